This is an optimization exercise on Yosys and OpenROAD, whose aim is small area, not a production implementation.
RTL that was checked went through simulation tests only; none was proved equivalent to the original.
The runs stand in the order in which they began. Some may have run side by side, so a run need not build on the results above it, and the first need not be the original design.
Some runs may be left out. An edit can pass the tests and still lose a function that they never use.
Only the layout flow was run in run 8; the RTL was not checked for function there.

==> flow/design.v <==
module multiplier(a,b,c);
input [12:0]a,b;
output [12:0]c;
wire [12:0]c,d;
wire [11:0]e;
assign d[0]=(a[0]&b[0]);
assign d[1]=(a[1]&b[0])^(a[0]&b[1]);
assign d[2]=(a[2]&b[0])^(a[1]&b[1])^(a[0]&b[2]);
assign d[3]=(a[3]&b[0])^(a[2]&b[1])^(a[1]&b[2])^(a[0]&b[3]);
assign d[4]=(a[4]&b[0])^(a[3]&b[1])^(a[2]&b[2])^(a[1]&b[3])^(a[0]&b[4]);
assign d[5]=(a[5]&b[0])^(a[4]&b[1])^(a[3]&b[2])^(a[2]&b[3])^(a[1]&b[4])^(a[0]&b[5]);
assign d[6]=(a[6]&b[0])^(a[5]&b[1])^(a[4]&b[2])^(a[3]&b[3])^(a[2]&b[4])^(a[1]&b[5])^(a[0]&b[6]);
assign d[7]=(a[7]&b[0])^(a[6]&b[1])^(a[5]&b[2])^(a[4]&b[3])^(a[3]&b[4])^(a[2]&b[5])^(a[1]&b[6])^(a[0]&b[7]);
assign d[8]=(a[8]&b[0])^(a[7]&b[1])^(a[6]&b[2])^(a[5]&b[3])^(a[4]&b[4])^(a[3]&b[5])^(a[2]&b[6])^(a[1]&b[7])^(a[0]&b[8]);
assign d[9]=(a[9]&b[0])^(a[8]&b[1])^(a[7]&b[2])^(a[6]&b[3])^(a[5]&b[4])^(a[4]&b[5])^(a[3]&b[6])^(a[2]&b[7])^(a[1]&b[8])^(a[0]&b[9]);
assign d[10]=(a[10]&b[0])^(a[9]&b[1])^(a[8]&b[2])^(a[7]&b[3])^(a[6]&b[4])^(a[5]&b[5])^(a[4]&b[6])^(a[3]&b[7])^(a[2]&b[8])^(a[1]&b[9])^(a[0]&b[10]);
assign d[11]=(a[11]&b[0])^(a[10]&b[1])^(a[9]&b[2])^(a[8]&b[3])^(a[7]&b[4])^(a[6]&b[5])^(a[5]&b[6])^(a[4]&b[7])^(a[3]&b[8])^(a[2]&b[9])^(a[1]&b[10])^(a[0]&b[11]);
assign d[12]=(a[12]&b[0])^(a[11]&b[1])^(a[10]&b[2])^(a[9]&b[3])^(a[8]&b[4])^(a[7]&b[5])^(a[6]&b[6])^(a[5]&b[7])^(a[4]&b[8])^(a[3]&b[9])^(a[2]&b[10])^(a[1]&b[11])^(a[0]&b[12]);
assign e[0]=(a[12]&b[1])^(a[11]&b[2])^(a[10]&b[3])^(a[9]&b[4])^(a[8]&b[5])^(a[7]&b[6])^(a[6]&b[7])^(a[5]&b[8])^(a[4]&b[9])^(a[3]&b[10])^(a[2]&b[11])^(a[1]&b[12]);
assign e[1]=(a[12]&b[2])^(a[11]&b[3])^(a[10]&b[4])^(a[9]&b[5])^(a[8]&b[6])^(a[7]&b[7])^(a[6]&b[8])^(a[5]&b[9])^(a[4]&b[10])^(a[3]&b[11])^(a[2]&b[12]);
assign e[2]=(a[12]&b[3])^(a[11]&b[4])^(a[10]&b[5])^(a[9]&b[6])^(a[8]&b[7])^(a[7]&b[8])^(a[6]&b[9])^(a[5]&b[10])^(a[4]&b[11])^(a[3]&b[12]);
assign e[3]=(a[12]&b[4])^(a[11]&b[5])^(a[10]&b[6])^(a[9]&b[7])^(a[8]&b[8])^(a[7]&b[9])^(a[6]&b[10])^(a[5]&b[11])^(a[4]&b[12]);
assign e[4]=(a[12]&b[5])^(a[11]&b[6])^(a[10]&b[7])^(a[9]&b[8])^(a[8]&b[9])^(a[7]&b[10])^(a[6]&b[11])^(a[5]&b[12]);
assign e[5]=(a[12]&b[6])^(a[11]&b[7])^(a[10]&b[8])^(a[9]&b[9])^(a[8]&b[10])^(a[7]&b[11])^(a[6]&b[12]);
assign e[6]=(a[12]&b[7])^(a[11]&b[8])^(a[10]&b[9])^(a[9]&b[10])^(a[8]&b[11])^(a[7]&b[12]);
assign e[7]=(a[12]&b[8])^(a[11]&b[9])^(a[10]&b[10])^(a[9]&b[11])^(a[8]&b[12]);
assign e[8]=(a[12]&b[9])^(a[11]&b[10])^(a[10]&b[11])^(a[9]&b[12]);
assign e[9]=(a[12]&b[10])^(a[11]&b[11])^(a[10]&b[12]);
assign e[10]=(a[12]&b[11])^(a[11]&b[12]);
assign e[11]=(a[12]&b[12]);
assign c[0]=d[0]^e[0] ^e[9] ^e[10] ;
assign c[1]=d[1]^e[0] ^e[1] ^e[9] ^e[11] ;
assign c[2]=d[2]^e[1] ^e[2] ^e[10] ;
assign c[3]=d[3]^e[0] ^e[2] ^e[3] ^e[9] ^e[10] ^e[11] ;
assign c[4]=d[4]^e[0] ^e[1] ^e[3] ^e[4] ^e[9] ^e[11] ;
assign c[5]=d[5]^e[1] ^e[2] ^e[4] ^e[5] ^e[10] ;
assign c[6]=d[6]^e[2] ^e[3] ^e[5] ^e[6] ^e[11] ;
assign c[7]=d[7]^e[3] ^e[4] ^e[6] ^e[7] ;
assign c[8]=d[8]^e[4] ^e[5] ^e[7] ^e[8] ;
assign c[9]=d[9]^e[5] ^e[6] ^e[8] ^e[9] ;
assign c[10]=d[10]^e[6] ^e[7] ^e[9] ^e[10] ;
assign c[11]=d[11]^e[7] ^e[8] ^e[10] ^e[11] ;
assign c[12]=d[12]^e[8] ^e[9] ^e[11] ;
endmodule
module multiplier_column8_p16(b,P1,P2,P3,P4,P5,P6,P7,P8,
                                P9,P10,P11,P12,P13,P14,P15,P16);
input [12:0]b;
output [12:0]P1,P2,P3,P4,P5,P6,P7,P8,P9,P10,P11,P12,P13,P14,P15,P16; 
wire	[207:0]P;
wire BBM1,BBM2,BBM3,BBM4,BBM5,BBM6,BBM7,BBM8,BBM9,BBM10,
BBM11,BBM12,BBM13,BBM14,BBM15,BBM16,BBM17,BBM18,BBM19,BBM20,
BBM21,BBM22,BBM23,BBM24,BBM25,BBM26,BBM27,BBM28,BBM29,BBM30,
BBM31,BBM32,BBM33,BBM34,BBM35,BBM36,BBM37,BBM38,BBM39,BBM40,
BBM41,BBM42,BBM43,BBM44,BBM45,BBM46,BBM47,BBM48,BBM49,BBM50,
BBM51,BBM52,BBM53,BBM54,BBM55,BBM56,BBM57,BBM58,BBM59,BBM60,
BBM61,BBM62,BBM63,BBM64,BBM65,BBM66,BBM67,BBM68,BBM69,BBM70,
BBM71,BBM72,BBM73,BBM74,BBM75,BBM76,BBM77,BBM78,BBM79,BBM80,
BBM81,BBM82,BBM83,BBM84,BBM85,BBM86,BBM87,BBM88,BBM89,BBM90,
BBM91,BBM92,BBM93,BBM94,BBM95,BBM96,BBM97,BBM98,BBM99,BBM100,
BBM101,BBM102,BBM103,BBM104,BBM105,BBM106,BBM107,BBM108,BBM109,BBM110,
BBM111,BBM112,BBM113,BBM114,BBM115,BBM116,BBM117,BBM118,BBM119,BBM120,
BBM121,BBM122,BBM123,BBM124,BBM125,BBM126,BBM127,BBM128,BBM129,BBM130,
BBM131,BBM132,BBM133,BBM134,BBM135,BBM136,BBM137,BBM138,BBM139,BBM140,
BBM141,BBM142,BBM143,BBM144,BBM145,BBM146,BBM147,BBM148,BBM149,BBM150,
BBM151,BBM152,BBM153,BBM154,BBM155,BBM156,BBM157,BBM158,BBM159,BBM160,
BBM161,BBM162,BBM163,BBM164,BBM165,BBM166,BBM167,BBM168,BBM169,BBM170,
BBM171,BBM172,BBM173,BBM174,BBM175,BBM176,BBM177,BBM178,BBM179,BBM180,
BBM181,BBM182,BBM183,BBM184,BBM185,BBM186,BBM187,BBM188,BBM189,BBM190,
BBM191,BBM192,BBM193,BBM194,BBM195,BBM196,BBM197,BBM198,BBM199,BBM200,
BBM201,BBM202,BBM203,BBM204,BBM205,BBM206,BBM207,BBM208,BBM209,BBM210,
BBM211,BBM212,BBM213,BBM214,BBM215,BBM216,BBM217,BBM218,BBM219,BBM220,
BBM221,BBM222,BBM223,BBM224,BBM225,BBM226,BBM227,BBM228,BBM229,BBM230,
BBM231;
assign BBM1=BBM4^BBM186;
assign BBM2=BBM5^BBM167;
assign BBM3=BBM24^BBM188;
assign BBM4=BBM25^BBM176;
assign BBM5=BBM42^BBM189;
assign BBM6=BBM11^b[3];
assign BBM7=BBM43^BBM190;
assign BBM8=BBM43^BBM191;
assign BBM9=BBM26^BBM181;
assign BBM10=BBM44^b[0];
assign BBM11=BBM33^b[2];
assign BBM12=BBM41^b[12];
assign BBM13=BBM48^BBM193;
assign BBM14=BBM39^b[0];
assign BBM15=BBM45^b[4];
assign BBM16=BBM46^b[2];
assign BBM17=BBM47^BBM210;
assign BBM18=BBM46^b[3];
assign BBM19=BBM44^b[2];
assign BBM20=BBM53^BBM167;
assign BBM21=BBM51^BBM190;
assign BBM22=BBM59^b[5];
assign BBM23=BBM60^b[1];
assign BBM24=BBM83^BBM194;
assign BBM25=BBM59^b[9];
assign BBM26=BBM54^b[3];
assign BBM27=BBM57^b[0];
assign BBM28=BBM58^b[3];
assign BBM29=BBM62^b[3];
assign BBM30=BBM63^b[11];
assign BBM31=BBM62^b[1];
assign BBM32=BBM84^BBM195;
assign BBM33=BBM64^b[7];
assign BBM34=BBM92^BBM183;
assign BBM35=BBM79^BBM177;
assign BBM36=BBM60^b[3];
assign BBM37=BBM63^b[1];
assign BBM38=BBM78^BBM174;
assign BBM39=BBM93^BBM197;
assign BBM40=BBM56^b[4];
assign BBM41=BBM75^b[1]^b[4];
assign BBM42=BBM88^BBM197;
assign BBM43=BBM102^BBM184^b[7];
assign BBM44=BBM98^BBM153;
assign BBM45=BBM64^b[2];
assign BBM46=BBM81^BBM179;
assign BBM47=BBM116^BBM198;
assign BBM48=BBM74^b[6];
assign BBM49=BBM69^b[5];
assign BBM50=BBM92^b[6];
assign BBM51=BBM82^b[2];
assign BBM52=BBM77^b[3];
assign BBM53=BBM123^b[0]^b[6];
assign BBM54=BBM86^b[8];
assign BBM55=BBM108^BBM199;
assign BBM56=BBM95^b[11];
assign BBM57=BBM93^b[9];
assign BBM58=BBM72^b[6];
assign BBM59=BBM123^BBM163;
assign BBM60=BBM95^b[8];
assign BBM62=BBM107^BBM172;
assign BBM63=BBM124^BBM164;
assign BBM64=BBM91^b[5];
assign BBM65=BBM134^BBM202;
assign BBM66=BBM125^b[6];
assign BBM67=BBM119^b[4];
assign BBM68=BBM120^b[5];
assign BBM69=BBM106^b[12];
assign BBM70=BBM136^b[0]^b[3];
assign BBM71=BBM126^b[2];
assign BBM72=BBM103^b[0];
assign BBM73=BBM147^BBM177;
assign BBM74=BBM113^b[12];
assign BBM75=BBM104^b[8];
assign BBM76=BBM149^BBM199;
assign BBM77=BBM135^BBM204;
assign BBM78=BBM126^b[0];
assign BBM79=BBM140^BBM194;
assign BBM80=BBM112^b[0];
assign BBM81=BBM115^b[1];
assign BBM82=BBM125^b[7];
assign BBM83=BBM152^BBM170;
assign BBM84=BBM122^b[0];
assign BBM85=BBM139^BBM198;
assign BBM86=BBM138^BBM180;
assign BBM87=BBM154^BBM207;
assign BBM88=BBM101^b[12];
assign BBM89=BBM126^b[6];
assign BBM90=BBM118^b[0];
assign BBM91=BBM117^b[6];
assign BBM92=BBM131^BBM169;
assign BBM93=BBM137^BBM173;
assign BBM95=BBM99^b[5];
assign BBM96=BBM150^b[9];
assign BBM97=BBM142^b[10];
assign BBM98=BBM143^b[12];
assign BBM99=BBM131^b[7];
assign BBM100=BBM154^b[2];
assign BBM101=BBM170^b[2]^b[8];
assign BBM102=BBM148^b[6];
assign BBM103=BBM129^b[4];
assign BBM104=BBM174^BBM197;
assign BBM105=BBM134^b[5];
assign BBM106=BBM153^b[3];
assign BBM107=BBM156^b[4];
assign BBM108=BBM161^BBM170;
assign BBM109=BBM162^BBM210;
assign BBM111=BBM177^BBM211;
assign BBM112=BBM174^b[4]^b[8];
assign BBM113=BBM158^b[7];
assign BBM115=BBM181^BBM206;
assign BBM116=BBM150^b[3];
assign BBM117=BBM160^b[12];
assign BBM118=BBM156^b[10];
assign BBM119=BBM160^b[3];
assign BBM120=BBM158^b[12];
assign BBM121=BBM165^BBM176;
assign BBM122=BBM141^b[12];
assign BBM123=BBM165^BBM218;
assign BBM124=BBM151^b[4];
assign BBM125=BBM168^BBM186;
assign BBM126=BBM182^BBM215;
assign BBM129=BBM211^b[5];
assign BBM130=BBM166^b[8];
assign BBM131=BBM171^b[10];
assign BBM132=BBM209^b[6];
assign BBM133=BBM178^b[6];
assign BBM134=BBM218^b[0];
assign BBM135=BBM171^b[5];
assign BBM136=BBM167^b[8];
assign BBM137=BBM169^b[4];
assign BBM138=BBM168^b[6];
assign BBM139=BBM206^b[0];
assign BBM140=BBM210^b[5];
assign BBM141=BBM172^b[7];
assign BBM142=BBM162^b[9];
assign BBM143=BBM194^b[9];
assign BBM144=BBM170^b[11];
assign BBM145=BBM164^b[1];
assign BBM147=BBM166^b[11];
assign BBM148=BBM172^b[11];
assign BBM149=BBM189^b[5];
assign BBM150=BBM161^b[8];
assign BBM151=BBM174^b[0];
assign BBM152=BBM204^b[9];
assign BBM153=BBM162^b[4];
assign BBM154=BBM167^b[7];
assign BBM156=BBM194^b[12];
assign BBM157=BBM166^b[9];
assign BBM158=BBM190^b[2];
assign BBM160=BBM199^b[0];
assign BBM61=b[1]^b[2]^b[6]^b[7]^b[8]^b[12];
assign BBM94=b[1]^b[4]^b[5]^b[9]^b[10];
assign BBM110=b[6]^b[7]^b[9]^b[10];
assign BBM114=b[2]^b[3]^b[7]^b[8];
assign BBM127=b[4]^b[8]^b[10]^b[11];
assign BBM128=b[7]^b[9]^b[10]^b[12];
assign BBM146=b[7]^b[8]^b[10];
assign BBM155=b[0]^b[7]^b[11];
assign BBM159=b[5]^b[6]^b[8];
assign BBM161=b[5]^b[6];
assign BBM162=b[6]^b[7];
assign BBM163=b[1]^b[10];
assign BBM164=b[2]^b[12];
assign BBM165=b[3]^b[12];
assign BBM166=b[7]^b[10];
assign BBM167=b[1]^b[9];
assign BBM168=b[1]^b[12];
assign BBM169=b[1]^b[2];
assign BBM170=b[0]^b[10];
assign BBM171=b[9]^b[12];
assign BBM172=b[2]^b[5];
assign BBM173=b[3]^b[10];
assign BBM174=b[3]^b[9];
assign BBM175=b[3]^b[4];
assign BBM176=b[4]^b[6];
assign BBM177=b[2]^b[3];
assign BBM178=b[10]^b[12];
assign BBM179=b[6]^b[8];
assign BBM180=b[2]^b[7];
assign BBM181=b[9]^b[10];
assign BBM182=b[4]^b[11];
assign BBM183=b[3]^b[8];
assign BBM184=b[0]^b[9];
assign BBM185=b[5]^b[12];
assign BBM186=b[0]^b[8];
assign BBM187=b[1]^b[9];
assign BBM188=b[3]^b[5];
assign BBM189=b[4]^b[7];
assign BBM190=b[4]^b[10];
assign BBM191=b[1]^b[8];
assign BBM192=b[6]^b[7];
assign BBM193=b[5]^b[9];
assign BBM194=b[8]^b[11];
assign BBM195=b[4]^b[9];
assign BBM196=b[3]^b[8];
assign BBM197=b[5]^b[11];
assign BBM198=b[10]^b[11];
assign BBM199=b[1]^b[11];
assign BBM200=b[1]^b[10];
assign BBM201=b[2]^b[5];
assign BBM202=b[8]^b[9];
assign BBM203=b[2]^b[3];
assign BBM204=b[2]^b[6];
assign BBM205=b[0]^b[10];
assign BBM206=b[4]^b[5];
assign BBM207=b[11]^b[12];
assign BBM208=b[2]^b[10];
assign BBM209=b[9]^b[11];
assign BBM210=b[0]^b[1];
assign BBM211=b[7]^b[8];
assign BBM212=b[4]^b[10];
assign BBM213=b[4]^b[6];
assign BBM214=b[0]^b[8];
assign BBM215=b[8]^b[10];
assign BBM216=b[1]^b[12];
assign BBM217=b[7]^b[9];
assign BBM218=b[7]^b[11];
assign BBM219=b[8]^b[11];
assign BBM220=b[7]^b[10];
assign BBM221=b[5]^b[6];
assign BBM222=b[1]^b[11];
assign BBM223=b[6]^b[7];
assign BBM224=b[1]^b[9];
assign BBM225=b[1]^b[12];
assign BBM226=b[0]^b[10];
assign BBM227=b[2]^b[5];
assign BBM228=b[4]^b[6];
assign BBM229=b[2]^b[3];
assign BBM230=b[3]^b[8];
assign BBM231=b[5];
assign P[1]=BBM161;
assign P[2]=BBM162;
assign P[3]=BBM129;
assign P[4]=BBM96;
assign P[5]=BBM97;
assign P[6]=BBM130^b[11];
assign P[7]=BBM98;
assign P[8]=BBM131^b[0];
assign P[9]=BBM163^b[11];
assign P[10]=BBM164^b[11];
assign P[11]=BBM165;
assign P[13]=BBM97;
assign P[14]=BBM132^b[8];
assign P[15]=BBM99;
assign P[16]=BBM65^b[6];
assign P[17]=BBM66;
assign P[18]=BBM100;
assign P[19]=BBM101^b[3];
assign P[20]=BBM67^b[9];
assign P[21]=BBM68^b[1];
assign P[22]=BBM102^b[3];
assign P[23]=BBM69;
assign P[24]=BBM103;
assign P[25]=BBM96;
assign P[26]=BBM100;
assign P[27]=BBM70^BBM166;
assign P[28]=BBM71^BBM167;
assign P[29]=BBM22^b[0];
assign P[30]=BBM10;
assign P[31]=BBM23;
assign P[32]=BBM24;
assign P[33]=BBM25;
assign P[34]=BBM71^b[12];
assign P[35]=BBM104^b[12];
assign P[36]=BBM133^b[4];
assign P[37]=BBM105;
assign P[38]=BBM66;
assign P[39]=BBM23;
assign P[40]=BBM11;
assign P[41]=BBM26^b[0];
assign P[42]=BBM68^b[3];
assign P[43]=BBM1;
assign P[44]=BBM2;
assign P[45]=BBM3^BBM168;
assign P[46]=BBM4^b[2];
assign P[47]=BBM5^b[3];
assign P[48]=BBM12^b[6];
assign P[49]=BBM13;
assign P[50]=BBM47^b[7];
assign P[51]=BBM10;
assign P[52]=BBM2;
assign P[53]=BBM106;
assign P[54]=BBM72;
assign P[55]=BBM48^b[11];
assign P[56]=BBM27;
assign P[57]=BBM14;
assign P[58]=BBM15^b[3];
assign P[59]=BBM49^BBM169;
assign P[60]=BBM28^b[2];
assign P[61]=BBM28^BBM167;
assign P[62]=BBM16^b[7];
assign P[63]=BBM3^b[7];
assign P[64]=BBM1;
assign P[65]=BBM14;
assign P[66]=BBM133;
assign P[67]=BBM134;
assign P[68]=BBM29^b[10];
assign P[69]=BBM50;
assign P[70]=BBM73;
assign P[71]=BBM107^b[3];
assign P[72]=BBM135^b[4];
assign P[73]=BBM108;
assign P[74]=BBM109^b[11];
assign P[75]=BBM51;
assign P[76]=BBM70^b[2];
assign P[77]=BBM27;
assign P[78]=BBM73;
assign P[79]=BBM74^b[8];
assign P[80]=BBM75;
assign P[81]=BBM30^BBM162;
assign P[82]=BBM31;
assign P[83]=BBM52;
assign P[84]=BBM106^BBM170;
assign P[85]=BBM76^b[8];
assign P[86]=BBM77^b[8];
assign P[87]=BBM97^b[3];
assign P[88]=BBM78^b[7];
assign P[89]=BBM79^BBM171;
assign P[90]=BBM50;
assign P[91]=BBM52;
assign P[92]=BBM32^b[10];
assign P[93]=BBM17;
assign P[94]=BBM76^b[3];
assign P[95]=BBM80;
assign P[96]=BBM81;
assign P[97]=BBM102^b[10];
assign P[98]=BBM53;
assign P[99]=BBM82^b[4];
assign P[100]=BBM136^BBM172;
assign P[101]=BBM83^b[3];
assign P[102]=BBM67^BBM166;
assign P[103]=BBM31;
assign P[104]=BBM81;
assign P[105]=BBM132^BBM137;
assign P[106]=BBM84^BBM173;
assign P[107]=BBM47^b[9];
assign P[108]=BBM33;
assign P[109]=BBM54;
assign P[110]=BBM111^b[9];
assign P[111]=BBM112^b[10];
assign P[112]=BBM85^b[9];
assign P[113]=BBM55^b[12];
assign P[114]=BBM86^b[11];
assign P[115]=BBM111^b[12];
assign P[116]=BBM80;
assign P[117]=BBM54;
assign P[118]=BBM138^BBM174;
assign P[119]=BBM113;
assign P[120]=BBM6;
assign P[121]=BBM175;
assign P[122]=BBM139;
assign P[123]=BBM140^b[6];
assign P[124]=BBM109^b[2];
assign P[125]=BBM111^b[1];
assign P[126]=BBM112^b[2];
assign P[127]=BBM115^b[3];
assign P[128]=BBM85^b[6];
assign P[129]=BBM33;
assign P[130]=BBM139;
assign P[131]=BBM176^b[1];
assign P[132]=BBM141;
assign P[133]=BBM116^b[4];
assign P[134]=BBM142;
assign P[135]=BBM130;
assign P[136]=BBM143;
assign P[137]=BBM131;
assign P[138]=BBM144;
assign P[139]=BBM117;
assign P[140]=BBM145;
assign P[141]=BBM177;
assign P[142]=BBM175;
assign P[143]=BBM130;
assign P[144]=BBM147^b[9];
assign P[145]=BBM118;
assign P[146]=BBM65^BBM178;
assign P[147]=BBM87;
assign P[148]=BBM88;
assign P[149]=BBM119^b[9];
assign P[150]=BBM120^b[1];
assign P[151]=BBM148^b[3];
assign P[152]=BBM121;
assign P[153]=BBM149;
assign P[154]=BBM150;
assign P[155]=BBM142;
assign P[156]=BBM88;
assign P[157]=BBM34^b[11];
assign P[158]=BBM30^b[10];
assign P[159]=BBM35^b[4];
assign P[160]=BBM18;
assign P[161]=BBM7;
assign P[162]=BBM22^BBM179;
assign P[163]=BBM19;
assign P[164]=BBM36;
assign P[165]=BBM89^b[9];
assign P[166]=BBM56;
assign P[167]=BBM90^b[6];
assign P[168]=BBM87;
assign P[169]=BBM7;
assign P[170]=BBM37^b[8];
assign P[171]=BBM57^b[5];
assign P[172]=BBM151^b[7];
assign P[173]=BBM8;
assign P[174]=BBM9;
assign P[175]=BBM38^BBM180;
assign P[176]=BBM12^BBM170;
assign P[177]=BBM15^BBM181;
assign P[178]=BBM6^b[10];
assign P[179]=BBM26^BBM182;
assign P[180]=BBM32^BBM183;
assign P[181]=BBM18;
assign P[182]=BBM9;
assign P[183]=BBM91^b[4];
assign P[184]=BBM122^b[1];
assign P[185]=BBM99^b[1];
assign P[186]=BBM20;
assign P[187]=BBM21;
assign P[188]=BBM35^b[9];
assign P[189]=BBM27^b[6]^b[12];
assign P[190]=BBM39^b[7];
assign P[191]=BBM29^b[6];
assign P[192]=BBM49^BBM184;
assign P[193]=BBM58^BBM163;
assign P[194]=BBM8;
assign P[195]=BBM21;
assign P[196]=BBM40^b[3];
assign P[197]=BBM89^BBM185;
assign P[198]=BBM16^b[11];
assign P[199]=BBM41^b[6];
assign P[200]=BBM13^b[0];
assign P[201]=BBM17^b[7];
assign P[202]=BBM19^b[1];
assign P[203]=BBM36^b[2];
assign P[204]=BBM38^b[6];
assign P[205]=BBM40^b[1];
assign P[206]=BBM42^b[6];
assign P[207]=BBM20;
assign P[0]=b[5];
assign P[12]=b[4];
assign P1[12:0]=P[12:0];
assign P2[12:0]=P[25:13];
assign P3[12:0]=P[38:26];
assign P4[12:0]=P[51:39];
assign P5[12:0]=P[64:52];
assign P6[12:0]=P[77:65];
assign P7[12:0]=P[90:78];
assign P8[12:0]=P[103:91];
assign P9[12:0]=P[116:104];
assign P10[12:0]=P[129:117];
assign P11[12:0]=P[142:130];
assign P12[12:0]=P[155:143];
assign P13[12:0]=P[168:156];
assign P14[12:0]=P[181:169];
assign P15[12:0]=P[194:182];
assign P16[12:0]=P[207:195];
endmodule
module multiplier_column1_p16(b,P1,P2,P3,P4,P5,P6,P7,P8,
                                P9,P10,P11,P12,P13,P14,P15,P16);
input [12:0]b;
output [12:0]P1,P2,P3,P4,P5,P6,P7,P8,P9,P10,P11,P12,P13,P14,P15,P16; 
wire	[207:0]P;
wire BBM1,BBM2,BBM3,BBM4,BBM5,BBM6,BBM7,BBM8,BBM9,BBM10,
BBM11,BBM12,BBM13,BBM14,BBM15,BBM16,BBM17,BBM18,BBM19,BBM20,
BBM21,BBM22,BBM23,BBM24,BBM25,BBM26,BBM27,BBM28,BBM29,BBM30,
BBM31,BBM32,BBM33,BBM34,BBM35,BBM36,BBM37,BBM38,BBM39,BBM40,
BBM41,BBM42,BBM43,BBM44,BBM45,BBM46,BBM47,BBM48,BBM49,BBM50,
BBM51,BBM52,BBM53,BBM54,BBM55,BBM56,BBM57,BBM58,BBM59,BBM60,
BBM61,BBM62,BBM63,BBM64,BBM65,BBM66,BBM67,BBM68,BBM69,BBM70,
BBM71,BBM72,BBM73,BBM74,BBM75,BBM76,BBM77,BBM78,BBM79,BBM80,
BBM81,BBM82,BBM83,BBM84,BBM85,BBM86,BBM87,BBM88,BBM89,BBM90,
BBM91,BBM92,BBM93,BBM94,BBM95,BBM96,BBM97,BBM98,BBM99,BBM100,
BBM101,BBM102,BBM103,BBM104,BBM105,BBM106,BBM107,BBM108,BBM109,BBM110,
BBM111,BBM112,BBM113,BBM114,BBM115,BBM116,BBM117,BBM118,BBM119,BBM120,
BBM121,BBM122,BBM123,BBM124,BBM125,BBM126,BBM127,BBM128,BBM129,BBM130,
BBM131,BBM132,BBM133,BBM134,BBM135,BBM136,BBM137,BBM138,BBM139,BBM140,
BBM141,BBM142,BBM143,BBM144,BBM145,BBM146,BBM147,BBM148,BBM149,BBM150,
BBM151,BBM152,BBM153,BBM154,BBM155,BBM156,BBM157,BBM158,BBM159,BBM160,
BBM161,BBM162,BBM163,BBM164,BBM165,BBM166,BBM167,BBM168,BBM169,BBM170,
BBM171,BBM172,BBM173,BBM174,BBM175,BBM176,BBM177,BBM178,BBM179,BBM180,
BBM181,BBM182,BBM183,BBM184,BBM185,BBM186,BBM187,BBM188,BBM189,BBM190,
BBM191,BBM192,BBM193,BBM194,BBM195,BBM196,BBM197,BBM198,BBM199,BBM200,
BBM201,BBM202,BBM203,BBM204,BBM205,BBM206,BBM207,BBM208;
assign BBM1=BBM37^BBM135;
assign BBM2=BBM59^BBM134;
assign BBM8=BBM95^BBM115;
assign BBM9=BBM98^BBM130;
assign BBM11=BBM59^b[12];
assign BBM13=BBM129^BBM136^b[8];
assign BBM22=BBM83^b[9];
assign BBM23=BBM85^b[8];
assign BBM24=BBM87^b[7];
assign BBM26=BBM89^b[6];
assign BBM28=BBM91^b[5];
assign BBM31=BBM93^b[4];
assign BBM37=BBM114^BBM127;
assign BBM41=BBM114^BBM135;
assign BBM42=BBM115^BBM118;
assign BBM49=BBM87^b[0];
assign BBM50=BBM120^b[1]^b[8];
assign BBM53=BBM89^b[12];
assign BBM54=BBM141^b[1]^b[2];
assign BBM57=BBM91^b[11];
assign BBM59=BBM117^b[0]^b[9];
assign BBM82=BBM114^b[11];
assign BBM83=BBM113^b[10];
assign BBM84=BBM117^b[10];
assign BBM85=BBM116^b[9];
assign BBM87=BBM118^b[8];
assign BBM89=BBM120^b[7];
assign BBM91=BBM121^b[6];
assign BBM93=BBM123^b[5];
assign BBM95=BBM124^b[4];
assign BBM97=BBM115^b[4];
assign BBM98=BBM126^b[3];
assign BBM100=BBM130^b[3];
assign BBM3=b[1]^b[2]^b[4]^b[5]^b[10]^b[12];
assign BBM4=b[0]^b[1]^b[3]^b[4]^b[9]^b[11];
assign BBM5=b[1]^b[2]^b[4]^b[5]^b[10]^b[12];
assign BBM6=b[0]^b[1]^b[3]^b[4]^b[9]^b[11];
assign BBM7=b[1]^b[2]^b[4]^b[5]^b[10]^b[12];
assign BBM10=b[3]^b[4]^b[6]^b[7]^b[12];
assign BBM12=b[2]^b[3]^b[5]^b[6]^b[11];
assign BBM14=b[3]^b[4]^b[6]^b[7]^b[12];
assign BBM15=b[2]^b[3]^b[5]^b[6]^b[11];
assign BBM16=b[0]^b[2]^b[3]^b[8]^b[10];
assign BBM17=b[3]^b[4]^b[6]^b[7]^b[12];
assign BBM18=b[2]^b[3]^b[5]^b[6]^b[11];
assign BBM19=b[3]^b[4]^b[6]^b[7]^b[12];
assign BBM20=b[2]^b[3]^b[5]^b[6]^b[11];
assign BBM21=b[3]^b[4]^b[6]^b[7]^b[12];
assign BBM25=b[0]^b[9]^b[10]^b[12];
assign BBM27=b[8]^b[9]^b[11]^b[12];
assign BBM29=b[7]^b[8]^b[10]^b[11];
assign BBM30=b[0]^b[9]^b[10]^b[12];
assign BBM32=b[6]^b[7]^b[9]^b[10];
assign BBM33=b[8]^b[9]^b[11]^b[12];
assign BBM34=b[5]^b[6]^b[8]^b[9];
assign BBM35=b[7]^b[8]^b[10]^b[11];
assign BBM36=b[0]^b[9]^b[10]^b[12];
assign BBM38=b[4]^b[5]^b[7]^b[8];
assign BBM39=b[6]^b[7]^b[9]^b[10];
assign BBM40=b[8]^b[9]^b[11]^b[12];
assign BBM43=b[5]^b[6]^b[8]^b[9];
assign BBM44=b[7]^b[8]^b[10]^b[11];
assign BBM45=b[0]^b[9]^b[10]^b[12];
assign BBM46=b[4]^b[5]^b[7]^b[8];
assign BBM47=b[6]^b[7]^b[9]^b[10];
assign BBM48=b[8]^b[9]^b[11]^b[12];
assign BBM51=b[5]^b[6]^b[8]^b[9];
assign BBM52=b[7]^b[8]^b[10]^b[11];
assign BBM55=b[4]^b[5]^b[7]^b[8];
assign BBM56=b[6]^b[7]^b[9]^b[10];
assign BBM58=b[5]^b[6]^b[8]^b[9];
assign BBM60=b[0]^b[9]^b[10]^b[12];
assign BBM61=b[8]^b[9]^b[11]^b[12];
assign BBM62=b[7]^b[8]^b[10]^b[11];
assign BBM63=b[6]^b[7]^b[9]^b[10];
assign BBM64=b[0]^b[9]^b[10]^b[12];
assign BBM65=b[4]^b[5]^b[7]^b[8];
assign BBM66=b[8]^b[9]^b[11]^b[12];
assign BBM67=b[5]^b[6]^b[8]^b[9];
assign BBM68=b[7]^b[8]^b[10]^b[11];
assign BBM69=b[6]^b[7]^b[9]^b[10];
assign BBM70=b[0]^b[9]^b[10]^b[12];
assign BBM71=b[4]^b[5]^b[7]^b[8];
assign BBM72=b[8]^b[9]^b[11]^b[12];
assign BBM73=b[5]^b[6]^b[8]^b[9];
assign BBM74=b[7]^b[8]^b[10]^b[11];
assign BBM75=b[6]^b[7]^b[9]^b[10];
assign BBM76=b[0]^b[9]^b[10]^b[12];
assign BBM77=b[4]^b[5]^b[7]^b[8];
assign BBM78=b[8]^b[9]^b[11]^b[12];
assign BBM79=b[5]^b[6]^b[8]^b[9];
assign BBM80=b[7]^b[8]^b[10]^b[11];
assign BBM81=b[6]^b[7]^b[9]^b[10];
assign BBM86=b[2]^b[11]^b[12];
assign BBM88=b[1]^b[10]^b[11];
assign BBM90=b[2]^b[11]^b[12];
assign BBM92=b[1]^b[10]^b[11];
assign BBM94=b[2]^b[11]^b[12];
assign BBM96=b[1]^b[10]^b[11];
assign BBM99=b[2]^b[11]^b[12];
assign BBM101=b[1]^b[10]^b[11];
assign BBM102=b[6]^b[8]^b[9];
assign BBM103=b[8]^b[10]^b[11];
assign BBM104=b[7]^b[9]^b[10];
assign BBM105=b[2]^b[11]^b[12];
assign BBM106=b[1]^b[10]^b[11];
assign BBM107=b[2]^b[11]^b[12];
assign BBM108=b[1]^b[10]^b[11];
assign BBM109=b[2]^b[11]^b[12];
assign BBM110=b[1]^b[10]^b[11];
assign BBM111=b[2]^b[11]^b[12];
assign BBM112=b[1]^b[10]^b[11];
assign BBM113=b[0]^b[12];
assign BBM114=b[2]^b[12];
assign BBM115=b[3]^b[12];
assign BBM116=b[11]^b[12];
assign BBM117=b[1]^b[11];
assign BBM118=b[10]^b[11];
assign BBM119=b[3]^b[12];
assign BBM120=b[9]^b[10];
assign BBM121=b[8]^b[9];
assign BBM122=b[3]^b[12];
assign BBM123=b[7]^b[8];
assign BBM124=b[6]^b[7];
assign BBM125=b[3]^b[12];
assign BBM126=b[5]^b[6];
assign BBM127=b[4]^b[5];
assign BBM128=b[3]^b[12];
assign BBM129=b[0]^b[2];
assign BBM130=b[2]^b[11];
assign BBM131=b[0]^b[7];
assign BBM132=b[1]^b[12];
assign BBM133=b[6]^b[8];
assign BBM134=b[3]^b[4];
assign BBM135=b[1]^b[10];
assign BBM136=b[3]^b[10];
assign BBM137=b[3]^b[12];
assign BBM138=b[4]^b[5];
assign BBM139=b[11]^b[12];
assign BBM140=b[8]^b[9];
assign BBM141=b[7]^b[9];
assign BBM142=b[0]^b[12];
assign BBM143=b[7]^b[8];
assign BBM144=b[6]^b[7];
assign BBM145=b[5]^b[6];
assign BBM146=b[2]^b[11];
assign BBM147=b[10]^b[11];
assign BBM148=b[11]^b[12];
assign BBM149=b[10]^b[11];
assign BBM150=b[3]^b[12];
assign BBM151=b[3]^b[12];
assign BBM152=b[2]^b[11];
assign BBM153=b[3]^b[12];
assign BBM154=b[3]^b[12];
assign BBM155=b[12];
assign P[1]=BBM113;
assign P[3]=BBM114;
assign P[4]=BBM115;
assign P[14]=BBM116;
assign P[15]=BBM113;
assign P[16]=BBM117;
assign P[17]=BBM82;
assign P[18]=BBM115;
assign P[27]=BBM118;
assign P[28]=BBM116;
assign P[29]=BBM83;
assign P[30]=BBM84;
assign P[31]=BBM82;
assign P[32]=BBM115;
assign P[40]=BBM120;
assign P[41]=BBM118;
assign P[42]=BBM85;
assign P[43]=BBM22;
assign P[44]=BBM84;
assign P[45]=BBM82;
assign P[46]=BBM115;
assign P[53]=BBM121;
assign P[54]=BBM120;
assign P[55]=BBM87;
assign P[56]=BBM23;
assign P[57]=BBM22;
assign P[58]=BBM84;
assign P[59]=BBM82;
assign P[60]=BBM115;
assign P[66]=BBM123;
assign P[67]=BBM121;
assign P[68]=BBM89;
assign P[69]=BBM24;
assign P[70]=BBM23;
assign P[71]=BBM22;
assign P[72]=BBM84;
assign P[73]=BBM82;
assign P[74]=BBM115;
assign P[79]=BBM124;
assign P[80]=BBM123;
assign P[81]=BBM91;
assign P[82]=BBM26;
assign P[83]=BBM24;
assign P[84]=BBM23;
assign P[85]=BBM22;
assign P[86]=BBM84;
assign P[87]=BBM82;
assign P[88]=BBM115;
assign P[92]=BBM126;
assign P[93]=BBM124;
assign P[94]=BBM93;
assign P[95]=BBM28;
assign P[96]=BBM26;
assign P[97]=BBM24;
assign P[98]=BBM23;
assign P[99]=BBM22;
assign P[100]=BBM84;
assign P[101]=BBM82;
assign P[102]=BBM115;
assign P[105]=BBM127;
assign P[106]=BBM126;
assign P[107]=BBM95;
assign P[108]=BBM31;
assign P[109]=BBM28;
assign P[110]=BBM26;
assign P[111]=BBM24;
assign P[112]=BBM23;
assign P[113]=BBM22;
assign P[114]=BBM84;
assign P[115]=BBM82;
assign P[116]=BBM115;
assign P[117]=BBM115;
assign P[118]=BBM97;
assign P[119]=BBM127;
assign P[120]=BBM98^b[12];
assign P[121]=BBM8;
assign P[122]=BBM31;
assign P[123]=BBM28;
assign P[124]=BBM26;
assign P[125]=BBM24;
assign P[126]=BBM23;
assign P[127]=BBM22;
assign P[128]=BBM84;
assign P[129]=BBM82;
assign P[130]=BBM82;
assign P[131]=BBM100;
assign P[132]=BBM97;
assign P[133]=BBM37^b[11];
assign P[134]=BBM9;
assign P[135]=BBM8;
assign P[136]=BBM31;
assign P[137]=BBM28;
assign P[138]=BBM26;
assign P[139]=BBM24;
assign P[140]=BBM23;
assign P[141]=BBM22;
assign P[142]=BBM84;
assign P[143]=BBM84;
assign P[144]=BBM41;
assign P[145]=BBM100;
assign P[146]=BBM42^b[1]^b[4];
assign P[147]=BBM1;
assign P[148]=BBM9;
assign P[149]=BBM8;
assign P[150]=BBM31;
assign P[151]=BBM28;
assign P[152]=BBM26;
assign P[153]=BBM24;
assign P[154]=BBM23;
assign P[155]=BBM22;
assign P[156]=BBM22;
assign P[157]=BBM11;
assign P[158]=BBM41;
assign P[159]=BBM22^BBM100;
assign P[160]=BBM2;
assign P[161]=BBM1;
assign P[162]=BBM9;
assign P[163]=BBM8;
assign P[164]=BBM31;
assign P[165]=BBM28;
assign P[166]=BBM26;
assign P[167]=BBM24;
assign P[168]=BBM23;
assign P[169]=BBM23;
assign P[170]=BBM49;
assign P[171]=BBM11;
assign P[172]=BBM50^BBM130;
assign P[173]=BBM13;
assign P[174]=BBM2;
assign P[175]=BBM1;
assign P[176]=BBM9;
assign P[177]=BBM8;
assign P[178]=BBM31;
assign P[179]=BBM28;
assign P[180]=BBM26;
assign P[181]=BBM24;
assign P[182]=BBM24;
assign P[183]=BBM53;
assign P[184]=BBM49;
assign P[185]=BBM22^BBM123^b[1];
assign P[186]=BBM54;
assign P[187]=BBM13;
assign P[188]=BBM2;
assign P[189]=BBM1;
assign P[190]=BBM9;
assign P[191]=BBM8;
assign P[192]=BBM31;
assign P[193]=BBM28;
assign P[194]=BBM26;
assign P[195]=BBM26;
assign P[196]=BBM57;
assign P[197]=BBM53;
assign P[198]=BBM57^BBM131;
assign P[199]=BBM113^BBM133^b[1];
assign P[200]=BBM54;
assign P[201]=BBM13;
assign P[202]=BBM2;
assign P[203]=BBM1;
assign P[204]=BBM9;
assign P[205]=BBM8;
assign P[206]=BBM31;
assign P[207]=BBM28;
assign P[0]=b[12];
assign P[2]=b[1];
assign P[5]=b[4];
assign P[6]=b[5];
assign P[7]=b[6];
assign P[8]=b[7];
assign P[9]=b[8];
assign P[10]=b[9];
assign P[11]=b[10];
assign P[12]=b[11];
assign P[13]=b[11];
assign P[19]=b[4];
assign P[20]=b[5];
assign P[21]=b[6];
assign P[22]=b[7];
assign P[23]=b[8];
assign P[24]=b[9];
assign P[25]=b[10];
assign P[26]=b[10];
assign P[33]=b[4];
assign P[34]=b[5];
assign P[35]=b[6];
assign P[36]=b[7];
assign P[37]=b[8];
assign P[38]=b[9];
assign P[39]=b[9];
assign P[47]=b[4];
assign P[48]=b[5];
assign P[49]=b[6];
assign P[50]=b[7];
assign P[51]=b[8];
assign P[52]=b[8];
assign P[61]=b[4];
assign P[62]=b[5];
assign P[63]=b[6];
assign P[64]=b[7];
assign P[65]=b[7];
assign P[75]=b[4];
assign P[76]=b[5];
assign P[77]=b[6];
assign P[78]=b[6];
assign P[89]=b[4];
assign P[90]=b[5];
assign P[91]=b[5];
assign P[103]=b[4];
assign P[104]=b[4];
assign P1[12:0]=P[12:0];
assign P2[12:0]=P[25:13];
assign P3[12:0]=P[38:26];
assign P4[12:0]=P[51:39];
assign P5[12:0]=P[64:52];
assign P6[12:0]=P[77:65];
assign P7[12:0]=P[90:78];
assign P8[12:0]=P[103:91];
assign P9[12:0]=P[116:104];
assign P10[12:0]=P[129:117];
assign P11[12:0]=P[142:130];
assign P12[12:0]=P[155:143];
assign P13[12:0]=P[168:156];
assign P14[12:0]=P[181:169];
assign P15[12:0]=P[194:182];
assign P16[12:0]=P[207:195];
endmodule
module multiplier_column2_p16(b,P1,P2,P3,P4,P5,P6,P7,P8,
                                P9,P10,P11,P12,P13,P14,P15,P16);
input [12:0]b;
output [12:0]P1,P2,P3,P4,P5,P6,P7,P8,P9,P10,P11,P12,P13,P14,P15,P16; 
wire	[207:0]P;
wire BBM1,BBM2,BBM3,BBM4,BBM5,BBM6,BBM7,BBM8,BBM9,BBM10,
BBM11,BBM12,BBM13,BBM14,BBM15,BBM16,BBM17,BBM18,BBM19,BBM20,
BBM21,BBM22,BBM23,BBM24,BBM25,BBM26,BBM27,BBM28,BBM29,BBM30,
BBM31,BBM32,BBM33,BBM34,BBM35,BBM36,BBM37,BBM38,BBM39,BBM40,
BBM41,BBM42,BBM43,BBM44,BBM45,BBM46,BBM47,BBM48,BBM49,BBM50,
BBM51,BBM52,BBM53,BBM54,BBM55,BBM56,BBM57,BBM58,BBM59,BBM60,
BBM61,BBM62,BBM63,BBM64,BBM65,BBM66,BBM67,BBM68,BBM69,BBM70,
BBM71,BBM72,BBM73,BBM74,BBM75,BBM76,BBM77,BBM78,BBM79,BBM80,
BBM81,BBM82,BBM83,BBM84,BBM85,BBM86,BBM87,BBM88,BBM89,BBM90,
BBM91,BBM92,BBM93,BBM94,BBM95,BBM96,BBM97,BBM98,BBM99,BBM100,
BBM101,BBM102,BBM103,BBM104,BBM105,BBM106,BBM107,BBM108,BBM109,BBM110,
BBM111,BBM112,BBM113,BBM114,BBM115,BBM116,BBM117,BBM118,BBM119,BBM120,
BBM121,BBM122,BBM123,BBM124,BBM125,BBM126,BBM127,BBM128,BBM129,BBM130,
BBM131,BBM132,BBM133,BBM134,BBM135,BBM136,BBM137,BBM138,BBM139,BBM140,
BBM141,BBM142,BBM143,BBM144,BBM145,BBM146,BBM147,BBM148,BBM149,BBM150,
BBM151,BBM152,BBM153,BBM154,BBM155,BBM156,BBM157,BBM158,BBM159,BBM160,
BBM161,BBM162,BBM163,BBM164,BBM165,BBM166,BBM167,BBM168,BBM169,BBM170,
BBM171,BBM172,BBM173,BBM174,BBM175,BBM176,BBM177,BBM178,BBM179,BBM180,
BBM181,BBM182,BBM183,BBM184,BBM185,BBM186,BBM187,BBM188,BBM189,BBM190,
BBM191,BBM192,BBM193,BBM194,BBM195,BBM196,BBM197,BBM198,BBM199,BBM200,
BBM201,BBM202,BBM203,BBM204,BBM205,BBM206,BBM207,BBM208;
assign BBM1=BBM8^BBM142;
assign BBM2=BBM19^BBM171^b[8];
assign BBM3=BBM16^BBM143;
assign BBM5=BBM45^BBM144;
assign BBM6=BBM29^BBM176;
assign BBM8=BBM49^BBM177;
assign BBM9=BBM29^b[6];
assign BBM10=BBM47^BBM177;
assign BBM16=BBM34^b[6];
assign BBM17=BBM75^b[0]^b[6];
assign BBM18=BBM76^b[3]^b[11];
assign BBM19=BBM49^b[7];
assign BBM20=BBM76^BBM179;
assign BBM21=BBM83^BBM145;
assign BBM29=BBM57^BBM178;
assign BBM34=BBM113^b[1]^b[4];
assign BBM35=BBM74^b[1];
assign BBM36=BBM75^b[1];
assign BBM37=BBM96^b[3]^b[4];
assign BBM40=BBM115^BBM180;
assign BBM43=BBM106^b[0]^b[1];
assign BBM45=BBM114^BBM168;
assign BBM46=BBM146^BBM147;
assign BBM47=BBM73^b[10];
assign BBM49=BBM113^b[0]^b[5];
assign BBM53=BBM117^b[3];
assign BBM54=BBM138^BBM162;
assign BBM55=BBM146^BBM184;
assign BBM57=BBM139^BBM181;
assign BBM58=BBM114^b[0];
assign BBM60=BBM141^BBM168;
assign BBM64=BBM129^b[3]^b[5];
assign BBM67=BBM116^b[10];
assign BBM71=BBM144^b[5]^b[10];
assign BBM72=BBM116^b[7];
assign BBM73=BBM117^b[5];
assign BBM74=BBM115^b[5];
assign BBM75=BBM140^BBM183;
assign BBM76=BBM100^b[1];
assign BBM82=BBM154^BBM157;
assign BBM83=BBM158^BBM159;
assign BBM84=BBM129^b[8];
assign BBM85=BBM160^BBM162;
assign BBM86=BBM131^b[6];
assign BBM88=BBM145^b[12];
assign BBM89=BBM133^b[4];
assign BBM96=BBM155^b[0]^b[9];
assign BBM100=BBM131^b[12];
assign BBM101=BBM143^b[1];
assign BBM104=BBM178^b[6]^b[10];
assign BBM105=BBM167^BBM168;
assign BBM106=BBM175^b[7]^b[12];
assign BBM113=BBM153^BBM184;
assign BBM114=BBM142^b[12];
assign BBM115=BBM137^b[4];
assign BBM116=BBM160^BBM173;
assign BBM117=BBM147^b[4];
assign BBM128=BBM153^b[2];
assign BBM129=BBM153^b[9];
assign BBM130=BBM155^b[10];
assign BBM131=BBM157^b[7];
assign BBM133=BBM159^b[5];
assign BBM137=BBM183^b[12];
assign BBM138=BBM165^b[11];
assign BBM139=BBM170^b[8];
assign BBM140=BBM160^b[11];
assign BBM141=BBM181^b[4];
assign BBM143=BBM177^b[7];
assign BBM144=BBM166^b[4];
assign BBM145=BBM162^b[3];
assign BBM146=BBM172^b[0];
assign BBM147=BBM163^b[12];
assign BBM4=b[0]^b[2]^b[3]^b[4]^b[5]^b[7]^b[8]^b[10]^b[11]^b[12];
assign BBM7=b[1]^b[3]^b[4]^b[5]^b[6]^b[8]^b[9]^b[11]^b[12];
assign BBM11=b[0]^b[4]^b[6]^b[7]^b[8]^b[9]^b[11]^b[12];
assign BBM12=b[2]^b[4]^b[5]^b[6]^b[7]^b[9]^b[10]^b[12];
assign BBM13=b[0]^b[4]^b[6]^b[7]^b[8]^b[9]^b[11]^b[12];
assign BBM14=b[2]^b[4]^b[5]^b[6]^b[7]^b[9]^b[10]^b[12];
assign BBM15=b[0]^b[4]^b[6]^b[7]^b[8]^b[9]^b[11]^b[12];
assign BBM22=b[0]^b[2]^b[6]^b[8]^b[9]^b[10]^b[11];
assign BBM23=b[1]^b[3]^b[7]^b[9]^b[10]^b[11]^b[12];
assign BBM24=b[1]^b[5]^b[7]^b[8]^b[9]^b[10]^b[12];
assign BBM25=b[1]^b[3]^b[7]^b[9]^b[10]^b[11]^b[12];
assign BBM26=b[3]^b[5]^b[6]^b[7]^b[8]^b[10]^b[11];
assign BBM27=b[0]^b[2]^b[6]^b[8]^b[9]^b[10]^b[11];
assign BBM28=b[1]^b[5]^b[7]^b[8]^b[9]^b[10]^b[12];
assign BBM30=b[3]^b[5]^b[6]^b[7]^b[8]^b[10]^b[11];
assign BBM31=b[0]^b[2]^b[6]^b[8]^b[9]^b[10]^b[11];
assign BBM32=b[1]^b[3]^b[7]^b[9]^b[10]^b[11]^b[12];
assign BBM33=b[1]^b[5]^b[7]^b[8]^b[9]^b[10]^b[12];
assign BBM38=b[1]^b[2]^b[4]^b[5]^b[10]^b[12];
assign BBM39=b[0]^b[1]^b[3]^b[4]^b[9]^b[11];
assign BBM41=b[1]^b[2]^b[4]^b[5]^b[10]^b[12];
assign BBM42=b[0]^b[1]^b[3]^b[4]^b[9]^b[11];
assign BBM44=b[2]^b[4]^b[8]^b[10]^b[11]^b[12];
assign BBM48=b[2]^b[4]^b[8]^b[10]^b[11]^b[12];
assign BBM50=b[1]^b[2]^b[4]^b[5]^b[10]^b[12];
assign BBM51=b[0]^b[1]^b[3]^b[4]^b[9]^b[11];
assign BBM52=b[2]^b[4]^b[8]^b[10]^b[11]^b[12];
assign BBM56=b[3]^b[4]^b[6]^b[7]^b[12];
assign BBM59=b[2]^b[3]^b[5]^b[6]^b[11];
assign BBM61=b[0]^b[2]^b[3]^b[8]^b[10];
assign BBM62=b[3]^b[4]^b[6]^b[7]^b[12];
assign BBM63=b[2]^b[3]^b[5]^b[6]^b[11];
assign BBM65=b[0]^b[1]^b[6]^b[8]^b[12];
assign BBM66=b[0]^b[2]^b[3]^b[8]^b[10];
assign BBM68=b[3]^b[5]^b[9]^b[11]^b[12];
assign BBM69=b[0]^b[1]^b[6]^b[8]^b[12];
assign BBM70=b[3]^b[5]^b[9]^b[11]^b[12];
assign BBM77=b[3]^b[4]^b[6]^b[7]^b[12];
assign BBM78=b[2]^b[3]^b[5]^b[6]^b[11];
assign BBM79=b[0]^b[2]^b[3]^b[8]^b[10];
assign BBM80=b[0]^b[1]^b[6]^b[8]^b[12];
assign BBM81=b[3]^b[5]^b[9]^b[11]^b[12];
assign BBM87=b[0]^b[9]^b[10]^b[12];
assign BBM90=b[7]^b[8]^b[10]^b[11];
assign BBM91=b[8]^b[9]^b[11]^b[12];
assign BBM92=b[5]^b[6]^b[8]^b[9];
assign BBM93=b[6]^b[7]^b[9]^b[10];
assign BBM94=b[0]^b[9]^b[10]^b[12];
assign BBM95=b[8]^b[9]^b[11]^b[12];
assign BBM97=b[4]^b[5]^b[7]^b[8];
assign BBM98=b[7]^b[8]^b[10]^b[11];
assign BBM99=b[6]^b[7]^b[9]^b[10];
assign BBM102=b[5]^b[6]^b[8]^b[9];
assign BBM103=b[4]^b[5]^b[7]^b[8];
assign BBM107=b[1]^b[2]^b[7]^b[9];
assign BBM108=b[4]^b[6]^b[10]^b[12];
assign BBM109=b[0]^b[5]^b[7]^b[11];
assign BBM110=b[1]^b[2]^b[7]^b[9];
assign BBM111=b[0]^b[5]^b[7]^b[11];
assign BBM112=b[4]^b[6]^b[10]^b[12];
assign BBM118=b[7]^b[8]^b[10]^b[11];
assign BBM119=b[0]^b[9]^b[10]^b[12];
assign BBM120=b[8]^b[9]^b[11]^b[12];
assign BBM121=b[5]^b[6]^b[8]^b[9];
assign BBM122=b[6]^b[7]^b[9]^b[10];
assign BBM123=b[4]^b[5]^b[7]^b[8];
assign BBM124=b[7]^b[8]^b[10]^b[11];
assign BBM125=b[1]^b[2]^b[7]^b[9];
assign BBM126=b[4]^b[6]^b[10]^b[12];
assign BBM127=b[0]^b[5]^b[7]^b[11];
assign BBM132=b[2]^b[11]^b[12];
assign BBM134=b[1]^b[10]^b[11];
assign BBM135=b[2]^b[11]^b[12];
assign BBM136=b[1]^b[10]^b[11];
assign BBM142=b[1]^b[6]^b[8];
assign BBM148=b[9]^b[11]^b[12];
assign BBM149=b[7]^b[9]^b[10];
assign BBM150=b[5]^b[7]^b[8];
assign BBM151=b[2]^b[11]^b[12];
assign BBM152=b[1]^b[10]^b[11];
assign BBM153=b[11]^b[12];
assign BBM154=b[0]^b[12];
assign BBM155=b[1]^b[11];
assign BBM156=b[3]^b[12];
assign BBM157=b[9]^b[10];
assign BBM158=b[10]^b[11];
assign BBM159=b[7]^b[8];
assign BBM160=b[8]^b[9];
assign BBM161=b[3]^b[12];
assign BBM162=b[5]^b[6];
assign BBM163=b[6]^b[7];
assign BBM164=b[3]^b[12];
assign BBM165=b[2]^b[3];
assign BBM166=b[3]^b[9];
assign BBM167=b[0]^b[7];
assign BBM168=b[5]^b[11];
assign BBM169=b[6]^b[11];
assign BBM170=b[0]^b[11];
assign BBM171=b[2]^b[4];
assign BBM172=b[2]^b[8];
assign BBM173=b[1]^b[3];
assign BBM174=b[3]^b[6];
assign BBM175=b[2]^b[5];
assign BBM176=b[1]^b[10];
assign BBM177=b[2]^b[9];
assign BBM178=b[4]^b[12];
assign BBM179=b[5]^b[8];
assign BBM180=b[8]^b[11];
assign BBM181=b[7]^b[9];
assign BBM182=b[5]^b[11];
assign BBM183=b[2]^b[10];
assign BBM184=b[3]^b[10];
assign BBM185=b[7]^b[9];
assign BBM186=b[11]^b[12];
assign BBM187=b[7]^b[8];
assign BBM188=b[11]^b[12];
assign BBM189=b[3]^b[12];
assign BBM190=b[3]^b[12];
assign BBM191=b[5]^b[11];
assign BBM192=b[7]^b[9];
assign BBM193=b[11];
assign P[1]=BBM153;
assign P[2]=BBM154;
assign P[3]=BBM155;
assign P[4]=BBM128;
assign P[5]=BBM156;
assign P[14]=BBM157;
assign P[15]=BBM158;
assign P[16]=BBM129;
assign P[17]=BBM82;
assign P[18]=BBM130;
assign P[19]=BBM128;
assign P[20]=BBM156;
assign P[27]=BBM159;
assign P[28]=BBM160;
assign P[29]=BBM131;
assign P[30]=BBM83;
assign P[31]=BBM84;
assign P[32]=BBM82;
assign P[33]=BBM130;
assign P[34]=BBM128;
assign P[35]=BBM156;
assign P[40]=BBM162;
assign P[41]=BBM163;
assign P[42]=BBM133;
assign P[43]=BBM85;
assign P[44]=BBM86;
assign P[45]=BBM83;
assign P[46]=BBM84;
assign P[47]=BBM82;
assign P[48]=BBM130;
assign P[49]=BBM128;
assign P[50]=BBM156;
assign P[52]=BBM156;
assign P[53]=BBM156^b[4];
assign P[55]=BBM88;
assign P[56]=BBM53;
assign P[57]=BBM89;
assign P[58]=BBM85;
assign P[59]=BBM86;
assign P[60]=BBM83;
assign P[61]=BBM84;
assign P[62]=BBM82;
assign P[63]=BBM130;
assign P[64]=BBM128;
assign P[65]=BBM130;
assign P[66]=BBM137^b[1];
assign P[67]=BBM138;
assign P[68]=BBM34;
assign P[69]=BBM35;
assign P[70]=BBM54;
assign P[71]=BBM53;
assign P[72]=BBM89;
assign P[73]=BBM85;
assign P[74]=BBM86;
assign P[75]=BBM83;
assign P[76]=BBM84;
assign P[77]=BBM82;
assign P[78]=BBM84;
assign P[79]=BBM139^b[10];
assign P[80]=BBM96^b[12];
assign P[81]=BBM36;
assign P[82]=BBM55;
assign P[83]=BBM37;
assign P[84]=BBM35;
assign P[85]=BBM54;
assign P[86]=BBM53;
assign P[87]=BBM89;
assign P[88]=BBM85;
assign P[89]=BBM86;
assign P[90]=BBM83;
assign P[91]=BBM86;
assign P[92]=BBM140^b[6];
assign P[93]=BBM100;
assign P[94]=BBM57^b[6];
assign P[95]=BBM58;
assign P[96]=BBM101;
assign P[97]=BBM55;
assign P[98]=BBM37;
assign P[99]=BBM35;
assign P[100]=BBM54;
assign P[101]=BBM53;
assign P[102]=BBM89;
assign P[103]=BBM85;
assign P[104]=BBM89;
assign P[105]=BBM141^b[6];
assign P[106]=BBM133^b[10];
assign P[107]=BBM60^b[6];
assign P[108]=BBM104;
assign P[109]=BBM105;
assign P[110]=BBM58;
assign P[111]=BBM101;
assign P[112]=BBM55;
assign P[113]=BBM37;
assign P[114]=BBM35;
assign P[115]=BBM54;
assign P[116]=BBM53;
assign P[117]=BBM54;
assign P[118]=BBM106^b[4]^b[11];
assign P[119]=BBM88^b[8];
assign P[120]=BBM60^BBM165;
assign P[121]=BBM40;
assign P[122]=BBM64;
assign P[123]=BBM104;
assign P[124]=BBM105;
assign P[125]=BBM58;
assign P[126]=BBM101;
assign P[127]=BBM55;
assign P[128]=BBM37;
assign P[129]=BBM35;
assign P[130]=BBM37;
assign P[131]=BBM8;
assign P[132]=BBM16;
assign P[133]=BBM43^BBM166;
assign P[134]=BBM17;
assign P[135]=BBM18;
assign P[136]=BBM40;
assign P[137]=BBM64;
assign P[138]=BBM104;
assign P[139]=BBM105;
assign P[140]=BBM58;
assign P[141]=BBM101;
assign P[142]=BBM55;
assign P[143]=BBM101;
assign P[144]=BBM67^BBM167;
assign P[145]=BBM36^b[4];
assign P[146]=BBM19^b[1];
assign P[147]=BBM9;
assign P[148]=BBM20;
assign P[149]=BBM17;
assign P[150]=BBM18;
assign P[151]=BBM40;
assign P[152]=BBM64;
assign P[153]=BBM104;
assign P[154]=BBM105;
assign P[155]=BBM58;
assign P[156]=BBM105;
assign P[157]=BBM45^b[7];
assign P[158]=BBM46^b[9];
assign P[159]=BBM67^BBM168;
assign P[160]=BBM10;
assign P[161]=BBM21;
assign P[162]=BBM9;
assign P[163]=BBM20;
assign P[164]=BBM17;
assign P[165]=BBM18;
assign P[166]=BBM40;
assign P[167]=BBM64;
assign P[168]=BBM104;
assign P[169]=BBM64;
assign P[170]=BBM71^BBM169;
assign P[171]=BBM47^BBM170;
assign P[172]=BBM72^b[6];
assign P[173]=BBM2;
assign P[174]=BBM5;
assign P[175]=BBM10;
assign P[176]=BBM21;
assign P[177]=BBM9;
assign P[178]=BBM20;
assign P[179]=BBM17;
assign P[180]=BBM18;
assign P[181]=BBM40;
assign P[182]=BBM18;
assign P[183]=BBM72^BBM171;
assign P[184]=BBM71^BBM172;
assign P[185]=BBM73^b[1];
assign P[186]=BBM1;
assign P[187]=BBM3;
assign P[188]=BBM2;
assign P[189]=BBM5;
assign P[190]=BBM10;
assign P[191]=BBM21;
assign P[192]=BBM9;
assign P[193]=BBM20;
assign P[194]=BBM17;
assign P[195]=BBM20;
assign P[196]=BBM43^BBM169;
assign P[197]=BBM46^BBM173;
assign P[198]=BBM74^b[3];
assign P[199]=BBM6^BBM174;
assign P[200]=BBM6^BBM175;
assign P[201]=BBM1;
assign P[202]=BBM3;
assign P[203]=BBM2;
assign P[204]=BBM5;
assign P[205]=BBM10;
assign P[206]=BBM21;
assign P[207]=BBM9;
assign P[0]=b[11];
assign P[6]=b[4];
assign P[7]=b[5];
assign P[8]=b[6];
assign P[9]=b[7];
assign P[10]=b[8];
assign P[11]=b[9];
assign P[12]=b[10];
assign P[13]=b[9];
assign P[21]=b[4];
assign P[22]=b[5];
assign P[23]=b[6];
assign P[24]=b[7];
assign P[25]=b[8];
assign P[26]=b[7];
assign P[36]=b[4];
assign P[37]=b[5];
assign P[38]=b[6];
assign P[39]=b[5];
assign P[51]=b[4];
assign P[54]=b[4]^b[5];
assign P1[12:0]=P[12:0];
assign P2[12:0]=P[25:13];
assign P3[12:0]=P[38:26];
assign P4[12:0]=P[51:39];
assign P5[12:0]=P[64:52];
assign P6[12:0]=P[77:65];
assign P7[12:0]=P[90:78];
assign P8[12:0]=P[103:91];
assign P9[12:0]=P[116:104];
assign P10[12:0]=P[129:117];
assign P11[12:0]=P[142:130];
assign P12[12:0]=P[155:143];
assign P13[12:0]=P[168:156];
assign P14[12:0]=P[181:169];
assign P15[12:0]=P[194:182];
assign P16[12:0]=P[207:195];
endmodule
module multiplier_column3_p16(b,P1,P2,P3,P4,P5,P6,P7,P8,
                                P9,P10,P11,P12,P13,P14,P15,P16);
input [12:0]b;
output [12:0]P1,P2,P3,P4,P5,P6,P7,P8,P9,P10,P11,P12,P13,P14,P15,P16; 
wire	[207:0]P;
wire BBM1,BBM2,BBM3,BBM4,BBM5,BBM6,BBM7,BBM8,BBM9,BBM10,
BBM11,BBM12,BBM13,BBM14,BBM15,BBM16,BBM17,BBM18,BBM19,BBM20,
BBM21,BBM22,BBM23,BBM24,BBM25,BBM26,BBM27,BBM28,BBM29,BBM30,
BBM31,BBM32,BBM33,BBM34,BBM35,BBM36,BBM37,BBM38,BBM39,BBM40,
BBM41,BBM42,BBM43,BBM44,BBM45,BBM46,BBM47,BBM48,BBM49,BBM50,
BBM51,BBM52,BBM53,BBM54,BBM55,BBM56,BBM57,BBM58,BBM59,BBM60,
BBM61,BBM62,BBM63,BBM64,BBM65,BBM66,BBM67,BBM68,BBM69,BBM70,
BBM71,BBM72,BBM73,BBM74,BBM75,BBM76,BBM77,BBM78,BBM79,BBM80,
BBM81,BBM82,BBM83,BBM84,BBM85,BBM86,BBM87,BBM88,BBM89,BBM90,
BBM91,BBM92,BBM93,BBM94,BBM95,BBM96,BBM97,BBM98,BBM99,BBM100,
BBM101,BBM102,BBM103,BBM104,BBM105,BBM106,BBM107,BBM108,BBM109,BBM110,
BBM111,BBM112,BBM113,BBM114,BBM115,BBM116,BBM117,BBM118,BBM119,BBM120,
BBM121,BBM122,BBM123,BBM124,BBM125,BBM126,BBM127,BBM128,BBM129,BBM130,
BBM131,BBM132,BBM133,BBM134,BBM135,BBM136,BBM137,BBM138,BBM139,BBM140,
BBM141,BBM142,BBM143,BBM144,BBM145,BBM146,BBM147,BBM148,BBM149,BBM150,
BBM151,BBM152,BBM153,BBM154,BBM155,BBM156,BBM157,BBM158,BBM159,BBM160,
BBM161,BBM162,BBM163,BBM164,BBM165,BBM166,BBM167,BBM168,BBM169,BBM170,
BBM171,BBM172,BBM173,BBM174,BBM175,BBM176,BBM177,BBM178,BBM179,BBM180,
BBM181,BBM182,BBM183,BBM184,BBM185,BBM186,BBM187,BBM188,BBM189,BBM190,
BBM191,BBM192,BBM193,BBM194,BBM195,BBM196,BBM197,BBM198,BBM199,BBM200,
BBM201,BBM202,BBM203,BBM204,BBM205,BBM206,BBM207,BBM208,BBM209,BBM210,
BBM211,BBM212,BBM213,BBM214,BBM215
;
assign BBM1=BBM24^b[1]^b[12];
assign BBM2=BBM23^BBM183;
assign BBM3=BBM23^b[2]^b[5];
assign BBM8=BBM41^BBM152;
assign BBM9=BBM36^BBM178;
assign BBM10=BBM24^b[7];
assign BBM15=BBM69^BBM153;
assign BBM17=BBM53^BBM184;
assign BBM18=BBM53^BBM185;
assign BBM19=BBM49^BBM186;
assign BBM23=BBM40^BBM187;
assign BBM24=BBM44^BBM180;
assign BBM26=BBM101^BBM144^b[0];
assign BBM27=BBM79^BBM154;
assign BBM30=BBM92^BBM155;
assign BBM31=BBM68^BBM188;
assign BBM32=BBM67^BBM188;
assign BBM36=BBM60^BBM180;
assign BBM40=BBM62^b[12];
assign BBM41=BBM56^b[6];
assign BBM42=BBM98^BBM192;
assign BBM43=BBM98^BBM190;
assign BBM44=BBM91^BBM193;
assign BBM45=BBM94^BBM175;
assign BBM49=BBM119^BBM156;
assign BBM51=BBM89^BBM191;
assign BBM53=BBM79^BBM181;
assign BBM56=BBM127^BBM194;
assign BBM57=BBM95^b[10];
assign BBM58=BBM127^BBM195;
assign BBM60=BBM99^b[12];
assign BBM62=BBM128^b[9]^b[10];
assign BBM63=BBM87^b[11];
assign BBM64=BBM118^BBM194;
assign BBM65=BBM129^BBM196;
assign BBM67=BBM129^b[4]^b[12];
assign BBM68=BBM141^BBM171^b[0];
assign BBM69=BBM97^b[9];
assign BBM70=BBM128^BBM197;
assign BBM71=BBM130^BBM195;
assign BBM76=BBM123^b[11];
assign BBM77=BBM144^BBM168;
assign BBM78=BBM124^b[8];
assign BBM79=BBM116^b[5];
assign BBM80=BBM156^b[8]^b[12];
assign BBM83=BBM130^b[4];
assign BBM84=BBM160^BBM192;
assign BBM87=BBM131^b[9];
assign BBM89=BBM149^BBM186;
assign BBM90=BBM147^b[7]^b[10];
assign BBM91=BBM111^b[6];
assign BBM92=BBM103^b[0];
assign BBM93=BBM104^b[1];
assign BBM94=BBM148^BBM192;
assign BBM95=BBM157^BBM197;
assign BBM96=BBM151^BBM200;
assign BBM97=BBM159^BBM196;
assign BBM98=BBM110^b[1];
assign BBM99=BBM131^b[11];
assign BBM100=BBM166^BBM169;
assign BBM101=BBM167^BBM170;
assign BBM102=BBM140^b[9];
assign BBM103=BBM148^b[4];
assign BBM104=BBM170^BBM172;
assign BBM105=BBM143^b[6];
assign BBM106=BBM154^b[1];
assign BBM110=BBM143^b[12];
assign BBM111=BBM158^b[8];
assign BBM112=BBM149^b[7];
assign BBM116=BBM144^b[9];
assign BBM117=BBM150^b[4];
assign BBM118=BBM151^b[5];
assign BBM119=BBM142^b[5];
assign BBM123=BBM155^b[5];
assign BBM124=BBM184^BBM185;
assign BBM125=BBM160^b[4];
assign BBM126=BBM172^BBM191;
assign BBM127=BBM176^BBM187;
assign BBM128=BBM169^BBM201;
assign BBM129=BBM153^b[7];
assign BBM130=BBM176^b[2]^b[8];
assign BBM131=BBM185^b[4]^b[8];
assign BBM140=BBM191^b[12];
assign BBM141=BBM166^b[1];
assign BBM142=BBM167^b[2];
assign BBM143=BBM179^b[10];
assign BBM144=BBM174^b[6];
assign BBM147=BBM188^b[11];
assign BBM148=BBM169^b[5];
assign BBM149=BBM193^b[1];
assign BBM150=BBM175^b[12];
assign BBM151=BBM178^b[11];
assign BBM152=BBM179^b[2];
assign BBM153=BBM172^b[1];
assign BBM154=BBM185^b[12];
assign BBM155=BBM183^b[2];
assign BBM156=BBM200^b[0];
assign BBM157=BBM171^b[1];
assign BBM158=BBM166^b[0];
assign BBM159=BBM168^b[4];
assign BBM161=BBM179^b[6];
assign BBM4=b[0]^b[1]^b[2]^b[3]^b[5]^b[6]^b[8]^b[9]^b[10]^b[11]^b[12];
assign BBM5=b[0]^b[1]^b[3]^b[4]^b[6]^b[7]^b[8]^b[9]^b[10]^b[11]^b[12];
assign BBM6=b[0]^b[1]^b[2]^b[4]^b[5]^b[7]^b[8]^b[9]^b[10]^b[11]^b[12];
assign BBM7=b[0]^b[1]^b[2]^b[3]^b[5]^b[6]^b[8]^b[9]^b[10]^b[11]^b[12];
assign BBM11=b[1]^b[2]^b[3]^b[4]^b[6]^b[7]^b[9]^b[10]^b[11]^b[12];
assign BBM12=b[0]^b[2]^b[3]^b[4]^b[5]^b[7]^b[8]^b[10]^b[11]^b[12];
assign BBM13=b[0]^b[2]^b[3]^b[5]^b[6]^b[7]^b[8]^b[9]^b[10]^b[11];
assign BBM14=b[0]^b[2]^b[3]^b[5]^b[6]^b[7]^b[8]^b[9]^b[10]^b[11];
assign BBM16=b[1]^b[3]^b[4]^b[5]^b[6]^b[8]^b[9]^b[11]^b[12];
assign BBM20=b[0]^b[1]^b[3]^b[4]^b[5]^b[6]^b[7]^b[8]^b[9];
assign BBM21=b[1]^b[2]^b[4]^b[5]^b[6]^b[7]^b[8]^b[9]^b[10];
assign BBM22=b[0]^b[1]^b[2]^b[3]^b[4]^b[5]^b[6]^b[11]^b[12];
assign BBM25=b[1]^b[3]^b[4]^b[5]^b[6]^b[8]^b[9]^b[11]^b[12];
assign BBM28=b[0]^b[4]^b[6]^b[7]^b[8]^b[9]^b[11]^b[12];
assign BBM29=b[2]^b[4]^b[5]^b[6]^b[7]^b[9]^b[10]^b[12];
assign BBM33=b[0]^b[2]^b[3]^b[4]^b[5]^b[6]^b[7]^b[8];
assign BBM34=b[0]^b[1]^b[2]^b[3]^b[4]^b[5]^b[10]^b[11];
assign BBM35=b[1]^b[2]^b[3]^b[4]^b[5]^b[6]^b[7]^b[12];
assign BBM37=b[0]^b[4]^b[6]^b[7]^b[8]^b[9]^b[11]^b[12];
assign BBM38=b[0]^b[2]^b[3]^b[4]^b[5]^b[6]^b[7]^b[8];
assign BBM39=b[0]^b[1]^b[2]^b[3]^b[4]^b[5]^b[10]^b[11];
assign BBM46=b[1]^b[3]^b[7]^b[9]^b[10]^b[11]^b[12];
assign BBM47=b[1]^b[5]^b[7]^b[8]^b[9]^b[10]^b[12];
assign BBM48=b[0]^b[2]^b[6]^b[8]^b[9]^b[10]^b[11];
assign BBM50=b[3]^b[5]^b[6]^b[7]^b[8]^b[10]^b[11];
assign BBM52=b[0]^b[1]^b[2]^b[3]^b[4]^b[9]^b[10];
assign BBM54=b[1]^b[3]^b[7]^b[9]^b[10]^b[11]^b[12];
assign BBM55=b[0]^b[2]^b[6]^b[8]^b[9]^b[10]^b[11];
assign BBM59=b[1]^b[2]^b[4]^b[5]^b[10]^b[12];
assign BBM61=b[0]^b[1]^b[3]^b[4]^b[9]^b[11];
assign BBM66=b[2]^b[4]^b[8]^b[10]^b[11]^b[12];
assign BBM72=b[0]^b[1]^b[2]^b[7]^b[8]^b[12];
assign BBM73=b[0]^b[1]^b[2]^b[3]^b[8]^b[9];
assign BBM74=b[1]^b[2]^b[4]^b[5]^b[10]^b[12];
assign BBM75=b[2]^b[4]^b[8]^b[10]^b[11]^b[12];
assign BBM81=b[2]^b[3]^b[5]^b[6]^b[11];
assign BBM82=b[3]^b[4]^b[6]^b[7]^b[12];
assign BBM85=b[0]^b[2]^b[3]^b[8]^b[10];
assign BBM86=b[0]^b[1]^b[6]^b[8]^b[12];
assign BBM88=b[3]^b[5]^b[9]^b[11]^b[12];
assign BBM107=b[7]^b[8]^b[10]^b[11];
assign BBM108=b[8]^b[9]^b[11]^b[12];
assign BBM109=b[0]^b[9]^b[10]^b[12];
assign BBM113=b[4]^b[5]^b[7]^b[8];
assign BBM114=b[5]^b[6]^b[8]^b[9];
assign BBM115=b[6]^b[7]^b[9]^b[10];
assign BBM120=b[1]^b[2]^b[7]^b[9];
assign BBM121=b[4]^b[6]^b[10]^b[12];
assign BBM122=b[0]^b[5]^b[7]^b[11];
assign BBM132=b[4]^b[5]^b[7]^b[8];
assign BBM133=b[7]^b[8]^b[10]^b[11];
assign BBM134=b[8]^b[9]^b[11]^b[12];
assign BBM135=b[5]^b[6]^b[8]^b[9];
assign BBM136=b[1]^b[2]^b[7]^b[9];
assign BBM137=b[4]^b[5]^b[7]^b[8];
assign BBM138=b[4]^b[6]^b[10]^b[12];
assign BBM139=b[0]^b[5]^b[7]^b[11];
assign BBM145=b[1]^b[10]^b[11];
assign BBM146=b[2]^b[11]^b[12];
assign BBM160=b[5]^b[9]^b[12];
assign BBM162=b[5]^b[7]^b[8];
assign BBM163=b[0]^b[7]^b[11];
assign BBM164=b[1]^b[10]^b[11];
assign BBM165=b[2]^b[11]^b[12];
assign BBM166=b[10]^b[11];
assign BBM167=b[11]^b[12];
assign BBM168=b[3]^b[12];
assign BBM169=b[7]^b[8];
assign BBM170=b[8]^b[9];
assign BBM171=b[4]^b[5];
assign BBM172=b[5]^b[6];
assign BBM173=b[3]^b[12];
assign BBM174=b[4]^b[7];
assign BBM175=b[6]^b[10];
assign BBM176=b[1]^b[3];
assign BBM177=b[4]^b[6];
assign BBM178=b[0]^b[7];
assign BBM179=b[7]^b[9];
assign BBM180=b[3]^b[5];
assign BBM181=b[1]^b[8];
assign BBM182=b[6]^b[9];
assign BBM183=b[3]^b[6];
assign BBM184=b[0]^b[3];
assign BBM185=b[2]^b[10];
assign BBM186=b[3]^b[4];
assign BBM187=b[4]^b[11];
assign BBM188=b[2]^b[3];
assign BBM189=b[3]^b[5];
assign BBM190=b[5]^b[8];
assign BBM191=b[0]^b[10];
assign BBM192=b[3]^b[11];
assign BBM193=b[2]^b[9];
assign BBM194=b[10]^b[12];
assign BBM195=b[0]^b[9];
assign BBM196=b[8]^b[11];
assign BBM197=b[2]^b[12];
assign BBM198=b[6]^b[7];
assign BBM199=b[3]^b[11];
assign BBM200=b[1]^b[6];
assign BBM201=b[0]^b[1];
assign BBM202=b[2]^b[3];
assign BBM203=b[2]^b[10];
assign BBM204=b[7]^b[8];
assign BBM205=b[10]^b[12];
assign BBM206=b[7]^b[9];
assign BBM207=b[0]^b[11];
assign BBM208=b[10]^b[11];
assign BBM209=b[11]^b[12];
assign BBM210=b[3]^b[12];
assign BBM211=b[7]^b[8];
assign BBM212=b[2]^b[10];
assign BBM213=b[3]^b[11];
assign BBM214=b[10]^b[12];
assign BBM215=b[10];
assign P[1]=BBM166;
assign P[2]=BBM167;
assign P[3]=BBM140;
assign P[4]=BBM141;
assign P[5]=BBM142;
assign P[6]=BBM168;
assign P[14]=BBM169;
assign P[15]=BBM170;
assign P[16]=BBM143;
assign P[17]=BBM100;
assign P[18]=BBM101;
assign P[19]=BBM102;
assign P[20]=BBM141;
assign P[21]=BBM142;
assign P[22]=BBM168;
assign P[27]=BBM171;
assign P[28]=BBM172;
assign P[29]=BBM144;
assign P[30]=BBM103;
assign P[31]=BBM104;
assign P[32]=BBM105;
assign P[33]=BBM100;
assign P[34]=BBM101;
assign P[35]=BBM102;
assign P[36]=BBM141;
assign P[37]=BBM142;
assign P[38]=BBM168;
assign P[39]=BBM141;
assign P[40]=BBM106;
assign P[41]=BBM147;
assign P[42]=BBM56;
assign P[43]=BBM57;
assign P[44]=BBM76;
assign P[45]=BBM77;
assign P[46]=BBM103;
assign P[47]=BBM104;
assign P[48]=BBM105;
assign P[49]=BBM100;
assign P[50]=BBM101;
assign P[51]=BBM102;
assign P[52]=BBM100;
assign P[53]=BBM110;
assign P[54]=BBM111;
assign P[55]=BBM40;
assign P[56]=BBM112;
assign P[57]=BBM78;
assign P[58]=BBM58;
assign P[59]=BBM57;
assign P[60]=BBM76;
assign P[61]=BBM77;
assign P[62]=BBM103;
assign P[63]=BBM104;
assign P[64]=BBM105;
assign P[65]=BBM103;
assign P[66]=BBM116;
assign P[67]=BBM148^b[10];
assign P[68]=BBM79^b[11];
assign P[69]=BBM117;
assign P[70]=BBM118;
assign P[71]=BBM80;
assign P[72]=BBM112;
assign P[73]=BBM78;
assign P[74]=BBM58;
assign P[75]=BBM57;
assign P[76]=BBM76;
assign P[77]=BBM77;
assign P[78]=BBM57;
assign P[79]=BBM41;
assign P[80]=BBM119^BBM174;
assign P[81]=BBM83^BBM175;
assign P[82]=BBM42;
assign P[83]=BBM60;
assign P[84]=BBM84;
assign P[85]=BBM117;
assign P[86]=BBM118;
assign P[87]=BBM80;
assign P[88]=BBM112;
assign P[89]=BBM78;
assign P[90]=BBM58;
assign P[91]=BBM112;
assign P[92]=BBM62^b[3];
assign P[93]=BBM63^b[1];
assign P[94]=BBM64^BBM176;
assign P[95]=BBM26;
assign P[96]=BBM43;
assign P[97]=BBM44;
assign P[98]=BBM42;
assign P[99]=BBM60;
assign P[100]=BBM84;
assign P[101]=BBM117;
assign P[102]=BBM118;
assign P[103]=BBM80;
assign P[104]=BBM117;
assign P[105]=BBM64^BBM177;
assign P[106]=BBM65^b[12];
assign P[107]=BBM87^BBM178;
assign P[108]=BBM15;
assign P[109]=BBM27;
assign P[110]=BBM45;
assign P[111]=BBM26;
assign P[112]=BBM43;
assign P[113]=BBM44;
assign P[114]=BBM42;
assign P[115]=BBM60;
assign P[116]=BBM84;
assign P[117]=BBM42;
assign P[118]=BBM83^BBM179;
assign P[119]=BBM87^BBM180;
assign P[120]=BBM67;
assign P[121]=BBM1;
assign P[122]=BBM8;
assign P[123]=BBM9;
assign P[124]=BBM15;
assign P[125]=BBM27;
assign P[126]=BBM45;
assign P[127]=BBM26;
assign P[128]=BBM43;
assign P[129]=BBM44;
assign P[130]=BBM26;
assign P[131]=BBM68^b[6];
assign P[132]=BBM49^b[7];
assign P[133]=BBM89^b[11];
assign P[134]=BBM10;
assign P[135]=BBM2;
assign P[136]=BBM3;
assign P[137]=BBM1;
assign P[138]=BBM8;
assign P[139]=BBM9;
assign P[140]=BBM15;
assign P[141]=BBM27;
assign P[142]=BBM45;
assign P[143]=BBM15;
assign P[144]=BBM90^BBM181;
assign P[145]=BBM69^b[2];
assign P[146]=BBM91^b[1];
assign P[147]=BBM30;
assign P[148]=BBM17;
assign P[149]=BBM18;
assign P[150]=BBM10;
assign P[151]=BBM2;
assign P[152]=BBM3;
assign P[153]=BBM1;
assign P[154]=BBM8;
assign P[155]=BBM9;
assign P[156]=BBM1;
assign P[157]=BBM92;
assign P[158]=BBM93^b[0];
assign P[159]=BBM94^b[12];
assign P[160]=BBM31;
assign P[161]=BBM19;
assign P[162]=BBM32;
assign P[163]=BBM30;
assign P[164]=BBM17;
assign P[165]=BBM18;
assign P[166]=BBM10;
assign P[167]=BBM2;
assign P[168]=BBM3;
assign P[169]=BBM10;
assign P[170]=BBM95;
assign P[171]=BBM123;
assign P[172]=BBM63^b[0]^b[5];
assign P[173]=BBM70;
assign P[174]=BBM71;
assign P[175]=BBM51;
assign P[176]=BBM31;
assign P[177]=BBM19;
assign P[178]=BBM32;
assign P[179]=BBM30;
assign P[180]=BBM17;
assign P[181]=BBM18;
assign P[182]=BBM30;
assign P[183]=BBM149;
assign P[184]=BBM124;
assign P[185]=BBM65^b[2];
assign P[186]=BBM125;
assign P[187]=BBM126;
assign P[188]=BBM96;
assign P[189]=BBM70;
assign P[190]=BBM71;
assign P[191]=BBM51;
assign P[192]=BBM31;
assign P[193]=BBM19;
assign P[194]=BBM32;
assign P[195]=BBM31;
assign P[196]=BBM150;
assign P[197]=BBM151;
assign P[198]=BBM36;
assign P[199]=BBM106^BBM182;
assign P[200]=BBM90;
assign P[201]=BBM97;
assign P[202]=BBM125;
assign P[203]=BBM126;
assign P[204]=BBM96;
assign P[205]=BBM70;
assign P[206]=BBM71;
assign P[207]=BBM51;
assign P[0]=b[10];
assign P[7]=b[4];
assign P[8]=b[5];
assign P[9]=b[6];
assign P[10]=b[7];
assign P[11]=b[8];
assign P[12]=b[9];
assign P[13]=b[7];
assign P[23]=b[4];
assign P[24]=b[5];
assign P[25]=b[6];
assign P[26]=b[4];
assign P1[12:0]=P[12:0];
assign P2[12:0]=P[25:13];
assign P3[12:0]=P[38:26];
assign P4[12:0]=P[51:39];
assign P5[12:0]=P[64:52];
assign P6[12:0]=P[77:65];
assign P7[12:0]=P[90:78];
assign P8[12:0]=P[103:91];
assign P9[12:0]=P[116:104];
assign P10[12:0]=P[129:117];
assign P11[12:0]=P[142:130];
assign P12[12:0]=P[155:143];
assign P13[12:0]=P[168:156];
assign P14[12:0]=P[181:169];
assign P15[12:0]=P[194:182];
assign P16[12:0]=P[207:195];
endmodule
module multiplier_column4_p16(b,P1,P2,P3,P4,P5,P6,P7,P8,
                                P9,P10,P11,P12,P13,P14,P15,P16);
input [12:0]b;
output [12:0]P1,P2,P3,P4,P5,P6,P7,P8,P9,P10,P11,P12,P13,P14,P15,P16; 
wire	[207:0]P;
wire BBM1,BBM2,BBM3,BBM4,BBM5,BBM6,BBM7,BBM8,BBM9,BBM10,
BBM11,BBM12,BBM13,BBM14,BBM15,BBM16,BBM17,BBM18,BBM19,BBM20,
BBM21,BBM22,BBM23,BBM24,BBM25,BBM26,BBM27,BBM28,BBM29,BBM30,
BBM31,BBM32,BBM33,BBM34,BBM35,BBM36,BBM37,BBM38,BBM39,BBM40,
BBM41,BBM42,BBM43,BBM44,BBM45,BBM46,BBM47,BBM48,BBM49,BBM50,
BBM51,BBM52,BBM53,BBM54,BBM55,BBM56,BBM57,BBM58,BBM59,BBM60,
BBM61,BBM62,BBM63,BBM64,BBM65,BBM66,BBM67,BBM68,BBM69,BBM70,
BBM71,BBM72,BBM73,BBM74,BBM75,BBM76,BBM77,BBM78,BBM79,BBM80,
BBM81,BBM82,BBM83,BBM84,BBM85,BBM86,BBM87,BBM88,BBM89,BBM90,
BBM91,BBM92,BBM93,BBM94,BBM95,BBM96,BBM97,BBM98,BBM99,BBM100,
BBM101,BBM102,BBM103,BBM104,BBM105,BBM106,BBM107,BBM108,BBM109,BBM110,
BBM111,BBM112,BBM113,BBM114,BBM115,BBM116,BBM117,BBM118,BBM119,BBM120,
BBM121,BBM122,BBM123,BBM124,BBM125,BBM126,BBM127,BBM128,BBM129,BBM130,
BBM131,BBM132,BBM133,BBM134,BBM135,BBM136,BBM137,BBM138,BBM139,BBM140,
BBM141,BBM142,BBM143,BBM144,BBM145,BBM146,BBM147,BBM148,BBM149,BBM150,
BBM151,BBM152,BBM153,BBM154,BBM155,BBM156,BBM157,BBM158,BBM159,BBM160,
BBM161,BBM162,BBM163,BBM164,BBM165,BBM166,BBM167,BBM168,BBM169,BBM170,
BBM171,BBM172,BBM173,BBM174,BBM175,BBM176,BBM177,BBM178,BBM179,BBM180,
BBM181,BBM182,BBM183,BBM184,BBM185,BBM186,BBM187,BBM188,BBM189,BBM190,
BBM191,BBM192,BBM193,BBM194,BBM195,BBM196,BBM197,BBM198,BBM199,BBM200,
BBM201,BBM202,BBM203,BBM204,BBM205,BBM206,BBM207,BBM208,BBM209,BBM210,
BBM211,BBM212,BBM213,BBM214,BBM215,BBM216,BBM217,BBM218,BBM219,BBM220,
BBM221,BBM222,BBM223,BBM224,BBM225,BBM226,BBM227;
assign BBM1=BBM17^BBM183;
assign BBM2=BBM16^BBM181;
assign BBM3=BBM16^BBM184;
assign BBM6=BBM26^BBM185;
assign BBM7=BBM17^b[2];
assign BBM8=BBM27^BBM179;
assign BBM10=BBM43^BBM186;
assign BBM12=BBM43^BBM185;
assign BBM13=BBM51^BBM171^b[7];
assign BBM14=BBM33^BBM187;
assign BBM16=BBM37^BBM188;
assign BBM17=BBM30^BBM176;
assign BBM18=BBM46^b[4]^b[12];
assign BBM19=BBM41^b[6];
assign BBM21=BBM70^BBM183;
assign BBM22=BBM69^b[2]^b[4];
assign BBM23=BBM70^BBM190;
assign BBM26=BBM49^BBM192;
assign BBM27=BBM48^BBM183;
assign BBM28=BBM64^b[8];
assign BBM29=BBM98^BBM188;
assign BBM30=BBM72^BBM193;
assign BBM31=BBM109^BBM171^b[3];
assign BBM33=BBM99^BBM194;
assign BBM34=BBM97^BBM195;
assign BBM35=BBM100^BBM188;
assign BBM37=BBM110^b[0]^b[1]^b[5];
assign BBM38=BBM74^BBM197;
assign BBM39=BBM99^BBM199;
assign BBM40=BBM87^BBM198;
assign BBM41=BBM84^BBM193;
assign BBM43=BBM107^BBM153;
assign BBM45=BBM84^b[1];
assign BBM46=BBM98^b[7];
assign BBM47=BBM87^b[9];
assign BBM48=BBM133^BBM197;
assign BBM49=BBM93^b[11];
assign BBM51=BBM131^BBM195;
assign BBM52=BBM121^b[10]^b[12];
assign BBM54=BBM135^BBM169;
assign BBM55=BBM103^b[2];
assign BBM56=BBM130^BBM200;
assign BBM57=BBM111^BBM202;
assign BBM58=BBM104^b[8];
assign BBM59=BBM109^b[0]^b[4];
assign BBM60=BBM104^b[3];
assign BBM61=BBM123^BBM173;
assign BBM62=BBM96^b[8];
assign BBM64=BBM116^b[1]^b[5];
assign BBM65=BBM103^b[4];
assign BBM66=BBM125^BBM202;
assign BBM69=BBM134^BBM174;
assign BBM70=BBM123^b[2]^b[5];
assign BBM72=BBM143^BBM170;
assign BBM73=BBM132^b[3];
assign BBM74=BBM123^b[12];
assign BBM75=BBM135^b[12];
assign BBM76=BBM125^b[8];
assign BBM78=BBM144^BBM181;
assign BBM79=BBM142^BBM192;
assign BBM80=BBM151^BBM177;
assign BBM83=BBM155^BBM202;
assign BBM84=BBM138^b[5];
assign BBM85=BBM147^BBM198;
assign BBM86=BBM155^b[8]^b[12];
assign BBM87=BBM137^b[11];
assign BBM88=BBM149^b[1]^b[6];
assign BBM90=BBM108^b[3];
assign BBM93=BBM138^b[8];
assign BBM95=BBM156^BBM206;
assign BBM96=BBM157^BBM207;
assign BBM97=BBM139^b[0];
assign BBM98=BBM115^b[0];
assign BBM99=BBM144^b[1]^b[5];
assign BBM100=BBM137^b[9];
assign BBM103=BBM154^BBM208;
assign BBM104=BBM158^BBM209;
assign BBM106=BBM161^b[0];
assign BBM107=BBM162^b[9];
assign BBM108=BBM168^BBM172;
assign BBM109=BBM152^b[8];
assign BBM110=BBM142^b[8];
assign BBM111=BBM160^b[1];
assign BBM112=BBM145^b[4];
assign BBM115=BBM159^b[6];
assign BBM116=BBM161^b[7];
assign BBM117=BBM178^b[1]^b[7];
assign BBM119=BBM162^b[3];
assign BBM120=BBM148^b[4];
assign BBM121=BBM149^b[5];
assign BBM123=BBM163^b[4];
assign BBM124=BBM181^BBM183;
assign BBM125=BBM173^BBM212;
assign BBM126=BBM164^b[6];
assign BBM127=BBM158^b[4];
assign BBM129=BBM159^b[5];
assign BBM130=BBM183^b[3]^b[9];
assign BBM131=BBM168^BBM207;
assign BBM132=BBM171^b[2]^b[11];
assign BBM133=BBM192^b[2]^b[7];
assign BBM134=BBM164^b[11];
assign BBM135=BBM177^BBM194;
assign BBM137=BBM153^b[0];
assign BBM138=BBM160^b[4];
assign BBM139=BBM163^b[12];
assign BBM142=BBM186^b[9];
assign BBM143=BBM169^b[1];
assign BBM144=BBM186^b[2];
assign BBM145=BBM208^b[5];
assign BBM147=BBM212^b[11];
assign BBM148=BBM179^b[12];
assign BBM149=BBM185^b[11];
assign BBM151=BBM193^b[3];
assign BBM152=BBM169^b[7];
assign BBM153=BBM174^b[4];
assign BBM154=BBM190^b[0];
assign BBM155=BBM187^b[11];
assign BBM156=BBM200^b[5];
assign BBM157=BBM211^b[7];
assign BBM158=BBM215^b[5];
assign BBM159=BBM197^b[8];
assign BBM160=BBM188^b[12];
assign BBM161=BBM168^b[12];
assign BBM162=BBM171^b[8];
assign BBM163=BBM172^b[3];
assign BBM164=BBM173^b[5];
assign BBM4=b[0]^b[1]^b[2]^b[4]^b[5]^b[7]^b[8]^b[9]^b[10]^b[11]^b[12];
assign BBM5=b[0]^b[1]^b[3]^b[4]^b[6]^b[7]^b[8]^b[9]^b[10]^b[11]^b[12];
assign BBM9=b[0]^b[2]^b[3]^b[4]^b[5]^b[7]^b[8]^b[10]^b[11]^b[12];
assign BBM11=b[1]^b[3]^b[4]^b[5]^b[6]^b[8]^b[9]^b[11]^b[12];
assign BBM15=b[0]^b[1]^b[3]^b[4]^b[5]^b[6]^b[7]^b[8]^b[9];
assign BBM20=b[0]^b[4]^b[6]^b[7]^b[8]^b[9]^b[11]^b[12];
assign BBM24=b[0]^b[2]^b[3]^b[4]^b[5]^b[6]^b[7]^b[8];
assign BBM25=b[0]^b[1]^b[2]^b[3]^b[4]^b[5]^b[10]^b[11];
assign BBM32=b[1]^b[5]^b[7]^b[8]^b[9]^b[10]^b[12];
assign BBM36=b[0]^b[1]^b[2]^b[3]^b[4]^b[9]^b[10];
assign BBM42=b[1]^b[2]^b[4]^b[5]^b[8]^b[11]^b[12];
assign BBM44=b[0]^b[1]^b[5]^b[8]^b[9]^b[11]^b[12];
assign BBM50=b[1]^b[2]^b[4]^b[5]^b[10]^b[12];
assign BBM53=b[2]^b[4]^b[8]^b[10]^b[11]^b[12];
assign BBM63=b[1]^b[2]^b[6]^b[9]^b[10]^b[12];
assign BBM67=b[2]^b[5]^b[6]^b[8]^b[9]^b[12];
assign BBM68=b[2]^b[3]^b[5]^b[6]^b[9]^b[12];
assign BBM71=b[2]^b[4]^b[8]^b[10]^b[11]^b[12];
assign BBM77=b[2]^b[3]^b[5]^b[6]^b[11];
assign BBM81=b[0]^b[1]^b[6]^b[8]^b[12];
assign BBM82=b[3]^b[5]^b[9]^b[11]^b[12];
assign BBM89=b[0]^b[1]^b[6]^b[7]^b[11];
assign BBM91=b[2]^b[3]^b[7]^b[10]^b[11];
assign BBM92=b[3]^b[4]^b[8]^b[11]^b[12];
assign BBM94=b[3]^b[6]^b[7]^b[9]^b[10];
assign BBM101=b[3]^b[4]^b[6]^b[7]^b[12];
assign BBM102=b[2]^b[4]^b[5]^b[10]^b[12];
assign BBM105=b[2]^b[3]^b[7]^b[10]^b[11];
assign BBM113=b[0]^b[9]^b[10]^b[12];
assign BBM114=b[6]^b[7]^b[9]^b[10];
assign BBM118=b[5]^b[6]^b[8]^b[9];
assign BBM122=b[1]^b[2]^b[7]^b[9];
assign BBM128=b[0]^b[5]^b[6]^b[10];
assign BBM136=b[0]^b[2]^b[3]^b[10];
assign BBM140=b[5]^b[6]^b[8]^b[9];
assign BBM141=b[6]^b[7]^b[9]^b[10];
assign BBM146=b[1]^b[10]^b[11];
assign BBM150=b[2]^b[11]^b[12];
assign BBM165=b[8]^b[9]^b[11];
assign BBM166=b[1]^b[10]^b[11];
assign BBM167=b[2]^b[11]^b[12];
assign BBM168=b[9]^b[10];
assign BBM169=b[10]^b[11];
assign BBM170=b[3]^b[12];
assign BBM171=b[5]^b[6];
assign BBM172=b[6]^b[7];
assign BBM173=b[0]^b[10];
assign BBM174=b[1]^b[3];
assign BBM175=b[5]^b[10];
assign BBM176=b[4]^b[6];
assign BBM177=b[1]^b[8];
assign BBM178=b[2]^b[9];
assign BBM179=b[6]^b[10];
assign BBM180=b[6]^b[8];
assign BBM181=b[4]^b[7];
assign BBM182=b[0]^b[2];
assign BBM183=b[0]^b[8];
assign BBM184=b[3]^b[6];
assign BBM185=b[0]^b[7];
assign BBM186=b[11]^b[12];
assign BBM187=b[3]^b[4];
assign BBM188=b[2]^b[10];
assign BBM189=b[1]^b[10];
assign BBM190=b[1]^b[12];
assign BBM191=b[0]^b[8];
assign BBM192=b[3]^b[5];
assign BBM193=b[7]^b[9];
assign BBM194=b[0]^b[6];
assign BBM195=b[2]^b[8];
assign BBM196=b[2]^b[10];
assign BBM197=b[9]^b[11];
assign BBM198=b[7]^b[10];
assign BBM199=b[4]^b[8];
assign BBM200=b[1]^b[2];
assign BBM201=b[10]^b[11];
assign BBM202=b[6]^b[9];
assign BBM203=b[3]^b[12];
assign BBM204=b[4]^b[7];
assign BBM205=b[6]^b[9];
assign BBM206=b[8]^b[9];
assign BBM207=b[1]^b[4];
assign BBM208=b[7]^b[8];
assign BBM209=b[2]^b[6];
assign BBM210=b[0]^b[7];
assign BBM211=b[5]^b[11];
assign BBM212=b[2]^b[3];
assign BBM213=b[1]^b[8];
assign BBM214=b[9]^b[10];
assign BBM215=b[9]^b[12];
assign BBM216=b[6]^b[10];
assign BBM217=b[7]^b[9];
assign BBM218=b[3]^b[4];
assign BBM219=b[5]^b[6];
assign BBM220=b[9]^b[11];
assign BBM221=b[11]^b[12];
assign BBM222=b[9]^b[10];
assign BBM223=b[10]^b[11];
assign BBM224=b[0]^b[8];
assign BBM225=b[0]^b[7];
assign BBM226=b[2]^b[10];
assign BBM227=b[9];
assign P[1]=BBM168;
assign P[2]=BBM169;
assign P[3]=BBM142;
assign P[4]=BBM106;
assign P[5]=BBM143;
assign P[6]=BBM144;
assign P[7]=BBM170;
assign P[14]=BBM171;
assign P[15]=BBM172;
assign P[16]=BBM145;
assign P[17]=BBM107;
assign P[18]=BBM108;
assign P[19]=BBM109;
assign P[20]=BBM110;
assign P[21]=BBM106;
assign P[22]=BBM143;
assign P[23]=BBM144;
assign P[24]=BBM170;
assign P[26]=BBM143;
assign P[27]=BBM111;
assign P[28]=BBM147;
assign P[29]=BBM72^b[4];
assign P[30]=BBM45;
assign P[31]=BBM73;
assign P[32]=BBM74;
assign P[33]=BBM112;
assign P[34]=BBM107;
assign P[35]=BBM108;
assign P[36]=BBM109;
assign P[37]=BBM110;
assign P[38]=BBM106;
assign P[39]=BBM108;
assign P[40]=BBM115;
assign P[41]=BBM116;
assign P[42]=BBM46;
assign P[43]=BBM75;
assign P[44]=BBM117;
assign P[45]=BBM76;
assign P[46]=BBM47;
assign P[47]=BBM45;
assign P[48]=BBM73;
assign P[49]=BBM74;
assign P[50]=BBM112;
assign P[51]=BBM107;
assign P[52]=BBM73;
assign P[53]=BBM78^b[5];
assign P[54]=BBM119^b[12];
assign P[55]=BBM48^b[4];
assign P[56]=BBM49;
assign P[57]=BBM79;
assign P[58]=BBM120;
assign P[59]=BBM121;
assign P[60]=BBM75;
assign P[61]=BBM117;
assign P[62]=BBM76;
assign P[63]=BBM47;
assign P[64]=BBM45;
assign P[65]=BBM117;
assign P[66]=BBM80^BBM173;
assign P[67]=BBM51^b[11];
assign P[68]=BBM52^BBM174;
assign P[69]=BBM18;
assign P[70]=BBM28;
assign P[71]=BBM29;
assign P[72]=BBM30;
assign P[73]=BBM49;
assign P[74]=BBM79;
assign P[75]=BBM120;
assign P[76]=BBM121;
assign P[77]=BBM75;
assign P[78]=BBM79;
assign P[79]=BBM83^BBM175;
assign P[80]=BBM52^BBM176;
assign P[81]=BBM80^b[6];
assign P[82]=BBM6;
assign P[83]=BBM10;
assign P[84]=BBM19;
assign P[85]=BBM31;
assign P[86]=BBM18;
assign P[87]=BBM28;
assign P[88]=BBM29;
assign P[89]=BBM30;
assign P[90]=BBM49;
assign P[91]=BBM28;
assign P[92]=BBM33^b[7];
assign P[93]=BBM34^b[1];
assign P[94]=BBM84^b[3];
assign P[95]=BBM1;
assign P[96]=BBM2;
assign P[97]=BBM3;
assign P[98]=BBM7;
assign P[99]=BBM6;
assign P[100]=BBM10;
assign P[101]=BBM19;
assign P[102]=BBM31;
assign P[103]=BBM18;
assign P[104]=BBM10;
assign P[105]=BBM85^BBM177;
assign P[106]=BBM86^BBM178;
assign P[107]=BBM54;
assign P[108]=BBM21;
assign P[109]=BBM12;
assign P[110]=BBM13;
assign P[111]=BBM8;
assign P[112]=BBM1;
assign P[113]=BBM2;
assign P[114]=BBM3;
assign P[115]=BBM7;
assign P[116]=BBM6;
assign P[117]=BBM2;
assign P[118]=BBM123;
assign P[119]=BBM112^b[0];
assign P[120]=BBM78^BBM179;
assign P[121]=BBM35;
assign P[122]=BBM22;
assign P[123]=BBM14;
assign P[124]=BBM23;
assign P[125]=BBM21;
assign P[126]=BBM12;
assign P[127]=BBM13;
assign P[128]=BBM8;
assign P[129]=BBM1;
assign P[130]=BBM12;
assign P[131]=BBM125;
assign P[132]=BBM87;
assign P[133]=BBM34^b[9];
assign P[134]=BBM126;
assign P[135]=BBM88;
assign P[136]=BBM55;
assign P[137]=BBM56;
assign P[138]=BBM35;
assign P[139]=BBM22;
assign P[140]=BBM14;
assign P[141]=BBM23;
assign P[142]=BBM21;
assign P[143]=BBM22;
assign P[144]=BBM148;
assign P[145]=BBM149;
assign P[146]=BBM26;
assign P[147]=BBM57;
assign P[148]=BBM85;
assign P[149]=BBM86;
assign P[150]=BBM127;
assign P[151]=BBM126;
assign P[152]=BBM88;
assign P[153]=BBM55;
assign P[154]=BBM56;
assign P[155]=BBM35;
assign P[156]=BBM88;
assign P[157]=BBM144^BBM180;
assign P[158]=BBM151^b[12];
assign P[159]=BBM54^BBM181;
assign P[160]=BBM58;
assign P[161]=BBM90;
assign P[162]=BBM59;
assign P[163]=BBM37;
assign P[164]=BBM57;
assign P[165]=BBM85;
assign P[166]=BBM86;
assign P[167]=BBM127;
assign P[168]=BBM126;
assign P[169]=BBM85;
assign P[170]=BBM93^b[7];
assign P[171]=BBM129^b[3];
assign P[172]=BBM38^BBM182;
assign P[173]=BBM39;
assign P[174]=BBM60;
assign P[175]=BBM61;
assign P[176]=BBM62;
assign P[177]=BBM58;
assign P[178]=BBM90;
assign P[179]=BBM59;
assign P[180]=BBM37;
assign P[181]=BBM57;
assign P[182]=BBM90;
assign P[183]=BBM83^BBM183;
assign P[184]=BBM64^b[4];
assign P[185]=BBM27;
assign P[186]=BBM65;
assign P[187]=BBM95;
assign P[188]=BBM66;
assign P[189]=BBM40;
assign P[190]=BBM39;
assign P[191]=BBM60;
assign P[192]=BBM61;
assign P[193]=BBM62;
assign P[194]=BBM58;
assign P[195]=BBM60;
assign P[196]=BBM41^b[0];
assign P[197]=BBM54^BBM192;
assign P[198]=BBM96^b[3];
assign P[199]=BBM130^b[4];
assign P[200]=BBM131^b[5];
assign P[201]=BBM132^b[10];
assign P[202]=BBM97^b[11];
assign P[203]=BBM65;
assign P[204]=BBM95;
assign P[205]=BBM66;
assign P[206]=BBM40;
assign P[207]=BBM39;
assign P[0]=b[9];
assign P[8]=b[4];
assign P[9]=b[5];
assign P[10]=b[6];
assign P[11]=b[7];
assign P[12]=b[8];
assign P[13]=b[5];
assign P[25]=b[4];
assign P1[12:0]=P[12:0];
assign P2[12:0]=P[25:13];
assign P3[12:0]=P[38:26];
assign P4[12:0]=P[51:39];
assign P5[12:0]=P[64:52];
assign P6[12:0]=P[77:65];
assign P7[12:0]=P[90:78];
assign P8[12:0]=P[103:91];
assign P9[12:0]=P[116:104];
assign P10[12:0]=P[129:117];
assign P11[12:0]=P[142:130];
assign P12[12:0]=P[155:143];
assign P13[12:0]=P[168:156];
assign P14[12:0]=P[181:169];
assign P15[12:0]=P[194:182];
assign P16[12:0]=P[207:195];
endmodule
module multiplier_column5_p16(b,P1,P2,P3,P4,P5,P6,P7,P8,
                                P9,P10,P11,P12,P13,P14,P15,P16);
input [12:0]b;
output [12:0]P1,P2,P3,P4,P5,P6,P7,P8,P9,P10,P11,P12,P13,P14,P15,P16; 
wire	[207:0]P;
wire BBM1,BBM2,BBM3,BBM4,BBM5,BBM6,BBM7,BBM8,BBM9,BBM10,
BBM11,BBM12,BBM13,BBM14,BBM15,BBM16,BBM17,BBM18,BBM19,BBM20,
BBM21,BBM22,BBM23,BBM24,BBM25,BBM26,BBM27,BBM28,BBM29,BBM30,
BBM31,BBM32,BBM33,BBM34,BBM35,BBM36,BBM37,BBM38,BBM39,BBM40,
BBM41,BBM42,BBM43,BBM44,BBM45,BBM46,BBM47,BBM48,BBM49,BBM50,
BBM51,BBM52,BBM53,BBM54,BBM55,BBM56,BBM57,BBM58,BBM59,BBM60,
BBM61,BBM62,BBM63,BBM64,BBM65,BBM66,BBM67,BBM68,BBM69,BBM70,
BBM71,BBM72,BBM73,BBM74,BBM75,BBM76,BBM77,BBM78,BBM79,BBM80,
BBM81,BBM82,BBM83,BBM84,BBM85,BBM86,BBM87,BBM88,BBM89,BBM90,
BBM91,BBM92,BBM93,BBM94,BBM95,BBM96,BBM97,BBM98,BBM99,BBM100,
BBM101,BBM102,BBM103,BBM104,BBM105,BBM106,BBM107,BBM108,BBM109,BBM110,
BBM111,BBM112,BBM113,BBM114,BBM115,BBM116,BBM117,BBM118,BBM119,BBM120,
BBM121,BBM122,BBM123,BBM124,BBM125,BBM126,BBM127,BBM128,BBM129,BBM130,
BBM131,BBM132,BBM133,BBM134,BBM135,BBM136,BBM137,BBM138,BBM139,BBM140,
BBM141,BBM142,BBM143,BBM144,BBM145,BBM146,BBM147,BBM148,BBM149,BBM150,
BBM151,BBM152,BBM153,BBM154,BBM155,BBM156,BBM157,BBM158,BBM159,BBM160,
BBM161,BBM162,BBM163,BBM164,BBM165,BBM166,BBM167,BBM168,BBM169,BBM170,
BBM171,BBM172,BBM173,BBM174,BBM175,BBM176,BBM177,BBM178,BBM179,BBM180,
BBM181,BBM182,BBM183,BBM184,BBM185,BBM186,BBM187,BBM188,BBM189,BBM190,
BBM191,BBM192,BBM193,BBM194,BBM195,BBM196,BBM197,BBM198,BBM199,BBM200,
BBM201,BBM202,BBM203,BBM204,BBM205,BBM206,BBM207,BBM208,BBM209,BBM210,
BBM211,BBM212,BBM213,BBM214,BBM215,BBM216,BBM217,BBM218,BBM219,BBM220,
BBM221,BBM222,BBM223,BBM224;
assign BBM1=BBM11^BBM178;
assign BBM2=BBM13^BBM179;
assign BBM3=BBM13^BBM180;
assign BBM4=BBM22^BBM170^b[3];
assign BBM5=BBM12^b[4];
assign BBM6=BBM19^BBM181;
assign BBM7=BBM31^BBM182;
assign BBM8=BBM35^BBM177;
assign BBM9=BBM35^BBM183;
assign BBM10=BBM20^b[4];
assign BBM11=BBM40^BBM149;
assign BBM12=BBM36^b[10]^b[12];
assign BBM13=BBM21^BBM184;
assign BBM14=BBM53^BBM185;
assign BBM15=BBM43^BBM186;
assign BBM16=BBM64^BBM175;
assign BBM17=BBM42^BBM187;
assign BBM18=BBM65^b[4]^b[6];
assign BBM19=BBM36^b[9];
assign BBM20=BBM64^BBM188;
assign BBM21=BBM41^b[12];
assign BBM22=BBM83^BBM189;
assign BBM23=BBM77^BBM190;
assign BBM24=BBM58^b[9];
assign BBM25=BBM93^BBM191;
assign BBM26=BBM76^BBM190;
assign BBM27=BBM94^BBM171;
assign BBM28=BBM95^BBM192;
assign BBM29=BBM94^BBM193;
assign BBM30=BBM95^BBM194;
assign BBM31=BBM57^b[9];
assign BBM32=BBM61^b[5];
assign BBM33=BBM66^b[10];
assign BBM34=BBM66^b[7];
assign BBM35=BBM96^BBM164;
assign BBM36=BBM65^b[11];
assign BBM37=BBM125^BBM195;
assign BBM38=BBM97^b[2];
assign BBM39=BBM126^BBM183;
assign BBM40=BBM93^b[12];
assign BBM41=BBM127^BBM192;
assign BBM42=BBM96^b[12];
assign BBM43=BBM83^b[7];
assign BBM44=BBM99^b[2];
assign BBM45=BBM124^BBM192;
assign BBM46=BBM110^BBM209;
assign BBM47=BBM121^BBM183;
assign BBM48=BBM97^b[7];
assign BBM49=BBM100^b[3];
assign BBM50=BBM115^b[0]^b[10];
assign BBM51=BBM107^BBM199;
assign BBM52=BBM100^b[8];
assign BBM53=BBM125^BBM200;
assign BBM54=BBM99^b[4];
assign BBM55=BBM117^BBM201;
assign BBM56=BBM128^BBM202;
assign BBM57=BBM90^b[4];
assign BBM58=BBM127^BBM182;
assign BBM59=BBM101^b[9];
assign BBM60=BBM102^b[11];
assign BBM61=BBM129^b[2]^b[7];
assign BBM62=BBM101^b[6];
assign BBM63=BBM102^b[8];
assign BBM64=BBM130^BBM199;
assign BBM65=BBM130^BBM203;
assign BBM66=BBM122^BBM204;
assign BBM67=BBM115^b[12];
assign BBM68=BBM117^b[8];
assign BBM69=BBM132^b[3];
assign BBM70=BBM147^BBM178;
assign BBM71=BBM120^b[12];
assign BBM72=BBM133^b[6];
assign BBM73=BBM136^b[2];
assign BBM74=BBM126^b[3];
assign BBM75=BBM105^b[4];
assign BBM76=BBM144^BBM199;
assign BBM77=BBM150^BBM206;
assign BBM78=BBM123^b[11];
assign BBM79=BBM151^BBM193;
assign BBM81=BBM109^b[3];
assign BBM82=BBM145^BBM207;
assign BBM83=BBM113^b[2];
assign BBM84=BBM135^b[12];
assign BBM85=BBM136^b[0];
assign BBM86=BBM137^b[1];
assign BBM87=BBM132^b[10];
assign BBM88=BBM135^b[9];
assign BBM89=BBM136^b[10];
assign BBM90=BBM150^BBM195;
assign BBM92=BBM137^b[3];
assign BBM93=BBM152^BBM208;
assign BBM94=BBM149^BBM209;
assign BBM95=BBM153^BBM210;
assign BBM96=BBM154^BBM168;
assign BBM97=BBM153^BBM175;
assign BBM99=BBM133^b[7];
assign BBM100=BBM152^BBM182;
assign BBM101=BBM148^BBM191;
assign BBM102=BBM154^b[2]^b[12];
assign BBM104=BBM155^b[9];
assign BBM105=BBM156^b[10];
assign BBM106=BBM157^b[5];
assign BBM107=BBM168^BBM203;
assign BBM108=BBM164^b[5]^b[6];
assign BBM109=BBM165^BBM214;
assign BBM110=BBM141^b[7];
assign BBM111=BBM141^b[0];
assign BBM112=BBM145^b[7];
assign BBM113=BBM175^BBM188;
assign BBM114=BBM178^b[0]^b[7];
assign BBM115=BBM167^BBM214;
assign BBM117=BBM151^b[0];
assign BBM118=BBM160^b[12];
assign BBM119=BBM161^b[10];
assign BBM120=BBM146^b[3];
assign BBM121=BBM188^b[1]^b[9];
assign BBM122=BBM161^b[1];
assign BBM123=BBM154^b[0];
assign BBM124=BBM163^b[1];
assign BBM125=BBM184^BBM192;
assign BBM126=BBM155^b[4];
assign BBM127=BBM170^b[8]^b[10];
assign BBM128=BBM157^b[7];
assign BBM129=BBM156^b[4];
assign BBM130=BBM172^BBM173;
assign BBM132=BBM178^b[2]^b[6];
assign BBM133=BBM208^b[1]^b[12];
assign BBM135=BBM163^b[7];
assign BBM136=BBM164^BBM167;
assign BBM137=BBM160^b[10];
assign BBM141=BBM191^b[8];
assign BBM142=BBM191^b[1];
assign BBM143=BBM204^b[2];
assign BBM144=BBM185^b[9];
assign BBM145=BBM171^b[1];
assign BBM146=BBM178^b[9];
assign BBM147=BBM194^b[7];
assign BBM148=BBM168^b[0];
assign BBM149=BBM190^b[1];
assign BBM150=BBM200^b[11];
assign BBM151=BBM183^b[3];
assign BBM152=BBM171^b[6];
assign BBM153=BBM182^b[1];
assign BBM154=BBM170^b[6];
assign BBM155=BBM204^b[8];
assign BBM156=BBM192^b[12];
assign BBM157=BBM166^b[6];
assign BBM160=BBM168^b[9];
assign BBM163=BBM176^b[2];
assign BBM80=b[3]^b[4]^b[8]^b[11]^b[12];
assign BBM91=b[2]^b[3]^b[4]^b[8]^b[9];
assign BBM98=b[2]^b[4]^b[6]^b[10]^b[12];
assign BBM103=b[2]^b[3]^b[4]^b[8]^b[9];
assign BBM116=b[4]^b[5]^b[7]^b[8];
assign BBM131=b[0]^b[2]^b[3]^b[10];
assign BBM134=b[6]^b[7]^b[9]^b[10];
assign BBM138=b[4]^b[6]^b[10]^b[12];
assign BBM139=b[3]^b[4]^b[8]^b[9];
assign BBM140=b[4]^b[5]^b[7]^b[8];
assign BBM158=b[8]^b[10]^b[11];
assign BBM159=b[1]^b[2]^b[9];
assign BBM161=b[0]^b[5]^b[6];
assign BBM162=b[1]^b[6]^b[7];
assign BBM164=b[8]^b[9];
assign BBM165=b[9]^b[10];
assign BBM166=b[3]^b[12];
assign BBM167=b[3]^b[4];
assign BBM168=b[4]^b[5];
assign BBM169=b[3]^b[9];
assign BBM170=b[1]^b[7];
assign BBM171=b[2]^b[9];
assign BBM172=b[3]^b[5];
assign BBM173=b[0]^b[2];
assign BBM174=b[1]^b[2];
assign BBM175=b[4]^b[10];
assign BBM176=b[3]^b[8];
assign BBM177=b[0]^b[3];
assign BBM178=b[5]^b[11];
assign BBM179=b[3]^b[6];
assign BBM180=b[2]^b[5];
assign BBM181=b[6]^b[10];
assign BBM182=b[5]^b[12];
assign BBM183=b[2]^b[10];
assign BBM184=b[4]^b[11];
assign BBM185=b[7]^b[12];
assign BBM186=b[5]^b[9];
assign BBM187=b[2]^b[3];
assign BBM188=b[6]^b[12];
assign BBM189=b[9]^b[11];
assign BBM190=b[3]^b[10];
assign BBM191=b[10]^b[11];
assign BBM192=b[0]^b[9];
assign BBM193=b[7]^b[11];
assign BBM194=b[2]^b[4];
assign BBM195=b[1]^b[3];
assign BBM196=b[0]^b[9];
assign BBM197=b[4]^b[7];
assign BBM198=b[2]^b[10];
assign BBM199=b[1]^b[11];
assign BBM200=b[6]^b[8];
assign BBM201=b[6]^b[9];
assign BBM202=b[0]^b[11];
assign BBM203=b[7]^b[8];
assign BBM204=b[11]^b[12];
assign BBM205=b[1]^b[11];
assign BBM206=b[5]^b[7];
assign BBM207=b[5]^b[8];
assign BBM208=b[0]^b[8];
assign BBM209=b[0]^b[4];
assign BBM210=b[8]^b[11];
assign BBM211=b[4]^b[10];
assign BBM212=b[5]^b[12];
assign BBM213=b[1]^b[10];
assign BBM214=b[6]^b[7];
assign BBM215=b[4]^b[7];
assign BBM216=b[8]^b[11];
assign BBM217=b[0]^b[9];
assign BBM218=b[3]^b[12];
assign BBM219=b[4]^b[5];
assign BBM220=b[5]^b[12];
assign BBM221=b[0]^b[9];
assign BBM222=b[1]^b[11];
assign BBM223=b[8]^b[11];
assign BBM224=b[8];
assign P[1]=BBM164;
assign P[2]=BBM165;
assign P[3]=BBM141;
assign P[4]=BBM104;
assign P[5]=BBM105;
assign P[6]=BBM142;
assign P[7]=BBM143;
assign P[8]=BBM166;
assign P[13]=BBM166;
assign P[14]=BBM166^b[4];
assign P[15]=BBM168;
assign P[16]=BBM106;
assign P[17]=BBM67;
assign P[18]=BBM107;
assign P[19]=BBM108;
assign P[20]=BBM109;
assign P[21]=BBM110;
assign P[22]=BBM104;
assign P[23]=BBM105;
assign P[24]=BBM142;
assign P[25]=BBM143;
assign P[26]=BBM110;
assign P[27]=BBM144^b[10];
assign P[28]=BBM111;
assign P[29]=BBM21;
assign P[30]=BBM112;
assign P[31]=BBM68;
assign P[32]=BBM37;
assign P[33]=BBM38;
assign P[34]=BBM69;
assign P[35]=BBM67;
assign P[36]=BBM107;
assign P[37]=BBM108;
assign P[38]=BBM109;
assign P[39]=BBM69;
assign P[40]=BBM70^b[12];
assign P[41]=BBM106^b[8];
assign P[42]=BBM70^BBM169;
assign P[43]=BBM39;
assign P[44]=BBM71;
assign P[45]=BBM113;
assign P[46]=BBM114;
assign P[47]=BBM72;
assign P[48]=BBM112;
assign P[49]=BBM68;
assign P[50]=BBM37;
assign P[51]=BBM38;
assign P[52]=BBM72;
assign P[53]=BBM40^b[7];
assign P[54]=BBM41^b[3];
assign P[55]=BBM22^b[0];
assign P[56]=BBM23;
assign P[57]=BBM14;
assign P[58]=BBM24;
assign P[59]=BBM25;
assign P[60]=BBM26;
assign P[61]=BBM39;
assign P[62]=BBM71;
assign P[63]=BBM113;
assign P[64]=BBM114;
assign P[65]=BBM26;
assign P[66]=BBM73^BBM170;
assign P[67]=BBM73^b[5]^b[10];
assign P[68]=BBM42;
assign P[69]=BBM1;
assign P[70]=BBM4;
assign P[71]=BBM5;
assign P[72]=BBM7;
assign P[73]=BBM15;
assign P[74]=BBM23;
assign P[75]=BBM14;
assign P[76]=BBM24;
assign P[77]=BBM25;
assign P[78]=BBM15;
assign P[79]=BBM73^BBM204;
assign P[80]=BBM75^BBM172;
assign P[81]=BBM76^BBM173;
assign P[82]=BBM8;
assign P[83]=BBM9;
assign P[84]=BBM6;
assign P[85]=BBM2;
assign P[86]=BBM3;
assign P[87]=BBM1;
assign P[88]=BBM4;
assign P[89]=BBM5;
assign P[90]=BBM7;
assign P[91]=BBM3;
assign P[92]=BBM115;
assign P[93]=BBM107^b[0];
assign P[94]=BBM43^b[11];
assign P[95]=BBM27;
assign P[96]=BBM16;
assign P[97]=BBM10;
assign P[98]=BBM17;
assign P[99]=BBM18;
assign P[100]=BBM8;
assign P[101]=BBM9;
assign P[102]=BBM6;
assign P[103]=BBM2;
assign P[104]=BBM18;
assign P[105]=BBM145;
assign P[106]=BBM117;
assign P[107]=BBM77^BBM174;
assign P[108]=BBM118;
assign P[109]=BBM119;
assign P[110]=BBM78;
assign P[111]=BBM44;
assign P[112]=BBM45;
assign P[113]=BBM27;
assign P[114]=BBM16;
assign P[115]=BBM10;
assign P[116]=BBM17;
assign P[117]=BBM45;
assign P[118]=BBM175^b[8];
assign P[119]=BBM146;
assign P[120]=BBM11;
assign P[121]=BBM46;
assign P[122]=BBM28;
assign P[123]=BBM47;
assign P[124]=BBM79;
assign P[125]=BBM74;
assign P[126]=BBM118;
assign P[127]=BBM119;
assign P[128]=BBM78;
assign P[129]=BBM44;
assign P[130]=BBM74;
assign P[131]=BBM120^b[8];
assign P[132]=BBM75^b[6];
assign P[133]=BBM48^BBM176;
assign P[134]=BBM49;
assign P[135]=BBM50;
assign P[136]=BBM51;
assign P[137]=BBM52;
assign P[138]=BBM81;
assign P[139]=BBM46;
assign P[140]=BBM28;
assign P[141]=BBM47;
assign P[142]=BBM79;
assign P[143]=BBM81;
assign P[144]=BBM53^b[3];
assign P[145]=BBM48^b[9];
assign P[146]=BBM19;
assign P[147]=BBM54;
assign P[148]=BBM82;
assign P[149]=BBM55;
assign P[150]=BBM29;
assign P[151]=BBM30;
assign P[152]=BBM49;
assign P[153]=BBM50;
assign P[154]=BBM51;
assign P[155]=BBM52;
assign P[156]=BBM30;
assign P[157]=BBM31;
assign P[158]=BBM32^b[10];
assign P[159]=BBM83^BBM177;
assign P[160]=BBM84;
assign P[161]=BBM85;
assign P[162]=BBM86;
assign P[163]=BBM87;
assign P[164]=BBM56;
assign P[165]=BBM54;
assign P[166]=BBM82;
assign P[167]=BBM55;
assign P[168]=BBM29;
assign P[169]=BBM56;
assign P[170]=BBM57;
assign P[171]=BBM32;
assign P[172]=BBM58^b[11];
assign P[173]=BBM88;
assign P[174]=BBM89;
assign P[175]=BBM59;
assign P[176]=BBM33;
assign P[177]=BBM60;
assign P[178]=BBM84;
assign P[179]=BBM85;
assign P[180]=BBM86;
assign P[181]=BBM87;
assign P[182]=BBM60;
assign P[183]=BBM90;
assign P[184]=BBM61;
assign P[185]=BBM12^b[6];
assign P[186]=BBM73;
assign P[187]=BBM92;
assign P[188]=BBM62;
assign P[189]=BBM34;
assign P[190]=BBM63;
assign P[191]=BBM88;
assign P[192]=BBM89;
assign P[193]=BBM59;
assign P[194]=BBM33;
assign P[195]=BBM63;
assign P[196]=BBM121^b[3];
assign P[197]=BBM147^b[10];
assign P[198]=BBM20^b[7];
assign P[199]=BBM167;
assign P[200]=BBM148;
assign P[201]=BBM122;
assign P[202]=BBM123^b[2];
assign P[203]=BBM124^b[7];
assign P[204]=BBM73;
assign P[205]=BBM92;
assign P[206]=BBM62;
assign P[207]=BBM34;
assign P[0]=b[8];
assign P[9]=b[4];
assign P[10]=b[5];
assign P[11]=b[6];
assign P[12]=b[7];
assign P1[12:0]=P[12:0];
assign P2[12:0]=P[25:13];
assign P3[12:0]=P[38:26];
assign P4[12:0]=P[51:39];
assign P5[12:0]=P[64:52];
assign P6[12:0]=P[77:65];
assign P7[12:0]=P[90:78];
assign P8[12:0]=P[103:91];
assign P9[12:0]=P[116:104];
assign P10[12:0]=P[129:117];
assign P11[12:0]=P[142:130];
assign P12[12:0]=P[155:143];
assign P13[12:0]=P[168:156];
assign P14[12:0]=P[181:169];
assign P15[12:0]=P[194:182];
assign P16[12:0]=P[207:195];
endmodule
module multiplier_column6_p16(b,P1,P2,P3,P4,P5,P6,P7,P8,
                                P9,P10,P11,P12,P13,P14,P15,P16);
input [12:0]b;
output [12:0]P1,P2,P3,P4,P5,P6,P7,P8,P9,P10,P11,P12,P13,P14,P15,P16; 
wire	[207:0]P;
wire BBM1,BBM2,BBM3,BBM4,BBM5,BBM6,BBM7,BBM8,BBM9,BBM10,
BBM11,BBM12,BBM13,BBM14,BBM15,BBM16,BBM17,BBM18,BBM19,BBM20,
BBM21,BBM22,BBM23,BBM24,BBM25,BBM26,BBM27,BBM28,BBM29,BBM30,
BBM31,BBM32,BBM33,BBM34,BBM35,BBM36,BBM37,BBM38,BBM39,BBM40,
BBM41,BBM42,BBM43,BBM44,BBM45,BBM46,BBM47,BBM48,BBM49,BBM50,
BBM51,BBM52,BBM53,BBM54,BBM55,BBM56,BBM57,BBM58,BBM59,BBM60,
BBM61,BBM62,BBM63,BBM64,BBM65,BBM66,BBM67,BBM68,BBM69,BBM70,
BBM71,BBM72,BBM73,BBM74,BBM75,BBM76,BBM77,BBM78,BBM79,BBM80,
BBM81,BBM82,BBM83,BBM84,BBM85,BBM86,BBM87,BBM88,BBM89,BBM90,
BBM91,BBM92,BBM93,BBM94,BBM95,BBM96,BBM97,BBM98,BBM99,BBM100,
BBM101,BBM102,BBM103,BBM104,BBM105,BBM106,BBM107,BBM108,BBM109,BBM110,
BBM111,BBM112,BBM113,BBM114,BBM115,BBM116,BBM117,BBM118,BBM119,BBM120,
BBM121,BBM122,BBM123,BBM124,BBM125,BBM126,BBM127,BBM128,BBM129,BBM130,
BBM131,BBM132,BBM133,BBM134,BBM135,BBM136,BBM137,BBM138,BBM139,BBM140,
BBM141,BBM142,BBM143,BBM144,BBM145,BBM146,BBM147,BBM148,BBM149,BBM150,
BBM151,BBM152,BBM153,BBM154,BBM155,BBM156,BBM157,BBM158,BBM159,BBM160,
BBM161,BBM162,BBM163,BBM164,BBM165,BBM166,BBM167,BBM168,BBM169,BBM170,
BBM171,BBM172,BBM173,BBM174,BBM175,BBM176,BBM177,BBM178,BBM179,BBM180,
BBM181,BBM182,BBM183,BBM184,BBM185,BBM186,BBM187,BBM188,BBM189,BBM190,
BBM191,BBM192,BBM193,BBM194,BBM195,BBM196,BBM197,BBM198,BBM199,BBM200,
BBM201,BBM202,BBM203,BBM204,BBM205,BBM206,BBM207,BBM208,BBM209,BBM210,
BBM211,BBM212,BBM213,BBM214,BBM215,BBM216,BBM217,BBM218;
assign BBM1=BBM9^BBM184;
assign BBM2=BBM16^BBM182^b[6];
assign BBM3=BBM13^b[0]^b[7];
assign BBM4=BBM9^b[7];
assign BBM5=BBM24^BBM185;
assign BBM6=BBM27^BBM186;
assign BBM7=BBM27^BBM187;
assign BBM8=BBM26^b[1]^b[4];
assign BBM9=BBM15^b[3]^b[5];
assign BBM10=BBM39^BBM177;
assign BBM11=BBM45^BBM188;
assign BBM12=BBM46^b[5]^b[11];
assign BBM13=BBM31^b[3]^b[5];
assign BBM14=BBM40^b[8];
assign BBM15=BBM47^b[6];
assign BBM16=BBM48^BBM183;
assign BBM17=BBM62^BBM189;
assign BBM18=BBM47^b[5];
assign BBM19=BBM46^b[9];
assign BBM20=BBM57^BBM179;
assign BBM21=BBM45^b[9];
assign BBM22=BBM64^BBM191;
assign BBM23=BBM80^BBM192;
assign BBM24=BBM72^BBM193;
assign BBM25=BBM61^BBM185;
assign BBM26=BBM65^BBM194;
assign BBM27=BBM81^BBM195;
assign BBM28=BBM59^b[10];
assign BBM29=BBM108^BBM194;
assign BBM30=BBM95^BBM185;
assign BBM31=BBM106^BBM182;
assign BBM32=BBM99^BBM193;
assign BBM33=BBM82^b[2];
assign BBM34=BBM108^b[0]^b[2];
assign BBM35=BBM88^BBM195;
assign BBM36=BBM109^BBM197;
assign BBM37=BBM81^b[11];
assign BBM38=BBM68^b[8];
assign BBM39=BBM110^BBM188;
assign BBM40=BBM98^BBM198;
assign BBM41=BBM82^b[4];
assign BBM42=BBM109^BBM199;
assign BBM43=BBM83^b[11];
assign BBM44=BBM83^b[8];
assign BBM45=BBM80^b[8];
assign BBM46=BBM105^BBM200;
assign BBM47=BBM94^b[9]^b[11];
assign BBM48=BBM125^BBM165;
assign BBM49=BBM96^b[11];
assign BBM50=BBM107^b[7];
assign BBM51=BBM111^b[5];
assign BBM52=BBM112^b[6];
assign BBM53=BBM143^b[0]^b[9];
assign BBM54=BBM113^b[4];
assign BBM55=BBM144^BBM201;
assign BBM56=BBM120^b[2];
assign BBM57=BBM101^b[5];
assign BBM58=BBM126^BBM194;
assign BBM59=BBM114^b[5];
assign BBM60=BBM144^b[4]^b[8];
assign BBM61=BBM115^b[11];
assign BBM62=BBM91^b[9];
assign BBM63=BBM90^b[3];
assign BBM64=BBM117^b[7];
assign BBM65=BBM86^b[0];
assign BBM67=BBM113^b[5];
assign BBM68=BBM146^BBM201;
assign BBM69=BBM119^b[12];
assign BBM70=BBM120^b[0];
assign BBM71=BBM103^b[1];
assign BBM72=BBM111^b[1];
assign BBM73=BBM119^b[9];
assign BBM74=BBM120^b[10];
assign BBM75=BBM117^b[5];
assign BBM76=BBM115^b[2];
assign BBM77=BBM119^b[1];
assign BBM79=BBM88^b[4];
assign BBM80=BBM133^BBM189;
assign BBM81=BBM89^b[1];
assign BBM82=BBM112^b[7];
assign BBM83=BBM135^b[6]^b[7];
assign BBM85=BBM137^b[11];
assign BBM86=BBM138^b[12];
assign BBM87=BBM139^b[0];
assign BBM88=BBM135^b[10];
assign BBM89=BBM136^b[8];
assign BBM90=BBM124^b[6];
assign BBM91=BBM130^b[4];
assign BBM92=BBM131^b[5];
assign BBM93=BBM149^b[7];
assign BBM94=BBM174^BBM200;
assign BBM95=BBM125^b[0];
assign BBM96=BBM171^BBM172;
assign BBM97=BBM151^b[12];
assign BBM98=BBM168^BBM202;
assign BBM99=BBM132^b[11];
assign BBM100=BBM152^b[11];
assign BBM101=BBM153^b[1];
assign BBM102=BBM154^b[5];
assign BBM103=BBM151^b[10];
assign BBM104=BBM140^b[0];
assign BBM105=BBM176^BBM180;
assign BBM106=BBM147^b[12];
assign BBM107=BBM153^b[3];
assign BBM108=BBM155^b[1];
assign BBM109=BBM152^b[10];
assign BBM110=BBM138^b[0];
assign BBM111=BBM188^b[9]^b[11];
assign BBM112=BBM169^b[0]^b[12];
assign BBM113=BBM149^b[8];
assign BBM114=BBM135^b[4];
assign BBM115=BBM154^b[7];
assign BBM117=BBM134^b[4];
assign BBM119=BBM145^b[8];
assign BBM120=BBM155^b[4];
assign BBM124=BBM183^b[10];
assign BBM125=BBM166^b[1];
assign BBM126=BBM179^b[11];
assign BBM127=BBM170^b[5];
assign BBM128=BBM183^b[6];
assign BBM129=BBM168^b[8];
assign BBM130=BBM192^b[6];
assign BBM131=BBM173^b[7];
assign BBM132=BBM168^b[6];
assign BBM133=BBM181^b[3];
assign BBM134=BBM166^b[0];
assign BBM135=BBM176^b[12];
assign BBM136=BBM197^b[5];
assign BBM137=BBM162^b[10];
assign BBM138=BBM163^b[11];
assign BBM139=BBM192^b[9];
assign BBM140=BBM164^b[1];
assign BBM143=BBM191^b[11];
assign BBM144=BBM164^b[3];
assign BBM145=BBM167^b[2];
assign BBM146=BBM178^b[6];
assign BBM147=BBM166^b[8];
assign BBM149=BBM176^b[9];
assign BBM150=BBM173^b[1];
assign BBM151=BBM201^b[4];
assign BBM152=BBM171^b[0];
assign BBM153=BBM188^b[12];
assign BBM154=BBM208^b[6];
assign BBM155=BBM163^b[3];
assign BBM66=b[2]^b[3]^b[7]^b[10]^b[11];
assign BBM78=b[2]^b[3]^b[4]^b[8]^b[9];
assign BBM84=b[2]^b[3]^b[4]^b[8]^b[9];
assign BBM116=b[4]^b[6]^b[10]^b[12];
assign BBM118=b[8]^b[9]^b[11]^b[12];
assign BBM121=b[2]^b[3]^b[7]^b[8];
assign BBM122=b[4]^b[5]^b[7]^b[8];
assign BBM123=b[3]^b[4]^b[8]^b[9];
assign BBM141=b[5]^b[6]^b[8];
assign BBM142=b[6]^b[7]^b[9];
assign BBM148=b[1]^b[2]^b[12];
assign BBM156=b[0]^b[10]^b[11];
assign BBM157=b[8]^b[9]^b[11];
assign BBM158=b[2]^b[3]^b[7];
assign BBM159=b[4]^b[5]^b[7];
assign BBM160=b[6]^b[7]^b[9];
assign BBM161=b[1]^b[2]^b[12];
assign BBM162=b[7]^b[8];
assign BBM163=b[8]^b[9];
assign BBM164=b[11]^b[12];
assign BBM165=b[3]^b[12];
assign BBM166=b[10]^b[11];
assign BBM167=b[3]^b[7];
assign BBM168=b[5]^b[10];
assign BBM169=b[1]^b[8];
assign BBM170=b[6]^b[8];
assign BBM171=b[3]^b[6];
assign BBM172=b[2]^b[5];
assign BBM173=b[0]^b[11];
assign BBM174=b[2]^b[8];
assign BBM175=b[8]^b[11];
assign BBM176=b[1]^b[2];
assign BBM177=b[7]^b[12];
assign BBM178=b[2]^b[12];
assign BBM179=b[2]^b[3];
assign BBM180=b[3]^b[4];
assign BBM181=b[0]^b[5];
assign BBM182=b[2]^b[4];
assign BBM183=b[7]^b[9];
assign BBM184=b[1]^b[12];
assign BBM185=b[5]^b[12];
assign BBM186=b[0]^b[3];
assign BBM187=b[2]^b[10];
assign BBM188=b[4]^b[6];
assign BBM189=b[2]^b[7];
assign BBM190=b[2]^b[3];
assign BBM191=b[1]^b[3];
assign BBM192=b[10]^b[12];
assign BBM193=b[3]^b[8];
assign BBM194=b[7]^b[10];
assign BBM195=b[6]^b[9];
assign BBM196=b[5]^b[12];
assign BBM197=b[4]^b[7];
assign BBM198=b[9]^b[12];
assign BBM199=b[2]^b[9];
assign BBM200=b[0]^b[10];
assign BBM201=b[5]^b[9];
assign BBM202=b[1]^b[7];
assign BBM203=b[3]^b[6];
assign BBM204=b[4]^b[9];
assign BBM205=b[7]^b[9];
assign BBM206=b[10]^b[11];
assign BBM207=b[5]^b[10];
assign BBM208=b[0]^b[1];
assign BBM209=b[4]^b[6];
assign BBM210=b[10]^b[11];
assign BBM211=b[8]^b[9];
assign BBM212=b[1]^b[2];
assign BBM213=b[5]^b[10];
assign BBM214=b[3]^b[6];
assign BBM215=b[2]^b[3];
assign BBM216=b[7]^b[9];
assign BBM217=b[10]^b[11];
assign BBM218=b[7];
assign P[1]=BBM162;
assign P[2]=BBM163;
assign P[3]=BBM124;
assign P[4]=BBM85;
assign P[5]=BBM86;
assign P[6]=BBM87;
assign P[7]=BBM125;
assign P[8]=BBM164^b[2];
assign P[9]=BBM165;
assign P[13]=BBM125;
assign P[14]=BBM88;
assign P[15]=BBM126;
assign P[16]=BBM48^b[4];
assign P[17]=BBM28;
assign P[18]=BBM49;
assign P[19]=BBM50;
assign P[20]=BBM89;
assign P[21]=BBM127^b[9];
assign P[22]=BBM90;
assign P[23]=BBM85;
assign P[24]=BBM86;
assign P[25]=BBM87;
assign P[26]=BBM89;
assign P[27]=BBM128^b[4];
assign P[28]=BBM129^b[7];
assign P[29]=BBM51^b[7];
assign P[30]=BBM91;
assign P[31]=BBM92;
assign P[32]=BBM52;
assign P[33]=BBM93;
assign P[34]=BBM94^b[3];
assign P[35]=BBM53^b[4];
assign P[36]=BBM28;
assign P[37]=BBM49;
assign P[38]=BBM50;
assign P[39]=BBM93;
assign P[40]=BBM29^b[0];
assign P[41]=BBM54^BBM166;
assign P[42]=BBM30^BBM167;
assign P[43]=BBM10;
assign P[44]=BBM14;
assign P[45]=BBM15;
assign P[46]=BBM16;
assign P[47]=BBM31;
assign P[48]=BBM55;
assign P[49]=BBM91;
assign P[50]=BBM92;
assign P[51]=BBM52;
assign P[52]=BBM16;
assign P[53]=BBM54^BBM167;
assign P[54]=BBM56^BBM168;
assign P[55]=BBM57^b[7];
assign P[56]=BBM1;
assign P[57]=BBM2;
assign P[58]=BBM3;
assign P[59]=BBM5;
assign P[60]=BBM17^b[5];
assign P[61]=BBM32^b[7];
assign P[62]=BBM10;
assign P[63]=BBM14;
assign P[64]=BBM15;
assign P[65]=BBM5;
assign P[66]=BBM58^BBM169;
assign P[67]=BBM56^BBM164;
assign P[68]=BBM95^BBM170;
assign P[69]=BBM11;
assign P[70]=BBM6;
assign P[71]=BBM7;
assign P[72]=BBM4;
assign P[73]=BBM8^BBM171;
assign P[74]=BBM8^BBM172;
assign P[75]=BBM1;
assign P[76]=BBM2;
assign P[77]=BBM3;
assign P[78]=BBM4;
assign P[79]=BBM59;
assign P[80]=BBM96;
assign P[81]=BBM18^b[4];
assign P[82]=BBM33;
assign P[83]=BBM34;
assign P[84]=BBM19;
assign P[85]=BBM12;
assign P[86]=BBM20^BBM173;
assign P[87]=BBM20^b[7];
assign P[88]=BBM11;
assign P[89]=BBM6;
assign P[90]=BBM7;
assign P[91]=BBM12;
assign P[92]=BBM130;
assign P[93]=BBM131;
assign P[94]=BBM13;
assign P[95]=BBM35;
assign P[96]=BBM58;
assign P[97]=BBM60;
assign P[98]=BBM97;
assign P[99]=BBM132^b[0];
assign P[100]=BBM61;
assign P[101]=BBM33;
assign P[102]=BBM34;
assign P[103]=BBM19;
assign P[104]=BBM97;
assign P[105]=BBM62^b[0];
assign P[106]=BBM98^b[11];
assign P[107]=BBM51^BBM174;
assign P[108]=BBM36;
assign P[109]=BBM37;
assign P[110]=BBM38;
assign P[111]=BBM63;
assign P[112]=BBM64^b[8];
assign P[113]=BBM65^b[1]^b[5];
assign P[114]=BBM35;
assign P[115]=BBM58;
assign P[116]=BBM60;
assign P[117]=BBM63;
assign P[118]=BBM39^b[3];
assign P[119]=BBM40^b[4];
assign P[120]=BBM21^b[11];
assign P[121]=BBM41;
assign P[122]=BBM67;
assign P[123]=BBM42;
assign P[124]=BBM22;
assign P[125]=BBM59^BBM175;
assign P[126]=BBM68^b[3];
assign P[127]=BBM36;
assign P[128]=BBM37;
assign P[129]=BBM38;
assign P[130]=BBM22;
assign P[131]=BBM23^b[8];
assign P[132]=BBM24;
assign P[133]=BBM55^BBM176;
assign P[134]=BBM43;
assign P[135]=BBM69;
assign P[136]=BBM70;
assign P[137]=BBM71;
assign P[138]=BBM99^b[2];
assign P[139]=BBM100^BBM177;
assign P[140]=BBM41;
assign P[141]=BBM67;
assign P[142]=BBM42;
assign P[143]=BBM71;
assign P[144]=BBM72^b[2];
assign P[145]=BBM23;
assign P[146]=BBM32^b[9];
assign P[147]=BBM25;
assign P[148]=BBM44;
assign P[149]=BBM73;
assign P[150]=BBM74;
assign P[151]=BBM75^b[9];
assign P[152]=BBM30^b[6];
assign P[153]=BBM43;
assign P[154]=BBM69;
assign P[155]=BBM70;
assign P[156]=BBM74;
assign P[157]=BBM133^BBM175;
assign P[158]=BBM101^b[9];
assign P[159]=BBM21^b[4];
assign P[160]=BBM102;
assign P[161]=BBM76;
assign P[162]=BBM77;
assign P[163]=BBM56;
assign P[164]=BBM103^b[3];
assign P[165]=BBM75^b[6];
assign P[166]=BBM25;
assign P[167]=BBM44;
assign P[168]=BBM73;
assign P[169]=BBM56;
assign P[170]=BBM129^b[2];
assign P[171]=BBM100^b[9];
assign P[172]=BBM29^BBM178;
assign P[173]=BBM134;
assign P[174]=BBM104;
assign P[175]=BBM135;
assign P[176]=BBM179;
assign P[177]=BBM180;
assign P[178]=BBM181^b[4];
assign P[179]=BBM102;
assign P[180]=BBM76;
assign P[181]=BBM77;
assign P[182]=BBM179;
assign P[183]=BBM182;
assign P[184]=BBM133;
assign P[185]=BBM105^b[6];
assign P[186]=BBM136;
assign P[187]=BBM127;
assign P[188]=BBM128;
assign P[189]=BBM137;
assign P[190]=BBM138;
assign P[191]=BBM139;
assign P[192]=BBM134;
assign P[193]=BBM104;
assign P[194]=BBM135;
assign P[195]=BBM137;
assign P[196]=BBM124^b[11];
assign P[197]=BBM106;
assign P[198]=BBM26;
assign P[199]=BBM140^BBM183;
assign P[200]=BBM94^b[12];
assign P[201]=BBM53;
assign P[202]=BBM79;
assign P[203]=BBM126^b[5];
assign P[204]=BBM107;
assign P[205]=BBM136;
assign P[206]=BBM127;
assign P[207]=BBM128;
assign P[0]=b[7];
assign P[10]=b[4];
assign P[11]=b[5];
assign P[12]=b[6];
assign P1[12:0]=P[12:0];
assign P2[12:0]=P[25:13];
assign P3[12:0]=P[38:26];
assign P4[12:0]=P[51:39];
assign P5[12:0]=P[64:52];
assign P6[12:0]=P[77:65];
assign P7[12:0]=P[90:78];
assign P8[12:0]=P[103:91];
assign P9[12:0]=P[116:104];
assign P10[12:0]=P[129:117];
assign P11[12:0]=P[142:130];
assign P12[12:0]=P[155:143];
assign P13[12:0]=P[168:156];
assign P14[12:0]=P[181:169];
assign P15[12:0]=P[194:182];
assign P16[12:0]=P[207:195];
endmodule
module multiplier_column7_p16(b,P1,P2,P3,P4,P5,P6,P7,P8,
                                P9,P10,P11,P12,P13,P14,P15,P16);
input [12:0]b;
output [12:0]P1,P2,P3,P4,P5,P6,P7,P8,P9,P10,P11,P12,P13,P14,P15,P16; 
wire	[207:0]P;
wire BBM1,BBM2,BBM3,BBM4,BBM5,BBM6,BBM7,BBM8,BBM9,BBM10,
BBM11,BBM12,BBM13,BBM14,BBM15,BBM16,BBM17,BBM18,BBM19,BBM20,
BBM21,BBM22,BBM23,BBM24,BBM25,BBM26,BBM27,BBM28,BBM29,BBM30,
BBM31,BBM32,BBM33,BBM34,BBM35,BBM36,BBM37,BBM38,BBM39,BBM40,
BBM41,BBM42,BBM43,BBM44,BBM45,BBM46,BBM47,BBM48,BBM49,BBM50,
BBM51,BBM52,BBM53,BBM54,BBM55,BBM56,BBM57,BBM58,BBM59,BBM60,
BBM61,BBM62,BBM63,BBM64,BBM65,BBM66,BBM67,BBM68,BBM69,BBM70,
BBM71,BBM72,BBM73,BBM74,BBM75,BBM76,BBM77,BBM78,BBM79,BBM80,
BBM81,BBM82,BBM83,BBM84,BBM85,BBM86,BBM87,BBM88,BBM89,BBM90,
BBM91,BBM92,BBM93,BBM94,BBM95,BBM96,BBM97,BBM98,BBM99,BBM100,
BBM101,BBM102,BBM103,BBM104,BBM105,BBM106,BBM107,BBM108,BBM109,BBM110,
BBM111,BBM112,BBM113,BBM114,BBM115,BBM116,BBM117,BBM118,BBM119,BBM120,
BBM121,BBM122,BBM123,BBM124,BBM125,BBM126,BBM127,BBM128,BBM129,BBM130,
BBM131,BBM132,BBM133,BBM134,BBM135,BBM136,BBM137,BBM138,BBM139,BBM140,
BBM141,BBM142,BBM143,BBM144,BBM145,BBM146,BBM147,BBM148,BBM149,BBM150,
BBM151,BBM152,BBM153,BBM154,BBM155,BBM156,BBM157,BBM158,BBM159,BBM160,
BBM161,BBM162,BBM163,BBM164,BBM165,BBM166,BBM167,BBM168,BBM169,BBM170,
BBM171,BBM172,BBM173,BBM174,BBM175,BBM176,BBM177,BBM178,BBM179,BBM180,
BBM181,BBM182,BBM183,BBM184,BBM185,BBM186,BBM187,BBM188,BBM189,BBM190,
BBM191,BBM192,BBM193,BBM194,BBM195,BBM196,BBM197,BBM198,BBM199,BBM200,
BBM201,BBM202,BBM203,BBM204,BBM205,BBM206,BBM207,BBM208,BBM209,BBM210,
BBM211,BBM212,BBM213,BBM214,BBM215,BBM216,BBM217,BBM218,BBM219,BBM220,
BBM221,BBM222,BBM223,BBM224,BBM225,BBM226,BBM227,BBM228,BBM229,BBM230,
BBM231,BBM232;
assign BBM1=BBM17^BBM182;
assign BBM2=BBM16^BBM183;
assign BBM3=BBM32^BBM161;
assign BBM4=BBM24^b[1]^b[9];
assign BBM5=BBM33^BBM184;
assign BBM6=BBM30^BBM185;
assign BBM7=BBM25^BBM183;
assign BBM8=BBM29^BBM187;
assign BBM9=BBM20^BBM188;
assign BBM10=BBM33^b[12];
assign BBM11=BBM56^BBM189;
assign BBM12=BBM49^BBM174;
assign BBM13=BBM32^b[10];
assign BBM14=BBM31^b[7];
assign BBM15=BBM36^BBM190;
assign BBM16=BBM71^BBM146;
assign BBM17=BBM48^BBM173;
assign BBM19=BBM82^BBM183;
assign BBM20=BBM53^b[7];
assign BBM21=BBM58^b[0];
assign BBM22=BBM57^b[0];
assign BBM23=BBM62^BBM193;
assign BBM24=BBM85^BBM179;
assign BBM25=BBM59^BBM179;
assign BBM26=BBM63^BBM184;
assign BBM27=BBM86^BBM183;
assign BBM28=BBM58^b[2];
assign BBM29=BBM87^BBM165;
assign BBM30=BBM60^BBM194;
assign BBM31=BBM88^BBM195;
assign BBM32=BBM64^b[5]^b[9];
assign BBM33=BBM87^BBM197;
assign BBM34=BBM83^b[4];
assign BBM35=BBM68^b[10];
assign BBM36=BBM113^BBM170;
assign BBM37=BBM70^b[11];
assign BBM38=BBM92^b[5]^b[6];
assign BBM39=BBM114^BBM198;
assign BBM40=BBM94^BBM188;
assign BBM41=BBM80^b[12];
assign BBM42=BBM74^b[2];
assign BBM43=BBM102^BBM199;
assign BBM44=BBM113^b[0]^b[4];
assign BBM45=BBM105^BBM163;
assign BBM46=BBM95^BBM186;
assign BBM47=BBM85^b[10];
assign BBM48=BBM92^b[0]^b[4];
assign BBM49=BBM116^BBM202;
assign BBM50=BBM99^BBM162;
assign BBM51=BBM89^b[9];
assign BBM52=BBM98^BBM204;
assign BBM53=BBM89^b[6];
assign BBM54=BBM117^b[5]^b[10];
assign BBM55=BBM94^BBM170;
assign BBM56=BBM90^b[7];
assign BBM57=BBM90^b[9];
assign BBM58=BBM117^BBM206;
assign BBM59=BBM107^b[9];
assign BBM60=BBM127^BBM207;
assign BBM61=BBM135^BBM199;
assign BBM62=BBM109^b[7];
assign BBM63=BBM116^b[11];
assign BBM64=BBM120^b[4];
assign BBM65=BBM100^b[12];
assign BBM66=BBM121^b[3];
assign BBM67=BBM120^b[9];
assign BBM68=BBM112^b[5];
assign BBM69=BBM144^BBM208;
assign BBM70=BBM132^BBM163;
assign BBM71=BBM97^b[2];
assign BBM72=BBM121^b[1];
assign BBM73=BBM147^BBM209;
assign BBM74=BBM148^BBM210;
assign BBM75=BBM103^b[9];
assign BBM76=BBM104^b[10];
assign BBM77=BBM122^b[12];
assign BBM78=BBM122^b[0];
assign BBM79=BBM103^b[1];
assign BBM80=BBM104^b[2];
assign BBM82=BBM117^b[1];
assign BBM83=BBM106^b[1];
assign BBM84=BBM126^b[3]^b[7];
assign BBM85=BBM119^b[0];
assign BBM86=BBM148^BBM204;
assign BBM87=BBM130^BBM171;
assign BBM88=BBM124^b[12];
assign BBM89=BBM115^b[5];
assign BBM90=BBM149^BBM183;
assign BBM91=BBM140^b[10];
assign BBM92=BBM141^b[11];
assign BBM93=BBM142^b[12];
assign BBM94=BBM136^b[8];
assign BBM95=BBM147^b[3];
assign BBM96=BBM138^b[8];
assign BBM97=BBM125^b[5];
assign BBM98=BBM151^b[0];
assign BBM99=BBM146^b[6];
assign BBM100=BBM131^b[3];
assign BBM101=BBM152^b[3];
assign BBM102=BBM153^b[1];
assign BBM103=BBM160^BBM173;
assign BBM104=BBM176^BBM207;
assign BBM105=BBM151^b[9];
assign BBM106=BBM172^b[0]^b[9];
assign BBM107=BBM154^b[0];
assign BBM108=BBM162^BBM168;
assign BBM109=BBM155^b[12];
assign BBM110=BBM125^b[10];
assign BBM111=BBM150^b[12];
assign BBM112=BBM137^b[4];
assign BBM113=BBM127^b[3];
assign BBM114=BBM141^b[5];
assign BBM115=BBM136^b[4];
assign BBM116=BBM133^b[2];
assign BBM117=BBM161^BBM215;
assign BBM118=BBM154^b[9];
assign BBM119=BBM155^b[7];
assign BBM120=BBM167^BBM184;
assign BBM121=BBM171^BBM180;
assign BBM122=BBM159^BBM193;
assign BBM124=BBM153^b[3];
assign BBM125=BBM201^b[8];
assign BBM126=BBM180^b[12];
assign BBM127=BBM174^b[10];
assign BBM128=BBM170^b[10];
assign BBM129=BBM190^b[0];
assign BBM130=BBM166^b[9];
assign BBM131=BBM189^b[5];
assign BBM132=BBM185^b[8];
assign BBM133=BBM171^b[12];
assign BBM134=BBM202^b[5];
assign BBM135=BBM163^b[8];
assign BBM136=BBM209^b[0];
assign BBM137=BBM193^b[12];
assign BBM138=BBM171^b[7];
assign BBM139=BBM179^b[6];
assign BBM140=BBM159^b[9];
assign BBM141=BBM160^b[10];
assign BBM142=BBM181^b[9];
assign BBM143=BBM160^b[5];
assign BBM144=BBM172^b[2];
assign BBM145=BBM215^b[3];
assign BBM146=BBM194^b[11];
assign BBM147=BBM168^b[6];
assign BBM148=BBM178^b[8];
assign BBM149=BBM177^b[1];
assign BBM150=BBM217^b[0];
assign BBM151=BBM170^b[1];
assign BBM152=BBM180^b[6];
assign BBM153=BBM188^b[8];
assign BBM154=BBM161^b[1];
assign BBM155=BBM167^b[4];
assign BBM18=b[1]^b[3]^b[4]^b[5]^b[6]^b[8]^b[9]^b[10];
assign BBM81=b[3]^b[4]^b[5]^b[9]^b[10];
assign BBM123=b[2]^b[3]^b[7]^b[8];
assign BBM156=b[1]^b[10]^b[11];
assign BBM157=b[7]^b[8]^b[10];
assign BBM158=b[0]^b[10]^b[11];
assign BBM159=b[6]^b[7];
assign BBM160=b[7]^b[8];
assign BBM161=b[11]^b[12];
assign BBM162=b[3]^b[12];
assign BBM163=b[2]^b[10];
assign BBM164=b[6]^b[11];
assign BBM165=b[0]^b[12];
assign BBM166=b[2]^b[7];
assign BBM167=b[3]^b[6];
assign BBM168=b[2]^b[5];
assign BBM169=b[2]^b[6];
assign BBM170=b[6]^b[12];
assign BBM171=b[4]^b[5];
assign BBM172=b[3]^b[11];
assign BBM173=b[2]^b[3];
assign BBM174=b[1]^b[11];
assign BBM175=b[0]^b[2];
assign BBM176=b[3]^b[4];
assign BBM177=b[2]^b[4];
assign BBM178=b[0]^b[1];
assign BBM179=b[5]^b[8];
assign BBM180=b[9]^b[10];
assign BBM181=b[8]^b[11];
assign BBM182=b[5]^b[12];
assign BBM183=b[3]^b[10];
assign BBM184=b[1]^b[8];
assign BBM185=b[4]^b[12];
assign BBM186=b[9]^b[12];
assign BBM187=b[3]^b[8];
assign BBM188=b[2]^b[9];
assign BBM189=b[9]^b[11];
assign BBM190=b[5]^b[7];
assign BBM191=b[2]^b[3];
assign BBM192=b[1]^b[11];
assign BBM193=b[1]^b[2];
assign BBM194=b[0]^b[7];
assign BBM195=b[1]^b[10];
assign BBM196=b[4]^b[5];
assign BBM197=b[6]^b[10];
assign BBM198=b[1]^b[12];
assign BBM199=b[0]^b[3];
assign BBM200=b[2]^b[10];
assign BBM201=b[6]^b[9];
assign BBM202=b[0]^b[6];
assign BBM203=b[3]^b[12];
assign BBM204=b[5]^b[11];
assign BBM205=b[6]^b[11];
assign BBM206=b[4]^b[6];
assign BBM207=b[8]^b[9];
assign BBM208=b[7]^b[10];
assign BBM209=b[10]^b[11];
assign BBM210=b[7]^b[12];
assign BBM211=b[10]^b[12];
assign BBM212=b[3]^b[10];
assign BBM213=b[1]^b[8];
assign BBM214=b[4]^b[5];
assign BBM215=b[7]^b[9];
assign BBM216=b[9]^b[11];
assign BBM217=b[8]^b[10];
assign BBM218=b[5]^b[7];
assign BBM219=b[5]^b[8];
assign BBM220=b[3]^b[11];
assign BBM221=b[7]^b[9];
assign BBM222=b[6]^b[12];
assign BBM223=b[9]^b[10];
assign BBM224=b[2]^b[9];
assign BBM225=b[2]^b[10];
assign BBM226=b[4]^b[5];
assign BBM227=b[2]^b[3];
assign BBM228=b[1]^b[11];
assign BBM229=b[1]^b[8];
assign BBM230=b[5]^b[7];
assign BBM231=b[4]^b[5];
assign BBM232=b[6];
assign P[1]=BBM159;
assign P[2]=BBM160;
assign P[3]=BBM125;
assign P[4]=BBM91;
assign P[5]=BBM92;
assign P[6]=BBM93;
assign P[7]=BBM126^b[0];
assign P[8]=BBM127;
assign P[9]=BBM161^b[2];
assign P[10]=BBM162;
assign P[13]=BBM93;
assign P[14]=BBM94;
assign P[15]=BBM59;
assign P[16]=BBM60^b[2];
assign P[17]=BBM61;
assign P[18]=BBM34;
assign P[19]=BBM35;
assign P[20]=BBM95^b[11];
assign P[21]=BBM62;
assign P[22]=BBM96;
assign P[23]=BBM97;
assign P[24]=BBM91;
assign P[25]=BBM92;
assign P[26]=BBM35;
assign P[27]=BBM36^b[4];
assign P[28]=BBM63^b[7];
assign P[29]=BBM64^BBM163;
assign P[30]=BBM19;
assign P[31]=BBM37;
assign P[32]=BBM65;
assign P[33]=BBM128^b[4];
assign P[34]=BBM129^b[11];
assign P[35]=BBM98^b[8];
assign P[36]=BBM130^b[1];
assign P[37]=BBM61;
assign P[38]=BBM34;
assign P[39]=BBM65;
assign P[40]=BBM66^BBM164;
assign P[41]=BBM20^b[12];
assign P[42]=BBM67^b[7];
assign P[43]=BBM1;
assign P[44]=BBM3;
assign P[45]=BBM10;
assign P[46]=BBM38^b[3];
assign P[47]=BBM21^b[8];
assign P[48]=BBM39^b[9];
assign P[49]=BBM40^b[6];
assign P[50]=BBM19;
assign P[51]=BBM37;
assign P[52]=BBM10;
assign P[53]=BBM41^b[11];
assign P[54]=BBM66^BBM165;
assign P[55]=BBM59^BBM166;
assign P[56]=BBM4;
assign P[57]=BBM5;
assign P[58]=BBM2;
assign P[59]=BBM6^BBM167;
assign P[60]=BBM6^BBM168;
assign P[61]=BBM7^BBM169;
assign P[62]=BBM11^BBM170;
assign P[63]=BBM1;
assign P[64]=BBM3;
assign P[65]=BBM2;
assign P[66]=BBM68;
assign P[67]=BBM95;
assign P[68]=BBM40^BBM171;
assign P[69]=BBM42;
assign P[70]=BBM43;
assign P[71]=BBM22;
assign P[72]=BBM44^BBM168;
assign P[73]=BBM12^b[3];
assign P[74]=BBM23^b[5];
assign P[75]=BBM24^b[2];
assign P[76]=BBM4;
assign P[77]=BBM5;
assign P[78]=BBM22;
assign P[79]=BBM131;
assign P[80]=BBM128;
assign P[81]=BBM11;
assign P[82]=BBM25;
assign P[83]=BBM45;
assign P[84]=BBM69;
assign P[85]=BBM132^BBM172;
assign P[86]=BBM133^b[9];
assign P[87]=BBM134^b[10];
assign P[88]=BBM99^b[1];
assign P[89]=BBM42;
assign P[90]=BBM43;
assign P[91]=BBM69;
assign P[92]=BBM70^b[7];
assign P[93]=BBM100^b[8];
assign P[94]=BBM21^BBM173;
assign P[95]=BBM26;
assign P[96]=BBM46;
assign P[97]=BBM47;
assign P[98]=BBM96^BBM174;
assign P[99]=BBM71^b[12];
assign P[100]=BBM91^b[3];
assign P[101]=BBM48;
assign P[102]=BBM25;
assign P[103]=BBM45;
assign P[104]=BBM47;
assign P[105]=BBM27^b[6];
assign P[106]=BBM28^b[1];
assign P[107]=BBM49^b[8];
assign P[108]=BBM72;
assign P[109]=BBM73;
assign P[110]=BBM50;
assign P[111]=BBM74^b[4];
assign P[112]=BBM102^b[5];
assign P[113]=BBM101^BBM175;
assign P[114]=BBM44^b[7];
assign P[115]=BBM26;
assign P[116]=BBM46;
assign P[117]=BBM50;
assign P[118]=BBM64^b[11];
assign P[119]=BBM29;
assign P[120]=BBM39^b[11];
assign P[121]=BBM75;
assign P[122]=BBM76;
assign P[123]=BBM51;
assign P[124]=BBM52^b[10];
assign P[125]=BBM77^b[11];
assign P[126]=BBM103^b[12];
assign P[127]=BBM104^b[0];
assign P[128]=BBM72;
assign P[129]=BBM73;
assign P[130]=BBM51;
assign P[131]=BBM105^b[4];
assign P[132]=BBM129^BBM163;
assign P[133]=BBM13^b[0];
assign P[134]=BBM78;
assign P[135]=BBM79;
assign P[136]=BBM80;
assign P[137]=BBM66;
assign P[138]=BBM53;
assign P[139]=BBM52^b[7];
assign P[140]=BBM77^b[8];
assign P[141]=BBM75;
assign P[142]=BBM76;
assign P[143]=BBM80;
assign P[144]=BBM135^b[5];
assign P[145]=BBM106^b[6];
assign P[146]=BBM14;
assign P[147]=BBM136;
assign P[148]=BBM107;
assign P[149]=BBM137;
assign P[150]=BBM173;
assign P[151]=BBM176;
assign P[152]=BBM171^b[0];
assign P[153]=BBM134^b[1];
assign P[154]=BBM78;
assign P[155]=BBM79;
assign P[156]=BBM137;
assign P[157]=BBM162^b[1];
assign P[158]=BBM177;
assign P[159]=BBM108^BBM178;
assign P[160]=BBM109;
assign P[161]=BBM138;
assign P[162]=BBM139;
assign P[163]=BBM140;
assign P[164]=BBM141;
assign P[165]=BBM142;
assign P[166]=BBM126;
assign P[167]=BBM136;
assign P[168]=BBM107;
assign P[169]=BBM139;
assign P[170]=BBM143^b[9];
assign P[171]=BBM110;
assign P[172]=BBM38^b[9];
assign P[173]=BBM54;
assign P[174]=BBM55;
assign P[175]=BBM82;
assign P[176]=BBM111^b[2];
assign P[177]=BBM83;
assign P[178]=BBM112^b[10];
assign P[179]=BBM144^b[5];
assign P[180]=BBM109;
assign P[181]=BBM138;
assign P[182]=BBM82;
assign P[183]=BBM30^b[2];
assign P[184]=BBM31^b[11];
assign P[185]=BBM56^b[0];
assign P[186]=BBM8;
assign P[187]=BBM13;
assign P[188]=BBM9;
assign P[189]=BBM15^b[8];
assign P[190]=BBM28^b[8];
assign P[191]=BBM84^BBM179;
assign P[192]=BBM110^b[4]^b[11];
assign P[193]=BBM54;
assign P[194]=BBM55;
assign P[195]=BBM9;
assign P[196]=BBM41^BBM178;
assign P[197]=BBM57^b[5];
assign P[198]=BBM145^b[0];
assign P[199]=BBM16^b[1];
assign P[200]=BBM14^b[6];
assign P[201]=BBM17^b[9];
assign P[202]=BBM7^b[4];
assign P[203]=BBM12^BBM180;
assign P[204]=BBM15^BBM175;
assign P[205]=BBM23^BBM181;
assign P[206]=BBM8;
assign P[207]=BBM13;
assign P[0]=b[6];
assign P[11]=b[4];
assign P[12]=b[5];
assign P1[12:0]=P[12:0];
assign P2[12:0]=P[25:13];
assign P3[12:0]=P[38:26];
assign P4[12:0]=P[51:39];
assign P5[12:0]=P[64:52];
assign P6[12:0]=P[77:65];
assign P7[12:0]=P[90:78];
assign P8[12:0]=P[103:91];
assign P9[12:0]=P[116:104];
assign P10[12:0]=P[129:117];
assign P11[12:0]=P[142:130];
assign P12[12:0]=P[155:143];
assign P13[12:0]=P[168:156];
assign P14[12:0]=P[181:169];
assign P15[12:0]=P[194:182];
assign P16[12:0]=P[207:195];
endmodule
module multiply_7934(a,c);
input [12:0]a;
output [12:0] c;
wire   [12:0] c;
assign c[0] =a[0]^a[1]^a[2]^a[3]^a[7]^a[9]^a[12];
assign c[1] =a[0]^a[4]^a[7]^a[8]^a[9]^a[10]^a[12];
assign c[2] =a[1]^a[5]^a[8]^a[9]^a[10]^a[11];
assign c[3] =a[0]^a[1]^a[3]^a[6]^a[7]^a[10]^a[11];
assign c[4] =a[0]^a[3]^a[4]^a[8]^a[9]^a[11];
assign c[5] =a[1]^a[4]^a[5]^a[9]^a[10]^a[12];
assign c[6] =a[0]^a[2]^a[5]^a[6]^a[10]^a[11];
assign c[7] =a[1]^a[3]^a[6]^a[7]^a[11]^a[12];
assign c[8] =a[2]^a[4]^a[7]^a[8]^a[12];
assign c[9] =a[3]^a[5]^a[8]^a[9];
assign c[10] =a[0]^a[4]^a[6]^a[9]^a[10];
assign c[11] =a[0]^a[1]^a[5]^a[7]^a[10]^a[11];
assign c[12] =a[0]^a[1]^a[2]^a[6]^a[8]^a[11]^a[12];
endmodule
module multiply_3196(a,c);
input [12:0]a;
output [12:0] c;
wire   [12:0] c;
assign c[0] =a[2]^a[4]^a[5]^a[7]^a[10]^a[11]^a[12];
assign c[1] =a[2]^a[3]^a[4]^a[6]^a[7]^a[8]^a[10];
assign c[2] =a[3]^a[4]^a[5]^a[7]^a[8]^a[9]^a[11];
assign c[3] =a[0]^a[2]^a[6]^a[7]^a[8]^a[9]^a[11];
assign c[4] =a[1]^a[2]^a[3]^a[4]^a[5]^a[8]^a[9]^a[11];
assign c[5] =a[2]^a[3]^a[4]^a[5]^a[6]^a[9]^a[10]^a[12];
assign c[6] =a[0]^a[3]^a[4]^a[5]^a[6]^a[7]^a[10]^a[11];
assign c[7] =a[1]^a[4]^a[5]^a[6]^a[7]^a[8]^a[11]^a[12];
assign c[8] =a[0]^a[2]^a[5]^a[6]^a[7]^a[8]^a[9]^a[12];
assign c[9] =a[0]^a[1]^a[3]^a[6]^a[7]^a[8]^a[9]^a[10];
assign c[10] =a[1]^a[2]^a[4]^a[7]^a[8]^a[9]^a[10]^a[11];
assign c[11] =a[0]^a[2]^a[3]^a[5]^a[8]^a[9]^a[10]^a[11]^a[12];
assign c[12] =a[1]^a[3]^a[4]^a[6]^a[9]^a[10]^a[11]^a[12];
endmodule
module multiply_3453(a,c);
input [12:0]a;
output [12:0] c;
wire   [12:0] c;
assign c[0] =a[3]^a[4]^a[8]^a[10]^a[11];
assign c[1] =a[0]^a[3]^a[5]^a[8]^a[9]^a[10]^a[12];
assign c[2] =a[0]^a[1]^a[4]^a[6]^a[9]^a[10]^a[11];
assign c[3] =a[0]^a[1]^a[2]^a[3]^a[4]^a[5]^a[7]^a[8]^a[12];
assign c[4] =a[1]^a[2]^a[5]^a[6]^a[9]^a[10]^a[11];
assign c[5] =a[0]^a[2]^a[3]^a[6]^a[7]^a[10]^a[11]^a[12];
assign c[6] =a[1]^a[3]^a[4]^a[7]^a[8]^a[11]^a[12];
assign c[7] =a[2]^a[4]^a[5]^a[8]^a[9]^a[12];
assign c[8] =a[3]^a[5]^a[6]^a[9]^a[10];
assign c[9] =a[0]^a[4]^a[6]^a[7]^a[10]^a[11];
assign c[10] =a[0]^a[1]^a[5]^a[7]^a[8]^a[11]^a[12];
assign c[11] =a[1]^a[2]^a[6]^a[8]^a[9]^a[12];
assign c[12] =a[2]^a[3]^a[7]^a[9]^a[10];
endmodule
module multiply_3710(a,c);
input [12:0]a;
output [12:0] c;
wire   [12:0] c;
assign c[0] =a[3]^a[4]^a[5]^a[6]^a[9]^a[10]^a[11]^a[12];
assign c[1] =a[3]^a[7]^a[9];
assign c[2] =a[0]^a[4]^a[8]^a[10];
assign c[3] =a[0]^a[1]^a[3]^a[4]^a[6]^a[10]^a[12];
assign c[4] =a[0]^a[1]^a[2]^a[3]^a[6]^a[7]^a[9]^a[10]^a[12];
assign c[5] =a[1]^a[2]^a[3]^a[4]^a[7]^a[8]^a[10]^a[11];
assign c[6] =a[2]^a[3]^a[4]^a[5]^a[8]^a[9]^a[11]^a[12];
assign c[7] =a[0]^a[3]^a[4]^a[5]^a[6]^a[9]^a[10]^a[12];
assign c[8] =a[0]^a[1]^a[4]^a[5]^a[6]^a[7]^a[10]^a[11];
assign c[9] =a[0]^a[1]^a[2]^a[5]^a[6]^a[7]^a[8]^a[11]^a[12];
assign c[10] =a[0]^a[1]^a[2]^a[3]^a[6]^a[7]^a[8]^a[9]^a[12];
assign c[11] =a[1]^a[2]^a[3]^a[4]^a[7]^a[8]^a[9]^a[10];
assign c[12] =a[2]^a[3]^a[4]^a[5]^a[8]^a[9]^a[10]^a[11];
endmodule
module multiply_3967(a,c);
input [12:0]a;
output [12:0] c;
wire   [12:0] c;
assign c[0] =a[0]^a[1]^a[8]^a[10]^a[11];
assign c[1] =a[2]^a[8]^a[9]^a[10]^a[12];
assign c[2] =a[3]^a[9]^a[10]^a[11];
assign c[3] =a[1]^a[4]^a[8]^a[12];
assign c[4] =a[1]^a[2]^a[5]^a[8]^a[9]^a[10]^a[11];
assign c[5] =a[0]^a[2]^a[3]^a[6]^a[9]^a[10]^a[11]^a[12];
assign c[6] =a[1]^a[3]^a[4]^a[7]^a[10]^a[11]^a[12];
assign c[7] =a[2]^a[4]^a[5]^a[8]^a[11]^a[12];
assign c[8] =a[3]^a[5]^a[6]^a[9]^a[12];
assign c[9] =a[4]^a[6]^a[7]^a[10];
assign c[10] =a[5]^a[7]^a[8]^a[11];
assign c[11] =a[6]^a[8]^a[9]^a[12];
assign c[12] =a[0]^a[7]^a[9]^a[10];
endmodule
module multiply_7163(a,c);
input [12:0]a;
output [12:0] c;
wire   [12:0] c;
assign c[0] =a[1]^a[2]^a[4]^a[5]^a[9]^a[11]^a[12];
assign c[1] =a[1]^a[3]^a[4]^a[6]^a[9]^a[10]^a[11];
assign c[2] =a[0]^a[2]^a[4]^a[5]^a[7]^a[10]^a[11]^a[12];
assign c[3] =a[0]^a[2]^a[3]^a[4]^a[6]^a[8]^a[9];
assign c[4] =a[0]^a[2]^a[3]^a[7]^a[10]^a[11]^a[12];
assign c[5] =a[1]^a[3]^a[4]^a[8]^a[11]^a[12];
assign c[6] =a[2]^a[4]^a[5]^a[9]^a[12];
assign c[7] =a[3]^a[5]^a[6]^a[10];
assign c[8] =a[0]^a[4]^a[6]^a[7]^a[11];
assign c[9] =a[0]^a[1]^a[5]^a[7]^a[8]^a[12];
assign c[10] =a[1]^a[2]^a[6]^a[8]^a[9];
assign c[11] =a[0]^a[2]^a[3]^a[7]^a[9]^a[10];
assign c[12] =a[0]^a[1]^a[3]^a[4]^a[8]^a[10]^a[11];
endmodule
module multiply_7420(a,c);
input [12:0]a;
output [12:0] c;
wire   [12:0] c;
assign c[0] =a[2]^a[3]^a[4]^a[5]^a[7]^a[9]^a[10]^a[12];
assign c[1] =a[0]^a[2]^a[6]^a[7]^a[8]^a[9]^a[11]^a[12];
assign c[2] =a[0]^a[1]^a[3]^a[7]^a[8]^a[9]^a[10]^a[12];
assign c[3] =a[0]^a[1]^a[3]^a[5]^a[7]^a[8]^a[11]^a[12];
assign c[4] =a[0]^a[1]^a[3]^a[5]^a[6]^a[7]^a[8]^a[10];
assign c[5] =a[1]^a[2]^a[4]^a[6]^a[7]^a[8]^a[9]^a[11];
assign c[6] =a[0]^a[2]^a[3]^a[5]^a[7]^a[8]^a[9]^a[10]^a[12];
assign c[7] =a[1]^a[3]^a[4]^a[6]^a[8]^a[9]^a[10]^a[11];
assign c[8] =a[0]^a[2]^a[4]^a[5]^a[7]^a[9]^a[10]^a[11]^a[12];
assign c[9] =a[0]^a[1]^a[3]^a[5]^a[6]^a[8]^a[10]^a[11]^a[12];
assign c[10] =a[0]^a[1]^a[2]^a[4]^a[6]^a[7]^a[9]^a[11]^a[12];
assign c[11] =a[0]^a[1]^a[2]^a[3]^a[5]^a[7]^a[8]^a[10]^a[12];
assign c[12] =a[1]^a[2]^a[3]^a[4]^a[6]^a[8]^a[9]^a[11];
endmodule
module multiply_7677(a,c);
input [12:0]a;
output [12:0] c;
wire   [12:0] c;
assign c[0] =a[1]^a[4]^a[6]^a[10];
assign c[1] =a[1]^a[2]^a[4]^a[5]^a[6]^a[7]^a[10]^a[11];
assign c[2] =a[0]^a[2]^a[3]^a[5]^a[6]^a[7]^a[8]^a[11]^a[12];
assign c[3] =a[3]^a[7]^a[8]^a[9]^a[10]^a[12];
assign c[4] =a[1]^a[6]^a[8]^a[9]^a[11];
assign c[5] =a[2]^a[7]^a[9]^a[10]^a[12];
assign c[6] =a[3]^a[8]^a[10]^a[11];
assign c[7] =a[0]^a[4]^a[9]^a[11]^a[12];
assign c[8] =a[1]^a[5]^a[10]^a[12];
assign c[9] =a[0]^a[2]^a[6]^a[11];
assign c[10] =a[1]^a[3]^a[7]^a[12];
assign c[11] =a[2]^a[4]^a[8];
assign c[12] =a[0]^a[3]^a[5]^a[9];
endmodule
module mux_13_2to1(a,b,sel,out);  
input [12:0]a,b;
input sel;
output [12:0]out;
wire [12:0]out;
assign out=sel?a:b;
endmodule
module mux13_13(a,b,sel,enable, out,clk,reset);  
parameter DELAY =1;
input [12:0]a,b;
input sel,clk,reset;
input enable;
output [12:0]out;
reg [12:0]out;
always@(posedge clk)
begin
 if(reset==0)
 begin
    out  <= 0;
 end
 if(reset==1)
 begin
 out <= enable== 1'b0 ? out : sel? a : b;
 end
end
endmodule
module mux_1_2to1(a,b,sel,out);  
input a,b;
input sel;
output out;
wire out;
assign out=sel?a:b;
endmodule
module mux_5(a,b,sel,out);
input [4:0]a,b;
input sel;
output [4:0]out;
wire [4:0]out;
assign out=sel?a:b;
endmodule
module mux_5_2to1(a,b,sel,out);  
input [4:0]a,b;
input sel;
output [4:0]out;
wire [4:0]out;
assign out=sel?a:b;
endmodule
module mux_13(a,b,sel,out);  
input [12:0]a,b;
input sel;
output [12:0]out;
wire [12:0]out;
assign out=sel?a:b;
endmodule
module feedback_ckt(Din,start,Qout,clk,reset);
input [12:0]Din;
input start,clk,reset;
output[12:0]Qout;
parameter DELAY =1;    
reg [12:0]D;
wire [12:0]feedback;
wire [12:0]out;
mux_13 mux(.a(feedback),.b(Din),.sel(start),.out(out));
assign feedback=Qout;
assign Qout=D;
always@(posedge clk or negedge reset)
begin
	 if(!reset)
	 begin
	     D <= 0;
	 end
	 else 
	 begin 
	    D <= out;
	 end 
end
endmodule
module degree_computation(deg_Ri,deg_Qi,stop_i,d1out,start, 
                          deg_Ro,deg_Qo,stop_o,sw, 
					 clk,reset); 
input [4:0]deg_Ri,deg_Qi;
input [12:0]d1out;
input stop_i,clk,start,reset;
output [4:0]deg_Ro,deg_Qo;
output stop_o,sw;
parameter DELAY =1;    
wire out,j1_signal,j2_signal,z_lead,stop1_signal,stop2_signal;
wire [4:0]rmux_signal,qmux_signal,
      addr_signal,addq_signal,
	 mr_signal,mq_signal,
	 r2mux_signal,q2mux_signal;
wire [12:0]dmux_signal;
reg shift_reg,sw_reg,start_reg;
reg [4:0]DR1,DR2,DR3,DQ1,DQ2,DQ3; 
assign out=(deg_Ri<deg_Qi);  
assign sw=shift_reg;
mux_5 mdeg1(.a(DQ1),.b(DR1),.sel(sw_reg),.out(rmux_signal));
mux_5 mdeg2(.a(DR1),.b(DQ1),.sel(sw_reg),.out(qmux_signal));
assign addr_signal=DR2-5'd1;
assign addq_signal=DQ2-5'd1;
mux_5 mdeg3(.a(DR2),.b(addr_signal),.sel(z_lead),.out(mr_signal));
mux_5 mdeg4(.a(addq_signal),.b(DQ2),.sel(z_lead),.out(mq_signal));
mux_5 mdeg5(.a(DR2),.b(mr_signal),.sel(stop_i),.out(r2mux_signal));
mux_5 mdeg6(.a(DQ2),.b(mq_signal),.sel(stop_i),.out(q2mux_signal));
assign deg_Ro=DR3;
assign deg_Qo=DQ3;
assign j1_signal=(mr_signal<8);
assign j2_signal=(mq_signal<8);
assign stop1_signal=(j1_signal || j2_signal); 
assign stop2_signal=start_reg;
assign stop_o=stop1_signal && stop2_signal;
mux_13 mdeg7(.a(d1out),.b(13'd1),.sel(start_reg),.out(dmux_signal));
assign z_lead=(dmux_signal==0);
always@(posedge clk or negedge reset)
begin
	   if(!reset)
	   begin
	    shift_reg <= 0;
		  sw_reg <= 0;
		  start_reg <= 1;
		  DR1 <= 0;
		  DR2 <= 0;
		  DR3 <= 0;
		  DQ1 <= 0;
		  DQ2 <= 0;
		  DQ3 <= 0;
	   end
	   else
	   begin
	         shift_reg <= out;
	         sw_reg <= out;
	         DR1 <= deg_Ri;
	         DQ1 <= deg_Qi;
           DR2 <= rmux_signal;
	         DQ2 <= qmux_signal;
	         DR3 <= r2mux_signal;
	         DQ3 <= q2mux_signal;
	         start_reg <= start;
	   end
end
endmodule
module euclidean_cell(deg_Ri,deg_Qi,stop_i,
                      Rin,Qin,Lin,Uin,start, 
                      deg_Ro,deg_Qo,stop_o,
				  Rout,Qout,Lout,Uout,st_out, 
				  clk,reset);
input clk,reset;
input stop_i;
input [4:0]deg_Ri,deg_Qi;
input [12:0]Rin,Qin,Lin,Uin;
input start;
output [4:0]deg_Ro,deg_Qo;
output stop_o;
output [12:0]Rout,Qout,Lout,Uout;
output st_out;
parameter DELAY =1;    
wire st_out;
wire [12:0]Rout,Qout,Lout,Uout;
wire [12:0]r_mux,q_mux,l_mux ,u_mux;
wire [12:0]d1out,d2out,d3out,d4out;
wire [12:0]m1out,m2out,m3out,m4out;
wire [12:0]add1out,add2out;
wire start_temp,sw;
reg [12:0]R1,R2,Q1,Q2,Q3,L1,L2,U1,U2,U3;
reg S1,S2,S3;
degree_computation degree1(.deg_Ri(deg_Ri),.deg_Qi(deg_Qi),.stop_i(stop_i),
                           .d1out(d1out),.start(start), 
                           .deg_Ro(deg_Ro),.deg_Qo(deg_Qo),.stop_o(stop_o),
				       .sw(sw), 
				       .clk(clk),.reset(reset));
mux_13 m1(.a(Q1),.b(R1),.sel(sw),.out(r_mux));
mux_13 m2(.a(R1),.b(Q1),.sel(sw),.out(q_mux));
mux_13 m3(.a(U1),.b(L1),.sel(sw),.out(l_mux));
mux_13 m4(.a(L1),.b(U1),.sel(sw),.out(u_mux));
assign st_out=S3; 
feedback_ckt D1(.Din(q_mux),.start(start_temp),.Qout(d1out),.clk(clk),.reset(reset));
feedback_ckt D2(.Din(r_mux),.start(start_temp),.Qout(d2out),.clk(clk),.reset(reset));
feedback_ckt D3(.Din(q_mux),.start(start_temp),.Qout(d3out),.clk(clk),.reset(reset));
feedback_ckt D4(.Din(r_mux),.start(start_temp),.Qout(d4out),.clk(clk),.reset(reset));
assign start_temp=S1;
multiplier mx1(.a(R2),.b(d1out),.c(m1out));
multiplier mx2(.a(d2out),.b(Q2),.c(m2out));
multiplier mx3(.a(L2),.b(d3out),.c(m3out));
multiplier mx4(.a(d4out),.b(U2),.c(m4out));
assign add1out=m1out^m2out;
assign add2out=m3out^m4out;
mux_13 m5(.a(R2),.b(add1out),.sel(stop_i),.out(Rout));
mux_13 m6(.a(Q2),.b(Q3),.sel(stop_i),.out(Qout));
mux_13 m7(.a(L2),.b(add2out),.sel(stop_i),.out(Lout));
mux_13 m8(.a(U2),.b(U3),.sel(stop_i),.out(Uout));
always@(posedge  clk or negedge reset)
begin
	if(!reset)
	begin
	     R1 <= 13'b0;
		R2 <= 13'b0;
          Q1 <= 13'b0;
		Q2 <= 13'b0;
		Q3 <= 13'b0;
		L1 <= 13'b0;
		L2 <= 13'b0;
		U1 <= 13'b0;
		U2 <= 13'b0;
		U3 <= 13'b0;
		S1 <= 1'b1;
		S2 <= 1'b1;
		S3 <= 1'b1;
	end
	else 
	begin
	R1 <= Rin;
	Q1 <= Qin;
	L1 <= Lin;
	U1 <= Uin;
     R2 <= r_mux;
	Q2 <= q_mux;
	L2 <= l_mux;
	U2 <= u_mux;
     Q3 <= Q2;
	U3 <= U2;
	S1 <= start;
	S2 <= S1;
	S3 <= S2;
	end
end
endmodule
module euclidean_4cells(deg_Ri,deg_Qi,stop_i, 
                         Rin,Qin,Lin,Uin,start,start_cnt, 
                         deg_Ro,deg_Qo,stop_o, 
				     Rout,Qout,Lout,Uout,st_out, 
				     clk,reset); 
parameter DELAY =1; 
input clk,reset;
input stop_i; 
input start_cnt;
input [4:0]deg_Ri,deg_Qi;
input [12:0]Rin,Qin,Lin,Uin;
input start;
output [4:0]deg_Ro,deg_Qo;
output stop_o; 
output [12:0]Rout,Qout,Lout,Uout; 
output st_out;
wire [4:0]L_dR1,L_dR2,L_dR3,L_dR4,L_dR5,L_dR6,L_dR7,
          L_dQ1,L_dQ2,L_dQ3,L_dQ4,L_dQ5,L_dQ6,L_dQ7;
wire [12:0]LR1,LR2,LR3,LR4,LR5,LR6,LR7, 
           LQ1,LQ2,LQ3,LQ4,LQ5,LQ6,LQ7,
		 LL1,LL2,LL3,LL4,LL5,LL6,LL7,
		 LU1,LU2,LU3,LU4,LU5,LU6,LU7;
wire LS1,LS2,LS3,LS4,LS5,LS6,LS7,
     Lstop1,Lstop2,Lstop3,Lstop4,Lstop5,Lstop6,Lstop7;
reg [3:0]stop1,stop2,stop3,stop4,stop5,
         stop6,stop7;
reg [12:0]L1,L2;
wire [12:0]Lout_temp;
wire [12:0]out_sel;
wire out_sel2;
reg ST1,ST2; 
wire [4:0]dR,dQ;
wire SS,St;
wire [12:0]RR,QQ,LL,UU;
reg feedback_sel;
reg temp; 
reg [4:0]dR_reg,dQ_reg;
reg SS_reg,St_reg;
reg [12:0]Rin_reg,Qin_reg,Lin_reg,Uin_reg;
reg [9:0]count;
reg [2:0]s_reg;
reg [4:0]DR1,DR2,DR3,DR4,DR5,DR6,DR7,DR8;
reg [4:0]DQ1,DQ2,DQ3,DQ4,DQ5,DQ6,DQ7,DQ8;
reg STOP1,STOP2,STOP3,STOP4,STOP5,STOP6,STOP7,STOP8;
reg [12:0]R1,R2,R3,R4,R5,R6,R7,R8;
reg [12:0]Q1,Q2,Q3,Q4,Q5,Q6,Q7,Q8;
reg [12:0]LLL1,LLL2,LLL3,LLL4,LLL5,LLL6,LLL7,LLL8;
reg [12:0]U1,U2,U3,U4,U5,U6,U7,U8;
reg START1,START2,START3,START4,START5,START6,START7,START8;
reg [12:0]Uout_temp;
mux_5_2to1    mmm1(.a(dR_reg),.b(DR8),.sel(feedback_sel),.out(dR)); 
mux_5_2to1    mmm2(.a(dQ_reg),.b(DQ8),.sel(feedback_sel),.out(dQ)); 
mux_1_2to1    mmm3(.a(St_reg),.b(s_reg[2]),.sel(feedback_sel),.out(St));
mux_13_2to1   mmm4(.a(Rin_reg),.b(R8),.sel(feedback_sel),.out(RR));
mux_13_2to1   mmm5(.a(Qin_reg),.b(Q8),.sel(feedback_sel),.out(QQ));
mux_13_2to1   mmm6(.a(Lin_reg),.b(LLL8),.sel(feedback_sel),.out(LL));
mux_13_2to1   mmm7(.a(Uin_reg),.b(U8),.sel(feedback_sel),.out(UU));
mux_1_2to1    mmm8(.a(SS_reg),.b(START8),.sel(feedback_sel),.out(SS));
euclidean_cell  cell_1(.deg_Ri(dR),
                       .deg_Qi(dQ),
			        .stop_i(St),
                       .Rin(RR),
			        .Qin(QQ),
			        .Lin(LL),
			        .Uin(UU),
			        .start(SS), 
                       .deg_Ro(L_dR1),
			        .deg_Qo(L_dQ1),
			        .stop_o(Lstop1), 
			        .Rout(LR1),
			        .Qout(LQ1),
			        .Lout(LL1),
			        .Uout(LU1),
			        .st_out(LS1), 
			        .clk(clk),
				   .reset(reset));
euclidean_cell  cell_2(.deg_Ri(L_dR1),
                       .deg_Qi(L_dQ1),
			        .stop_i(stop1[2]),
                       .Rin(LR1),
			        .Qin(LQ1),
			        .Lin(LL1),
			        .Uin(LU1),
			        .start(LS1), 
                       .deg_Ro(L_dR2),
			        .deg_Qo(L_dQ2),
			        .stop_o(Lstop2),
			        .Rout(LR2),
			        .Qout(LQ2),
			        .Lout(LL2),
			        .Uout(LU2),
			        .st_out(LS2), 
			        .clk(clk),
				   .reset(reset));
euclidean_cell  cell_3(.deg_Ri(L_dR2),
                       .deg_Qi(L_dQ2),
			        .stop_i(stop2[2]),
                       .Rin(LR2),
			        .Qin(LQ2),
			        .Lin(LL2),
			        .Uin(LU2),
			        .start(LS2), 
                       .deg_Ro(L_dR3),
			        .deg_Qo(L_dQ3),
			        .stop_o(Lstop3),
			        .Rout(LR3),
			        .Qout(LQ3),
			        .Lout(LL3),
			        .Uout(LU3),
			        .st_out(LS3), 
			        .clk(clk),
				   .reset(reset));
euclidean_cell  cell_4(.deg_Ri(L_dR3),
                       .deg_Qi(L_dQ3),
			        .stop_i(stop3[2]),
                       .Rin(LR3),	
			        .Qin(LQ3),
			        .Lin(LL3),
			        .Uin(LU3),
			        .start(LS3), 
                       .deg_Ro(deg_Ro),
			        .deg_Qo(deg_Qo),
			        .stop_o(stop_o),
			        .Rout(Rout),
			        .Qout(Qout),
			        .Lout(Lout_temp),
			        .Uout(Uout),
			        .st_out(st_out), 
			        .clk(clk),
				   .reset(reset)); 
 feedback_ckt F1(.Din(Qout),.start(ST2),.Qout(out_sel),.clk(clk),.reset(reset));
assign out_sel2=out_sel[0]||out_sel[1]||out_sel[2]||out_sel[3]||out_sel[4]||out_sel[5]||
                out_sel[6]||out_sel[7]||out_sel[8]||out_sel[9]||out_sel[10]||out_sel[11]||
			 out_sel[12];	   
mux_13  m_out(.a(L2),.b(Uout_temp),.sel(out_sel2),.out(Lout));					
always@(posedge clk or negedge reset)
begin
	 if(!reset)
	 begin
	 temp<=1	;
	    stop1 <= 3'b111;
	    stop2 <= 3'b111;
	    stop3 <= 3'b111;
	    L1 <= 13'd0;
	    L2 <= 13'd0;
	    ST1 <= 1'b0;
	    ST2 <= 1'b0;
	    Uout_temp <= 13'b0;
	    feedback_sel <= 1'b1;
	    dR_reg <= 5'b0;
	    dQ_reg <= 5'b0;
	    St_reg <= 1'b1;
	    SS_reg <= 1'b1;
         Rin_reg <= 13'b0;
	    Qin_reg <= 13'b0;
	    Lin_reg <= 13'b0;
	    Uin_reg <= 13'b0;
	    s_reg <= 3'b111;
	    DR1 <= 5'b0; DR2 <= 5'b0; DR3 <= 5'b0; 
	    DR4 <= 5'b0; DR5 <= 5'b0; DR6 <= 5'b0;
	    DR7 <= 5'b0; DR8 <= 5'b0;
      DQ1 <= 5'b0; DQ2 <= 5'b0; DQ3 <= 5'b0;
	    DQ4 <= 5'b0; DQ5 <= 5'b0; DQ6 <= 5'b0; 
	    DQ7 <= 5'b0; DQ8 <= 5'b0;
         STOP1 <= 1'b1; STOP2 <= 1'b1; STOP3 <= 1'b1; 
	    STOP4 <= 1'b1; STOP5 <= 1'b1; STOP6 <= 1'b1;
	    STOP7 <= 1'b1; STOP8 <= 1'b1;
         R1 <= 13'b0; R2 <= 13'b0; R3 <= 13'b0;
	    R4 <= 13'b0; R5 <= 13'b0; R6 <= 13'b0;
	    R7 <= 13'b0; R8 <= 13'b0;
         Q1 <= 13'b0; Q2 <= 13'b0; Q3 <= 13'b0;
	    Q4 <= 13'b0; Q5 <= 13'b0; Q6 <= 13'b0;
	    Q7 <= 13'b0; Q8 <= 13'b0;
         LLL1 <= 13'b0; LLL2 <= 13'b0; LLL3 <= 13'b0;
	    LLL4 <= 13'b0; LLL5 <= 13'b0; LLL6 <= 13'b0;
	    LLL7 <= 13'b0; LLL8 <= 13'b0;
         U1 <= 13'b0; U2 <= 13'b0; U3 <= 13'b0;
	    U4 <= 13'b0; U5 <= 13'b0; U6 <= 13'b0;
	    U7 <= 13'b0; U8 <= 13'b0;
         START1 <= 1'b1; START2 <= 1'b1; START3 <= 1'b1;
	    START4 <= 1'b1; START5 <= 1'b1; START6 <= 1'b1;
	    START7 <= 1'b1; START8 <= 1'b1; 
	 end
	 else 
	 begin
      stop1[0] <= Lstop1;
	 stop1[1] <= stop1[0];
	 stop1[2] <= stop1[1];
	 stop2[0] <= Lstop2;
	 stop2[1] <= stop2[0];
	 stop2[2] <= stop2[1];
	 stop3[0] <= Lstop3;
	 stop3[1] <= stop3[0];
	 stop3[2] <= stop3[1];
             L1 <= Lout_temp;
		   L2 <= L1;
		   ST1 <= stop_o;     
		   ST2 <= ST1;
		   Uout_temp <= Uout;
      dR_reg <= deg_Ri;
	 dQ_reg <= deg_Qi;
	 St_reg <= stop_i;
	 SS_reg <= start;
	 Rin_reg <= Rin;
	 Qin_reg <= Qin;
	 Lin_reg <= Lin;
	 Uin_reg <= Uin;
	  DR1 <= deg_Ro;
	  DR2 <= DR1;
	  DR3 <= DR2;
	  DR4 <= DR3;
	  DR5 <= DR4;
	  DR6 <= DR5;
	  DR7 <= DR6;
	  DR8 <= DR7;
	  DQ1 <= deg_Qo;
	  DQ2 <= DQ1;
	  DQ3 <= DQ2;
	  DQ4 <= DQ3;
	  DQ5 <= DQ4;
	  DQ6 <= DQ5;
	  DQ7 <= DQ6;
	  DQ8 <= DQ7;
	  STOP1 <= stop_o;
	  STOP2 <= STOP1;
	  STOP3 <= STOP2;
	  STOP4 <= STOP3;
	  STOP5 <= STOP4;
	  STOP6 <= STOP5;
	  STOP7 <= STOP6;
	  STOP8 <= STOP7;
	  R1 <= Rout;
	  R2 <= R1;
	  R3 <= R2;
	  R4 <= R3;
	  R5 <= R4;
	  R6 <= R5;
	  R7 <= R6;
	  R8 <= R7;
	  Q1 <= Qout;
	  Q2 <= Q1;
	  Q3 <= Q2;
	  Q4 <= Q3;
	  Q5 <= Q4;
	  Q6 <= Q5;
	  Q7 <= Q6;
	  Q8 <= Q7;
	  LLL1 <= Lout_temp;
	  LLL2 <= LLL1;
	  LLL3 <= LLL2;
	  LLL4 <= LLL3;
	  LLL5 <= LLL4;
	  LLL6 <= LLL5;
	  LLL7 <= LLL6;
	  LLL8 <= LLL7;
	  U1 <= Uout;
	  U2 <= U1;
	  U3 <= U2;
	  U4 <= U3;
	  U5 <= U4;
	  U6 <= U5;
	  U7 <= U6;
	  U8 <= U7;
	  START1 <= st_out;
	  START2 <= START1;
	  START3 <= START2;
	  START4 <= START3;
	  START5 <= START4;
	  START6 <= START5;
	  START7 <= START6;
	  START8 <= START7;
	  s_reg[0] <= STOP8;
       s_reg[1] <= s_reg[0];
       s_reg[2] <= s_reg[1];
	 if(count==10'd20)
	 begin
	 feedback_sel <= 0;
	 end
	 end	  
end	
always @ (posedge clk or negedge reset)
begin
	if(!reset)          count <= 10'b0;
	else if(start_cnt)  count <= count + 10'b1;
	else		    count <= count;
end			    
endmodule
module chien_search_p16_t8(lambda0,lambda1,lambda2,lambda3,lambda4,
                           lambda5,lambda6,lambda7,lambda8, 
					  enable,
       sigma1,sigma2,sigma3,sigma4,sigma5,sigma6,sigma7,sigma8,
	  sigma9,sigma10,sigma11,sigma12,sigma13,sigma14,sigma15,sigma16, 
	  sel,clk,reset); 
input [12:0]lambda0,lambda1,lambda2,lambda3,lambda4,lambda5,lambda6,lambda7,lambda8;
input sel,clk,reset;
input enable;
output [12:0]sigma1,sigma2,sigma3,sigma4,sigma5,sigma6,sigma7,sigma8,
             sigma9,sigma10,sigma11,sigma12,sigma13,sigma14,sigma15,sigma16; 
reg [12:0]sigma1,sigma2,sigma3,sigma4,sigma5,sigma6,sigma7,sigma8,
          sigma9,sigma10,sigma11,sigma12,sigma13,sigma14,sigma15,sigma16;
wire [12:0]col0,col1,col2,col3,col4,col5,col6,col7,col8;
wire [12:0]L1_1,L1_2,L1_3,L1_4,L1_5,L1_6,L1_7,L1_8,
L2_1,L2_2,L2_3,L2_4,L2_5,L2_6,L2_7,L2_8,
L3_1,L3_2,L3_3,L3_4,L3_5,L3_6,L3_7,L3_8,
L4_1,L4_2,L4_3,L4_4,L4_5,L4_6,L4_7,L4_8,
L5_1,L5_2,L5_3,L5_4,L5_5,L5_6,L5_7,L5_8,
L6_1,L6_2,L6_3,L6_4,L6_5,L6_6,L6_7,L6_8,
L7_1,L7_2,L7_3,L7_4,L7_5,L7_6,L7_7,L7_8,
L8_1,L8_2,L8_3,L8_4,L8_5,L8_6,L8_7,L8_8,
L9_1,L9_2,L9_3,L9_4,L9_5,L9_6,L9_7,L9_8,
L10_1,L10_2,L10_3,L10_4,L10_5,L10_6,L10_7,L10_8,
L11_1,L11_2,L11_3,L11_4,L11_5,L11_6,L11_7,L11_8,
L12_1,L12_2,L12_3,L12_4,L12_5,L12_6,L12_7,L12_8,
L13_1,L13_2,L13_3,L13_4,L13_5,L13_6,L13_7,L13_8,
L14_1,L14_2,L14_3,L14_4,L14_5,L14_6,L14_7,L14_8,
L15_1,L15_2,L15_3,L15_4,L15_5,L15_6,L15_7,L15_8,
L16_1,L16_2,L16_3,L16_4,L16_5,L16_6,L16_7,L16_8;
wire [12:0]line1,line2,line3,line4,line5,line6,line7,line8;
   multiply_3967 m1(.a(lambda1),.c(line1));
   multiply_7934 m2(.a(lambda2),.c(line2));
   multiply_3710 m3(.a(lambda3),.c(line3));
   multiply_7677 m4(.a(lambda4),.c(line4));
   multiply_3453 m5(.a(lambda5),.c(line5));
   multiply_7420 m6(.a(lambda6),.c(line6));
   multiply_3196 m7(.a(lambda7),.c(line7));
   multiply_7163 m8(.a(lambda8),.c(line8));
   mux13_13 mmm0(.a(lambda0),.b(col0 ),.sel(sel),.enable(enable) ,.out(col0),.clk(clk),.reset(reset));
   mux13_13 mmm1(.a(line1),.b(L16_1 ),.sel(sel),.enable(enable) ,.out(col1),.clk(clk),.reset(reset));
   mux13_13 mmm2(.a(line2),.b(L16_2 ),.sel(sel),.enable(enable) ,.out(col2),.clk(clk),.reset(reset));
   mux13_13 mmm3(.a(line3),.b(L16_3 ),.sel(sel),.enable(enable) ,.out(col3),.clk(clk),.reset(reset));
   mux13_13 mmm4(.a(line4),.b(L16_4 ),.sel(sel),.enable(enable) ,.out(col4),.clk(clk),.reset(reset));
   mux13_13 mmm5(.a(line5),.b(L16_5 ),.sel(sel),.enable(enable) ,.out(col5),.clk(clk),.reset(reset));
   mux13_13 mmm6(.a(line6),.b(L16_6 ),.sel(sel),.enable(enable) ,.out(col6),.clk(clk),.reset(reset));
   mux13_13 mmm7(.a(line7),.b(L16_7 ),.sel(sel),.enable(enable) ,.out(col7),.clk(clk),.reset(reset));
   mux13_13 mmm8(.a(line8),.b(L16_8 ),.sel(sel),.enable(enable) ,.out(col8),.clk(clk),.reset(reset));
  multiplier_column1_p16 c1(.b(col1),
.P1(L1_1),.P2(L2_1),.P3(L3_1),.P4(L4_1),.P5(L5_1),
.P6(L6_1),.P7(L7_1),.P8(L8_1),.P9(L9_1),.P10(L10_1),
.P11(L11_1),.P12(L12_1),.P13(L13_1),.P14(L14_1),.P15(L15_1),
.P16(L16_1));
 multiplier_column2_p16 c2(.b(col2),
.P1(L1_2),.P2(L2_2),.P3(L3_2),.P4(L4_2),.P5(L5_2),
.P6(L6_2),.P7(L7_2),.P8(L8_2),.P9(L9_2),.P10(L10_2),
.P11(L11_2),.P12(L12_2),.P13(L13_2),.P14(L14_2),.P15(L15_2),
.P16(L16_2));
 multiplier_column3_p16 c3(.b(col3),
.P1(L1_3),.P2(L2_3),.P3(L3_3),.P4(L4_3),.P5(L5_3),
.P6(L6_3),.P7(L7_3),.P8(L8_3),.P9(L9_3),.P10(L10_3),
.P11(L11_3),.P12(L12_3),.P13(L13_3),.P14(L14_3),.P15(L15_3),
.P16(L16_3));
 multiplier_column4_p16 c4(.b(col4),
.P1(L1_4),.P2(L2_4),.P3(L3_4),.P4(L4_4),.P5(L5_4),
.P6(L6_4),.P7(L7_4),.P8(L8_4),.P9(L9_4),.P10(L10_4),
.P11(L11_4),.P12(L12_4),.P13(L13_4),.P14(L14_4),.P15(L15_4),
.P16(L16_4));
 multiplier_column5_p16 c5(.b(col5),
.P1(L1_5),.P2(L2_5),.P3(L3_5),.P4(L4_5),.P5(L5_5),
.P6(L6_5),.P7(L7_5),.P8(L8_5),.P9(L9_5),.P10(L10_5),
.P11(L11_5),.P12(L12_5),.P13(L13_5),.P14(L14_5),.P15(L15_5),
.P16(L16_5));
 multiplier_column6_p16 c6(.b(col6),
.P1(L1_6),.P2(L2_6),.P3(L3_6),.P4(L4_6),.P5(L5_6),
.P6(L6_6),.P7(L7_6),.P8(L8_6),.P9(L9_6),.P10(L10_6),
.P11(L11_6),.P12(L12_6),.P13(L13_6),.P14(L14_6),.P15(L15_6),
.P16(L16_6));
 multiplier_column7_p16 c7(.b(col7),
.P1(L1_7),.P2(L2_7),.P3(L3_7),.P4(L4_7),.P5(L5_7),
.P6(L6_7),.P7(L7_7),.P8(L8_7),.P9(L9_7),.P10(L10_7),
.P11(L11_7),.P12(L12_7),.P13(L13_7),.P14(L14_7),.P15(L15_7),
.P16(L16_7));
 multiplier_column8_p16 c8(.b(col8),
.P1(L1_8),.P2(L2_8),.P3(L3_8),.P4(L4_8),.P5(L5_8),
.P6(L6_8),.P7(L7_8),.P8(L8_8),.P9(L9_8),.P10(L10_8),
.P11(L11_8),.P12(L12_8),.P13(L13_8),.P14(L14_8),.P15(L15_8),
.P16(L16_8));
always@(posedge clk or negedge reset)
begin
	if(!reset)
	begin
	  sigma1<= 13'b0;
	  sigma2<= 13'b0;
	  sigma3<= 13'b0;
	  sigma4<= 13'b0;
	  sigma5<= 13'b0;
	  sigma6<= 13'b0;
	  sigma7<= 13'b0;
	  sigma8<= 13'b0;
	  sigma9<= 13'b0;
	  sigma10<= 13'b0;
	  sigma11<= 13'b0;
	  sigma12<= 13'b0;
	  sigma13<= 13'b0;
	  sigma14<= 13'b0;
	  sigma15<= 13'b0;
	  sigma16<= 13'b0;
	end
	else if( enable)
	begin 
 sigma1<= col0^L1_1^L1_2^L1_3^L1_4^L1_5^L1_6^L1_7^L1_8;
 sigma2<= col0^L2_1^L2_2^L2_3^L2_4^L2_5^L2_6^L2_7^L2_8;
 sigma3<= col0^L3_1^L3_2^L3_3^L3_4^L3_5^L3_6^L3_7^L3_8;
 sigma4<= col0^L4_1^L4_2^L4_3^L4_4^L4_5^L4_6^L4_7^L4_8;
 sigma5<= col0^L5_1^L5_2^L5_3^L5_4^L5_5^L5_6^L5_7^L5_8;
 sigma6<= col0^L6_1^L6_2^L6_3^L6_4^L6_5^L6_6^L6_7^L6_8;
 sigma7<= col0^L7_1^L7_2^L7_3^L7_4^L7_5^L7_6^L7_7^L7_8;
 sigma8<= col0^L8_1^L8_2^L8_3^L8_4^L8_5^L8_6^L8_7^L8_8;
 sigma9<= col0^L9_1^L9_2^L9_3^L9_4^L9_5^L9_6^L9_7^L9_8;
 sigma10<= col0^L10_1^L10_2^L10_3^L10_4^L10_5^L10_6^L10_7^L10_8;
 sigma11<= col0^L11_1^L11_2^L11_3^L11_4^L11_5^L11_6^L11_7^L11_8;
 sigma12<= col0^L12_1^L12_2^L12_3^L12_4^L12_5^L12_6^L12_7^L12_8;
 sigma13<= col0^L13_1^L13_2^L13_3^L13_4^L13_5^L13_6^L13_7^L13_8;
 sigma14<= col0^L14_1^L14_2^L14_3^L14_4^L14_5^L14_6^L14_7^L14_8;
 sigma15<= col0^L15_1^L15_2^L15_3^L15_4^L15_5^L15_6^L15_7^L15_8;
 sigma16<= col0^L16_1^L16_2^L16_3^L16_4^L16_5^L16_6^L16_7^L16_8;
	end
end
endmodule
module correct_module_4cells_p16(rstn,clk,start,
                      gsynd,
				  aadd1,aadd2,aadd3,aadd4,aadd5,aadd6,aadd7,aadd8,
				   sigma1,sigma2,sigma3,sigma4,sigma5,sigma6,sigma7,sigma8,
	  sigma9,sigma10,sigma11,sigma12,sigma13,sigma14,sigma15,sigma16, 
				  Lout); 
input rstn,clk,start; 
input [12:0]gsynd; 
output [12:0]aadd1,aadd2,aadd3,aadd4,aadd5,aadd6,aadd7,aadd8;
output [12:0]Lout; 
output [12:0]sigma1,sigma2,sigma3,sigma4,sigma5,sigma6,sigma7,sigma8,
             sigma9,sigma10,sigma11,sigma12,sigma13,sigma14,sigma15,sigma16; 
parameter DELAY =1;    
reg [9:0]count; 
wire [4:0]deg_Ri=5'd16;
wire [4:0]deg_Qi=5'd15;
wire [12:0]Lin = 13'd0;
reg [12:0]Rin,Uin;	 
reg start_eu;  
reg stop_i;
reg [12:0]err_loc0,err_loc1,err_loc2,err_loc3,err_loc4,err_loc5,err_loc6,
          err_loc7,err_loc8;
reg sel_ch;
    wire [12:0] sigma1;
    wire [12:0] sigma2;
    wire [12:0] sigma3;
    wire [12:0] sigma4;
    wire [12:0] sigma5;
    wire [12:0] sigma6;
    wire [12:0] sigma7;
    wire [12:0] sigma8;
    wire [12:0] sigma9;
    wire [12:0] sigma10;
    wire [12:0] sigma11;
    wire [12:0] sigma12;
    wire [12:0] sigma13;
    wire [12:0] sigma14;
    wire [12:0] sigma15;
    wire [12:0] sigma16;
wire x1,x2,x3,x4,x5,x6,x7,x8,x9,x10,
    x11,x12,x13,x14,x15,x16;
wire  x_1_w ,  
      x_2_w ,
      x_3_w ,
      x_4_w ,
      x_5_w ,
      x_6_w ,
      x_7_w ,
      x_8_w ,
      x_9_w ,
      x_10_w,
      x_11_w,
      x_12_w,
      x_13_w,
      x_14_w,
      x_15_w,
      x_16_w;
reg e1,e2,e3,e4,e5,e6,e7,e8,e9,e10,
    e11,e12,e13,e14,e15,e16;
reg [3:0]error_number;
reg [12:0]aadd[7:0]; 
reg [12:0]err_count;
reg start_aadd;
wire  enable_cs;
wire sig_all_zero;
euclidean_4cells euclidean(
                  .deg_Ri(deg_Ri),.deg_Qi(deg_Qi),.stop_i(stop_i), 
                  .Rin(Rin),.Qin(gsynd),.Lin(Lin),.Uin(Uin),.start(start_eu),.start_cnt(start), 
			    .Lout(Lout), 
			   .clk(clk),.reset(rstn));
chien_search_p16_t8 chien(
     .lambda0(err_loc0),.lambda1(err_loc1),.lambda2(err_loc2),.lambda3(err_loc3),
	.lambda4(err_loc4),.lambda5(err_loc5),.lambda6(err_loc6),.lambda7(err_loc7),
	.lambda8(err_loc8),
	   .sigma1(sigma1), 
        .sigma2(sigma2), 
        .sigma3(sigma3), 
        .sigma4(sigma4), 
        .sigma5(sigma5), 
        .sigma6(sigma6), 
        .sigma7(sigma7), 
        .sigma8(sigma8), 
        .sigma9(sigma9), 
        .sigma10(sigma10), 
        .sigma11(sigma11), 
        .sigma12(sigma12), 
        .sigma13(sigma13), 
        .sigma14(sigma14), 
        .sigma15(sigma15), 
        .sigma16(sigma16),  
     .sel(sel_ch),
     .enable(enable_cs),
	.clk(clk),
	.reset(rstn));
or(x1_w,sigma1[0],sigma1[1],sigma1[2],sigma1[3],sigma1[4],sigma1[5],sigma1[6],sigma1[7],sigma1[8],sigma1[9],sigma1[10],sigma1[11],sigma1[12]);
or(x2_w,sigma2[0],sigma2[1],sigma2[2],sigma2[3],sigma2[4],sigma2[5],sigma2[6],sigma2[7],sigma2[8],sigma2[9],sigma2[10],sigma2[11],sigma2[12]);
or(x3_w,sigma3[0],sigma3[1],sigma3[2],sigma3[3],sigma3[4],sigma3[5],sigma3[6],sigma3[7],sigma3[8],sigma3[9],sigma3[10],sigma3[11],sigma3[12]);
or(x4_w,sigma4[0],sigma4[1],sigma4[2],sigma4[3],sigma4[4],sigma4[5],sigma4[6],sigma4[7],sigma4[8],sigma4[9],sigma4[10],sigma4[11],sigma4[12]);
or(x5_w,sigma5[0],sigma5[1],sigma5[2],sigma5[3],sigma5[4],sigma5[5],sigma5[6],sigma5[7],sigma5[8],sigma5[9],sigma5[10],sigma5[11],sigma5[12]);
or(x6_w,sigma6[0],sigma6[1],sigma6[2],sigma6[3],sigma6[4],sigma6[5],sigma6[6],sigma6[7],sigma6[8],sigma6[9],sigma6[10],sigma6[11],sigma6[12]);
or(x7_w,sigma7[0],sigma7[1],sigma7[2],sigma7[3],sigma7[4],sigma7[5],sigma7[6],sigma7[7],sigma7[8],sigma7[9],sigma7[10],sigma7[11],sigma7[12]);
or(x8_w,sigma8[0],sigma8[1],sigma8[2],sigma8[3],sigma8[4],sigma8[5],sigma8[6],sigma8[7],sigma8[8],sigma8[9],sigma8[10],sigma8[11],sigma8[12]);
or(x9_w,sigma9[0],sigma9[1],sigma9[2],sigma9[3],sigma9[4],sigma9[5],sigma9[6],sigma9[7],sigma9[8],sigma9[9],sigma9[10],sigma9[11],sigma9[12]);
or(x10_w,sigma10[0],sigma10[1],sigma10[2],sigma10[3],sigma10[4],sigma10[5],sigma10[6],sigma10[7],sigma10[8],sigma10[9],sigma10[10],sigma10[11],sigma10[12]);
or(x11_w,sigma11[0],sigma11[1],sigma11[2],sigma11[3],sigma11[4],sigma11[5],sigma11[6],sigma11[7],sigma11[8],sigma11[9],sigma11[10],sigma11[11],sigma11[12]);
or(x12_w,sigma12[0],sigma12[1],sigma12[2],sigma12[3],sigma12[4],sigma12[5],sigma12[6],sigma12[7],sigma12[8],sigma12[9],sigma12[10],sigma12[11],sigma12[12]);
or(x13_w,sigma13[0],sigma13[1],sigma13[2],sigma13[3],sigma13[4],sigma13[5],sigma13[6],sigma13[7],sigma13[8],sigma13[9],sigma13[10],sigma13[11],sigma13[12]);
or(x14_w,sigma14[0],sigma14[1],sigma14[2],sigma14[3],sigma14[4],sigma14[5],sigma14[6],sigma14[7],sigma14[8],sigma14[9],sigma14[10],sigma14[11],sigma14[12]);
or(x15_w,sigma15[0],sigma15[1],sigma15[2],sigma15[3],sigma15[4],sigma15[5],sigma15[6],sigma15[7],sigma15[8],sigma15[9],sigma15[10],sigma15[11],sigma15[12]);
or(x16_w,sigma16[0],sigma16[1],sigma16[2],sigma16[3],sigma16[4],sigma16[5],sigma16[6],sigma16[7],sigma16[8],sigma16[9],sigma16[10],sigma16[11],sigma16[12]);
assign sig_all_zero=x1_w|x2_w|x3_w|x4_w|x5_w|x6_w|x7_w|x8_w|x9_w|x10_w|x11_w|x12_w|x13_w|x14_w|x15_w|x16_w;
assign aadd1=aadd[0];
assign aadd2=aadd[1];
assign aadd3=aadd[2];
assign aadd4=aadd[3];
assign aadd5=aadd[4];
assign aadd6=aadd[5];
assign aadd7=aadd[6];
assign aadd8=aadd[7];
always@(posedge clk or negedge rstn) 
begin
  if(!rstn)
    begin
      Rin <= 13'b1;
      Uin <= 13'b0;
      start_eu <= 1'b0;
      count    <= 10'b0;
      stop_i   <= 1'b1;
    end
else if(start==1)
begin 
    if(count== 10'd0) 
    begin
	    Rin <= 13'b0;
	    Uin <= 13'b0;
	    start_eu <= 1'b1;
	    stop_i <= 1'b1;
    end
    else if(count==10'd1)
    begin
      Rin <= 13'b0;
	    Uin <= 13'b0;
	    start_eu <= 1'b1;
	    stop_i <= 1'b0;
    end
    else if(count>10'd1 && count<10'd14)
    begin
      Rin <= 13'b0;
	    Uin <= 13'b0;
	    start_eu <= 1'b1;
	    stop_i <= 1'b0;
    end
    else if(count==10'd14)
    begin
      Rin <= 13'b0;
	    Uin <= 13'b1;
	    start_eu <= 1'b1;
	    stop_i <= 1'b0;
    end
    else if(count==10'd15)
    begin
      Rin <= 13'b0;
	    Uin <= 13'b0;
	    start_eu <= 1'b1;
	    stop_i <= 1'b0;
    end
    else if(count>10'd15)
    begin
      Rin <= 13'b0;
	    Uin <= 13'b0;
	    start_eu <= 1'b1;
	    stop_i <= 1'b0;
    end
    if(count==10'd1000)
    begin
       count <= 10'b0;
    end
    else
    	 count <= count+10'b1;
end  
else
begin
      Rin <= Rin;
      Uin <= Uin;
      start_eu <= start_eu;
      count    <= count;
      stop_i   <= stop_i;
end
end 
always@(posedge clk or negedge rstn)
begin
if(!rstn)
begin
err_loc0 <= 13'b0;
err_loc1 <= 13'b0;
err_loc2 <= 13'b0;
err_loc3 <= 13'b0;
err_loc4 <= 13'b0;
err_loc5 <= 13'b0;
err_loc6 <= 13'b0;
err_loc7 <= 13'b0;
err_loc8 <= 13'b0;
sel_ch <= 1'b0;
end
else if(start==1 & enable_cs)
begin
err_loc0 <= Lout;
err_loc1 <= err_loc0;
err_loc2 <= err_loc1;
err_loc3 <= err_loc2;
err_loc4 <= err_loc3;
err_loc5 <= err_loc4;
err_loc6 <= err_loc5;
err_loc7 <= err_loc6;
err_loc8 <= err_loc7;
if(count==10'd82) 
begin
   sel_ch <= 1'b1;
end
else
begin
   sel_ch <= 1'b0;
end
end  
else
begin
err_loc0 <= err_loc0;
err_loc1 <= err_loc1;
err_loc2 <= err_loc2;
err_loc3 <= err_loc3;
err_loc4 <= err_loc4;
err_loc5 <= err_loc5;
err_loc6 <= err_loc6;
err_loc7 <= err_loc7;
err_loc8 <= err_loc8;
sel_ch <= sel_ch;
end
end 
reg       start_aadd_d;
reg enable_cs_r;
reg  [3:0]e_sum_r; 
reg [15:0]e_vecter_r; 
always@(posedge clk or negedge rstn)
begin
	if(!rstn) begin
   enable_cs_r<= 1'b0;
	end
	else begin
   enable_cs_r<= enable_cs;
   end
end
assign   enable_cs = (err_count<=13'd4208 && error_number<=4'd8)?((e_sum_r<=3'd1)?1'b1:1'b0):(1'b0);  
assign x1 =(enable_cs==1&&sig_all_zero==1)?(x1_w ):e1;
assign x2 =(enable_cs==1&&sig_all_zero==1)?(x2_w ):e2;          
assign x3 =(enable_cs==1&&sig_all_zero==1)?(x3_w ):e3;          
assign x4 =(enable_cs==1&&sig_all_zero==1)?(x4_w ):e4;          
assign x5 =(enable_cs==1&&sig_all_zero==1)?(x5_w ):e5;          
assign x6 =(enable_cs==1&&sig_all_zero==1)?(x6_w ):e6;          
assign x7 =(enable_cs==1&&sig_all_zero==1)?(x7_w ):e7;          
assign x8 =(enable_cs==1&&sig_all_zero==1)?(x8_w ):e8;          
assign x9 =(enable_cs==1&&sig_all_zero==1)?(x9_w ):e9;          
assign x10=(enable_cs==1&&sig_all_zero==1)?(x10_w):e10;         
assign x11=(enable_cs==1&&sig_all_zero==1)?(x11_w):e11;         
assign x12=(enable_cs==1&&sig_all_zero==1)?(x12_w):e12;         
assign x13=(enable_cs==1&&sig_all_zero==1)?(x13_w):e13;         
assign x14=(enable_cs==1&&sig_all_zero==1)?(x14_w):e14;         
assign x15=(enable_cs==1&&sig_all_zero==1)?(x15_w):e15;         
assign x16=(enable_cs==1&&sig_all_zero==1)?(x16_w):e16;         
wire	e1go;
wire	e2go;
wire	e3go;
wire	e4go;
wire	e5go;
wire	e6go;
wire	e7go;
wire	e8go;
wire	e9go;
wire	e10go;
wire	e11go;
wire	e12go;
wire	e13go;
wire	e14go;
wire	e15go;
wire	e16go;
assign e1go = !e1;
assign e2go = (e1 && !e2);
assign e3go = (e1 && e2 && !e3);
assign e4go = (e1 && e2 && e3 && !e4);
assign e5go = (e1 && e2 && e3 && e4 && !e5);
assign e6go = (e1 && e2 && e3 && e4 && e5 && !e6);
assign e7go = (e1 && e2 && e3 && e4 && e5 && e6 && !e7);
assign e8go = (e1 && e2 && e3 && e4 && e5 && e6 && e7 && !e8);
assign e9go = (e1 && e2 && e3 && e4 && e5 && e6 && e7 && e8 && !e9);
assign e10go = (e1 && e2 && e3 && e4 && e5 && e6 && e7 && e8 && e9 && !e10);
assign e11go = (e1 && e2 && e3 && e4 && e5 && e6 && e7 && e8 && e9 && e10 && !e11);
assign e12go = (e1 && e2 && e3 && e4 && e5 && e6 && e7 && e8 && e9 && e10 && e11 && !e12); 
assign e13go = (e1 && e2 && e3 && e4 && e5 && e6 && e7 && e8 && e9 && e10 && e11 && e12 && !e13); 
assign e14go = (e1 && e2 && e3 && e4 && e5 && e6 && e7 && e8 && e9 && e10 && e11 && e12 && e13 && !e14);
assign e15go = (e1 && e2 && e3 && e4 && e5 && e6 && e7 && e8 && e9 && e10 && e11 && e12 && e13 && e14 && !e15);
assign e16go = (e1 && e2 && e3 && e4 && e5 && e6 && e7 && e8 && e9 && e10 && e11 && e12 && e13 && e14 && e15 && !e16);
always@(posedge clk or negedge rstn)
begin
if(!rstn)
begin
     aadd[0]  <= 13'd8191;
     aadd[1]  <= 13'd8191;
     aadd[2]  <= 13'd8191;
     aadd[3]  <= 13'd8191;
     aadd[4]  <= 13'd8191;
     aadd[5]  <= 13'd8191;
     aadd[6]  <= 13'd8191;
     aadd[7]  <= 13'd8191;
     e_sum_r <= 3'b0;
     err_count  <= 13'd4208;  
     error_number  <= 4'b0;
     start_aadd  <= 1'b0;
end
else if(start==1 )
begin
    e_sum_r <= {3'd0,~x1}+{3'd0,~x2}+{3'd0,~x3}+{3'd0,~x4}+{3'd0,~x5}+{3'd0,~x6}+{3'd0,~x7}+{3'd0,~x8}+{3'd0,~x9}
          +{3'd0,~x10}+{3'd0,~x11}+{3'd0,~x12}+{3'd0,~x13}+{3'd0,~x14}+{3'd0,~x15}+{3'd0,~x16};
  if(start_aadd==1)
        begin  
           if(e1go)
                 begin
                     aadd[error_number]  <= {err_count[12:4], 4'd15}; 
                     error_number        <= error_number+4'b1;
                 end
				else if(e2go)
                 begin
                     aadd[error_number]  <= {err_count[12:4], 4'd14}; 
                     error_number        <= error_number+4'b1;
                 end
        else if(e3go)
                 begin
                     aadd[error_number]  <= {err_count[12:4], 4'd13}; 
                     error_number        <= error_number+4'b1;
                 end
        else if(e4go)
                 begin
                     aadd[error_number]  <= {err_count[12:4], 4'd12}; 
                     error_number        <= error_number+4'b1;
                 end
        else if(e5go)
                 begin
                     aadd[error_number]  <= {err_count[12:4], 4'd11}; 
                     error_number        <= error_number+4'b1;
                 end
        else if(e6go)  
                 begin
                     aadd[error_number]  <= {err_count[12:4], 4'd10}; 
                     error_number        <= error_number+4'b1;
                 end
        else if(e7go)  
                 begin
                     aadd[error_number]  <= {err_count[12:4], 4'd9}; 
                     error_number        <= error_number+4'b1;
                 end
       else if(e8go)  
                 begin
                     aadd[error_number]  <= {err_count[12:4], 4'd8}; 
                     error_number        <= error_number+4'b1;
                 end
			  else if(e9go)  
                 begin
                     aadd[error_number]  <= {err_count[12:4], 4'd7}; 
                     error_number        <= error_number+4'b1;
                 end
       else if(e10go)  
                 begin
                     aadd[error_number]  <= {err_count[12:4], 4'd6}; 
                     error_number        <= error_number+4'b1;
                 end
      else if(e11go)  
                 begin
                     aadd[error_number]  <= {err_count[12:4], 4'd5}; 
                     error_number        <= error_number+4'b1;
                 end
      else if(e12go)  
                 begin
                     aadd[error_number]  <= {err_count[12:4], 4'd4}; 
                     error_number        <= error_number+4'b1;
                 end
     else if(e13go)  
                 begin
                     aadd[error_number]  <= {err_count[12:4], 4'd3}; 
                     error_number        <= error_number+4'b1;
                 end
     else if(e14go)  
                 begin
                     aadd[error_number]  <= {err_count[12:4], 4'd2}; 
                     error_number        <= error_number+4'b1;
                 end
    else if(e15go)  
                 begin
                     aadd[error_number]  <= {err_count[12:4], 4'd1}; 
                     error_number        <= error_number+4'b1;
                 end
    else if(e16go)  
                 begin
                     aadd[error_number]  <= {err_count[12:4], 4'd0}; 
                     error_number        <= error_number+4'b1;
                 end
               else
               begin
                  aadd[error_number]  <= aadd[error_number]; 
                     error_number        <= error_number;
               end
        end
	if(count>=10'd85) 
	begin
	     start_aadd  <= 1'b1;
	end
     if((count>=10'd86) && enable_cs)   
     begin
          err_count  <= err_count+ 13'b1111111110000;  
     end
end  
else begin
     aadd[0]  <= aadd[0];
     aadd[1]  <= aadd[1];
     aadd[2]  <= aadd[2];
     aadd[3]  <= aadd[3];
     aadd[4]  <= aadd[4];
     aadd[5]  <= aadd[5];
     aadd[6]  <= aadd[6];
     aadd[7]  <= aadd[7];
     e_sum_r <= e_sum_r;
     err_count  <= err_count;  
     error_number  <= error_number ;
     start_aadd  <= start_aadd;
end
end  
always@(posedge clk or negedge rstn)
begin
if(!rstn)
begin
   e1 <= 1'b1;
   e2 <= 1'b1;
   e3 <= 1'b1;
   e4 <= 1'b1;
   e5 <= 1'b1;
   e6 <= 1'b1;
   e7 <= 1'b1;
   e8 <= 1'b1;              
    e9 <= 1'b1;
   e10 <= 1'b1;
   e11 <= 1'b1;
   e12 <= 1'b1;
   e13 <= 1'b1;
   e14 <= 1'b1;
   e15 <= 1'b1;
   e16 <= 1'b1;
end 
else if(start==1 )
begin
   if(enable_cs==1&&sig_all_zero==1)
   begin
        e1 <= x1_w;
        e2 <= x2_w;
        e3 <= x3_w;
        e4 <= x4_w;
        e5 <= x5_w;
        e6 <= x6_w;
        e7 <= x7_w;
        e8 <= x8_w;  
        e9 <= x9_w;
        e10 <= x10_w;
        e11 <= x11_w;
        e12 <= x12_w;
        e13 <= x13_w;
        e14 <= x14_w;
        e15 <= x15_w;
        e16 <= x16_w;
   end
   else 
   begin
 	      if(e1go) e1 <= 1'b1;
 	      else    e1 <= e1;
 	      if(e2go) e2 <= 1'b1;
 	      else		 e2 <= e2;
 	      if(e3go) e3 <= 1'b1;
 	      else		 e3 <= e3;
 	      if(e4go) e4 <= 1'b1;
 	      else		 e4 <= e4;
 	      if(e5go) e5 <= 1'b1;
 	      else		 e5 <= e5;
 	      if(e6go) e6 <= 1'b1;
 	      else		 e6 <= e6;
 	      if(e7go) e7 <= 1'b1;
 	      else		 e7 <= e7;
 	      if(e8go) e8 <= 1'b1;
 	      else		 e8 <= e8;
 	      if(e9go) e9 <= 1'b1;
 	      else		 e9 <= e9;
  			if(e10go) e10 <= 1'b1;
 	      else		  e10 <= e10;
  			if(e11go) e11 <= 1'b1;
 	      else		  e11 <= e11;
 	      if(e12go) e12 <= 1'b1;
 	      else 		  e12 <= e12;
 	      if(e13go) e13 <= 1'b1;
 	      else 		  e13 <= e13;
 	      if(e14go) e14 <= 1'b1;
 	      else 		  e14 <= e14;
 	      if(e15go) e15 <= 1'b1;
 	      else 		  e15 <= e15;
 	      if(e16go) e16 <= 1'b1;
 	      else 		  e16 <= e16;
   end
end 
else begin
 	 e1 <= e1;
 	 e2 <= e2;
 	 e3 <= e3;
 	 e4 <= e4;
 	 e5 <= e5;
 	 e6 <= e6;
 	 e7 <= e7;
 	 e8 <= e8;
 	 e9 <= e8;
 	 e10 <= e10;
 	 e11 <= e11;
 	 e12 <= e12;
 	 e13 <= e13;
 	 e14 <= e14;
 	 e15 <= e15;
 	 e16 <= e16;
end
end 
endmodule
module bch_kes_chien(clk, rstn, start, gsynd,
                     aadd1, aadd2, aadd3, aadd4, aadd5, aadd6, aadd7, aadd8);
input clk, rstn, start;
input [12:0] gsynd;
output [12:0] aadd1, aadd2, aadd3, aadd4, aadd5, aadd6, aadd7, aadd8;
correct_module_4cells_p16 u_core(
  .rstn(rstn), .clk(clk), .start(start), .gsynd(gsynd),
  .aadd1(aadd1), .aadd2(aadd2), .aadd3(aadd3), .aadd4(aadd4),
  .aadd5(aadd5), .aadd6(aadd6), .aadd7(aadd7), .aadd8(aadd8),
  .sigma1(), .sigma2(), .sigma3(), .sigma4(), .sigma5(), .sigma6(), .sigma7(), .sigma8(),
  .sigma9(), .sigma10(), .sigma11(), .sigma12(), .sigma13(), .sigma14(), .sigma15(), .sigma16(),
  .Lout());
endmodule
==> flow/run.sh <==
#!/bin/bash
# synth_recipe.tcl (not shown) runs the flow's synth.tcl, then flattens the netlist and writes it again
# the make line also repeats each setting of config.mk as NAME=value (left out here)
make -C /OpenROAD-flow-scripts/flow DESIGN_CONFIG=/design/flow/config.mk WORK_HOME=/design/flow/orfs CLKGATE_MAP_FILE= SYNTH_SCRIPT=/design/flow/synth_recipe.tcl finish
==> flow/config.mk <==
export PLATFORM = sky130hd
export DESIGN_NAME = bch_kes_chien
export DESIGN_NICKNAME = bch_kes_chien
export VERILOG_FILES = /design/flow/design.v
export SDC_FILE = /design/flow/constraint.sdc
export NUM_CORES = 4
export LEC_CHECK = 0
export CAP_MARGIN = 20
export CORE_MARGIN = 2
export CORE_UTILIZATION = 40
export SLEW_MARGIN = 20
==> flow/constraint.sdc <==
create_clock -name core_clock -period 8.0 [get_ports {clk}]
set_input_delay 1.6000 -clock core_clock [delete_from_list [all_inputs] [get_ports {clk}]]
set_output_delay 1.6000 -clock core_clock [all_outputs]
set_load 0.01 [all_outputs]
==> results of run 1 <==
[worst paths after layout]
kind	to	cells past startpoint
min in group asynchronous	u_core.euclidean.Q3[10]$_DFF_PN0_	1
worst max-delay path	u_core.e_sum_r[1]$_DFFE_PN0P_	15
worst min-delay path	u_core.euclidean.R2[0]$_DFF_PN0_	0
max in group asynchronous	u_core.euclidean.LLL2[10]$_DFF_PN0_	3
worst min register to register	u_core.euclidean.R2[0]$_DFF_PN0_	0
worst max register to register	u_core.e_sum_r[1]$_DFFE_PN0P_	15
[kinds of logic after synthesis]
kind of cell	share of synthesized area, %
buffers and inverters	3.058
and+or+nand+nor	10.81
AOI/OAI and AO/OA	3.331
xor gates and xnor gates	41.90
adders and majority gates	0.5338
DFF	34.51
other	0.002712
muxes	5.858
[cell usage after synthesis, types with 16 or more instances]
library cell     n  area share [%]
xnor2_1       4983              32
nand2_1       3306             9.0
dfrtp_1       1636              30
xor2_1        1311             8.3
clkbuf_1       715             1.9
mux2_2         682             5.6
o21ai_0        376             1.4
dfstp_2        169             3.2
nor2_1         151            0.41
a21oi_1        147            0.53
buf_2          134            0.48
buf_1          129            0.35
dfxtp_1        117             1.7
inv_1           85            0.23
o21ai_1         74            0.27
nor2b_1         66            0.30
xnor2_2         59            0.69
nand3_1         57            0.21
nor4_1          50            0.23
a21boi_0        46            0.25
xnor3_1         44            0.72
ha_1            43            0.39
mux2i_1         42            0.30
xor2_2          41            0.48
o211ai_1        39            0.21
nor3_1          34            0.12
nand4_1         25            0.11
nand2b_1        21           0.095
a31oi_1         20           0.090
and2_1          20           0.090
and3_1          20           0.090
a22oi_1         19            0.10
a211oi_1        16           0.087
[through the flow]
stage / cell area [µm²] / instances
2_1_floorplan: 138300 / 14810
3_3_place_gp: 147200 / 19080
3_5_place_dp: 147300 / 19080
4_1_cts: 154400 / 19450
5_1_grt: 154600 / 19450
6_report: 154600 / 19470
[worst max-delay path, cell delays in order (launching register included)]
cell and delay [ns]:
dfrtp_1 0.39, nor4_1 0.37, nand4_1 0.94, nor4_1 0.63, a31o_1 0.38, buf_4 0.41
mux2i_1 0.29, fa_1 0.47, fa_1 0.51, fa_1 0.52, fa_1 0.55, inv_1 0.05
fa_1 0.41, inv_1 0.09, fa_1 0.41, mux2_2 0.27
[cell type report]
type / instances / area share (%)
Clock buffer: 278 / 3.726
Antenna cell: 20 / 0.03236
Sequential cell: 1922 / 30.89
Multi-Input combinational cell: 11810 / 56.90
Clock inverter: 92 / 0.8252
Tap cell: 4557 / 3.687
Timing Repair Buffer: 705 / 3.717
Inverter: 88 / 0.2136
[per-layer routing]
layer	share of wire, %	track usage, %	vias up
met3	12	12.52	1124
met5	0.16	1.150	-
li1	-	-	45790
met4	5.1	15.21	32
met1	44	52.47	53240
met2	38	48.71	6120
==> impl_metrics.sql, run 1 <==
INSERT INTO impl_metrics (metric_group, metric, value, unit) VALUES
('yosys', 'syn_area', '138300', 'µm²'),
('routing', 'route.antenna.remaining_nets', '0', ''),
('finish', 'fillCellCount', '32710', ''),
('yosys', 'synth_sequential_area_ratio', '34.51', '%'),
('floorplanning', 'fp.dieArea', '350400', 'µm²'),
('critical_path', 'cp.arrival', '7.59', 'ns'),
('finish', 'nets', '14800', ''),
('critical_path', 'r2r_start', 'u_core.chien.sigma15[1]$_DFFE_PN0P_', ''),
('grt', 'grt_start_max_net_pins', '187', ''),
('clock_network', 'cts.path.max_buffers', '4', ''),
('timing', 'tightestPinTransition', '1.380', 'ns'),
('timing', 'min_period_over_period', '85.72', '%'),
('routing', 'drcViolationCount', '0', ''),
('timing', 'drv_slew', '0', ''),
('clock_network', 'clk_pin_slew_worst_paths', '0.09', 'ns'),
('finish', 'synthToLayoutAreaGrowth', '11.83', '%'),
('yosys', 'ys.flop_type', 'dfrtp_1', ''),
('routing', 'detailedRoute.firstIterationViolations', '14640', ''),
('yosys', 'synth_fp_nets', '14880', ''),
('timing', 'timing.final.crit_period', '6.858', 'ns'),
('worst_hold_path', 'worstHoldPathType', 'flip-flop to flip-flop', ''),
('timing', 'final_critical_path_setup_slack', '1.142', 'ns'),
('timing', 'totalNegativeSetupSlack', '0', 'ns'),
('placed_design', 'detailedPlacementHpwl', '482.0', 'mm'),
('worst_hold_path', 'hold_path.startpoint', 'u_core.euclidean.R1[0]$_DFF_PN0_', ''),
('routing', 'drt-wirelength-per-cell', '33.36', 'µm'),
('finish', 'mostFrequentLayoutCells', 'xnor2_1 (4,870), nand2_1 (3,305), dfrtp_1 (1,630), xor2_1 (1,282), mux2_2 (682)', ''),
('yosys', 'async_reset_ff_share', '93.91', '%'),
('finish', 'drive_gt1_share', '13.91', '%'),
('finish', 'multiInputGateArea', '88000', 'µm²'),
('clock_network', 'cts_root_buffer', 'clkbuf_16', ''),
('clock_network', 'cts_sinks', '1922', ''),
('yosys', 'postSynthRegisterBits', '1922', ''),
('grt', 'global_route_wire_length_before_repair', '876.3', 'mm'),
('critical_path', 'worst-path-max-fanout', '35', ''),
('finish', 'footprint_of_the_flip_flops_and_latches', '47780', 'µm²'),
('clock_network', 'clock_insertion_delay_worst_skew', '0.95', 'ns'),
('routing', '1st_pass_router_iterations', '8', ''),
('yosys', 'post_synth_num_cell_types', '66', ''),
('finish', 'layout.core_utilization', '45.02', '%'),
('timing', 'achievable-frequency', '145.8', 'MHz'),
('yosys', 'syn_inst', '14810', ''),
('floorplanning', 'core', '343500', 'µm²'),
('clock_network', 'tritoncts.num_buffers', '203', ''),
('clock_network', 'postCtsSetupBuffers', '0', ''),
('routing', 'drt-total-wl', '649.6', 'mm'),
('timing', 'final.setup_skew', '0.09722', 'ns'),
('outcome', 'outcome', 'complete, no violations', ''),
('critical_path', 'setup.worst_path.start_class', 'flip-flop', ''),
('clock_network', 'cts-resized-gates', '0', ''),
('grt', 'globalRouteOverflowTotal', '0', ''),
('grt', 'grt.total_usage', '36.43', '%'),
('timing', 'setup-violations-final', '0', ''),
('grt', 'grt_pass1_vias', '98490', ''),
('floorplanning', 'die_w', '592.0', 'µm'),
('finish', 'most_frequent_standard_cell_in_the_layout_excluding_fill_and_tap_cells', 'xnor2_1', ''),
('clock_network', 'tritoncts', 'done', ''),
('placed_design', 'place_ws', '1.453', 'ns'),
('timing', 'number_of_hold_slack_violations_in_the_final_timing_report', '0', ''),
('critical_path', 'worst_ep_required_time', '8.74', 'ns'),
('routing', 'route.vias.total', '106300', ''),
('critical_path', 'critPathCaptureType', 'flip-flop', ''),
('routing', 'viasPerCell', '5.460', ''),
('timing', 'hold_ws', '0.2753', 'ns'),
('clock_network', 'clock_tree.htree_level_count', '4', ''),
('critical_path', 'r2r_slack', '1.14', 'ns'),
('yosys', 'synth.yosys.warnings', '24', ''),
('placed_design', 'finalWeightedCongestion', '1.154', ''),
('floorplanning', 'design.portCount', '120', ''),
('floorplanning', 'die_y', '592.0', 'µm'),
('yosys', 'post_synth.cell_area_avg', '9.340', 'µm²');
Power of run 1 is not shown: default switching activity piles up to over one toggle a cycle in this logic, so the estimate is an artifact.
## Run 2: large edit since run 1, in outline
flow/design.v: 5091 -> 2723 lines; modules unchanged: 0
  gf_mac: new, 21 lines
  feedback_ckt: edited, 23 -> 10 lines
  degree_computation: edited, 64 -> 41 lines
  euclidean_cell: edited, 85 -> 56 lines
  euclidean_4cells: edited, 287 -> 92 lines
  chien_search_p16_t8: edited, 130 -> 2007 lines, shown in part
  correct_module_4cells_p16: edited, 531 -> 486 lines
  bch_kes_chien: edited, 13 -> 10 lines
  removed: multiplier, multiplier_column8_p16, multiplier_column1_p16, multiplier_column2_p16, multiplier_column3_p16, multiplier_column4_p16, multiplier_column5_p16, multiplier_column6_p16, multiplier_column7_p16, multiply_7934, multiply_3196, multiply_3453, multiply_3710, multiply_3967, multiply_7163, multiply_7420, multiply_7677, mux_13_2to1, mux13_13, mux_1_2to1, mux_5, mux_5_2to1, mux_13
==> module gf_mac as of run 2 <==
module gf_mac(a,b,c,d,y);
input  [12:0] a,b,c,d;
output [12:0] y;
reg [24:0] p;
integer i,j;
always @*
begin
  p = 25'd0;
  for (i=0;i<13;i=i+1)
    for (j=0;j<13;j=j+1)
      p[i+j] = p[i+j] ^ (a[i]&b[j]) ^ (c[i]&d[j]);
  for (i=24;i>=13;i=i-1)
  begin
    p[i-13] = p[i-13] ^ p[i];
    p[i-12] = p[i-12] ^ p[i];
    p[i-10] = p[i-10] ^ p[i];
    p[i-9]  = p[i-9]  ^ p[i];
  end
end
assign y = p[12:0];
endmodule
==> module feedback_ckt as of run 2 <==
module feedback_ckt(Din,start,Qout,clk,reset);
input [12:0]Din;
input start,clk,reset;
output reg [12:0]Qout;
always@(posedge clk or negedge reset)
begin
  if(!reset) Qout <= 13'd0;
  else if(!start) Qout <= Din;
end
endmodule
==> module degree_computation as of run 2 <==
module degree_computation(deg_Ri,deg_Qi,stop_i,d1out,start, 
                          deg_Ro,deg_Qo,stop_o,sw, 
                          clk,reset);
input [4:0]deg_Ri,deg_Qi;
input [12:0]d1out;
input stop_i,clk,start,reset;
output [4:0]deg_Ro,deg_Qo;
output stop_o,sw;
reg sw_reg,start_reg;
reg [4:0]DR1,DR2,DR3,DQ1,DQ2,DQ3;
wire [4:0] rmux_signal = sw_reg ? DQ1 : DR1;
wire [4:0] qmux_signal = sw_reg ? DR1 : DQ1;
wire z_lead = start_reg & (d1out==13'd0);
wire [4:0] mr_signal = z_lead ? DR2 : DR2-5'd1;
wire [4:0] mq_signal = z_lead ? DQ2-5'd1 : DQ2;
assign sw=sw_reg;
assign deg_Ro=DR3;
assign deg_Qo=DQ3;
assign stop_o=((mr_signal<5'd8) || (mq_signal<5'd8)) && start_reg;
always@(posedge clk or negedge reset)
begin
  if(!reset)
  begin
    sw_reg <= 1'b0;
    start_reg <= 1'b1;
    DR1 <= 5'd0; DR2 <= 5'd0; DR3 <= 5'd0;
    DQ1 <= 5'd0; DQ2 <= 5'd0; DQ3 <= 5'd0;
  end
  else
  begin
    sw_reg <= (deg_Ri<deg_Qi);
    DR1 <= deg_Ri;
    DQ1 <= deg_Qi;
    DR2 <= rmux_signal;
    DQ2 <= qmux_signal;
    DR3 <= stop_i ? DR2 : mr_signal;
    DQ3 <= stop_i ? DQ2 : mq_signal;
    start_reg <= start;
  end
end
endmodule
==> module euclidean_cell as of run 2 <==
module euclidean_cell(deg_Ri,deg_Qi,stop_i,
                      Rin,Qin,Lin,Uin,start, 
                      deg_Ro,deg_Qo,stop_o,
                      Rout,Qout,Lout,Uout,st_out, 
                      clk,reset);
input clk,reset;
input stop_i;
input [4:0]deg_Ri,deg_Qi;
input [12:0]Rin,Qin,Lin,Uin;
input start;
output [4:0]deg_Ro,deg_Qo;
output stop_o;
output [12:0]Rout,Qout,Lout,Uout;
output st_out;
wire [12:0]r_mux,q_mux,l_mux,u_mux;
wire [12:0]lcq,lcr;
wire [12:0]add1out,add2out;
wire sw;
reg [12:0]R1,R2,Q1,Q2,Q3,L1,L2,U1,U2,U3;
reg S1,S2,S3;
degree_computation degree1(.deg_Ri(deg_Ri),.deg_Qi(deg_Qi),.stop_i(stop_i),
                           .d1out(lcq),.start(start),
                           .deg_Ro(deg_Ro),.deg_Qo(deg_Qo),.stop_o(stop_o),
                           .sw(sw),.clk(clk),.reset(reset));
assign r_mux = sw ? Q1 : R1;
assign q_mux = sw ? R1 : Q1;
assign l_mux = sw ? U1 : L1;
assign u_mux = sw ? L1 : U1;
assign st_out=S3;
feedback_ckt D1(.Din(q_mux),.start(S1),.Qout(lcq),.clk(clk),.reset(reset));
feedback_ckt D2(.Din(r_mux),.start(S1),.Qout(lcr),.clk(clk),.reset(reset));
gf_mac mac1(.a(R2),.b(lcq),.c(lcr),.d(Q2),.y(add1out));
gf_mac mac2(.a(L2),.b(lcq),.c(lcr),.d(U2),.y(add2out));
assign Rout = stop_i ? R2 : add1out;
assign Qout = stop_i ? Q2 : Q3;
assign Lout = stop_i ? L2 : add2out;
assign Uout = stop_i ? U2 : U3;
always@(posedge clk or negedge reset)
begin
  if(!reset)
  begin
    R1 <= 13'b0; R2 <= 13'b0;
    Q1 <= 13'b0; Q2 <= 13'b0; Q3 <= 13'b0;
    L1 <= 13'b0; L2 <= 13'b0;
    U1 <= 13'b0; U2 <= 13'b0; U3 <= 13'b0;
    S1 <= 1'b1; S2 <= 1'b1; S3 <= 1'b1;
  end
  else
  begin
    R1 <= Rin; Q1 <= Qin; L1 <= Lin; U1 <= Uin;
    R2 <= r_mux; Q2 <= q_mux; L2 <= l_mux; U2 <= u_mux;
    Q3 <= Q2; U3 <= U2;
    S1 <= start; S2 <= S1; S3 <= S2;
  end
end
endmodule
==> module euclidean_4cells as of run 2 <==
module euclidean_4cells(stop_i,Rin,Qin,Uin,start,close_loop,Lout,clk,reset);
input clk,reset;
input stop_i;
input close_loop;    
input [12:0]Rin,Qin,Uin;
input start;
output [12:0]Lout;
wire [4:0]L_dR1,L_dR2,L_dR3,L_dQ1,L_dQ2,L_dQ3,dRo,dQo;
wire [12:0]LR1,LR2,LR3,LQ1,LQ2,LQ3,LL1,LL2,LL3,LU1,LU2,LU3;
wire LS1,LS2,LS3,Lstop1,Lstop2,Lstop3,stop_o,st_out;
wire [12:0]Rout,Qout,Lout_temp,Uout;
wire [12:0]out_sel;
reg [2:0]stop1,stop2,stop3;
reg [12:0]L1,L2;
reg ST1,ST2;
reg [12:0]Uout_temp;
reg feedback_sel;
reg in_valid;            
reg St_reg,SS_reg;
reg [12:0]Rin_reg,Qin_reg,Uin_reg;
reg [2:0]s_reg;
reg [39:0]DR,DQ;      
reg [7:0]STOP,START;  
reg [103:0]R,Q,LLL,U;  
wire [4:0] dR = feedback_sel ? (in_valid ? 5'd16 : 5'd0) : DR[39:35];
wire [4:0] dQ = feedback_sel ? (in_valid ? 5'd15 : 5'd0) : DQ[39:35];
wire St = feedback_sel ? St_reg : s_reg[2];
wire [12:0] RR = feedback_sel ? Rin_reg : R[103:91];
wire [12:0] QQ = feedback_sel ? Qin_reg : Q[103:91];
wire [12:0] LL = feedback_sel ? 13'd0 : LLL[103:91];
wire [12:0] UU = feedback_sel ? Uin_reg : U[103:91];
wire SS = feedback_sel ? SS_reg : START[7];
euclidean_cell cell_1(.deg_Ri(dR),.deg_Qi(dQ),.stop_i(St),
  .Rin(RR),.Qin(QQ),.Lin(LL),.Uin(UU),.start(SS),
  .deg_Ro(L_dR1),.deg_Qo(L_dQ1),.stop_o(Lstop1),
  .Rout(LR1),.Qout(LQ1),.Lout(LL1),.Uout(LU1),.st_out(LS1),
  .clk(clk),.reset(reset));
euclidean_cell cell_2(.deg_Ri(L_dR1),.deg_Qi(L_dQ1),.stop_i(stop1[2]),
  .Rin(LR1),.Qin(LQ1),.Lin(LL1),.Uin(LU1),.start(LS1),
  .deg_Ro(L_dR2),.deg_Qo(L_dQ2),.stop_o(Lstop2),
  .Rout(LR2),.Qout(LQ2),.Lout(LL2),.Uout(LU2),.st_out(LS2),
  .clk(clk),.reset(reset));
euclidean_cell cell_3(.deg_Ri(L_dR2),.deg_Qi(L_dQ2),.stop_i(stop2[2]),
  .Rin(LR2),.Qin(LQ2),.Lin(LL2),.Uin(LU2),.start(LS2),
  .deg_Ro(L_dR3),.deg_Qo(L_dQ3),.stop_o(Lstop3),
  .Rout(LR3),.Qout(LQ3),.Lout(LL3),.Uout(LU3),.st_out(LS3),
  .clk(clk),.reset(reset));
euclidean_cell cell_4(.deg_Ri(L_dR3),.deg_Qi(L_dQ3),.stop_i(stop3[2]),
  .Rin(LR3),.Qin(LQ3),.Lin(LL3),.Uin(LU3),.start(LS3),
  .deg_Ro(dRo),.deg_Qo(dQo),.stop_o(stop_o),
  .Rout(Rout),.Qout(Qout),.Lout(Lout_temp),.Uout(Uout),.st_out(st_out),
  .clk(clk),.reset(reset));
feedback_ckt F1(.Din(Qout),.start(ST2),.Qout(out_sel),.clk(clk),.reset(reset));
assign Lout = (out_sel!=13'd0) ? L2 : Uout_temp;
always@(posedge clk or negedge reset)
begin
  if(!reset)
  begin
    stop1 <= 3'b111; stop2 <= 3'b111; stop3 <= 3'b111;
    L1 <= 13'd0; L2 <= 13'd0;
    ST1 <= 1'b0; ST2 <= 1'b0;
    Uout_temp <= 13'b0;
    feedback_sel <= 1'b1;
    in_valid <= 1'b0;
    St_reg <= 1'b1;
    SS_reg <= 1'b1;
    Rin_reg <= 13'b0; Qin_reg <= 13'b0; Uin_reg <= 13'b0;
    s_reg <= 3'b111;
    DR <= 40'b0; DQ <= 40'b0; STOP <= 8'hff; START <= 8'hff;
    R <= 104'b0; Q <= 104'b0; LLL <= 104'b0; U <= 104'b0;
  end
  else
  begin
    stop1 <= {stop1[1:0],Lstop1};
    stop2 <= {stop2[1:0],Lstop2};
    stop3 <= {stop3[1:0],Lstop3};
    L1 <= Lout_temp; L2 <= L1;
    ST1 <= stop_o; ST2 <= ST1;
    Uout_temp <= Uout;
    in_valid <= 1'b1;
    St_reg <= stop_i;
    SS_reg <= start;
    Rin_reg <= Rin; Qin_reg <= Qin; Uin_reg <= Uin;
    DR <= {DR[34:0],dRo}; DQ <= {DQ[34:0],dQo};
    STOP <= {STOP[6:0],stop_o}; START <= {START[6:0],st_out};
    R <= {R[90:0],Rout}; Q <= {Q[90:0],Qout};
    LLL <= {LLL[90:0],Lout_temp}; U <= {U[90:0],Uout};
    s_reg <= {s_reg[1:0],STOP[7]};
    if(close_loop) feedback_sel <= 1'b0;
  end
end
endmodule
==> module chien_search_p16_t8 as of run 2, first 58 of 2007 lines <==
module chien_search_p16_t8(lambda0,lambda1,lambda2,lambda3,lambda4,lambda5,lambda6,lambda7,lambda8,
                           enable,sel,clk,reset,x);
input [12:0] lambda0,lambda1,lambda2,lambda3,lambda4,lambda5,lambda6,lambda7,lambda8;
input enable,sel,clk,reset;
output reg [16:1] x;
reg [12:0] col0,col1,col2,col3,col4,col5,col6,col7,col8;
wire [86:0] t1;
assign t1[12:0]=col1;
assign t1[13]=t1[0]^t1[1];
assign t1[14]=t1[11]^t1[12];
assign t1[15]=t1[2]^t1[3];
assign t1[16]=t1[9]^t1[10];
assign t1[17]=t1[10]^t1[11];
assign t1[18]=t1[8]^t1[9];
assign t1[19]=t1[3]^t1[12];
assign t1[20]=t1[4]^t1[5];
assign t1[21]=t1[0]^t1[12];
assign t1[22]=t1[6]^t1[7];
assign t1[23]=t1[7]^t1[8];
assign t1[24]=t1[2]^t1[13];
assign t1[25]=t1[2]^t1[14];
assign t1[26]=t1[0]^t1[6];
assign t1[27]=t1[1]^t1[15];
assign t1[28]=t1[1]^t1[17];
assign t1[29]=t1[4]^t1[15];
assign t1[30]=t1[16]^t1[21];
assign t1[31]=t1[2]^t1[5];
assign t1[32]=t1[3]^t1[20];
assign t1[33]=t1[6]^t1[18];
assign t1[34]=t1[14]^t1[18];
assign t1[35]=t1[1]^t1[4];
assign t1[36]=t1[17]^t1[23];
assign t1[37]=t1[20]^t1[26];
assign t1[38]=t1[16]^t1[22];
assign t1[39]=t1[3]^t1[26];
assign t1[40]=t1[1]^t1[2];
assign t1[41]=t1[0]^t1[3];
assign t1[42]=t1[7]^t1[16];
assign t1[43]=t1[5]^t1[33];
assign t1[44]=t1[7]^t1[35];
assign t1[45]=t1[5]^t1[13];
assign t1[46]=t1[8]^t1[31];
assign t1[47]=t1[5]^t1[6];
assign t1[48]=t1[22]^t1[45];
assign t1[49]=t1[9]^t1[39];
assign t1[50]=t1[10]^t1[37];
assign t1[51]=t1[9]^t1[32];
assign t1[52]=t1[8]^t1[29];
assign t1[53]=t1[7]^t1[27];
assign t1[54]=t1[6]^t1[24];
assign t1[55]=t1[0]^t1[4];
assign t1[56]=t1[2]^t1[12];
assign t1[57]=t1[1]^t1[11];
assign t1[58]=t1[10]^t1[21];
assign t1[59]=t1[9]^t1[14];
assign t1[60]=t1[8]^t1[17];
assign t1[61]=t1[5]^t1[23];
assign t1[62]=t1[11]^t1[33];
==> module correct_module_4cells_p16, changes in run 2 <==
@@ -1,19 +1,11 @@
-module correct_module_4cells_p16(rstn,clk,start,
-                      gsynd,
-				  aadd1,aadd2,aadd3,aadd4,aadd5,aadd6,aadd7,aadd8,
-				   sigma1,sigma2,sigma3,sigma4,sigma5,sigma6,sigma7,sigma8,
-	  sigma9,sigma10,sigma11,sigma12,sigma13,sigma14,sigma15,sigma16, 
-				  Lout); 
+module correct_module_4cells_p16(rstn,clk,start,gsynd,
+                  aadd1,aadd2,aadd3,aadd4,aadd5,aadd6,aadd7,aadd8);
 input rstn,clk,start; 
 input [12:0]gsynd; 
 output [12:0]aadd1,aadd2,aadd3,aadd4,aadd5,aadd6,aadd7,aadd8;
-output [12:0]Lout; 
-output [12:0]sigma1,sigma2,sigma3,sigma4,sigma5,sigma6,sigma7,sigma8,
-             sigma9,sigma10,sigma11,sigma12,sigma13,sigma14,sigma15,sigma16; 
+wire [12:0]Lout;
+wire [16:1]xw;  
 parameter DELAY =1;    
 reg [9:0]count; 
-wire [4:0]deg_Ri=5'd16;
-wire [4:0]deg_Qi=5'd15;
-wire [12:0]Lin = 13'd0;
 reg [12:0]Rin,Uin;	 
 reg start_eu;  
@@ -22,20 +14,4 @@
           err_loc7,err_loc8;
 reg sel_ch;
-    wire [12:0] sigma1;
-    wire [12:0] sigma2;
-    wire [12:0] sigma3;
-    wire [12:0] sigma4;
-    wire [12:0] sigma5;
-    wire [12:0] sigma6;
-    wire [12:0] sigma7;
-    wire [12:0] sigma8;
-    wire [12:0] sigma9;
-    wire [12:0] sigma10;
-    wire [12:0] sigma11;
-    wire [12:0] sigma12;
-    wire [12:0] sigma13;
-    wire [12:0] sigma14;
-    wire [12:0] sigma15;
-    wire [12:0] sigma16;
 wire x1,x2,x3,x4,x5,x6,x7,x8,x9,x10,
     x11,x12,x13,x14,x15,x16;
@@ -64,50 +40,29 @@
 wire  enable_cs;
 wire sig_all_zero;
-euclidean_4cells euclidean(
-                  .deg_Ri(deg_Ri),.deg_Qi(deg_Qi),.stop_i(stop_i), 
-                  .Rin(Rin),.Qin(gsynd),.Lin(Lin),.Uin(Uin),.start(start_eu),.start_cnt(start), 
-			    .Lout(Lout), 
-			   .clk(clk),.reset(rstn));
+euclidean_4cells euclidean(.stop_i(stop_i),.Rin(Rin),.Qin(gsynd),.Uin(Uin),
+                  .start(start_eu),.close_loop(count==10'd20),.Lout(Lout),
+                  .clk(clk),.reset(rstn));
 chien_search_p16_t8 chien(
      .lambda0(err_loc0),.lambda1(err_loc1),.lambda2(err_loc2),.lambda3(err_loc3),
-	.lambda4(err_loc4),.lambda5(err_loc5),.lambda6(err_loc6),.lambda7(err_loc7),
-	.lambda8(err_loc8),
-	   .sigma1(sigma1), 
-        .sigma2(sigma2), 
-        .sigma3(sigma3), 
-        .sigma4(sigma4), 
-        .sigma5(sigma5), 
-        .sigma6(sigma6), 
-        .sigma7(sigma7), 
-        .sigma8(sigma8), 
-        .sigma9(sigma9), 
-        .sigma10(sigma10), 
-        .sigma11(sigma11), 
-        .sigma12(sigma12), 
-        .sigma13(sigma13), 
-        .sigma14(sigma14), 
-        .sigma15(sigma15), 
-        .sigma16(sigma16),  
-     .sel(sel_ch),
-     .enable(enable_cs),
-	.clk(clk),
-	.reset(rstn));
-or(x1_w,sigma1[0],sigma1[1],sigma1[2],sigma1[3],sigma1[4],sigma1[5],sigma1[6],sigma1[7],sigma1[8],sigma1[9],sigma1[10],sigma1[11],sigma1[12]);
-or(x2_w,sigma2[0],sigma2[1],sigma2[2],sigma2[3],sigma2[4],sigma2[5],sigma2[6],sigma2[7],sigma2[8],sigma2[9],sigma2[10],sigma2[11],sigma2[12]);
-or(x3_w,sigma3[0],sigma3[1],sigma3[2],sigma3[3],sigma3[4],sigma3[5],sigma3[6],sigma3[7],sigma3[8],sigma3[9],sigma3[10],sigma3[11],sigma3[12]);
-or(x4_w,sigma4[0],sigma4[1],sigma4[2],sigma4[3],sigma4[4],sigma4[5],sigma4[6],sigma4[7],sigma4[8],sigma4[9],sigma4[10],sigma4[11],sigma4[12]);
-or(x5_w,sigma5[0],sigma5[1],sigma5[2],sigma5[3],sigma5[4],sigma5[5],sigma5[6],sigma5[7],sigma5[8],sigma5[9],sigma5[10],sigma5[11],sigma5[12]);
-or(x6_w,sigma6[0],sigma6[1],sigma6[2],sigma6[3],sigma6[4],sigma6[5],sigma6[6],sigma6[7],sigma6[8],sigma6[9],sigma6[10],sigma6[11],sigma6[12]);
-or(x7_w,sigma7[0],sigma7[1],sigma7[2],sigma7[3],sigma7[4],sigma7[5],sigma7[6],sigma7[7],sigma7[8],sigma7[9],sigma7[10],sigma7[11],sigma7[12]);
-or(x8_w,sigma8[0],sigma8[1],sigma8[2],sigma8[3],sigma8[4],sigma8[5],sigma8[6],sigma8[7],sigma8[8],sigma8[9],sigma8[10],sigma8[11],sigma8[12]);
-or(x9_w,sigma9[0],sigma9[1],sigma9[2],sigma9[3],sigma9[4],sigma9[5],sigma9[6],sigma9[7],sigma9[8],sigma9[9],sigma9[10],sigma9[11],sigma9[12]);
-or(x10_w,sigma10[0],sigma10[1],sigma10[2],sigma10[3],sigma10[4],sigma10[5],sigma10[6],sigma10[7],sigma10[8],sigma10[9],sigma10[10],sigma10[11],sigma10[12]);
-or(x11_w,sigma11[0],sigma11[1],sigma11[2],sigma11[3],sigma11[4],sigma11[5],sigma11[6],sigma11[7],sigma11[8],sigma11[9],sigma11[10],sigma11[11],sigma11[12]);
-or(x12_w,sigma12[0],sigma12[1],sigma12[2],sigma12[3],sigma12[4],sigma12[5],sigma12[6],sigma12[7],sigma12[8],sigma12[9],sigma12[10],sigma12[11],sigma12[12]);
-or(x13_w,sigma13[0],sigma13[1],sigma13[2],sigma13[3],sigma13[4],sigma13[5],sigma13[6],sigma13[7],sigma13[8],sigma13[9],sigma13[10],sigma13[11],sigma13[12]);
-or(x14_w,sigma14[0],sigma14[1],sigma14[2],sigma14[3],sigma14[4],sigma14[5],sigma14[6],sigma14[7],sigma14[8],sigma14[9],sigma14[10],sigma14[11],sigma14[12]);
-or(x15_w,sigma15[0],sigma15[1],sigma15[2],sigma15[3],sigma15[4],sigma15[5],sigma15[6],sigma15[7],sigma15[8],sigma15[9],sigma15[10],sigma15[11],sigma15[12]);
-or(x16_w,sigma16[0],sigma16[1],sigma16[2],sigma16[3],sigma16[4],sigma16[5],sigma16[6],sigma16[7],sigma16[8],sigma16[9],sigma16[10],sigma16[11],sigma16[12]);
-assign sig_all_zero=x1_w|x2_w|x3_w|x4_w|x5_w|x6_w|x7_w|x8_w|x9_w|x10_w|x11_w|x12_w|x13_w|x14_w|x15_w|x16_w;
+     .lambda4(err_loc4),.lambda5(err_loc5),.lambda6(err_loc6),.lambda7(err_loc7),
+     .lambda8(err_loc8),.x(xw),
+     .sel(sel_ch),.enable(enable_cs),.clk(clk),.reset(rstn));
+wire x1_w = xw[1];
+wire x2_w = xw[2];
+wire x3_w = xw[3];
+wire x4_w = xw[4];
+wire x5_w = xw[5];
+wire x6_w = xw[6];
+wire x7_w = xw[7];
+wire x8_w = xw[8];
+wire x9_w = xw[9];
+wire x10_w = xw[10];
+wire x11_w = xw[11];
+wire x12_w = xw[12];
+wire x13_w = xw[13];
+wire x14_w = xw[14];
+wire x15_w = xw[15];
+wire x16_w = xw[16];
+assign sig_all_zero=|xw;
 assign aadd1=aadd[0];
 assign aadd2=aadd[1];
==> module bch_kes_chien as of run 2 <==
module bch_kes_chien(clk, rstn, start, gsynd,
                     aadd1, aadd2, aadd3, aadd4, aadd5, aadd6, aadd7, aadd8);
input clk, rstn, start;
input [12:0] gsynd;
output [12:0] aadd1, aadd2, aadd3, aadd4, aadd5, aadd6, aadd7, aadd8;
correct_module_4cells_p16 u_core(
  .rstn(rstn), .clk(clk), .start(start), .gsynd(gsynd),
  .aadd1(aadd1), .aadd2(aadd2), .aadd3(aadd3), .aadd4(aadd4),
  .aadd5(aadd5), .aadd6(aadd6), .aadd7(aadd7), .aadd8(aadd8));
endmodule
==> run 2 against run 1 <==
Critical path depth up 4. Core utilization about the same. Clock skew up 0.018 ns. Global-route usage up 3.6 points. Count of clock-buffer cells in the layout down 33. First-iteration DRC count up 3.5%. Via count down 4.3%. Sequential cell count down 202. Worst hold slack better by 0.033 ns. Fmax up 7.4%. Critical endpoint unchanged. Largest cell class unchanged.
==> impl_metrics.sql, run 2 <==
INSERT INTO impl_metrics (metric_group, metric, value, unit) VALUES
('yosys', 'async_reset_ff_share', '93.20', '%'),
('floorplanning', 'row_count', '209', ''),
('routing', 'route.vias.total', '101700', ''),
('yosys', 'post_synth_num_cell_types', '73', ''),
('clock_network', 'cts.hold.buffers_added', '0', ''),
('yosys', 'ys.flop_type', 'dfrtp_1', ''),
('floorplanning', 'core', '323700', 'µm²'),
('clock_network', 'clock_tree.htree_level_count', '4', ''),
('yosys', 'yosys-top-cells-count', 'xnor2_1 (4,813), nand2_1 (3,187), dfrtp_1 (1,434)', ''),
('timing', 'grt_setup_unrepaired', 'false', ''),
('routing', 'drcViolationCount', '0', ''),
('floorplanning', 'die_y', '574.2', 'µm'),
('finish', 'footprint_of_the_flip_flops_and_latches', '42750', 'µm²'),
('placed_design', 'port_buffers', '119', ''),
('floorplanning', 'design.portCount', '120', ''),
('yosys', 'post_synth.cell_area_avg', '9.309', 'µm²'),
('grt', 'grt_pass1_vias', '94390', ''),
('grt', 'grt_most_used_layer', 'met1', ''),
('routing', 'drt-wirelength-per-cell', '36.54', 'µm'),
('critical_path', 'critPathCaptureType', 'flip-flop', ''),
('critical_path', 'cp.arrival', '7.15', 'ns'),
('grt', 'grt_start_max_net_pins', '175', ''),
('clock_network', 'cts_sinks', '1720', ''),
('placed_design', 'finalWeightedCongestion', '1.118', ''),
('job', 'drv_cap', '0', ''),
('clock_network', 'tritoncts.num_buffers', '189', ''),
('timing', 'achievable-frequency', '156.7', 'MHz'),
('yosys', 'synth_fp_nets', '14040', ''),
('timing', 'max_slew_margin', '2.247', '%'),
('critical_path', 'setup.worst_path.start_class', 'flip-flop', ''),
('timing', 'totalNegativeSetupSlack', '0', 'ns'),
('routing', 'route.antenna.remaining_nets', '0', ''),
('yosys', 'yosysTopAreaCell', 'xnor2_1', ''),
('yosys', 'syn_inst', '13970', ''),
('outcome', 'outcome', 'complete, no violations', ''),
('floorplanning', 'fp.dieArea', '329700', 'µm²'),
('clock_network', 'tritoncts', 'done', ''),
('finish', 'mostFrequentLayoutCells', 'xnor2_1 (4,691), nand2_1 (3,185), dfrtp_1 (1,421), xor2_1 (1,298), mux2_2 (620)', ''),
('clock_network', 'cts_root_buffer', 'clkbuf_16', ''),
('timing', 'final.setup_skew', '0.1154', 'ns'),
('yosys', 'synth.yosys.warnings', '8', ''),
('yosys', 'syn_area', '130000', 'µm²'),
('grt', 'number_of_antenna_violations_at_the_first_check_in_global_routing', '60', ''),
('clock_network', 'postCtsSetupBuffers', '0', ''),
('timing', 'tightestPinTransition', '1.465', 'ns'),
('floorplanning', 'die_w', '574.2', 'µm'),
('timing', 'drv_slew', '0', ''),
('clock_network', 'clk_pin_slew_worst_paths', '0.06', 'ns'),
('placed_design', 'detailedPlacementHpwl', '503.0', 'mm'),
('finish', 'nets', '14010', ''),
('routing', 'drt-total-wl', '673.7', 'mm'),
('yosys', 'yosys.area.top_type_share', '32.42', '%'),
('finish', 'drive_gt1_share', '14.62', '%'),
('grt', 'grt.total_usage', '40.04', '%'),
('yosys', 'synth-edff-count', '0', ''),
('yosys', 'synth_area_leaders', 'xnor2_1 (32%), dfrtp_1 (28%), nand2_1 (9.2%), xor2_1 (9.0%), mux2_2 (5.4%)', ''),
('timing', 'timing.final.crit_period', '6.383', 'ns'),
('finish', 'multiInputGateArea', '84810', 'µm²'),
('grt', 'global_route_wire_length_before_repair', '895.5', 'mm'),
('clock_network', 'cts.path.max_buffers', '4', ''),
('critical_path', 'worst_ep_required_time', '8.77', 'ns'),
('grt', 'grt_util_met2', '53.87', '%'),
('critical_path', 'worstSetupPathType', 'flip-flop to flip-flop', ''),
('finish', 'most_frequent_standard_cell_in_the_layout_excluding_fill_and_tap_cells', 'xnor2_1', ''),
('worst_hold_path', 'worstHoldPathType', 'flip-flop to flip-flop', ''),
('clock_network', 'cts-resized-gates', '0', ''),
('timing', 'number_of_hold_slack_violations_in_the_final_timing_report', '0', ''),
('grt', 'grt_util_met3', '12.93', '%'),
('routing', '1st_pass_router_iterations', '8', ''),
('floorplanning', 'floorplan.initialDensity', '40.17', '%'),
('timing', 'setup-violations-final', '0', ''),
('grt', 'grt.met1_usage', '57.55', '%'),
('finish', 'synthToLayoutAreaGrowth', '12.10', '%'),
('finish', 'fillCellCount', '31330', ''),
('timing', 'min_period_over_period', '79.78', '%'),
('critical_path', 'worst-path-max-fanout', '8', ''),
('yosys', 'cell_with_the_most_instances_after_synthesis', 'xnor2_1', ''),
('grt', 'globalRouteOverflowTotal', '0', ''),
('yosys', 'synth_sequential_area_ratio', '32.81', '%'),
('yosys', 'postSynthRegisterBits', '1720', ''),
('routing', 'detailedRoute.firstIterationViolations', '15150', ''),
('clock_network', 'clock_insertion_delay_worst_skew', '0.94', 'ns'),
('routing', 'viasPerCell', '5.516', '');
## run 2: cell count changes after synthesis, sizes merged, moves of 24 or more
cell    previous run  this run
dfrtp           1636      1434
o21ai            450       258
xnor2           5047      4870
nand2           3306      3187
mux2             682       620
clkbuf           715       669
a21oi            147       107
o211ai            39        73
nor2             151       126
a21boi            47        71
## run 2: layout make-up
class | instances | share of cell area (%)
Multi-Input combinational cell | 11230 | 58.17
Clock inverter | 100 | 0.9106
Sequential cell | 1720 | 29.33
Clock buffer | 245 | 3.561
Tap cell | 4325 | 3.712
Antenna cell | 16 | 0.02746
Timing Repair Buffer | 733 | 4.104
Inverter | 71 | 0.1828
## run 2: worst max-delay path: stages (launching register included)
cell and delay (ns):
dfrtp_1 0.43, inv_1 0.12, ha_1 0.33, nand2_1 0.11
a2111oi_0 0.76, a21boi_4 0.31, and2_1 0.26, mux2i_1 0.11
ha_1 0.29, inv_1 0.06, fa_1 0.53, inv_1 0.06
fa_1 0.50, fa_1 0.55, inv_1 0.06, fa_1 0.53
inv_1 0.06, fa_1 0.46, fa_1 0.44, mux2_2 0.27
## run 2: per-stage QoR
step,cell area (µm²),setup WS [ns],std cells,utilization (%),hold slack [ns]
CTS,145600,1.567,18420,44.97,0.3046
floorplan,130000,1.950,13970,-,0.3312
finish,145800,1.617,18440,45.03,0.3085
detailed placement,139100,1.588,18080,42.95,0.3347
global route,145700,1.240,18420,45.02,0.3087
global placement,138900,1.553,18070,42.91,0.3312
## run 2: kinds of logic after synthesis
logic type | count (synthesis) | share of synthesized area [%]
other cells | 1 | 0.002884
flops | 1720 | 32.81
mux | 653 | 5.623
compound gates | 641 | 3.120
buf+inv | 1022 | 3.182
simple gates | 3576 | 10.80
xor+xnor | 6305 | 43.91
fa+ha+maj | 52 | 0.5580
## run 2: metal layers
metal,up-vias,wire length (µm)
met1,51190,295700
met3,1170,79610
met5,-,125
met4,20,37130
li1,43190,-
met2,6141,261100
## run 2: final timing paths
kind                                                    startpoint                                        to  slack [ns]  cells past startpoint
worst max-delay path            u_core.error_number[0]$_DFFE_PN0P_             u_core.e_sum_r[1]$_DFFE_PN0P_        1.62                     19
worst min-delay path              u_core.euclidean.R[65]$_DFF_PN0_          u_core.euclidean.R[78]$_DFF_PN0_        0.31                      0
worst max register to register  u_core.error_number[0]$_DFFE_PN0P_             u_core.e_sum_r[1]$_DFFE_PN0P_        1.62                     19
worst min register to register    u_core.euclidean.R[65]$_DFF_PN0_          u_core.euclidean.R[78]$_DFF_PN0_        0.31                      0
max in group asynchronous                                     rstn             u_core.aadd[2][6]$_DFFE_PN1P_        5.35                      3
min in group asynchronous                                     rstn  u_core.euclidean.cell_4.L2[12]$_DFF_PN0_        0.62                      1
Power of run 2 is left out for the same reason.
==> inputs of run 3 (changes only) <==
--- a/flow/design.v
+++ b/flow/design.v
@@ -24,8 +24,7 @@
 input start,clk,reset;
 output reg [12:0]Qout;
-always@(posedge clk or negedge reset)
+always@(posedge clk)
 begin
-  if(!reset) Qout <= 13'd0;
-  else if(!start) Qout <= Din;
+  Qout <= start ? Qout : Din;
 end
 endmodule
@@ -53,21 +52,21 @@
   if(!reset)
   begin
-    sw_reg <= 1'b0;
     start_reg <= 1'b1;
-    DR1 <= 5'd0; DR2 <= 5'd0; DR3 <= 5'd0;
-    DQ1 <= 5'd0; DQ2 <= 5'd0; DQ3 <= 5'd0;
   end
   else
   begin
-    sw_reg <= (deg_Ri<deg_Qi);
-    DR1 <= deg_Ri;
-    DQ1 <= deg_Qi;
-    DR2 <= rmux_signal;
-    DQ2 <= qmux_signal;
-    DR3 <= stop_i ? DR2 : mr_signal;
-    DQ3 <= stop_i ? DQ2 : mq_signal;
     start_reg <= start;
   end
 end
+always@(posedge clk)
+begin
+  sw_reg <= (deg_Ri<deg_Qi);
+  DR1 <= deg_Ri;
+  DQ1 <= deg_Qi;
+  DR2 <= rmux_signal;
+  DQ2 <= qmux_signal;
+  DR3 <= stop_i ? DR2 : mr_signal;
+  DQ3 <= stop_i ? DQ2 : mq_signal;
+end
 endmodule
 module euclidean_cell(deg_Ri,deg_Qi,stop_i,
@@ -112,18 +111,17 @@
   if(!reset)
   begin
-    R1 <= 13'b0; R2 <= 13'b0;
-    Q1 <= 13'b0; Q2 <= 13'b0; Q3 <= 13'b0;
-    L1 <= 13'b0; L2 <= 13'b0;
-    U1 <= 13'b0; U2 <= 13'b0; U3 <= 13'b0;
     S1 <= 1'b1; S2 <= 1'b1; S3 <= 1'b1;
   end
   else
   begin
-    R1 <= Rin; Q1 <= Qin; L1 <= Lin; U1 <= Uin;
-    R2 <= r_mux; Q2 <= q_mux; L2 <= l_mux; U2 <= u_mux;
-    Q3 <= Q2; U3 <= U2;
     S1 <= start; S2 <= S1; S3 <= S2;
   end
 end
+always@(posedge clk)
+begin
+  R1 <= Rin; Q1 <= Qin; L1 <= Lin; U1 <= Uin;
+  R2 <= r_mux; Q2 <= q_mux; L2 <= l_mux; U2 <= u_mux;
+  Q3 <= Q2; U3 <= U2;
+end
 endmodule
 module euclidean_4cells(stop_i,Rin,Qin,Uin,start,close_loop,Lout,clk,reset);
@@ -185,37 +183,32 @@
   if(!reset)
   begin
-    stop1 <= 3'b111; stop2 <= 3'b111; stop3 <= 3'b111;
-    L1 <= 13'd0; L2 <= 13'd0;
-    ST1 <= 1'b0; ST2 <= 1'b0;
-    Uout_temp <= 13'b0;
     feedback_sel <= 1'b1;
     in_valid <= 1'b0;
     St_reg <= 1'b1;
     SS_reg <= 1'b1;
-    Rin_reg <= 13'b0; Qin_reg <= 13'b0; Uin_reg <= 13'b0;
-    s_reg <= 3'b111;
-    DR <= 40'b0; DQ <= 40'b0; STOP <= 8'hff; START <= 8'hff;
-    R <= 104'b0; Q <= 104'b0; LLL <= 104'b0; U <= 104'b0;
   end
   else
   begin
-    stop1 <= {stop1[1:0],Lstop1};
-    stop2 <= {stop2[1:0],Lstop2};
-    stop3 <= {stop3[1:0],Lstop3};
-    L1 <= Lout_temp; L2 <= L1;
-    ST1 <= stop_o; ST2 <= ST1;
-    Uout_temp <= Uout;
     in_valid <= 1'b1;
     St_reg <= stop_i;
     SS_reg <= start;
-    Rin_reg <= Rin; Qin_reg <= Qin; Uin_reg <= Uin;
-    DR <= {DR[34:0],dRo}; DQ <= {DQ[34:0],dQo};
-    STOP <= {STOP[6:0],stop_o}; START <= {START[6:0],st_out};
-    R <= {R[90:0],Rout}; Q <= {Q[90:0],Qout};
-    LLL <= {LLL[90:0],Lout_temp}; U <= {U[90:0],Uout};
-    s_reg <= {s_reg[1:0],STOP[7]};
     if(close_loop) feedback_sel <= 1'b0;
   end
 end
+always@(posedge clk)
+begin
+  DR <= {DR[34:0],dRo}; DQ <= {DQ[34:0],dQo};
+  STOP <= {STOP[6:0],stop_o}; START <= {START[6:0],st_out};
+  R <= {R[90:0],Rout}; Q <= {Q[90:0],Qout};
+  LLL <= {LLL[90:0],Lout_temp}; U <= {U[90:0],Uout};
+  s_reg <= {s_reg[1:0],STOP[7]};
+  stop1 <= {stop1[1:0],Lstop1};
+  stop2 <= {stop2[1:0],Lstop2};
+  stop3 <= {stop3[1:0],Lstop3};
+  L1 <= Lout_temp; L2 <= L1;
+  ST1 <= stop_o; ST2 <= ST1;
+  Uout_temp <= Uout;
+  Rin_reg <= Rin; Qin_reg <= Qin; Uin_reg <= Uin;
+end
 endmodule
 module chien_search_p16_t8(lambda0,lambda1,lambda2,lambda3,lambda4,lambda5,lambda6,lambda7,lambda8,
@@ -2198,15 +2191,5 @@
 always@(posedge clk)
 begin
-  if(!reset) begin
-    col0<=13'd0;
-    col1<=13'd0;
-    col2<=13'd0;
-    col3<=13'd0;
-    col4<=13'd0;
-    col5<=13'd0;
-    col6<=13'd0;
-    col7<=13'd0;
-    col8<=13'd0;
-  end else if(enable) begin
+  if(enable) begin
     col0<=sel?lambda0:col0;
     col1<=sel?ld1:u1;
@@ -2220,8 +2203,14 @@
   end
 end
+reg loaded;
+always@(posedge clk or negedge reset)
+begin
+  if(!reset) loaded<=1'b0;
+  else if(enable&sel) loaded<=1'b1;
+end
 always@(posedge clk or negedge reset)
 begin
   if(!reset) x<=16'd0;
-  else if(enable) x<={|s16,|s15,|s14,|s13,|s12,|s11,|s10,|s9,|s8,|s7,|s6,|s5,|s4,|s3,|s2,|s1};
+  else if(enable) x<=loaded ? {|s16,|s15,|s14,|s13,|s12,|s11,|s10,|s9,|s8,|s7,|s6,|s5,|s4,|s3,|s2,|s1} : 16'd0;
 end
 endmodule
@@ -2370,56 +2359,28 @@
 end
 end 
-always@(posedge clk or negedge rstn)
-begin
-if(!rstn)
-begin
-err_loc0 <= 13'b0;
-err_loc1 <= 13'b0;
-err_loc2 <= 13'b0;
-err_loc3 <= 13'b0;
-err_loc4 <= 13'b0;
-err_loc5 <= 13'b0;
-err_loc6 <= 13'b0;
-err_loc7 <= 13'b0;
-err_loc8 <= 13'b0;
-sel_ch <= 1'b0;
-end
-else if(start==1 & enable_cs)
-begin
-err_loc0 <= Lout;
-err_loc1 <= err_loc0;
-err_loc2 <= err_loc1;
-err_loc3 <= err_loc2;
-err_loc4 <= err_loc3;
-err_loc5 <= err_loc4;
-err_loc6 <= err_loc5;
-err_loc7 <= err_loc6;
-err_loc8 <= err_loc7;
-if(count==10'd82) 
-begin
-   sel_ch <= 1'b1;
-end
-else
+always@(posedge clk)
 begin
-   sel_ch <= 1'b0;
+  err_loc0 <= Lout;
+  err_loc1 <= err_loc0;
+  err_loc2 <= err_loc1;
+  err_loc3 <= err_loc2;
+  err_loc4 <= err_loc3;
+  err_loc5 <= err_loc4;
+  err_loc6 <= err_loc5;
+  err_loc7 <= err_loc6;
+  err_loc8 <= err_loc7;
 end
-end  
-else
+always@(posedge clk or negedge rstn)
 begin
-err_loc0 <= err_loc0;
-err_loc1 <= err_loc1;
-err_loc2 <= err_loc2;
-err_loc3 <= err_loc3;
-err_loc4 <= err_loc4;
-err_loc5 <= err_loc5;
-err_loc6 <= err_loc6;
-err_loc7 <= err_loc7;
-err_loc8 <= err_loc8;
-sel_ch <= sel_ch;
+  if(!rstn)
+    sel_ch <= 1'b0;
+  else if(start==1 & enable_cs)
+    sel_ch <= (count==10'd82);
 end
-end 
 reg       start_aadd_d;
 reg enable_cs_r;
-reg  [3:0]e_sum_r; 
+reg e_sum_ok;
+wire [15:0] nzx = ~{x16,x15,x14,x13,x12,x11,x10,x9,x8,x7,x6,x5,x4,x3,x2,x1};
+wire nzx_le1 = ((nzx & (nzx - 16'd1)) == 16'd0) | (&nzx);
 reg [15:0]e_vecter_r; 
 always@(posedge clk or negedge rstn)
@@ -2432,5 +2393,5 @@
    end
 end
-assign   enable_cs = (err_count<=13'd4208 && error_number<=4'd8)?((e_sum_r<=3'd1)?1'b1:1'b0):(1'b0);  
+assign   enable_cs = (err_count<=13'd4208 && error_number<=4'd8)?e_sum_ok:(1'b0);  
 assign x1 =(enable_cs==1&&sig_all_zero==1)?(x1_w ):e1;
 assign x2 =(enable_cs==1&&sig_all_zero==1)?(x2_w ):e2;          
@@ -2493,5 +2454,5 @@
      aadd[6]  <= 13'd8191;
      aadd[7]  <= 13'd8191;
-     e_sum_r <= 3'b0;
+     e_sum_ok <= 1'b1;
      err_count  <= 13'd4208;  
      error_number  <= 4'b0;
@@ -2500,6 +2461,5 @@
 else if(start==1 )
 begin
-    e_sum_r <= {3'd0,~x1}+{3'd0,~x2}+{3'd0,~x3}+{3'd0,~x4}+{3'd0,~x5}+{3'd0,~x6}+{3'd0,~x7}+{3'd0,~x8}+{3'd0,~x9}
-          +{3'd0,~x10}+{3'd0,~x11}+{3'd0,~x12}+{3'd0,~x13}+{3'd0,~x14}+{3'd0,~x15}+{3'd0,~x16};
+    e_sum_ok <= nzx_le1;
   if(start_aadd==1)
         begin  
@@ -2608,5 +2568,5 @@
      aadd[6]  <= aadd[6];
      aadd[7]  <= aadd[7];
-     e_sum_r <= e_sum_r;
+     e_sum_ok <= e_sum_ok;
      err_count  <= err_count;  
      error_number  <= error_number ;
==> run 3 against run 2 <==
Critical path type unchanged. Fmax rose by 18%. Design area fell by 6.7%. Synthesized cell count fell by 4.5%. Routed wire length fell by 4.0%. Still clean. Worst hold slack got worse by 0.021 ns. Sequential cell count fell by 3. Register-to-register slack improved by 0.95 ns.
==> impl_metrics.sql, run 3 <==
INSERT INTO impl_metrics (metric_group, metric, value, unit) VALUES
('clock_network', 'cts-resized-gates', '0', ''),
('worst_hold_path', 'worstHoldPathType', 'flip-flop to flip-flop', ''),
('routing', 'viasPerCell', '5.489', ''),
('timing', 'grt_setup_unrepaired', 'false', ''),
('routing', 'drt-total-wl', '646.8', 'mm'),
('routing', 'routedLengthMet1', '286.2', 'mm'),
('clock_network', 'cts_sinks', '1717', ''),
('routing', 'route.met3.wl', '77.98', 'mm'),
('critical_path', 'critPathCaptureType', 'flip-flop', ''),
('grt', 'grt_start_max_net_pins', '136', ''),
('critical_path', 'r2r_start', 'u_core.chien.col5[2]$_DFFE_PP_', ''),
('yosys', 'synth-edff-count', '234', ''),
('timing', 'min_period_over_period', '67.89', '%'),
('floorplanning', 'design.portCount', '120', ''),
('timing', 'number_of_hold_slack_violations_in_the_final_timing_report', '0', ''),
('timing', 'drv_slew', '0', ''),
('placed_design', 'detailedPlacementHpwl', '491.1', 'mm'),
('yosys', 'synth_fp_nets', '13390', ''),
('floorplanning', 'floorplan.initialDensity', '40.12', '%'),
('critical_path', 'reg2regPathDepth', '10', ''),
('finish', 'most_frequent_standard_cell_in_the_layout_excluding_fill_and_tap_cells', 'xnor2_1', ''),
('yosys', 'async_reset_ff_share', '10.66', '%'),
('routing', 'drcViolationCount', '0', ''),
('job', 'drv_cap', '0', ''),
('worst_hold_path', 'min_to', 'u_core.euclidean.stop3[1]$_DFF_P_', ''),
('clock_network', 'clock_insertion_delay_worst_skew', '0.99', 'ns'),
('critical_path', 'cp.arrival', '6.12', 'ns'),
('finish', 'nets', '13410', ''),
('critical_path', 'worstSetupPathType', 'flip-flop to flip-flop', ''),
('yosys', 'synth.yosys.warnings', '8', ''),
('yosys', 'synth_sequential_area_ratio', '31.18', '%'),
('clock_network', 'cts.hold.buffers_added', '0', ''),
('timing', 'achievable-frequency', '184.1', 'MHz'),
('placed_design', 'port_buffers', '119', ''),
('finish', 'synthToLayoutAreaGrowth', '12.17', '%'),
('clock_network', 'clock_tree.htree_level_count', '4', ''),
('timing', 'final_critical_path_setup_slack', '2.569', 'ns'),
('clock_network', 'postCtsSetupBuffers', '0', ''),
('critical_path', 'worst-path-max-fanout', '9', ''),
('outcome', 'outcome', 'complete, no violations', ''),
('yosys', 'yosysTopAreaCell', 'xnor2_1', ''),
('placed_design', 'place_ws', '2.783', 'ns'),
('routing', 'route.met2.wl', '249.8', 'mm'),
('yosys', 'postSynthRegisterBits', '1717', ''),
('timing', 'setup-violations-final', '0', ''),
('grt', 'global_route_wire_length_before_repair', '849.9', 'mm'),
('clock_network', 'tritoncts.num_buffers', '186', ''),
('clock_network', 'cts_root_buffer', 'clkbuf_16', ''),
('timing', 'max_slew_margin', '7.817', '%'),
('grt', 'grt_pass1_vias', '87770', ''),
('yosys', 'synth_area_leaders', 'xnor2_1 (34%), dfxtp_1 (21%), xor2_1 (10%), nand2_1 (9.3%), edfxtp_1 (5.8%)', ''),
('grt', 'grt.total_usage', '40.88', '%'),
('yosys', 'yosys.area.top_type_share', '33.92', '%'),
('yosys', 'ys.flop_type', 'dfxtp_1', ''),
('clock_network', 'clk_pin_slew_worst_paths', '0.06', 'ns'),
('critical_path', 'r2r_slack', '2.57', 'ns'),
('yosys', 'syn_area', '121300', 'µm²'),
('floorplanning', 'fp.dieArea', '307600', 'µm²'),
('finish', 'mostFrequentLayoutCells', 'xnor2_1 (4,594), nand2_1 (2,989), xor2_1 (1,345), dfxtp_1 (1,293), buf_4 (564)', ''),
('routing', 'detailedRoute.firstIterationViolations', '14700', ''),
('grt', 'globalRouteOverflowTotal', '0', ''),
('routing', 'highest_layer', 'met5', ''),
('timing', 'final.setup_skew', '0.1684', 'ns'),
('floorplanning', 'die_y', '554.6', 'µm'),
('routing', '1st_pass_router_iterations', '8', ''),
('grt', 'number_of_antenna_violations_at_the_first_check_in_global_routing', '47', ''),
('clock_network', 'cts.path.max_buffers', '4', ''),
('yosys', 'cell_with_the_most_instances_after_synthesis', 'xnor2_1', ''),
('timing', 'timing.final.crit_period', '5.432', 'ns'),
('routing', 'drt-wirelength-per-cell', '36.95', 'µm'),
('floorplanning', 'die_w', '554.6', 'µm'),
('critical_path', 'setup.worst_path.start_class', 'flip-flop', ''),
('routing', 'route.antenna.remaining_nets', '0', ''),
('clock_network', 'tritoncts', 'done', ''),
('worst_hold_path', 'timing.hold.worst_path_depth', '0', ''),
('yosys', 'yosys-top-cells-count', 'xnor2_1 (4,697), nand2_1 (2,989), xor2_1 (1,380)', ''),
('yosys', 'syn_inst', '13340', ''),
('yosys', 'post_synth_num_cell_types', '79', ''),
('yosys', 'post_synth.cell_area_avg', '9.090', 'µm²'),
('timing', 'tightestPinTransition', '1.373', 'ns'),
('finish', 'drive_gt1_share', '12.84', '%'),
('timing', 'totalNegativeSetupSlack', '0', 'ns'),
('routing', 'route.vias.total', '96110', ''),
('floorplanning', 'row_count', '202', ''),
('critical_path', 'worst_ep_required_time', '8.69', 'ns'),
('placed_design', 'finalWeightedCongestion', '1.151', ''),
('worst_hold_path', 'hold_path.startpoint', 'u_core.euclidean.stop3[0]$_DFF_P_', ''),
('critical_path', 'worstReg2RegEnd', 'u_core.chien.x[12]$_DFFE_PN0P_', ''),
('floorplanning', 'core', '302300', 'µm²');
run 3: cell types whose count changed after synthesis, sizes merged, moves of 68 or more:
| cell | change |
|---|---|
| a21boi | -68 |
| nand2 | -198 |
| xnor2 | -95 |
| edfxtp | +234 |
| dfxtp | +1183 |
| clkbuf | -79 |
| dfrtp | -1393 |
| o211ai | -71 |
| mux2 | -179 |
run 3: cell type report:
type / count / area [µm²]
fillers: 29290 / 166200
multi-input cells: 10700 / 80900
flip-flops and latches: 1717 / 37820
repair buffers: 690 / 5563
clock buffers: 261 / 5426
well taps: 3978 / 4977
clock inverters: 84 / 1046
inverters: 70 / 265.3
diodes: 13 / 32.53
run 3: logic make-up (layout without fill, tap and decap cells):
kind of cell	after synthesis	after routing	synth area share [%]
XOR/XNOR	6286	6286	47.55
multiplexers	462	462	4.268
AO/OA/AOI/OAI	498	498	2.319
buffers and inverters	929	1105	3.186
adder cells (fa/ha/maj)	41	41	0.4147
other	1	14	0.003092
flip-flops	1717	1717	31.18
AND/OR/NAND/NOR	3407	3407	11.09
run 3: critical path, stage by stage (launching register included):
cell	delay, ns
edfxtp_1	0.53
buf_4	0.46
xor2_2	0.71
xnor2_1	0.48
xor2_1	1.01
xnor3_1	0.60
xnor2_1	0.14
nor4_1	0.76
nand3_1	0.16
o41ai_1	0.30
o21ai_1	0.09
run 3: routing by layer:
layer | vias up | GRT usage, %
li1 | 41240 | -
met1 | 47680 | 58.90
met2 | 6129 | 55.56
met3 | 1040 | 12.65
met4 | 20 | 16.64
met5 | - | 0
run 3: how the worst max path moves through the flow:
stage / to / startpoint / slack (ns) / cells past startpoint
after floorplan: u_core.e_sum_ok$_DFFE_PN1P_ / u_core.err_count[11]$_DFFE_PN0P_ / 3.91 / 9
after global placement: u_core.chien.x[10]$_DFFE_PN0P_ / u_core.chien.col8[5]$_DFFE_PP_ / 2.43 / 11
after detailed placement: u_core.chien.x[12]$_DFFE_PN0P_ / u_core.chien.col5[2]$_DFFE_PP_ / 2.78 / 10
after CTS: u_core.chien.x[12]$_DFFE_PN0P_ / u_core.chien.col5[2]$_DFFE_PP_ / 2.71 / 10
after global routing: u_core.chien.x[12]$_DFFE_PN0P_ / u_core.chien.col5[2]$_DFFE_PP_ / 2.67 / 10
final: u_core.chien.x[12]$_DFFE_PN0P_ / u_core.chien.col5[2]$_DFFE_PP_ / 2.57 / 10
run 3: through the flow:
step	area (µm²)	hold slack, ns	cells	utilization [%]
finish	136000	0.2871	17510	45.00
detailed placement	129400	0.3121	17150	42.81
global placement	129200	0.3098	17140	42.74
floorplan	121300	0.3096	13340	-
CTS	135900	0.2800	17490	44.96
global route	136000	0.2966	17500	44.99
Power of run 3 is left out for the same reason.
## Run 4: large edit since run 3, in outline
flow/design.v: 2683 -> 2413 lines; modules unchanged: 7
  chien_search_p16_t8: edited, 2003 -> 1733 lines, shown in part
==> module chien_search_p16_t8, changes in run 4, first 62 of 3662 lines <==
@@ -5,1979 +5,1709 @@
 output reg [16:1] x;
 reg [12:0] col0,col1,col2,col3,col4,col5,col6,col7,col8;
-wire [86:0] t1;
+wire [204:0] t0;
+assign t0[12:0]=col0;
+assign t0[13]=t0[10]^t0[11];
+assign t0[14]=t0[6]^t0[7];
+assign t0[15]=t0[3]^t0[9];
+assign t0[16]=t0[2]^t0[8];
+assign t0[17]=t0[4]^t0[5];
+assign t0[18]=t0[0]^t0[1];
+assign t0[19]=t0[11]^t0[12];
+assign t0[20]=t0[12]^t0[13];
+assign t0[21]=t0[1]^t0[15];
+assign t0[22]=t0[9]^t0[14];
+assign t0[23]=t0[7]^t0[8];
+assign t0[24]=t0[10]^t0[12];
+assign t0[25]=t0[3]^t0[4];
+assign t0[26]=t0[10]^t0[16];
+assign t0[27]=t0[5]^t0[14];
+assign t0[28]=t0[15]^t0[18];
+assign t0[29]=t0[0]^t0[6];
+assign t0[30]=t0[5]^t0[6];
+assign t0[31]=t0[8]^t0[13];
+assign t0[32]=t0[3]^t0[17];
+assign t0[33]=t0[12]^t0[14];
+assign t0[34]=t0[7]^t0[21];
+assign t0[35]=t0[1]^t0[9];
+assign t0[36]=t0[8]^t0[19];
+assign t0[37]=t0[0]^t0[5];
+assign t0[38]=t0[2]^t0[7];
+assign t0[39]=t0[2]^t0[3];
+assign t0[40]=t0[1]^t0[27];
+assign t0[41]=t0[3]^t0[12];
+assign t0[42]=t0[17]^t0[22];
+assign t0[43]=t0[15]^t0[17];
+assign t0[44]=t0[0]^t0[16];
+assign t0[45]=t0[17]^t0[29];
+assign t0[46]=t0[2]^t0[14];
+assign t0[47]=t0[13]^t0[16];
+assign t0[48]=t0[0]^t0[3];
+assign t0[49]=t0[4]^t0[26];
+assign t0[50]=t0[6]^t0[18];
+assign t0[51]=t0[16]^t0[18];
+assign t0[52]=t0[15]^t0[37];
+assign t0[53]=t0[24]^t0[42];
+assign t0[54]=t0[7]^t0[32];
+assign t0[55]=t0[20]^t0[25];
+assign t0[56]=t0[7]^t0[11];
+assign t0[57]=t0[21]^t0[46];
+assign t0[58]=t0[2]^t0[52];
+assign t0[59]=t0[4]^t0[57];
+assign t0[60]=t0[16]^t0[34];
+assign t0[61]=t0[18]^t0[19];
+assign t0[62]=t0[1]^t0[17];
+assign t0[63]=t0[17]^t0[23];
+assign t0[64]=t0[8]^t0[9];
+assign t0[65]=t0[2]^t0[19];
+assign t0[66]=t0[15]^t0[49];
+assign t0[67]=t0[23]^t0[24];
+assign t0[68]=t0[50]^t0[55];
==> run 4 against run 3 <==
Still clean. Global-route usage down 7.4 points. First-iteration DRC count fell by 15%. Largest cell class unchanged. Clock skew shrank 0.077 ns.
==> impl_metrics.sql, run 4 <==
INSERT INTO impl_metrics (metric_group, metric, value, unit) VALUES
('grt', 'grt_pass1_vias', '81770', ''),
('yosys', 'yosys.area.top_type_share', '33.26', '%'),
('finish', 'synthToLayoutAreaGrowth', '10.97', '%'),
('critical_path', 'setup.worst_path.start_class', 'flip-flop', ''),
('floorplanning', 'die_w', '545.0', 'µm'),
('placed_design', 'detailedPlacementHpwl', '369.0', 'mm'),
('finish', 'mostFrequentLayoutCells', 'xnor2_1 (4,394), nand2_1 (2,975), dfxtp_1 (1,293), xor2_1 (1,212), buf_4 (445)', ''),
('floorplanning', 'floorplan.initialDensity', '40.21', '%'),
('yosys', 'post_synth_num_cell_types', '75', ''),
('finish', 'stdcell_count', '16870', ''),
('critical_path', 'critPathSlowestCell', 'edfxtp_1', ''),
('timing', 'min_period_over_period', '56.27', '%'),
('yosys', 'synth_fp_nets', '12960', ''),
('placed_design', 'placed_cells_incl_taps', '16530', ''),
('grt', 'grt_start_max_net_pins', '98', ''),
('job', 'drv_cap', '0', ''),
('routing', 'viasPerCell', '5.262', ''),
('timing', 'totalNegativeSetupSlack', '0', 'ns'),
('critical_path', 'critical_path.cell_chain', 'xnor2_2 -> buf_4 -> xor2_1 -> buf_4 -> xor2_2 -> xor2_1 -> xnor2_1 -> xnor2_1 -> nand4_1 -> nor4_1 -> a41oi_1', ''),
('yosys', 'synth_area_leaders', 'xnor2_1 (33%), dfxtp_1 (22%), nand2_1 (9.5%), xor2_1 (9.1%), edfxtp_1 (6.0%)', ''),
('finish', 'fillCellCount', '28020', ''),
('yosys', 'synth_sequential_area_ratio', '32.30', '%'),
('timing', 'tightestPinTransition', '1.386', 'ns'),
('timing', 'final.setup_skew', '0.09136', 'ns'),
('routing', '1st_pass_router_iterations', '6', ''),
('routing', 'route.antenna.remaining_nets', '0', ''),
('routing', 'drt-wirelength-per-cell', '30.22', 'µm'),
('placed_design', 'port_buffers', '119', ''),
('critical_path', 'worst-path-max-fanout', '12', ''),
('clock_network', 'tritoncts.num_buffers', '185', ''),
('clock_network', 'clk_pin_slew_worst_paths', '0.06', 'ns'),
('clock_network', 'cts_root_buffer', 'clkbuf_16', ''),
('yosys', 'yosys-top-cells-count', 'xnor2_1 (4,445), nand2_1 (2,975), dfxtp_1 (1,300)', ''),
('yosys', 'postSynthRegisterBits', '1717', ''),
('routing', 'drcViolationCount', '0', ''),
('yosys', 'ys.flop_type', 'dfxtp_1', ''),
('placed_design', 'finalWeightedCongestion', '1.074', ''),
('critical_path', 'critPathCaptureType', 'flip-flop', ''),
('clock_network', 'clock_insertion_delay_worst_skew', '0.89', 'ns'),
('worst_hold_path', 'worstHoldPathType', 'flip-flop to flip-flop', ''),
('finish', 'drive_gt1_share', '11.95', '%'),
('critical_path', 'worst_ep_required_time', '8.71', 'ns'),
('routing', 'route.vias.total', '88760', ''),
('timing', 'max_slew_margin', '6.915', '%'),
('yosys', 'syn_area', '117100', 'µm²'),
('timing', 'grt_setup_unrepaired', 'false', ''),
('finish', 'most_frequent_standard_cell_in_the_layout_excluding_fill_and_tap_cells', 'xnor2_1', ''),
('clock_network', 'tritoncts', 'done', ''),
('critical_path', 'path_buf_inv', '2', ''),
('timing', 'hold_ws', '0.2855', 'ns'),
('clock_network', 'cts_sinks', '1717', ''),
('routing', 'detailedRoute.firstIterationViolations', '12510', ''),
('yosys', 'cell_with_the_most_instances_after_synthesis', 'xnor2_1', ''),
('critical_path', 'cp.arrival', '5.21', 'ns'),
('floorplanning', 'row_count', '198', ''),
('routing', 'drt-total-wl', '509.8', 'mm'),
('floorplanning', 'design.portCount', '120', ''),
('timing', 'achievable-frequency', '222.1', 'MHz'),
('critical_path', 'slowest_delay', '1.15', 'ns'),
('critical_path', 'worstSetupPathType', 'flip-flop to flip-flop', ''),
('timing', 'number_of_hold_slack_violations_in_the_final_timing_report', '0', ''),
('yosys', 'yosysTopAreaCell', 'xnor2_1', ''),
('yosys', 'synth.yosys.warnings', '8', ''),
('yosys', 'async_reset_ff_share', '10.66', '%'),
('timing', 'timing.final.crit_period', '4.502', 'ns'),
('outcome', 'outcome', 'complete, no violations', ''),
('grt', 'grt.total_usage', '33.53', '%'),
('timing', 'drv_slew', '0', ''),
('yosys', 'post_synth.cell_area_avg', '9.073', 'µm²'),
('grt', 'number_of_antenna_violations_at_the_first_check_in_global_routing', '24', ''),
('timing', 'setup-violations-final', '0', ''),
('yosys', 'synth-edff-count', '234', ''),
('clock_network', 'postCtsSetupBuffers', '0', ''),
('clock_network', 'cts.hold.buffers_added', '0', ''),
('yosys', 'syn_inst', '12900', ''),
('finish', 'nets', '12870', ''),
('floorplanning', 'core', '291100', 'µm²'),
('grt', 'global_route_wire_length_before_repair', '698.6', 'mm'),
('clock_network', 'clock_tree.htree_level_count', '4', ''),
('floorplanning', 'fp.dieArea', '297000', 'µm²'),
('critical_path', 'critical_path.top_delay_family', 'XOR/XNOR gates', ''),
('floorplanning', 'die_y', '545.0', 'µm'),
('clock_network', 'cts-resized-gates', '0', ''),
('clock_network', 'cts.path.max_buffers', '4', ''),
('grt', 'globalRouteOverflowTotal', '0', '');
==> run 4: changes by cell type after synthesis, sizes merged, moves of 10 or more <==
cell / change
a21oi: +14
clkbuf: -21
mux2: -10
nand2: -14
nand4: +12
nor2: +25
o21ai: -22
xnor2: -237
xnor3: -47
xor2: -142
==> run 4: final timing paths <==
check	startpoint	end	slack, ns	cells after the start
max	u_core.chien.col6[10]$_DFFE_PP_	u_core.chien.x[2]$_DFFE_PN0P_	3.50	11
min	u_core.euclidean.DR[34]$_DFF_P_	u_core.euclidean.DR[39]$_DFF_P_	0.29	0
max reg2reg	u_core.chien.col6[10]$_DFFE_PP_	u_core.chien.x[2]$_DFFE_PN0P_	3.50	11
min reg2reg	u_core.euclidean.DR[34]$_DFF_P_	u_core.euclidean.DR[39]$_DFF_P_	0.29	0
max in group asynchronous	rstn	u_core.chien.x[13]$_DFFE_PN0P_	5.72	2
min in group asynchronous	rstn	u_core.start_eu$_DFFE_PN0P_	0.72	1
==> run 4: metal layers <==
layer | wire [µm] | GRT usage (%) | up-vias
met5 | 68 | 0 | -
met4 | 20480 | 11.31 | 10
met3 | 53540 | 7.518 | 786
met2 | 206400 | 47.77 | 4784
met1 | 229400 | 49.16 | 43460
li1 | - | - | 39720
==> run 4: kinds of logic (layout without fill, tap and decap cells) <==
group	after synthesis	after routing	synth area share (%)
adder cells (fa/ha/maj)	40	40	0.4211
multiplexers	449	449	4.300
buffers and inverters	911	972	3.255
flip-flops	1717	1717	32.30
AND/OR/NAND/NOR	3410	3410	11.47
XOR/XNOR	5856	5856	45.69
other	1	7	0.003204
AO/OA/AOI/OAI	518	518	2.561
==> run 4: cell type report <==
class | instances | area, µm² | area share [%]
inverter | 69 | 261.5 | 0.2013
clock buffer | 253 | 5409 | 4.164
antenna | 6 | 15.01 | 0.01156
multi-input combinational | 10270 | 76020 | 58.52
timing repair buffer | 567 | 4571 | 3.519
tap | 3900 | 4880 | 3.757
sequential | 1717 | 37820 | 29.12
clock inverter | 83 | 920.9 | 0.7090
==> run 4: stage by stage <==
step	utilization (%)	cell area, µm²	setup slack [ns]
floorplan	-	117100	3.995
global placement	42.38	123400	3.404
detailed placement	42.44	123500	3.633
CTS	44.61	129900	3.601
global route	44.62	129900	3.496
finish	44.62	129900	3.498
Power of run 4 is left out for the same reason.
==> inputs of run 5 (changes only) <==
--- a/flow/config.mk
+++ b/flow/config.mk
@@ -9,3 +9,4 @@
 export CORE_MARGIN = 2
 export CORE_UTILIZATION = 40
+export GPL_TIMING_DRIVEN = 0
 export SLEW_MARGIN = 20
==> run 5 against run 4 <==
Still clean. Worst setup slack got worse by 0.86 ns. Count of clock-buffer cells in the layout decreased by 11. Area after synthesis unchanged. First-iteration DRC count increased by 2.1%. Design area increased by 1.0%. Sequential cell count unchanged. Highest routed layer unchanged.
==> impl_metrics.sql, run 5 <==
INSERT INTO impl_metrics (metric_group, metric, value, unit) VALUES
('yosys', 'postSynthRegisterBits', '1717', ''),
('clock_network', 'tritoncts.num_buffers', '182', ''),
('yosys', 'post_synth.cell_area_avg', '9.073', 'µm²'),
('floorplanning', 'floorplan.initialDensity', '40.21', '%'),
('clock_network', 'postCtsSetupBuffers', '0', ''),
('grt', 'global_route_wire_length_before_repair', '713.9', 'mm'),
('critical_path', 'worst_ep_required_time', '8.66', 'ns'),
('routing', 'drt-total-wl', '525.2', 'mm'),
('timing', 'grt_setup_unrepaired', 'false', ''),
('clock_network', 'clock_tree.htree_level_count', '4', ''),
('routing', 'drcViolationCount', '0', ''),
('grt', 'grt_start_max_net_pins', '101', ''),
('critical_path', 'setup.worst_path.start_class', 'flip-flop', ''),
('yosys', 'synth_sequential_area_ratio', '32.30', '%'),
('clock_network', 'cts_sinks', '1717', ''),
('worst_hold_path', 'hold_path.startpoint', 'u_core.euclidean.DR[20]$_DFF_P_', ''),
('worst_hold_path', 'worstHoldPathType', 'flip-flop to flip-flop', ''),
('finish', 'drive_gt1_share', '10.33', '%'),
('grt', 'number_of_antenna_violations_at_the_first_check_in_global_routing', '23', ''),
('yosys', 'cell_with_the_most_instances_after_synthesis', 'xnor2_1', ''),
('routing', 'drt-wirelength-per-cell', '30.34', 'µm'),
('placed_design', 'port_buffers', '119', ''),
('timing', 'achievable-frequency', '186.5', 'MHz'),
('finish', 'nets', '13310', ''),
('timing', 'hold_ws', '0.2512', 'ns'),
('yosys', 'async_reset_ff_share', '10.66', '%'),
('finish', 'most_frequent_standard_cell_in_the_layout_excluding_fill_and_tap_cells', 'xnor2_1', ''),
('clock_network', 'cts-resized-gates', '0', ''),
('clock_network', 'tritoncts', 'done', ''),
('finish', 'fillCellCount', '28440', ''),
('outcome', 'outcome', 'complete, no violations', ''),
('critical_path', 'r2r_start', 'u_core.chien.col1[8]$_DFFE_PP_', ''),
('clock_network', 'cts.hold.buffers_added', '0', ''),
('routing', 'detailedRoute.firstIterationViolations', '12770', ''),
('critical_path', 'critPathCaptureType', 'flip-flop', ''),
('routing', 'route.vias.total', '92100', ''),
('critical_path', 'worst-path-max-fanout', '4', ''),
('floorplanning', 'die_y', '545.0', 'µm'),
('yosys', 'yosysTopAreaCell', 'xnor2_1', ''),
('grt', 'grt_pass1_vias', '85260', ''),
('routing', 'route.antenna.remaining_nets', '0', ''),
('yosys', 'synth_fp_nets', '12960', ''),
('timing', 'drv_slew', '0', ''),
('grt', 'grt.total_usage', '34.36', '%'),
('critical_path', 'worstSetupPathType', 'flip-flop to flip-flop', ''),
('floorplanning', 'design.portCount', '120', ''),
('grt', 'globalRouteOverflowTotal', '0', ''),
('placed_design', 'finalWeightedCongestion', '1.136', ''),
('critical_path', 'cp.arrival', '6.02', 'ns'),
('clock_network', 'cts.path.max_buffers', '4', ''),
('job', 'drv_cap', '0', ''),
('finish', 'mostFrequentLayoutCells', 'xnor2_1 (4,370), nand2_1 (2,975), dfxtp_1 (1,300), xor2_1 (1,203), clkbuf_1 (580)', ''),
('yosys', 'yosys-top-cells-count', 'xnor2_1 (4,445), nand2_1 (2,975), dfxtp_1 (1,300)', ''),
('clock_network', 'clock_insertion_delay_worst_skew', '0.93', 'ns'),
('yosys', 'synth-edff-count', '234', ''),
('floorplanning', 'die_w', '545.0', 'µm'),
('timing', 'timing.final.crit_period', '5.361', 'ns'),
('floorplanning', 'core', '291100', 'µm²'),
('timing', 'number_of_hold_slack_violations_in_the_final_timing_report', '0', ''),
('clock_network', 'cts_root_buffer', 'clkbuf_16', ''),
('yosys', 'syn_inst', '12900', ''),
('yosys', 'synth.yosys.warnings', '8', ''),
('timing', 'max_slew_margin', '10.66', '%'),
('placed_design', 'placed_cells_incl_taps', '16980', ''),
('finish', 'synthToLayoutAreaGrowth', '12.08', '%'),
('yosys', 'yosys.area.top_type_share', '33.26', '%'),
('timing', 'setup-violations-final', '0', ''),
('placed_design', 'detailedPlacementHpwl', '396.8', 'mm'),
('yosys', 'syn_area', '117100', 'µm²'),
('clock_network', 'clk_pin_slew_worst_paths', '0.07', 'ns'),
('yosys', 'ys.flop_type', 'dfxtp_1', ''),
('yosys', 'synth_area_leaders', 'xnor2_1 (33%), dfxtp_1 (22%), nand2_1 (9.5%), xor2_1 (9.1%), edfxtp_1 (6.0%)', ''),
('critical_path', 'setup.worst_path.start', 'u_core.chien.col1[8]$_DFFE_PP_', ''),
('routing', '1st_pass_router_iterations', '8', ''),
('floorplanning', 'fp.dieArea', '297000', 'µm²'),
('timing', 'min_period_over_period', '67.02', '%'),
('floorplanning', 'row_count', '198', ''),
('yosys', 'post_synth_num_cell_types', '75', ''),
('routing', 'viasPerCell', '5.320', ''),
('timing', 'tightestPinTransition', '1.331', 'ns'),
('timing', 'final.setup_skew', '0.1293', 'ns'),
('finish', 'stdcell_count', '17310', '');
run 5: metrics by stage:
| step | TNS, ns | util (%) | cell area, µm² | setup slack [ns] |
|---|---|---|---|---|
| 2_1_floorplan | 0 | - | 117100 | 3.995 |
| 3_3_place_gp | -183.34 | 42.30 | 123100 | -3.029 |
| 3_5_place_dp | 0 | 42.87 | 124800 | 3.024 |
| 4_1_cts | 0 | 45.02 | 131100 | 2.958 |
| 5_1_grt | 0 | 45.06 | 131200 | 2.810 |
| 6_report | 0 | 45.07 | 131200 | 2.639 |
run 5: final cells by class:
cell class / count / area [µm²] / area share (%)
diodes: 12 / 30.03 / 0.02289
plain buffers: 842 / 3581 / 2.729
clock buffers: 242 / 5149 / 3.924
clock inverters: 84 / 1109 / 0.8449
inverters: 69 / 266.5 / 0.2031
multi-input cells: 10270 / 76310 / 58.16
flip-flops and latches: 1717 / 37810 / 28.82
well taps: 3900 / 4880 / 3.719
repair buffers: 173 / 2066 / 1.574
run 5: kinds of logic after synthesis:
logic type	count (synthesis)	share of synthesized area [%]
AO/OA/AOI/OAI	518	2.561
XOR/XNOR	5856	45.69
adder cells (fa/ha/maj)	40	0.4211
buffers and inverters	911	3.255
flip-flops	1717	32.30
multiplexers	449	4.300
other	1	0.003204
AND/OR/NAND/NOR	3410	11.47
run 5: path summary, 6_finish.rpt:
path / end / slack, ns / cells after the start
max: u_core.chien.x[5]$_DFFE_PN0P_ / 2.64 / 10
min: u_core.euclidean.DR[25]$_DFF_P_ / 0.25 / 0
max reg2reg: u_core.chien.x[5]$_DFFE_PN0P_ / 2.64 / 10
min reg2reg: u_core.euclidean.DR[25]$_DFF_P_ / 0.25 / 0
max in group asynchronous: u_core.aadd[5][6]$_DFFE_PN1P_ / 6.20 / 3
min in group asynchronous: u_core.start_eu$_DFFE_PN0P_ / 0.62 / 1
run 5: routing by layer:
| metal | share of wire [%] | vias to the layer above | track usage [%] | wire (µm) |
|---|---|---|---|---|
| met2 | 40 | 5887 | 48.48 | 209700 |
| met4 | 5.5 | 24 | 15.97 | 29110 |
| met3 | 13 | 1138 | 11.36 | 68080 |
| li1 | - | 40640 | - | - |
| met1 | 41 | 44410 | 46.83 | 217900 |
| met5 | 0.081 | - | 0 | 425 |
run 5: critical path, cell delays in order (launching register included):
cell       delay (ns)
edfxtp_1         0.33
clkbuf_1         0.59
xor2_1           0.16
xnor2_1          0.94
xnor2_1          0.65
xnor3_1          0.61
xnor2_1          0.14
nor4_1           0.58
o2111ai_1        0.23
o311ai_2         0.83
nand2_1          0.11
Power of run 5 is left out for the same reason.
--- run 6: outline of the changes from run 5 ---
flow/design.v: 2413 -> 2658 lines; modules unchanged: 6
  chien_search_p16_t8: edited, 1733 -> 1995 lines, shown in part
  correct_module_4cells_p16: edited, 457 -> 440 lines
==> module chien_search_p16_t8 as of run 6, first 34 of 1995 lines <==
module chien_search_p16_t8(Lin,enable,sel,clk,reset,x);
input [12:0] Lin;
input enable,sel,clk,reset;
output reg [16:1] x;
reg [12:0] col0,col1,col2,col3,col4,col5,col6,col7,col8;
reg loaded;
wire [21:0] n1_c0j9_t;
assign n1_c0j9_t[12:0]=col0;
assign n1_c0j9_t[13]=n1_c0j9_t[2]^n1_c0j9_t[3];
assign n1_c0j9_t[14]=n1_c0j9_t[1]^n1_c0j9_t[13];
assign n1_c0j9_t[15]=n1_c0j9_t[0]^n1_c0j9_t[1];
assign n1_c0j9_t[16]=n1_c0j9_t[4]^n1_c0j9_t[13];
assign n1_c0j9_t[17]=n1_c0j9_t[2]^n1_c0j9_t[5];
assign n1_c0j9_t[18]=n1_c0j9_t[0]^n1_c0j9_t[3];
assign n1_c0j9_t[19]=n1_c0j9_t[18]^n1_c0j9_t[6];
assign n1_c0j9_t[20]=n1_c0j9_t[7]^n1_c0j9_t[14];
assign n1_c0j9_t[21]=n1_c0j9_t[2]^n1_c0j9_t[15];
wire [12:0] n1_c0j9={n1_c0j9_t[14],n1_c0j9_t[21],n1_c0j9_t[15],n1_c0j9_t[0],n1_c0j9_t[12],n1_c0j9_t[11],n1_c0j9_t[10],n1_c0j9_t[9],n1_c0j9_t[8],n1_c0j9_t[20],n1_c0j9_t[19],n1_c0j9_t[17],n1_c0j9_t[16]};
wire [21:0] n2_c0j10_t;
assign n2_c0j10_t[12:0]=n1_c0j9;
assign n2_c0j10_t[13]=n2_c0j10_t[2]^n2_c0j10_t[3];
assign n2_c0j10_t[14]=n2_c0j10_t[1]^n2_c0j10_t[13];
assign n2_c0j10_t[15]=n2_c0j10_t[0]^n2_c0j10_t[1];
assign n2_c0j10_t[16]=n2_c0j10_t[4]^n2_c0j10_t[13];
assign n2_c0j10_t[17]=n2_c0j10_t[2]^n2_c0j10_t[5];
assign n2_c0j10_t[18]=n2_c0j10_t[0]^n2_c0j10_t[3];
assign n2_c0j10_t[19]=n2_c0j10_t[18]^n2_c0j10_t[6];
assign n2_c0j10_t[20]=n2_c0j10_t[7]^n2_c0j10_t[14];
assign n2_c0j10_t[21]=n2_c0j10_t[2]^n2_c0j10_t[15];
wire [12:0] n2_c0j10={n2_c0j10_t[14],n2_c0j10_t[21],n2_c0j10_t[15],n2_c0j10_t[0],n2_c0j10_t[12],n2_c0j10_t[11],n2_c0j10_t[10],n2_c0j10_t[9],n2_c0j10_t[8],n2_c0j10_t[20],n2_c0j10_t[19],n2_c0j10_t[17],n2_c0j10_t[16]};
wire [21:0] n3_c0j11_t;
assign n3_c0j11_t[12:0]=n2_c0j10;
assign n3_c0j11_t[13]=n3_c0j11_t[2]^n3_c0j11_t[3];
assign n3_c0j11_t[14]=n3_c0j11_t[1]^n3_c0j11_t[13];
==> module correct_module_4cells_p16, changes in run 6 <==
@@ -11,6 +11,4 @@
 reg start_eu;  
 reg stop_i;
-reg [12:0]err_loc0,err_loc1,err_loc2,err_loc3,err_loc4,err_loc5,err_loc6,
-          err_loc7,err_loc8;
 reg sel_ch;
 wire x1,x2,x3,x4,x5,x6,x7,x8,x9,x10,
@@ -43,8 +41,5 @@
                   .start(start_eu),.close_loop(count==10'd20),.Lout(Lout),
                   .clk(clk),.reset(rstn));
-chien_search_p16_t8 chien(
-     .lambda0(err_loc0),.lambda1(err_loc1),.lambda2(err_loc2),.lambda3(err_loc3),
-     .lambda4(err_loc4),.lambda5(err_loc5),.lambda6(err_loc6),.lambda7(err_loc7),
-     .lambda8(err_loc8),.x(xw),
+chien_search_p16_t8 chien(.Lin(Lout),.x(xw),
      .sel(sel_ch),.enable(enable_cs),.clk(clk),.reset(rstn));
 wire x1_w = xw[1];
@@ -143,16 +138,4 @@
 end
 end 
-always@(posedge clk)
-begin
-  err_loc0 <= Lout;
-  err_loc1 <= err_loc0;
-  err_loc2 <= err_loc1;
-  err_loc3 <= err_loc2;
-  err_loc4 <= err_loc3;
-  err_loc5 <= err_loc4;
-  err_loc6 <= err_loc5;
-  err_loc7 <= err_loc6;
-  err_loc8 <= err_loc7;
-end
 always@(posedge clk or negedge rstn)
 begin
--- a/flow/config.mk
+++ b/flow/config.mk
@@ -9,4 +9,5 @@
 export CORE_MARGIN = 2
 export CORE_UTILIZATION = 40
-export GPL_TIMING_DRIVEN = 0
+export CTS_CLUSTER_DIAMETER = 100
+export CTS_CLUSTER_SIZE = 20
 export SLEW_MARGIN = 20
==> run 6 against run 5 <==
Design area down 6.6%. Largest cell class unchanged. Critical endpoint is now u_core.chien.x[1]$_DFFE_PN0P_. Still clean on timing, DRC and antenna. Area after synthesis fell by 2.6%. Routed wire length is 19% lower.
==> impl_metrics.sql, run 6 <==
INSERT INTO impl_metrics (metric_group, metric, value, unit) VALUES
('timing', 'final.setup_skew', '0.1085', 'ns'),
('floorplanning', 'row_count', '196', ''),
('finish', 'fillCellCount', '27680', ''),
('clock_network', 'clock_insertion_delay_worst_skew', '0.80', 'ns'),
('timing', 'number_of_hold_slack_violations_in_the_final_timing_report', '0', ''),
('routing', 'route.vias.total', '84310', ''),
('floorplanning', 'die_y', '537.9', 'µm'),
('yosys', 'async_reset_ff_share', '11.44', '%'),
('yosys', 'postSynthRegisterBits', '1600', ''),
('clock_network', 'tritoncts', 'done', ''),
('critical_path', 'worstSetupPathType', 'flip-flop to flip-flop', ''),
('critical_path', 'setup.worst_path.start_class', 'flip-flop', ''),
('yosys', 'syn_inst', '12590', ''),
('placed_design', 'place_ws', '2.980', 'ns'),
('yosys', 'ys.flop_type', 'dfxtp_1', ''),
('grt', 'globalRouteOverflowTotal', '0', ''),
('yosys', 'yosys.area.top_type_share', '32.35', '%'),
('critical_path', 'cp.arrival', '5.80', 'ns'),
('critical_path', 'r2r_slack', '2.74', 'ns'),
('clock_network', 'cts.hold.buffers_added', '0', ''),
('yosys', 'cell_with_the_most_instances_after_synthesis', 'xnor2_1', ''),
('clock_network', 'cts_root_buffer', 'clkbuf_16', ''),
('finish', 'nets', '12370', ''),
('critical_path', 'worst_ep_required_time', '8.54', 'ns'),
('finish', 'synthToLayoutAreaGrowth', '7.475', '%'),
('yosys', 'synth_area_leaders', 'xnor2_1 (32%), dfxtp_1 (21%), nand2_1 (9.8%), xor2_1 (8.7%), edfxtp_1 (6.2%)', ''),
('yosys', 'synth_fp_nets', '12650', ''),
('routing', 'drt-wirelength-per-cell', '26.31', 'µm'),
('timing', 'timing.final.crit_period', '5.255', 'ns'),
('grt', 'number_of_antenna_violations_at_the_first_check_in_global_routing', '17', ''),
('routing', 'detailedRoute.firstIterationViolations', '10260', ''),
('timing', 'setup-violations-final', '0', ''),
('floorplanning', 'core', '284500', 'µm²'),
('placed_design', 'port_buffers', '119', ''),
('routing', 'drt-total-wl', '424.7', 'mm'),
('floorplanning', 'fp.dieArea', '289400', 'µm²'),
('timing', 'final_critical_path_setup_slack', '2.745', 'ns'),
('clock_network', 'cts_sinks', '1600', ''),
('placed_design', 'detailedPlacementHpwl', '301.6', 'mm'),
('routing', 'drcViolationCount', '0', ''),
('grt', 'grt.total_usage', '28.59', '%'),
('floorplanning', 'design.portCount', '120', ''),
('grt', 'grt_start_max_net_pins', '114', ''),
('finish', 'drive_gt1_share', '9.343', '%'),
('clock_network', 'cts-resized-gates', '0', ''),
('yosys', 'post_synth_num_cell_types', '87', ''),
('finish', 'mostFrequentLayoutCells', 'xnor2_1 (4,199), nand2_1 (2,989), dfxtp_1 (1,176), xor2_1 (1,136), mux2_2 (424)', ''),
('yosys', 'syn_area', '114000', 'µm²'),
('floorplanning', 'die_w', '537.9', 'µm'),
('yosys', 'synth_sequential_area_ratio', '31.10', '%'),
('yosys', 'yosys-top-cells-count', 'xnor2_1 (4,212), nand2_1 (2,989), dfxtp_1 (1,183)', ''),
('timing', 'max_slew_margin', '12.63', '%'),
('yosys', 'yosysTopAreaCell', 'xnor2_1', ''),
('critical_path', 'worst-path-max-fanout', '13', ''),
('clock_network', 'tritoncts.num_buffers', '104', ''),
('yosys', 'synth.yosys.warnings', '8', ''),
('timing', 'hold_ws', '0.2968', 'ns'),
('timing', 'tightestPinTransition', '1.301', 'ns'),
('routing', 'viasPerCell', '5.223', ''),
('timing', 'totalNegativeSetupSlack', '0', 'ns'),
('floorplanning', 'floorplan.initialDensity', '40.08', '%'),
('outcome', 'outcome', 'complete, no violations', ''),
('yosys', 'post_synth.cell_area_avg', '9.055', 'µm²'),
('timing', 'achievable-frequency', '190.3', 'MHz'),
('routing', '1st_pass_router_iterations', '7', ''),
('grt', 'grt_pass1_vias', '77760', ''),
('routing', 'route.antenna.remaining_nets', '0', ''),
('timing', 'grt_setup_unrepaired', 'false', ''),
('placed_design', 'finalWeightedCongestion', '1.041', ''),
('job', 'drv_cap', '0', ''),
('yosys', 'synth-edff-count', '234', ''),
('timing', 'drv_slew', '0', ''),
('timing', 'min_period_over_period', '65.69', '%'),
('grt', 'global_route_wire_length_before_repair', '603.0', 'mm'),
('clock_network', 'clk_pin_slew_worst_paths', '0.08', 'ns'),
('clock_network', 'cts.path.max_buffers', '3', ''),
('clock_network', 'clock_tree.htree_level_count', '3', ''),
('critical_path', 'critPathCaptureType', 'flip-flop', ''),
('worst_hold_path', 'worstHoldPathType', 'flip-flop to flip-flop', ''),
('finish', 'most_frequent_standard_cell_in_the_layout_excluding_fill_and_tap_cells', 'xnor2_1', ''),
('clock_network', 'postCtsSetupBuffers', '0', '');
## run 6: layout make-up
cell class	count	area (µm²)	area share, %
Antenna cell	5	12.51	0.01021
Clock buffer	136	2775	2.264
Clock inverter	30	474.2	0.3869
Inverter	63	236.5	0.1930
Multi-Input combinational cell	10080	75080	61.26
Sequential cell	1600	35480	28.95
Tap cell	3762	4707	3.841
Timing Repair Buffer	461	3787	3.090
## run 6: per-stage QoR
stage / cell area, µm² / std cells / util (%)
detailed placement: 119300 / 15970 / 41.93
finish: 122600 / 16140 / 43.08
CTS: 122500 / 16140 / 43.07
floorplan: 114000 / 12590 / -
global route: 122500 / 16140 / 43.08
global placement: 119300 / 15970 / 41.92
## run 6: logic make-up (layout without fill, tap and decap cells)
kind of cell / after synthesis / count (layout) / synth area share (%)
other: 1 / 6 / 0.003289
AO/OA/AOI/OAI: 531 / 531 / 2.738
flip-flops: 1600 / 1600 / 31.10
multiplexers: 451 / 451 / 4.424
buffers and inverters: 910 / 690 / 3.175
AND/OR/NAND/NOR: 3442 / 3442 / 11.90
XOR/XNOR: 5619 / 5619 / 46.23
adder cells (fa/ha/maj): 39 / 39 / 0.4235
## run 6: worst max-delay path: stages (launching register included)
cell and delay [ns]:
edfxtp_1 1.01, xnor2_2 0.37, xnor2_1 0.58, xor2_1 0.70, xnor3_1 0.58, xnor3_1 0.42
or2_1 0.24, mux2_2 0.27, or3_4 0.34, a2111oi_4 0.37, a32oi_1 0.14
## run 6: per-layer routing
metal | part of all wire [%] | track usage [%] | vias to the layer above
met5 | 0.0080 | 0 | -
met4 | 3.5 | 8.326 | 6
met3 | 10 | 4.963 | 676
met2 | 42 | 42.83 | 4273
met1 | 44 | 41.71 | 40880
li1 | - | - | 38470
## run 6: path summary, 6_finish.rpt
| check | start | endpoint | cells past startpoint |
|---|---|---|---|
| min reg2reg | u_core.euclidean.cell_3.S2$_DFF_PN1_ | u_core.euclidean.cell_3.S3$_DFF_PN1_ | 0 |
| min | u_core.euclidean.cell_3.S2$_DFF_PN1_ | u_core.euclidean.cell_3.S3$_DFF_PN1_ | 0 |
| max | u_core.chien.col7[11]$_DFFE_PP_ | u_core.chien.x[1]$_DFFE_PN0P_ | 10 |
| max in group asynchronous | rstn | u_core.chien.loaded$_DFFE_PN0P_ | 2 |
| min in group asynchronous | rstn | u_core.chien.x[16]$_DFFE_PN0P_ | 1 |
| max reg2reg | u_core.chien.col7[11]$_DFFE_PP_ | u_core.chien.x[1]$_DFFE_PN0P_ | 10 |
Power of run 6 is left out for the same reason.
==> inputs of run 7 (changes only) <==
--- a/flow/config.mk
+++ b/flow/config.mk
@@ -9,5 +9,3 @@
 export CORE_MARGIN = 2
 export CORE_UTILIZATION = 40
-export CTS_CLUSTER_DIAMETER = 100
-export CTS_CLUSTER_SIZE = 20
 export SLEW_MARGIN = 20
==> run 7 against run 6 <==
Register-to-register slack gained 0.09 ns. Core utilization grew 0.86 points. Count of clock-buffer cells in the layout grew 91. Final cell count grew 0.82%. Critical endpoint unchanged. Routed wire length grew 0.42%. Die area is the same. Sequential cell count is the same. Critical path depth is the same. Worst setup slack gained 0.091 ns.
==> impl_metrics.sql, run 7 <==
INSERT INTO impl_metrics (metric_group, metric, value, unit) VALUES
('timing', 'setup-violations-final', '0', ''),
('yosys', 'async_reset_ff_share', '11.44', '%'),
('routing', 'route.antenna.remaining_nets', '0', ''),
('yosys', 'syn_area', '114000', 'µm²'),
('finish', 'synthToLayoutAreaGrowth', '9.613', '%'),
('grt', 'grt_start_max_net_pins', '114', ''),
('placed_design', 'finalWeightedCongestion', '1.041', ''),
('yosys', 'synth-edff-count', '234', ''),
('timing', 'hold_ws', '0.2731', 'ns'),
('yosys', 'synth_area_leaders', 'xnor2_1 (32%), dfxtp_1 (21%), nand2_1 (9.8%), xor2_1 (8.7%), edfxtp_1 (6.2%)', ''),
('clock_network', 'clk_pin_slew_worst_paths', '0.06', 'ns'),
('clock_network', 'clock_tree.htree_level_count', '4', ''),
('floorplanning', 'floorplan.initialDensity', '40.08', '%'),
('timing', 'final.setup_skew', '0.08319', 'ns'),
('yosys', 'post_synth_num_cell_types', '87', ''),
('clock_network', 'cts-resized-gates', '0', ''),
('critical_path', 'reg2regPathDepth', '10', ''),
('timing', 'drv_slew', '0', ''),
('floorplanning', 'die_y', '537.9', 'µm'),
('clock_network', 'cts.hold.buffers_added', '0', ''),
('finish', 'drive_gt1_share', '10.31', '%'),
('placed_design', 'port_buffers', '119', ''),
('clock_network', 'tritoncts.num_buffers', '170', ''),
('finish', 'stdcell_count', '16270', ''),
('routing', 'drcViolationCount', '0', ''),
('clock_network', 'cts_root_buffer', 'clkbuf_16', ''),
('critical_path', 'worst-path-max-fanout', '13', ''),
('grt', 'grt.total_usage', '28.73', '%'),
('clock_network', 'clock_insertion_delay_worst_skew', '0.85', 'ns'),
('finish', 'nets', '12430', ''),
('worst_hold_path', 'worstHoldPathType', 'flip-flop to flip-flop', ''),
('job', 'drv_cap', '0', ''),
('timing', 'timing.final.crit_period', '5.164', 'ns'),
('grt', 'grt_pass1_vias', '78480', ''),
('worst_hold_path', 'timing.hold.worst_path_depth', '0', ''),
('grt', 'global_route_wire_length_before_repair', '606.3', 'mm'),
('timing', 'achievable-frequency', '193.6', 'MHz'),
('finish', 'most_frequent_standard_cell_in_the_layout_excluding_fill_and_tap_cells', 'xnor2_1', ''),
('yosys', 'ys.flop_type', 'dfxtp_1', ''),
('finish', 'layout.core_utilization', '43.94', '%'),
('timing', 'max_slew_margin', '10.94', '%'),
('placed_design', 'placed_cells_incl_taps', '15970', ''),
('floorplanning', 'die_w', '537.9', 'µm'),
('critical_path', 'worst_ep_required_time', '8.65', 'ns'),
('timing', 'tightestPinTransition', '1.319', 'ns'),
('floorplanning', 'row_count', '196', ''),
('outcome', 'outcome', 'complete, no violations', ''),
('yosys', 'post_synth.cell_area_avg', '9.055', 'µm²'),
('finish', 'mostFrequentLayoutCells', 'xnor2_1 (4,198), nand2_1 (2,989), dfxtp_1 (1,176), xor2_1 (1,136), mux2_2 (424)', ''),
('yosys', 'postSynthRegisterBits', '1600', ''),
('critical_path', 'cp.arrival', '5.82', 'ns'),
('routing', 'route.vias.total', '84630', ''),
('timing', 'totalNegativeSetupSlack', '0', 'ns'),
('yosys', 'yosys.area.top_type_share', '32.35', '%'),
('routing', 'detailedRoute.firstIterationViolations', '10790', ''),
('finish', 'multiInputGateArea', '75090', 'µm²'),
('clock_network', 'cts_sinks', '1600', ''),
('placed_design', 'detailedPlacementHpwl', '301.6', 'mm'),
('yosys', 'syn_inst', '12590', ''),
('yosys', 'yosysTopAreaCell', 'xnor2_1', ''),
('critical_path', 'worstSetupPathType', 'flip-flop to flip-flop', ''),
('routing', '1st_pass_router_iterations', '6', ''),
('clock_network', 'tritoncts', 'done', ''),
('yosys', 'cell_with_the_most_instances_after_synthesis', 'xnor2_1', ''),
('routing', 'drt-total-wl', '426.5', 'mm'),
('finish', 'footprint_of_the_flip_flops_and_latches', '35480', 'µm²'),
('yosys', 'synth.yosys.warnings', '8', ''),
('timing', 'min_period_over_period', '64.55', '%'),
('timing', 'grt_setup_unrepaired', 'false', ''),
('yosys', 'synth_fp_nets', '12650', ''),
('yosys', 'synth_sequential_area_ratio', '31.10', '%'),
('floorplanning', 'design.portCount', '120', ''),
('floorplanning', 'fp.dieArea', '289400', 'µm²'),
('grt', 'globalRouteOverflowTotal', '0', ''),
('routing', 'drt-wirelength-per-cell', '26.21', 'µm'),
('yosys', 'yosys-top-cells-count', 'xnor2_1 (4,212), nand2_1 (2,989), dfxtp_1 (1,183)', ''),
('critical_path', 'setup.worst_path.start_class', 'flip-flop', ''),
('timing', 'number_of_hold_slack_violations_in_the_final_timing_report', '0', ''),
('floorplanning', 'core', '284500', 'µm²'),
('clock_network', 'cts.path.max_buffers', '4', ''),
('clock_network', 'postCtsSetupBuffers', '0', ''),
('finish', 'fillCellCount', '27440', ''),
('routing', 'viasPerCell', '5.200', ''),
('grt', 'number_of_antenna_violations_at_the_first_check_in_global_routing', '12', ''),
('critical_path', 'critPathCaptureType', 'flip-flop', '');
==> run 7: cell count changes in the layout (fill, tap and decap cells not counted), moves of 5 or more <==
cell,delta
clkbuf_16,+70
bufinv_16,+13
inv_12,-5
inv_16,-6
clkinv_2,+23
clkinv_4,+9
clkbuf_8,+21
==> run 7: final timing paths <==
kind                                                         from                                 to  slack, ns
worst min register to register  u_core.euclidean.START[0]$_DFF_P_  u_core.euclidean.START[1]$_DFF_P_       0.27
worst max-delay path              u_core.chien.col7[11]$_DFFE_PP_      u_core.chien.x[1]$_DFFE_PN0P_       2.84
min in group asynchronous                                    rstn     u_core.chien.x[13]$_DFFE_PN0P_       0.86
worst min-delay path            u_core.euclidean.START[0]$_DFF_P_  u_core.euclidean.START[1]$_DFF_P_       0.27
max in group asynchronous                                    rstn    u_core.chien.loaded$_DFFE_PN0P_       5.96
worst max register to register    u_core.chien.col7[11]$_DFFE_PP_      u_core.chien.x[1]$_DFFE_PN0P_       2.84
==> run 7: critical path, cell delays in order (launching register included) <==
cell	delay [ns]
edfxtp_1	0.98
xnor2_2	0.36
xnor2_1	0.56
xor2_1	0.70
xnor3_1	0.58
xnor3_1	0.42
or2_1	0.24
mux2_2	0.28
or3_4	0.34
a2111oi_4	0.37
a32oi_1	0.14
==> run 7: area by class of cell <==
cell class / instances / area share (%)
sequential: 1600 / 28.39
timing repair buffer: 461 / 3.030
clock inverter: 74 / 0.6957
clock buffer: 227 / 3.853
antenna: 3 / 0.006006
multi-input combinational: 10080 / 60.07
tap: 3762 / 3.766
inverter: 63 / 0.1892
==> run 7: cell families (layout without fill, tap and decap cells) <==
| family | Yosys count | after routing | synth area share, % |
|---|---|---|---|
| AO/OA/AOI/OAI | 531 | 531 | 2.738 |
| buffers and inverters | 910 | 825 | 3.175 |
| XOR/XNOR | 5619 | 5619 | 46.23 |
| flip-flops | 1600 | 1600 | 31.10 |
| other | 1 | 4 | 0.003289 |
| AND/OR/NAND/NOR | 3442 | 3442 | 11.90 |
| multiplexers | 451 | 451 | 4.424 |
| adder cells (fa/ha/maj) | 39 | 39 | 0.4235 |
==> run 7: metrics by stage <==
stage,setup WS [ns],area (µm²)
2_1_floorplan,1.879,114000
6_report,2.836,125000
4_1_cts,2.888,125000
3_3_place_gp,3.043,119300
5_1_grt,2.774,125000
3_5_place_dp,2.980,119300
==> run 7: metal layers <==
| metal | share of wire [%] | global-route usage (%) |
|---|---|---|
| met1 | 44 | 41.66 |
| met2 | 43 | 43.18 |
| met3 | 10 | 5.332 |
| met4 | 3.3 | 8.155 |
| met5 | 0.0030 | 0 |
Power of run 7 is left out for the same reason.
==> inputs of run 8 (changes only) <==
--- a/flow/design.v
+++ b/flow/design.v
@@ -101,9 +101,11 @@
 feedback_ckt D1(.Din(q_mux),.start(S1),.Qout(lcq),.clk(clk),.reset(reset));
 feedback_ckt D2(.Din(r_mux),.start(S1),.Qout(lcr),.clk(clk),.reset(reset));
-gf_mac mac1(.a(R2),.b(lcq),.c(lcr),.d(Q2),.y(add1out));
-gf_mac mac2(.a(L2),.b(lcq),.c(lcr),.d(U2),.y(add2out));
-assign Rout = stop_i ? R2 : add1out;
+wire [12:0] mq = stop_i ? 13'd1 : lcq;
+wire [12:0] mr = stop_i ? 13'd0 : lcr;
+gf_mac mac1(.a(R2),.b(mq),.c(mr),.d(Q2),.y(add1out));
+gf_mac mac2(.a(L2),.b(mq),.c(mr),.d(U2),.y(add2out));
+assign Rout = add1out;
 assign Qout = stop_i ? Q2 : Q3;
-assign Lout = stop_i ? L2 : add2out;
+assign Lout = add2out;
 assign Uout = stop_i ? U2 : U3;
 always@(posedge clk or negedge reset)
--- a/flow/config.mk
+++ b/flow/config.mk
@@ -9,3 +9,6 @@
 export CORE_MARGIN = 2
 export CORE_UTILIZATION = 40
+export CTS_CLUSTER_DIAMETER = 100
+export CTS_CLUSTER_SIZE = 20
+export PLACE_DENSITY = 0.72
 export SLEW_MARGIN = 20
==> run 8 against run 7 <==
Still clean. Area after synthesis is 0.86% lower. Synthesized cell count is 0.46% lower. Critical path depth is 2 higher. Die area is 0.86% lower. Worst hold slack worse by 0.0070 ns. Sequential share of layout area is 0.89 points higher. Register-to-register slack better by 0.06 ns. Final cell count is 1.6% lower. Via count is 0.50% higher. Core utilization is 0.93 points lower.
==> impl_metrics.sql, run 8 <==
INSERT INTO impl_metrics (metric_group, metric, value, unit) VALUES
('outcome', 'outcome', 'complete, no violations', ''),
('worst_hold_path', 'hold_path.startpoint', 'u_core.euclidean.U[55]$_DFF_P_', ''),
('clock_network', 'cts_root_buffer', 'clkbuf_16', ''),
('yosys', 'yosys-top-cells-count', 'xnor2_1 (4,275), nand2_1 (2,944), dfxtp_1 (1,183)', ''),
('finish', 'footprint_of_the_flip_flops_and_latches', '35480', 'µm²'),
('yosys', 'yosysTopAreaCell', 'xnor2_1', ''),
('routing', 'route.vias.total', '85050', ''),
('floorplanning', 'core', '281800', 'µm²'),
('finish', 'nets', '12250', ''),
('clock_network', 'clock_insertion_delay_worst_skew', '0.80', 'ns'),
('yosys', 'syn_inst', '12540', ''),
('clock_network', 'tritoncts.num_buffers', '98', ''),
('worst_hold_path', 'min_to', 'u_core.euclidean.U[68]$_DFF_P_', ''),
('clock_network', 'clk_pin_slew_worst_paths', '0.08', 'ns'),
('yosys', 'yosys.area.top_type_share', '33.12', '%'),
('finish', 'synthToLayoutAreaGrowth', '7.213', '%'),
('timing', 'totalNegativeSetupSlack', '0', 'ns'),
('routing', 'drt-total-wl', '396.8', 'mm'),
('clock_network', 'cts.path.max_buffers', '3', ''),
('timing', 'setup-violations-final', '0', ''),
('floorplanning', 'design.portCount', '120', ''),
('routing', 'detailedRoute.firstIterationViolations', '11630', ''),
('routing', 'route.antenna.remaining_nets', '0', ''),
('clock_network', 'postCtsSetupBuffers', '0', ''),
('floorplanning', 'fp.dieArea', '286900', 'µm²'),
('grt', 'grt_start_max_net_pins', '118', ''),
('critical_path', 'worstSetupPathType', 'flip-flop to flip-flop', ''),
('clock_network', 'clock_tree.htree_level_count', '3', ''),
('critical_path', 'worst_ep_required_time', '8.60', 'ns'),
('timing', 'timing.final.crit_period', '5.107', 'ns'),
('placed_design', 'finalWeightedCongestion', '1.081', ''),
('critical_path', 'critPathCaptureType', 'flip-flop', ''),
('timing', 'max_slew_margin', '11.54', '%'),
('critical_path', 'worst-path-max-fanout', '75', ''),
('critical_path', 'r2r_slack', '2.89', 'ns'),
('timing', 'tightestPinTransition', '1.317', 'ns'),
('critical_path', 'reg2regPathDepth', '12', ''),
('yosys', 'post_synth.cell_area_avg', '9.018', 'µm²'),
('yosys', 'syn_area', '113000', 'µm²'),
('critical_path', 'cp.arrival', '5.71', 'ns'),
('floorplanning', 'die_y', '535.6', 'µm'),
('finish', 'mostFrequentLayoutCells', 'xnor2_1 (4,264), nand2_1 (2,944), dfxtp_1 (1,176), xor2_1 (1,122), mux2_2 (398)', ''),
('grt', 'globalRouteOverflowTotal', '0', ''),
('yosys', 'synth-edff-count', '234', ''),
('yosys', 'synth_area_leaders', 'xnor2_1 (33%), dfxtp_1 (21%), nand2_1 (9.8%), xor2_1 (8.7%), edfxtp_1 (6.2%)', ''),
('worst_hold_path', 'worstHoldPathType', 'flip-flop to flip-flop', ''),
('clock_network', 'tritoncts', 'done', ''),
('grt', 'grt.total_usage', '26.78', '%'),
('finish', 'multiInputGateArea', '74360', 'µm²'),
('yosys', 'synth_sequential_area_ratio', '31.37', '%'),
('finish', 'drive_gt1_share', '9.470', '%'),
('finish', 'fillCellCount', '27130', ''),
('clock_network', 'cts.hold.buffers_added', '0', ''),
('placed_design', 'detailedPlacementHpwl', '277.7', 'mm'),
('routing', 'viasPerCell', '5.314', ''),
('yosys', 'postSynthRegisterBits', '1600', ''),
('grt', 'number_of_antenna_violations_at_the_first_check_in_global_routing', '12', ''),
('grt', 'global_route_wire_length_before_repair', '572.8', 'mm'),
('finish', 'final_cell_area', '121200', 'µm²'),
('yosys', 'ys.flop_type', 'dfxtp_1', ''),
('timing', 'min_period_over_period', '63.84', '%'),
('yosys', 'synth.yosys.warnings', '8', ''),
('finish', 'most_frequent_standard_cell_in_the_layout_excluding_fill_and_tap_cells', 'xnor2_1', ''),
('job', 'drv_cap', '0', ''),
('yosys', 'cell_with_the_most_instances_after_synthesis', 'xnor2_1', ''),
('timing', 'final.setup_skew', '0.07887', 'ns'),
('floorplanning', 'die_w', '535.6', 'µm'),
('yosys', 'synth_fp_nets', '12590', ''),
('critical_path', 'setup.worst_path.start_class', 'flip-flop', ''),
('grt', 'grt_pass1_vias', '79330', ''),
('routing', 'drt-wirelength-per-cell', '24.79', 'µm'),
('routing', 'drcViolationCount', '0', ''),
('routing', '1st_pass_router_iterations', '7', ''),
('placed_design', 'place_area', '118100', 'µm²'),
('placed_design', 'port_buffers', '119', ''),
('critical_path', 'r2r_start', 'u_core.euclidean.feedback_sel$_DFFE_PN1N_', ''),
('worst_hold_path', 'timing.hold.worst_path_depth', '0', ''),
('yosys', 'async_reset_ff_share', '11.44', '%'),
('timing', 'number_of_hold_slack_violations_in_the_final_timing_report', '0', ''),
('floorplanning', 'row_count', '195', ''),
('critical_path', 'worstReg2RegEnd', 'u_core.euclidean.cell_2.L1[4]$_DFF_P_', ''),
('clock_network', 'cts_sinks', '1600', ''),
('timing', 'achievable-frequency', '195.8', 'MHz'),
('timing', 'grt_setup_unrepaired', 'false', ''),
('timing', 'drv_slew', '0', ''),
('clock_network', 'cts-resized-gates', '0', ''),
('floorplanning', 'floorplan.initialDensity', '40.12', '%'),
('yosys', 'post_synth_num_cell_types', '78', '');
[run 8: changes by cell type in the layout (fill, tap and decap cells not counted), sizes merged, moves of 26 or more]
cell / delta
nor2b: +79
xnor2: +82
xnor3: -56
nor2: -30
buf: -50
a21oi: -56
mux2: -26
nand2: -45
nand3: +26
clkbuf: -93
[run 8: stage by stage]
| stage | worst slack (ns) | hold WS (ns) | std cells | util (%) |
|---|---|---|---|---|
| 2_1_floorplan | 4.278 | 0.3096 | 12540 | - |
| 5_1_grt | 2.690 | 0.2574 | 16000 | 43.01 |
| 6_report | 2.893 | 0.2661 | 16010 | 43.01 |
| 3_3_place_gp | 3.095 | 0.3098 | 15840 | 41.91 |
| 4_1_cts | 2.983 | 0.2553 | 16000 | 43.00 |
| 3_5_place_dp | 3.086 | 0.3121 | 15840 | 41.92 |
[run 8: how the worst max path moves through the flow]
| stage | to | from | slack, ns | depth (start not counted) |
|---|---|---|---|---|
| after floorplan | u_core.chien.x[16]$_DFFE_PN0P_ | u_core.chien.col1[3]$_DFFE_PP_ | 4.28 | 11 |
| after global placement | u_core.euclidean.cell_2.L1[4]$_DFF_P_ | u_core.euclidean.feedback_sel$_DFFE_PN1N_ | 3.10 | 12 |
| after detailed placement | u_core.euclidean.cell_2.L1[4]$_DFF_P_ | u_core.euclidean.feedback_sel$_DFFE_PN1N_ | 3.09 | 12 |
| after CTS | u_core.euclidean.cell_2.L1[4]$_DFF_P_ | u_core.euclidean.feedback_sel$_DFFE_PN1N_ | 2.98 | 12 |
| after global routing | u_core.euclidean.cell_2.L1[4]$_DFF_P_ | u_core.euclidean.feedback_sel$_DFFE_PN1N_ | 2.69 | 12 |
| final | u_core.euclidean.cell_2.L1[4]$_DFF_P_ | u_core.euclidean.feedback_sel$_DFFE_PN1N_ | 2.89 | 12 |
[run 8: worst max-delay path, cell delays in order (launching register included)]
cell and delay [ns]:
dfstp_2 0.88, mux2i_4 0.30, buf_4 0.60, and2_1 0.91, buf_4 0.30, nand2_1 0.08, xor2_1 0.20, xnor2_1 0.18
xnor2_1 0.14, xnor3_1 0.44, xnor2_1 0.39, xnor2_1 0.23, xnor2_1 0.18
[run 8: cells by family after synthesis]
kind of cell | Yosys count | synth area share, %
XOR/XNOR | 5630 | 46.10
flip-flops | 1600 | 31.37
AND/OR/NAND/NOR | 3502 | 12.46
other | 1 | 0.003317
multiplexers | 422 | 4.177
adder cells (fa/ha/maj) | 40 | 0.4361
buffers and inverters | 909 | 3.231
AO/OA/AOI/OAI | 431 | 2.218
[run 8: metal layers]
layer / global-route usage [%] / up-vias / share of wire [%]
li1: - / 37960 / -
met1: 36.66 / 40680 / 41
met2: 40.43 / 5335 / 42
met3: 5.344 / 1076 / 12
met4: 12.22 / 6 / 5.5
met5: 0 / - / 0.0098
[run 8: area by class of cell]
| type | count | share of cell area [%] |
|---|---|---|
| multi-input combinational | 10030 | 61.35 |
| sequential | 1600 | 29.27 |
| tap | 3743 | 3.864 |
| timing repair buffer | 411 | 2.795 |
| clock buffer | 134 | 2.187 |
| clock inverter | 26 | 0.3273 |
| inverter | 63 | 0.1951 |
| antenna | 3 | 0.006194 |
Power of run 8 is left out for the same reason.
==> inputs of run 9 (changes only) <==
--- a/flow/design.v
+++ b/flow/design.v
@@ -2,12 +2,27 @@
 input  [12:0] a,b,c,d;
 output [12:0] y;
+reg [12:0] lo, mid;    
+reg [10:0] hi;         
+reg [6:0] as, bs, cs, ds;
 reg [24:0] p;
 integer i,j;
 always @*
 begin
-  p = 25'd0;
-  for (i=0;i<13;i=i+1)
-    for (j=0;j<13;j=j+1)
-      p[i+j] = p[i+j] ^ (a[i]&b[j]) ^ (c[i]&d[j]);
+  as = a[6:0] ^ {1'b0,a[12:7]};
+  bs = b[6:0] ^ {1'b0,b[12:7]};
+  cs = c[6:0] ^ {1'b0,c[12:7]};
+  ds = d[6:0] ^ {1'b0,d[12:7]};
+  lo = 13'd0; mid = 13'd0; hi = 11'd0;
+  for (i=0;i<7;i=i+1)
+    for (j=0;j<7;j=j+1)
+    begin
+      lo[i+j]  = lo[i+j]  ^ (a[i]&b[j]) ^ (c[i]&d[j]);
+      mid[i+j] = mid[i+j] ^ (as[i]&bs[j]) ^ (cs[i]&ds[j]);
+    end
+  for (i=0;i<6;i=i+1)
+    for (j=0;j<6;j=j+1)
+      hi[i+j] = hi[i+j] ^ (a[7+i]&b[7+j]) ^ (c[7+i]&d[7+j]);
+  mid = mid ^ lo ^ {2'b00,hi};
+  p = {12'd0,lo} ^ {5'd0,mid,7'd0} ^ {hi,14'd0};
   for (i=24;i>=13;i=i-1)
   begin
--- a/flow/config.mk
+++ b/flow/config.mk
@@ -11,4 +11,3 @@
 export CTS_CLUSTER_DIAMETER = 100
 export CTS_CLUSTER_SIZE = 20
-export PLACE_DENSITY = 0.72
 export SLEW_MARGIN = 20
==> run 9 against run 8 <==
Still clean. Design area is 3.5% lower. Highest routed layer unchanged. Register-to-register slack got worse by 0.21 ns. Critical endpoint is now u_core.chien.x[16]$_DFFE_PN0P_. Area after synthesis shrank 3.7%. Via count shrank 4.6%.
==> impl_metrics.sql, run 9 <==
INSERT INTO impl_metrics (metric_group, metric, value, unit) VALUES
('yosys', 'yosys-top-cells-count', 'xnor2_1 (3,893), nand2_1 (1,917), dfxtp_1 (1,183)', ''),
('grt', 'grt.total_usage', '28.73', '%'),
('routing', '1st_pass_router_iterations', '8', ''),
('yosys', 'synth_sequential_area_ratio', '32.57', '%'),
('yosys', 'postSynthRegisterBits', '1600', ''),
('critical_path', 'critPathSlowestCell', 'edfxtp_1', ''),
('finish', 'most_frequent_standard_cell_in_the_layout_excluding_fill_and_tap_cells', 'xnor2_1', ''),
('floorplanning', 'die_w', '525.8', 'µm'),
('timing', 'max_slew_margin', '8.182', '%'),
('clock_network', 'cts_root_buffer', 'clkbuf_16', ''),
('routing', 'route.antenna.remaining_nets', '0', ''),
('clock_network', 'clk_pin_slew_worst_paths', '0.10', 'ns'),
('clock_network', 'tritoncts', 'done', ''),
('routing', 'drt-wirelength-per-cell', '27.00', 'µm'),
('critical_path', 'worstReg2RegEnd', 'u_core.chien.x[16]$_DFFE_PN0P_', ''),
('critical_path', 'setup.worst_path.end', 'u_core.chien.x[16]$_DFFE_PN0P_', ''),
('timing', 'min_period_over_period', '66.50', '%'),
('clock_network', 'cts.hold.buffers_added', '0', ''),
('critical_path', 'slowest_delay', '0.88', 'ns'),
('finish', 'drive_gt1_share', '8.945', '%'),
('grt', 'globalRouteOverflowTotal', '0', ''),
('critical_path', 'worst_ep_required_time', '8.65', 'ns'),
('job', 'drv_cap', '0', ''),
('floorplanning', 'floorplan.initialDensity', '40.22', '%'),
('yosys', 'synth.yosys.warnings', '8', ''),
('yosys', 'yosys.area.top_type_share', '31.31', '%'),
('critical_path', 'reg2regPathDepth', '9', ''),
('routing', 'detailedRoute.firstIterationViolations', '9994', ''),
('timing', 'number_of_hold_slack_violations_in_the_final_timing_report', '0', ''),
('floorplanning', 'core', '270800', 'µm²'),
('floorplanning', 'row_count', '191', ''),
('critical_path', 'setup.worst_path.start_class', 'flip-flop', ''),
('clock_network', 'tritoncts.num_buffers', '99', ''),
('yosys', 'async_reset_ff_share', '11.44', '%'),
('critical_path', 'setup.worst_path.start', 'u_core.chien.col0[6]$_DFFE_PP_', ''),
('grt', 'grt_pass1_vias', '78400', ''),
('critical_path', 'worstSetupPathType', 'flip-flop to flip-flop', ''),
('yosys', 'synth_fp_nets', '11850', ''),
('yosys', 'synth_area_leaders', 'xnor2_1 (31%), dfxtp_1 (22%), xor2_1 (8.5%), nand2_1 (6.6%), edfxtp_1 (6.5%)', ''),
('routing', 'viasPerCell', '5.352', ''),
('placed_design', 'detailedPlacementHpwl', '304.6', 'mm'),
('finish', 'footprint_of_the_flip_flops_and_latches', '35490', 'µm²'),
('floorplanning', 'design.portCount', '120', ''),
('worst_hold_path', 'hold_path.startpoint', 'u_core.euclidean.LLL[61]$_DFF_P_', ''),
('timing', 'timing.final.crit_period', '5.320', 'ns'),
('floorplanning', 'fp.dieArea', '276500', 'µm²'),
('grt', 'number_of_antenna_violations_at_the_first_check_in_global_routing', '20', ''),
('finish', 'synthToLayoutAreaGrowth', '7.432', '%'),
('timing', 'drv_slew', '0', ''),
('timing', 'setup-violations-final', '0', ''),
('grt', 'global_route_wire_length_before_repair', '584.3', 'mm'),
('critical_path', 'r2r_slack', '2.68', 'ns'),
('critical_path', 'cp.arrival', '5.97', 'ns'),
('routing', 'drcViolationCount', '0', ''),
('critical_path', 'critical_path.top_delay_family', 'XOR/XNOR gates', ''),
('timing', 'totalNegativeSetupSlack', '0', 'ns'),
('timing', 'tightestPinTransition', '1.367', 'ns'),
('yosys', 'syn_area', '108900', 'µm²'),
('timing', 'final.setup_skew', '0.1211', 'ns'),
('routing', 'route.vias.total', '81120', ''),
('yosys', 'post_synth.cell_area_avg', '9.235', 'µm²'),
('outcome', 'outcome', 'complete, no violations', ''),
('finish', 'multiInputGateArea', '70380', 'µm²'),
('worst_hold_path', 'worstHoldPathType', 'flip-flop to flip-flop', ''),
('worst_hold_path', 'timing.hold.worst_path_depth', '0', ''),
('critical_path', 'critical_path.cell_chain', 'xnor3_2 -> xnor2_2 -> xnor3_1 -> xnor3_1 -> xnor2_1 -> xor3_1 -> mux2_2 -> o31ai_1 -> a41oi_2', ''),
('yosys', 'cell_with_the_most_instances_after_synthesis', 'xnor2_1', ''),
('grt', 'grt_start_max_net_pins', '116', ''),
('clock_network', 'clock_insertion_delay_worst_skew', '0.83', 'ns'),
('yosys', 'ys.flop_type', 'dfxtp_1', ''),
('clock_network', 'postCtsSetupBuffers', '0', ''),
('finish', 'nets', '11570', ''),
('routing', 'drt-total-wl', '409.2', 'mm'),
('clock_network', 'cts-resized-gates', '0', ''),
('critical_path', 'r2r_start', 'u_core.chien.col0[6]$_DFFE_PP_', ''),
('yosys', 'synth-edff-count', '234', ''),
('finish', 'mostFrequentLayoutCells', 'xnor2_1 (3,872), nand2_1 (1,917), dfxtp_1 (1,176), xor2_1 (1,055), nor2_1 (778)', ''),
('floorplanning', 'die_y', '525.8', 'µm'),
('clock_network', 'clock_tree.htree_level_count', '3', ''),
('clock_network', 'cts_sinks', '1600', ''),
('placed_design', 'port_buffers', '119', ''),
('critical_path', 'worstSetupPathDepth', '9', ''),
('critical_path', 'critical-path-top-cell-by-count', 'xnor3_1', ''),
('yosys', 'yosysTopAreaCell', 'xnor2_1', ''),
('clock_network', 'cts.path.max_buffers', '3', ''),
('critical_path', 'critPathCaptureType', 'flip-flop', ''),
('placed_design', 'finalWeightedCongestion', '1.046', ''),
('yosys', 'syn_inst', '11790', ''),
('critical_path', 'worst-path-max-fanout', '11', ''),
('finish', 'fillCellCount', '26180', ''),
('critical_path', 'path_buf_inv', '0', ''),
('yosys', 'post_synth_num_cell_types', '80', ''),
('timing', 'grt_setup_unrepaired', 'false', ''),
('timing', 'achievable-frequency', '188.0', 'MHz');
[run 9: cell types whose count changed in the layout (fill, tap and decap cells not counted), sizes merged, moves of 57 or more]
cell and delta:
a21oi +94, nand2 -1027, nor2 +635, nor2b -74
o21ai +57, xnor2 -412, xnor3 +66, xor2 -73
[run 9: routing by layer]
| metal | global-route usage [%] | vias up | routed length, µm |
|---|---|---|---|
| li1 | - | 36250 | - |
| met1 | 40.78 | 40030 | 180600 |
| met2 | 43.24 | 4092 | 174400 |
| met3 | 5.472 | 750 | 37900 |
| met4 | 9.977 | 4 | 16350 |
| met5 | 0 | - | 33 |
[run 9: per-stage QoR]
stage | worst slack, ns | utilization, % | hold slack [ns] | std cells | instance area, µm²
after CTS | 2.849 | 43.17 | 0.3074 | 15150 | 116900
after floorplan | 2.242 | - | 0.3096 | 11790 | 108900
after global routing | 2.737 | 43.21 | 0.3148 | 15150 | 117000
final | 2.680 | 43.21 | 0.3093 | 15160 | 117000
after global placement | 2.925 | 41.99 | 0.3099 | 14990 | 113700
after detailed placement | 2.912 | 42.02 | 0.3121 | 14990 | 113800
[run 9: logic make-up after synthesis]
group,share of synthesized area [%]
xor+xnor,45.12
other cells,0.003443
mux,4.244
buf+inv,3.061
fa+ha+maj,0.4802
simple gates,11.26
compound gates,3.270
flops,32.57
[run 9: cell type report]
type                    count  area share, %
multi-input cells        9347          60.15
clock buffers             136          2.254
inverters                  89         0.2855
well taps                3570          3.818
flip-flops and latches   1600          30.33
repair buffers            382          2.726
clock inverters            28         0.4171
diodes                      7        0.01497
[run 9: worst min-delay path by stage]
stage	slack (ns)	endpoint
after floorplan	0.31	u_core.euclidean.DQ[0]$_DFF_P_
after global placement	0.31	u_core.euclidean.LLL[97]$_DFF_P_
after detailed placement	0.31	u_core.euclidean.DR[15]$_DFF_P_
after CTS	0.31	u_core.euclidean.stop2[1]$_DFF_P_
after global routing	0.31	u_core.euclidean.LLL[74]$_DFF_P_
final	0.31	u_core.euclidean.LLL[74]$_DFF_P_
Power of run 9 is left out for the same reason.
==> inputs of run 10 (changes only) <==
--- a/flow/config.mk
+++ b/flow/config.mk
@@ -10,4 +10,4 @@
 export CORE_UTILIZATION = 40
 export CTS_CLUSTER_DIAMETER = 100
-export CTS_CLUSTER_SIZE = 20
+export CTS_CLUSTER_SIZE = 25
 export SLEW_MARGIN = 20
==> run 10 against run 9 <==
Still clean. Clock skew fell by 0.039 ns. Non-clock buffer count stayed put. Core utilization shrank 0.15 points. Sequential share of layout area grew 0.11 points. Sequential cell count did not move. Via count is essentially flat. Worst hold slack worse by 0.026 ns. Routed wire length hardly changed. Area after synthesis did not move. Final cell count decreased by 0.11%. Synthesized cell count stayed put. Largest cell class unchanged.
==> impl_metrics.sql, run 10 <==
INSERT INTO impl_metrics (metric_group, metric, value, unit) VALUES
('placed_design', 'detailedPlacementHpwl', '304.6', 'mm'),
('routing', 'routedLengthMet1', '179.7', 'mm'),
('routing', 'drcViolationCount', '0', ''),
('critical_path', 'critPathCaptureType', 'flip-flop', ''),
('timing', 'grt_setup_unrepaired', 'false', ''),
('routing', 'route.met2.wl', '173.7', 'mm'),
('placed_design', 'finalWeightedCongestion', '1.046', ''),
('finish', 'footprint_of_the_flip_flops_and_latches', '35490', 'µm²'),
('clock_network', 'tritoncts.num_buffers', '84', ''),
('critical_path', 'critical_path.cell_chain', 'xnor3_2 -> xnor2_2 -> xnor3_1 -> xnor3_1 -> xnor2_1 -> xor3_1 -> mux2_2 -> o31ai_1 -> a41oi_2', ''),
('routing', 'detailedRoute.firstIterationViolations', '9849', ''),
('timing', 'drv_slew', '0', ''),
('floorplanning', 'design.portCount', '120', ''),
('grt', 'globalRouteOverflowTotal', '0', ''),
('clock_network', 'cts.hold.buffers_added', '0', ''),
('floorplanning', 'fp.dieArea', '276500', 'µm²'),
('finish', 'synthToLayoutAreaGrowth', '7.059', '%'),
('yosys', 'synth-edff-count', '234', ''),
('job', 'drv_cap', '0', ''),
('clock_network', 'clk_pin_slew_worst_paths', '0.10', 'ns'),
('finish', 'nets', '11560', ''),
('timing', 'achievable-frequency', '186.9', 'MHz'),
('critical_path', 'critPathSlowestCell', 'edfxtp_1', ''),
('yosys', 'synth_fp_nets', '11850', ''),
('floorplanning', 'die_y', '525.8', 'µm'),
('routing', 'route.antenna.remaining_nets', '0', ''),
('yosys', 'cell_with_the_most_instances_after_synthesis', 'xnor2_1', ''),
('grt', 'grt_start_max_net_pins', '116', ''),
('yosys', 'postSynthRegisterBits', '1600', ''),
('clock_network', 'clock_insertion_delay_worst_skew', '0.80', 'ns'),
('timing', 'number_of_hold_slack_violations_in_the_final_timing_report', '0', ''),
('worst_hold_path', 'hold_path.startpoint', 'u_core.euclidean.U[63]$_DFF_P_', ''),
('critical_path', 'critical-path-top-cell-by-count', 'xnor3_1', ''),
('yosys', 'synth_area_leaders', 'xnor2_1 (31%), dfxtp_1 (22%), xor2_1 (8.5%), nand2_1 (6.6%), edfxtp_1 (6.5%)', ''),
('routing', 'highest_layer', 'met5', ''),
('critical_path', 'worst-path-max-fanout', '11', ''),
('critical_path', 'critical_path.top_delay_family', 'XOR/XNOR gates', ''),
('routing', '1st_pass_router_iterations', '8', ''),
('finish', 'drive_gt1_share', '8.839', '%'),
('outcome', 'outcome', 'complete, no violations', ''),
('floorplanning', 'row_count', '191', ''),
('worst_hold_path', 'worstHoldPathType', 'flip-flop to flip-flop', ''),
('clock_network', 'cts.path.max_buffers', '3', ''),
('critical_path', 'worst_ep_required_time', '8.60', 'ns'),
('critical_path', 'cp.arrival', '5.95', 'ns'),
('finish', 'most_frequent_standard_cell_in_the_layout_excluding_fill_and_tap_cells', 'xnor2_1', ''),
('routing', 'drt-total-wl', '409.3', 'mm'),
('timing', 'setup-violations-final', '0', ''),
('yosys', 'yosysTopAreaCell', 'xnor2_1', ''),
('floorplanning', 'floorplan.initialDensity', '40.22', '%'),
('yosys', 'synth_sequential_area_ratio', '32.57', '%'),
('floorplanning', 'core', '270800', 'µm²'),
('grt', 'global_route_wire_length_before_repair', '583.7', 'mm'),
('yosys', 'synth.yosys.warnings', '8', ''),
('clock_network', 'cts_sinks', '1600', ''),
('critical_path', 'r2r_slack', '2.65', 'ns'),
('timing', 'timing.final.crit_period', '5.351', 'ns'),
('critical_path', 'r2r_start', 'u_core.chien.col0[6]$_DFFE_PP_', ''),
('critical_path', 'setup.worst_path.start_class', 'flip-flop', ''),
('yosys', 'async_reset_ff_share', '11.44', '%'),
('grt', 'grt_pass1_vias', '78230', ''),
('routing', 'drt-wirelength-per-cell', '27.03', 'µm'),
('routing', 'route.met3.wl', '39.49', 'mm'),
('routing', 'viasPerCell', '5.357', ''),
('yosys', 'post_synth.cell_area_avg', '9.235', 'µm²'),
('timing', 'totalNegativeSetupSlack', '0', 'ns'),
('critical_path', 'worstSetupPathType', 'flip-flop to flip-flop', ''),
('yosys', 'syn_area', '108900', 'µm²'),
('clock_network', 'postCtsSetupBuffers', '0', ''),
('grt', 'grt.total_usage', '28.71', '%'),
('finish', 'multiInputGateArea', '70380', 'µm²'),
('grt', 'number_of_antenna_violations_at_the_first_check_in_global_routing', '20', ''),
('critical_path', 'slowest_delay', '0.89', 'ns'),
('clock_network', 'cts-resized-gates', '0', ''),
('yosys', 'yosys-top-cells-count', 'xnor2_1 (3,893), nand2_1 (1,917), dfxtp_1 (1,183)', ''),
('yosys', 'ys.flop_type', 'dfxtp_1', ''),
('timing', 'tightestPinTransition', '1.351', 'ns'),
('placed_design', 'port_buffers', '119', ''),
('routing', 'route.vias.total', '81120', ''),
('floorplanning', 'die_w', '525.8', 'µm'),
('yosys', 'yosys.area.top_type_share', '31.31', '%'),
('yosys', 'post_synth_num_cell_types', '80', ''),
('critical_path', 'setup.worst_path.start', 'u_core.chien.col0[6]$_DFFE_PP_', ''),
('clock_network', 'cts_root_buffer', 'clkbuf_16', ''),
('finish', 'fillCellCount', '26220', ''),
('clock_network', 'tritoncts', 'done', ''),
('critical_path', 'path_buf_inv', '0', ''),
('timing', 'min_period_over_period', '66.88', '%'),
('timing', 'max_slew_margin', '9.297', '%'),
('finish', 'mostFrequentLayoutCells', 'xnor2_1 (3,872), nand2_1 (1,917), dfxtp_1 (1,176), xor2_1 (1,055), nor2_1 (778)', ''),
('clock_network', 'clock_tree.htree_level_count', '3', ''),
('timing', 'final.setup_skew', '0.08171', 'ns'),
('yosys', 'syn_inst', '11790', '');
-- run 10: path summary, 6_finish.rpt --
| path | depth (start not counted) | to |
|---|---|---|
| min reg2reg | 0 | u_core.euclidean.U[76]$_DFF_P_ |
| max | 9 | u_core.chien.x[16]$_DFFE_PN0P_ |
| min | 0 | u_core.euclidean.U[76]$_DFF_P_ |
| min in group asynchronous | 1 | u_core.error_number[2]$_DFFE_PN0P_ |
| max in group asynchronous | 2 | u_core.Uin[0]$_DFFE_PN0P_ |
| max reg2reg | 9 | u_core.chien.x[16]$_DFFE_PN0P_ |
-- run 10: kinds of logic after synthesis --
group,Yosys count,synth area share [%]
xor+xnor,5218,45.12
simple gates,3054,11.26
flops,1600,32.57
buf+inv,846,3.061
compound gates,617,3.270
mux,414,4.244
fa+ha+maj,43,0.4802
other cells,1,0.003443
-- run 10: per-stage QoR --
stage / utilization [%] / hold slack (ns) / instances / setup slack, ns / instance area (µm²)
2_1_floorplan: - / 0.3096 / 11790 / 2.242 / 108900
3_3_place_gp: 41.99 / 0.3099 / 14990 / 2.925 / 113700
3_5_place_dp: 42.02 / 0.3121 / 14990 / 2.912 / 113800
4_1_cts: 43.02 / 0.2796 / 15130 / 2.844 / 116500
5_1_grt: 43.05 / 0.2972 / 15130 / 2.735 / 116600
6_report: 43.06 / 0.2835 / 15140 / 2.649 / 116600
-- run 10: worst register-to-register path, stage by stage (launching register included) --
cell and delay, ns:
edfxtp_1 0.89, xnor3_2 0.68, xnor2_2 0.44, xnor3_1 0.75, xnor3_1 0.52, xnor2_1 0.65, xor3_1 0.59, mux2_2 0.28
o31ai_1 0.25, a41oi_2 0.13
-- run 10: routing by layer --
metal,vias to the layer above,GRT usage [%]
met5,-,0
met4,4,9.942
met3,790,6.009
met2,4138,43.14
met1,40000,40.49
li1,36190,-
-- run 10: cell type report --
cell class	instances	area share, %
Clock inverter	28	0.4099
Timing Repair Buffer	382	2.735
Antenna cell	9	0.01932
Multi-Input combinational cell	9347	60.36
Inverter	89	0.2865
Clock buffer	117	1.918
Sequential cell	1600	30.44
Tap cell	3570	3.831
Power of run 10 is left out for the same reason.
==> inputs of run 11 (changes only) <==
--- a/flow/config.mk
+++ b/flow/config.mk
@@ -8,6 +8,6 @@
 export CAP_MARGIN = 20
 export CORE_MARGIN = 2
-export CORE_UTILIZATION = 40
+export CORE_UTILIZATION = 50
 export CTS_CLUSTER_DIAMETER = 100
-export CTS_CLUSTER_SIZE = 25
+export CTS_CLUSTER_SIZE = 20
 export SLEW_MARGIN = 20
==> run 11 against run 10 <==
Design area fell by 0.61%. Final cell count fell by 4.7%. Via count barely moved. Clock skew fell by 0.015 ns. Still clean. Count of clock-buffer cells in the layout rose by 23. Core utilization rose by 10 points. Critical path type unchanged.
==> impl_metrics.sql, run 11 <==
INSERT INTO impl_metrics (metric_group, metric, value, unit) VALUES
('grt', 'grt_pass1_vias', '78290', ''),
('timing', 'timing.final.crit_period', '5.389', 'ns'),
('routing', 'drt-total-wl', '403.6', 'mm'),
('yosys', 'synth_fp_nets', '11850', ''),
('critical_path', 'r2r_slack', '2.61', 'ns'),
('floorplanning', 'floorplan.initialDensity', '50.25', '%'),
('placed_design', 'finalWeightedCongestion', '1.068', ''),
('routing', 'detailedRoute.firstIterationViolations', '10420', ''),
('yosys', 'postSynthRegisterBits', '1600', ''),
('clock_network', 'tritoncts.num_buffers', '100', ''),
('timing', 'grt_setup_unrepaired', 'false', ''),
('routing', 'drcViolationCount', '0', ''),
('clock_network', 'cts.path.max_buffers', '3', ''),
('critical_path', 'critPathCaptureType', 'flip-flop', ''),
('timing', 'totalNegativeSetupSlack', '0', 'ns'),
('floorplanning', 'die_w', '470.7', 'µm'),
('yosys', 'post_synth_num_cell_types', '80', ''),
('finish', 'nets', '11560', ''),
('job', 'drv_cap', '0', ''),
('grt', 'global_route_wire_length_before_repair', '575.6', 'mm'),
('floorplanning', 'row_count', '171', ''),
('critical_path', 'worst_ep_required_time', '8.64', 'ns'),
('routing', 'drt-wirelength-per-cell', '27.97', 'µm'),
('yosys', 'yosys.area.top_type_share', '31.31', '%'),
('yosys', 'synth-edff-count', '234', ''),
('critical_path', 'worstSetupPathType', 'flip-flop to flip-flop', ''),
('grt', 'globalRouteOverflowTotal', '0', ''),
('timing', 'min_period_over_period', '67.36', '%'),
('routing', 'route.vias.total', '81070', ''),
('placed_design', 'port_buffers', '119', ''),
('critical_path', 'r2r_start', 'u_core.chien.col7[10]$_DFFE_PP_', ''),
('worst_hold_path', 'worstHoldPathType', 'flip-flop to flip-flop', ''),
('clock_network', 'clock_tree.htree_level_count', '3', ''),
('outcome', 'outcome', 'complete, no violations', ''),
('finish', 'fillCellCount', '19680', ''),
('clock_network', 'postCtsSetupBuffers', '0', ''),
('clock_network', 'cts_sinks', '1600', ''),
('timing', 'setup-violations-final', '0', ''),
('timing', 'number_of_hold_slack_violations_in_the_final_timing_report', '0', ''),
('clock_network', 'tritoncts', 'done', ''),
('critical_path', 'cp.arrival', '6.03', 'ns'),
('routing', 'route.antenna.remaining_nets', '0', ''),
('yosys', 'synth_sequential_area_ratio', '32.57', '%'),
('yosys', 'yosys-top-cells-count', 'xnor2_1 (3,893), nand2_1 (1,917), dfxtp_1 (1,183)', ''),
('yosys', 'cell_with_the_most_instances_after_synthesis', 'xnor2_1', ''),
('yosys', 'synth_area_leaders', 'xnor2_1 (31%), dfxtp_1 (22%), xor2_1 (8.5%), nand2_1 (6.6%), edfxtp_1 (6.5%)', ''),
('clock_network', 'cts-resized-gates', '0', ''),
('floorplanning', 'core', '216700', 'µm²'),
('clock_network', 'clk_pin_slew_worst_paths', '0.09', 'ns'),
('routing', 'viasPerCell', '5.619', ''),
('yosys', 'post_synth.cell_area_avg', '9.235', 'µm²'),
('critical_path', 'setup.worst_path.start', 'u_core.chien.col7[10]$_DFFE_PP_', ''),
('routing', '1st_pass_router_iterations', '6', ''),
('timing', 'achievable-frequency', '185.6', 'MHz'),
('grt', 'grt.total_usage', '35.47', '%'),
('yosys', 'async_reset_ff_share', '11.44', '%'),
('yosys', 'syn_inst', '11790', ''),
('worst_hold_path', 'hold_path.startpoint', 'u_core.euclidean.LLL[4]$_DFF_P_', ''),
('clock_network', 'cts.hold.buffers_added', '0', ''),
('floorplanning', 'die_y', '470.7', 'µm'),
('finish', 'most_frequent_standard_cell_in_the_layout_excluding_fill_and_tap_cells', 'xnor2_1', ''),
('yosys', 'ys.flop_type', 'dfxtp_1', ''),
('floorplanning', 'design.portCount', '120', ''),
('finish', 'mostFrequentLayoutCells', 'xnor2_1 (3,873), nand2_1 (1,917), dfxtp_1 (1,176), xor2_1 (1,060), nor2_1 (778)', ''),
('timing', 'final.setup_skew', '0.06667', 'ns'),
('clock_network', 'cts_root_buffer', 'clkbuf_16', ''),
('clock_network', 'clock_insertion_delay_worst_skew', '0.82', 'ns'),
('yosys', 'syn_area', '108900', 'µm²'),
('grt', 'number_of_antenna_violations_at_the_first_check_in_global_routing', '12', ''),
('critical_path', 'setup.worst_path.start_class', 'flip-flop', ''),
('placed_design', 'detailedPlacementHpwl', '299.4', 'mm'),
('finish', 'synthToLayoutAreaGrowth', '6.405', '%'),
('critical_path', 'worst-path-max-fanout', '13', ''),
('floorplanning', 'fp.dieArea', '221600', 'µm²'),
('timing', 'tightestPinTransition', '1.272', 'ns'),
('yosys', 'synth.yosys.warnings', '8', ''),
('timing', 'drv_slew', '0', ''),
('yosys', 'yosysTopAreaCell', 'xnor2_1', ''),
('timing', 'max_slew_margin', '14.60', '%'),
('finish', 'drive_gt1_share', '8.749', '%'),
('grt', 'grt_start_max_net_pins', '164', '');
[run 11: per-layer routing]
metal / share of wire, % / routed length (µm) / global-route usage [%]
met1: 43 / 173900 / 49.59
met2: 42 / 170000 / 52.70
met3: 10 / 41860 / 8.387
met4: 4.4 / 17780 / 13.66
met5: 0.017 / 69 / 0
[run 11: worst paths after layout]
kind	to	cells past startpoint
max reg2reg	u_core.chien.x[16]$_DFFE_PN0P_	9
max in group asynchronous	u_core.chien.x[15]$_DFFE_PN0P_	2
max	u_core.chien.x[16]$_DFFE_PN0P_	9
min reg2reg	u_core.euclidean.LLL[17]$_DFF_P_	0
min	u_core.euclidean.LLL[17]$_DFF_P_	0
min in group asynchronous	u_core.euclidean.in_valid$_DFF_PN0_	1
[run 11: logic make-up (layout without fill, tap and decap cells)]
family,after synthesis,count (layout),share of synthesized area (%)
buffers and inverters,846,620,3.061
XOR/XNOR,5218,5218,45.12
other,1,9,0.003443
AO/OA/AOI/OAI,617,617,3.270
adder cells (fa/ha/maj),43,43,0.4802
multiplexers,414,414,4.244
AND/OR/NAND/NOR,3054,3054,11.26
flip-flops,1600,1600,32.57
[run 11: worst max-delay path, cell delays in order (launching register included)]
cell and delay (ns):
edfxtp_1 0.77, xnor2_1 0.75, xor2_2 0.39, xor2_1 0.93, xor3_1 0.77, xor3_1 0.50, xor3_1 0.43, mux2_2 0.28
o31ai_1 0.26, a41oi_2 0.14
[run 11: area by class of cell]
type                            instances  area [µm²]  share of cell area (%)
Tap cell                             2854        3571                   3.082
Antenna cell                            8       20.02                 0.01728
Clock buffer                          140        2653                   2.289
Clock inverter                         26       437.9                  0.3779
Inverter                               89       334.1                  0.2883
Timing Repair Buffer                  365        3067                   2.646
Multi-Input combinational cell       9347       70310                   60.68
Sequential cell                      1600       35490                   30.62
[run 11: metrics by stage]
| step | instances | instance area (µm²) | worst slack (ns) | utilization [%] | hold WS (ns) |
|---|---|---|---|---|---|
| final | 14430 | 115900 | 2.611 | 53.47 | 0.2898 |
| after global routing | 14420 | 115900 | 2.538 | 53.46 | 0.2965 |
| after CTS | 14420 | 115800 | 2.708 | 53.43 | 0.2860 |
| after detailed placement | 14260 | 112700 | 2.749 | 52.01 | 0.3121 |
| after global placement | 14250 | 112700 | 2.808 | 51.99 | 0.3097 |
| after floorplan | 11790 | 108900 | 2.242 | - | 0.3096 |
Power of run 11 is left out for the same reason.
==> inputs of run 12 (changes only) <==
--- a/flow/design.v
+++ b/flow/design.v
@@ -153,5 +153,4 @@
 wire LS1,LS2,LS3,Lstop1,Lstop2,Lstop3,stop_o,st_out;
 wire [12:0]Rout,Qout,Lout_temp,Uout;
-wire [12:0]out_sel;
 reg [2:0]stop1,stop2,stop3;
 reg [12:0]L1,L2;
@@ -194,6 +193,8 @@
   .Rout(Rout),.Qout(Qout),.Lout(Lout_temp),.Uout(Uout),.st_out(st_out),
   .clk(clk),.reset(reset));
-feedback_ckt F1(.Din(Qout),.start(ST2),.Qout(out_sel),.clk(clk),.reset(reset));
-assign Lout = (out_sel!=13'd0) ? L2 : Uout_temp;
+reg out_sel_nz;
+always@(posedge clk)
+  out_sel_nz <= ST2 ? out_sel_nz : (Qout!=13'd0);
+assign Lout = out_sel_nz ? L2 : Uout_temp;
 always@(posedge clk or negedge reset)
 begin
--- a/flow/config.mk
+++ b/flow/config.mk
@@ -8,6 +8,6 @@
 export CAP_MARGIN = 20
 export CORE_MARGIN = 2
-export CORE_UTILIZATION = 50
+export CORE_UTILIZATION = 40
 export CTS_CLUSTER_DIAMETER = 100
-export CTS_CLUSTER_SIZE = 20
+export CTS_CLUSTER_SIZE = 25
 export SLEW_MARGIN = 20
==> run 12 against run 11 <==
Design area down 0.46%. Core utilization down 10 points. Fmax up 4.2%. Non-clock buffer count up 63. Sequential cell count down 12. Count of clock-buffer cells in the layout down 25. Routed wire length down 2.0%. Area after synthesis down 1.6%.
==> impl_metrics.sql, run 12 <==
INSERT INTO impl_metrics (metric_group, metric, value, unit) VALUES
('outcome', 'outcome', 'complete, no violations', ''),
('critical_path', 'worst_ep_required_time', '8.59', 'ns'),
('clock_network', 'tritoncts.num_buffers', '84', ''),
('grt', 'number_of_antenna_violations_at_the_first_check_in_global_routing', '16', ''),
('yosys', 'yosys-top-cells-count', 'xnor2_1 (4,120), nand2_1 (1,896), dfxtp_1 (1,183)', ''),
('finish', 'nets', '11680', ''),
('critical_path', 'critPathCaptureType', 'flip-flop', ''),
('finish', 'most_frequent_standard_cell_in_the_layout_excluding_fill_and_tap_cells', 'xnor2_1', ''),
('timing', 'final.setup_skew', '0.08030', 'ns'),
('clock_network', 'tritoncts', 'done', ''),
('timing', 'final_critical_path_setup_slack', '2.826', 'ns'),
('critical_path', 'r2r_slack', '2.83', 'ns'),
('yosys', 'ys.flop_type', 'dfxtp_1', ''),
('clock_network', 'cts_root_buffer', 'clkbuf_16', ''),
('routing', '1st_pass_router_iterations', '6', ''),
('clock_network', 'clock_tree.htree_level_count', '3', ''),
('routing', 'detailedRoute.firstIterationViolations', '9999', ''),
('job', 'drv_cap', '0', ''),
('grt', 'globalRouteOverflowTotal', '0', ''),
('yosys', 'synth_sequential_area_ratio', '32.76', '%'),
('floorplanning', 'core', '267200', 'µm²'),
('finish', 'synthToLayoutAreaGrowth', '7.631', '%'),
('routing', 'route.antenna.remaining_nets', '0', ''),
('routing', 'route.vias.total', '78750', ''),
('clock_network', 'clk_pin_slew_worst_paths', '0.10', 'ns'),
('yosys', 'synth_fp_nets', '11900', ''),
('yosys', 'post_synth_num_cell_types', '79', ''),
('placed_design', 'finalWeightedCongestion', '1.071', ''),
('yosys', 'syn_area', '107200', 'µm²'),
('timing', 'tightestPinTransition', '1.352', 'ns'),
('yosys', 'post_synth.cell_area_avg', '9.044', 'µm²'),
('critical_path', 'worst-path-max-fanout', '12', ''),
('floorplanning', 'floorplan.initialDensity', '40.11', '%'),
('timing', 'totalNegativeSetupSlack', '0', 'ns'),
('timing', 'drv_slew', '0', ''),
('routing', 'drt-total-wl', '395.7', 'mm'),
('grt', 'grt.total_usage', '28.26', '%'),
('timing', 'grt_setup_unrepaired', 'false', ''),
('floorplanning', 'row_count', '190', ''),
('yosys', 'yosysTopAreaCell', 'xnor2_1', ''),
('clock_network', 'clock_insertion_delay_worst_skew', '0.78', 'ns'),
('finish', 'drive_gt1_share', '9.012', '%'),
('clock_network', 'cts.hold.buffers_added', '0', ''),
('yosys', 'postSynthRegisterBits', '1588', ''),
('critical_path', 'setup.worst_path.start_class', 'flip-flop', ''),
('floorplanning', 'fp.dieArea', '272100', 'µm²'),
('timing', 'max_slew_margin', '8.710', '%'),
('placed_design', 'detailedPlacementHpwl', '295.2', 'mm'),
('worst_hold_path', 'worstHoldPathType', 'flip-flop to flip-flop', ''),
('floorplanning', 'die_w', '521.6', 'µm'),
('placed_design', 'port_buffers', '119', ''),
('yosys', 'synth-edff-count', '222', ''),
('yosys', 'async_reset_ff_share', '11.52', '%'),
('grt', 'grt_start_max_net_pins', '105', ''),
('timing', 'achievable-frequency', '193.3', 'MHz'),
('floorplanning', 'die_y', '521.6', 'µm'),
('timing', 'number_of_hold_slack_violations_in_the_final_timing_report', '0', ''),
('placed_design', 'place_ws', '2.949', 'ns'),
('yosys', 'synth.yosys.warnings', '8', ''),
('grt', 'grt_pass1_vias', '73570', ''),
('critical_path', 'worstSetupPathType', 'flip-flop to flip-flop', ''),
('grt', 'global_route_wire_length_before_repair', '562.5', 'mm'),
('clock_network', 'postCtsSetupBuffers', '0', ''),
('yosys', 'syn_inst', '11850', ''),
('timing', 'min_period_over_period', '64.67', '%'),
('yosys', 'synth_area_leaders', 'xnor2_1 (34%), dfxtp_1 (22%), xor2_1 (9.1%), nand2_1 (6.6%), edfxtp_1 (6.2%)', ''),
('routing', 'drcViolationCount', '0', ''),
('clock_network', 'cts-resized-gates', '0', ''),
('critical_path', 'cp.arrival', '5.77', 'ns'),
('routing', 'drt-wirelength-per-cell', '25.95', 'µm'),
('floorplanning', 'design.portCount', '120', ''),
('clock_network', 'cts_sinks', '1588', ''),
('timing', 'setup-violations-final', '0', ''),
('finish', 'mostFrequentLayoutCells', 'xnor2_1 (4,100), nand2_1 (1,896), dfxtp_1 (1,176), xor2_1 (1,097), nor2_1 (814)', ''),
('yosys', 'yosys.area.top_type_share', '33.67', '%'),
('yosys', 'cell_with_the_most_instances_after_synthesis', 'xnor2_1', ''),
('clock_network', 'cts.path.max_buffers', '3', ''),
('finish', 'fillCellCount', '26210', ''),
('routing', 'viasPerCell', '5.164', ''),
('timing', 'timing.final.crit_period', '5.174', 'ns');
run 12: changes by cell type after synthesis, moves of 21 or more:
cell	before	now
xor2_1	1063	1109
nor2_1	779	815
mux2i_1	41	20
xnor2_1	3893	4120
xor3_1	34	7
xnor3_1	183	60
nand2_1	1917	1896
or2_2	38	5
run 12: logic make-up (layout without fill, tap and decap cells):
logic type	count (synthesis)	after routing	synth area share, %
compound gates	619	619	3.318
xor+xnor	5352	5352	45.10
fa+ha+maj	39	39	0.4507
buf+inv	832	667	3.025
flops	1588	1588	32.76
mux	392	392	4.096
other cells	1	14	0.003499
simple gates	3027	3027	11.25
run 12: final timing paths:
path | startpoint | endpoint | cells past startpoint
worst max-delay path | u_core.chien.col0[8]$_DFFE_PP_ | u_core.chien.x[16]$_DFFE_PN0P_ | 10
worst min-delay path | u_core.euclidean.DR[23]$_DFF_P_ | u_core.euclidean.DR[28]$_DFF_P_ | 0
worst max register to register | u_core.chien.col0[8]$_DFFE_PP_ | u_core.chien.x[16]$_DFFE_PN0P_ | 10
worst min register to register | u_core.euclidean.DR[23]$_DFF_P_ | u_core.euclidean.DR[28]$_DFF_P_ | 0
max in group asynchronous | rstn | u_core.chien.x[14]$_DFFE_PN0P_ | 2
min in group asynchronous | rstn | u_core.count[0]$_DFFE_PN0P_ | 1
run 12: worst max-delay path, cell delays in order (launching register included):
cell,delay [ns]
edfxtp_1,0.77
xnor2_1,0.74
xor3_1,0.86
xnor2_1,0.20
xnor2_1,0.88
xor2_1,0.28
xnor2_2,0.31
xnor2_1,0.13
or3_1,0.35
a221oi_1,0.32
a41oi_1,0.15
run 12: layout make-up:
cell class              instances  area, µm²  area share (%)
flip-flops and latches       1588      35120           30.45
multi-input cells            9430      69150           59.95
diodes                         13      32.53         0.02820
repair buffers                428       3515           3.047
clock buffers                 115       2250           1.950
well taps                    3552       4444           3.853
clock inverters                27      475.5          0.4122
inverters                      97      364.1          0.3157
run 12: layer usage:
metal  part of all wire (%)  up-vias  GRT usage, %
li1                       -    36340             -
met4                    3.4        6         8.549
met2                     41     3858         41.10
met5                  0.012        -             0
met1                     46    37940         41.83
met3                    9.7      602         5.287
run 12: metrics by stage:
| step | instances | util, % | instance area, µm² | hold slack, ns |
|---|---|---|---|---|
| finish | 15250 | 43.17 | 115300 | 0.3043 |
| global route | 15240 | 43.16 | 115300 | 0.3129 |
| CTS | 15240 | 43.15 | 115300 | 0.2917 |
| detailed placement | 15100 | 42.13 | 112600 | 0.3118 |
| global placement | 15100 | 42.12 | 112500 | 0.3098 |
| floorplan | 11850 | - | 107200 | 0.3096 |
Power of run 12 is left out for the same reason.
==> inputs of run 13 (changes only) <==
==> flow/flow/run.sh (new file) <==
#!/bin/bash
# Standard layout, except that after the standard synthesis every 3-input
# XOR/XNOR cell is replaced by two 2-input cells (smaller area; same function,
# same registers). Each tool's output goes to a log file in this folder.
set -euo pipefail
here=$(pwd)
res="$here/orfs/results/${FLOW_PLATFORM:-sky130hd}/bch_kes_chien/base"
bash standard.sh synth > "$here/flow_synth.log" 2>&1
python3 flow/split3.py "$res/1_2_yosys.v" > "$here/flow_split3.log" 2>&1
rm -f "$res/1_synth.odb" "$res/1_synth.sdc"
bash standard.sh > "$here/flow_layout.log" 2>&1
==> flow/flow/split3.py (new file) <==
#!/usr/bin/env python3
"""Rewrite a Yosys-mapped sky130hd netlist in place: every 3-input XOR/XNOR
cell (xor3_N, xnor3_N) becomes two 2-input cells, which take less area:
  xor3(A,B,C)  -> xor2(A,B)=t ; xor2(t,C)
  xnor3(A,B,C) -> xor2(A,B)=t ; xnor2(t,C)
Nothing else changes (registers keep their names and cells)."""
import re, sys
path = sys.argv[1]
src = open(path).read()
inst = re.compile(r'(^[ \t]*)sky130_fd_sc_hd__(xor3|xnor3)_\d+\s+(\S+)\s*\((.*?)\);', re.S | re.M)
pin = re.compile(r'\.(\w+)\s*\(((?:[^()]|\([^()]*\))*)\)')
count = {'xor3': 0, 'xnor3': 0}
def repl(m):
    ind, kind, name, body = m.group(1), m.group(2), m.group(3), m.group(4)
    pins = {p: n.strip() for p, n in pin.findall(body)}
    a, b, c, x = pins['A'], pins['B'], pins['C'], pins['X']
    count[kind] += 1
    t = '_split3_%d_' % (count['xor3'] + count['xnor3'])
    base = name.rstrip()
    out = '%swire %s;\n' % (ind, t)
    out += '%ssky130_fd_sc_hd__xor2_1 %s_s1 (.A(%s ),\n    .B(%s ),\n    .X(%s ));\n' % (ind, base, a, b, t)
    if kind == 'xor3':
        out += '%ssky130_fd_sc_hd__xor2_1 %s_s2 (.A(%s ),\n    .B(%s ),\n    .X(%s ));' % (ind, base, t, c, x)
    else:
        out += '%ssky130_fd_sc_hd__xnor2_1 %s_s2 (.A(%s ),\n    .B(%s ),\n    .Y(%s ));' % (ind, base, t, c, x)
    return out
new = inst.sub(repl, src)
open(path, 'w').write(new)
print('split %d xor3 and %d xnor3 cells' % (count['xor3'], count['xnor3']))
==> flow/standard.sh (new file) <==
#!/bin/bash
# synth_recipe.tcl (not shown) runs the flow's synth.tcl, then flattens the netlist and writes it again
# the make line also repeats each setting of config.mk as NAME=value (left out here)
make -C /OpenROAD-flow-scripts/flow DESIGN_CONFIG=/design/flow/config.mk WORK_HOME=/design/flow/orfs CLKGATE_MAP_FILE= SYNTH_SCRIPT=/design/flow/synth_recipe.tcl "${@:-finish}"
removed: flow/run.sh
==> run 13 against run 12 <==
Design area is 0.20% lower. Die area is 0.34% lower. Worst setup slack better by 0.10 ns. Critical path type unchanged. Global-route usage is 0.050 points lower. Highest routed layer unchanged.
==> impl_metrics.sql, run 13 <==
INSERT INTO impl_metrics (metric_group, metric, value, unit) VALUES
('job', 'drv_cap', '0', ''),
('yosys', 'synth_fp_nets', '11970', ''),
('critical_path', 'r2r_slack', '2.93', 'ns'),
('grt', 'grt.total_usage', '28.20', '%'),
('routing', 'drt-total-wl', '393.7', 'mm'),
('routing', 'route.vias.total', '78450', ''),
('routing', 'route.antenna.remaining_nets', '0', ''),
('grt', 'grt_pass1_vias', '73450', ''),
('finish', 'mostFrequentLayoutCells', 'xnor2_1 (4,153), nand2_1 (1,896), dfxtp_1 (1,176), xor2_1 (1,174), nor2_1 (814)', ''),
('clock_network', 'cts_sinks', '1588', ''),
('clock_network', 'cts-resized-gates', '0', ''),
('yosys', 'post_synth.cell_area_avg', '8.960', 'µm²'),
('yosys', 'syn_area', '106800', 'µm²'),
('clock_network', 'postCtsSetupBuffers', '0', ''),
('yosys', 'synth.yosys.warnings', '8', ''),
('critical_path', 'worst-path-max-fanout', '13', ''),
('critical_path', 'reg2regPathDepth', '12', ''),
('critical_path', 'setup.worst_path.end', 'u_core.chien.x[1]$_DFFE_PN0P_', ''),
('floorplanning', 'die_w', '520.7', 'µm'),
('floorplanning', 'row_count', '189', ''),
('routing', 'viasPerCell', '5.122', ''),
('finish', 'nets', '11770', ''),
('finish', 'drive_gt1_share', '9.147', '%'),
('critical_path', 'cp.arrival', '5.70', 'ns'),
('timing', 'final.setup_skew', '0.06796', 'ns'),
('placed_design', 'port_buffers', '119', ''),
('timing', 'number_of_hold_slack_violations_in_the_final_timing_report', '0', ''),
('floorplanning', 'design.portCount', '120', ''),
('clock_network', 'clock_tree.htree_level_count', '3', ''),
('placed_design', 'detailedPlacementHpwl', '295.3', 'mm'),
('grt', 'number_of_antenna_violations_at_the_first_check_in_global_routing', '12', ''),
('critical_path', 'setup.worst_path.start_class', 'flip-flop', ''),
('grt', 'global_route_wire_length_before_repair', '560.0', 'mm'),
('grt', 'globalRouteOverflowTotal', '0', ''),
('floorplanning', 'floorplan.initialDensity', '40.25', '%'),
('critical_path', 'r2r_start', 'u_core.chien.col7[4]$_DFFE_PP_', ''),
('critical_path', 'worst_ep_required_time', '8.63', 'ns'),
('finish', 'synthToLayoutAreaGrowth', '7.778', '%'),
('critical_path', 'worstReg2RegEnd', 'u_core.chien.x[1]$_DFFE_PN0P_', ''),
('floorplanning', 'fp.dieArea', '271200', 'µm²'),
('timing', 'grt_setup_unrepaired', 'false', ''),
('clock_network', 'clk_pin_slew_worst_paths', '0.10', 'ns'),
('finish', 'stdcell_count', '15320', ''),
('timing', 'tightestPinTransition', '1.269', 'ns'),
('routing', '1st_pass_router_iterations', '6', ''),
('timing', 'min_period_over_period', '63.36', '%'),
('placed_design', 'placed_cells_incl_taps', '15160', ''),
('routing', 'drcViolationCount', '0', ''),
('timing', 'drv_slew', '0', ''),
('clock_network', 'cts_root_buffer', 'clkbuf_16', ''),
('routing', 'drt-wirelength-per-cell', '25.70', 'µm'),
('critical_path', 'worstSetupPathType', 'flip-flop to flip-flop', ''),
('yosys', 'syn_inst', '11920', ''),
('timing', 'achievable-frequency', '197.3', 'MHz'),
('outcome', 'outcome', 'complete, no violations', ''),
('placed_design', 'finalWeightedCongestion', '1.066', ''),
('timing', 'setup-violations-final', '0', ''),
('clock_network', 'tritoncts', 'done', ''),
('timing', 'totalNegativeSetupSlack', '0', 'ns'),
('finish', 'most_frequent_standard_cell_in_the_layout_excluding_fill_and_tap_cells', 'xnor2_1', ''),
('clock_network', 'cts.hold.buffers_added', '0', ''),
('floorplanning', 'core', '265300', 'µm²'),
('timing', 'timing.final.crit_period', '5.069', 'ns'),
('clock_network', 'cts.path.max_buffers', '3', ''),
('critical_path', 'setup.worst_path.start', 'u_core.chien.col7[4]$_DFFE_PP_', ''),
('worst_hold_path', 'worstHoldPathType', 'flip-flop to flip-flop', ''),
('grt', 'grt_start_max_net_pins', '93', ''),
('timing', 'max_slew_margin', '15.10', '%'),
('clock_network', 'tritoncts.num_buffers', '83', ''),
('clock_network', 'clock_insertion_delay_worst_skew', '0.80', 'ns'),
('floorplanning', 'die_y', '520.7', 'µm'),
('routing', 'detailedRoute.firstIterationViolations', '9589', ''),
('critical_path', 'critPathCaptureType', 'flip-flop', '');
==> run 13: cell count changes in the layout (fill, tap and decap cells not counted), moves of 2 or more <==
cell       before   now
clkinv_8        7     3
xnor3_2         2     0
xor3_1          7     0
clkbuf_16      85    83
xnor3_1        60     0
xor2_1       1097  1174
xnor2_1      4100  4153
diode_2        13    10
buf_4         309   328
xnor2_2        53    62
==> run 13: area by class of cell <==
type	instances	area, µm²
fillers	26150	150200
diodes	10	25.02
inverters	97	364.1
multi-input cells	9500	68840
clock inverters	26	446.7
well taps	3533	4420
repair buffers	449	3677
clock buffers	114	2213
flip-flops and latches	1588	35120
==> run 13: worst min path at each step <==
stage | startpoint | to | cells after the start
after floorplan | u_core.euclidean.cell_4.degree1.DQ3[0]$_DFF_P_ | u_core.euclidean.DQ[0]$_DFF_P_ | 0
final | u_core.euclidean.LLL[4]$_DFF_P_ | u_core.euclidean.LLL[17]$_DFF_P_ | 0
after CTS | u_core.euclidean.U[86]$_DFF_P_ | u_core.euclidean.U[99]$_DFF_P_ | 0
after global placement | u_core.euclidean.DQ[9]$_DFF_P_ | u_core.euclidean.DQ[14]$_DFF_P_ | 0
after global routing | u_core.euclidean.U[86]$_DFF_P_ | u_core.euclidean.U[99]$_DFF_P_ | 0
after detailed placement | u_core.euclidean.stop2[1]$_DFF_P_ | u_core.euclidean.stop2[2]$_DFF_P_ | 0
==> run 13: through the flow <==
| step | setup WS (ns) | cell area (µm²) | util [%] | hold WS, ns |
|---|---|---|---|---|
| 2_1_floorplan | 4.139 | 106800 | - | 0.3096 |
| 3_3_place_gp | 2.957 | 112300 | 42.33 | 0.3096 |
| 3_5_place_dp | 3.091 | 112300 | 42.34 | 0.3120 |
| 4_1_cts | 3.044 | 115000 | 43.35 | 0.3089 |
| 5_1_grt | 2.798 | 115100 | 43.38 | 0.3061 |
| 6_report | 2.931 | 115100 | 43.38 | 0.3098 |
==> run 13: per-layer routing <==
metal | wire [µm] | GRT usage [%] | vias up
met5 | 13 | 0 | -
met4 | 15060 | 9.526 | 2
met3 | 36600 | 5.691 | 609
met2 | 162700 | 41.12 | 3515
met1 | 179400 | 41.06 | 37830
li1 | - | - | 36500
==> run 13: critical path, stage by stage (launching register included) <==
cell and delay, ns:
edfxtp_1 0.74, xnor2_1 0.73, xor2_1 0.24, xnor2_1 0.33, xor2_1 0.86, xnor2_1 0.22, xnor2_1 0.30, xor2_1 0.21
xnor2_1 0.10, xor2_1 0.17, or3_1 0.37, a2111oi_1 0.48, a31oi_1 0.14
Power of run 13 is left out for the same reason.
==> inputs of run 14 (changes only) <==
==> flow/run.sh (new file) <==
#!/bin/bash
# synth_recipe.tcl (not shown) runs the flow's synth.tcl, then flattens the netlist and writes it again
# the make line also repeats each setting of config.mk as NAME=value (left out here)
make -C /OpenROAD-flow-scripts/flow DESIGN_CONFIG=/design/flow/config.mk WORK_HOME=/design/flow/orfs CLKGATE_MAP_FILE= SYNTH_SCRIPT=/design/flow/synth_recipe.tcl finish
--- a/flow/config.mk
+++ b/flow/config.mk
@@ -9,5 +9,5 @@
 export CORE_MARGIN = 2
 export CORE_UTILIZATION = 40
-export CTS_CLUSTER_DIAMETER = 100
-export CTS_CLUSTER_SIZE = 25
+export CTS_CLUSTER_DIAMETER = 80
+export CTS_CLUSTER_SIZE = 30
 export SLEW_MARGIN = 20
removed: flow/flow/run.sh
removed: flow/flow/split3.py
removed: flow/standard.sh
==> run 14 against run 13 <==
Still clean on timing, DRC and antenna. Worst setup slack got worse by 0.094 ns. Via count increased by 0.39%. Core utilization is essentially flat. Synthesized cell count fell by 0.59%. Sequential share of layout area fell by 0.22 points. Final cell count is 0.26% lower. Worst hold slack got worse by 0.025 ns. Fmax shrank 1.8%. Register-to-register slack got worse by 0.09 ns. Area after synthesis is 0.34% higher. Global-route usage is 0.053 points higher. Count of clock-buffer cells in the layout shrank 7. Critical path type unchanged.
==> impl_metrics.sql, run 14 <==
INSERT INTO impl_metrics (metric_group, metric, value, unit) VALUES
('outcome', 'outcome', 'complete, no violations', ''),
('yosys', 'post_synth.cell_area_avg', '9.044', 'µm²'),
('yosys', 'yosysTopAreaCell', 'xnor2_1', ''),
('clock_network', 'clk_pin_slew_worst_paths', '0.10', 'ns'),
('routing', '1st_pass_router_iterations', '5', ''),
('critical_path', 'worstReg2RegEnd', 'u_core.chien.x[16]$_DFFE_PN0P_', ''),
('routing', 'drt-wirelength-per-cell', '25.90', 'µm'),
('finish', 'most_frequent_standard_cell_in_the_layout_excluding_fill_and_tap_cells', 'xnor2_1', ''),
('critical_path', 'worst_ep_required_time', '8.62', 'ns'),
('placed_design', 'detailedPlacementHpwl', '295.2', 'mm'),
('yosys', 'synth_sequential_area_ratio', '32.76', '%'),
('placed_design', 'finalWeightedCongestion', '1.071', ''),
('yosys', 'syn_inst', '11850', ''),
('critical_path', 'cp.arrival', '5.79', 'ns'),
('floorplanning', 'fp.dieArea', '272100', 'µm²'),
('placed_design', 'port_buffers', '119', ''),
('clock_network', 'postCtsSetupBuffers', '0', ''),
('worst_hold_path', 'timing.hold.worst_path_depth', '0', ''),
('yosys', 'synth_fp_nets', '11900', ''),
('timing', 'min_period_over_period', '64.54', '%'),
('clock_network', 'cts_root_buffer', 'clkbuf_16', ''),
('clock_network', 'tritoncts.num_buffers', '87', ''),
('yosys', 'syn_area', '107200', 'µm²'),
('clock_network', 'tritoncts', 'done', ''),
('worst_hold_path', 'min_to', 'u_core.euclidean.stop1[2]$_DFF_P_', ''),
('clock_network', 'cts_sinks', '1588', ''),
('critical_path', 'r2r_start', 'u_core.chien.col1[7]$_DFFE_PP_', ''),
('grt', 'globalRouteOverflowTotal', '0', ''),
('finish', 'fillCellCount', '26130', ''),
('floorplanning', 'row_count', '190', ''),
('critical_path', 'critical_path.cell_chain', 'xnor2_1 -> buf_4 -> xnor3_1 -> xnor2_2 -> xnor2_1 -> xor2_1 -> xnor2_2 -> xnor2_1 -> or3_1 -> a221oi_1 -> a41oi_1', ''),
('yosys', 'postSynthRegisterBits', '1588', ''),
('floorplanning', 'design.portCount', '120', ''),
('yosys', 'async_reset_ff_share', '11.52', '%'),
('finish', 'nets', '11690', ''),
('floorplanning', 'die_y', '521.6', 'µm'),
('timing', 'drv_slew', '0', ''),
('routing', 'drcViolationCount', '0', ''),
('critical_path', 'critical_path.top_delay_family', 'XOR/XNOR gates', ''),
('timing', 'totalNegativeSetupSlack', '0', 'ns'),
('timing', 'number_of_hold_slack_violations_in_the_final_timing_report', '0', ''),
('finish', 'drive_gt1_share', '9.213', '%'),
('routing', 'route.vias.total', '78760', ''),
('yosys', 'yosys.area.top_type_share', '33.67', '%'),
('yosys', 'post_synth_num_cell_types', '79', ''),
('worst_hold_path', 'worstHoldPathType', 'flip-flop to flip-flop', ''),
('critical_path', 'path_buf_inv', '1', ''),
('finish', 'synthToLayoutAreaGrowth', '8.179', '%'),
('timing', 'grt_setup_unrepaired', 'false', ''),
('yosys', 'synth.yosys.warnings', '8', ''),
('finish', 'mostFrequentLayoutCells', 'xnor2_1 (4,100), nand2_1 (1,896), dfxtp_1 (1,176), xor2_1 (1,097), nor2_1 (814)', ''),
('critical_path', 'slowest_delay', '0.88', 'ns'),
('routing', 'viasPerCell', '5.155', ''),
('yosys', 'ys.flop_type', 'dfxtp_1', ''),
('grt', 'grt_start_max_net_pins', '105', ''),
('yosys', 'cell_with_the_most_instances_after_synthesis', 'xnor2_1', ''),
('floorplanning', 'die_w', '521.6', 'µm'),
('grt', 'grt.total_usage', '28.26', '%'),
('worst_hold_path', 'hold_path.startpoint', 'u_core.euclidean.stop1[1]$_DFF_P_', ''),
('critical_path', 'worst-path-max-fanout', '10', ''),
('yosys', 'yosys-top-cells-count', 'xnor2_1 (4,120), nand2_1 (1,896), dfxtp_1 (1,183)', ''),
('routing', 'detailedRoute.firstIterationViolations', '10060', ''),
('routing', 'route.antenna.remaining_nets', '0', ''),
('timing', 'timing.final.crit_period', '5.163', 'ns'),
('floorplanning', 'core', '267200', 'µm²'),
('critical_path', 'reg2regPathDepth', '11', ''),
('clock_network', 'cts.hold.buffers_added', '0', ''),
('critical_path', 'critPathCaptureType', 'flip-flop', ''),
('job', 'drv_cap', '0', ''),
('critical_path', 'r2r_slack', '2.84', 'ns'),
('timing', 'tightestPinTransition', '1.292', 'ns'),
('timing', 'achievable-frequency', '193.7', 'MHz'),
('critical_path', 'critPathSlowestCell', 'xnor2_1', ''),
('clock_network', 'clock_tree.htree_level_count', '3', ''),
('grt', 'number_of_antenna_violations_at_the_first_check_in_global_routing', '18', ''),
('grt', 'global_route_wire_length_before_repair', '562.7', 'mm'),
('routing', 'drt-total-wl', '395.7', 'mm'),
('grt', 'grt_pass1_vias', '73770', ''),
('yosys', 'synth_area_leaders', 'xnor2_1 (34%), dfxtp_1 (22%), xor2_1 (9.1%), nand2_1 (6.6%), edfxtp_1 (6.2%)', ''),
('clock_network', 'cts.path.max_buffers', '3', ''),
('critical_path', 'critical-path-top-cell-by-count', 'xnor2_1', ''),
('timing', 'final.setup_skew', '0.06895', 'ns'),
('timing', 'setup-violations-final', '0', ''),
('floorplanning', 'floorplan.initialDensity', '40.11', '%'),
('critical_path', 'setup.worst_path.start_class', 'flip-flop', ''),
('clock_network', 'clock_insertion_delay_worst_skew', '0.81', 'ns'),
('yosys', 'synth-edff-count', '222', ''),
('critical_path', 'worstSetupPathType', 'flip-flop to flip-flop', ''),
('timing', 'max_slew_margin', '13.26', '%'),
('clock_network', 'cts-resized-gates', '0', '');
-- run 14: layer usage --
layer | wire length (µm) | track usage, %
met2 | 161700 | 40.58
met5 | 23 | 0.5616
met4 | 15540 | 9.645
met1 | 181400 | 41.75
met3 | 37080 | 5.379
-- run 14: worst register-to-register path, stage by stage (launching register included) --
cell	delay [ns]
edfxtp_1	0.71
xnor2_1	0.88
buf_4	0.36
xnor3_1	0.57
xnor2_2	0.56
xnor2_1	0.35
xor2_1	0.39
xnor2_2	0.21
xnor2_1	0.13
or3_1	0.35
a221oi_1	0.34
a41oi_1	0.16
-- run 14: through the flow --
step	std cells	hold slack, ns	area, µm²	util, %	setup WS [ns]
floorplan	11850	0.3096	107200	-	4.246
CTS	15250	0.2797	115800	43.35	2.918
global route	15260	0.2842	115900	43.37	2.683
detailed placement	15100	0.3118	112600	42.13	2.949
global placement	15100	0.3098	112500	42.12	2.958
finish	15280	0.2846	115900	43.39	2.837
-- run 14: final cells by class --
cell class	count	area (µm²)	share of cell area [%]
diodes	24	60.06	0.05180
inverters	97	364.1	0.3141
flip-flops and latches	1588	35120	30.29
clock inverters	51	1011	0.8720
repair buffers	428	3515	3.032
multi-input cells	9430	69150	59.64
clock buffers	107	2273	1.961
well taps	3552	4444	3.833
-- run 14: kinds of logic (layout without fill, tap and decap cells) --
logic type                 after synthesis  in the layout  synth area share [%]
AOI/OAI and AO/OA                      619            619                 3.318
xor gates and xnor gates              5352           5352                 45.10
adders and majority gates               39             39                0.4507
buffers and inverters                  832            683                 3.025
DFF                                   1588           1588                 32.76
muxes                                  392            392                 4.096
other                                    1             25              0.003499
and+or+nand+nor                       3027           3027                 11.25
-- run 14: worst max path at each step --
stage	cells after the start	slack [ns]	to	start
floorplan	12	4.25	u_core.chien.x[1]$_DFFE_PN0P_	u_core.chien.col8[0]$_DFFE_PP_
global placement	11	2.96	u_core.chien.x[1]$_DFFE_PN0P_	u_core.chien.col7[4]$_DFFE_PP_
detailed placement	10	2.95	u_core.chien.x[16]$_DFFE_PN0P_	u_core.chien.col0[8]$_DFFE_PP_
CTS	10	2.92	u_core.chien.x[16]$_DFFE_PN0P_	u_core.chien.col0[8]$_DFFE_PP_
global route	11	2.68	u_core.chien.x[16]$_DFFE_PN0P_	u_core.chien.col1[7]$_DFFE_PP_
finish	11	2.84	u_core.chien.x[16]$_DFFE_PN0P_	u_core.chien.col1[7]$_DFFE_PP_
Power of run 14 is left out for the same reason.

==> separate check: timing with driven ports <==
How much do the figures lean on ideal ports? The routed layouts below were timed once more, with nothing changed but the port constraints.
Step 1 (the two cells are an assumption about what drives the block):
set clk [get_ports {clk}]
set_driving_cell -lib_cell sky130_fd_sc_hd__clkbuf_16 $clk
set_driving_cell -lib_cell sky130_fd_sc_hd__buf_2 [delete_from_list [all_inputs] $clk]
Step 2 adds t to the input delays and takes it off the output delays; t is the mean of the earliest and latest rising clock arrival at the registers after step 1. Input paths then give back, and output paths get back, about the clock's delay inside the block.
Slacks: ideal ports / drivers / drivers and shift; pairs: ideal ports / drivers.
run	t, ns	slack for setup (ns)	worst data-port slew with drivers (ns)
run 1	0.998	1.142 / 1.142 / 1.142	0.08
run 2	0.971	1.617 / 1.617 / 1.617	0.11
run 3	1.029	2.569 / 2.569 / 2.569	0.06
run 4	0.953	3.498 / 3.498 / 3.498	0.06
run 5	0.958	2.639 / 2.639 / 2.639	0.06
run 6	0.848	2.745 / 2.745 / 2.745	0.04
run 7	0.914	2.836 / 2.836 / 2.836	0.04
run 8	0.839	2.893 / 2.893 / 2.893	0.07
run 9	0.862	2.680 / 2.680 / 2.680	0.05
run 10	0.851	2.649 / 2.649 / 2.649	0.05
run 11	0.871	2.611 / 2.611 / 2.611	0.09
run 12	0.843	2.826 / 2.826 / 2.826	0.05
run 13	0.849	2.931 / 2.931 / 2.931	0.10
run 14	0.869	2.837 / 2.837 / 2.837	0.05
After both steps setup and hold are still met in every run listed.
